This is an optimization exercise on Yosys and OpenROAD, whose aim is small area, not a production implementation. RTL that was checked went through simulation tests only; none was proved equivalent to the original. Runs are listed by start time; runs that overlapped did not see each other's results, and the first one shown may already differ from the original design. Not every run is shown, and edits may drop behaviour that the tests do not exercise. Only the layout flow was run in runs 1 to 8, 16 and 17; the RTL was not checked for function there.

File: flow/run.sh
#!/bin/bash
# synth_recipe.tcl (not shown) runs the flow's synth.tcl, then flattens the netlist and writes it again
# the make line also repeats each setting of config.mk as NAME=value (left out here)
make -C /OpenROAD-flow-scripts/flow DESIGN_CONFIG=/design/flow/config.mk WORK_HOME=/design/flow/orfs CLKGATE_MAP_FILE= SYNTH_SCRIPT=/design/flow/synth_recipe.tcl finish
File: flow/config.mk
export PLATFORM = sky130hd
export DESIGN_NAME = lsort_detect
export DESIGN_NICKNAME = lsort_detect
export VERILOG_FILES = /design/flow/design.v
export SDC_FILE = /design/flow/constraint.sdc
export NUM_CORES = 4
export LEC_CHECK = 0
export CAP_MARGIN = 20
export CORE_MARGIN = 2
export CORE_UTILIZATION = 40
export SLEW_MARGIN = 20
File: flow/constraint.sdc
create_clock -name core_clock -period 14.0 [get_ports {clk}]
set_input_delay 2.8000 -clock core_clock [delete_from_list [all_inputs] [get_ports {clk}]]
set_output_delay 2.8000 -clock core_clock [all_outputs]
set_load 0.01 [all_outputs]
File: flow/design.v
package conf_pkg;
  parameter int CHANNEL_COUNT = 4;
  parameter int WINDOW_LENGTH = 25;
  parameter int DATA_WIDTH = 12;
  parameter int COE_WIDTH = 12;
  parameter int X_WIDTH = 11;
  parameter int Y_WIDTH = 11;
  typedef logic unsigned [$clog2(CHANNEL_COUNT)-1:0] channel_t;
  typedef logic unsigned [$clog2(WINDOW_LENGTH-1)-1:0] window_t;
  typedef logic signed [DATA_WIDTH-1:0] data_t;
  typedef logic signed [COE_WIDTH-1:0] coe_t;
  parameter coe_t COE_B0 = 12'b0001_1001_1110;
  parameter coe_t COE_B1 = 12'b0000_0000_0000;
  parameter coe_t COE_B2 = 12'b1110_0110_0010;
  parameter coe_t COE_A0 = 12'b0100_0000_0000;
  parameter coe_t COE_A1 = 12'b1011_0111_0011;
  parameter coe_t COE_A2 = 12'b0000_1100_0011;
  parameter int Q_SCALE = 10;
  typedef logic unsigned [DATA_WIDTH-2:0] udata_t;
  parameter int BUFFER_DEPTH = 4;
  typedef logic [$clog2(BUFFER_DEPTH)-1:0] buffer_pointer_t;
  typedef logic unsigned [X_WIDTH-1:0] x_t;
  typedef logic unsigned [Y_WIDTH-1:0] y_t;
  typedef logic unsigned [X_WIDTH+Y_WIDTH-1:0] p_t;
  typedef logic unsigned [X_WIDTH+DATA_WIDTH+5-1:0] x_acc_t;
  typedef logic unsigned [Y_WIDTH+DATA_WIDTH+5-1:0] y_acc_t;
  typedef logic unsigned [DATA_WIDTH+5-1:0] a_acc_t;
  parameter int TIME_TH = 12;
  parameter channel_t CHANNEL_TH = 30;
  parameter int INTERVEL = 20;
  parameter int CLUSTER_COUNT = CHANNEL_COUNT;
  typedef logic unsigned [$clog2(CLUSTER_COUNT)-1:0] cluster_t;
  typedef logic unsigned [64-X_WIDTH-Y_WIDTH-$clog2(CLUSTER_COUNT)-1-1:0] time_t;
  parameter logic unsigned [2*Y_WIDTH-1:0] POS_TH = 1600;
  parameter int C_SLACK = 31 - $clog2(CLUSTER_COUNT);
endpackage
`timescale 1ns / 1ps
module conditional_relay #(
    parameter int CYCLE = 1,
    parameter int WIDTH = 11
) (
    input clk,
    input rst_n,
    input [WIDTH-1:0] in,
    input valid,
    output [WIDTH-1:0] out
);
  genvar i;
  logic [WIDTH-1:0] data_relay[CYCLE];
  generate
    for (i = 0; i < CYCLE; i++) begin : gen_relay
      if (i == 0) begin : gen_first
        always @(posedge clk or negedge rst_n) begin
          if (~rst_n) begin
            data_relay[0] <= {WIDTH{1'b0}};
          end else begin
            if (valid) begin
              data_relay[0] <= in;
            end else begin
              data_relay[0] <= data_relay[0];
            end
          end
        end
      end else begin : gen_others
        always @(posedge clk or negedge rst_n) begin
          if (~rst_n) begin
            data_relay[i] <= {WIDTH{1'b0}};
          end else begin
            if (valid) begin
              data_relay[i] <= data_relay[i-1];
            end else begin
              data_relay[i] <= data_relay[i];
            end
          end
        end
      end
    end
  endgenerate
  assign out = data_relay[CYCLE-1];
endmodule
`timescale 1ns / 1ps
module bram_sdp #(
    parameter int WIDTH = 24,
    parameter int DEPTH = 4,
    parameter int AW = 2,
    parameter logic [WIDTH-1:0] INIT = '0
) (
    input                    rst_n,
    input        [   AW-1:0] addra,
    input                    clka,
    input        [WIDTH-1:0] dina,
    input                    ena,
    input                    wea,
    input        [   AW-1:0] addrb,
    input                    clkb,
    output logic [WIDTH-1:0] doutb,
    input                    enb,
    input                    regceb
);
  logic [DEPTH-1:0][WIDTH-1:0] mem;
  logic [WIDTH-1:0] latch_q;
  genvar i;
  generate
    for (i = 0; i < DEPTH; i++) begin : gen_word
      always @(posedge clka or negedge rst_n) begin
        if (~rst_n) begin
          mem[i] <= INIT;
        end else if (ena & wea & (addra == i)) begin
          mem[i] <= dina;
        end
      end
    end
  endgenerate
  always @(posedge clkb or negedge rst_n) begin
    if (~rst_n) begin
      latch_q <= '0;
    end else if (enb) begin
      latch_q <= mem[addrb];
    end
  end
  always @(posedge clkb or negedge rst_n) begin
    if (~rst_n) begin
      doutb <= '0;
    end else if (regceb) begin
      doutb <= latch_q;
    end
  end
endmodule
`timescale 1ns / 1ps
module bram_filter (
    input                         rst_n,
    input  conf_pkg::channel_t              addra,
    input                         clka,
    input  [  2*conf_pkg::DATA_WIDTH-1:0]   dina,
    input                         ena,
    input                         wea,
    input  conf_pkg::channel_t              addrb,
    input                         clkb,
    output [  2*conf_pkg::DATA_WIDTH-1:0]   doutb,
    input                         enb,
    input                         regceb
);
  bram_sdp #(
      .WIDTH(2 * conf_pkg::DATA_WIDTH),
      .DEPTH(conf_pkg::CHANNEL_COUNT),
      .AW($clog2(conf_pkg::CHANNEL_COUNT)),
      .INIT('0)
  ) u_ram (
      .rst_n(rst_n),
      .addra(addra),
      .clka(clka),
      .dina(dina),
      .ena(ena),
      .wea(wea),
      .addrb(addrb),
      .clkb(clkb),
      .doutb(doutb),
      .enb(enb),
      .regceb(regceb)
  );
endmodule
`timescale 1ns / 1ps
module bram_median (
    input                   rst_n,
    input  conf_pkg::channel_t        addra,
    input                   clka,
    input  [(conf_pkg::WINDOW_LENGTH-1)*($clog2(conf_pkg::WINDOW_LENGTH-1)+conf_pkg::DATA_WIDTH-1)-1:0]   dina,
    input                   ena,
    input                   wea,
    input  conf_pkg::channel_t        addrb,
    input                   clkb,
    output [(conf_pkg::WINDOW_LENGTH-1)*($clog2(conf_pkg::WINDOW_LENGTH-1)+conf_pkg::DATA_WIDTH-1)-1:0]   doutb,
    input                   enb,
    input                   regceb
);
  localparam int SLOT_CNT_WIDTH = $clog2(conf_pkg::WINDOW_LENGTH - 1);
  localparam int SLOT_WIDTH = $clog2(conf_pkg::WINDOW_LENGTH - 1) + conf_pkg::DATA_WIDTH - 1;
  localparam int MW_WIDTH = (conf_pkg::WINDOW_LENGTH - 1) * SLOT_WIDTH;
  function automatic logic [(conf_pkg::WINDOW_LENGTH-1)*($clog2(conf_pkg::WINDOW_LENGTH-1)+conf_pkg::DATA_WIDTH-1)-1:0] init_word();
    logic [(conf_pkg::WINDOW_LENGTH-1)*($clog2(conf_pkg::WINDOW_LENGTH-1)+conf_pkg::DATA_WIDTH-1)-1:0] w;
    logic [SLOT_CNT_WIDTH-1:0] age;
    w = '0;
    for (int s = 0; s < conf_pkg::WINDOW_LENGTH - 1; s++) begin
      age = s + 1;
      w[s*SLOT_WIDTH+:SLOT_WIDTH] = {age, {(conf_pkg::DATA_WIDTH - 1) {1'b1}}};
    end
    init_word = w;
  endfunction
  bram_sdp #(
      .WIDTH(MW_WIDTH),
      .DEPTH(conf_pkg::CHANNEL_COUNT),
      .AW($clog2(conf_pkg::CHANNEL_COUNT)),
      .INIT(init_word())
  ) u_ram (
      .rst_n(rst_n),
      .addra(addra),
      .clka(clka),
      .dina(dina),
      .ena(ena),
      .wea(wea),
      .addrb(addrb),
      .clkb(clkb),
      .doutb(doutb),
      .enb(enb),
      .regceb(regceb)
  );
endmodule
`timescale 1ns / 1ps
module insert_index (
    input  [conf_pkg::WINDOW_LENGTH-2:0][conf_pkg::DATA_WIDTH-2:0] buffer,
    input  conf_pkg::udata_t   data,
    output conf_pkg::window_t index
);
  logic [conf_pkg::WINDOW_LENGTH-2:0] comparison;
  genvar i;
  generate
    for (i = 0; i < conf_pkg::WINDOW_LENGTH - 1; i++) begin : gen_comparison
      assign comparison[i] = (data < buffer[i]);
    end
  endgenerate
  always_comb begin
    index = 0;
    if (!comparison) begin
        index = conf_pkg::WINDOW_LENGTH - 1;
    end
    else begin
        for (int j = conf_pkg::WINDOW_LENGTH - 2; j >= 0; j = j - 1) begin
          if (comparison[j] == 1'b1) begin
            index = j;   
          end
        end
    end
  end
endmodule
`timescale 1ns / 1ps
module digital_filter (
    input clk,
    input rst_n,
    input  conf_pkg::channel_t s_axis_a_tchannel,
    input  conf_pkg::data_t    s_axis_a_tdata,
    input            s_axis_a_tvalid,
    input            s_axis_a_tlast,
    output conf_pkg::channel_t m_axis_b_tchannel,
    output conf_pkg::data_t    m_axis_b_tdata,
    output logic     m_axis_b_tvalid,
    output logic     m_axis_b_tlast
);
  conf_pkg::channel_t                             bram_read_channel;
  logic        [      2*conf_pkg::DATA_WIDTH-1:0] bram_dout;
  logic                                 bram_ena;
  conf_pkg::channel_t                             bram_write_channel;
  logic        [      2*conf_pkg::DATA_WIDTH-1:0] bram_din;
  logic                                 bram_wea;
  logic                                 bram_ceb;
  conf_pkg::data_t                                D                  [3];
  logic signed [conf_pkg::Q_SCALE+conf_pkg::DATA_WIDTH-1:0] d_partial          [3];
  logic signed [conf_pkg::Q_SCALE+conf_pkg::DATA_WIDTH-1:0] d_temp;
  logic signed [conf_pkg::Q_SCALE+conf_pkg::DATA_WIDTH-1:0] result_partial     [3];
  logic signed [conf_pkg::Q_SCALE+conf_pkg::DATA_WIDTH-1:0] result;
  conf_pkg::data_t                                data_relay;
  assign D[0] = bram_dout[0+:conf_pkg::DATA_WIDTH];
  assign D[1] = bram_dout[conf_pkg::DATA_WIDTH+:conf_pkg::DATA_WIDTH];
  assign bram_din[0+:conf_pkg::DATA_WIDTH] = D[1];
  assign bram_din[conf_pkg::DATA_WIDTH+:conf_pkg::DATA_WIDTH] = D[2];
  bram_filter u_bram_filter (
      .rst_n(rst_n),
      .addra(bram_write_channel),
      .clka (clk),
      .dina (bram_din),
      .ena  (bram_wea),
      .wea  (bram_wea),
      .addrb(bram_read_channel),
      .clkb (clk),
      .doutb(bram_dout),
      .enb  (bram_ena),
      .regceb(bram_ceb)
  );
  assign bram_read_channel = s_axis_a_tchannel;
  assign bram_ena = s_axis_a_tvalid;
  conditional_relay #(
      .CYCLE(2),
      .WIDTH($clog2(conf_pkg::CHANNEL_COUNT))
  ) u_conditional_relay_channel (
      .clk(clk),
      .rst_n(rst_n),
      .in(s_axis_a_tchannel),
      .valid(1'b1),
      .out(bram_write_channel)
  );   
  conditional_relay #(
      .CYCLE(2),
      .WIDTH(conf_pkg::DATA_WIDTH)
  ) u_conditional_relay_data (
      .clk(clk),
      .rst_n(rst_n),
      .in(s_axis_a_tdata),
      .valid(1'b1),
      .out(data_relay)
  );   
  conditional_relay #(
      .CYCLE(1),
      .WIDTH(1)
  ) u_conditional_relay_ceb (
      .clk(clk),
      .rst_n(rst_n),
      .in(s_axis_a_tvalid),
      .valid(1'b1),
      .out(bram_ceb)
  );   
  conditional_relay #(
      .CYCLE(1),
      .WIDTH(1)
  ) u_conditional_relay_wea (
      .clk(clk),
      .rst_n(rst_n),
      .in(bram_ceb),
      .valid(1'b1),
      .out(bram_wea)
  );   
  conditional_relay #(
      .CYCLE(2),
      .WIDTH(1)
  ) u_conditional_relay_last (
      .clk(clk),
      .rst_n(rst_n),
      .in(s_axis_a_tlast),
      .valid(1'b1),
      .out(m_axis_b_tlast)
  );   
  assign d_partial[0] = {data_relay, {conf_pkg::Q_SCALE{data_relay[conf_pkg::DATA_WIDTH-1]}}};
  assign d_partial[1] = conf_pkg::COE_A1 * D[1];
  assign d_partial[2] = conf_pkg::COE_A2 * D[0];
  assign d_temp = d_partial[0] - d_partial[1] - d_partial[2];
  assign D[2] = d_temp[conf_pkg::Q_SCALE+conf_pkg::DATA_WIDTH-1:conf_pkg::Q_SCALE];
  assign result_partial[0] = conf_pkg::COE_B0 * D[2];
  assign result_partial[1] = conf_pkg::COE_B1 * D[1];
  assign result_partial[2] = conf_pkg::COE_B2 * D[0];
  assign result = result_partial[0] + result_partial[1] + result_partial[2];
  assign m_axis_b_tdata = result[conf_pkg::Q_SCALE+conf_pkg::DATA_WIDTH-1:conf_pkg::Q_SCALE];
  assign m_axis_b_tchannel = bram_write_channel;
  assign m_axis_b_tvalid = bram_wea;
endmodule
`timescale 1ns / 1ps
module median_detector (
    input clk,
    input rst_n,
    input  conf_pkg::channel_t s_axis_a_tchannel,
    input  conf_pkg::udata_t   s_axis_a_tdata,
    input            s_axis_a_tvalid,
    input  logic     s_axis_a_tlast,
    output conf_pkg::time_t    m_axis_b_time,
    output conf_pkg::channel_t m_axis_b_tchannel,
    output conf_pkg::udata_t   m_axis_b_tdata,
    output           m_axis_b_tvalid,
    output logic     m_axis_b_tlast
);
  genvar i;
  conf_pkg::channel_t bram_read_channel;
  conf_pkg::window_t bram_read_counter[conf_pkg::WINDOW_LENGTH-1];
  logic [conf_pkg::WINDOW_LENGTH-2:0][conf_pkg::DATA_WIDTH-2:0] bram_read_data;
  logic bram_ena;
  conf_pkg::channel_t bram_write_channel;
  conf_pkg::window_t bram_write_counter[conf_pkg::WINDOW_LENGTH-1];
  conf_pkg::udata_t bram_write_data[conf_pkg::WINDOW_LENGTH-1];
  logic bram_wea;
  logic bram_ceb;
  logic [(conf_pkg::WINDOW_LENGTH-1)*($clog2(conf_pkg::WINDOW_LENGTH-1)+conf_pkg::DATA_WIDTH-1)-1:0] bram_dout;
  logic [(conf_pkg::WINDOW_LENGTH-1)*($clog2(conf_pkg::WINDOW_LENGTH-1)+conf_pkg::DATA_WIDTH-1)-1:0] bram_din;
  conf_pkg::window_t tmp_counter[conf_pkg::WINDOW_LENGTH-2];
  conf_pkg::udata_t  tmp_data[conf_pkg::WINDOW_LENGTH-2];
  logic unsigned [conf_pkg::DATA_WIDTH-1+5-1:0] com[2];
  logic vld_relay;
  generate
    for (i = 0; i < conf_pkg::WINDOW_LENGTH - 1; i++) begin : gen_bram
      assign bram_read_counter[i] = bram_dout[(($clog2(conf_pkg::WINDOW_LENGTH-1)+conf_pkg::DATA_WIDTH-1)*i+conf_pkg::DATA_WIDTH-1)+:$clog2(conf_pkg::WINDOW_LENGTH-1)];
      assign bram_read_data[i] = bram_dout[(($clog2(conf_pkg::WINDOW_LENGTH-1)+conf_pkg::DATA_WIDTH-1)*i)+:(conf_pkg::DATA_WIDTH-1)];
      assign bram_din[(($clog2(conf_pkg::WINDOW_LENGTH-1)+conf_pkg::DATA_WIDTH-1)*i+conf_pkg::DATA_WIDTH-1)+:$clog2(conf_pkg::WINDOW_LENGTH-1)] = bram_write_counter[i];
      assign bram_din[(($clog2(conf_pkg::WINDOW_LENGTH-1)+conf_pkg::DATA_WIDTH-1)*i)+:(conf_pkg::DATA_WIDTH-1)] = bram_write_data[i];
    end
  endgenerate
  bram_median u_bram_median (
      .rst_n(rst_n),
      .addra(bram_write_channel),
      .clka (clk),
      .dina (bram_din),
      .ena  (bram_wea),
      .wea  (bram_wea),
      .addrb(bram_read_channel),
      .clkb (clk),
      .doutb(bram_dout),
      .enb  (bram_ena),
      .regceb(bram_ceb)
  );
  conf_pkg::window_t index_in;
  conf_pkg::window_t index_out;
  conf_pkg::window_t index_insert;
  conf_pkg::window_t reduced_counter[conf_pkg::WINDOW_LENGTH-1];
  assign bram_read_channel = s_axis_a_tchannel;   
  assign bram_ena = s_axis_a_tvalid;
  assign m_axis_b_tchannel = bram_write_channel;   
     conditional_relay #(
      .CYCLE(2),
      .WIDTH($clog2(conf_pkg::CHANNEL_COUNT))
  ) u_conditional_relay_channel (
      .clk(clk),
      .rst_n(rst_n),
      .in(s_axis_a_tchannel),
      .valid(1'b1),
      .out(bram_write_channel)
  );   
  conditional_relay #(
      .CYCLE(2),
      .WIDTH(conf_pkg::DATA_WIDTH)
  ) u_conditional_relay_data (
      .clk(clk),
      .rst_n(rst_n),
      .in(s_axis_a_tdata),
      .valid(1'b1),
      .out(m_axis_b_tdata)
  );   
  conditional_relay #(
      .CYCLE(1),
      .WIDTH(1)
  ) u_conditional_relay_ceb (
      .clk(clk),
      .rst_n(rst_n),
      .in(s_axis_a_tvalid),
      .valid(1'b1),
      .out(bram_ceb)
  );   
  conditional_relay #(
      .CYCLE(1),
      .WIDTH(1)
  ) u_conditional_relay_wea (
      .clk(clk),
      .rst_n(rst_n),
      .in(bram_ceb),
      .valid(1'b1),
      .out(bram_wea)
  );   
  conditional_relay #(
      .CYCLE(2),
      .WIDTH(1)
  ) u_conditional_relay_last (
      .clk(clk),
      .rst_n(rst_n),
      .in(s_axis_a_tlast),
      .valid(1'b1),
      .out(m_axis_b_tlast)
  );   
    conditional_relay #(
      .CYCLE(2),
      .WIDTH(1)
    ) u_conditional_relay_vld (
      .clk(clk),
      .rst_n(rst_n),
      .in(s_axis_a_tvalid),
      .valid(1'b1),
      .out(vld_relay)
  );   
  insert_index u_insert_index (
      .buffer(bram_read_data),
      .data  (m_axis_b_tdata),
      .index (index_in)
  );   
  generate
    for (i = 0; i < conf_pkg::WINDOW_LENGTH - 1; i++) begin : gen_reduced_counter
      assign reduced_counter[i] = bram_read_counter[i] - 1;   
    end
  endgenerate
  always_comb begin
    index_out = 0;
    for (int j = conf_pkg::WINDOW_LENGTH - 2; j >= 0; j = j - 1) begin
      if (reduced_counter[j] == {$clog2(conf_pkg::WINDOW_LENGTH - 1) {1'b0}}) begin
        index_out = j;   
      end
    end
  end
  assign index_insert = index_in - (index_out < index_in);   
  generate
    for (i = 0; i < conf_pkg::WINDOW_LENGTH - 2; i++) begin : gen_tmp
      assign tmp_counter[i] = reduced_counter[i + (i >= index_out)];
      assign tmp_data[i] = bram_read_data[i + (i >= index_out)];
    end
  endgenerate
  generate
    for (i = 0; i < conf_pkg::WINDOW_LENGTH - 1; i++) begin : gen_writer
      assign bram_write_counter[i] = (index_insert == i) ? (conf_pkg::WINDOW_LENGTH-1) : tmp_counter[i - (i > index_insert)];
      assign bram_write_data[i] = (index_insert == i) ? m_axis_b_tdata : tmp_data[i - (i > index_insert)];
    end
  endgenerate
  assign com[0] = {5'b0, m_axis_b_tdata};
  assign com[1] = {bram_write_data[(conf_pkg::WINDOW_LENGTH-1)/2], 5'b0};
  assign m_axis_b_tvalid = (com[0] > com[1]) & (com[0] > 32);
  always @(posedge clk or negedge rst_n) begin
    if (~rst_n) begin
      m_axis_b_time <= 0;
    end else begin
      if ((m_axis_b_tchannel == conf_pkg::CHANNEL_COUNT - 1) & vld_relay) begin
        m_axis_b_time <= m_axis_b_time + 1'b1;
      end else begin
        m_axis_b_time <= m_axis_b_time;
      end
    end
  end
endmodule
`timescale 1ns / 1ps
module lsort_detect (
    input               clk,
    input               rst_n,
    input               in_valid,
    input  conf_pkg::channel_t    in_channel,
    input  conf_pkg::data_t       in_data,
    output logic        out_valid,
    output conf_pkg::channel_t    out_channel,
    output conf_pkg::udata_t      out_data,
    output logic        out_spike,
    output conf_pkg::time_t       out_time
);
  conf_pkg::channel_t filtered_channel;
  conf_pkg::data_t    filtered_data;
  logic     filtered_valid;
  logic     filtered_last;
  conf_pkg::udata_t   ufiltered_data;
  logic     detected_last;
  digital_filter u_digital_filter (
      .clk(clk),
      .rst_n(rst_n),
      .s_axis_a_tchannel(in_channel),
      .s_axis_a_tdata(in_data),
      .s_axis_a_tvalid(in_valid),
      .s_axis_a_tlast(1'b0),
      .m_axis_b_tchannel(filtered_channel),
      .m_axis_b_tdata(filtered_data),
      .m_axis_b_tvalid(filtered_valid),
      .m_axis_b_tlast(filtered_last)
  );
  assign ufiltered_data = filtered_data[conf_pkg::DATA_WIDTH-1] ? (~filtered_data[conf_pkg::DATA_WIDTH-2:0] + 1'b1) : filtered_data[conf_pkg::DATA_WIDTH-2:0];
  median_detector u_median_detector (
      .clk(clk),
      .rst_n(rst_n),
      .s_axis_a_tchannel(filtered_channel),
      .s_axis_a_tdata(ufiltered_data),
      .s_axis_a_tvalid(filtered_valid),
      .s_axis_a_tlast(filtered_last),
      .m_axis_b_time(out_time),
      .m_axis_b_tchannel(out_channel),
      .m_axis_b_tdata(out_data),
      .m_axis_b_tvalid(out_spike),
      .m_axis_b_tlast(detected_last)
  );
  conditional_relay #(
      .CYCLE(2),
      .WIDTH(1)
  ) u_conditional_relay_valid (
      .clk(clk),
      .rst_n(rst_n),
      .in(filtered_valid),
      .valid(1'b1),
      .out(out_valid)
  );
endmodule
==> summary.txt, run 1 <==
outcome - finished clean
post-synthesis register bit count - 2,545
die area - 333,000 µm²
CTS tree - done
commonest non-fill, non-tap cell in the layout - nand2_1
hpwl dp - 247,000 µm
CP Capture Type - output port
Hold WC Path Type - flip-flop to flip-flop
post-synthesis cell count - 12.3k
Worst Skew - 77.7 ps
worst hold stages - 0
starting density of the core - 0.402
Routed Antenna Nets - 0
period utilization - 0.963
RSZ-0062 raised after global routing - no
Max Slew Vio Count - 0
Final Hold Fails - 0
# IOs - 71
clk sinks - 2,545
max_slew headroom - 0.219
DR vias - 91.9k
Synth Warn # - 25
Critical Path RT - 11,200 ps
global-route wire length before repair - 579,000 µm
largest net degree at the start of global routing - 199
FF-to-FF Start - u_digital_filter.u_bram_filter.u_ram.doutb[13]
EDFF count, synth - 0
Crit Path Category - flip-flop to output port
post-synth cell types - 104
Layout area overhead - 11.4%
total grt overflow - 0
DR DRC count - 0
FF-to-FF setup slack - 1240 ps
cell family with most CP delay - compound AO/OA/AOI/OAI gates
Worst-Margin Slew - 1160 ps
critical path launch point type - flip-flop
Clk Latency, worst-skew pair - 920 ps
sequential fraction of the synthesis area - 0.497
commonest cells after routing, fill and taps aside - nand2_1 (2,175), o21ai_0 (1,957), dfstp_2 (1,272)
Total Routing Usage GR - 0.222
core footprint - 327,000 µm²
Main synth FF type - dfrtp_1
CP max stage delay - 910 ps
Worst path slowest cell - dfrtp_4
R2R depth - 47
CTS max path bufs - 4
Num CTS Buffers - 290
Syn Nets - 13.1k
Crit Path Max Fanout - 24
NumNets Final - 12.9k
DRT iter0 DRCs - 7,020
H-tree depth - 5
post-route cell area - 146,000 µm²
Avg WL per Cell - 22.2 µm
asr flop ratio synth - 1.00
initial antenna violation count - 7
WP data arrival - 10,680 ps
I/O Buffers - 70
most frequent CP cell - ha_1
chip width - 577 µm
Syn Area/Cell - 10.7 µm²
layout cells sized above 1 - 0.246
Clk Tree Root Cell - clkbuf_16
Mapped Area - 131,000 µm²
DRT Wirelength - 371,000 µm
TritonRoute pass-1 iters - 8
vias in the first global route - 92.9k
fin crit period - 13,480 ps
Post-DP Area - 137,000 µm²
CP Buf/Inv Count - 6
Clock transition at path regs - 60 ps
fmax - 74.2 MHz
max cap viols - 0
final setup violation count - 0
FP Rows - 210
sum of negative setup slack - 0 ps
Placer Congestion - 0.897
DIE HEIGHT - 577 µm
Vias/cell - 5.50
## layer usage
layer	wire length [µm]	global-route usage	vias to the layer above
li1	-	-	42435
met3	17900	0.0257	632
met4	12100	0.0698	4
met5	27	0	-
met2	174000	0.359	2422
met1	167000	0.312	46442
## cell type report
type,count,area (µm²)
fillers,30650,181000
well taps,4346,5440
flip-flops and latches,2545,65300
clock buffers,450,8540
inverters,742,2790
clock inverters,83,1050
repair buffers,276,2540
multi-input cells,8259,60800
diodes,3,7.51
## state kept, by name, summed over array words and instances, names as in the netlist
name	cells
u_median_detector.u_bram_median.u_ram.doutb	384
u_median_detector.u_conditional_relay_ceb.data_relay	1
u_median_detector.u_conditional_relay_data.data_relay	22
u_median_detector.u_bram_median.u_ram.latch_q	384
u_median_detector.m_axis_b_time	39
u_digital_filter.u_conditional_relay_ceb.data_relay	1
u_median_detector.u_conditional_relay_channel.data_relay	4
u_median_detector.u_bram_median.u_ram.mem	1536
u_digital_filter.u_bram_filter.u_ram.latch_q	24
u_digital_filter.u_bram_filter.u_ram.mem	96
u_median_detector.u_conditional_relay_wea.data_relay	1
u_digital_filter.u_bram_filter.u_ram.doutb	24
u_digital_filter.u_conditional_relay_data.data_relay	24
u_digital_filter.u_conditional_relay_channel.data_relay	4
u_digital_filter.u_conditional_relay_wea.data_relay	1
## kinds of logic (layout without fill, tap and decap cells)
group,after synthesis,after routing,synth area share
xor+xnor,168,168,0.0112
flops,2545,2545,0.497
compound gates,3038,3038,0.132
simple gates,3097,3097,0.0976
other cells,0,3,0
buf+inv,1512,1551,0.0436
mux,1192,1192,0.135
fa+ha+maj,764,764,0.0843
## cell usage after synthesis (28+ instances only)
master       n  area share
nor3_1      58      0.0022
clkbuf_1   643       0.018
o21ai_1     29      0.0011
o22ai_1     59      0.0028
nand2b_1    48      0.0023
and2_1      54      0.0026
nor2b_1     28      0.0013
mux4_2     408       0.070
buf_2       32      0.0012
a31oi_1     53      0.0025
a221o_1     30      0.0023
dfrtp_1   1273        0.24
o21ai_0   1960       0.075
mux2i_1    220       0.017
a21o_1      53      0.0030
o31ai_1     32      0.0018
a21oi_1    364       0.014
nor3b_1     32      0.0018
dfstp_2   1272        0.25
ha_1       561       0.053
xor2_1      34      0.0023
a22oi_1     45      0.0026
a211oi_1   100      0.0057
o21a_1      40      0.0023
xnor2_1    133      0.0089
fa_1       203       0.031
nor2_1     462       0.013
nand3_1     59      0.0022
nand2_1   2175       0.062
a221oi_1    34      0.0023
nand4_1     34      0.0016
buf_1       88      0.0025
inv_1      738       0.021
mux2_2     562       0.048
## stage by stage
step	hold slack, ps	setup slack (ps)	std cells	utilization
after floorplan	331	2110	12316	-
after global placement	332	1220	16167	0.418
after detailed placement	335	1040	16167	0.418
after CTS	347	637	16700	0.448
after global routing	354	76.5	16702	0.448
final	345	525	16704	0.448
## timing repair
action,CTS,global route
endpoints found under the hold margin,0,0
gates resized for setup,0,1
setup endpoints to repair,0,1
buffers inserted,0,0
hold buffers,0,0
## worst max path at each step
stage | slack, ps | from | cells past startpoint | endpoint
2_1_floorplan | 2110 | u_digital_filter.u_bram_filter.u_ram.doutb[13] | 39 | flip-flop
3_3_place_gp | 1220 | u_digital_filter.u_bram_filter.u_ram.doutb[13] | 47 | flip-flop
3_5_place_dp | 1040 | u_digital_filter.u_bram_filter.u_ram.doutb[13] | 47 | flip-flop
4_1_cts | 640 | flip-flop | 34 | out_spike
5_1_grt | 80 | flip-flop | 34 | out_spike
6_report | 520 | flip-flop | 34 | out_spike
Power of run 1 is left out: the tool's default activity adds up to more than one toggle a clock period on the data nets, which glitch-free logic cannot reach.
==> inputs of run 2 (changes only) <==
==> flow/design.v (replaced) <==
`timescale 1ns / 1ps
module lsort_detect (
    input               clk,
    input               rst_n,
    input               in_valid,
    input        [ 1:0] in_channel,
    input        [11:0] in_data,
    output logic        out_valid,
    output logic [ 1:0] out_channel,
    output logic [10:0] out_data,
    output logic        out_spike,
    output logic [37:0] out_time
);
  localparam int NS = 24;   
  logic [1:0] ph;
  always_ff @(posedge clk or negedge rst_n)
    if (!rst_n) ph <= 2'd0;
    else ph <= ph + 2'd1;
  logic [3:1] dv;
  logic [1:0] dc[1:3];
  logic [11:0] dd[1:3];
  always_ff @(posedge clk or negedge rst_n)
    if (!rst_n) dv <= '0;
    else dv <= {dv[2:1], in_valid};
  always_ff @(posedge clk) begin
    dc[1] <= in_channel;
    dd[1] <= in_data;
    dc[2] <= dc[1];
    dd[2] <= dd[1];
    dc[3] <= dc[2];
    dd[3] <= dd[2];
  end
  logic pv;
  logic [11:0] x;
  always_comb begin
    pv = 1'b0;
    x  = in_data;
    if (in_valid && in_channel == ph) begin
      pv = 1'b1;
      x  = in_data;
    end else if (dv[1] && dc[1] == ph) begin
      pv = 1'b1;
      x  = dd[1];
    end else if (dv[2] && dc[2] == ph) begin
      pv = 1'b1;
      x  = dd[2];
    end else if (dv[3] && dc[3] == ph) begin
      pv = 1'b1;
      x  = dd[3];
    end
  end
  logic [23:0] flt0, flt1, flt2, flt3;   
  logic [NS-1:0][5:0] win0, win1, win2, win3;
  logic [4:0] fill;
  always_ff @(posedge clk or negedge rst_n)
    if (!rst_n) fill <= '0;
    else if (pv && ph == 2'd3 && fill != 5'd24) fill <= fill + 5'd1;
  logic first;
  logic signed [11:0] s1, s2, d, y;
  logic signed [21:0] w;
  logic signed [12:0] t;
  logic signed [21:0] r;
  logic [10:0] u;
  logic [5:0] g;
  assign first = (fill == 5'd0);
  assign s1 = first ? 12'sd0 : flt3[23:12];
  assign s2 = first ? 12'sd0 : flt3[11:0];
  always_comb begin
    w = $signed({x, {10{x[11]}}}) + 22'sd1165 * s1 - 22'sd195 * s2;
    d = w[21:10];
    t = $signed({d[11], d}) - $signed({s2[11], s2});
    r = 22'sd414 * t;
    y = r[21:10];
    u = y[11] ? (~y[10:0] + 11'd1) : y[10:0];
    g = (u[10:6] != 0) ? 6'd63 : (u[5:0] == 0) ? 6'd0 : u[5:0] - 6'd1;
  end
  always_ff @(posedge clk) begin
    flt0 <= pv ? {d, s1} : flt3;
    flt1 <= flt0;
    flt2 <= flt1;
    flt3 <= flt2;
    win0[0] <= pv ? g : win3[0];
    for (int j = 1; j < NS; j++) win0[j] <= pv ? win3[j-1] : win3[j];
    win1 <= win0;
    win2 <= win1;
    win3 <= win2;
  end
  logic v1;
  logic [10:0] u1;
  always_ff @(posedge clk or negedge rst_n)
    if (!rst_n) v1 <= 1'b0;
    else v1 <= pv;
  always_ff @(posedge clk) u1 <= u;
  logic is3;
  logic [NS-1:0] valid_slot;
  assign is3 = (ph == 2'd0);   
  always_comb
    for (int j = 0; j < NS; j++) valid_slot[j] = (5'(j) + {4'd0, is3}) <= fill;
  logic [NS-1:0] c1;
  logic [3:0] k1;
  logic [2:0] mh;
  always_comb begin
    logic [NS-1:0] c, z;
    logic [4:0] cnt;
    logic [3:0] k;
    c = valid_slot;
    k = 4'd12;
    for (int b = 5; b >= 3; b--) begin
      cnt = '0;
      for (int j = 0; j < NS; j++) begin
        z[j] = c[j] & ~win0[j][b];
        cnt = cnt + 5'(z[j]);
      end
      if (cnt > 5'(k)) begin
        mh[b-3] = 1'b0;
        c = z;
      end else begin
        mh[b-3] = 1'b1;
        k = k - 4'(cnt);
        c = c & ~z;
      end
    end
    c1 = c;
    k1 = k;
  end
  logic v2;
  logic [10:0] u2;
  logic [NS-1:0] c2;
  logic [3:0] k2;
  logic [2:0] mh2;
  always_ff @(posedge clk or negedge rst_n)
    if (!rst_n) v2 <= 1'b0;
    else v2 <= v1;
  always_ff @(posedge clk) begin
    u2  <= u1;
    c2  <= c1;
    k2  <= k1;
    mh2 <= mh;
  end
  logic [2:0] ml;
  always_comb begin
    logic [NS-1:0] c, z;
    logic [4:0] cnt;
    logic [3:0] k;
    c = c2;
    k = k2;
    for (int b = 2; b >= 0; b--) begin
      cnt = '0;
      for (int j = 0; j < NS; j++) begin
        z[j] = c[j] & ~win1[j][b];
        cnt = cnt + 5'(z[j]);
      end
      if (cnt > 5'(k)) begin
        ml[b] = 1'b0;
        c = z;
      end else begin
        ml[b] = 1'b1;
        k = k - 4'(cnt);
        c = c & ~z;
      end
    end
  end
  logic [6:0] thr;   
  assign thr = {1'b0, mh2, ml} + 7'd1;
  assign out_valid = v2;
  assign out_data  = u2;
  assign out_spike = {1'b0, u2} > {thr, 5'd0};
  always_ff @(posedge clk or negedge rst_n)
    if (!rst_n) {out_time, out_channel} <= '0;
    else if (v2) {out_time, out_channel} <= {out_time, out_channel} + 40'd1;
endmodule
==> run 2 against run 1 <==
Against the previous run:
- the layout now fails its checks (setup timing)
- register-to-register slack lost 4100 ps
- largest cell class is now multi-input combinational cells
- synthesized cell count shrank 73%
- highest routed layer is now met4
- sequential cell count shrank 1726
- routed wire length shrank 79%
- critical path depth grew 33
- non-clock buffer count grew 334
- sequential share of layout area shrank 8.9 points
==> summary.txt, run 2 <==
post-synthesis xor/xnor area fraction - 0.0615 (was 0.0112)
RSZ-0062 raised after global routing - yes (was no)
Clock transition at path regs - 70 ps (was 60 ps)
Synth Area in Adders - 0.248 (was 0.0843)
final setup violation count - 35 (was 0)
Max Slew Vio Count - 0 (unchanged)
max cap viols - 0 (unchanged)
Num CTS Buffers - 83 (was 290)
hold buffers post-CTS - 0 (unchanged)
Syn Nets - 3,945 (was 13.1k)
Clk Tree Root Cell - clkbuf_16 (unchanged)
post-synthesis register bit count - 819 (was 2,545)
CP Buf/Inv Count - 12 (was 6)
SO Viols - setup timing
commonest non-fill, non-tap cell in the layout - dfxtp_1 (was nand2_1)
WHS - 286 ps (was 345 ps)
most frequent CP cell - fa_1 (was ha_1)
Avg WL per Cell - 15.1 µm (was 22.2 µm)
# IOs - 70 (was 71)
I/O Buffers - 69 (was 70)
Crit Path Category - flip-flop to output port (unchanged)
die area - 92,100 µm² (was 333,000 µm²)
FP Rows - 109 (was 210)
layout cells sized above 1 - 0.246 (about the same)
Worst path slowest cell - fa_2 (was dfrtp_4)
global-route wire length before repair - 130,000 µm (was 579,000 µm)
Hold Path End - flt1[16]
ranking of synthesized cells by area - dfxtp_1 (43%), fa_1 (15%), ha_1 (9.7%), nand2_1 (5.9%), inv_1 (4.9%) (was dfstp_2 (25%), dfrtp_1 (24%), o21ai_0 (7.5%), mux4_2 (7.0%), nand2_1 (6.2%))
max_slew headroom - 0.367 (was 0.219)
DIE HEIGHT - 303 µm (was 577 µm)
fin crit period - 19,870 ps (was 13,480 ps)
largest net degree at the start of global routing - 165 (was 199)
clk sinks - 819 (was 2,545)
Worst-Margin Slew - 949 ps (was 1160 ps)
R2R depth - 68 (was 47)
Placer Congestion - 0.835 (was 0.897)
DR vias - 23.6k (was 91.9k)
Crit Path Max Fanout - 8 (was 24)
mux cell area share after synthesis - 0.00530 (was 0.135)
CP max stage delay - 570 ps (was 910 ps)
total grt overflow - 0 (unchanged)
H-tree depth - 3 (was 5)
outcome - finished with violations (was finished clean)
leading area contributor after synthesis - dfxtp_1 (was dfstp_2)
commonest cells after routing, fill and taps aside - dfxtp_1 (766), nand2_1 (556), buf_4 (502) (was nand2_1 (2,175), o21ai_0 (1,957), dfstp_2 (1,272))
sum of negative setup slack - -87,310 ps (was 0 ps)
Hold WC Path Type - flip-flop to flip-flop (unchanged)
post-synthesis cell count - 3,379 (was 12.3k)
FF-to-FF Start - ph[0] (was u_digital_filter.u_bram_filter.u_ram.doutb[13])
critical path depth - 67 (was 34)
TritonRoute pass-1 iters - 5 (was 8)
asr flop ratio synth - 0.0635 (was 1.00)
Layout area overhead - 30.2% (was 11.4%)
WP data arrival - 17,070 ps (was 10,680 ps)
RR Endpoint - c2[4]
top-area cell type share of the netlist area - 0.428 (was 0.254)
DRT iter0 DRCs - 1,050 (was 7,020)
chip width - 303 µm (was 577 µm)
EDFF count, synth - 0 (unchanged)
Main synth FF type - dfxtp_1 (was dfrtp_1)
fmax - 50.3 MHz (was 74.2 MHz)
initial antenna violation count - 1 (was 7)
core footprint - 88,600 µm² (was 327,000 µm²)
starting density of the core - 0.405 (was 0.402)
Routed Antenna Nets - 0 (unchanged)
NumNets Final - 4,566 (was 12.9k)
Synth Warn # - 3 (was 25)
FF-to-FF setup slack - -2890 ps (was 1240 ps)
top-count cell post-synth - dfxtp_1 (was nand2_1)
post-synth cell types - 66 (was 104)
CTS max path bufs - 3 (was 4)
DR DRC count - 0 (unchanged)
post-synthesis simple-gate area fraction - 0.120 (was 0.0976)
DRT Wirelength - 78,900 µm (was 371,000 µm)
CTS tree - done (unchanged)
cell family with most CP delay - adder cells (was compound AO/OA/AOI/OAI gates)
Worst Skew - 60.0 ps (was 77.7 ps)
Final Hold Fails - 0 (unchanged)
vias in the first global route - 24.6k (was 92.9k)
period utilization - 1.42 (was 0.963)
Total Routing Usage GR - 0.179 (was 0.222)
Commonest cells post-synth - dfxtp_1 (767), nand2_1 (559), inv_1 (468) (was nand2_1 (2,175), o21ai_0 (1,960), dfrtp_1 (1,273))
Vias/cell - 4.51 (was 5.50)
Critical Path RT - 11,200 ps (about the same)
sequential fraction of the synthesis area - 0.464 (was 0.497)
Final Worst Setup Slack - -5870 ps (was 525 ps)
largest family of logic cells by synthesized area - adder cells (was multiplexers)
Syn Area/Cell - 10.6 µm² (was 10.7 µm²)
beginning of the worst hold path - flt0[16]
Clk Latency, worst-skew pair - 670 ps (was 920 ps)
CP Capture Type - output port (unchanged)
critical path launch point type - flip-flop (unchanged)
hpwl dp - 58,000 µm (was 247,000 µm)
worst hold stages - 0 (unchanged)
Mapped Area - 35,900 µm² (was 131,000 µm²)
pre-CTS setup slack - -5800 ps (was 1040 ps)
Compound-Gate Fraction of Synth Area - 0.0434 (was 0.132)
[run 2: changes by cell type after synthesis, sizes merged, moves of 408 or more]
cell    delta
o21ai   -1938
nand2   -1617
dfstp   -1272
dfrtp   -1221
dfxtp    +767
clkbuf   -587
mux2     -556
mux4     -408
[run 2: final cells by class]
type                       instances  area [µm²]
antenna                            1        2.50
clock buffer                     108        2340
clock inverter                    42         547
fill                            7826       42000
inverter                         469        1780
multi-input combinational       2017       18900
sequential                       819       16700
tap                             1165        1460
timing repair buffer             610        5030
[run 2: kinds of logic after synthesis]
group	count (synthesis)
simple gates	956
flops	819
fa+ha+maj	549
buf+inv	543
xor+xnor	252
compound gates	242
mux	18
[run 2: worst register-to-register path, delay by kind of cell, from the launching register on]
kind	cells	cell delay, ps
compound gates	11	1930
fa+ha+maj	26	10720
xor+xnor	3	400
flops	1	410
buf+inv	17	1690
simple gates	11	1700
[run 2: worst max path at each step]
| stage | endpoint | startpoint | slack, ps |
|---|---|---|---|
| 2_1_floorplan | out_spike | c2[17] | -4460 |
| 3_3_place_gp | out_spike | c2[0] | -5650 |
| 3_5_place_dp | out_spike | c2[0] | -5800 |
| 4_1_cts | out_spike | c2[7] | -6020 |
| 5_1_grt | out_spike | c2[5] | -6710 |
| 6_report | out_spike | c2[5] | -5870 |
[run 2: per-layer routing]
layer  routed length [µm]  GRT usage  vias to the layer above
met5                    0          0                        -
li1                     -          -                    11767
met4                 1480     0.0473                        0
met3                 2590     0.0221                       95
met1                39400      0.257                    11451
met2                35500      0.286                      277
[run 2: repair_timing]
item | in CTS | in global routing
buffers inserted | 103 | 24
cloned | 2 | 0
pin swaps | 125 | 128
resized for setup | 166 | 132
endpoints found under the setup margin | 46 | 46
[run 2: stage by stage]
step                      instance area (µm²)  utilization  instances
after global routing                    46700        0.527       5230
after global placement                  41500        0.469       4968
after detailed placement                41500        0.469       4968
after CTS                               46000        0.519       5218
final                                   46700        0.527       5231
after floorplan                         36600            -       3379
Power of run 2 is left out for the same reason.
==> inputs of run 3 (changes only) <==
==> flow/design.v (replaced) <==
module lsd_filter (
    input  [11:0] x,
    input  [11:0] s1,
    input  [11:0] s2,
    output [11:0] d
);
  wire f0, f1, f2, f3, f4, f5, f6, f7;
  wire f8, f9, f10, f11, f12, f13, f14, f15;
  wire f16, f17, f18, f19, f20, f21, f22, f23;
  wire f24, f25, f26, f27, f28, f29, f30, f31;
  wire f32, f33, f34, f35, f36, f37, f38, f39;
  wire f40, f41, f42, f43, f44, f45, f46, f47;
  wire f48, f49, f50, f51, f52, f53, f54, f55;
  wire f56, f57, f58, f59, f60, f61, f62, f63;
  wire f64, f65, f66, f67, f68, f69, f70, f71;
  wire f72, f73, f74, f75, f76, f77, f78, f79;
  wire f80, f81, f82, f83, f84, f85, f86, f87;
  wire f88, f89, f90, f91, f92, f93, f94, f95;
  wire f96, f97, f98, f99, f100, f101, f102, f103;
  wire f104, f105, f106, f107, f108, f109, f110, f111;
  wire f112, f113, f114, f115, f116, f117, f118, f119;
  wire f120, f121, f122, f123, f124, f125, f126, f127;
  wire f128, f129, f130, f131, f132, f133, f134, f135;
  wire f136, f137, f138, f139, f140, f141, f142, f143;
  wire f144, f145, f146, f147, f148, f149, f150, f151;
  wire f152, f153, f154, f155, f156, f157, f158, f159;
  wire f160, f161, f162, f163, f164, f165, f166, f167;
  wire f168, f169, f170, f171, f172, f173, f174, f175;
  wire f176, f177, f178, f179, f180, f181, f182, f183;
  wire f184, f185, f186, f187, f188, f189, f190, f191;
  wire f192, f193, f194, f195, f196, f197, f198, f199;
  wire f200, f201, f202, f203, f204, f205, f206, f207;
  wire f208, f209, f210, f211, f212, f213, f214, f215;
  wire f216, f217;
  assign f0 = s1[1] ^ ~s2[0] ^ ~s2[1];
  assign f1 = (s1[1] & ~s2[0]) | (s1[1] & ~s2[1]) | (~s2[0] & ~s2[1]);
  assign f2 = s1[0] ^ s1[2] ^ ~s2[1];
  assign f3 = (s1[0] & s1[2]) | (s1[0] & ~s2[1]) | (s1[2] & ~s2[1]);
  assign f4 = ~s2[2] ^ f1 ^ f2;
  assign f5 = (~s2[2] & f1) | (~s2[2] & f2) | (f1 & f2);
  assign f6 = s1[0] ^ s1[1] ^ s1[3];
  assign f7 = (s1[0] & s1[1]) | (s1[0] & s1[3]) | (s1[1] & s1[3]);
  assign f8 = ~s2[2] ^ ~s2[3] ^ f3;
  assign f9 = (~s2[2] & ~s2[3]) | (~s2[2] & f3) | (~s2[3] & f3);
  assign f10 = f5 ^ f6 ^ f8;
  assign f11 = (f5 & f6) | (f5 & f8) | (f6 & f8);
  assign f12 = s1[1] ^ s1[2] ^ s1[4];
  assign f13 = (s1[1] & s1[2]) | (s1[1] & s1[4]) | (s1[2] & s1[4]);
  assign f14 = ~s2[3] ^ ~s2[4] ^ f7;
  assign f15 = (~s2[3] & ~s2[4]) | (~s2[3] & f7) | (~s2[4] & f7);
  assign f16 = f9 ^ f11 ^ f12;
  assign f17 = (f9 & f11) | (f9 & f12) | (f11 & f12);
  assign f18 = s1[2] ^ s1[3] ^ s1[5];
  assign f19 = (s1[2] & s1[3]) | (s1[2] & s1[5]) | (s1[3] & s1[5]);
  assign f20 = ~s2[4] ^ ~s2[5] ^ f13;
  assign f21 = (~s2[4] & ~s2[5]) | (~s2[4] & f13) | (~s2[5] & f13);
  assign f22 = f15 ^ f17 ^ f18;
  assign f23 = (f15 & f17) | (f15 & f18) | (f17 & f18);
  assign f24 = s1[3] ^ s1[4] ^ s1[6];
  assign f25 = (s1[3] & s1[4]) | (s1[3] & s1[6]) | (s1[4] & s1[6]);
  assign f26 = ~s2[0] ^ ~s2[5] ^ ~s2[6];
  assign f27 = (~s2[0] & ~s2[5]) | (~s2[0] & ~s2[6]) | (~s2[5] & ~s2[6]);
  assign f28 = f19 ^ f21 ^ f23;
  assign f29 = (f19 & f21) | (f19 & f23) | (f21 & f23);
  assign f30 = f24 ^ f26 ^ f28;
  assign f31 = (f24 & f26) | (f24 & f28) | (f26 & f28);
  assign f32 = s1[0] ^ s1[4] ^ s1[5];
  assign f33 = (s1[0] & s1[4]) | (s1[0] & s1[5]) | (s1[4] & s1[5]);
  assign f34 = s1[7] ^ ~s2[0] ^ ~s2[1];
  assign f35 = (s1[7] & ~s2[0]) | (s1[7] & ~s2[1]) | (~s2[0] & ~s2[1]);
  assign f36 = ~s2[6] ^ ~s2[7] ^ f25;
  assign f37 = (~s2[6] & ~s2[7]) | (~s2[6] & f25) | (~s2[7] & f25);
  assign f38 = f27 ^ f29 ^ f31;
  assign f39 = (f27 & f29) | (f27 & f31) | (f29 & f31);
  assign f40 = f32 ^ f34 ^ f36;
  assign f41 = (f32 & f34) | (f32 & f36) | (f34 & f36);
  assign f42 = ~(f38 ^ f40);
  assign f43 = f38 | f40;
  assign f44 = s1[1] ^ s1[5] ^ s1[6];
  assign f45 = (s1[1] & s1[5]) | (s1[1] & s1[6]) | (s1[5] & s1[6]);
  assign f46 = s1[8] ^ ~s2[1] ^ ~s2[2];
  assign f47 = (s1[8] & ~s2[1]) | (s1[8] & ~s2[2]) | (~s2[1] & ~s2[2]);
  assign f48 = ~s2[7] ^ ~s2[8] ^ f33;
  assign f49 = (~s2[7] & ~s2[8]) | (~s2[7] & f33) | (~s2[8] & f33);
  assign f50 = f35 ^ f37 ^ f39;
  assign f51 = (f35 & f37) | (f35 & f39) | (f37 & f39);
  assign f52 = f41 ^ f43 ^ f44;
  assign f53 = (f41 & f43) | (f41 & f44) | (f43 & f44);
  assign f54 = f46 ^ f48 ^ f50;
  assign f55 = (f46 & f48) | (f46 & f50) | (f48 & f50);
  assign f56 = s1[2] ^ s1[6] ^ s1[7];
  assign f57 = (s1[2] & s1[6]) | (s1[2] & s1[7]) | (s1[6] & s1[7]);
  assign f58 = s1[9] ^ ~s2[2] ^ ~s2[3];
  assign f59 = (s1[9] & ~s2[2]) | (s1[9] & ~s2[3]) | (~s2[2] & ~s2[3]);
  assign f60 = ~s2[8] ^ ~s2[9] ^ f45;
  assign f61 = (~s2[8] & ~s2[9]) | (~s2[8] & f45) | (~s2[9] & f45);
  assign f62 = f47 ^ f49 ^ f51;
  assign f63 = (f47 & f49) | (f47 & f51) | (f49 & f51);
  assign f64 = f53 ^ f55 ^ f56;
  assign f65 = (f53 & f55) | (f53 & f56) | (f55 & f56);
  assign f66 = f58 ^ f60 ^ f62;
  assign f67 = (f58 & f60) | (f58 & f62) | (f60 & f62);
  assign f68 = s1[0] ^ s1[3] ^ s1[7];
  assign f69 = (s1[0] & s1[3]) | (s1[0] & s1[7]) | (s1[3] & s1[7]);
  assign f70 = s1[8] ^ s1[10] ^ ~s2[3];
  assign f71 = (s1[8] & s1[10]) | (s1[8] & ~s2[3]) | (s1[10] & ~s2[3]);
  assign f72 = ~s2[4] ^ ~s2[9] ^ ~s2[10];
  assign f73 = (~s2[4] & ~s2[9]) | (~s2[4] & ~s2[10]) | (~s2[9] & ~s2[10]);
  assign f74 = f57 ^ f59 ^ f61;
  assign f75 = (f57 & f59) | (f57 & f61) | (f59 & f61);
  assign f76 = f63 ^ f65 ^ f67;
  assign f77 = (f63 & f65) | (f63 & f67) | (f65 & f67);
  assign f78 = f68 ^ f70 ^ f72;
  assign f79 = (f68 & f70) | (f68 & f72) | (f70 & f72);
  assign f80 = f74 ^ f76 ^ f78;
  assign f81 = (f74 & f76) | (f74 & f78) | (f76 & f78);
  assign f82 = s1[1] ^ s1[4] ^ s1[8];
  assign f83 = (s1[1] & s1[4]) | (s1[1] & s1[8]) | (s1[4] & s1[8]);
  assign f84 = s1[9] ^ ~s1[11] ^ ~s2[4];
  assign f85 = (s1[9] & ~s1[11]) | (s1[9] & ~s2[4]) | (~s1[11] & ~s2[4]);
  assign f86 = ~s2[5] ^ ~s2[10] ^ s2[11];
  assign f87 = (~s2[5] & ~s2[10]) | (~s2[5] & s2[11]) | (~s2[10] & s2[11]);
  assign f88 = f69 ^ f71 ^ f73;
  assign f89 = (f69 & f71) | (f69 & f73) | (f71 & f73);
  assign f90 = f75 ^ f77 ^ f79;
  assign f91 = (f75 & f77) | (f75 & f79) | (f77 & f79);
  assign f92 = f81 ^ f82 ^ f84;
  assign f93 = (f81 & f82) | (f81 & f84) | (f82 & f84);
  assign f94 = f86 ^ f88 ^ f90;
  assign f95 = (f86 & f88) | (f86 & f90) | (f88 & f90);
  assign f96 = s1[2] ^ s1[5] ^ s1[9];
  assign f97 = (s1[2] & s1[5]) | (s1[2] & s1[9]) | (s1[5] & s1[9]);
  assign f98 = s1[10] ^ ~s2[5] ^ ~s2[6];
  assign f99 = (s1[10] & ~s2[5]) | (s1[10] & ~s2[6]) | (~s2[5] & ~s2[6]);
  assign f100 = s2[11] ^ f83 ^ f85;
  assign f101 = (s2[11] & f83) | (s2[11] & f85) | (f83 & f85);
  assign f102 = f87 ^ f89 ^ f91;
  assign f103 = (f87 & f89) | (f87 & f91) | (f89 & f91);
  assign f104 = f93 ^ f95 ^ f96;
  assign f105 = (f93 & f95) | (f93 & f96) | (f95 & f96);
  assign f106 = f98 ^ f100 ^ f102;
  assign f107 = (f98 & f100) | (f98 & f102) | (f100 & f102);
  assign f108 = s1[3] ^ s1[6] ^ s1[10];
  assign f109 = (s1[3] & s1[6]) | (s1[3] & s1[10]) | (s1[6] & s1[10]);
  assign f110 = ~s1[11] ^ ~s2[6] ^ ~s2[7];
  assign f111 = (~s1[11] & ~s2[6]) | (~s1[11] & ~s2[7]) | (~s2[6] & ~s2[7]);
  assign f112 = f97 ^ f99 ^ f101;
  assign f113 = (f97 & f99) | (f97 & f101) | (f99 & f101);
  assign f114 = f103 ^ f105 ^ f107;
  assign f115 = (f103 & f105) | (f103 & f107) | (f105 & f107);
  assign f116 = f108 ^ f110 ^ f112;
  assign f117 = (f108 & f110) | (f108 & f112) | (f110 & f112);
  assign f118 = s1[4] ^ s1[7] ^ ~s1[11];
  assign f119 = (s1[4] & s1[7]) | (s1[4] & ~s1[11]) | (s1[7] & ~s1[11]);
  assign f120 = ~s2[7] ^ ~s2[8] ^ f109;
  assign f121 = (~s2[7] & ~s2[8]) | (~s2[7] & f109) | (~s2[8] & f109);
  assign f122 = f111 ^ f113 ^ f115;
  assign f123 = (f111 & f113) | (f111 & f115) | (f113 & f115);
  assign f124 = f117 ^ f118 ^ f120;
  assign f125 = (f117 & f118) | (f117 & f120) | (f118 & f120);
  assign f126 = s1[5] ^ s1[8] ^ ~s2[8];
  assign f127 = (s1[5] & s1[8]) | (s1[5] & ~s2[8]) | (s1[8] & ~s2[8]);
  assign f128 = ~s2[9] ^ f119 ^ f121;
  assign f129 = (~s2[9] & f119) | (~s2[9] & f121) | (f119 & f121);
  assign f130 = f123 ^ f125 ^ f126;
  assign f131 = (f123 & f125) | (f123 & f126) | (f125 & f126);
  assign f132 = ~(f128 ^ f130);
  assign f133 = f128 | f130;
  assign f134 = s1[6] ^ s1[9] ^ ~s2[9];
  assign f135 = (s1[6] & s1[9]) | (s1[6] & ~s2[9]) | (s1[9] & ~s2[9]);
  assign f136 = ~s2[10] ^ f127 ^ f129;
  assign f137 = (~s2[10] & f127) | (~s2[10] & f129) | (f127 & f129);
  assign f138 = f131 ^ f133 ^ f134;
  assign f139 = (f131 & f133) | (f131 & f134) | (f133 & f134);
  assign f140 = ~(f136 ^ f138);
  assign f141 = f136 | f138;
  assign f142 = s1[7] ^ s1[10] ^ ~s2[10];
  assign f143 = (s1[7] & s1[10]) | (s1[7] & ~s2[10]) | (s1[10] & ~s2[10]);
  assign f144 = s2[11] ^ f135 ^ f137;
  assign f145 = (s2[11] & f135) | (s2[11] & f137) | (f135 & f137);
  assign f146 = f139 ^ f141 ^ f142;
  assign f147 = (f139 & f141) | (f139 & f142) | (f141 & f142);
  assign f148 = s1[8] ^ ~s1[11] ^ s2[11];
  assign f149 = (s1[8] & ~s1[11]) | (s1[8] & s2[11]) | (~s1[11] & s2[11]);
  assign f150 = f143 ^ f145 ^ f147;
  assign f151 = (f143 & f145) | (f143 & f147) | (f145 & f147);
  assign f152 = ~(f148 ^ f150);
  assign f153 = f148 | f150;
  assign f154 = s1[9] ^ f149 ^ f151;
  assign f155 = (s1[9] & f149) | (s1[9] & f151) | (f149 & f151);
  assign f156 = ~(s1[10] ^ f155);
  assign f157 = s1[10] | f155;
  assign f158 = ~(~s1[11] ^ f157);
  assign f159 = ~s1[11] | f157;
  assign f160 = f80 ^ x[0] ^ x[11];
  assign f161 = (f80 & x[0]) | (f80 & x[11]) | (x[0] & x[11]);
  assign f162 = f92 ^ f94 ^ x[1];
  assign f163 = (f92 & f94) | (f92 & x[1]) | (f94 & x[1]);
  assign f164 = f104 ^ f106 ^ x[2];
  assign f165 = (f104 & f106) | (f104 & x[2]) | (f106 & x[2]);
  assign f166 = f114 ^ f116 ^ x[3];
  assign f167 = (f114 & f116) | (f114 & x[3]) | (f116 & x[3]);
  assign f168 = f122 ^ f124 ^ x[4];
  assign f169 = (f122 & f124) | (f122 & x[4]) | (f124 & x[4]);
  assign f170 = f132 ^ x[5] ^ f169;
  assign f171 = (f132 & x[5]) | (f132 & f169) | (x[5] & f169);
  assign f172 = f140 ^ x[6] ^ f171;
  assign f173 = (f140 & x[6]) | (f140 & f171) | (x[6] & f171);
  assign f174 = f144 ^ f146 ^ x[7];
  assign f175 = (f144 & f146) | (f144 & x[7]) | (f146 & x[7]);
  assign f176 = f152 ^ x[8] ^ f175;
  assign f177 = (f152 & x[8]) | (f152 & f175) | (x[8] & f175);
  assign f178 = f153 ^ f154 ^ x[9];
  assign f179 = (f153 & f154) | (f153 & x[9]) | (f154 & x[9]);
  assign f180 = f156 ^ x[10] ^ f179;
  assign f181 = (f156 & x[10]) | (f156 & f179) | (x[10] & f179);
  assign f182 = f158 ^ ~x[11] ^ f181;
  assign f183 = (f158 & ~x[11]) | (f158 & f181) | (~x[11] & f181);
  assign f184 = (s1[0] & ~s2[0]) | (s1[0] & ~x[11]) | (~s2[0] & ~x[11]);
  assign f185 = (1'b1 & f0) | (1'b1 & f184) | (f0 & f184);
  assign f186 = f4 & f185;
  assign f187 = f10 & f186;
  assign f188 = (f14 & f16) | (f14 & f187) | (f16 & f187);
  assign f189 = (f20 & f22) | (f20 & f188) | (f22 & f188);
  assign f190 = (1'b1 & f30) | (1'b1 & f189) | (f30 & f189);
  assign f191 = f42 & f190;
  assign f192 = (f52 & f54) | (f52 & f191) | (f54 & f191);
  assign f193 = (f64 & f66) | (f64 & f192) | (f66 & f192);
  assign f194 = f160 ^ f193;
  assign f195 = f160 & f193;
  assign f196 = f161 ^ f162 ^ f195;
  assign f197 = (f161 & f162) | (f161 & f195) | (f162 & f195);
  assign f198 = f163 ^ f164 ^ f197;
  assign f199 = (f163 & f164) | (f163 & f197) | (f164 & f197);
  assign f200 = f165 ^ f166 ^ f199;
  assign f201 = (f165 & f166) | (f165 & f199) | (f166 & f199);
  assign f202 = f167 ^ f168 ^ f201;
  assign f203 = (f167 & f168) | (f167 & f201) | (f168 & f201);
  assign f204 = f170 ^ f203;
  assign f205 = f170 & f203;
  assign f206 = f172 ^ f205;
  assign f207 = f172 & f205;
  assign f208 = f173 ^ f174 ^ f207;
  assign f209 = (f173 & f174) | (f173 & f207) | (f174 & f207);
  assign f210 = f176 ^ f209;
  assign f211 = f176 & f209;
  assign f212 = f177 ^ f178 ^ f211;
  assign f213 = (f177 & f178) | (f177 & f211) | (f178 & f211);
  assign f214 = f180 ^ f213;
  assign f215 = f180 & f213;
  assign f216 = f182 ^ f215;
  assign f217 = f182 & f215;
  assign d = {f216, f214, f212, f210, f208, f206, f204, f202, f200, f198, f196, f194};
endmodule
module lsd_mag (
    input  [11:0] d,
    input  [11:0] s2,
    output [10:0] u
);
  wire m0, m1, m2, m3, m4, m5, m6, m7;
  wire m8, m9, m10, m11, m12, m13, m14, m15;
  wire m16, m17, m18, m19, m20, m21, m22, m23;
  wire m24, m25, m26, m27, m28, m29, m30, m31;
  wire m32, m33, m34, m35, m36, m37, m38, m39;
  wire m40, m41, m42, m43, m44, m45, m46, m47;
  wire m48, m49, m50, m51, m52, m53, m54, m55;
  wire m56, m57, m58, m59, m60, m61, m62, m63;
  wire m64, m65, m66, m67, m68, m69, m70, m71;
  wire m72, m73, m74, m75, m76, m77, m78, m79;
  wire m80, m81, m82, m83, m84, m85, m86, m87;
  wire m88, m89, m90, m91, m92, m93, m94, m95;
  wire m96, m97, m98, m99, m100, m101, m102, m103;
  wire m104, m105, m106, m107, m108, m109, m110, m111;
  wire m112, m113, m114, m115, m116, m117, m118, m119;
  wire m120, m121, m122, m123, m124, m125, m126, m127;
  wire m128, m129, m130, m131, m132, m133, m134, m135;
  wire m136, m137, m138, m139, m140, m141, m142, m143;
  wire m144, m145, m146;
  assign m0 = ~(d[0] ^ ~s2[0]);
  assign m1 = d[0] | ~s2[0];
  assign m2 = d[1] ^ ~s2[1] ^ m1;
  assign m3 = (d[1] & ~s2[1]) | (d[1] & m1) | (~s2[1] & m1);
  assign m4 = d[2] ^ ~s2[2] ^ m3;
  assign m5 = (d[2] & ~s2[2]) | (d[2] & m3) | (~s2[2] & m3);
  assign m6 = d[3] ^ ~s2[3] ^ m5;
  assign m7 = (d[3] & ~s2[3]) | (d[3] & m5) | (~s2[3] & m5);
  assign m8 = d[4] ^ ~s2[4] ^ m7;
  assign m9 = (d[4] & ~s2[4]) | (d[4] & m7) | (~s2[4] & m7);
  assign m10 = d[5] ^ ~s2[5] ^ m9;
  assign m11 = (d[5] & ~s2[5]) | (d[5] & m9) | (~s2[5] & m9);
  assign m12 = d[6] ^ ~s2[6] ^ m11;
  assign m13 = (d[6] & ~s2[6]) | (d[6] & m11) | (~s2[6] & m11);
  assign m14 = d[7] ^ ~s2[7] ^ m13;
  assign m15 = (d[7] & ~s2[7]) | (d[7] & m13) | (~s2[7] & m13);
  assign m16 = d[8] ^ ~s2[8] ^ m15;
  assign m17 = (d[8] & ~s2[8]) | (d[8] & m15) | (~s2[8] & m15);
  assign m18 = d[9] ^ ~s2[9] ^ m17;
  assign m19 = (d[9] & ~s2[9]) | (d[9] & m17) | (~s2[9] & m17);
  assign m20 = d[10] ^ ~s2[10] ^ m19;
  assign m21 = (d[10] & ~s2[10]) | (d[10] & m19) | (~s2[10] & m19);
  assign m22 = ~d[11] ^ s2[11] ^ m21;
  assign m23 = (~d[11] & s2[11]) | (~d[11] & m21) | (s2[11] & m21);
  assign m24 = 1'b1 ^ m23;
  assign m25 = 1'b1 & m23;
  assign m26 = ~m0 ^ m4 ^ ~m12;
  assign m27 = (~m0 & m4) | (~m0 & ~m12) | (m4 & ~m12);
  assign m28 = ~m2 ^ m6 ^ ~m14;
  assign m29 = (~m2 & m6) | (~m2 & ~m14) | (m6 & ~m14);
  assign m30 = m0 ^ ~m4 ^ m8;
  assign m31 = (m0 & ~m4) | (m0 & m8) | (~m4 & m8);
  assign m32 = ~m16 ^ m29 ^ m30;
  assign m33 = (~m16 & m29) | (~m16 & m30) | (m29 & m30);
  assign m34 = m2 ^ ~m6 ^ m10;
  assign m35 = (m2 & ~m6) | (m2 & m10) | (~m6 & m10);
  assign m36 = ~m18 ^ m31 ^ m33;
  assign m37 = (~m18 & m31) | (~m18 & m33) | (m31 & m33);
  assign m38 = m4 ^ ~m8 ^ m12;
  assign m39 = (m4 & ~m8) | (m4 & m12) | (~m8 & m12);
  assign m40 = ~m20 ^ m35 ^ m37;
  assign m41 = (~m20 & m35) | (~m20 & m37) | (m35 & m37);
  assign m42 = m6 ^ ~m10 ^ m14;
  assign m43 = (m6 & ~m10) | (m6 & m14) | (~m10 & m14);
  assign m44 = ~m22 ^ m39 ^ m41;
  assign m45 = (~m22 & m39) | (~m22 & m41) | (m39 & m41);
  assign m46 = m8 ^ ~m12 ^ m16;
  assign m47 = (m8 & ~m12) | (m8 & m16) | (~m12 & m16);
  assign m48 = m24 ^ m43 ^ m45;
  assign m49 = (m24 & m43) | (m24 & m45) | (m43 & m45);
  assign m50 = ~(m46 ^ m48);
  assign m51 = m46 | m48;
  assign m52 = m10 ^ ~m14 ^ m18;
  assign m53 = (m10 & ~m14) | (m10 & m18) | (~m14 & m18);
  assign m54 = m47 ^ m49 ^ m51;
  assign m55 = (m47 & m49) | (m47 & m51) | (m49 & m51);
  assign m56 = ~(m52 ^ m54);
  assign m57 = m52 | m54;
  assign m58 = m12 ^ ~m16 ^ m20;
  assign m59 = (m12 & ~m16) | (m12 & m20) | (~m16 & m20);
  assign m60 = m53 ^ m55 ^ m57;
  assign m61 = (m53 & m55) | (m53 & m57) | (m55 & m57);
  assign m62 = ~(m58 ^ m60);
  assign m63 = m58 | m60;
  assign m64 = m14 ^ ~m18 ^ m22;
  assign m65 = (m14 & ~m18) | (m14 & m22) | (~m18 & m22);
  assign m66 = m59 ^ m61 ^ m63;
  assign m67 = (m59 & m61) | (m59 & m63) | (m61 & m63);
  assign m68 = ~(m64 ^ m66);
  assign m69 = m64 | m66;
  assign m70 = m16 ^ ~m20 ^ ~m24;
  assign m71 = (m16 & ~m20) | (m16 & ~m24) | (~m20 & ~m24);
  assign m72 = m65 ^ m67 ^ m69;
  assign m73 = (m65 & m67) | (m65 & m69) | (m67 & m69);
  assign m74 = m18 ^ ~m22 ^ m71;
  assign m75 = (m18 & ~m22) | (m18 & m71) | (~m22 & m71);
  assign m76 = ~(m73 ^ m74);
  assign m77 = m73 | m74;
  assign m78 = m20 ^ m24 ^ m75;
  assign m79 = (m20 & m24) | (m20 & m75) | (m24 & m75);
  assign m80 = ~(m22 ^ m79);
  assign m81 = m22 | m79;
  assign m82 = ~m0 & 1'b1;
  assign m83 = ~m2 & m82;
  assign m84 = ~m4 & m83;
  assign m85 = ~m6 & m84;
  assign m86 = (m0 & ~m8) | (m0 & m85) | (~m8 & m85);
  assign m87 = (m2 & ~m10) | (m2 & m86) | (~m10 & m86);
  assign m88 = (1'b1 & m26) | (1'b1 & m87) | (m26 & m87);
  assign m89 = (m27 & m28) | (m27 & m88) | (m28 & m88);
  assign m90 = m32 & m89;
  assign m91 = m34 ^ m36 ^ m90;
  assign m92 = (m34 & m36) | (m34 & m90) | (m36 & m90);
  assign m93 = m38 ^ m40 ^ m92;
  assign m94 = (m38 & m40) | (m38 & m92) | (m40 & m92);
  assign m95 = m42 ^ m44 ^ m94;
  assign m96 = (m42 & m44) | (m42 & m94) | (m44 & m94);
  assign m97 = m50 ^ m96;
  assign m98 = m50 & m96;
  assign m99 = m56 ^ m98;
  assign m100 = m56 & m98;
  assign m101 = m62 ^ m100;
  assign m102 = m62 & m100;
  assign m103 = m68 ^ m102;
  assign m104 = m68 & m102;
  assign m105 = m70 ^ m72 ^ m104;
  assign m106 = (m70 & m72) | (m70 & m104) | (m72 & m104);
  assign m107 = m76 ^ m106;
  assign m108 = m76 & m106;
  assign m109 = m77 ^ m78 ^ m108;
  assign m110 = (m77 & m78) | (m77 & m108) | (m78 & m108);
  assign m111 = m80 ^ m110;
  assign m112 = m80 & m110;
  assign m113 = ~m24 ^ m81 ^ m112;
  assign m114 = (~m24 & m81) | (~m24 & m112) | (m81 & m112);
  assign m115 = m91 ^ m113;
  assign m116 = m115 ^ m113;
  assign m117 = m115 & m113;
  assign m118 = m93 ^ m113;
  assign m119 = m118 ^ m117;
  assign m120 = m118 & m117;
  assign m121 = m95 ^ m113;
  assign m122 = m121 ^ m120;
  assign m123 = m121 & m120;
  assign m124 = m97 ^ m113;
  assign m125 = m124 ^ m123;
  assign m126 = m124 & m123;
  assign m127 = m99 ^ m113;
  assign m128 = m127 ^ m126;
  assign m129 = m127 & m126;
  assign m130 = m101 ^ m113;
  assign m131 = m130 ^ m129;
  assign m132 = m130 & m129;
  assign m133 = m103 ^ m113;
  assign m134 = m133 ^ m132;
  assign m135 = m133 & m132;
  assign m136 = m105 ^ m113;
  assign m137 = m136 ^ m135;
  assign m138 = m136 & m135;
  assign m139 = m107 ^ m113;
  assign m140 = m139 ^ m138;
  assign m141 = m139 & m138;
  assign m142 = m109 ^ m113;
  assign m143 = m142 ^ m141;
  assign m144 = m142 & m141;
  assign m145 = m111 ^ m113;
  assign m146 = m145 ^ m144;
  assign u = {m146, m143, m140, m137, m134, m131, m128, m125, m122, m119, m116};
endmodule
module lsd_radix (
    input  [23:0] c,
    input  [23:0] v,
    input  [3:0] kc,
    output bit1,
    output [23:0] co,
    output [3:0] kco
);
  wire r0, r1, r2, r3, r4, r5, r6, r7;
  wire r8, r9, r10, r11, r12, r13, r14, r15;
  wire r16, r17, r18, r19, r20, r21, r22, r23;
  wire r24, r25, r26, r27, r28, r29, r30, r31;
  wire r32, r33, r34, r35, r36, r37, r38, r39;
  wire r40, r41, r42, r43, r44, r45, r46, r47;
  wire r48, r49, r50, r51, r52, r53, r54, r55;
  wire r56, r57, r58, r59, r60, r61, r62, r63;
  wire r64, r65, r66, r67, r68, r69, r70, r71;
  assign r0 = c[0] & ~v[0];
  assign r1 = c[1] & ~v[1];
  assign r2 = c[2] & ~v[2];
  assign r3 = c[3] & ~v[3];
  assign r4 = c[4] & ~v[4];
  assign r5 = c[5] & ~v[5];
  assign r6 = c[6] & ~v[6];
  assign r7 = c[7] & ~v[7];
  assign r8 = c[8] & ~v[8];
  assign r9 = c[9] & ~v[9];
  assign r10 = c[10] & ~v[10];
  assign r11 = c[11] & ~v[11];
  assign r12 = c[12] & ~v[12];
  assign r13 = c[13] & ~v[13];
  assign r14 = c[14] & ~v[14];
  assign r15 = c[15] & ~v[15];
  assign r16 = c[16] & ~v[16];
  assign r17 = c[17] & ~v[17];
  assign r18 = c[18] & ~v[18];
  assign r19 = c[19] & ~v[19];
  assign r20 = c[20] & ~v[20];
  assign r21 = c[21] & ~v[21];
  assign r22 = c[22] & ~v[22];
  assign r23 = c[23] & ~v[23];
  assign r24 = r0 ^ r1 ^ r2;
  assign r25 = (r0 & r1) | (r0 & r2) | (r1 & r2);
  assign r26 = r3 ^ r4 ^ r5;
  assign r27 = (r3 & r4) | (r3 & r5) | (r4 & r5);
  assign r28 = r6 ^ r7 ^ r8;
  assign r29 = (r6 & r7) | (r6 & r8) | (r7 & r8);
  assign r30 = r9 ^ r10 ^ r11;
  assign r31 = (r9 & r10) | (r9 & r11) | (r10 & r11);
  assign r32 = r12 ^ r13 ^ r14;
  assign r33 = (r12 & r13) | (r12 & r14) | (r13 & r14);
  assign r34 = r15 ^ r16 ^ r17;
  assign r35 = (r15 & r16) | (r15 & r17) | (r16 & r17);
  assign r36 = r18 ^ r19 ^ r20;
  assign r37 = (r18 & r19) | (r18 & r20) | (r19 & r20);
  assign r38 = r21 ^ r22 ^ r23;
  assign r39 = (r21 & r22) | (r21 & r23) | (r22 & r23);
  assign r40 = kc[0] ^ r24 ^ r26;
  assign r41 = (kc[0] & r24) | (kc[0] & r26) | (r24 & r26);
  assign r42 = r28 ^ r30 ^ r32;
  assign r43 = (r28 & r30) | (r28 & r32) | (r30 & r32);
  assign r44 = r34 ^ r36 ^ r38;
  assign r45 = (r34 & r36) | (r34 & r38) | (r36 & r38);
  assign r46 = r40 ^ r42 ^ r44;
  assign r47 = (r40 & r42) | (r40 & r44) | (r42 & r44);
  assign r48 = kc[1] ^ r25 ^ r27;
  assign r49 = (kc[1] & r25) | (kc[1] & r27) | (r25 & r27);
  assign r50 = r29 ^ r31 ^ r33;
  assign r51 = (r29 & r31) | (r29 & r33) | (r31 & r33);
  assign r52 = r35 ^ r37 ^ r39;
  assign r53 = (r35 & r37) | (r35 & r39) | (r37 & r39);
  assign r54 = r41 ^ r43 ^ r45;
  assign r55 = (r41 & r43) | (r41 & r45) | (r43 & r45);
  assign r56 = r47 ^ r48 ^ r50;
  assign r57 = (r47 & r48) | (r47 & r50) | (r48 & r50);
  assign r58 = r52 ^ r54 ^ r56;
  assign r59 = (r52 & r54) | (r52 & r56) | (r54 & r56);
  assign r60 = kc[2] ^ r49 ^ r51;
  assign r61 = (kc[2] & r49) | (kc[2] & r51) | (r49 & r51);
  assign r62 = r53 ^ r55 ^ r57;
  assign r63 = (r53 & r55) | (r53 & r57) | (r55 & r57);
  assign r64 = r59 ^ r60 ^ r62;
  assign r65 = (r59 & r60) | (r59 & r62) | (r60 & r62);
  assign r66 = kc[3] ^ r61 ^ r63;
  assign r67 = (kc[3] & r61) | (kc[3] & r63) | (r61 & r63);
  assign r68 = r65 ^ r66;
  assign r69 = r65 & r66;
  assign r70 = r67 ^ r69;
  assign r71 = r67 & r69;
  assign bit1 = ~(r71 | r70);
  assign kco = bit1 ? {r68, r64, r58, r46} : kc;
  assign co = bit1 ? (c & v) : (c & ~v);
endmodule
`timescale 1ns / 1ps
module lsort_detect (
    input               clk,
    input               rst_n,
    input               in_valid,
    input        [ 1:0] in_channel,
    input        [11:0] in_data,
    output logic        out_valid,
    output logic [ 1:0] out_channel,
    output logic [10:0] out_data,
    output logic        out_spike,
    output logic [37:0] out_time
);
  localparam int NS = 24;   
  localparam int NB1 = 3;   
  logic [1:0] ph;
  always_ff @(posedge clk or negedge rst_n)
    if (!rst_n) ph <= 2'd0;
    else ph <= ph + 2'd1;
  logic [3:1] dv;
  logic [1:0] dc1, dc2, dc3;
  logic [11:0] dd1, dd2, dd3;
  always_ff @(posedge clk or negedge rst_n)
    if (!rst_n) dv <= '0;
    else dv <= {dv[2:1], in_valid};
  always_ff @(posedge clk) begin
    dc1 <= in_channel;
    dd1 <= in_data;
    dc2 <= dc1;
    dd2 <= dd1;
    dc3 <= dc2;
    dd3 <= dd2;
  end
  logic pv;
  logic [11:0] x;
  always_comb begin
    pv = 1'b1;
    if (in_valid && in_channel == ph) x = in_data;
    else if (dv[1] && dc1 == ph) x = dd1;
    else if (dv[2] && dc2 == ph) x = dd2;
    else begin
      x  = dd3;
      pv = dv[3] && dc3 == ph;
    end
  end
  logic [23:0] flt0, flt1, flt2, flt3;   
  logic seen3;
  always_ff @(posedge clk or negedge rst_n)
    if (!rst_n) seen3 <= 1'b0;
    else if (pv && ph == 2'd3) seen3 <= 1'b1;
  logic [11:0] s1, s2, d;
  assign s1 = seen3 ? flt3[23:12] : 12'd0;
  assign s2 = seen3 ? flt3[11:0] : 12'd0;
  lsd_filter u_filter (
      .x (x),
      .s1(s1),
      .s2(s2),
      .d (d)
  );
  logic v1;
  logic [11:0] s2o;
  always_ff @(posedge clk or negedge rst_n)
    if (!rst_n) v1 <= 1'b0;
    else v1 <= pv;
  always_ff @(posedge clk) begin
    flt0 <= pv ? {d, s1} : flt3;
    flt1 <= flt0;
    flt2 <= flt1;
    flt3 <= flt2;
    s2o  <= s2;
  end
  logic [10:0] u;
  logic [5:0] g;
  lsd_mag u_mag (
      .d (flt0[23:12]),
      .s2(s2o),
      .u (u)
  );
  assign g = (u[10:6] != 0) ? 6'd63 : (u[5:0] == 0) ? 6'd0 : u[5:0] - 6'd1;
  logic [NS-1:0][5:0] win0, win1, win2, win3;   
  always_ff @(posedge clk) begin
    win0[0] <= v1 ? g : win3[0];
    for (int j = 1; j < NS; j++) win0[j] <= v1 ? win3[j-1] : win3[j];
    win1 <= win0;
    win2 <= win1;
    win3 <= win2;
  end
  logic v2;
  logic [10:0] u2;
  always_ff @(posedge clk or negedge rst_n)
    if (!rst_n) v2 <= 1'b0;
    else v2 <= v1;
  always_ff @(posedge clk) u2 <= u;
  logic [4:0] fill;
  always_ff @(posedge clk or negedge rst_n)
    if (!rst_n) fill <= '0;
    else if (v2 && ph == 2'd1 && fill != 5'd24) fill <= fill + 5'd1;
  logic [NS-1:0] vld;   
  always_comb for (int j = 0; j < NS; j++) vld[j] = 5'(j) <= fill;
  logic [5:0][NS-1:0] vb0, vb1;   
  always_comb
    for (int b = 0; b < 6; b++)
      for (int j = 0; j < NS; j++) begin
        vb0[b][j] = win0[j][b];
        vb1[b][j] = win1[j][b];
      end
  logic [6:0][NS-1:0] cand;
  logic [6:0][3:0] kc;
  logic [5:0] mb;
  logic [NS-1:0] cand_q;
  logic [3:0] kc_q;
  logic [5:0] mb_q;
  assign cand[0] = vld;
  assign kc[0] = 4'd3;   
  genvar i;
  generate
    for (i = 0; i < 6; i++) begin : gen_step
      logic [NS-1:0] ci;
      logic [3:0] ki;
      if (i == NB1) begin : gen_m2
        assign ci = cand_q;
        assign ki = kc_q;
      end else begin : gen_m1
        assign ci = cand[i];
        assign ki = kc[i];
      end
      lsd_radix u_radix (
          .c   (ci),
          .v   (i < NB1 ? vb0[5-i] : vb1[5-i]),
          .kc  (ki),
          .bit1(mb[5-i]),
          .co  (cand[i+1]),
          .kco (kc[i+1])
      );
    end
  endgenerate
  logic v3;
  logic [10:0] u3;
  always_ff @(posedge clk or negedge rst_n)
    if (!rst_n) v3 <= 1'b0;
    else v3 <= v2;
  always_ff @(posedge clk) begin
    u3 <= u2;
    cand_q <= cand[NB1];
    kc_q <= kc[NB1];
    mb_q <= mb;
  end
  logic [5:0] med, q;
  always_comb
    for (int b = 0; b < 6; b++) med[b] = (b >= 6 - NB1) ? mb_q[b] : mb[b];
  assign q = u3[10:5] - {5'd0, u3[4:0] == 5'd0};
  assign out_valid = v3;
  assign out_data  = u3;
  assign out_spike = (u3 != 11'd0) && (q > med);
  logic [39:0] cnt, cnt_carry;
  assign {out_time, out_channel} = cnt;
  always_comb begin
    cnt_carry[0] = v3;
    for (int b = 1; b < 40; b++) cnt_carry[b] = cnt_carry[b-1] & cnt[b-1];
  end
  always_ff @(posedge clk or negedge rst_n)
    if (!rst_n) cnt <= '0;
    else cnt <= cnt ^ cnt_carry;
endmodule
==> run 3 against run 2 <==
Against the previous run:
- still fails the layout checks on setup timing
- die area down 16%
- first-iteration DRC count down 49%
- via count down 34%
- critical path depth down 22
- synthesized cell count down 33%
- hold slack better by 28 ps
- highest routed layer unchanged
==> summary.txt, run 3 <==
diodes inserted - 0 (was 1)
initial antenna violation count - 0 (was 1)
Layout area overhead - 19.3% (was 30.2%)
vias in the first global route - 17.3k (was 24.6k)
global-route wire length before repair - 91,100 µm (was 130,000 µm)
chip width - 279 µm (was 303 µm)
CP max stage delay - 590 ps (was 570 ps)
I/O Buffers - 69 (unchanged)
WP data arrival - 11,750 ps (was 17,070 ps)
CTS tree - done (unchanged)
DR vias - 15.6k (was 23.6k)
Clock transition at path regs - 60 ps (was 70 ps)
Synth Warn # - 1 (was 3)
SO Viols - setup timing (unchanged)
Clk Latency, worst-skew pair - 630 ps (was 670 ps)
max_slew headroom - 0.365 (was 0.367)
asr flop ratio synth - 0.0648 (was 0.0635)
core footprint - 74,600 µm² (was 88,600 µm²)
most frequent CP cell - fa_2 (was fa_1)
clk sinks - 833 (was 819)
die area - 77,700 µm² (was 92,100 µm²)
DIE HEIGHT - 279 µm (was 303 µm)
Num CTS Buffers - 81 (was 83)
Mapped Area - 30,200 µm² (was 35,900 µm²)
Syn Nets - 2,644 (was 3,945)
Avg WL per Cell - 15.9 µm (was 15.1 µm)
top-count cell post-synth - dfxtp_1 (unchanged)
Max Slew Vio Count - 0 (unchanged)
# fillers - 6,552 (was 7,826)
commonest cells after routing, fill and taps aside - dfxtp_1 (776), inv_1 (249), fa_1 (236) (was dfxtp_1 (766), nand2_1 (556), buf_4 (502))
Commonest cells post-synth - dfxtp_1 (779), inv_1 (257), fa_1 (255) (was dfxtp_1 (767), nand2_1 (559), inv_1 (468))
Critical Path RT - 11,200 ps (about the same)
fmax - 68.7 MHz (was 50.3 MHz)
Placer Congestion - 0.830 (was 0.835)
FP Rows - 100 (was 109)
post-synthesis register bit count - 833 (was 819)
EDFF count, synth - 0 (unchanged)
sequential fraction of the synthesis area - 0.561 (was 0.464)
ranking of synthesized cells by area - dfxtp_1 (52%), fa_1 (17%), mux2_2 (5.7%), dfrtp_1 (4.5%), ha_1 (3.9%) (was dfxtp_1 (43%), fa_1 (15%), ha_1 (9.7%), nand2_1 (5.9%), inv_1 (4.9%))
Final Worst Setup Slack - -549 ps (was -5870 ps)
Final Hold Fails - 0 (unchanged)
starting density of the core - 0.405 (about the same)
Total Routing Usage GR - 0.148 (was 0.179)
DRT Wirelength - 56,100 µm (was 78,900 µm)
DR DRC count - 0 (unchanged)
Worst-Margin Slew - 953 ps (was 949 ps)
largest net degree at the start of global routing - 73 (was 165)
CTS max path bufs - 3 (unchanged)
CP Capture Type - output port (unchanged)
top-area cell type share of the netlist area - 0.516 (was 0.428)
Main synth FF type - dfxtp_1 (unchanged)
total grt overflow - 0 (unchanged)
Worst Skew - 40.2 ps (was 60.0 ps)
RSZ-0062 raised after global routing - yes (unchanged)
H-tree depth - 3 (unchanged)
TritonRoute pass-1 iters - 6 (was 5)
hpwl dp - 42,000 µm (was 58,000 µm)
post-synth cell types - 53 (was 66)
critical path launch point type - flip-flop (unchanged)
post-synthesis cell count - 2,279 (was 3,379)
sum of negative setup slack - -549 ps (was -87,310 ps)
Crit Path Category - flip-flop to output port (unchanged)
Syn Area/Cell - 13.3 µm² (was 10.6 µm²)
Worst path slowest cell - fa_2 (unchanged)
hold buffers post-CTS - 0 (unchanged)
max cap viols - 0 (unchanged)
# IOs - 70 (unchanged)
Vias/cell - 4.41 (was 4.51)
outcome - finished with violations (unchanged)
fin crit period - 14,550 ps (was 19,870 ps)
period utilization - 1.04 (was 1.42)
Hold WC Path Type - flip-flop to flip-flop (unchanged)
layout cells sized above 1 - 0.211 (was 0.246)
final setup violation count - 1 (was 35)
Clk Tree Root Cell - clkbuf_16 (unchanged)
leading area contributor after synthesis - dfxtp_1 (unchanged)
commonest non-fill, non-tap cell in the layout - dfxtp_1 (unchanged)
Routed Antenna Nets - 0 (unchanged)
Crit Path Max Fanout - 6 (was 8)
NumNets Final - 2,858 (was 4,566)
DRT iter0 DRCs - 531 (was 1,050)
## run 3: cell families after synthesis
kind of cell	after synthesis	synth area share
compound gates	94	0.0197
flops	833	0.561
simple gates	357	0.0589
buf+inv	317	0.0418
xor+xnor	157	0.0465
fa+ha+maj	350	0.208
mux	171	0.0640
## run 3: worst paths after layout
path / startpoint / end / slack, ps / depth (start not counted)
hold reg to reg: win2[118] / win3[118] / 310 / 0
hold / removal: win2[118] / win3[118] / 310 / 0
setup reg to reg: fill[1] / cand_q[0] / 440 / 47
setup / recovery: cand_q[11] / out_spike / -550 / 45
min in group asynchronous: rst_n / dv[1] / 2310 / 2
max in group asynchronous: rst_n / v1 / 11120 / 2
## run 3: repair_timing
item / CTS / global route
cloned: 0 / 1
gates resized for setup: 35 / 56
setup endpoints to repair: 5 / 36
setup buffers: 4 / 12
pin swaps: 29 / 57
## run 3: per-layer routing
metal,track usage,part of all wire
met3,0.0261,0.028
met5,0,0
met2,0.254,0.49
met1,0.189,0.45
met4,0.0495,0.027
## run 3: layout make-up
cell class,count,area [µm²],area share
well taps,969,1210,0.0336
inverters,259,972,0.0270
clock inverters,44,644,0.0179
flip-flops and latches,833,17000,0.471
repair buffers,189,1680,0.0467
clock buffers,105,2310,0.0642
multi-input cells,1129,12300,0.340
## run 3: critical path, delay by kind of cell, from the launching register on
| family | cells | cell delay [ps] |
|---|---|---|
| AO/OA/AOI/OAI | 4 | 370 |
| XOR/XNOR | 2 | 230 |
| adder cells (fa/ha/maj) | 20 | 8080 |
| buffers and inverters | 9 | 800 |
| flip-flops | 1 | 310 |
| AND/OR/NAND/NOR | 10 | 1300 |
## run 3: metrics by stage
stage	std cells	hold slack, ps	instance area [µm²]	worst slack, ps	utilization
after floorplan	2279	310	30200	17.7	-
after global placement	3362	310	32700	-617	0.438
after detailed placement	3362	312	32700	-789	0.438
after CTS	3515	320	35700	-798	0.479
after global routing	3528	324	36000	-926	0.483
final	3528	314	36000	-549	0.483
Power of run 3 is left out for the same reason.
==> inputs of run 4 (changes only) <==
==> flow/design.v (replaced) <==
module lsd_filter (
    input  [11:0] x,
    input  [11:0] s1,
    input  [11:0] s2,
    output [11:0] d
);
  wire f0, f1, f2, f3, f4, f5, f6, f7;
  wire f8, f9, f10, f11, f12, f13, f14, f15;
  wire f16, f17, f18, f19, f20, f21, f22, f23;
  wire f24, f25, f26, f27, f28, f29, f30, f31;
  wire f32, f33, f34, f35, f36, f37, f38, f39;
  wire f40, f41, f42, f43, f44, f45, f46, f47;
  wire f48, f49, f50, f51, f52, f53, f54, f55;
  wire f56, f57, f58, f59, f60, f61, f62, f63;
  wire f64, f65, f66, f67, f68, f69, f70, f71;
  wire f72, f73, f74, f75, f76, f77, f78, f79;
  wire f80, f81, f82, f83, f84, f85, f86, f87;
  wire f88, f89, f90, f91, f92, f93, f94, f95;
  wire f96, f97, f98, f99, f100, f101, f102, f103;
  wire f104, f105, f106, f107, f108, f109, f110, f111;
  wire f112, f113, f114, f115, f116, f117, f118, f119;
  wire f120, f121, f122, f123, f124, f125, f126, f127;
  wire f128, f129, f130, f131, f132, f133, f134, f135;
  wire f136, f137, f138, f139, f140, f141, f142, f143;
  wire f144, f145, f146, f147, f148, f149, f150, f151;
  wire f152, f153, f154, f155, f156, f157, f158, f159;
  wire f160, f161, f162, f163, f164, f165, f166, f167;
  wire f168, f169, f170, f171, f172, f173, f174, f175;
  wire f176, f177, f178, f179, f180, f181, f182, f183;
  wire f184, f185, f186, f187, f188, f189, f190, f191;
  wire f192, f193, f194, f195, f196, f197, f198, f199;
  wire f200, f201, f202, f203, f204, f205, f206, f207;
  wire f208, f209, f210, f211, f212, f213, f214, f215;
  wire f216, f217;
  assign f0 = s1[1] ^ ~s2[0] ^ ~s2[1];
  assign f1 = (s1[1] & ~s2[0]) | (s1[1] & ~s2[1]) | (~s2[0] & ~s2[1]);
  assign f2 = s1[0] ^ s1[2] ^ ~s2[1];
  assign f3 = (s1[0] & s1[2]) | (s1[0] & ~s2[1]) | (s1[2] & ~s2[1]);
  assign f4 = s1[0] ^ s1[1] ^ s1[3];
  assign f5 = (s1[0] & s1[1]) | (s1[0] & s1[3]) | (s1[1] & s1[3]);
  assign f6 = s1[1] ^ s1[2] ^ s1[4];
  assign f7 = (s1[1] & s1[2]) | (s1[1] & s1[4]) | (s1[2] & s1[4]);
  assign f8 = s1[2] ^ s1[3] ^ s1[5];
  assign f9 = (s1[2] & s1[3]) | (s1[2] & s1[5]) | (s1[3] & s1[5]);
  assign f10 = s1[3] ^ s1[4] ^ s1[6];
  assign f11 = (s1[3] & s1[4]) | (s1[3] & s1[6]) | (s1[4] & s1[6]);
  assign f12 = ~s2[0] ^ ~s2[5] ^ ~s2[6];
  assign f13 = (~s2[0] & ~s2[5]) | (~s2[0] & ~s2[6]) | (~s2[5] & ~s2[6]);
  assign f14 = s1[0] ^ s1[4] ^ s1[5];
  assign f15 = (s1[0] & s1[4]) | (s1[0] & s1[5]) | (s1[4] & s1[5]);
  assign f16 = s1[7] ^ ~s2[0] ^ ~s2[1];
  assign f17 = (s1[7] & ~s2[0]) | (s1[7] & ~s2[1]) | (~s2[0] & ~s2[1]);
  assign f18 = ~(~s2[6] ^ ~s2[7]);
  assign f19 = ~s2[6] | ~s2[7];
  assign f20 = s1[1] ^ s1[5] ^ s1[6];
  assign f21 = (s1[1] & s1[5]) | (s1[1] & s1[6]) | (s1[5] & s1[6]);
  assign f22 = s1[8] ^ ~s2[1] ^ ~s2[2];
  assign f23 = (s1[8] & ~s2[1]) | (s1[8] & ~s2[2]) | (~s2[1] & ~s2[2]);
  assign f24 = s1[2] ^ s1[6] ^ s1[7];
  assign f25 = (s1[2] & s1[6]) | (s1[2] & s1[7]) | (s1[6] & s1[7]);
  assign f26 = s1[9] ^ ~s2[2] ^ ~s2[3];
  assign f27 = (s1[9] & ~s2[2]) | (s1[9] & ~s2[3]) | (~s2[2] & ~s2[3]);
  assign f28 = s1[0] ^ s1[3] ^ s1[7];
  assign f29 = (s1[0] & s1[3]) | (s1[0] & s1[7]) | (s1[3] & s1[7]);
  assign f30 = s1[8] ^ s1[10] ^ ~s2[3];
  assign f31 = (s1[8] & s1[10]) | (s1[8] & ~s2[3]) | (s1[10] & ~s2[3]);
  assign f32 = ~s2[4] ^ ~s2[9] ^ ~s2[10];
  assign f33 = (~s2[4] & ~s2[9]) | (~s2[4] & ~s2[10]) | (~s2[9] & ~s2[10]);
  assign f34 = s1[1] ^ s1[4] ^ s1[8];
  assign f35 = (s1[1] & s1[4]) | (s1[1] & s1[8]) | (s1[4] & s1[8]);
  assign f36 = s1[9] ^ ~s1[11] ^ ~s2[4];
  assign f37 = (s1[9] & ~s1[11]) | (s1[9] & ~s2[4]) | (~s1[11] & ~s2[4]);
  assign f38 = ~s2[5] ^ ~s2[10] ^ s2[11];
  assign f39 = (~s2[5] & ~s2[10]) | (~s2[5] & s2[11]) | (~s2[10] & s2[11]);
  assign f40 = s1[2] ^ s1[5] ^ s1[9];
  assign f41 = (s1[2] & s1[5]) | (s1[2] & s1[9]) | (s1[5] & s1[9]);
  assign f42 = s1[10] ^ ~s2[5] ^ ~s2[6];
  assign f43 = (s1[10] & ~s2[5]) | (s1[10] & ~s2[6]) | (~s2[5] & ~s2[6]);
  assign f44 = s1[3] ^ s1[6] ^ s1[10];
  assign f45 = (s1[3] & s1[6]) | (s1[3] & s1[10]) | (s1[6] & s1[10]);
  assign f46 = ~s1[11] ^ ~s2[6] ^ ~s2[7];
  assign f47 = (~s1[11] & ~s2[6]) | (~s1[11] & ~s2[7]) | (~s2[6] & ~s2[7]);
  assign f48 = s1[4] ^ s1[7] ^ ~s1[11];
  assign f49 = (s1[4] & s1[7]) | (s1[4] & ~s1[11]) | (s1[7] & ~s1[11]);
  assign f50 = s1[5] ^ s1[8] ^ ~s2[8];
  assign f51 = (s1[5] & s1[8]) | (s1[5] & ~s2[8]) | (s1[8] & ~s2[8]);
  assign f52 = s1[6] ^ s1[9] ^ ~s2[9];
  assign f53 = (s1[6] & s1[9]) | (s1[6] & ~s2[9]) | (s1[9] & ~s2[9]);
  assign f54 = s1[7] ^ s1[10] ^ ~s2[10];
  assign f55 = (s1[7] & s1[10]) | (s1[7] & ~s2[10]) | (s1[10] & ~s2[10]);
  assign f56 = s1[8] ^ ~s1[11] ^ s2[11];
  assign f57 = (s1[8] & ~s1[11]) | (s1[8] & s2[11]) | (~s1[11] & s2[11]);
  assign f58 = f1 ^ f2 ^ ~s2[2];
  assign f59 = (f1 & f2) | (f1 & ~s2[2]) | (f2 & ~s2[2]);
  assign f60 = f3 ^ f4 ^ ~s2[2];
  assign f61 = (f3 & f4) | (f3 & ~s2[2]) | (f4 & ~s2[2]);
  assign f62 = f5 ^ f6 ^ ~s2[3];
  assign f63 = (f5 & f6) | (f5 & ~s2[3]) | (f6 & ~s2[3]);
  assign f64 = f7 ^ f8 ^ ~s2[4];
  assign f65 = (f7 & f8) | (f7 & ~s2[4]) | (f8 & ~s2[4]);
  assign f66 = f9 ^ f10 ^ f12;
  assign f67 = (f9 & f10) | (f9 & f12) | (f10 & f12);
  assign f68 = f11 ^ f13 ^ f14;
  assign f69 = (f11 & f13) | (f11 & f14) | (f13 & f14);
  assign f70 = f15 ^ f17 ^ f19;
  assign f71 = (f15 & f17) | (f15 & f19) | (f17 & f19);
  assign f72 = f20 ^ f22 ^ ~s2[7];
  assign f73 = (f20 & f22) | (f20 & ~s2[7]) | (f22 & ~s2[7]);
  assign f74 = f21 ^ f23 ^ f24;
  assign f75 = (f21 & f23) | (f21 & f24) | (f23 & f24);
  assign f76 = f26 ^ ~s2[8] ^ ~s2[9];
  assign f77 = (f26 & ~s2[8]) | (f26 & ~s2[9]) | (~s2[8] & ~s2[9]);
  assign f78 = f25 ^ f27 ^ f28;
  assign f79 = (f25 & f27) | (f25 & f28) | (f27 & f28);
  assign f80 = f29 ^ f31 ^ f33;
  assign f81 = (f29 & f31) | (f29 & f33) | (f31 & f33);
  assign f82 = f34 ^ f36 ^ f38;
  assign f83 = (f34 & f36) | (f34 & f38) | (f36 & f38);
  assign f84 = f35 ^ f37 ^ f39;
  assign f85 = (f35 & f37) | (f35 & f39) | (f37 & f39);
  assign f86 = f40 ^ f42 ^ s2[11];
  assign f87 = (f40 & f42) | (f40 & s2[11]) | (f42 & s2[11]);
  assign f88 = f41 ^ f43 ^ f44;
  assign f89 = (f41 & f43) | (f41 & f44) | (f43 & f44);
  assign f90 = f45 ^ f47 ^ f48;
  assign f91 = (f45 & f47) | (f45 & f48) | (f47 & f48);
  assign f92 = f49 ^ f50 ^ ~s2[9];
  assign f93 = (f49 & f50) | (f49 & ~s2[9]) | (f50 & ~s2[9]);
  assign f94 = f51 ^ f52 ^ ~s2[10];
  assign f95 = (f51 & f52) | (f51 & ~s2[10]) | (f52 & ~s2[10]);
  assign f96 = f53 ^ f54 ^ s2[11];
  assign f97 = (f53 & f54) | (f53 & s2[11]) | (f54 & s2[11]);
  assign f98 = ~(f55 ^ f56);
  assign f99 = f55 | f56;
  assign f100 = f59 ^ f60 ^ ~s2[3];
  assign f101 = (f59 & f60) | (f59 & ~s2[3]) | (f60 & ~s2[3]);
  assign f102 = f61 ^ f62 ^ ~s2[4];
  assign f103 = (f61 & f62) | (f61 & ~s2[4]) | (f62 & ~s2[4]);
  assign f104 = f63 ^ f64 ^ ~s2[5];
  assign f105 = (f63 & f64) | (f63 & ~s2[5]) | (f64 & ~s2[5]);
  assign f106 = ~(f65 ^ f66);
  assign f107 = f65 | f66;
  assign f108 = f67 ^ f68 ^ f16;
  assign f109 = (f67 & f68) | (f67 & f16) | (f68 & f16);
  assign f110 = f69 ^ f70 ^ f72;
  assign f111 = (f69 & f70) | (f69 & f72) | (f70 & f72);
  assign f112 = f71 ^ f73 ^ f74;
  assign f113 = (f71 & f73) | (f71 & f74) | (f73 & f74);
  assign f114 = f75 ^ f77 ^ f78;
  assign f115 = (f75 & f77) | (f75 & f78) | (f77 & f78);
  assign f116 = f30 ^ f32 ^ x[0];
  assign f117 = (f30 & f32) | (f30 & x[0]) | (f32 & x[0]);
  assign f118 = f79 ^ f80 ^ f82;
  assign f119 = (f79 & f80) | (f79 & f82) | (f80 & f82);
  assign f120 = f81 ^ f83 ^ f84;
  assign f121 = (f81 & f83) | (f81 & f84) | (f83 & f84);
  assign f122 = f85 ^ f87 ^ f88;
  assign f123 = (f85 & f87) | (f85 & f88) | (f87 & f88);
  assign f124 = f89 ^ f90 ^ ~s2[7];
  assign f125 = (f89 & f90) | (f89 & ~s2[7]) | (f90 & ~s2[7]);
  assign f126 = f91 ^ f92 ^ x[5];
  assign f127 = (f91 & f92) | (f91 & x[5]) | (f92 & x[5]);
  assign f128 = f93 ^ f94 ^ x[6];
  assign f129 = (f93 & f94) | (f93 & x[6]) | (f94 & x[6]);
  assign f130 = f95 ^ f96 ^ x[7];
  assign f131 = (f95 & f96) | (f95 & x[7]) | (f96 & x[7]);
  assign f132 = f97 ^ f98 ^ x[8];
  assign f133 = (f97 & f98) | (f97 & x[8]) | (f98 & x[8]);
  assign f134 = f99 ^ f57 ^ s1[9];
  assign f135 = (f99 & f57) | (f99 & s1[9]) | (f57 & s1[9]);
  assign f136 = ~(s1[10] ^ x[10]);
  assign f137 = s1[10] | x[10];
  assign f138 = ~(~s1[11] ^ ~x[11]);
  assign f139 = ~s1[11] | ~x[11];
  assign f140 = f107 ^ f108 ^ f18;
  assign f141 = (f107 & f108) | (f107 & f18) | (f108 & f18);
  assign f142 = f109 ^ f110 ^ ~s2[8];
  assign f143 = (f109 & f110) | (f109 & ~s2[8]) | (f110 & ~s2[8]);
  assign f144 = f111 ^ f112 ^ f76;
  assign f145 = (f111 & f112) | (f111 & f76) | (f112 & f76);
  assign f146 = f113 ^ f114 ^ f116;
  assign f147 = (f113 & f114) | (f113 & f116) | (f114 & f116);
  assign f148 = f115 ^ f117 ^ f118;
  assign f149 = (f115 & f117) | (f115 & f118) | (f117 & f118);
  assign f150 = f119 ^ f120 ^ f86;
  assign f151 = (f119 & f120) | (f119 & f86) | (f120 & f86);
  assign f152 = f121 ^ f122 ^ f46;
  assign f153 = (f121 & f122) | (f121 & f46) | (f122 & f46);
  assign f154 = f123 ^ f124 ^ ~s2[8];
  assign f155 = (f123 & f124) | (f123 & ~s2[8]) | (f124 & ~s2[8]);
  assign f156 = ~(f125 ^ f126);
  assign f157 = f125 | f126;
  assign f158 = ~(f127 ^ f128);
  assign f159 = f127 | f128;
  assign f160 = f133 ^ f134 ^ x[9];
  assign f161 = (f133 & f134) | (f133 & x[9]) | (f134 & x[9]);
  assign f162 = f145 ^ f146 ^ x[11];
  assign f163 = (f145 & f146) | (f145 & x[11]) | (f146 & x[11]);
  assign f164 = f147 ^ f148 ^ x[1];
  assign f165 = (f147 & f148) | (f147 & x[1]) | (f148 & x[1]);
  assign f166 = f149 ^ f150 ^ x[2];
  assign f167 = (f149 & f150) | (f149 & x[2]) | (f150 & x[2]);
  assign f168 = f151 ^ f152 ^ x[3];
  assign f169 = (f151 & f152) | (f151 & x[3]) | (f152 & x[3]);
  assign f170 = f153 ^ f154 ^ x[4];
  assign f171 = (f153 & f154) | (f153 & x[4]) | (f154 & x[4]);
  assign f172 = f159 ^ f129 ^ f130;
  assign f173 = (f159 & f129) | (f159 & f130) | (f129 & f130);
  assign f174 = f161 ^ f135 ^ f136;
  assign f175 = (f161 & f135) | (f161 & f136) | (f135 & f136);
  assign f176 = f171 ^ f155 ^ f156;
  assign f177 = (f171 & f155) | (f171 & f156) | (f155 & f156);
  assign f178 = f173 ^ f131 ^ f132;
  assign f179 = (f173 & f131) | (f173 & f132) | (f131 & f132);
  assign f180 = f175 ^ f137 ^ f138;
  assign f181 = (f175 & f137) | (f175 & f138) | (f137 & f138);
  assign f182 = f177 ^ f157 ^ f158;
  assign f183 = (f177 & f157) | (f177 & f158) | (f157 & f158);
  assign f184 = (s1[0] & ~s2[0]) | (s1[0] & ~x[11]) | (~s2[0] & ~x[11]);
  assign f185 = (f0 & 1'b1) | (f0 & f184) | (1'b1 & f184);
  assign f186 = f58 & f185;
  assign f187 = f100 & f186;
  assign f188 = (f101 & f102) | (f101 & f187) | (f102 & f187);
  assign f189 = (f103 & f104) | (f103 & f188) | (f104 & f188);
  assign f190 = (f105 & f106) | (f105 & f189) | (f106 & f189);
  assign f191 = f140 & f190;
  assign f192 = (f141 & f142) | (f141 & f191) | (f142 & f191);
  assign f193 = (f143 & f144) | (f143 & f192) | (f144 & f192);
  assign f194 = f162 ^ f193;
  assign f195 = f162 & f193;
  assign f196 = f163 ^ f164 ^ f195;
  assign f197 = (f163 & f164) | (f163 & f195) | (f164 & f195);
  assign f198 = f165 ^ f166 ^ f197;
  assign f199 = (f165 & f166) | (f165 & f197) | (f166 & f197);
  assign f200 = f167 ^ f168 ^ f199;
  assign f201 = (f167 & f168) | (f167 & f199) | (f168 & f199);
  assign f202 = f169 ^ f170 ^ f201;
  assign f203 = (f169 & f170) | (f169 & f201) | (f170 & f201);
  assign f204 = f176 ^ f203;
  assign f205 = f176 & f203;
  assign f206 = f182 ^ f205;
  assign f207 = f182 & f205;
  assign f208 = f183 ^ f172 ^ f207;
  assign f209 = (f183 & f172) | (f183 & f207) | (f172 & f207);
  assign f210 = f178 ^ f209;
  assign f211 = f178 & f209;
  assign f212 = f179 ^ f160 ^ f211;
  assign f213 = (f179 & f160) | (f179 & f211) | (f160 & f211);
  assign f214 = f174 ^ f213;
  assign f215 = f174 & f213;
  assign f216 = f180 ^ f215;
  assign f217 = f180 & f215;
  assign d = {f216, f214, f212, f210, f208, f206, f204, f202, f200, f198, f196, f194};
endmodule
module lsd_mag (
    input  [11:0] d,
    input  [11:0] s2,
    output [11:0] y,
    output [10:0] u
);
  wire m0, m1, m2, m3, m4, m5, m6, m7;
  wire m8, m9, m10, m11, m12, m13, m14, m15;
  wire m16, m17, m18, m19, m20, m21, m22, m23;
  wire m24, m25, m26, m27, m28, m29, m30, m31;
  wire m32, m33, m34, m35, m36, m37, m38, m39;
  wire m40, m41, m42, m43, m44, m45, m46, m47;
  wire m48, m49, m50, m51, m52, m53, m54, m55;
  wire m56, m57, m58, m59, m60, m61, m62, m63;
  wire m64, m65, m66, m67, m68, m69, m70, m71;
  wire m72, m73, m74, m75, m76, m77, m78, m79;
  wire m80, m81, m82, m83, m84, m85, m86, m87;
  wire m88, m89, m90, m91, m92, m93, m94, m95;
  wire m96, m97, m98, m99, m100, m101, m102, m103;
  wire m104, m105, m106, m107, m108, m109, m110, m111;
  wire m112, m113, m114, m115, m116, m117, m118, m119;
  wire m120, m121, m122, m123, m124, m125, m126, m127;
  wire m128, m129, m130, m131, m132, m133, m134, m135;
  wire m136, m137, m138, m139, m140, m141, m142, m143;
  wire m144, m145, m146;
  assign m0 = ~(d[0] ^ ~s2[0]);
  assign m1 = d[0] | ~s2[0];
  assign m2 = m1 ^ d[1] ^ ~s2[1];
  assign m3 = (m1 & d[1]) | (m1 & ~s2[1]) | (d[1] & ~s2[1]);
  assign m4 = m3 ^ d[2] ^ ~s2[2];
  assign m5 = (m3 & d[2]) | (m3 & ~s2[2]) | (d[2] & ~s2[2]);
  assign m6 = m5 ^ d[3] ^ ~s2[3];
  assign m7 = (m5 & d[3]) | (m5 & ~s2[3]) | (d[3] & ~s2[3]);
  assign m8 = m7 ^ d[4] ^ ~s2[4];
  assign m9 = (m7 & d[4]) | (m7 & ~s2[4]) | (d[4] & ~s2[4]);
  assign m10 = m9 ^ d[5] ^ ~s2[5];
  assign m11 = (m9 & d[5]) | (m9 & ~s2[5]) | (d[5] & ~s2[5]);
  assign m12 = m11 ^ d[6] ^ ~s2[6];
  assign m13 = (m11 & d[6]) | (m11 & ~s2[6]) | (d[6] & ~s2[6]);
  assign m14 = m13 ^ d[7] ^ ~s2[7];
  assign m15 = (m13 & d[7]) | (m13 & ~s2[7]) | (d[7] & ~s2[7]);
  assign m16 = m15 ^ d[8] ^ ~s2[8];
  assign m17 = (m15 & d[8]) | (m15 & ~s2[8]) | (d[8] & ~s2[8]);
  assign m18 = m17 ^ d[9] ^ ~s2[9];
  assign m19 = (m17 & d[9]) | (m17 & ~s2[9]) | (d[9] & ~s2[9]);
  assign m20 = m19 ^ d[10] ^ ~s2[10];
  assign m21 = (m19 & d[10]) | (m19 & ~s2[10]) | (d[10] & ~s2[10]);
  assign m22 = m21 ^ ~d[11] ^ s2[11];
  assign m23 = (m21 & ~d[11]) | (m21 & s2[11]) | (~d[11] & s2[11]);
  assign m24 = m23 ^ 1'b1;
  assign m25 = m23 & 1'b1;
  assign m26 = ~m0 ^ m4 ^ ~m12;
  assign m27 = (~m0 & m4) | (~m0 & ~m12) | (m4 & ~m12);
  assign m28 = ~m2 ^ m6 ^ ~m14;
  assign m29 = (~m2 & m6) | (~m2 & ~m14) | (m6 & ~m14);
  assign m30 = m0 ^ ~m4 ^ m8;
  assign m31 = (m0 & ~m4) | (m0 & m8) | (~m4 & m8);
  assign m32 = m2 ^ ~m6 ^ m10;
  assign m33 = (m2 & ~m6) | (m2 & m10) | (~m6 & m10);
  assign m34 = m4 ^ ~m8 ^ m12;
  assign m35 = (m4 & ~m8) | (m4 & m12) | (~m8 & m12);
  assign m36 = m6 ^ ~m10 ^ m14;
  assign m37 = (m6 & ~m10) | (m6 & m14) | (~m10 & m14);
  assign m38 = m8 ^ ~m12 ^ m16;
  assign m39 = (m8 & ~m12) | (m8 & m16) | (~m12 & m16);
  assign m40 = m10 ^ ~m14 ^ m18;
  assign m41 = (m10 & ~m14) | (m10 & m18) | (~m14 & m18);
  assign m42 = m12 ^ ~m16 ^ m20;
  assign m43 = (m12 & ~m16) | (m12 & m20) | (~m16 & m20);
  assign m44 = m14 ^ ~m18 ^ m22;
  assign m45 = (m14 & ~m18) | (m14 & m22) | (~m18 & m22);
  assign m46 = m16 ^ ~m20 ^ ~m24;
  assign m47 = (m16 & ~m20) | (m16 & ~m24) | (~m20 & ~m24);
  assign m48 = ~(m18 ^ ~m22);
  assign m49 = m18 | ~m22;
  assign m50 = m29 ^ m30 ^ ~m16;
  assign m51 = (m29 & m30) | (m29 & ~m16) | (m30 & ~m16);
  assign m52 = m31 ^ m32 ^ ~m18;
  assign m53 = (m31 & m32) | (m31 & ~m18) | (m32 & ~m18);
  assign m54 = m33 ^ m34 ^ ~m20;
  assign m55 = (m33 & m34) | (m33 & ~m20) | (m34 & ~m20);
  assign m56 = m35 ^ m36 ^ ~m22;
  assign m57 = (m35 & m36) | (m35 & ~m22) | (m36 & ~m22);
  assign m58 = m37 ^ m38 ^ m24;
  assign m59 = (m37 & m38) | (m37 & m24) | (m38 & m24);
  assign m60 = ~(m39 ^ m40);
  assign m61 = m39 | m40;
  assign m62 = ~(m41 ^ m42);
  assign m63 = m41 | m42;
  assign m64 = ~(m43 ^ m44);
  assign m65 = m43 | m44;
  assign m66 = m49 ^ m20 ^ m24;
  assign m67 = (m49 & m20) | (m49 & m24) | (m20 & m24);
  assign m68 = ~(m57 ^ m58);
  assign m69 = m57 | m58;
  assign m70 = m65 ^ m45 ^ m46;
  assign m71 = (m65 & m45) | (m65 & m46) | (m45 & m46);
  assign m72 = ~(m67 ^ m22);
  assign m73 = m67 | m22;
  assign m74 = m69 ^ m59 ^ m60;
  assign m75 = (m69 & m59) | (m69 & m60) | (m59 & m60);
  assign m76 = m71 ^ m47 ^ m48;
  assign m77 = (m71 & m47) | (m71 & m48) | (m47 & m48);
  assign m78 = m75 ^ m61 ^ m62;
  assign m79 = (m75 & m61) | (m75 & m62) | (m61 & m62);
  assign m80 = m79 ^ m63 ^ m64;
  assign m81 = (m79 & m63) | (m79 & m64) | (m63 & m64);
  assign m82 = ~m0 & 1'b1;
  assign m83 = ~m2 & m82;
  assign m84 = ~m4 & m83;
  assign m85 = ~m6 & m84;
  assign m86 = (m0 & ~m8) | (m0 & m85) | (~m8 & m85);
  assign m87 = (m2 & ~m10) | (m2 & m86) | (~m10 & m86);
  assign m88 = (m26 & 1'b1) | (m26 & m87) | (1'b1 & m87);
  assign m89 = (m27 & m28) | (m27 & m88) | (m28 & m88);
  assign m90 = m50 & m89;
  assign m91 = m51 ^ m52 ^ m90;
  assign m92 = (m51 & m52) | (m51 & m90) | (m52 & m90);
  assign m93 = m53 ^ m54 ^ m92;
  assign m94 = (m53 & m54) | (m53 & m92) | (m54 & m92);
  assign m95 = m55 ^ m56 ^ m94;
  assign m96 = (m55 & m56) | (m55 & m94) | (m56 & m94);
  assign m97 = m68 ^ m96;
  assign m98 = m68 & m96;
  assign m99 = m74 ^ m98;
  assign m100 = m74 & m98;
  assign m101 = m78 ^ m100;
  assign m102 = m78 & m100;
  assign m103 = m80 ^ m102;
  assign m104 = m80 & m102;
  assign m105 = m81 ^ m70 ^ m104;
  assign m106 = (m81 & m70) | (m81 & m104) | (m70 & m104);
  assign m107 = m76 ^ m106;
  assign m108 = m76 & m106;
  assign m109 = m77 ^ m66 ^ m108;
  assign m110 = (m77 & m66) | (m77 & m108) | (m66 & m108);
  assign m111 = m72 ^ m110;
  assign m112 = m72 & m110;
  assign m113 = m73 ^ ~m24 ^ m112;
  assign m114 = (m73 & ~m24) | (m73 & m112) | (~m24 & m112);
  assign m115 = m91 ^ m113;
  assign m116 = m115 ^ m113;
  assign m117 = m115 & m113;
  assign m118 = m93 ^ m113;
  assign m119 = m118 ^ m117;
  assign m120 = m118 & m117;
  assign m121 = m95 ^ m113;
  assign m122 = m121 ^ m120;
  assign m123 = m121 & m120;
  assign m124 = m97 ^ m113;
  assign m125 = m124 ^ m123;
  assign m126 = m124 & m123;
  assign m127 = m99 ^ m113;
  assign m128 = m127 ^ m126;
  assign m129 = m127 & m126;
  assign m130 = m101 ^ m113;
  assign m131 = m130 ^ m129;
  assign m132 = m130 & m129;
  assign m133 = m103 ^ m113;
  assign m134 = m133 ^ m132;
  assign m135 = m133 & m132;
  assign m136 = m105 ^ m113;
  assign m137 = m136 ^ m135;
  assign m138 = m136 & m135;
  assign m139 = m107 ^ m113;
  assign m140 = m139 ^ m138;
  assign m141 = m139 & m138;
  assign m142 = m109 ^ m113;
  assign m143 = m142 ^ m141;
  assign m144 = m142 & m141;
  assign m145 = m111 ^ m113;
  assign m146 = m145 ^ m144;
  assign u = {m146, m143, m140, m137, m134, m131, m128, m125, m122, m119, m116};
  assign y = {m113, m111, m109, m107, m105, m103, m101, m99, m97, m95, m93, m91};
endmodule
module lsd_radix (
    input  [23:0] c,
    input  [23:0] v,
    input  [3:0] kc,
    output bit1,
    output [23:0] co,
    output [3:0] kco
);
  wire r0, r1, r2, r3, r4, r5, r6, r7;
  wire r8, r9, r10, r11, r12, r13, r14, r15;
  wire r16, r17, r18, r19, r20, r21, r22, r23;
  wire r24, r25, r26, r27, r28, r29, r30, r31;
  wire r32, r33, r34, r35, r36, r37, r38, r39;
  wire r40, r41, r42, r43, r44, r45, r46, r47;
  wire r48, r49, r50, r51, r52, r53, r54, r55;
  wire r56, r57, r58, r59, r60, r61, r62, r63;
  wire r64, r65, r66, r67, r68, r69, r70;
  assign r0 = c[0] & ~v[0];
  assign r1 = c[1] & ~v[1];
  assign r2 = c[2] & ~v[2];
  assign r3 = c[3] & ~v[3];
  assign r4 = c[4] & ~v[4];
  assign r5 = c[5] & ~v[5];
  assign r6 = c[6] & ~v[6];
  assign r7 = c[7] & ~v[7];
  assign r8 = c[8] & ~v[8];
  assign r9 = c[9] & ~v[9];
  assign r10 = c[10] & ~v[10];
  assign r11 = c[11] & ~v[11];
  assign r12 = c[12] & ~v[12];
  assign r13 = c[13] & ~v[13];
  assign r14 = c[14] & ~v[14];
  assign r15 = c[15] & ~v[15];
  assign r16 = c[16] & ~v[16];
  assign r17 = c[17] & ~v[17];
  assign r18 = c[18] & ~v[18];
  assign r19 = c[19] & ~v[19];
  assign r20 = c[20] & ~v[20];
  assign r21 = c[21] & ~v[21];
  assign r22 = c[22] & ~v[22];
  assign r23 = c[23] & ~v[23];
  assign r24 = r0 ^ r1 ^ r2;
  assign r25 = (r0 & r1) | (r0 & r2) | (r1 & r2);
  assign r26 = r3 ^ r4 ^ r5;
  assign r27 = (r3 & r4) | (r3 & r5) | (r4 & r5);
  assign r28 = r6 ^ r7 ^ r8;
  assign r29 = (r6 & r7) | (r6 & r8) | (r7 & r8);
  assign r30 = r9 ^ r10 ^ r11;
  assign r31 = (r9 & r10) | (r9 & r11) | (r10 & r11);
  assign r32 = r12 ^ r13 ^ r14;
  assign r33 = (r12 & r13) | (r12 & r14) | (r13 & r14);
  assign r34 = r15 ^ r16 ^ r17;
  assign r35 = (r15 & r16) | (r15 & r17) | (r16 & r17);
  assign r36 = r18 ^ r19 ^ r20;
  assign r37 = (r18 & r19) | (r18 & r20) | (r19 & r20);
  assign r38 = r21 ^ r22 ^ r23;
  assign r39 = (r21 & r22) | (r21 & r23) | (r22 & r23);
  assign r40 = r24 ^ r26 ^ r28;
  assign r41 = (r24 & r26) | (r24 & r28) | (r26 & r28);
  assign r42 = r30 ^ r32 ^ r34;
  assign r43 = (r30 & r32) | (r30 & r34) | (r32 & r34);
  assign r44 = r25 ^ r27 ^ r29;
  assign r45 = (r25 & r27) | (r25 & r29) | (r27 & r29);
  assign r46 = r31 ^ r33 ^ r35;
  assign r47 = (r31 & r33) | (r31 & r35) | (r33 & r35);
  assign r48 = r40 ^ r42 ^ r36;
  assign r49 = (r40 & r42) | (r40 & r36) | (r42 & r36);
  assign r50 = r41 ^ r43 ^ r44;
  assign r51 = (r41 & r43) | (r41 & r44) | (r43 & r44);
  assign r52 = r46 ^ r37 ^ r39;
  assign r53 = (r46 & r37) | (r46 & r39) | (r37 & r39);
  assign r54 = r45 ^ r47 ^ kc[2];
  assign r55 = (r45 & r47) | (r45 & kc[2]) | (r47 & kc[2]);
  assign r56 = r48 ^ r38 ^ kc[0];
  assign r57 = (r48 & r38) | (r48 & kc[0]) | (r38 & kc[0]);
  assign r58 = r49 ^ r50 ^ r52;
  assign r59 = (r49 & r50) | (r49 & r52) | (r50 & r52);
  assign r60 = r51 ^ r53 ^ r54;
  assign r61 = (r51 & r53) | (r51 & r54) | (r53 & r54);
  assign r62 = r57 ^ r58 ^ kc[1];
  assign r63 = (r57 & r58) | (r57 & kc[1]) | (r58 & kc[1]);
  assign r64 = r61 ^ r55 ^ kc[3];
  assign r65 = (r61 & r55) | (r61 & kc[3]) | (r55 & kc[3]);
  assign r66 = r63 ^ r59 ^ r60;
  assign r67 = (r63 & r59) | (r63 & r60) | (r59 & r60);
  assign r68 = r67 ^ r64;
  assign r69 = r67 & r64;
  assign r70 = (1'b0 & r62 & r66 & (r67 | r64)) | (1'b0 & r66 & (r67 | r64)) | (1'b0 & (r67 | r64)) | ((r67 & r64));
  assign bit1 = ~(r70 | r65);
  assign kco = bit1 ? {r68, r66, r62, r56} : kc;
  assign co = bit1 ? (c & v) : (c & ~v);
endmodule
`timescale 1ns / 1ps
module lsort_detect (
    input               clk,
    input               rst_n,
    input               in_valid,
    input        [ 1:0] in_channel,
    input        [11:0] in_data,
    output logic        out_valid,
    output logic [ 1:0] out_channel,
    output logic [10:0] out_data,
    output logic        out_spike,
    output logic [37:0] out_time
);
  localparam int NS = 24;   
  localparam int NB1 = 4;   
  logic [1:0] ph;
  always_ff @(posedge clk or negedge rst_n)
    if (!rst_n) ph <= 2'd0;
    else ph <= ph + 2'd1;
  logic [3:1] dv;
  logic [1:0] dc1, dc2, dc3;
  logic [11:0] dd1, dd2, dd3;
  always_ff @(posedge clk or negedge rst_n)
    if (!rst_n) dv <= '0;
    else dv <= {dv[2:1], in_valid};
  always_ff @(posedge clk) begin
    dc1 <= in_channel;
    dd1 <= in_data;
    dc2 <= dc1;
    dd2 <= dd1;
    dc3 <= dc2;
    dd3 <= dd2;
  end
  logic pv;
  logic [11:0] x;
  always_comb begin
    pv = 1'b1;
    if (in_valid && in_channel == ph) x = in_data;
    else if (dv[1] && dc1 == ph) x = dd1;
    else if (dv[2] && dc2 == ph) x = dd2;
    else begin
      x  = dd3;
      pv = dv[3] && dc3 == ph;
    end
  end
  logic [23:0] flt0, flt1, flt2, flt3;   
  logic seen3;
  always_ff @(posedge clk or negedge rst_n)
    if (!rst_n) seen3 <= 1'b0;
    else if (pv && ph == 2'd3) seen3 <= 1'b1;
  logic [11:0] s1, s2, d;
  assign s1 = seen3 ? flt3[23:12] : 12'd0;
  assign s2 = seen3 ? flt3[11:0] : 12'd0;
  lsd_filter u_filter (
      .x (x),
      .s1(s1),
      .s2(s2),
      .d (d)
  );
  logic v1;
  logic [11:0] s2o;
  always_ff @(posedge clk or negedge rst_n)
    if (!rst_n) v1 <= 1'b0;
    else v1 <= pv;
  always_ff @(posedge clk) begin
    flt0 <= pv ? {d, s1} : flt3;
    flt1 <= flt0;
    flt2 <= flt1;
    flt3 <= flt2;
    s2o  <= s2;
  end
  logic [10:0] u;
  logic [11:0] y;
  logic [5:0] g;
  lsd_mag u_mag (
      .d (flt0[23:12]),
      .s2(s2o),
      .y (y),
      .u (u)
  );
  always_comb
    if (y[11]) g = (&y[10:6]) ? ~y[5:0] : 6'd63;
    else if (y[10:6] != 0) g = 6'd63;
    else g = (y[5:0] == 0) ? 6'd0 : y[5:0] - 6'd1;
  logic [NS-1:0][5:0] win0, win1, win2, win3;   
  always_ff @(posedge clk) begin
    win0[0] <= v1 ? g : win3[0];
    for (int j = 1; j < NS; j++) win0[j] <= v1 ? win3[j-1] : win3[j];
    win1 <= win0;
    win2 <= win1;
    win3 <= win2;
  end
  logic v2;
  logic [10:0] u2;
  always_ff @(posedge clk or negedge rst_n)
    if (!rst_n) v2 <= 1'b0;
    else v2 <= v1;
  always_ff @(posedge clk) u2 <= u;
  logic [4:0] fill;
  always_ff @(posedge clk or negedge rst_n)
    if (!rst_n) fill <= '0;
    else if (v2 && ph == 2'd1 && fill != 5'd24) fill <= fill + 5'd1;
  logic [NS-1:0] vld;   
  always_comb for (int j = 0; j < NS; j++) vld[j] = 5'(j) <= fill;
  logic [5:0][NS-1:0] vb0, vb1;   
  always_comb
    for (int b = 0; b < 6; b++)
      for (int j = 0; j < NS; j++) begin
        vb0[b][j] = win0[j][b];
        vb1[b][j] = win1[j][b];
      end
  logic [6:0][NS-1:0] cand;
  logic [6:0][3:0] kc;
  logic [5:0] mb;
  logic [NS-1:0] cand_q;
  logic [3:0] kc_q;
  logic [5:0] mb_q;
  assign cand[0] = vld;
  assign kc[0] = 4'd3;   
  genvar i;
  generate
    for (i = 0; i < 6; i++) begin : gen_step
      logic [NS-1:0] ci;
      logic [3:0] ki;
      if (i == NB1) begin : gen_m2
        assign ci = cand_q;
        assign ki = kc_q;
      end else begin : gen_m1
        assign ci = cand[i];
        assign ki = kc[i];
      end
      lsd_radix u_radix (
          .c   (ci),
          .v   (i < NB1 ? vb0[5-i] : vb1[5-i]),
          .kc  (ki),
          .bit1(mb[5-i]),
          .co  (cand[i+1]),
          .kco (kc[i+1])
      );
    end
  endgenerate
  logic v3;
  logic [10:0] u3;
  always_ff @(posedge clk or negedge rst_n)
    if (!rst_n) v3 <= 1'b0;
    else v3 <= v2;
  always_ff @(posedge clk) begin
    u3 <= u2;
    cand_q <= cand[NB1];
    kc_q <= kc[NB1];
    mb_q <= mb;
  end
  logic [5:0] med, q;
  always_comb
    for (int b = 0; b < 6; b++) med[b] = (b >= 6 - NB1) ? mb_q[b] : mb[b];
  assign q = u3[10:5] - {5'd0, u3[4:0] == 5'd0};
  assign out_valid = v3;
  assign out_data  = u3;
  assign out_spike = (u3 != 11'd0) && (q > med);
  logic [39:0] cnt, cnt_carry;
  assign {out_time, out_channel} = cnt;
  always_comb begin
    cnt_carry[0] = v3;
    for (int b = 1; b < 40; b++) cnt_carry[b] = cnt_carry[b-1] & cnt[b-1];
  end
  always_ff @(posedge clk or negedge rst_n)
    if (!rst_n) cnt <= '0;
    else cnt <= cnt ^ cnt_carry;
endmodule
==> run 4 against run 3 <==
Against the previous run:
- the layout still fails its checks (setup timing)
- fmax is 6.8% lower
- non-clock buffer count up 100
- first-iteration DRC count increased by 17%
==> summary.txt, run 4 <==
outcome - finished with violations (unchanged)
SO Viols - setup timing (unchanged)
post-synth cell types - 63 (was 53)
final setup violation count - 29 (was 1)
Crit Path Category - flip-flop to flip-flop (was flip-flop to output port)
Final Worst Setup Slack - -1620 ps (was -549 ps)
Main synth FF type - dfxtp_1 (unchanged)
period utilization - 1.12 (was 1.04)
Avg WL per Cell - 15.8 µm (was 15.9 µm)
core footprint - 75,700 µm² (was 74,600 µm²)
Mapped Area - 30,500 µm² (was 30,200 µm²)
Syn Area/Cell - 13.2 µm² (was 13.3 µm²)
DRT iter0 DRCs - 622 (was 531)
Worst-Margin Slew - 1020 ps (was 953 ps)
# fillers - 6,574 (was 6,552)
area of the multi-input gates - 12,700 µm² (was 12,300 µm²)
post-synthesis cell count - 2,311 (was 2,279)
Hold WC Path Type - flip-flop to flip-flop (unchanged)
met3 GRT Util - 0.0249 (was 0.0261)
Total Routing Usage GR - 0.152 (was 0.148)
initial antenna violation count - 0 (unchanged)
Finished Layout Cells - 3,667 (was 3,528)
Syn Nets - 2,677 (was 2,644)
Clock transition at path regs - 60 ps (about the same)
pre-CTS setup slack - -1770 ps (was -789 ps)
Crit Path Max Fanout - 16 (was 6)
layout cells sized above 1 - 0.247 (was 0.211)
Commonest cells post-synth - dfxtp_1 (780), inv_1 (278), fa_1 (254) (was dfxtp_1 (779), inv_1 (257), fa_1 (255))
FP Rows - 101 (was 100)
DR vias - 16.1k (was 15.6k)
Critical Path RT - 14,520 ps (was 11,200 ps)
sequential fraction of the synthesis area - 0.557 (was 0.561)
leading area contributor after synthesis - dfxtp_1 (unchanged)
most frequent CP cell - fa_2 (unchanged)
max_slew headroom - 0.322 (was 0.365)
critical path launch point type - flip-flop (unchanged)
CTS tree - done (unchanged)
hpwl dp - 42,300 µm (was 42,000 µm)
fin crit period - 15,620 ps (was 14,550 ps)
fmax - 64.0 MHz (was 68.7 MHz)
top-count cell post-synth - dfxtp_1 (unchanged)
EDFF count, synth - 0 (unchanged)
Placer Congestion - 0.846 (was 0.830)
ranking of synthesized cells by area - dfxtp_1 (51%), fa_1 (17%), mux2_2 (5.7%), dfrtp_1 (4.4%), ha_1 (3.9%) (was dfxtp_1 (52%), fa_1 (17%), mux2_2 (5.7%), dfrtp_1 (4.5%), ha_1 (3.9%))
Worst Skew - 43.3 ps (was 40.2 ps)
hold buffers post-CTS - 0 (unchanged)
CP Capture Type - flip-flop (was output port)
Routed Antenna Nets - 0 (unchanged)
Num CTS Buffers - 80 (was 81)
DR DRC count - 0 (unchanged)
global-route wire length before repair - 94,000 µm (was 91,100 µm)
asr flop ratio synth - 0.0647 (was 0.0648)
total grt overflow - 0 (unchanged)
die area - 78,400 µm² (was 77,700 µm²)
I/O Buffers - 69 (unchanged)
Max Slew Vio Count - 0 (unchanged)
Worst path slowest cell - fa_2 (unchanged)
chip width - 280 µm (was 279 µm)
diodes inserted - 0 (unchanged)
placed insts - 3,465 (was 3,362)
CTS max path bufs - 3 (unchanged)
WP data arrival - 16,130 ps (was 11,750 ps)
NumNets Final - 2,991 (was 2,858)
starting density of the core - 0.402 (was 0.405)
GR Layer Usage met1 - 0.198 (was 0.189)
Clk Tree Root Cell - clkbuf_16 (unchanged)
DIE HEIGHT - 280 µm (was 279 µm)
max cap viols - 0 (unchanged)
Vias/cell - 4.40 (was 4.41)
Sequential Area - 17,000 µm² (about the same)
CP max stage delay - 560 ps (was 590 ps)
Layout area overhead - 22.4% (was 19.3%)
largest net degree at the start of global routing - 63 (was 73)
GR Util met2 - 0.256 (was 0.254)
post-synthesis register bit count - 834 (was 833)
vias in the first global route - 17.7k (was 17.3k)
H-tree depth - 3 (unchanged)
# IOs - 70 (unchanged)
DRT Wirelength - 58,000 µm (was 56,100 µm)
Final Hold Fails - 0 (unchanged)
clk sinks - 834 (was 833)
TritonRoute pass-1 iters - 5 (was 6)
commonest cells after routing, fill and taps aside - dfxtp_1 (780), inv_1 (253), fa_1 (225) (was dfxtp_1 (776), inv_1 (249), fa_1 (236))
RSZ-0062 raised after global routing - yes (unchanged)
sum of negative setup slack - -45,070 ps (was -549 ps)
Synth Warn # - 1 (unchanged)
global route hottest layer - met2 (unchanged)
top-area cell type share of the netlist area - 0.513 (was 0.516)
commonest non-fill, non-tap cell in the layout - dfxtp_1 (unchanged)
Clk Latency, worst-skew pair - 640 ps (was 630 ps)
## run 4: cell types whose count changed in the layout (fill, tap and decap cells not counted), sizes merged, moves of 6 or more
cell    delta
clkbuf    +10
nor2b     +14
o22a       -6
bufinv     -6
or2        -8
nand3b    +27
buf       +97
inv       +22
nand2     -28
nand3     +14
nor2      -15
or3       -43
nor3b     +23
o21ai     +14
## run 4: worst max-delay path, delay by kind of cell, from the launching register on
family	cells	cell delay, ps
multiplexers	1	300
AND/OR/NAND/NOR	8	1910
XOR/XNOR	3	360
buffers and inverters	19	1600
AO/OA/AOI/OAI	3	470
flip-flops	1	450
adder cells (fa/ha/maj)	28	10410
## run 4: worst paths after layout
check / start / cells past startpoint / slack [ps] / end
setup / recovery: fill[1] / 62 / -1620 / kc_q[1]
hold / removal: flt2[5] / 0 / 280 / flt3[5]
setup reg to reg: fill[1] / 62 / -1620 / kc_q[1]
hold reg to reg: flt2[5] / 0 / 280 / flt3[5]
max in group asynchronous: rst_n / 2 / 11140 / v1
min in group asynchronous: rst_n / 2 / 2300 / dv[1]
## run 4: cell type report
class / instances / area share
clock inverters: 33 / 0.0121
repair buffers: 289 / 0.0680
multi-input cells: 1140 / 0.341
well taps: 978 / 0.0328
clock buffers: 113 / 0.0621
flip-flops and latches: 834 / 0.455
inverters: 280 / 0.0284
## run 4: metrics by stage
step / util / hold slack [ps] / cell area (µm²)
after floorplan: - / 310 / 30800
after global placement: 0.444 / 310 / 33600
after detailed placement: 0.444 / 312 / 33600
after CTS: 0.486 / 282 / 36800
after global routing: 0.493 / 300 / 37300
final: 0.493 / 282 / 37300
## run 4: what timing repair did
item / 4_1_cts / 5_1_grt
buffers inserted: 35 / 17
gates resized for setup: 23 / 73
setup endpoints to repair: 29 / 29
pin swaps: 1 / 48
cloned: 2 / 3
endpoints found under the hold margin: 0 / 0
## run 4: cells by family (layout without fill, tap and decap cells)
family / count (synthesis) / in the layout / synth area share
flip-flops: 834 / 834 / 0.557
AO/OA/AOI/OAI: 124 / 124 / 0.0258
XOR/XNOR: 153 / 153 / 0.0444
adder cells (fa/ha/maj): 351 / 351 / 0.207
multiplexers: 171 / 171 / 0.0627
AND/OR/NAND/NOR: 341 / 341 / 0.0606
buffers and inverters: 337 / 715 / 0.0429
## run 4: layer usage
layer | up-vias | wire length [µm]
met5 | - | 0
met4 | 0 | 1580
met3 | 99 | 1450
li1 | 7909 | -
met2 | 170 | 28200
met1 | 7959 | 26700
Power of run 4 is left out for the same reason.
==> inputs of run 5 (changes only) <==
--- a/flow/design.v
+++ b/flow/design.v
@@ -519,6 +519,62 @@
   assign kco = bit1 ? {r68, r66, r62, r56} : kc;
   assign co = bit1 ? (c & v) : (c & ~v);
 endmodule
+module lsd_pop (
+    input  [22:0] z,
+    output [4:0] cnt
+);
+  wire p0, p1, p2, p3, p4, p5, p6, p7;
+  wire p8, p9, p10, p11, p12, p13, p14, p15;
+  wire p16, p17, p18, p19, p20, p21, p22, p23;
+  wire p24, p25, p26, p27, p28, p29, p30, p31;
+  wire p32, p33, p34, p35, p36, p37, p38, p39;
+  wire p40, p41, p42, p43;
+  assign p0 = z[0] ^ z[1] ^ z[2];
+  assign p1 = (z[0] & z[1]) | (z[0] & z[2]) | (z[1] & z[2]);
+  assign p2 = z[3] ^ z[4] ^ z[5];
+  assign p3 = (z[3] & z[4]) | (z[3] & z[5]) | (z[4] & z[5]);
+  assign p4 = z[6] ^ z[7] ^ z[8];
+  assign p5 = (z[6] & z[7]) | (z[6] & z[8]) | (z[7] & z[8]);
+  assign p6 = z[9] ^ z[10] ^ z[11];
+  assign p7 = (z[9] & z[10]) | (z[9] & z[11]) | (z[10] & z[11]);
+  assign p8 = z[12] ^ z[13] ^ z[14];
+  assign p9 = (z[12] & z[13]) | (z[12] & z[14]) | (z[13] & z[14]);
+  assign p10 = z[15] ^ z[16] ^ z[17];
+  assign p11 = (z[15] & z[16]) | (z[15] & z[17]) | (z[16] & z[17]);
+  assign p12 = z[18] ^ z[19] ^ z[20];
+  assign p13 = (z[18] & z[19]) | (z[18] & z[20]) | (z[19] & z[20]);
+  assign p14 = ~(z[21] ^ z[22]);
+  assign p15 = z[21] | z[22];
+  assign p16 = p0 ^ p2 ^ p4;
+  assign p17 = (p0 & p2) | (p0 & p4) | (p2 & p4);
+  assign p18 = p6 ^ p8 ^ p10;
+  assign p19 = (p6 & p8) | (p6 & p10) | (p8 & p10);
+  assign p20 = p1 ^ p3 ^ p5;
+  assign p21 = (p1 & p3) | (p1 & p5) | (p3 & p5);
+  assign p22 = p7 ^ p9 ^ p11;
+  assign p23 = (p7 & p9) | (p7 & p11) | (p9 & p11);
+  assign p24 = ~(p13 ^ p15);
+  assign p25 = p13 | p15;
+  assign p26 = p16 ^ p18 ^ p12;
+  assign p27 = (p16 & p18) | (p16 & p12) | (p18 & p12);
+  assign p28 = p17 ^ p19 ^ p20;
+  assign p29 = (p17 & p19) | (p17 & p20) | (p19 & p20);
+  assign p30 = p21 ^ p23 ^ p25;
+  assign p31 = (p21 & p23) | (p21 & p25) | (p23 & p25);
+  assign p32 = p27 ^ p28 ^ p22;
+  assign p33 = (p27 & p28) | (p27 & p22) | (p28 & p22);
+  assign p34 = p33 ^ p29 ^ p30;
+  assign p35 = (p33 & p29) | (p33 & p30) | (p29 & p30);
+  assign p36 = p26 ^ p14;
+  assign p37 = p26 & p14;
+  assign p38 = p32 ^ p24 ^ p37;
+  assign p39 = (p32 & p24) | (p32 & p37) | (p24 & p37);
+  assign p40 = p34 ^ p39;
+  assign p41 = p34 & p39;
+  assign p42 = p35 ^ p31 ^ p41;
+  assign p43 = (p35 & p31) | (p35 & p41) | (p31 & p41);
+  assign cnt = {p43, p42, p40, p38, p36};
+endmodule
 `timescale 1ns / 1ps
 module lsort_detect (
     input               clk,
@@ -538,32 +594,26 @@
   always_ff @(posedge clk or negedge rst_n)
     if (!rst_n) ph <= 2'd0;
     else ph <= ph + 2'd1;
-  logic [3:1] dv;
-  logic [1:0] dc1, dc2, dc3;
-  logic [11:0] dd1, dd2, dd3;
+  logic [1:0] dly;
+  logic [3:1] ev;
+  logic [11:0] ed1, ed2, ed3;
+  assign dly = in_channel - ph;
   always_ff @(posedge clk or negedge rst_n)
-    if (!rst_n) dv <= '0;
-    else dv <= {dv[2:1], in_valid};
+    if (!rst_n) ev <= '0;
+    else begin
+      ev[1] <= in_valid && dly == 2'd3;
+      ev[2] <= ev[1] || (in_valid && dly == 2'd2);
+      ev[3] <= ev[2] || (in_valid && dly == 2'd1);
+    end
   always_ff @(posedge clk) begin
-    dc1 <= in_channel;
-    dd1 <= in_data;
-    dc2 <= dc1;
-    dd2 <= dd1;
-    dc3 <= dc2;
-    dd3 <= dd2;
+    ed1 <= in_data;
+    ed2 <= (in_valid && dly == 2'd2) ? in_data : ed1;
+    ed3 <= (in_valid && dly == 2'd1) ? in_data : ed2;
   end
   logic pv;
   logic [11:0] x;
-  always_comb begin
-    pv = 1'b1;
-    if (in_valid && in_channel == ph) x = in_data;
-    else if (dv[1] && dc1 == ph) x = dd1;
-    else if (dv[2] && dc2 == ph) x = dd2;
-    else begin
-      x  = dd3;
-      pv = dv[3] && dc3 == ph;
-    end
-  end
+  assign pv = ev[3] || (in_valid && dly == 2'd0);
+  assign x  = ev[3] ? ed3 : in_data;
   logic [23:0] flt0, flt1, flt2, flt3;   
   logic seen3;
   always_ff @(posedge clk or negedge rst_n)
@@ -611,18 +661,31 @@
     win2 <= win1;
     win3 <= win2;
   end
+  logic [4:0] fill;
+  always_ff @(posedge clk or negedge rst_n)
+    if (!rst_n) fill <= '0;
+    else if (v1 && ph == 2'd0 && fill != 5'd24) fill <= fill + 5'd1;
+  logic [NS-1:1] z1;
+  logic [4:0] cnt1;
+  always_comb for (int j = 1; j < NS; j++) z1[j] = (5'(j) <= fill) && !win3[j-1][5];
+  lsd_pop u_pop (
+      .z  (z1),
+      .cnt(cnt1)
+  );
   logic v2;
   logic [10:0] u2;
+  logic [4:0] cnt1_q;
   always_ff @(posedge clk or negedge rst_n)
     if (!rst_n) v2 <= 1'b0;
     else v2 <= v1;
-  always_ff @(posedge clk) u2 <= u;
-  logic [4:0] fill;
-  always_ff @(posedge clk or negedge rst_n)
-    if (!rst_n) fill <= '0;
-    else if (v2 && ph == 2'd1 && fill != 5'd24) fill <= fill + 5'd1;
+  always_ff @(posedge clk) begin
+    u2 <= u;
+    cnt1_q <= cnt1;
+  end
+  logic is3;
   logic [NS-1:0] vld;   
-  always_comb for (int j = 0; j < NS; j++) vld[j] = 5'(j) <= fill;
+  assign is3 = (ph == 2'd1);
+  always_comb for (int j = 0; j < NS; j++) vld[j] = 5'(j) + {4'd0, is3} <= fill;
   logic [5:0][NS-1:0] vb0, vb1;   
   always_comb
     for (int b = 0; b < 6; b++)
@@ -636,11 +699,14 @@
   logic [NS-1:0] cand_q;
   logic [3:0] kc_q;
   logic [5:0] mb_q;
-  assign cand[0] = vld;
-  assign kc[0] = 4'd3;   
+  logic [4:0] s1c;
+  assign s1c = cnt1_q + {4'd0, !win0[0][5]};
+  assign mb[5] = s1c < 5'd16;
+  assign kc[1] = mb[5] ? s1c[3:0] : 4'd3;
+  assign cand[1] = mb[5] ? (vld & vb0[5]) : (vld & ~vb0[5]);
   genvar i;
   generate
-    for (i = 0; i < 6; i++) begin : gen_step
+    for (i = 1; i < 6; i++) begin : gen_step
       logic [NS-1:0] ci;
       logic [3:0] ki;
       if (i == NB1) begin : gen_m2
==> run 5 against run 4 <==
Against the previous run:
- the run now finishes clean
- count of clock-buffer cells in the layout up 1
- final area fell by 2.8%
- final cell count fell by 2.0%
- critical path depth decreased by 5
- clock skew rose by 12 ps
- setup slack better by 2200 ps
- non-clock buffer count shrank 166
- synthesized cell count up 1.0%
- fmax rose by 17%
- area after synthesis up 1.1%
- utilization down 1.6 points
- via count up 0.26%
- largest cell class unchanged
- highest routed layer unchanged
==> summary.txt, run 5 <==
DR vias - 16.2k (was 16.1k)
# fillers - 6,823 (was 6,574)
post-synthesis register bit count - 833 (was 834)
FP Rows - 101 (unchanged)
global-route wire length before repair - 95,400 µm (was 94,000 µm)
DIE HEIGHT - 281 µm (was 280 µm)
Commonest cells post-synth - dfxtp_1 (779), inv_1 (298), fa_1 (253) (was dfxtp_1 (780), inv_1 (278), fa_1 (254))
top-count cell post-synth - dfxtp_1 (unchanged)
clk sinks - 833 (was 834)
largest net degree at the start of global routing - 74 (was 63)
Worst path slowest cell - fa_2 (unchanged)
max_slew headroom - 0.305 (was 0.322)
ranking of synthesized cells by area - dfxtp_1 (51%), fa_1 (16%), mux2_2 (6.8%), dfrtp_1 (4.4%), ha_1 (4.3%) (was dfxtp_1 (51%), fa_1 (17%), mux2_2 (5.7%), dfrtp_1 (4.4%), ha_1 (3.9%))
leading area contributor after synthesis - dfxtp_1 (unchanged)
hold buffers post-CTS - 0 (unchanged)
H-tree depth - 3 (unchanged)
diodes inserted - 0 (unchanged)
RSZ-0062 raised after global routing - no (was yes)
CP Capture Type - flip-flop (unchanged)
Clock transition at path regs - 60 ps (about the same)
post-route cell area - 36,300 µm² (was 37,300 µm²)
Avg WL per Cell - 16.5 µm (was 15.8 µm)
fin crit period - 13,400 ps (was 15,620 ps)
WP data arrival - 13,910 ps (was 16,130 ps)
EDFF count, synth - 0 (unchanged)
Clk Latency, worst-skew pair - 650 ps (was 640 ps)
vias in the first global route - 17.5k (was 17.7k)
Total Routing Usage GR - 0.155 (was 0.152)
Final Hold Fails - 0 (unchanged)
commonest non-fill, non-tap cell in the layout - dfxtp_1 (unchanged)
commonest cells after routing, fill and taps aside - dfxtp_1 (778), inv_1 (294), fa_1 (246) (was dfxtp_1 (780), inv_1 (253), fa_1 (225))
initial antenna violation count - 1 (was 0)
asr flop ratio synth - 0.0648 (was 0.0647)
starting density of the core - 0.405 (was 0.402)
Worst Skew - 55.4 ps (was 43.3 ps)
TritonRoute pass-1 iters - 5 (unchanged)
Final Worst Setup Slack - 601 ps (was -1620 ps)
final setup violation count - 0 (was 29)
CP max stage delay - 550 ps (was 560 ps)
Num CTS Buffers - 84 (was 80)
period utilization - 0.957 (was 1.12)
core footprint - 76,100 µm² (was 75,700 µm²)
Layout area overhead - 17.7% (was 22.4%)
outcome - finished clean (was finished with violations)
I/O Buffers - 69 (unchanged)
chip width - 281 µm (was 280 µm)
max cap viols - 0 (unchanged)
Clk Tree Root Cell - clkbuf_16 (unchanged)
fmax - 74.6 MHz (was 64.0 MHz)
Crit Path Category - flip-flop to flip-flop (unchanged)
pre-CTS setup slack - -437 ps (was -1770 ps)
NumNets Final - 2,867 (was 2,991)
die area - 79,200 µm² (was 78,400 µm²)
Worst-Margin Slew - 1040 ps (was 1020 ps)
Mapped Area - 30,800 µm² (was 30,500 µm²)
utilization after layout - 0.477 (was 0.493)
Syn Area/Cell - 13.2 µm² (about the same)
Synth Warn # - 1 (unchanged)
Routed Antenna Nets - 0 (unchanged)
DRT Wirelength - 59,300 µm (was 58,000 µm)
top-area cell type share of the netlist area - 0.506 (was 0.513)
DRT iter0 DRCs - 842 (was 622)
Crit Path Max Fanout - 9 (was 16)
Placer Congestion - 0.826 (was 0.846)
DR DRC count - 0 (unchanged)
most frequent CP cell - fa_1 (was fa_2)
Vias/cell - 4.50 (was 4.40)
Syn Nets - 2,710 (was 2,677)
CTS max path bufs - 3 (unchanged)
CTS tree - done (unchanged)
critical path launch point type - flip-flop (unchanged)
WHS - 272 ps (was 282 ps)
Post-DP Area - 32,900 µm² (was 33,600 µm²)
layout cells sized above 1 - 0.179 (was 0.247)
hpwl dp - 43,700 µm (was 42,300 µm)
total grt overflow - 0 (unchanged)
Hold WC Path Type - flip-flop to flip-flop (unchanged)
post-synthesis cell count - 2,335 (was 2,311)
Max Slew Vio Count - 0 (unchanged)
post-synth cell types - 66 (was 63)
# IOs - 70 (unchanged)
sequential fraction of the synthesis area - 0.550 (was 0.557)
Main synth FF type - dfxtp_1 (unchanged)
Critical Path RT - 14,510 ps (was 14,520 ps)
-- run 5: changes by cell type after synthesis, sizes merged, moves of 10 or more --
cell | previous run | this run
nand2 | 55 | 74
inv | 280 | 298
nor4 | 4 | 16
nor3 | 12 | 23
nor2 | 86 | 50
ha | 95 | 105
nand3 | 19 | 8
mux2 | 155 | 187
or2 | 28 | 6
xor2 | 54 | 43
-- run 5: kinds of logic after synthesis --
group                    Yosys count  synth area share
AO/OA/AOI/OAI                    122            0.0251
buffers and inverters            353            0.0442
XOR/XNOR                         150            0.0433
multiplexers                     196            0.0713
flip-flops                       833             0.550
adder cells (fa/ha/maj)          362             0.208
AND/OR/NAND/NOR                  319            0.0574
-- run 5: metal layers --
metal | vias to the layer above | track usage | wire [µm] | share of wire
li1 | 7737 | - | - | -
met1 | 8070 | 0.204 | 27000 | 0.46
met2 | 259 | 0.255 | 28500 | 0.48
met3 | 113 | 0.0270 | 1980 | 0.033
met4 | 0 | 0.0569 | 1800 | 0.030
met5 | - | 0 | 0 | 0
-- run 5: worst max-delay path, delay by kind of cell, from the launching register on --
kind | cells | cell delay [ps]
AOI/OAI and AO/OA | 1 | 130
buffers and inverters | 18 | 1570
xor gates and xnor gates | 5 | 660
and+or+nand+nor | 10 | 2040
adders and majority gates | 23 | 8510
DFF | 1 | 350
-- run 5: metrics by stage --
step           cells  setup TNS (ps)
6_report        3592               0
2_1_floorplan   2335               0
3_3_place_gp    3422            -348
4_1_cts         3579               0
5_1_grt         3592               0
3_5_place_dp    3422           -4400
-- run 5: final timing paths --
path                                    to  cells after the start  slack, ps  startpoint
worst max-delay path            cand_q[11]                     57        600     win0[5]
worst min-delay path              win2[53]                      0        270    win1[53]
worst max register to register  cand_q[11]                     57        600     win0[5]
worst min register to register    win2[53]                      0        270    win1[53]
max in group asynchronous               v1                      2      11190       rst_n
min in group asynchronous            ev[2]                      2       2290       rst_n
-- run 5: repair_timing --
action	in CTS	in global routing
endpoints found under the setup margin	28	29
setup buffers	1	11
cloned	0	1
pin swaps	2	19
gates resized for setup	10	73
-- run 5: area by class of cell --
class / instances / area [µm²] / area share
tap: 1030 / 1290 / 0.0355
clock inverter: 42 / 507 / 0.0140
timing repair buffer: 123 / 1190 / 0.0328
inverter: 301 / 1130 / 0.0313
multi-input combinational: 1149 / 12800 / 0.353
sequential: 833 / 17000 / 0.468
clock buffer: 114 / 2380 / 0.0656
Power of run 5 is left out for the same reason.
==> inputs of run 6 (changes only) <==
--- a/flow/config.mk
+++ b/flow/config.mk
@@ -7,5 +7,8 @@
 export LEC_CHECK = 0
 export CAP_MARGIN = 20
 export CORE_MARGIN = 2
-export CORE_UTILIZATION = 40
+export CORE_UTILIZATION = 50
+export CTS_BUF_LIST = sky130_fd_sc_hd__clkbuf_8
+export CTS_CLUSTER_SIZE = 20
+export GPL_TIMING_DRIVEN = 0
 export SLEW_MARGIN = 20
==> run 6 against run 5 <==
Against the previous run:
- non-clock buffer count rose by 100
- register-to-register slack got worse by 400 ps
- utilization rose by 13 points
- critical endpoint is now cand_q[17]
- die area fell by 20%
- clock skew fell by 26 ps
- via count rose by 5.2%
- area after synthesis did not move
- global-route usage rose by 5.1 points
- synthesized cell count did not move
- final cell count fell by 1.8%
- critical path depth rose by 21
- still clean
==> summary.txt, run 6 <==
top-count cell post-synth - dfxtp_1 (unchanged)
starting density of the core - 0.508 (was 0.405)
EDFF count, synth - 0 (unchanged)
TritonRoute pass-1 iters - 5 (unchanged)
max_slew headroom - 0.342 (was 0.305)
largest net degree at the start of global routing - 55 (was 74)
NumNets Final - 3,017 (was 2,867)
Worst-Margin Slew - 987 ps (was 1040 ps)
WL met3 - 2380 µm (was 1980 µm)
Crit Path Max Fanout - 8 (was 9)
DR vias - 17.0k (was 16.2k)
fin crit period - 13,800 ps (was 13,400 ps)
Placer Congestion - 0.855 (was 0.826)
Layout area overhead - 19.5% (was 17.7%)
Commonest cells post-synth - dfxtp_1 (779), inv_1 (298), fa_1 (253) (unchanged)
Mapped Area - 30,800 µm² (unchanged)
CTS max path bufs - 3 (unchanged)
die area - 63,600 µm² (was 79,200 µm²)
highest metal used - met4 (unchanged)
clk sinks - 833 (unchanged)
Critical Path RT - 14,720 ps (was 14,510 ps)
Avg WL per Cell - 17.8 µm (was 16.5 µm)
Clk Latency, worst-skew pair - 800 ps (was 650 ps)
Clk Tree Root Cell - clkbuf_8 (was clkbuf_16)
Syn Area/Cell - 13.2 µm² (unchanged)
asr flop ratio synth - 0.0648 (unchanged)
FP Rows - 90 (was 101)
Worst path slowest cell - fa_2 (unchanged)
Synth Warn # - 1 (unchanged)
hold buffers post-CTS - 0 (unchanged)
# fillers - 4,768 (was 6,823)
H-tree depth - 4 (was 3)
R2R depth - 78 (was 57)
ranking of synthesized cells by area - dfxtp_1 (51%), fa_1 (16%), mux2_2 (6.8%), dfrtp_1 (4.4%), ha_1 (4.3%) (unchanged)
I/O Buffers - 69 (unchanged)
most frequent CP cell - buf_4 (was fa_1)
total grt overflow - 0 (unchanged)
Hold WC Path Type - flip-flop to flip-flop (unchanged)
Syn Nets - 2,710 (unchanged)
layout cells sized above 1 - 0.232 (was 0.179)
core footprint - 60,600 µm² (was 76,100 µm²)
CP Capture Type - flip-flop (unchanged)
Num CTS Buffers - 134 (was 84)
commonest cells after routing, fill and taps aside - dfxtp_1 (778), inv_1 (308), fa_1 (233) (was dfxtp_1 (778), inv_1 (294), fa_1 (246))
WP data arrival - 14,520 ps (was 13,910 ps)
Max Slew Vio Count - 0 (unchanged)
worst hold stages - 0 (unchanged)
chip width - 252 µm (was 281 µm)
metal2 WL - 28,900 µm (was 28,500 µm)
final setup violation count - 0 (unchanged)
Main synth FF type - dfxtp_1 (unchanged)
outcome - finished clean (unchanged)
WHS - 306 ps (was 272 ps)
Final Worst Setup Slack - 202 ps (was 601 ps)
period utilization - 0.986 (was 0.957)
Vias/cell - 4.83 (was 4.50)
fmax - 72.5 MHz (was 74.6 MHz)
CP max stage delay - 550 ps (about the same)
DR DRC count - 0 (unchanged)
vias in the first global route - 18.2k (was 17.5k)
DRT iter0 DRCs - 789 (was 842)
Crit Path Category - flip-flop to flip-flop (unchanged)
initial antenna violation count - 2 (was 1)
CTS tree - done (unchanged)
global-route wire length before repair - 99,400 µm (was 95,400 µm)
Routed Antenna Nets - 0 (unchanged)
# IOs - 70 (unchanged)
hpwl dp - 45,200 µm (was 43,700 µm)
Total Routing Usage GR - 0.206 (was 0.155)
Clock transition at path regs - 70 ps (was 60 ps)
post-synthesis register bit count - 833 (unchanged)
top-area cell type share of the netlist area - 0.506 (unchanged)
post-synthesis cell count - 2,335 (unchanged)
DRT Wirelength - 62,900 µm (was 59,300 µm)
commonest non-fill, non-tap cell in the layout - dfxtp_1 (unchanged)
Final Hold Fails - 0 (unchanged)
sequential fraction of the synthesis area - 0.550 (unchanged)
Worst Skew - 29.3 ps (was 55.4 ps)
post-synth cell types - 66 (unchanged)
DIE HEIGHT - 252 µm (was 281 µm)
pre-CTS setup slack - -2960 ps (was -437 ps)
critical path launch point type - flip-flop (unchanged)
leading area contributor after synthesis - dfxtp_1 (unchanged)
max cap viols - 0 (unchanged)
WL met1 - 29,700 µm (was 27,000 µm)
==> run 6: logic make-up after synthesis <==
group / synth area share
AOI/OAI and AO/OA: 0.0251
adders and majority gates: 0.208
and+or+nand+nor: 0.0574
buffers and inverters: 0.0442
muxes: 0.0713
DFF: 0.550
xor gates and xnor gates: 0.0433
==> run 6: cell type report <==
class,instances,area (µm²),share of cell area
Clock inverter,71,598,0.0163
Inverter,301,1150,0.0312
Sequential cell,833,17000,0.461
Clock buffer,167,2300,0.0625
Buffer,51,359,0.00976
Antenna cell,2,5.00,0.000136
Timing Repair Buffer,172,1530,0.0416
Multi-Input combinational cell,1149,12900,0.351
Tap cell,782,978,0.0266
==> run 6: metal layers <==
metal  GRT usage  vias to the layer above
met1       0.277                     8501
met4      0.0847                        0
met5           0                        -
met3      0.0503                      131
met2       0.320                      305
li1            -                     8091
==> run 6: worst max-delay path: cells and delay by family, from the launching register on <==
kind	cells	cell delay, ps
adder cells (fa/ha/maj)	16	5750
buffers and inverters	50	5660
AO/OA/AOI/OAI	4	800
AND/OR/NAND/NOR	6	720
flip-flops	1	430
XOR/XNOR	2	280
==> run 6: final timing paths <==
| kind | from | endpoint | slack, ps |
|---|---|---|---|
| hold / removal | win2[80] | win3[80] | 310 |
| max in group asynchronous | rst_n | cnt[39] | 11730 |
| setup reg to reg | ph[1] | cand_q[17] | 200 |
| min in group asynchronous | rst_n | seen3 | 2000 |
| hold reg to reg | win2[80] | win3[80] | 310 |
| setup / recovery | ph[1] | cand_q[17] | 200 |
==> run 6: timing repair <==
| action | 4_1_cts | 5_1_grt |
|---|---|---|
| setup endpoints to repair | 29 | 29 |
| gates resized for setup | 110 | 56 |
| endpoints found under the hold margin | 0 | 0 |
| setup buffers | 66 | 37 |
| pin swaps | 21 | 37 |
==> run 6: metrics by stage <==
step	instance area, µm²	setup TNS (ps)	std cells	util
after global placement	32500	-72650	3186	0.536
final	36800	0	3528	0.607
after CTS	36300	0	3490	0.599
after floorplan	30800	0	2335	-
after detailed placement	32500	-76540	3187	0.536
after global routing	36800	-756	3528	0.607
Power of run 6 is left out for the same reason.
==> inputs of run 7 (changes only) <==
--- a/flow/config.mk
+++ b/flow/config.mk
@@ -7,8 +7,7 @@
 export LEC_CHECK = 0
 export CAP_MARGIN = 20
 export CORE_MARGIN = 2
-export CORE_UTILIZATION = 50
-export CTS_BUF_LIST = sky130_fd_sc_hd__clkbuf_8
-export CTS_CLUSTER_SIZE = 20
-export GPL_TIMING_DRIVEN = 0
+export CORE_UTILIZATION = 40
+export CTS_CLUSTER_DIAMETER = 100
+export CTS_CLUSTER_SIZE = 30
 export SLEW_MARGIN = 20
==> run 7 against run 6 <==
Against the previous run:
- area after synthesis stayed put
- sequential share of layout area is 3.3 points higher
- setup slack better by 380 ps
- routed wire length is 8.7% lower
- largest cell class unchanged
- highest routed layer unchanged
- sequential cell count stayed put
- non-clock buffer count is 102 lower
- critical endpoint is now cand_q[11]
==> summary.txt, run 7 <==
Num CTS Buffers - 34 (was 134)
max cap viols - 0 (unchanged)
CP max stage delay - 550 ps (about the same)
asr flop ratio synth - 0.0648 (unchanged)
period utilization - 0.958 (was 0.986)
Avg WL per Cell - 16.5 µm (was 17.8 µm)
post-synthesis register bit count - 833 (unchanged)
diodes inserted - 0 (was 2)
EDFF count, synth - 0 (unchanged)
hpwl dp - 43,700 µm (was 45,200 µm)
Clock transition at path regs - 100 ps (was 70 ps)
final setup violation count - 0 (unchanged)
Layout area overhead - 11.5% (was 19.5%)
FP Rows - 101 (was 90)
vias in the first global route - 16.8k (was 18.2k)
Finished Layout Cells - 3,481 (was 3,528)
top-area cell type share of the netlist area - 0.506 (unchanged)
Post-DP Area - 32,900 µm² (was 32,500 µm²)
Worst-Margin Slew - 1040 ps (was 987 ps)
R2R depth - 55 (was 78)
sequential fraction of the synthesis area - 0.550 (unchanged)
initial antenna violation count - 1 (was 2)
I/O Buffers - 69 (unchanged)
Crit Path Max Fanout - 9 (was 8)
DRT iter0 DRCs - 786 (was 789)
Total Routing Usage GR - 0.149 (was 0.206)
TritonRoute pass-1 iters - 5 (unchanged)
commonest non-fill, non-tap cell in the layout - dfxtp_1 (unchanged)
Crit Path Category - flip-flop to flip-flop (unchanged)
post-synthesis cell count - 2,335 (unchanged)
Synth Warn # - 1 (unchanged)
Routed Antenna Nets - 0 (unchanged)
FF-to-FF setup slack - 590 ps (was 200 ps)
most frequent CP cell - fa_1 (was buf_4)
total grt overflow - 0 (unchanged)
beginning of the worst hold path - flt2[1] (was win2[80])
ranking of synthesized cells by area - dfxtp_1 (51%), fa_1 (16%), mux2_2 (6.8%), dfrtp_1 (4.4%), ha_1 (4.3%) (unchanged)
worst hold stages - 0 (unchanged)
Mapped Area - 30,800 µm² (unchanged)
DIE HEIGHT - 281 µm (was 252 µm)
Hold Path End - flt3[1] (was win3[80])
CTS max path bufs - 3 (unchanged)
die area - 79,200 µm² (was 63,600 µm²)
Syn Nets - 2,710 (unchanged)
critical path launch point type - flip-flop (unchanged)
Hold WC Path Type - flip-flop to flip-flop (unchanged)
placed insts - 3,422 (was 3,187)
Commonest cells post-synth - dfxtp_1 (779), inv_1 (298), fa_1 (253) (unchanged)
DR vias - 15.7k (was 17.0k)
Worst path slowest cell - fa_1 (was fa_2)
post-route cell area - 34,300 µm² (was 36,800 µm²)
fin crit period - 13,410 ps (was 13,800 ps)
outcome - finished clean (unchanged)
largest net degree at the start of global routing - 74 (was 55)
hold buffers post-CTS - 0 (unchanged)
sum of negative setup slack - 0 ps (unchanged)
# fillers - 6,982 (was 4,768)
DRT Wirelength - 57,400 µm (was 62,900 µm)
top-count cell post-synth - dfxtp_1 (unchanged)
Max Slew Vio Count - 0 (unchanged)
H-tree depth - 2 (was 4)
Syn Area/Cell - 13.2 µm² (unchanged)
max_slew headroom - 0.306 (was 0.342)
Final Hold Fails - 0 (unchanged)
fmax - 74.5 MHz (was 72.5 MHz)
DR DRC count - 0 (unchanged)
Clk Tree Root Cell - clkbuf_16 (was clkbuf_8)
clk sinks - 833 (unchanged)
Sequential Area - 17,000 µm² (about the same)
FF-to-FF Start - win0[5] (was ph[1])
chip width - 281 µm (was 252 µm)
Clk Latency, worst-skew pair - 600 ps (was 800 ps)
core footprint - 76,100 µm² (was 60,600 µm²)
Critical Path RT - 14,450 ps (was 14,720 ps)
post-synth cell types - 66 (unchanged)
layout cells sized above 1 - 0.145 (was 0.232)
NumNets Final - 2,815 (was 3,017)
WP data arrival - 13,870 ps (was 14,520 ps)
leading area contributor after synthesis - dfxtp_1 (unchanged)
area of the multi-input gates - 12,800 µm² (was 12,900 µm²)
Vias/cell - 4.50 (was 4.83)
CP Capture Type - flip-flop (unchanged)
starting density of the core - 0.405 (was 0.508)
# IOs - 70 (unchanged)
Worst Skew - 30.8 ps (was 29.3 ps)
global-route wire length before repair - 92,700 µm (was 99,400 µm)
commonest cells after routing, fill and taps aside - dfxtp_1 (778), inv_1 (295), fa_1 (247) (was dfxtp_1 (778), inv_1 (308), fa_1 (233))
CTS tree - done (unchanged)
RR Endpoint - cand_q[11] (was cand_q[17])
Main synth FF type - dfxtp_1 (unchanged)
Placer Congestion - 0.826 (was 0.855)
[run 7: cell count changes in the layout (fill, tap and decap cells not counted), moves of 6 or more]
cell,previous run,this run
fa_2,20,6
buf_12,9,3
buf_2,8,1
clkinvlp_4,12,0
clkbuf_16,0,37
fa_1,233,247
clkinv_2,16,0
buf_4,100,40
bufinv_16,8,0
clkbuf_1,26,6
inv_1,308,295
clkbuf_8,169,0
inv_2,13,2
xor2_2,1,7
[run 7: routing by layer]
metal / part of all wire / global-route usage
met5: 0 / 0
met4: 0.023 / 0.0391
met3: 0.027 / 0.0193
met2: 0.48 / 0.251
met1: 0.47 / 0.203
[run 7: cells by family after synthesis]
| family | Yosys count | synth area share |
|---|---|---|
| adders and majority gates | 362 | 0.208 |
| xor gates and xnor gates | 150 | 0.0433 |
| buffers and inverters | 353 | 0.0442 |
| muxes | 196 | 0.0713 |
| DFF | 833 | 0.550 |
| and+or+nand+nor | 319 | 0.0574 |
| AOI/OAI and AO/OA | 122 | 0.0251 |
[run 7: metrics by stage]
step / setup WS [ps] / util / hold WS [ps]
floorplan: 53.6 / - / 310
global placement: -195 / 0.432 / 310
detailed placement: -437 / 0.432 / 312
CTS: 13.9 / 0.446 / 296
global route: -1.28 / 0.451 / 298
finish: 585 / 0.451 / 309
[run 7: layout make-up]
class | count | share of cell area
clock buffer | 41 | 0.0262
clock inverter | 6 | 0.00215
inverter | 301 | 0.0330
multi-input combinational | 1149 | 0.373
sequential | 833 | 0.494
tap | 1030 | 0.0375
timing repair buffer | 121 | 0.0348
[run 7: worst max-delay path, delay by kind of cell (launching register included)]
kind	cells	cell delay, ps
AND/OR/NAND/NOR	10	2350
adder cells (fa/ha/maj)	23	8390
XOR/XNOR	5	720
flip-flops	1	360
buffers and inverters	17	1450
[run 7: worst max-delay path by stage]
stage,to,cells after the start,slack [ps],startpoint
2_1_floorplan,cand_q[14],53,50,win0[5]
3_3_place_gp,cand_q[11],51,-200,ph[1]
3_5_place_dp,cand_q[11],50,-440,ph[1]
4_1_cts,cand_q[8],52,10,ph[1]
5_1_grt,cand_q[11],57,-1,win0[5]
6_report,cand_q[11],55,590,win0[5]
[run 7: timing repair]
item                       in CTS  in global routing
setup endpoints to repair      27                 29
pin swaps                       2                 17
buffers inserted                1                  8
cloned                          0                  2
resized for setup               8                 73
Power of run 7 is left out for the same reason.
==> inputs of run 8 (changes only) <==
--- a/flow/config.mk
+++ b/flow/config.mk
@@ -8,6 +8,6 @@
 export CAP_MARGIN = 20
 export CORE_MARGIN = 2
 export CORE_UTILIZATION = 40
-export CTS_CLUSTER_DIAMETER = 100
-export CTS_CLUSTER_SIZE = 30
+export CTS_CLUSTER_DIAMETER = 70
+export CTS_CLUSTER_SIZE = 24
 export SLEW_MARGIN = 20
==> run 8 against run 7 <==
Against the previous run:
- final cell count rose by 0.60%
- sequential share of layout area shrank 0.62 points
- final area grew 1.3%
- largest cell class unchanged
- area after synthesis is the same
- sequential cell count is the same
- setup slack worse by 5.2 ps
- critical path type unchanged
==> summary.txt, run 8 <==
commonest cells after routing, fill and taps aside - dfxtp_1 (778), inv_1 (295), fa_1 (247) (unchanged)
Mapped Area - 30,800 µm² (unchanged)
Worst-Margin Slew - 1040 ps (about the same)
die area - 79,200 µm² (unchanged)
FF-to-FF Start - win0[5] (unchanged)
utilization after layout - 0.457 (was 0.451)
DR DRC count - 0 (unchanged)
diodes inserted - 0 (unchanged)
TritonRoute pass-1 iters - 5 (unchanged)
CP Buf/Inv Count - 16 (was 17)
post-synthesis cell count - 2,335 (unchanged)
ranking of synthesized cells by area - dfxtp_1 (51%), fa_1 (16%), mux2_2 (6.8%), dfrtp_1 (4.4%), ha_1 (4.3%) (unchanged)
Routed Antenna Nets - 0 (unchanged)
core footprint - 76,100 µm² (unchanged)
hpwl dp - 43,700 µm (unchanged)
cell family with most CP delay - adder cells (unchanged)
Final Hold Fails - 0 (unchanged)
post-synth cell types - 66 (unchanged)
Commonest cells post-synth - dfxtp_1 (779), inv_1 (298), fa_1 (253) (unchanged)
Final Worst Setup Slack - 580 ps (was 585 ps)
WP data arrival - 13,900 ps (was 13,870 ps)
initial antenna violation count - 1 (unchanged)
EDFF count, synth - 0 (unchanged)
DRT Wirelength - 57,800 µm (was 57,400 µm)
global-route wire length before repair - 93,500 µm (was 92,700 µm)
total grt overflow - 0 (unchanged)
beginning of the worst hold path - win2[88] (was flt2[1])
fin crit period - 13,420 ps (was 13,410 ps)
Crit Path Max Fanout - 7 (was 9)
final setup violation count - 0 (unchanged)
largest net degree at the start of global routing - 74 (unchanged)
Avg WL per Cell - 16.5 µm (about the same)
max_slew headroom - 0.307 (was 0.306)
FP Rows - 101 (unchanged)
vias in the first global route - 17.0k (was 16.8k)
Worst path slowest cell - fa_1 (unchanged)
starting density of the core - 0.405 (unchanged)
Num CTS Buffers - 45 (was 34)
CP max stage delay - 610 ps (was 550 ps)
RSZ-0062 raised after global routing - yes
max cap viols - 0 (unchanged)
H-tree depth - 2 (unchanged)
clk sinks - 833 (unchanged)
Total Routing Usage GR - 0.150 (was 0.149)
Layout area overhead - 12.9% (was 11.5%)
DRT iter0 DRCs - 725 (was 786)
fmax - 74.5 MHz (about the same)
outcome - finished clean (unchanged)
leading area contributor after synthesis - dfxtp_1 (unchanged)
Placer Congestion - 0.826 (unchanged)
CP Capture Type - flip-flop (unchanged)
# IOs - 70 (unchanged)
Worst Skew - 48.9 ps (was 30.8 ps)
Hold WC Path Type - flip-flop to flip-flop (unchanged)
Syn Area/Cell - 13.2 µm² (unchanged)
CTS tree - done (unchanged)
chip width - 281 µm (unchanged)
NumNets Final - 2,827 (was 2,815)
crit path launch - win0[5] (unchanged)
I/O Buffers - 69 (unchanged)
sequential fraction of the synthesis area - 0.550 (unchanged)
post-synthesis register bit count - 833 (unchanged)
top-count cell post-synth - dfxtp_1 (unchanged)
commonest non-fill, non-tap cell in the layout - dfxtp_1 (unchanged)
Critical Path RT - 14,480 ps (was 14,450 ps)
hold buffers post-CTS - 0 (unchanged)
Vias/cell - 4.52 (was 4.50)
Syn Nets - 2,710 (unchanged)
Clk Tree Root Cell - clkbuf_16 (unchanged)
CTS max path bufs - 3 (unchanged)
DR vias - 15.8k (was 15.7k)
DIE HEIGHT - 281 µm (unchanged)
pre-CTS setup slack - -437 ps (unchanged)
layout cells sized above 1 - 0.153 (was 0.145)
Max Slew Vio Count - 0 (unchanged)
most frequent CP cell - fa_1 (unchanged)
Clock transition at path regs - 90 ps (was 100 ps)
top-area cell type share of the netlist area - 0.506 (unchanged)
critical path launch point type - flip-flop (unchanged)
post-route cell area - 34,800 µm² (was 34,300 µm²)
Synth Warn # - 1 (unchanged)
Main synth FF type - dfxtp_1 (unchanged)
asr flop ratio synth - 0.0648 (unchanged)
period utilization - 0.959 (was 0.958)
Crit Path Category - flip-flop to flip-flop (unchanged)
Clk Latency, worst-skew pair - 620 ps (was 600 ps)
Post-DP Area - 32,900 µm² (unchanged)
run 8: final timing paths:
| path | to | slack [ps] | cells after the start |
|---|---|---|---|
| worst max-delay path | cand_q[11] | 580 | 53 |
| worst min-delay path | win3[88] | 280 | 0 |
| worst max register to register | cand_q[11] | 580 | 53 |
| worst min register to register | win3[88] | 280 | 0 |
| max in group asynchronous | v1 | 11140 | 2 |
| min in group asynchronous | ev[2] | 2310 | 2 |
run 8: worst reg2reg max path, delay by kind of cell, from the launching register on:
kind | cells | cell delay [ps]
xor+xnor | 5 | 800
buf+inv | 16 | 1450
flops | 1 | 350
simple gates | 9 | 2160
fa+ha+maj | 23 | 8490
run 8: cells by family after synthesis:
| group | Yosys count | synth area share |
|---|---|---|
| AOI/OAI and AO/OA | 122 | 0.0251 |
| xor gates and xnor gates | 150 | 0.0433 |
| adders and majority gates | 362 | 0.208 |
| buffers and inverters | 353 | 0.0442 |
| DFF | 833 | 0.550 |
| muxes | 196 | 0.0713 |
| and+or+nand+nor | 319 | 0.0574 |
run 8: through the flow:
step / hold slack [ps] / cells / setup TNS, ps
3_5_place_dp: 312 / 3422 / -4400
3_3_place_gp: 310 / 3422 / -348
4_1_cts: 272 / 3490 / 0
5_1_grt: 285 / 3502 / -12.7
2_1_floorplan: 310 / 2335 / 0
6_report: 284 / 3502 / 0
run 8: cell type report:
class	instances	area (µm²)
Clock buffer	52	1180
Clock inverter	15	213
Fill cell	6937	41300
Inverter	301	1130
Multi-Input combinational cell	1149	12800
Sequential cell	833	17000
Tap cell	1030	1290
Timing Repair Buffer	122	1210
run 8: per-layer routing:
metal,up-vias,global-route usage,part of all wire
met3,89,0.0191,0.031
met5,-,0,0
met1,7891,0.204,0.46
li1,7626,-,-
met4,0,0.0430,0.025
met2,207,0.252,0.48
run 8: repair_timing:
item,4_1_cts,5_1_grt
buffers inserted,1,9
resized for setup,6,77
pin swaps,2,17
endpoints found under the setup margin,27,29
gates cloned,0,2
Power of run 8 is left out for the same reason.
==> inputs of run 9 (changes only) <==
--- a/flow/design.v
+++ b/flow/design.v
@@ -586,7 +586,7 @@
     output logic [ 1:0] out_channel,
     output logic [10:0] out_data,
     output logic        out_spike,
-    output logic [37:0] out_time
+    output logic [38:0] out_time
 );
   localparam int NS = 24;   
   localparam int NB1 = 4;   
@@ -744,11 +744,11 @@
   assign out_valid = v3;
   assign out_data  = u3;
   assign out_spike = (u3 != 11'd0) && (q > med);
-  logic [39:0] cnt, cnt_carry;
+  logic [40:0] cnt, cnt_carry;
   assign {out_time, out_channel} = cnt;
   always_comb begin
     cnt_carry[0] = v3;
-    for (int b = 1; b < 40; b++) cnt_carry[b] = cnt_carry[b-1] & cnt[b-1];
+    for (int b = 1; b < 41; b++) cnt_carry[b] = cnt_carry[b-1] & cnt[b-1];
   end
   always_ff @(posedge clk or negedge rst_n)
     if (!rst_n) cnt <= '0;
--- a/flow/config.mk
+++ b/flow/config.mk
@@ -8,6 +8,6 @@
 export CAP_MARGIN = 20
 export CORE_MARGIN = 2
 export CORE_UTILIZATION = 40
-export CTS_CLUSTER_DIAMETER = 70
-export CTS_CLUSTER_SIZE = 24
+export CTS_CLUSTER_DIAMETER = 100
+export CTS_CLUSTER_SIZE = 30
 export SLEW_MARGIN = 20
==> run 9 against run 8 <==
Against the previous run:
- sequential share of layout area is 0.63 points higher
- highest routed layer unchanged
- area after synthesis grew 0.30%
- global-route usage barely moved
- non-clock buffer count is 6 lower
- critical endpoint is now cand_q[15]
- sequential cell count increased by 1
- final area is 1.1% lower
==> summary.txt, run 9 <==
outcome - finished clean (unchanged)
initial antenna violation count - 0 (was 1)
vias in the first global route - 16.7k (was 17.0k)
FF-to-FF Start - win0[5] (unchanged)
RR Endpoint - cand_q[15] (was cand_q[11])
Crit Path Category - flip-flop to flip-flop (unchanged)
DIE HEIGHT - 282 µm (was 281 µm)
Final Hold Fails - 0 (unchanged)
chip width - 282 µm (was 281 µm)
CTS tree - done (unchanged)
# IOs - 71 (was 70)
fmax - 73.9 MHz (was 74.5 MHz)
Clock transition at path regs - 110 ps (was 90 ps)
pre-CTS setup slack - -23.2 ps (was -437 ps)
hold buffers post-CTS - 0 (unchanged)
FF-to-FF setup slack - 480 ps (was 580 ps)
sequential fraction of the synthesis area - 0.549 (was 0.550)
Num CTS Buffers - 36 (was 45)
top-count cell post-synth - dfxtp_1 (unchanged)
Commonest cells post-synth - dfxtp_1 (779), inv_1 (298), fa_1 (253) (unchanged)
Mapped Area - 30,900 µm² (was 30,800 µm²)
DR DRC count - 0 (unchanged)
CP Buf/Inv Count - 15 (was 16)
period utilization - 0.966 (was 0.959)
ranking of synthesized cells by area - dfxtp_1 (50%), fa_1 (16%), mux2_2 (6.9%), dfrtp_1 (4.5%), ha_1 (4.3%) (was dfxtp_1 (51%), fa_1 (16%), mux2_2 (6.8%), dfrtp_1 (4.4%), ha_1 (4.3%))
Max Slew Vio Count - 0 (unchanged)
R2R depth - 54 (was 53)
starting density of the core - 0.405 (about the same)
layout cells sized above 1 - 0.141 (was 0.153)
Crit Path Max Fanout - 8 (was 7)
Placer Congestion - 0.854 (was 0.826)
fin crit period - 13,520 ps (was 13,420 ps)
Critical Path RT - 14,530 ps (was 14,480 ps)
most frequent CP cell - fa_1 (unchanged)
critical path launch point type - flip-flop (unchanged)
critical path depth - 54 (was 53)
post-synthesis cell count - 2,340 (was 2,335)
largest net degree at the start of global routing - 78 (was 74)
final setup violation count - 0 (unchanged)
CP max stage delay - 560 ps (was 610 ps)
max_slew headroom - 0.284 (was 0.307)
worst hold stages - 0 (unchanged)
core footprint - 76,200 µm² (was 76,100 µm²)
die area - 79,500 µm² (was 79,200 µm²)
Vias/cell - 4.56 (was 4.52)
Layout area overhead - 11.3% (was 12.9%)
asr flop ratio synth - 0.0659 (was 0.0648)
clk sinks - 834 (was 833)
TritonRoute pass-1 iters - 5 (unchanged)
global-route wire length before repair - 93,300 µm (was 93,500 µm)
Clk Latency, worst-skew pair - 600 ps (was 620 ps)
EDFF count, synth - 0 (unchanged)
DRT Wirelength - 58,300 µm (was 57,800 µm)
Worst path slowest cell - fa_1 (unchanged)
# fillers - 6,914 (was 6,937)
post-synth cell types - 70 (was 66)
DRT iter0 DRCs - 803 (was 725)
Synth Warn # - 1 (unchanged)
utilization after layout - 0.451 (was 0.457)
commonest non-fill, non-tap cell in the layout - dfxtp_1 (unchanged)
Hold Path End - flt3[2] (was win3[88])
Main synth FF type - dfxtp_1 (unchanged)
Clk Tree Root Cell - clkbuf_16 (unchanged)
H-tree depth - 2 (unchanged)
max cap viols - 0 (unchanged)
total grt overflow - 0 (unchanged)
Avg WL per Cell - 16.7 µm (was 16.5 µm)
FP Rows - 101 (unchanged)
top-area cell type share of the netlist area - 0.505 (was 0.506)
CP Capture Type - flip-flop (unchanged)
post-synthesis register bit count - 834 (was 833)
I/O Buffers - 70 (was 69)
cell family with most CP delay - adder cells (unchanged)
Finished Layout Cells - 3,483 (was 3,502)
Syn Nets - 2,716 (was 2,710)
hpwl dp - 44,100 µm (was 43,700 µm)
Routed Antenna Nets - 0 (unchanged)
leading area contributor after synthesis - dfxtp_1 (unchanged)
commonest cells after routing, fill and taps aside - dfxtp_1 (778), inv_1 (296), fa_1 (250) (was dfxtp_1 (778), inv_1 (295), fa_1 (247))
WP data arrival - 14,050 ps (was 13,900 ps)
placed insts - 3,414 (was 3,422)
CTS max path bufs - 3 (unchanged)
Final Worst Setup Slack - 477 ps (was 580 ps)
Total Routing Usage GR - 0.150 (about the same)
RSZ-0062 raised after global routing - yes (unchanged)
beginning of the worst hold path - flt2[2] (was win2[88])
Worst-Margin Slew - 1070 ps (was 1040 ps)
Syn Area/Cell - 13.2 µm² (about the same)
DR vias - 15.9k (was 15.8k)
Hold WC Path Type - flip-flop to flip-flop (unchanged)
NumNets Final - 2,816 (was 2,827)
Worst Skew - 37.2 ps (was 48.9 ps)
-- run 9: kinds of logic (layout without fill, tap and decap cells) --
kind of cell | after synthesis | after routing | synth area share
simple gates | 317 | 317 | 0.0574
buf+inv | 354 | 466 | 0.0442
other cells | 0 | 1 | 0
fa+ha+maj | 363 | 363 | 0.208
flops | 834 | 834 | 0.549
compound gates | 127 | 127 | 0.0266
mux | 197 | 197 | 0.0714
xor+xnor | 148 | 148 | 0.0427
-- run 9: worst register-to-register path, delay by kind of cell (launching register included) --
family / cells / cell delay, ps
buffers and inverters: 15 / 1480
XOR/XNOR: 5 / 950
adder cells (fa/ha/maj): 23 / 8530
AND/OR/NAND/NOR: 10 / 1980
AO/OA/AOI/OAI: 1 / 170
flip-flops: 1 / 340
-- run 9: final cells by class --
| cell class | count | area [µm²] | area share |
|---|---|---|---|
| Antenna cell | 1 | 2.50 | 0.0000728 |
| Clock buffer | 43 | 958 | 0.0279 |
| Clock inverter | 7 | 134 | 0.00389 |
| Inverter | 300 | 1130 | 0.0329 |
| Multi-Input combinational cell | 1152 | 12700 | 0.370 |
| Sequential cell | 834 | 17000 | 0.494 |
| Tap cell | 1030 | 1290 | 0.0375 |
| Timing Repair Buffer | 116 | 1160 | 0.0337 |
-- run 9: timing repair --
item                                    4_1_cts  5_1_grt
endpoints found under the setup margin        9       29
resized for setup                             1       63
buffers inserted                              0       16
gates cloned                                  0        1
pin swaps                                     0       13
-- run 9: how the worst max path moves through the flow --
stage | endpoint | slack [ps] | from
after global routing | cand_q[18] | -60 | win0[5]
after CTS | cand_q[15] | 4 | win0[5]
after floorplan | cand_q[15] | 120 | win0[5]
after global placement | cand_q[15] | 290 | ph[1]
after detailed placement | cand_q[15] | -20 | win0[5]
final | cand_q[15] | 480 | win0[5]
-- run 9: routing by layer --
metal	track usage	part of all wire	up-vias
li1	-	-	7610
met1	0.207	0.47	7974
met2	0.250	0.48	220
met3	0.0186	0.029	66
met4	0.0400	0.021	0
met5	0	0	-
-- run 9: per-stage QoR --
| stage | TNS, ps | hold WS (ps) | instance area [µm²] |
|---|---|---|---|
| 5_1_grt | -255 | 294 | 34400 |
| 4_1_cts | 0 | 297 | 34000 |
| 6_report | 0 | 307 | 34400 |
| 3_3_place_gp | 0 | 310 | 32900 |
| 3_5_place_dp | -25.1 | 312 | 32900 |
| 2_1_floorplan | 0 | 310 | 30900 |
Power of run 9 is left out for the same reason.
==> inputs of run 10 (changes only) <==
==> flow/flow/run.sh (new file) <==
#!/bin/bash
# Layout flow: the standard layout (standard.sh), with the port buffers
# made of the smallest buffer cell. Each tool's output goes to its own log
# under orfs/logs; this script's own output goes to flow_standard.log.
set -euo pipefail
export BUFFER_PORTS_ARGS="-buffer_cell sky130_fd_sc_hd__buf_1"
bash standard.sh finish > flow_standard.log 2>&1
==> flow/standard.sh (new file) <==
#!/bin/bash
# synth_recipe.tcl (not shown) runs the flow's synth.tcl, then flattens the netlist and writes it again
# the make line also repeats each setting of config.mk as NAME=value (left out here)
make -C /OpenROAD-flow-scripts/flow DESIGN_CONFIG=/design/flow/config.mk WORK_HOME=/design/flow/orfs CLKGATE_MAP_FILE= SYNTH_SCRIPT=/design/flow/synth_recipe.tcl "${@:-finish}"
removed: flow/run.sh
==> run 10 against run 9 <==
Against the previous run:
- hold slack gained 0.98 ps
- global-route usage shrank 0.066 points
- first-iteration DRC count grew 0.75%
- highest routed layer unchanged
- via count shrank 0.11%
- register-to-register slack gained 97 ps
- sequential cell count is the same
- area after synthesis is the same
- critical endpoint is now cand_q[7]
- sequential share of layout area grew 0.55 points
- non-clock buffer count grew 14
- setup slack gained 97 ps
==> summary.txt, run 10 <==
WL met1 - 27,200 µm (was 27,100 µm)
core footprint - 76,200 µm² (unchanged)
top-count cell post-synth - dfxtp_1 (unchanged)
Finished Layout Cells - 3,495 (was 3,483)
Syn Nets - 2,716 (unchanged)
worst hold stages - 0 (unchanged)
critical path depth - 53 (was 54)
asr flop ratio synth - 0.0659 (unchanged)
Placer Congestion - 0.863 (was 0.854)
FP Rows - 101 (unchanged)
top-area cell type share of the netlist area - 0.505 (unchanged)
beginning of the worst hold path - flt2[2] (unchanged)
Routed Antenna Nets - 0 (unchanged)
sequential fraction of the synthesis area - 0.549 (unchanged)
Worst path slowest cell - fa_1 (unchanged)
ranking of synthesized cells by area - dfxtp_1 (50%), fa_1 (16%), mux2_2 (6.9%), dfrtp_1 (4.5%), ha_1 (4.3%) (unchanged)
# IOs - 71 (unchanged)
final setup violation count - 0 (unchanged)
period utilization - 0.959 (was 0.966)
Vias/cell - 4.54 (was 4.56)
post-route cell area - 34,000 µm² (was 34,400 µm²)
DR DRC count - 0 (unchanged)
CP max stage delay - 580 ps (was 560 ps)
initial antenna violation count - 0 (unchanged)
Final Worst Setup Slack - 573 ps (was 477 ps)
Commonest cells post-synth - dfxtp_1 (779), inv_1 (298), fa_1 (253) (unchanged)
DRT iter0 DRCs - 809 (was 803)
WP data arrival - 13,940 ps (was 14,050 ps)
commonest cells after routing, fill and taps aside - dfxtp_1 (778), inv_1 (294), fa_1 (248) (was dfxtp_1 (778), inv_1 (296), fa_1 (250))
DR vias - 15.9k (about the same)
Clock transition at path regs - 110 ps (about the same)
Synth Warn # - 1 (unchanged)
Final Hold Fails - 0 (unchanged)
total grt overflow - 0 (unchanged)
DIE HEIGHT - 282 µm (unchanged)
hpwl dp - 44,200 µm (was 44,100 µm)
Layout area overhead - 10.1% (was 11.3%)
diodes inserted - 0 (was 1)
Crit Path Max Fanout - 10 (was 8)
cell family with most CP delay - adder cells (unchanged)
DRT Wirelength - 58,000 µm (was 58,300 µm)
layout cells sized above 1 - 0.145 (was 0.141)
I/O Buffers - 70 (unchanged)
CP Capture Type - flip-flop (unchanged)
clk sinks - 834 (unchanged)
utilization after layout - 0.446 (was 0.451)
Clk Tree Root Cell - clkbuf_16 (unchanged)
H-tree depth - 2 (unchanged)
leading area contributor after synthesis - dfxtp_1 (unchanged)
metal2 WL - 27,600 µm (was 28,200 µm)
post-synthesis cell count - 2,340 (unchanged)
Syn Area/Cell - 13.2 µm² (unchanged)
Post-DP Area - 32,500 µm² (was 32,900 µm²)
placed insts - 3,422 (was 3,414)
most frequent CP cell - fa_1 (unchanged)
EDFF count, synth - 0 (unchanged)
CTS tree - done (unchanged)
hold buffers post-CTS - 0 (unchanged)
Avg WL per Cell - 16.6 µm (was 16.7 µm)
NumNets Final - 2,828 (was 2,816)
Worst-Margin Slew - 811 ps (was 1070 ps)
R2R depth - 53 (was 54)
highest metal used - met4 (unchanged)
chip width - 282 µm (unchanged)
largest net degree at the start of global routing - 61 (was 78)
Total Routing Usage GR - 0.150 (about the same)
post-synth cell types - 70 (unchanged)
FF-to-FF Start - win0[5] (unchanged)
global-route wire length before repair - 93,600 µm (was 93,300 µm)
die area - 79,500 µm² (unchanged)
outcome - finished clean (unchanged)
critical path launch point type - flip-flop (unchanged)
commonest non-fill, non-tap cell in the layout - dfxtp_1 (unchanged)
fmax - 74.5 MHz (was 73.9 MHz)
Clk Latency, worst-skew pair - 600 ps (about the same)
TritonRoute pass-1 iters - 7 (was 5)
post-synthesis register bit count - 834 (unchanged)
Main synth FF type - dfxtp_1 (unchanged)
Num CTS Buffers - 34 (was 36)
Mapped Area - 30,900 µm² (unchanged)
Hold WC Path Type - flip-flop to flip-flop (unchanged)
starting density of the core - 0.405 (unchanged)
CTS max path bufs - 3 (unchanged)
fin crit period - 13,430 ps (was 13,520 ps)
vias in the first global route - 17.0k (was 16.7k)
max cap viols - 0 (unchanged)
Crit Path Category - flip-flop to flip-flop (unchanged)
crit path launch - win0[5] (unchanged)
WL met3 - 1710 µm (was 1700 µm)
CP Buf/Inv Count - 14 (was 15)
Worst Skew - 35.9 ps (was 37.2 ps)
pre-CTS setup slack - -257 ps (was -23.2 ps)
Max Slew Vio Count - 0 (unchanged)
Critical Path RT - 14,510 ps (was 14,530 ps)
max_slew headroom - 0.459 (was 0.284)
-- run 10: cell types whose count changed in the layout (fill, tap and decap cells not counted), sizes merged --
cell | previous run | this run
buf | 46 | 126
bufinv | 0 | 1
clkbuf | 44 | 48
clkdlybuf4s50 | 69 | 0
clkinv | 5 | 2
diode | 1 | 0
-- run 10: worst register-to-register path: cells and delay by family (launching register included) --
| kind | cells | cell delay [ps] |
|---|---|---|
| fa+ha+maj | 23 | 8570 |
| xor+xnor | 4 | 570 |
| flops | 1 | 380 |
| buf+inv | 14 | 1320 |
| simple gates | 9 | 1890 |
| compound gates | 3 | 580 |
-- run 10: final timing paths --
path,end,slack [ps]
max,cand_q[7],570
min,flt3[2],310
max reg2reg,cand_q[7],570
min in group asynchronous,ev[1],2320
max in group asynchronous,v1,11130
min reg2reg,flt3[2],310
-- run 10: area by class of cell --
type	instances	area, µm²
fillers	6868	42200
flip-flops and latches	834	17000
multi-input cells	1152	12800
well taps	1030	1290
inverters	300	1130
clock buffers	44	910
repair buffers	130	856
clock inverters	5	95.1
-- run 10: what timing repair did --
action	in CTS	in global routing
buffers inserted	6	14
pin swaps	1	11
endpoints found under the setup margin	28	29
cloned	0	3
gates resized for setup	2	53
-- run 10: stage by stage --
| stage | TNS [ps] | hold slack, ps |
|---|---|---|
| final | 0 | 308 |
| after global routing | -16.8 | 306 |
| after CTS | 0 | 309 |
| after detailed placement | -4250 | 312 |
| after global placement | 0 | 310 |
| after floorplan | 0 | 310 |
-- run 10: cells by family (layout without fill, tap and decap cells) --
group                      count (synthesis)  count (layout)  share of synthesized area
AOI/OAI and AO/OA                        127             127                     0.0266
xor gates and xnor gates                 148             148                     0.0427
adders and majority gates                363             363                      0.208
buffers and inverters                    354             479                     0.0442
DFF                                      834             834                      0.549
muxes                                    197             197                     0.0714
and+or+nand+nor                          317             317                     0.0574
-- run 10: metal layers --
metal	vias up	global-route usage
met1	7954	0.207
met3	67	0.0185
met5	-	0
met4	0	0.0412
met2	208	0.248
li1	7623	-
Power of run 10 is left out for the same reason.
==> inputs of run 11 (changes only) <==
==> flow/flow/run.sh (replaced) <==
#!/bin/bash
# Layout flow: the standard layout (standard.sh) with two changes:
#  - after the standard synthesis, fa_polarity.py picks the polarity of each
#    full adder so that fewer inverters sit between adders (the registers and
#    all other cells stay as synthesis made them);
#  - the port buffers are the smallest buffer cell.
# Each step's output goes to a log of its own here; the tools' own logs are
# under orfs/logs.
set -euo pipefail
export BUFFER_PORTS_ARGS="-buffer_cell sky130_fd_sc_hd__buf_1"
R=orfs/results/${FLOW_PLATFORM}/lsort_detect/base
bash standard.sh synth > flow_synth.log 2>&1
cp $R/1_2_yosys.v flow_yosys_standard.v
python3 flow/fa_polarity.py flow_yosys_standard.v $R/1_2_yosys.new.v > flow_fa_polarity.log 2>&1
# the edited netlist is newer than 1_synth.odb, so make rebuilds it from there
mv $R/1_2_yosys.new.v $R/1_2_yosys.v
bash standard.sh finish > flow_finish.log 2>&1
==> flow/flow/fa_polarity.py (new file) <==
#!/usr/bin/env python3
"""Removes inverters around full adders in a Yosys gate-level netlist.

Yosys's extract_fa gives each full adder the polarity it finds first, so
chains of adders often pass through inverters. A full adder is self-dual:
FA(~a, ~b, ~c) = (~sum, ~carry), so each adder may take either polarity.
This pass folds the netlist's inverters into signal polarities, chooses the
polarity of every adder by local search to need the fewest inverters, and
writes the netlist back with one inverter per signal that some sink needs
inverted. Registers and all other cells are left as they are.

usage: fa_polarity.py IN.v OUT.v
"""
import random
import re
import sys

INV = "sky130_fd_sc_hd__inv_1"
OUT_PINS = {"X", "Y", "Q", "Q_N", "SUM", "COUT", "HI", "LO"}


def parse(text):
    m = re.search(r"^\s*module\s+(\S+)\s*\((.*?)\);", text, re.S | re.M)
    head_end = m.end()
    body_end = text.rindex("endmodule")
    body = text[head_end:body_end]
    items = []
    cell_re = re.compile(
        r"\s*(\S+)\s+(\\\S+\s|\S+)\s*\(\s*((?:\.\w+\([^()]*\)\s*,?\s*)*)\);", re.S)
    stmts = re.findall(r"[^;]*;", body, re.S)
    for s in stmts:
        cm = cell_re.fullmatch(s)
        if cm and cm.group(1).startswith("sky130_"):
            pins = [[p, n.strip()] for p, n in re.findall(r"\.(\w+)\(([^()]*)\)", cm.group(3))]
            items.append(["cell", cm.group(1), cm.group(2).strip(), pins])
        else:
            items.append(["text", s])
    tail = body[sum(len(x) for x in stmts):]
    return text[:head_end], items, tail, text[body_end:]


def run(src, dst, iters=300000, seed=1):
    text = open(src).read()
    head, items, tail, end = parse(text)
    cells = [it for it in items if it[0] == "cell"]

    # nets that assigns or ports name keep their driver and value
    fixed_text = " ".join(it[1] for it in items
                          if it[0] == "text" and it[1].strip().startswith("assign")) + head
    names = set(re.findall(r"\\\S+|[A-Za-z_][\w$]*", fixed_text))

    def fixed(n):
        return n in names or n.split("[")[0] in names

    def is_inv(c):
        return re.fullmatch(r"sky130_fd_sc_hd__inv_\d+", c[1]) is not None

    def is_fa(c):
        return re.fullmatch(r"sky130_fd_sc_hd__fa_\d+", c[1]) is not None

    drv = {}
    for c in cells:
        for p, n in c[3]:
            if p in OUT_PINS:
                drv[n] = c
    # foldable inverters: those whose output net is not fixed
    fold = set()
    for c in cells:
        if is_inv(c) and not fixed(dict(c[3])["Y"]):
            fold.add(id(c))

    def base(n):
        pol = 0
        seen = 0
        while n in drv and id(drv[n]) in fold and seen < 100:
            n = dict(drv[n][3])["A"]
            pol ^= 1
            seen += 1
        return n, pol

    fas = [c for c in cells if is_fa(c)]
    fa_index = {id(c): i for i, c in enumerate(fas)}
    # requirements: signal -> list of (adder index or -1, polarity)
    req = {}
    for c in cells:
        if id(c) in fold:
            continue
        fi = fa_index.get(id(c), -1)
        for p, n in c[3]:
            if p in OUT_PINS:
                continue
            s, pol = base(n)
            req.setdefault(s, []).append((fi, pol))
    for c in cells:
        if id(c) in fold:
            continue
        for p, n in c[3]:
            if p in OUT_PINS and fixed(n):
                req.setdefault(n, []).append((-1, 0))
    src_fa = {}
    for c in fas:
        for p, n in c[3]:
            if p in ("SUM", "COUT"):
                src_fa[n] = fa_index[id(c)]
    sigs = list(req)
    sig_id = {s: i for i, s in enumerate(sigs)}
    touch = [[] for _ in fas]
    for s in sigs:
        if s in src_fa:
            touch[src_fa[s]].append(sig_id[s])
        for fi, _ in req[s]:
            if fi >= 0:
                touch[fi].append(sig_id[s])
    touch = [sorted(set(t)) for t in touch]
    x = [0] * len(fas)

    def cost(si):
        s = sigs[si]
        pi = x[src_fa[s]] if s in src_fa else 0
        for fi, pol in req[s]:
            if (pol ^ (x[fi] if fi >= 0 else 0)) != pi:
                return 1
        return 0

    cur = [cost(i) for i in range(len(sigs))]
    total0 = sum(cur)
    total = total0
    best = total
    best_x = list(x)
    rng = random.Random(seed)
    for it in range(iters if fas else 0):
        temp = max(0.05, 1.0 - it / (0.8 * iters))
        f = rng.randrange(len(fas))
        x[f] ^= 1
        new = [(si, cost(si)) for si in touch[f]]
        delta = sum(c for _, c in new) - sum(cur[si] for si in touch[f])
        if delta <= 0 or rng.random() < pow(2.718281828, -delta / temp):
            for si, c in new:
                cur[si] = c
            total += delta
            if total < best:
                best = total
                best_x = list(x)
        else:
            x[f] ^= 1
    x = best_x

    # rebuild: one inverter per signal that some sink needs inverted
    inv_net = {}
    new_cells = []
    for s in sigs:
        pi = x[src_fa[s]] if s in src_fa else 0
        if any((pol ^ (x[fi] if fi >= 0 else 0)) != pi for fi, pol in req[s]):
            m = f"fapol_n{len(inv_net)}"
            inv_net[s] = m
            new_cells.append(["cell", INV, f"fapol_i{len(inv_net)}", [["A", s], ["Y", m]]])
    for c in cells:
        if id(c) in fold:
            continue
        fi = fa_index.get(id(c), -1)
        for pn in c[3]:
            p, n = pn
            if p in OUT_PINS:
                continue
            s, pol = base(n)
            want = pol ^ (x[fi] if fi >= 0 else 0)
            pi = x[src_fa[s]] if s in src_fa else 0
            pn[1] = s if want == pi else inv_net[s]
    for c in cells:
        if id(c) in fold:
            c[1] = None
    out = [head]
    out.append("".join(f"\n  wire {w};" for w in sorted(inv_net.values())))
    esc = chr(92)
    for it in items + new_cells:
        if it[0] == "text":
            out.append(it[1])
        elif it[1] is not None:
            conns = ",\n".join(f"    .{p}({n}{' ' if n.startswith(esc) else ''})"
                               for p, n in it[3])
            name = it[2] + (" " if it[2].startswith(esc) else "")
            out.append(f"\n  {it[1]} {name} (\n{conns}\n  );")
    out.append(tail)
    out.append(end)
    open(dst, "w").write("".join(out))
    print(f"fa_polarity: {len(fas)} adders, {len(fold)} inverters folded, "
          f"{len(inv_net)} placed ({total0} before the search)")


if __name__ == "__main__":
    run(sys.argv[1], sys.argv[2])
==> run 11 against run 10 <==
Against the previous run:
- still clean on timing, DRC and antenna
- critical path depth decreased by 5
- count of clock-buffer cells in the layout decreased by 2
- utilization decreased by 0.23 points
- sequential share of layout area increased by 0.67 points
- fmax decreased by 0.40%
- clock skew decreased by 0.90 ps
- final cell count decreased by 5.1%
- register-to-register slack got worse by 50 ps
- final area decreased by 1.3%
- non-clock buffer count increased by 5
==> summary.txt, run 11 <==
outcome - finished clean (unchanged)
critical path launch point type - flip-flop (unchanged)
Worst Skew - 35.0 ps (was 35.9 ps)
Clock transition at path regs - 110 ps (about the same)
FP Rows - 101 (unchanged)
Final Worst Setup Slack - 520 ps (was 573 ps)
CTS tree - done (unchanged)
Mapped Area - 30,400 µm² (was 30,900 µm²)
Total Routing Usage GR - 0.149 (was 0.150)
vias in the first global route - 16.6k (was 17.0k)
max cap viols - 0 (unchanged)
Syn Area/Cell - 13.8 µm² (was 13.2 µm²)
diodes inserted - 0 (unchanged)
WP data arrival - 14,020 ps (was 13,940 ps)
Layout area overhead - 10.4% (was 10.1%)
Critical Path RT - 14,540 ps (was 14,510 ps)
TritonRoute pass-1 iters - 5 (was 7)
CP max stage delay - 590 ps (was 580 ps)
Crit Path Category - flip-flop to flip-flop (unchanged)
pre-CTS setup slack - -561 ps (was -257 ps)
largest net degree at the start of global routing - 75 (was 61)
WHS - 298 ps (was 308 ps)
chip width - 280 µm (was 282 µm)
DR vias - 15.3k (was 15.9k)
Clk Latency, worst-skew pair - 610 ps (was 600 ps)
initial antenna violation count - 1 (was 0)
I/O Buffers - 70 (unchanged)
DR DRC count - 0 (unchanged)
Worst-Margin Slew - 1010 ps (was 811 ps)
Worst path slowest cell - fa_2 (was fa_1)
DRT iter0 DRCs - 714 (was 809)
Num CTS Buffers - 35 (was 34)
starting density of the core - 0.402 (was 0.405)
CTS max path bufs - 3 (unchanged)
die area - 78,200 µm² (was 79,500 µm²)
Crit Path Max Fanout - 7 (was 10)
final setup violation count - 0 (unchanged)
Clk Tree Root Cell - clkbuf_16 (unchanged)
commonest non-fill, non-tap cell in the layout - dfxtp_1 (unchanged)
CP Capture Type - flip-flop (unchanged)
post-route cell area - 33,600 µm² (was 34,000 µm²)
# IOs - 71 (unchanged)
post-synthesis cell count - 2,208 (was 2,340)
Vias/cell - 4.62 (was 4.54)
Max Slew Vio Count - 0 (unchanged)
core footprint - 75,600 µm² (was 76,200 µm²)
layout cells sized above 1 - 0.159 (was 0.145)
hpwl dp - 43,100 µm (was 44,200 µm)
clk sinks - 834 (unchanged)
Placer Congestion - 0.860 (was 0.863)
commonest cells after routing, fill and taps aside - dfxtp_1 (778), fa_1 (242), mux2_2 (188) (was dfxtp_1 (778), inv_1 (294), fa_1 (248))
utilization after layout - 0.444 (was 0.446)
global-route wire length before repair - 91,700 µm (was 93,600 µm)
period utilization - 0.963 (was 0.959)
Avg WL per Cell - 17.1 µm (was 16.6 µm)
DIE HEIGHT - 280 µm (was 282 µm)
NumNets Final - 2,703 (was 2,828)
total grt overflow - 0 (unchanged)
Post-DP Area - 32,100 µm² (was 32,500 µm²)
Final Hold Fails - 0 (unchanged)
most frequent CP cell - fa_1 (unchanged)
Hold WC Path Type - flip-flop to flip-flop (unchanged)
fin crit period - 13,480 ps (was 13,430 ps)
Synth Warn # - 1 (unchanged)
Syn Nets - 2,584 (was 2,716)
max_slew headroom - 0.328 (was 0.459)
fmax - 74.2 MHz (was 74.5 MHz)
DRT Wirelength - 56,900 µm (was 58,000 µm)
H-tree depth - 2 (unchanged)
Routed Antenna Nets - 0 (unchanged)
==> run 11: through the flow <==
step | instances | setup TNS [ps]
after floorplan | 2208 | 0
after global placement | 3252 | -330
after detailed placement | 3252 | -8620
after CTS | 3305 | 0
after global routing | 3317 | -15.8
final | 3317 | 0
==> run 11: timing repair <==
| item | CTS | global route |
|---|---|---|
| hold buffers | 0 | 0 |
| setup buffers | 3 | 10 |
| endpoints found under the setup margin | 29 | 29 |
| gates resized for setup | 18 | 46 |
| pin swaps | 5 | 18 |
| gates cloned | 1 | 2 |
==> run 11: layer usage <==
layer / share of wire / wire length, µm / vias to the layer above / track usage
met5: 0.00023 / 13 / - / 0
li1: - / - / 7371 / -
met4: 0.028 / 1580 / 2 / 0.0444
met1: 0.47 / 26500 / 7672 / 0.203
met3: 0.027 / 1530 / 89 / 0.0181
met2: 0.48 / 27300 / 190 / 0.249
==> run 11: worst max-delay path, delay by kind of cell (launching register included) <==
family                   cells  cell delay [ps]
flip-flops                   1              350
AO/OA/AOI/OAI                1              180
AND/OR/NAND/NOR              9             1690
adder cells (fa/ha/maj)     23             9100
XOR/XNOR                     5              800
buffers and inverters       10             1290
==> run 11: cell type report <==
type | count | area (µm²)
timing repair buffer | 135 | 862
tap | 978 | 1220
multi-input combinational | 1153 | 12800
clock buffer | 42 | 902
sequential | 834 | 17000
fill | 6841 | 42000
clock inverter | 7 | 134
inverter | 168 | 631
==> run 11: final timing paths <==
| path | from | to | slack, ps | depth (start not counted) |
|---|---|---|---|---|
| min in group asynchronous | rst_n | ev[1] | 2340 | 2 |
| max reg2reg | win0[5] | cand_q[3] | 520 | 48 |
| max | win0[5] | cand_q[3] | 520 | 48 |
| min | win1[65] | win2[65] | 300 | 0 |
| max in group asynchronous | rst_n | v1 | 11100 | 2 |
| min reg2reg | win1[65] | win2[65] | 300 | 0 |
Power of run 11 is left out for the same reason.
==> inputs of run 12 (changes only) <==
==> flow/run.sh (new file) <==
#!/bin/bash
# synth_recipe.tcl (not shown) runs the flow's synth.tcl, then flattens the netlist and writes it again
# the make line also repeats each setting of config.mk as NAME=value (left out here)
make -C /OpenROAD-flow-scripts/flow DESIGN_CONFIG=/design/flow/config.mk WORK_HOME=/design/flow/orfs CLKGATE_MAP_FILE= SYNTH_SCRIPT=/design/flow/synth_recipe.tcl finish
--- a/flow/config.mk
+++ b/flow/config.mk
@@ -8,6 +8,6 @@
 export CAP_MARGIN = 20
 export CORE_MARGIN = 2
 export CORE_UTILIZATION = 40
-export CTS_CLUSTER_DIAMETER = 100
-export CTS_CLUSTER_SIZE = 30
+export CTS_CLUSTER_DIAMETER = 110
+export CTS_CLUSTER_SIZE = 36
 export SLEW_MARGIN = 20
removed: flow/flow/run.sh
removed: flow/flow/fa_polarity.py
removed: flow/standard.sh
==> run 12 against run 11 <==
Against the previous run:
- via count increased by 2.8%
- count of clock-buffer cells in the layout decreased by 9
- fmax increased by 0.14%
- global-route usage about the same
- area after synthesis increased by 1.6%
- non-clock buffer count decreased by 21
- hold slack improved by 6.9 ps
- final cell count increased by 4.7%
- sequential cell count unchanged
- routed wire length increased by 2.1%
- sequential share of layout area decreased by 0.96 points
- critical path type unchanged
==> summary.txt, run 12 <==
outcome - finished clean (unchanged)
TritonRoute pass-1 iters - 6 (was 5)
commonest cells after routing, fill and taps aside - dfxtp_1 (778), inv_1 (297), fa_1 (250) (was dfxtp_1 (778), fa_1 (242), mux2_2 (188))
largest net degree at the start of global routing - 78 (was 75)
beginning of the worst hold path - win1[83] (was win1[65])
commonest non-fill, non-tap cell in the layout - dfxtp_1 (unchanged)
RSZ-0062 raised after global routing - no
I/O Buffers - 70 (unchanged)
top-area cell type share of the netlist area - 0.505
core footprint - 76,200 µm² (was 75,600 µm²)
final setup violation count - 0 (unchanged)
Num CTS Buffers - 29 (was 35)
Syn Area/Cell - 13.2 µm² (was 13.8 µm²)
CTS max path bufs - 3 (unchanged)
starting density of the core - 0.405 (was 0.402)
top-count cell post-synth - dfxtp_1
period utilization - 0.962 (was 0.963)
NumNets Final - 2,807 (was 2,703)
Clock transition at path regs - 130 ps (was 110 ps)
post-synthesis register bit count - 834
Main synth FF type - dfxtp_1
Synth Area in Adders - 0.208
Vias/cell - 4.54 (was 4.62)
Crit Path Max Fanout - 8 (was 7)
chip width - 282 µm (was 280 µm)
FF-to-FF Start - win0[5] (unchanged)
most frequent CP cell - fa_1 (unchanged)
leading area contributor after synthesis - dfxtp_1
Total Routing Usage GR - 0.149 (about the same)
Clk Latency, worst-skew pair - 640 ps (was 610 ps)
mux cell area share after synthesis - 0.0714
Max Slew Vio Count - 0 (unchanged)
fmax - 74.3 MHz (was 74.2 MHz)
sequential fraction of the synthesis area - 0.549
critical path launch point type - flip-flop (unchanged)
crit path launch - win0[5] (unchanged)
Commonest cells post-synth - dfxtp_1 (779), inv_1 (298), fa_1 (253)
max_slew headroom - 0.289 (was 0.328)
Layout area overhead - 10.7% (was 10.4%)
initial antenna violation count - 0 (was 1)
max cap viols - 0 (unchanged)
DRT Wirelength - 58,100 µm (was 56,900 µm)
Synth Warn # - 1 (unchanged)
Routed Antenna Nets - 0 (unchanged)
CP max stage delay - 560 ps (was 590 ps)
post-synth cell types - 70
post-synthesis xor/xnor area fraction - 0.0427
fin crit period - 13,460 ps (was 13,480 ps)
total grt overflow - 0 (unchanged)
FP Rows - 101 (unchanged)
EDFF count, synth - 0
Finished Layout Cells - 3,473 (was 3,317)
layout cells sized above 1 - 0.139 (was 0.159)
largest family of logic cells by synthesized area - adder cells
post-synthesis cell count - 2,340 (was 2,208)
Worst-Margin Slew - 1060 ps (was 1010 ps)
CTS tree - done (unchanged)
Avg WL per Cell - 16.7 µm (was 17.1 µm)
Worst path slowest cell - fa_1 (was fa_2)
global-route wire length before repair - 92,700 µm (was 91,700 µm)
die area - 79,500 µm² (was 78,200 µm²)
DR DRC count - 0 (unchanged)
WP data arrival - 14,010 ps (was 14,020 ps)
asr flop ratio synth - 0.0659
Clk Tree Root Cell - clkbuf_16 (unchanged)
Placer Congestion - 0.854 (was 0.860)
clk sinks - 834 (unchanged)
vias in the first global route - 16.6k (about the same)
Hold WC Path Type - flip-flop to flip-flop (unchanged)
DR vias - 15.8k (was 15.3k)
Crit Path Category - flip-flop to flip-flop (unchanged)
ranking of synthesized cells by area - dfxtp_1 (50%), fa_1 (16%), mux2_2 (6.9%), dfrtp_1 (4.5%), ha_1 (4.3%)
diodes inserted - 0 (unchanged)
Final Hold Fails - 0 (unchanged)
DRT iter0 DRCs - 901 (was 714)
CP Capture Type - flip-flop (unchanged)
post-synthesis simple-gate area fraction - 0.0574
# IOs - 71 (unchanged)
Syn Nets - 2,716 (was 2,584)
cell family with most CP delay - adder cells (unchanged)
hpwl dp - 44,100 µm (was 43,100 µm)
Compound-Gate Fraction of Synth Area - 0.0266
Critical Path RT - 14,550 ps (was 14,540 ps)
Worst Skew - 27.9 ps (was 35.0 ps)
placed insts - 3,414 (was 3,252)
DIE HEIGHT - 282 µm (was 280 µm)
CP Buf/Inv Count - 14 (was 10)
Mapped Area - 30,900 µm² (was 30,400 µm²)
H-tree depth - 1 (was 2)
[run 12: through the flow]
stage | instance area [µm²] | util | hold slack, ps | setup WS (ps) | setup TNS (ps)
after CTS | 33800 | 0.443 | 305 | 25.1 | 0
final | 34200 | 0.449 | 305 | 539 | 0
after global routing | 34200 | 0.449 | 300 | 2.84 | 0
after floorplan | 30900 | - | 310 | 121 | 0
after detailed placement | 32900 | 0.431 | 312 | -23.2 | -25.1
after global placement | 32900 | 0.431 | 310 | 293 | 0
[run 12: area by class of cell]
class | count | area, µm²
Clock inverter | 10 | 165
Inverter | 300 | 1130
Multi-Input combinational cell | 1152 | 12800
Clock buffer | 33 | 741
Fill cell | 6925 | 42000
Timing Repair Buffer | 114 | 1140
Tap cell | 1030 | 1290
Sequential cell | 834 | 17000
[run 12: cells by family after synthesis]
logic type               after synthesis
flip-flops                           834
XOR/XNOR                             148
AND/OR/NAND/NOR                      317
buffers and inverters                354
AO/OA/AOI/OAI                        127
adder cells (fa/ha/maj)              363
multiplexers                         197
[run 12: layer usage]
| layer | GRT usage | wire length (µm) | vias to the layer above | part of all wire |
|---|---|---|---|---|
| met5 | 0 | 0 | - | 0 |
| met4 | 0.0355 | 1240 | 0 | 0.021 |
| met3 | 0.0161 | 1740 | 67 | 0.030 |
| met2 | 0.249 | 27800 | 237 | 0.48 |
| met1 | 0.207 | 27300 | 7868 | 0.47 |
| li1 | - | - | 7586 | - |
[run 12: final timing paths]
kind	endpoint	slack, ps	depth (start not counted)
worst max-delay path	cand_q[11]	540	52
worst max register to register	cand_q[11]	540	52
min in group asynchronous	ev[3]	2280	2
max in group asynchronous	v1	11190	2
worst min-delay path	win2[83]	300	0
worst min register to register	win2[83]	300	0
[run 12: timing repair]
action / CTS / global route
gates resized for setup: 1 / 66
buffers inserted: 0 / 14
setup endpoints to repair: 4 / 29
cloned: 0 / 1
pin swaps: 0 / 13
hold endpoints to repair: 0 / 0
hold buffers: 0 / 0
Power of run 12 is left out for the same reason.
==> inputs of run 13 (changes only) <==
==> flow/flow/run.sh (new file) <==
#!/bin/bash
# Layout flow: the standard layout (standard.sh) with two changes:
#  - after the standard synthesis, fa_polarity.py picks the polarity of each
#    full adder so that fewer inverters sit between adders (the registers and
#    all other cells stay as synthesis made them);
#  - the port buffers are the smallest buffer cell.
# Each step's output goes to a log of its own here; the tools' own logs are
# under orfs/logs.
set -euo pipefail
export BUFFER_PORTS_ARGS="-buffer_cell sky130_fd_sc_hd__buf_1"
R=orfs/results/${FLOW_PLATFORM}/lsort_detect/base
bash standard.sh synth > flow_synth.log 2>&1
cp $R/1_2_yosys.v flow_yosys_standard.v
python3 flow/fa_polarity.py flow_yosys_standard.v $R/1_2_yosys.new.v > flow_fa_polarity.log 2>&1
# the edited netlist is newer than 1_synth.odb, so make rebuilds it from there
mv $R/1_2_yosys.new.v $R/1_2_yosys.v
bash standard.sh finish > flow_finish.log 2>&1
==> flow/flow/fa_polarity.py: back to that of run 11 <==
==> flow/standard.sh (new file) <==
#!/bin/bash
# synth_recipe.tcl (not shown) runs the flow's synth.tcl, then flattens the netlist and writes it again
# the make line also repeats each setting of config.mk as NAME=value (left out here)
make -C /OpenROAD-flow-scripts/flow DESIGN_CONFIG=/design/flow/config.mk WORK_HOME=/design/flow/orfs CLKGATE_MAP_FILE= SYNTH_SCRIPT=/design/flow/synth_recipe.tcl "${@:-finish}"
--- a/flow/config.mk
+++ b/flow/config.mk
@@ -7,7 +7,7 @@
 export LEC_CHECK = 0
 export CAP_MARGIN = 20
 export CORE_MARGIN = 2
-export CORE_UTILIZATION = 40
-export CTS_CLUSTER_DIAMETER = 110
-export CTS_CLUSTER_SIZE = 36
+export CORE_UTILIZATION = 55
+export CTS_CLUSTER_DIAMETER = 100
+export CTS_CLUSTER_SIZE = 30
 export SLEW_MARGIN = 20
removed: flow/run.sh
==> run 13 against run 12 <==
Against the previous run:
- non-clock buffer count up 53
- clock skew shrank 0.58 ps
- first-iteration DRC count fell by 8.2%
- count of clock-buffer cells in the layout is 12 higher
- setup slack lost 160 ps
- die area fell by 28%
- fmax decreased by 1.2%
==> summary.txt, run 13 <==
hpwl dp - 42,500 µm (was 44,100 µm)
post-synthesis cell count - 2,208 (was 2,340)
Syn Nets - 2,584 (was 2,716)
Synth Warn # - 1 (unchanged)
Final Worst Setup Slack - 380 ps (was 539 ps)
Worst-Margin Slew - 1020 ps (was 1060 ps)
max cap viols - 0 (unchanged)
critical path depth - 69 (was 52)
DRT Wirelength - 57,100 µm (was 58,100 µm)
WP data arrival - 14,140 ps (was 14,010 ps)
Max Slew Vio Count - 0 (unchanged)
starting density of the core - 0.554 (was 0.405)
Total Routing Usage GR - 0.208 (was 0.149)
Clk Tree Root Cell - clkbuf_16 (unchanged)
Critical Path RT - 14,520 ps (was 14,550 ps)
Avg WL per Cell - 18.6 µm (was 16.7 µm)
DR vias - 15.5k (was 15.8k)
I/O Buffers - 70 (unchanged)
max_slew headroom - 0.318 (was 0.289)
CP Buf/Inv Count - 40 (was 14)
die area - 57,200 µm² (was 79,500 µm²)
Crit Path Category - flip-flop to flip-flop (unchanged)
outcome - finished clean (unchanged)
# fillers - 4,392 (was 6,925)
pre-CTS setup slack - -480 ps (was -23.2 ps)
Vias/cell - 5.02 (was 4.54)
diodes inserted - 0 (unchanged)
commonest non-fill, non-tap cell in the layout - dfxtp_1 (unchanged)
WL met1 - 26,800 µm (was 27,300 µm)
DIE HEIGHT - 239 µm (was 282 µm)
chip width - 239 µm (was 282 µm)
Hold WC Path Type - flip-flop to flip-flop (unchanged)
CTS max path bufs - 3 (unchanged)
total grt overflow - 0 (unchanged)
Syn Area/Cell - 13.8 µm² (was 13.2 µm²)
largest net degree at the start of global routing - 71 (was 78)
global-route wire length before repair - 91,400 µm (was 92,700 µm)
commonest cells after routing, fill and taps aside - dfxtp_1 (778), fa_1 (244), mux2_2 (188) (was dfxtp_1 (778), inv_1 (297), fa_1 (250))
period utilization - 0.973 (was 0.962)
H-tree depth - 2 (was 1)
initial antenna violation count - 1 (was 0)
area of the multi-input gates - 12,900 µm² (was 12,800 µm²)
clk sinks - 834 (unchanged)
highest metal used - met4 (unchanged)
worst hold stages - 0 (unchanged)
layout cells sized above 1 - 0.172 (was 0.139)
core footprint - 54,900 µm² (was 76,200 µm²)
critical path launch point type - flip-flop (unchanged)
Mapped Area - 30,400 µm² (was 30,900 µm²)
NumNets Final - 2,734 (was 2,807)
R2R depth - 69 (was 52)
FP Rows - 86 (was 101)
most frequent CP cell - buf_4 (was fa_1)
hold buffers post-CTS - 0 (unchanged)
Worst Skew - 27.4 ps (was 27.9 ps)
Crit Path Max Fanout - 8 (unchanged)
Routed Antenna Nets - 0 (unchanged)
WHS - 321 ps (was 305 ps)
cell family with most CP delay - adder cells (unchanged)
DR DRC count - 0 (unchanged)
DRT iter0 DRCs - 827 (was 901)
CP Capture Type - flip-flop (unchanged)
placed insts - 2,975 (was 3,414)
fmax - 73.4 MHz (was 74.3 MHz)
Worst path slowest cell - fa_2 (was fa_1)
Finished Layout Cells - 3,076 (was 3,473)
fin crit period - 13,620 ps (was 13,460 ps)
Clk Latency, worst-skew pair - 590 ps (was 640 ps)
utilization after layout - 0.610 (was 0.449)
WL met3 - 2060 µm (was 1740 µm)
Final Hold Fails - 0 (unchanged)
Clock transition at path regs - 110 ps (was 130 ps)
metal2 WL - 27,000 µm (was 27,800 µm)
TritonRoute pass-1 iters - 5 (was 6)
Layout area overhead - 10.2% (was 10.7%)
vias in the first global route - 16.6k (about the same)
Sequential Area - 17,000 µm² (about the same)
# IOs - 71 (unchanged)
final setup violation count - 0 (unchanged)
Num CTS Buffers - 35 (was 29)
CP max stage delay - 570 ps (was 560 ps)
CTS tree - done (unchanged)
Placer Congestion - 0.861 (was 0.854)
run 13: worst register-to-register path: cells and delay by family, from the launching register on:
family / cells / cell delay (ps)
adder cells (fa/ha/maj): 16 / 6190
buffers and inverters: 40 / 4850
AO/OA/AOI/OAI: 3 / 630
flip-flops: 1 / 400
AND/OR/NAND/NOR: 8 / 1250
XOR/XNOR: 2 / 270
run 13: area by class of cell:
type	instances	share of cell area
Timing Repair Buffer	167	0.0330
Clock inverter	6	0.00228
Clock buffer	45	0.0288
Multi-Input combinational cell	1152	0.384
Tap cell	704	0.0263
Sequential cell	834	0.507
Inverter	168	0.0188
run 13: final timing paths:
| check | from | to | slack, ps |
|---|---|---|---|
| worst max register to register | ph[1] | cand_q[17] | 380 |
| worst max-delay path | ph[1] | cand_q[17] | 380 |
| min in group asynchronous | rst_n | cnt[14] | 2370 |
| worst min register to register | win2[41] | win3[41] | 320 |
| worst min-delay path | win2[41] | win3[41] | 320 |
| max in group asynchronous | rst_n | v1 | 11020 |
run 13: through the flow:
step / instance area [µm²] / TNS, ps
6_report: 33500 / 0
3_5_place_dp: 31700 / -9940
4_1_cts: 33100 / 0
2_1_floorplan: 30400 / 0
3_3_place_gp: 31700 / -5940
5_1_grt: 33500 / -10.9
run 13: what timing repair did:
item,4_1_cts,5_1_grt
pin swaps,7,25
buffers inserted,39,9
gates cloned,0,1
setup endpoints to repair,29,29
gates resized for setup,17,55
run 13: layer usage:
layer,global-route usage,up-vias
li1,-,7444
met1,0.291,7707
met2,0.340,226
met3,0.0341,74
met4,0.0534,0
met5,0,-
Power of run 13 is left out for the same reason.
==> inputs of run 14 (changes only) <==
--- a/flow/config.mk
+++ b/flow/config.mk
@@ -7,7 +7,8 @@
 export LEC_CHECK = 0
 export CAP_MARGIN = 20
 export CORE_MARGIN = 2
-export CORE_UTILIZATION = 55
+export CORE_UTILIZATION = 40
 export CTS_CLUSTER_DIAMETER = 100
 export CTS_CLUSTER_SIZE = 30
+export GPL_TIMING_DRIVEN = 0
 export SLEW_MARGIN = 20
==> run 14 against run 13 <==
Against the previous run:
- fmax increased by 0.53%
- synthesized cell count unchanged
- global-route usage decreased by 5.0 points
- die area increased by 37%
- sequential cell count unchanged
- critical path depth decreased by 19
- setup slack improved by 71 ps
- largest cell class unchanged
==> summary.txt, run 14 <==
most frequent CP cell - fa_2 (was buf_4)
outcome - finished clean (unchanged)
FF-to-FF setup slack - 450 ps (was 380 ps)
commonest non-fill, non-tap cell in the layout - dfxtp_1 (unchanged)
Vias/cell - 4.70 (was 5.02)
Post-DP Area - 31,900 µm² (was 31,700 µm²)
fmax - 73.8 MHz (was 73.4 MHz)
Clk Latency, worst-skew pair - 600 ps (was 590 ps)
RR Endpoint - cand_q[0] (was cand_q[17])
final setup violation count - 0 (unchanged)
GR Util met2 - 0.264 (was 0.340)
Mapped Area - 30,400 µm² (unchanged)
period utilization - 0.968 (was 0.973)
total grt overflow - 0 (unchanged)
Crit Path Category - flip-flop to flip-flop (unchanged)
Clock transition at path regs - 110 ps (about the same)
global route hottest layer - met2 (unchanged)
Syn Nets - 2,584 (unchanged)
Routed Antenna Nets - 0 (unchanged)
Num CTS Buffers - 35 (unchanged)
crit path launch - win0[5] (was ph[1])
Max Slew Vio Count - 0 (unchanged)
Avg WL per Cell - 17.6 µm (was 18.6 µm)
post-route cell area - 34,500 µm² (was 33,500 µm²)
Layout area overhead - 13.5% (was 10.2%)
placed insts - 3,257 (was 2,975)
H-tree depth - 2 (unchanged)
Final Hold Fails - 0 (unchanged)
global-route wire length before repair - 96,500 µm (was 91,400 µm)
met3 GRT Util - 0.0203 (was 0.0341)
diodes inserted - 0 (unchanged)
DIE HEIGHT - 280 µm (was 239 µm)
die area - 78,200 µm² (was 57,200 µm²)
Placer Congestion - 0.886 (was 0.861)
Finished Layout Cells - 3,411 (was 3,076)
beginning of the worst hold path - flt2[18] (was win2[41])
pre-CTS setup slack - -2620 ps (was -480 ps)
DRT iter0 DRCs - 761 (was 827)
vias in the first global route - 17.5k (was 16.6k)
Syn Area/Cell - 13.8 µm² (unchanged)
NumNets Final - 2,797 (was 2,734)
WP data arrival - 14,020 ps (was 14,140 ps)
hpwl dp - 45,100 µm (was 42,500 µm)
hold buffers post-CTS - 0 (unchanged)
Final Worst Setup Slack - 451 ps (was 380 ps)
initial antenna violation count - 1 (unchanged)
starting density of the core - 0.402 (was 0.554)
critical path launch point type - flip-flop (unchanged)
fin crit period - 13,550 ps (was 13,620 ps)
DR DRC count - 0 (unchanged)
Critical Path End - cand_q[0] (was cand_q[17])
core footprint - 75,600 µm² (was 54,900 µm²)
# IOs - 71 (unchanged)
Worst path slowest cell - fa_2 (unchanged)
CTS max path bufs - 3 (unchanged)
utilization after layout - 0.456 (was 0.610)
post-synthesis cell count - 2,208 (unchanged)
max_slew headroom - 0.502 (was 0.318)
TritonRoute pass-1 iters - 5 (unchanged)
R2R depth - 50 (was 69)
commonest cells after routing, fill and taps aside - dfxtp_1 (778), fa_1 (232), mux2_2 (188) (was dfxtp_1 (778), fa_1 (244), mux2_2 (188))
layout cells sized above 1 - 0.202 (was 0.172)
FF-to-FF Start - win0[5] (was ph[1])
GR Layer Usage met1 - 0.210 (was 0.291)
I/O Buffers - 70 (unchanged)
chip width - 280 µm (was 239 µm)
Clk Tree Root Cell - clkbuf_16 (unchanged)
DRT Wirelength - 60,100 µm (was 57,100 µm)
Worst-Margin Slew - 747 ps (was 1020 ps)
clk sinks - 834 (unchanged)
CP max stage delay - 620 ps (was 570 ps)
max cap viols - 0 (unchanged)
FP Rows - 101 (was 86)
Total Routing Usage GR - 0.158 (was 0.208)
DR vias - 16.0k (was 15.5k)
Crit Path Max Fanout - 10 (was 8)
CTS tree - done (unchanged)
Hold WC Path Type - flip-flop to flip-flop (unchanged)
CP Capture Type - flip-flop (unchanged)
largest net degree at the start of global routing - 33 (was 71)
Critical Path RT - 14,470 ps (was 14,520 ps)
Synth Warn # - 1 (unchanged)
Worst Skew - 42.6 ps (was 27.4 ps)
[run 14: cell count changes in the layout (fill, tap and decap cells not counted), sizes merged]
cell / previous run / this run
bufbuf: 0 / 1
buf: 165 / 206
clkinv: 2 / 6
clkbuf: 47 / 65
inv: 171 / 169
clkinvlp: 1 / 0
[run 14: worst min path at each step]
stage                            to  cells after the start
after global placement      win3[2]                      0
after CTS                 win3[130]                      0
after detailed placement   flt3[17]                      0
final                      flt3[18]                      0
after floorplan             flt1[0]                      0
after global routing       flt3[18]                      0
[run 14: worst max-delay path, delay by kind of cell (launching register included)]
kind	cells	cell delay, ps
flops	1	390
compound gates	1	110
buf+inv	13	1530
simple gates	8	1510
fa+ha+maj	23	9000
xor+xnor	5	850
[run 14: layout make-up]
type / instances / area, µm²
fill: 6742 / 41100
clock inverter: 7 / 116
sequential: 834 / 17000
multi-input combinational: 1152 / 13100
clock buffer: 42 / 902
inverter: 168 / 638
tap: 978 / 1220
timing repair buffer: 178 / 1120
buffer: 52 / 359
[run 14: timing repair]
action,4_1_cts,5_1_grt
gates resized for setup,124,59
setup buffers,93,19
setup endpoints to repair,29,29
gates cloned,1,0
pin swaps,31,42
[run 14: metrics by stage]
stage,TNS [ps],hold WS [ps]
4_1_cts,0,309
2_1_floorplan,0,310
6_report,0,311
5_1_grt,-13.9,310
3_3_place_gp,-58940,310
3_5_place_dp,-63810,312
[run 14: metal layers]
metal  share of wire  up-vias
met1            0.45     8077
li1                -     7576
met3           0.030      120
met5               0        -
met2            0.48      256
met4           0.036        0
Power of run 14 is left out for the same reason.
==> inputs of run 15 (changes only) <==
--- a/flow/design.v
+++ b/flow/design.v
@@ -656,7 +656,8 @@
   logic [NS-1:0][5:0] win0, win1, win2, win3;   
   always_ff @(posedge clk) begin
     win0[0] <= v1 ? g : win3[0];
-    for (int j = 1; j < NS; j++) win0[j] <= v1 ? win3[j-1] : win3[j];
+    for (int j = 1; j < NS - 1; j++) win0[j] <= v1 ? win3[j-1] : win3[j];
+    win0[NS-1] <= win3[NS-2];
     win1 <= win0;
     win2 <= win1;
     win3 <= win2;
--- a/flow/config.mk
+++ b/flow/config.mk
@@ -10,5 +10,4 @@
 export CORE_UTILIZATION = 40
 export CTS_CLUSTER_DIAMETER = 100
 export CTS_CLUSTER_SIZE = 30
-export GPL_TIMING_DRIVEN = 0
 export SLEW_MARGIN = 20
==> run 15 against run 14 <==
Against the previous run:
- highest routed layer unchanged
- register-to-register slack better by 70 ps
- fmax up 0.52%
- final area down 3.6%
- via count down 5.1%
- global-route usage down 0.82 points
- critical endpoint is now cand_q[15]
- utilization down 1.0 points
- count of clock-buffer cells in the layout up 2
- routed wire length down 6.1%
- sequential share of layout area up 0.88 points
- critical path type unchanged
- clock skew about the same
==> summary.txt, run 15 <==
max reg flops - 144
Hold Path End - win3[77] (was flt3[18])
CTS max path bufs - 3 (unchanged)
largest net degree at the start of global routing - 69 (was 33)
Crit Path Max Fanout - 8 (was 10)
Clk Tree Root Cell - clkbuf_16 (unchanged)
critical path launch point type - flip-flop (unchanged)
Total Routing Usage GR - 0.150 (was 0.158)
DRT iter0 DRCs - 792 (was 761)
max cap viols - 0 (unchanged)
placed insts - 3,227 (was 3,257)
Critical Path RT - 14,540 ps (was 14,470 ps)
FF-to-FF setup slack - 520 ps (was 450 ps)
DIE HEIGHT - 278 µm (was 280 µm)
fmax - 74.2 MHz (was 73.8 MHz)
global-route wire length before repair - 91,500 µm (was 96,500 µm)
RR Endpoint - cand_q[15] (was cand_q[0])
DRT Wirelength - 56,400 µm (was 60,100 µm)
Final Hold Fails - 0 (unchanged)
core footprint - 74,400 µm² (was 75,600 µm²)
Clk Latency, worst-skew pair - 600 ps (about the same)
starting density of the core - 0.404 (was 0.402)
most frequent CP cell - fa_1 (was fa_2)
total grt overflow - 0 (unchanged)
chip width - 278 µm (was 280 µm)
fin crit period - 13,480 ps (was 13,550 ps)
max_slew headroom - 0.350 (was 0.502)
CP Capture Type - flip-flop (unchanged)
biggest regs - win0: 144 flops, win1: 140 flops
layout cells sized above 1 - 0.162 (was 0.202)
commonest non-fill, non-tap cell in the layout - dfxtp_1 (unchanged)
Routed Antenna Nets - 0 (unchanged)
sum of negative setup slack - 0 ps (unchanged)
commonest cells after routing, fill and taps aside - dfxtp_1 (763), fa_1 (243), mux2_2 (178) (was dfxtp_1 (778), fa_1 (232), mux2_2 (188))
Finished Layout Cells - 3,295 (was 3,411)
H-tree depth - 2 (unchanged)
Worst-Margin Slew - 975 ps (was 747 ps)
Placer Congestion - 0.869 (was 0.886)
DR DRC count - 0 (unchanged)
Post-DP Area - 31,800 µm² (was 31,900 µm²)
Num CTS Buffers - 36 (was 35)
Mapped Area - 30,100 µm² (was 30,400 µm²)
period utilization - 0.963 (was 0.968)
post-synthesis cell count - 2,182 (was 2,208)
Final Worst Setup Slack - 521 ps (was 451 ps)
outcome - finished clean (unchanged)
CP max stage delay - 590 ps (was 620 ps)
Clock transition at path regs - 120 ps (was 110 ps)
Hold WC Path Type - flip-flop to flip-flop (unchanged)
DR vias - 15.2k (was 16.0k)
post-route cell area - 33,200 µm² (was 34,500 µm²)
worst hold stages - 0 (unchanged)
vias in the first global route - 16.5k (was 17.5k)
I/O Buffers - 70 (unchanged)
final setup violation count - 0 (unchanged)
WP data arrival - 14,020 ps (about the same)
Crit Path Category - flip-flop to flip-flop (unchanged)
FP Rows - 100 (was 101)
pre-CTS setup slack - -424 ps (was -2620 ps)
beginning of the worst hold path - win2[77] (was flt2[18])
hpwl dp - 42,700 µm (was 45,100 µm)
Syn Nets - 2,558 (was 2,584)
Worst path slowest cell - fa_2 (unchanged)
# IOs - 71 (unchanged)
clk sinks - 818 (was 834)
hold buffers post-CTS - 0 (unchanged)
R2R depth - 47 (was 50)
diodes inserted - 0 (unchanged)
Biggest register - win0
TritonRoute pass-1 iters - 5 (unchanged)
Vias/cell - 4.62 (was 4.70)
Syn Area/Cell - 13.8 µm² (about the same)
Avg WL per Cell - 17.1 µm (was 17.6 µm)
CTS tree - done (unchanged)
die area - 77,400 µm² (was 78,200 µm²)
FF-to-FF Start - win0[5] (unchanged)
NumNets Final - 2,686 (was 2,797)
Layout area overhead - 10.6% (was 13.5%)
Worst Skew - 42.3 ps (was 42.6 ps)
RSZ-0062 raised after global routing - no
Max Slew Vio Count - 0 (unchanged)
initial antenna violation count - 1 (unchanged)
Synth Warn # - 1 (unchanged)
==> run 15: timing repair <==
action | in CTS | in global routing
resized for setup | 9 | 41
pin swaps | 2 | 17
gates cloned | 1 | 0
setup buffers | 3 | 9
setup endpoints to repair | 28 | 29
==> run 15: through the flow <==
stage | util | hold WS [ps]
6_report | 0.446 | 315
5_1_grt | 0.446 | 312
3_3_place_gp | 0.427 | 310
2_1_floorplan | - | 310
4_1_cts | 0.443 | 305
3_5_place_dp | 0.427 | 312
==> run 15: worst max path at each step <==
stage                     startpoint    endpoint  slack (ps)  cells past startpoint
after global placement         ph[1]  cand_q[15]          90                     45
after CTS                      ph[1]  cand_q[15]           4                     45
final                        win0[5]  cand_q[15]         520                     47
after floorplan                ph[1]  cand_q[16]          50                     49
after global routing         win0[5]  cand_q[15]           4                     46
after detailed placement       ph[1]  cand_q[15]        -420                     45
==> run 15: routing by layer <==
layer | up-vias | global-route usage | part of all wire
met5 | - | 0 | 0
met4 | 0 | 0.0380 | 0.022
met3 | 67 | 0.0180 | 0.027
met2 | 160 | 0.256 | 0.49
met1 | 7711 | 0.202 | 0.46
li1 | 7281 | - | -
==> run 15: critical path, delay by kind of cell (launching register included) <==
family                     cells  cell delay (ps)
AOI/OAI and AO/OA              1              100
DFF                            1              350
buffers and inverters          8              950
xor gates and xnor gates       5              700
adders and majority gates     23             9180
and+or+nand+nor               10             2160
==> run 15: area by class of cell <==
class / instances / area (µm²)
fill: 6707 / 41200
sequential: 818 / 16700
multi-input combinational: 1141 / 12800
tap: 969 / 1210
clock buffer: 44 / 941
timing repair buffer: 141 / 842
inverter: 172 / 646
clock inverter: 10 / 181
Power of run 15 is left out for the same reason.
==> inputs of run 16 (changes only) <==
--- a/flow/design.v
+++ b/flow/design.v
@@ -427,98 +427,6 @@
   assign u = {m146, m143, m140, m137, m134, m131, m128, m125, m122, m119, m116};
   assign y = {m113, m111, m109, m107, m105, m103, m101, m99, m97, m95, m93, m91};
 endmodule
-module lsd_radix (
-    input  [23:0] c,
-    input  [23:0] v,
-    input  [3:0] kc,
-    output bit1,
-    output [23:0] co,
-    output [3:0] kco
-);
-  wire r0, r1, r2, r3, r4, r5, r6, r7;
-  wire r8, r9, r10, r11, r12, r13, r14, r15;
-  wire r16, r17, r18, r19, r20, r21, r22, r23;
-  wire r24, r25, r26, r27, r28, r29, r30, r31;
-  wire r32, r33, r34, r35, r36, r37, r38, r39;
-  wire r40, r41, r42, r43, r44, r45, r46, r47;
-  wire r48, r49, r50, r51, r52, r53, r54, r55;
-  wire r56, r57, r58, r59, r60, r61, r62, r63;
-  wire r64, r65, r66, r67, r68, r69, r70;
-  assign r0 = c[0] & ~v[0];
-  assign r1 = c[1] & ~v[1];
-  assign r2 = c[2] & ~v[2];
-  assign r3 = c[3] & ~v[3];
-  assign r4 = c[4] & ~v[4];
-  assign r5 = c[5] & ~v[5];
-  assign r6 = c[6] & ~v[6];
-  assign r7 = c[7] & ~v[7];
-  assign r8 = c[8] & ~v[8];
-  assign r9 = c[9] & ~v[9];
-  assign r10 = c[10] & ~v[10];
-  assign r11 = c[11] & ~v[11];
-  assign r12 = c[12] & ~v[12];
-  assign r13 = c[13] & ~v[13];
-  assign r14 = c[14] & ~v[14];
-  assign r15 = c[15] & ~v[15];
-  assign r16 = c[16] & ~v[16];
-  assign r17 = c[17] & ~v[17];
-  assign r18 = c[18] & ~v[18];
-  assign r19 = c[19] & ~v[19];
-  assign r20 = c[20] & ~v[20];
-  assign r21 = c[21] & ~v[21];
-  assign r22 = c[22] & ~v[22];
-  assign r23 = c[23] & ~v[23];
-  assign r24 = r0 ^ r1 ^ r2;
-  assign r25 = (r0 & r1) | (r0 & r2) | (r1 & r2);
-  assign r26 = r3 ^ r4 ^ r5;
-  assign r27 = (r3 & r4) | (r3 & r5) | (r4 & r5);
-  assign r28 = r6 ^ r7 ^ r8;
-  assign r29 = (r6 & r7) | (r6 & r8) | (r7 & r8);
-  assign r30 = r9 ^ r10 ^ r11;
-  assign r31 = (r9 & r10) | (r9 & r11) | (r10 & r11);
-  assign r32 = r12 ^ r13 ^ r14;
-  assign r33 = (r12 & r13) | (r12 & r14) | (r13 & r14);
-  assign r34 = r15 ^ r16 ^ r17;
-  assign r35 = (r15 & r16) | (r15 & r17) | (r16 & r17);
-  assign r36 = r18 ^ r19 ^ r20;
-  assign r37 = (r18 & r19) | (r18 & r20) | (r19 & r20);
-  assign r38 = r21 ^ r22 ^ r23;
-  assign r39 = (r21 & r22) | (r21 & r23) | (r22 & r23);
-  assign r40 = r24 ^ r26 ^ r28;
-  assign r41 = (r24 & r26) | (r24 & r28) | (r26 & r28);
-  assign r42 = r30 ^ r32 ^ r34;
-  assign r43 = (r30 & r32) | (r30 & r34) | (r32 & r34);
-  assign r44 = r25 ^ r27 ^ r29;
-  assign r45 = (r25 & r27) | (r25 & r29) | (r27 & r29);
-  assign r46 = r31 ^ r33 ^ r35;
-  assign r47 = (r31 & r33) | (r31 & r35) | (r33 & r35);
-  assign r48 = r40 ^ r42 ^ r36;
-  assign r49 = (r40 & r42) | (r40 & r36) | (r42 & r36);
-  assign r50 = r41 ^ r43 ^ r44;
-  assign r51 = (r41 & r43) | (r41 & r44) | (r43 & r44);
-  assign r52 = r46 ^ r37 ^ r39;
-  assign r53 = (r46 & r37) | (r46 & r39) | (r37 & r39);
-  assign r54 = r45 ^ r47 ^ kc[2];
-  assign r55 = (r45 & r47) | (r45 & kc[2]) | (r47 & kc[2]);
-  assign r56 = r48 ^ r38 ^ kc[0];
-  assign r57 = (r48 & r38) | (r48 & kc[0]) | (r38 & kc[0]);
-  assign r58 = r49 ^ r50 ^ r52;
-  assign r59 = (r49 & r50) | (r49 & r52) | (r50 & r52);
-  assign r60 = r51 ^ r53 ^ r54;
-  assign r61 = (r51 & r53) | (r51 & r54) | (r53 & r54);
-  assign r62 = r57 ^ r58 ^ kc[1];
-  assign r63 = (r57 & r58) | (r57 & kc[1]) | (r58 & kc[1]);
-  assign r64 = r61 ^ r55 ^ kc[3];
-  assign r65 = (r61 & r55) | (r61 & kc[3]) | (r55 & kc[3]);
-  assign r66 = r63 ^ r59 ^ r60;
-  assign r67 = (r63 & r59) | (r63 & r60) | (r59 & r60);
-  assign r68 = r67 ^ r64;
-  assign r69 = r67 & r64;
-  assign r70 = (1'b0 & r62 & r66 & (r67 | r64)) | (1'b0 & r66 & (r67 | r64)) | (1'b0 & (r67 | r64)) | ((r67 & r64));
-  assign bit1 = ~(r70 | r65);
-  assign kco = bit1 ? {r68, r66, r62, r56} : kc;
-  assign co = bit1 ? (c & v) : (c & ~v);
-endmodule
 module lsd_pop (
     input  [22:0] z,
     output [4:0] cnt
@@ -589,7 +497,6 @@
     output logic [38:0] out_time
 );
   localparam int NS = 24;   
-  localparam int NB1 = 4;   
   logic [1:0] ph;
   always_ff @(posedge clk or negedge rst_n)
     if (!rst_n) ph <= 2'd0;
@@ -666,89 +573,31 @@
   always_ff @(posedge clk or negedge rst_n)
     if (!rst_n) fill <= '0;
     else if (v1 && ph == 2'd0 && fill != 5'd24) fill <= fill + 5'd1;
-  logic [NS-1:1] z1;
-  logic [4:0] cnt1;
-  always_comb for (int j = 1; j < NS; j++) z1[j] = (5'(j) <= fill) && !win3[j-1][5];
-  lsd_pop u_pop (
-      .z  (z1),
-      .cnt(cnt1)
-  );
   logic v2;
   logic [10:0] u2;
-  logic [4:0] cnt1_q;
   always_ff @(posedge clk or negedge rst_n)
     if (!rst_n) v2 <= 1'b0;
     else v2 <= v1;
-  always_ff @(posedge clk) begin
-    u2 <= u;
-    cnt1_q <= cnt1;
-  end
+  always_ff @(posedge clk) u2 <= u;
   logic is3;
-  logic [NS-1:0] vld;   
-  assign is3 = (ph == 2'd1);
-  always_comb for (int j = 0; j < NS; j++) vld[j] = 5'(j) + {4'd0, is3} <= fill;
-  logic [5:0][NS-1:0] vb0, vb1;   
+  logic [5:0] q;
+  logic [NS-1:1] lt;
+  logic [4:0] nlt;
+  assign is3 = (ph == 2'd1);   
+  assign q = u2[10:5] - {5'd0, u2[4:0] == 5'd0};
   always_comb
-    for (int b = 0; b < 6; b++)
-      for (int j = 0; j < NS; j++) begin
-        vb0[b][j] = win0[j][b];
-        vb1[b][j] = win1[j][b];
-      end
-  logic [6:0][NS-1:0] cand;
-  logic [6:0][3:0] kc;
-  logic [5:0] mb;
-  logic [NS-1:0] cand_q;
-  logic [3:0] kc_q;
-  logic [5:0] mb_q;
-  logic [4:0] s1c;
-  assign s1c = cnt1_q + {4'd0, !win0[0][5]};
-  assign mb[5] = s1c < 5'd16;
-  assign kc[1] = mb[5] ? s1c[3:0] : 4'd3;
-  assign cand[1] = mb[5] ? (vld & vb0[5]) : (vld & ~vb0[5]);
-  genvar i;
-  generate
-    for (i = 1; i < 6; i++) begin : gen_step
-      logic [NS-1:0] ci;
-      logic [3:0] ki;
-      if (i == NB1) begin : gen_m2
-        assign ci = cand_q;
-        assign ki = kc_q;
-      end else begin : gen_m1
-        assign ci = cand[i];
-        assign ki = kc[i];
-      end
-      lsd_radix u_radix (
-          .c   (ci),
-          .v   (i < NB1 ? vb0[5-i] : vb1[5-i]),
-          .kc  (ki),
-          .bit1(mb[5-i]),
-          .co  (cand[i+1]),
-          .kco (kc[i+1])
-      );
-    end
-  endgenerate
-  logic v3;
-  logic [10:0] u3;
-  always_ff @(posedge clk or negedge rst_n)
-    if (!rst_n) v3 <= 1'b0;
-    else v3 <= v2;
-  always_ff @(posedge clk) begin
-    u3 <= u2;
-    cand_q <= cand[NB1];
-    kc_q <= kc[NB1];
-    mb_q <= mb;
-  end
-  logic [5:0] med, q;
-  always_comb
-    for (int b = 0; b < 6; b++) med[b] = (b >= 6 - NB1) ? mb_q[b] : mb[b];
-  assign q = u3[10:5] - {5'd0, u3[4:0] == 5'd0};
-  assign out_valid = v3;
-  assign out_data  = u3;
-  assign out_spike = (u3 != 11'd0) && (q > med);
+    for (int j = 1; j < NS; j++) lt[j] = (5'(j) + {4'd0, is3} <= fill) && (win0[j] < q);
+  lsd_pop u_pop (
+      .z  (lt),
+      .cnt(nlt)   
+  );
+  assign out_valid = v2;
+  assign out_data  = u2;
+  assign out_spike = (u2 != 11'd0) && nlt[4];
   logic [40:0] cnt, cnt_carry;
   assign {out_time, out_channel} = cnt;
   always_comb begin
-    cnt_carry[0] = v3;
+    cnt_carry[0] = v2;
     for (int b = 1; b < 41; b++) cnt_carry[b] = cnt_carry[b-1] & cnt[b-1];
   end
   always_ff @(posedge clk or negedge rst_n)
==> run 16 against run 15 <==
Against the previous run:
- hold slack better by 14 ps
- still clean on timing, DRC and antenna
- clock skew shrank 14 ps
- routed wire length fell by 22%
- fmax increased by 19%
- critical endpoint is now u2[10]
- critical path type unchanged
- final area down 15%
- setup slack gained 2200 ps
==> summary.txt, run 16 <==
DIE HEIGHT - 259 µm (was 278 µm)
die area - 66,900 µm² (was 77,400 µm²)
utilization after layout - 0.438 (was 0.446)
max cap viols - 0 (unchanged)
DR vias - 12.8k (was 15.2k)
# IOs - 71 (unchanged)
max reg flops - 144 (unchanged)
Layout area overhead - 8.49% (was 10.6%)
total grt overflow - 0 (unchanged)
starting density of the core - 0.404 (about the same)
Hold WC Path Type - flip-flop to flip-flop (unchanged)
# fillers - 5,837 (was 6,707)
NumNets Final - 2,271 (was 2,686)
Worst path slowest cell - xnor3_1 (was fa_2)
CP Capture Type - flip-flop (unchanged)
TritonRoute pass-1 iters - 4 (was 5)
WHS - 329 ps (was 315 ps)
Syn Area/Cell - 14.3 µm² (was 13.8 µm²)
postcts setup bufs - 0 (was 3)
post-synthesis cell count - 1,818 (was 2,182)
critical path launch point type - flip-flop (unchanged)
initial antenna violation count - 0 (was 1)
WP data arrival - 11,790 ps (was 14,020 ps)
Vias/cell - 4.61 (was 4.62)
period utilization - 0.806 (was 0.963)
FP Rows - 93 (was 100)
Worst-Margin Slew - 951 ps (was 975 ps)
DRT Wirelength - 43,900 µm (was 56,400 µm)
clk sinks - 767 (was 818)
commonest non-fill, non-tap cell in the layout - dfxtp_1 (unchanged)
placed insts - 2,721 (was 3,227)
chip width - 259 µm (was 278 µm)
Biggest register - win0 (unchanged)
DR DRC count - 0 (unchanged)
fin crit period - 11,290 ps (was 13,480 ps)
I/O Buffers - 70 (unchanged)
vias in the first global route - 13.7k (was 16.5k)
Crit Path Category - flip-flop to flip-flop (unchanged)
max_slew headroom - 0.348 (was 0.350)
hold buffers post-CTS - 0 (unchanged)
Finished Layout Cells - 2,764 (was 3,295)
H-tree depth - 1 (was 2)
DRT iter0 DRCs - 454 (was 792)
CP max stage delay - 670 ps (was 590 ps)
most frequent CP cell - fa_1 (unchanged)
fmax - 88.6 MHz (was 74.2 MHz)
Clk Latency, worst-skew pair - 620 ps (was 600 ps)
largest net degree at the start of global routing - 55 (was 69)
Clk Tree Root Cell - clkbuf_16 (unchanged)
diodes inserted - 0 (unchanged)
outcome - finished clean (unchanged)
Synth Warn # - 1 (unchanged)
RSZ-0062 raised after global routing - no (unchanged)
Total Routing Usage GR - 0.135 (was 0.150)
global-route wire length before repair - 72,400 µm (was 91,500 µm)
# resized after CTS - 0 (was 9)
Num CTS Buffers - 31 (was 36)
CTS tree - done (unchanged)
Crit Path Max Fanout - 13 (was 8)
Syn Nets - 2,189 (was 2,558)
Avg WL per Cell - 15.9 µm (was 17.1 µm)
core footprint - 64,200 µm² (was 74,400 µm²)
Max Slew Vio Count - 0 (unchanged)
CTS max path bufs - 3 (unchanged)
Mapped Area - 25,900 µm² (was 30,100 µm²)
Worst Skew - 28.3 ps (was 42.3 ps)
cell family with most CP delay - adder cells (unchanged)
layout cells sized above 1 - 0.124 (was 0.162)
Critical Path RT - 14,500 ps (was 14,540 ps)
sum of negative setup slack - 0 ps (unchanged)
Clock transition at path regs - 110 ps (was 120 ps)
Routed Antenna Nets - 0 (unchanged)
final setup violation count - 0 (unchanged)
Final Hold Fails - 0 (unchanged)
Placer Congestion - 0.792 (was 0.869)
CP Buf/Inv Count - 5 (was 8)
hpwl dp - 30,900 µm (was 42,700 µm)
commonest cells after routing, fill and taps aside - dfxtp_1 (713), ha_1 (212), mux2_2 (172) (was dfxtp_1 (763), fa_1 (243), mux2_2 (178))
[run 16: final timing paths]
path | startpoint | to | slack, ps | cells past startpoint
max in group asynchronous | rst_n | v1 | 11170 | 2
min in group asynchronous | rst_n | cnt[10] | 2300 | 2
setup / recovery | flt0[12] | u2[10] | 2710 | 40
hold reg to reg | win2[95] | win3[95] | 330 | 0
hold / removal | win2[95] | win3[95] | 330 | 0
setup reg to reg | flt0[12] | u2[10] | 2710 | 40
[run 16: final cells by class]
cell class,count,area [µm²],share of cell area
Sequential cell,767,15600,0.555
Multi-Input combinational cell,904,9780,0.347
Tap cell,855,1070,0.0380
Clock buffer,36,805,0.0286
Inverter,115,432,0.0153
Timing Repair Buffer,81,354,0.0126
Clock inverter,6,78.8,0.00280
[run 16: stage by stage]
| step | setup slack, ps | instance area, µm² |
|---|---|---|
| CTS | 2640 | 28100 |
| finish | 2710 | 28100 |
| global route | 2280 | 28100 |
| floorplan | 3290 | 25900 |
| detailed placement | 2640 | 27200 |
| global placement | 2830 | 27200 |
[run 16: per-layer routing]
layer | vias up | wire [µm] | track usage | part of all wire
li1 | 6234 | - | - | -
met3 | 61 | 1250 | 0.0186 | 0.029
met4 | 0 | 1140 | 0.0368 | 0.026
met5 | - | 0 | 0 | 0
met1 | 6318 | 21300 | 0.185 | 0.49
met2 | 140 | 20100 | 0.222 | 0.46
Power of run 16 is left out for the same reason.
==> inputs of run 17 (changes only) <==
--- a/flow/design.v
+++ b/flow/design.v
@@ -496,7 +496,7 @@
     output logic        out_spike,
     output logic [38:0] out_time
 );
-  localparam int NS = 24;   
+  localparam int NW = 23;   
   logic [1:0] ph;
   always_ff @(posedge clk or negedge rst_n)
     if (!rst_n) ph <= 2'd0;
@@ -548,45 +548,36 @@
     s2o  <= s2;
   end
   logic [10:0] u;
-  logic [11:0] y;
-  logic [5:0] g;
   lsd_mag u_mag (
       .d (flt0[23:12]),
       .s2(s2o),
-      .y (y),
+      .y (),
       .u (u)
   );
-  always_comb
-    if (y[11]) g = (&y[10:6]) ? ~y[5:0] : 6'd63;
-    else if (y[10:6] != 0) g = 6'd63;
-    else g = (y[5:0] == 0) ? 6'd0 : y[5:0] - 6'd1;
-  logic [NS-1:0][5:0] win0, win1, win2, win3;   
+  logic v2;
+  logic [10:0] u2;
+  always_ff @(posedge clk or negedge rst_n)
+    if (!rst_n) v2 <= 1'b0;
+    else v2 <= v1;
+  always_ff @(posedge clk) u2 <= u;
+  logic [5:0] g;   
+  assign g = (u2[10:6] != 0) ? 6'd63 : (u2[5:0] == 0) ? 6'd0 : u2[5:0] - 6'd1;
+  logic [NW-1:0][5:0] win0, win1, win2, win3;
   always_ff @(posedge clk) begin
-    win0[0] <= v1 ? g : win3[0];
-    for (int j = 1; j < NS - 1; j++) win0[j] <= v1 ? win3[j-1] : win3[j];
-    win0[NS-1] <= win3[NS-2];
-    win1 <= win0;
+    win0 <= win3;
+    win1 <= v2 ? {win0[NW-2:0], g} : win0;
     win2 <= win1;
     win3 <= win2;
   end
   logic [4:0] fill;
   always_ff @(posedge clk or negedge rst_n)
     if (!rst_n) fill <= '0;
-    else if (v1 && ph == 2'd0 && fill != 5'd24) fill <= fill + 5'd1;
-  logic v2;
-  logic [10:0] u2;
-  always_ff @(posedge clk or negedge rst_n)
-    if (!rst_n) v2 <= 1'b0;
-    else v2 <= v1;
-  always_ff @(posedge clk) u2 <= u;
-  logic is3;
+    else if (v2 && ph == 2'd1 && fill != 5'd23) fill <= fill + 5'd1;
   logic [5:0] q;
-  logic [NS-1:1] lt;
+  logic [NW-1:0] lt;
   logic [4:0] nlt;
-  assign is3 = (ph == 2'd1);   
   assign q = u2[10:5] - {5'd0, u2[4:0] == 5'd0};
-  always_comb
-    for (int j = 1; j < NS; j++) lt[j] = (5'(j) + {4'd0, is3} <= fill) && (win0[j] < q);
+  always_comb for (int j = 0; j < NW; j++) lt[j] = (5'(j) < fill) && (win0[j] < q);
   lsd_pop u_pop (
       .z  (lt),
       .cnt(nlt)   
==> run 17 against run 16 <==
Against the previous run:
- first-iteration DRC count increased by 10%
- register-to-register slack got worse by 210 ps
- setup slack worse by 210 ps
- critical path depth increased by 5
- sequential share of layout area increased by 0.69 points
- still clean
==> summary.txt, run 17 <==
highest metal used - met4 (unchanged)
Crit Path Max Fanout - 12 (was 13)
Syn Nets - 2,116 (was 2,189)
largest net degree at the start of global routing - 55 (unchanged)
period utilization - 0.821 (was 0.806)
CP max stage delay - 590 ps (was 670 ps)
DRT iter0 DRCs - 501 (was 454)
WHS - 309 ps (was 329 ps)
diodes inserted - 0 (unchanged)
TritonRoute pass-1 iters - 4 (unchanged)
WP data arrival - 12,020 ps (was 11,790 ps)
outcome - finished clean (unchanged)
chip width - 256 µm (was 259 µm)
Syn Area/Cell - 14.5 µm² (was 14.3 µm²)
I/O Buffers - 70 (unchanged)
H-tree depth - 1 (unchanged)
NumNets Final - 2,193 (was 2,271)
metal2 WL - 20,300 µm (was 20,100 µm)
Avg WL per Cell - 15.4 µm (was 15.9 µm)
Sequential Area - 15,500 µm² (was 15,600 µm²)
Hold WC Path Type - flip-flop to flip-flop (unchanged)
most frequent CP cell - fa_1 (unchanged)
Final Hold Fails - 0 (unchanged)
Clk Tree Root Cell - clkbuf_16 (unchanged)
Clk Latency, worst-skew pair - 620 ps (about the same)
sum of negative setup slack - 0 ps (unchanged)
Clock transition at path regs - 110 ps (about the same)
global-route wire length before repair - 69,400 µm (was 72,400 µm)
Placer Congestion - 0.789 (was 0.792)
clk sinks - 761 (was 767)
critical path launch point type - flip-flop (unchanged)
Synth Warn # - 1 (unchanged)
starting density of the core - 0.404 (about the same)
post-route cell area - 27,600 µm² (was 28,100 µm²)
CTS tree - done (unchanged)
hold buffers post-CTS - 0 (unchanged)
CTS max path bufs - 3 (unchanged)
commonest non-fill, non-tap cell in the layout - dfxtp_1 (unchanged)
pre-CTS setup slack - 2410 ps (was 2640 ps)
Mapped Area - 25,500 µm² (was 25,900 µm²)
Critical Path RT - 14,520 ps (was 14,500 ps)
Worst Skew - 27.8 ps (was 28.3 ps)
core footprint - 63,000 µm² (was 64,200 µm²)
commonest cells after routing, fill and taps aside - dfxtp_1 (707), ha_1 (200), mux2_2 (174) (was dfxtp_1 (713), ha_1 (212), mux2_2 (172))
layout cells sized above 1 - 0.125 (was 0.124)
Final Worst Setup Slack - 2500 ps (was 2710 ps)
RSZ-0062 raised after global routing - no (unchanged)
WL met1 - 19,600 µm (was 21,300 µm)
FF-to-FF setup slack - 2500 ps (was 2710 ps)
vias in the first global route - 13.1k (was 13.7k)
Vias/cell - 4.49 (was 4.61)
DR vias - 12.1k (was 12.8k)
# fillers - 5,693 (was 5,837)
Max Slew Vio Count - 0 (unchanged)
postcts setup bufs - 0 (unchanged)
FP Rows - 92 (was 93)
# resized after CTS - 0 (unchanged)
Routed Antenna Nets - 0 (unchanged)
Num CTS Buffers - 29 (was 31)
Layout area overhead - 8.32% (was 8.49%)
CP Buf/Inv Count - 9 (was 5)
max_slew headroom - 0.316 (was 0.348)
post-synthesis cell count - 1,756 (was 1,818)
die area - 65,700 µm² (was 66,900 µm²)
cell family with most CP delay - adder cells (unchanged)
DR DRC count - 0 (unchanged)
area of the multi-input gates - 9440 µm² (was 9780 µm²)
max cap viols - 0 (unchanged)
# IOs - 71 (unchanged)
WL met3 - 831 µm (was 1250 µm)
DIE HEIGHT - 256 µm (was 259 µm)
initial antenna violation count - 0 (unchanged)
Worst path slowest cell - fa_1 (was xnor3_1)
total grt overflow - 0 (unchanged)
Total Routing Usage GR - 0.129 (was 0.135)
fin crit period - 11,500 ps (was 11,290 ps)
CP Capture Type - flip-flop (unchanged)
Worst-Margin Slew - 1030 ps (was 951 ps)
fmax - 87.0 MHz (was 88.6 MHz)
DRT Wirelength - 41,500 µm (was 43,900 µm)
final setup violation count - 0 (unchanged)
hpwl dp - 28,600 µm (was 30,900 µm)
Crit Path Category - flip-flop to flip-flop (unchanged)
Post-DP Area - 26,700 µm² (was 27,200 µm²)
-- run 17: cell types whose count changed in the layout (fill, tap and decap cells not counted), sizes merged, moves of 5 or more --
| cell | change |
|---|---|
| o21a | +5 |
| dfxtp | -6 |
| ha | -12 |
| o21ai | -5 |
| o22ai | -5 |
| o211ai | -5 |
| inv | -12 |
| a21oi | -14 |
| nor2b | -5 |
| nand3 | -7 |
-- run 17: routing by layer --
metal | vias to the layer above | track usage
li1 | 5995 | -
met1 | 5956 | 0.171
met2 | 78 | 0.228
met3 | 46 | 0.0158
met4 | 0 | 0.0273
met5 | - | 0
-- run 17: path summary, 6_finish.rpt --
kind | startpoint | endpoint | cells past startpoint
min in group asynchronous | rst_n | cnt[7] | 2
worst min-delay path | flt0[8] | flt1[8] | 0
worst max-delay path | flt0[12] | u2[10] | 45
max in group asynchronous | rst_n | v2 | 2
worst max register to register | flt0[12] | u2[10] | 45
worst min register to register | flt0[8] | flt1[8] | 0
-- run 17: layout make-up --
type	count	area share
inverter	106	0.0144
clock inverter	3	0.00240
sequential	761	0.562
multi-input combinational	853	0.342
clock buffer	37	0.0274
tap	846	0.0384
timing repair buffer	82	0.0131
-- run 17: worst register-to-register path, delay by kind of cell (launching register included) --
family	cells	cell delay, ps
buffers and inverters	9	750
flip-flops	1	330
XOR/XNOR	4	590
adder cells (fa/ha/maj)	32	9720
-- run 17: per-stage QoR --
stage | utilization | std cells
6_report | 0.438 | 2688
5_1_grt | 0.438 | 2688
4_1_cts | 0.438 | 2687
3_5_place_dp | 0.425 | 2647
3_3_place_gp | 0.425 | 2647
2_1_floorplan | - | 1756
Power of run 17 is left out for the same reason.
==> inputs of run 18 (changes only) <==
--- a/flow/design.v
+++ b/flow/design.v
@@ -577,7 +577,13 @@
   logic [NW-1:0] lt;
   logic [4:0] nlt;
   assign q = u2[10:5] - {5'd0, u2[4:0] == 5'd0};
-  always_comb for (int j = 0; j < NW; j++) lt[j] = (5'(j) < fill) && (win0[j] < q);
+  always_comb
+    for (int j = 0; j < NW; j++) begin
+      logic c;
+      c = 1'b0;
+      for (int b = 0; b < 6; b++) c = (~win0[j][b] & q[b]) | ((~win0[j][b] | q[b]) & c);
+      lt[j] = (5'(j) < fill) && c;
+    end
   lsd_pop u_pop (
       .z  (lt),
       .cnt(nlt)   
==> run 18 against run 17 <==
Against the previous run:
- utilization is essentially flat
- register-to-register slack gained 70 ps
- final cell count grew 0.52%
- final area shrank 2.2%
==> summary.txt, run 18 <==
hold buffers post-CTS - 0 (unchanged)
postcts setup bufs - 0 (unchanged)
Worst path slowest cell - fa_1 (unchanged)
RR Endpoint - u2[10] (unchanged)
Placer Congestion - 0.815 (was 0.789)
max_slew headroom - 0.335 (was 0.316)
Crit Path Max Fanout - 12 (unchanged)
CTS max path bufs - 3 (unchanged)
NumNets Final - 2,104 (was 2,193)
commonest cells after routing, fill and taps aside - dfxtp_1 (707), mux2_2 (178), fa_1 (143) (was dfxtp_1 (707), ha_1 (200), mux2_2 (174))
starting density of the core - 0.403 (was 0.404)
I/O Buffers - 70 (unchanged)
sum of negative setup slack - 0 ps (unchanged)
diodes inserted - 0 (unchanged)
DRT Wirelength - 42,300 µm (was 41,500 µm)
Total Routing Usage GR - 0.137 (was 0.129)
Mapped Area - 24,900 µm² (was 25,500 µm²)
Syn Nets - 2,049 (was 2,116)
DIE HEIGHT - 253 µm (was 256 µm)
# resized after CTS - 0 (unchanged)
CP Capture Type - flip-flop (unchanged)
commonest non-fill, non-tap cell in the layout - dfxtp_1 (unchanged)
clk sinks - 761 (unchanged)
CTS tree - done (unchanged)
Worst Skew - 27.0 ps (was 27.8 ps)
Syn Area/Cell - 13.8 µm² (was 14.5 µm²)
post-synthesis cell count - 1,804 (was 1,756)
fmax - 87.5 MHz (was 87.0 MHz)
initial antenna violation count - 1 (was 0)
TritonRoute pass-1 iters - 6 (was 4)
max cap viols - 0 (unchanged)
period utilization - 0.816 (was 0.821)
total grt overflow - 0 (unchanged)
largest net degree at the start of global routing - 66 (was 55)
outcome - finished clean (unchanged)
RSZ-0062 raised after global routing - no (unchanged)
global-route wire length before repair - 71,300 µm (was 69,400 µm)
DR vias - 12.8k (was 12.1k)
Routed Antenna Nets - 0 (unchanged)
Num CTS Buffers - 30 (was 29)
die area - 64,100 µm² (was 65,700 µm²)
Final Hold Fails - 0 (unchanged)
Max Slew Vio Count - 0 (unchanged)
DR DRC count - 0 (unchanged)
FP Rows - 91 (was 92)
Crit Path Category - flip-flop to flip-flop (unchanged)
critical path launch point type - flip-flop (unchanged)
Clk Tree Root Cell - clkbuf_16 (unchanged)
hpwl dp - 29,100 µm (was 28,600 µm)
Hold WC Path Type - flip-flop to flip-flop (unchanged)
most frequent CP cell - fa_1 (unchanged)
Avg WL per Cell - 15.7 µm (was 15.4 µm)
layout cells sized above 1 - 0.130 (was 0.125)
crit path launch - flt0[12] (unchanged)
Clk Latency, worst-skew pair - 640 ps (was 620 ps)
FF-to-FF setup slack - 2570 ps (was 2500 ps)
CP max stage delay - 590 ps (about the same)
FF-to-FF Start - flt0[12] (unchanged)
vias in the first global route - 13.5k (was 13.1k)
Synth Warn # - 1 (unchanged)
DRT iter0 DRCs - 635 (was 501)
Layout area overhead - 8.50% (was 8.32%)
R2R depth - 45 (unchanged)
Critical Path RT - 14,540 ps (was 14,520 ps)
Vias/cell - 4.72 (was 4.49)
chip width - 253 µm (was 256 µm)
final setup violation count - 0 (unchanged)
Critical Path End - u2[10] (unchanged)
Worst-Margin Slew - 997 ps (was 1030 ps)
fin crit period - 11,430 ps (was 11,500 ps)
# IOs - 71 (unchanged)
core footprint - 61,600 µm² (was 63,000 µm²)
H-tree depth - 1 (unchanged)
WP data arrival - 11,970 ps (was 12,020 ps)
Clock transition at path regs - 120 ps (was 110 ps)
[run 18: cell count changes in the layout (fill, tap and decap cells not counted), moves of 22 or more]
cell / previous run / this run
o221ai_1: 0 / 23
nor2_1: 26 / 56
nand3_1: 6 / 54
ha_1: 200 / 85
o21a_1: 24 / 2
nand2_1: 63 / 93
[run 18: worst min-delay path by stage]
| stage | start | to | slack (ps) | cells after the start |
|---|---|---|---|---|
| floorplan | flt0[0] | flt1[0] | 310 | 0 |
| global placement | win1[3] | win2[3] | 310 | 0 |
| detailed placement | win3[98] | win0[98] | 310 | 0 |
| CTS | win1[85] | win2[85] | 320 | 0 |
| global route | win2[48] | win3[48] | 330 | 0 |
| finish | flt2[16] | flt3[16] | 320 | 0 |
[run 18: layout make-up]
type                    count  area (µm²)
flip-flops and latches    761       15500
repair buffers             84         369
well taps                 837        1050
multi-input cells         874        8770
inverters                 108         405
clock inverters             4        92.6
fillers                  5612       34600
clock buffers              34         776
[run 18: critical path, delay by kind of cell, from the launching register on]
| kind | cells | cell delay [ps] |
|---|---|---|
| flops | 1 | 340 |
| xor+xnor | 4 | 570 |
| fa+ha+maj | 32 | 9680 |
| buf+inv | 9 | 760 |
[run 18: per-stage QoR]
| step | cells | hold WS, ps | area, µm² | utilization | setup slack (ps) |
|---|---|---|---|---|---|
| after floorplan | 1804 | 310 | 24900 | - | 2670 |
| after global placement | 2664 | 310 | 26100 | 0.424 | 2720 |
| after detailed placement | 2664 | 312 | 26100 | 0.424 | 2460 |
| after CTS | 2702 | 319 | 27000 | 0.438 | 2480 |
| after global routing | 2702 | 328 | 27000 | 0.438 | 1970 |
| final | 2702 | 324 | 27000 | 0.438 | 2570 |
[run 18: per-layer routing]
layer / global-route usage / routed length (µm)
met5: 0 / 0
met4: 0.0303 / 725
met3: 0.0170 / 1130
met2: 0.225 / 19700
met1: 0.192 / 20700
Power of run 18 is left out for the same reason.
==> inputs of run 19 (changes only) <==
--- a/flow/design.v
+++ b/flow/design.v
@@ -569,10 +569,9 @@
     win2 <= win1;
     win3 <= win2;
   end
-  logic [4:0] fill;
-  always_ff @(posedge clk or negedge rst_n)
-    if (!rst_n) fill <= '0;
-    else if (v2 && ph == 2'd1 && fill != 5'd23) fill <= fill + 5'd1;
+  logic [NW-1:0] old_ok;
+  always_comb
+    for (int j = 0; j < NW; j++) old_ok[j] = (out_time[38:5] != 0) || (5'(j) < out_time[4:0]);
   logic [5:0] q;
   logic [NW-1:0] lt;
   logic [4:0] nlt;
@@ -582,7 +581,7 @@
       logic c;
       c = 1'b0;
       for (int b = 0; b < 6; b++) c = (~win0[j][b] & q[b]) | ((~win0[j][b] | q[b]) & c);
-      lt[j] = (5'(j) < fill) && c;
+      lt[j] = old_ok[j] && c;
     end
   lsd_pop u_pop (
       .z  (lt),
@@ -591,13 +590,13 @@
   assign out_valid = v2;
   assign out_data  = u2;
   assign out_spike = (u2 != 11'd0) && nlt[4];
-  logic [40:0] cnt, cnt_carry;
-  assign {out_time, out_channel} = cnt;
+  assign out_channel = ph + 2'd2;
+  logic [38:0] tcarry;
   always_comb begin
-    cnt_carry[0] = v2;
-    for (int b = 1; b < 41; b++) cnt_carry[b] = cnt_carry[b-1] & cnt[b-1];
+    tcarry[0] = v2 && ph == 2'd1;
+    for (int b = 1; b < 39; b++) tcarry[b] = tcarry[b-1] & out_time[b-1];
   end
   always_ff @(posedge clk or negedge rst_n)
-    if (!rst_n) cnt <= '0;
-    else cnt <= cnt ^ cnt_carry;
+    if (!rst_n) out_time <= '0;
+    else out_time <= out_time ^ tcarry;
 endmodule
==> run 19 against run 18 <==
Against the previous run:
- register-to-register slack gained 30 ps
- final area fell by 1.7%
- highest routed layer unchanged
- count of clock-buffer cells in the layout unchanged
- utilization is 0.057 points higher
- sequential share of layout area increased by 0.34 points
- area after synthesis shrank 1.4%
- routed wire length fell by 0.11%
- fmax rose by 0.29%
- non-clock buffer count did not move
- hold slack got worse by 12 ps
- critical endpoint unchanged
- critical path depth unchanged
- still clean on timing, DRC and antenna
==> summary.txt, run 19 <==
outcome - finished clean (unchanged)
most frequent CP cell - fa_1 (unchanged)
Critical Path RT - 14,500 ps (was 14,540 ps)
Finished Layout Cells - 2,584 (was 2,702)
TritonRoute pass-1 iters - 5 (was 6)
core footprint - 60,500 µm² (was 61,600 µm²)
Crit Path Max Fanout - 12 (unchanged)
critical path launch point type - flip-flop (unchanged)
post-route cell area - 26,500 µm² (was 27,000 µm²)
DRT Wirelength - 42,300 µm (about the same)
total grt overflow - 0 (unchanged)
sum of negative setup slack - 0 ps (unchanged)
commonest non-fill, non-tap cell in the layout - dfxtp_1 (unchanged)
RSZ-0062 raised after global routing - no (unchanged)
CP max stage delay - 570 ps (was 590 ps)
Worst-Margin Slew - 857 ps (was 997 ps)
post-synthesis cell count - 1,735 (was 1,804)
vias in the first global route - 13.0k (was 13.5k)
placed insts - 2,546 (was 2,664)
hpwl dp - 29,600 µm (was 29,100 µm)
Clk Latency, worst-skew pair - 610 ps (was 640 ps)
global-route wire length before repair - 70,300 µm (was 71,300 µm)
H-tree depth - 1 (unchanged)
Sequential Area - 15,300 µm² (was 15,500 µm²)
max cap viols - 0 (unchanged)
Placer Congestion - 0.794 (was 0.815)
period utilization - 0.814 (was 0.816)
largest net degree at the start of global routing - 56 (was 66)
Worst Skew - 21.6 ps (was 27.0 ps)
Syn Area/Cell - 14.1 µm² (was 13.8 µm²)
DIE HEIGHT - 251 µm (was 253 µm)
Avg WL per Cell - 16.4 µm (was 15.7 µm)
Final Hold Fails - 0 (unchanged)
# resized after CTS - 0 (unchanged)
Worst path slowest cell - fa_1 (unchanged)
initial antenna violation count - 0 (was 1)
hold buffers post-CTS - 0 (unchanged)
NumNets Final - 2,038 (was 2,104)
starting density of the core - 0.405 (was 0.403)
I/O Buffers - 70 (unchanged)
Routed Antenna Nets - 0 (unchanged)
CTS max path bufs - 3 (unchanged)
fin crit period - 11,390 ps (was 11,430 ps)
diodes inserted - 0 (unchanged)
Syn Nets - 1,977 (was 2,049)
DR DRC count - 0 (unchanged)
R2R depth - 45 (unchanged)
Max Slew Vio Count - 0 (unchanged)
CP Capture Type - flip-flop (unchanged)
FP Rows - 90 (was 91)
Clk Tree Root Cell - clkbuf_16 (unchanged)
DRT iter0 DRCs - 583 (was 635)
Num CTS Buffers - 29 (was 30)
clk sinks - 754 (was 761)
Vias/cell - 4.78 (was 4.72)
# fillers - 5,423 (was 5,612)
Hold WC Path Type - flip-flop to flip-flop (unchanged)
layout cells sized above 1 - 0.135 (was 0.130)
# IOs - 71 (unchanged)
worst hold stages - 0 (unchanged)
Post-DP Area - 25,700 µm² (was 26,100 µm²)
postcts setup bufs - 0 (unchanged)
final setup violation count - 0 (unchanged)
WHS - 312 ps (was 324 ps)
Clock transition at path regs - 110 ps (was 120 ps)
commonest cells after routing, fill and taps aside - dfxtp_1 (707), mux2_2 (179), fa_1 (143) (was dfxtp_1 (707), mux2_2 (178), fa_1 (143))
area of the multi-input gates - 8600 µm² (was 8770 µm²)
Total Routing Usage GR - 0.138 (was 0.137)
die area - 63,200 µm² (was 64,100 µm²)
Layout area overhead - 8.21% (was 8.50%)
Synth Warn # - 1 (unchanged)
Crit Path Category - flip-flop to flip-flop (unchanged)
WP data arrival - 11,900 ps (was 11,970 ps)
DR vias - 12.4k (was 12.8k)
chip width - 251 µm (was 253 µm)
CTS tree - done (unchanged)
max_slew headroom - 0.412 (was 0.335)
fmax - 87.8 MHz (was 87.5 MHz)
Mapped Area - 24,500 µm² (was 24,900 µm²)
[run 19: changes by cell type in the layout (fill, tap and decap cells not counted), moves of 9 or more]
cell       change
maj3_1        +21
nand2_1       -18
nor4_1         +9
o221ai_1      -13
nand3_1       -45
nor2_1        -27
o311a_1       -10
a221o_1        +9
o2111ai_1     -18
o22a_1        +10
nand2b_1      +14
[run 19: routing by layer]
layer	GRT usage	wire length, µm
met1	0.197	20800
met2	0.222	19300
met3	0.0197	1360
met4	0.0333	823
met5	0	0
[run 19: cell type report]
class | instances | share of cell area
Sequential cell | 754 | 0.578
Multi-Input combinational cell | 818 | 0.325
Tap cell | 782 | 0.0369
Clock buffer | 34 | 0.0285
Inverter | 109 | 0.0154
Timing Repair Buffer | 84 | 0.0147
Clock inverter | 3 | 0.00142
[run 19: final timing paths]
check	start	to	slack [ps]
setup / recovery	flt0[12]	u2[10]	2610
hold / removal	flt1[10]	flt2[10]	310
setup reg to reg	flt0[12]	u2[10]	2610
hold reg to reg	flt1[10]	flt2[10]	310
max in group asynchronous	rst_n	v2	11250
min in group asynchronous	rst_n	out_time[9]	2280
[run 19: worst max-delay path, delay by kind of cell, from the launching register on]
family                   cells  cell delay [ps]
XOR/XNOR                     4              590
adder cells (fa/ha/maj)     32             9590
buffers and inverters        9              750
flip-flops                   1              340
[run 19: metrics by stage]
step	util	setup slack, ps
4_1_cts	0.438	2500
3_3_place_gp	0.425	2670
3_5_place_dp	0.425	2530
5_1_grt	0.438	2010
6_report	0.438	2610
2_1_floorplan	-	2670
Power of run 19 is left out for the same reason.
==> inputs of run 20 (changes only) <==
--- a/flow/config.mk
+++ b/flow/config.mk
@@ -7,7 +7,7 @@
 export LEC_CHECK = 0
 export CAP_MARGIN = 20
 export CORE_MARGIN = 2
-export CORE_UTILIZATION = 40
-export CTS_CLUSTER_DIAMETER = 100
-export CTS_CLUSTER_SIZE = 30
+export CORE_UTILIZATION = 60
+export CTS_CLUSTER_DIAMETER = 80
+export CTS_CLUSTER_SIZE = 36
 export SLEW_MARGIN = 20
==> run 20 against run 19 <==
Against the previous run:
- final area decreased by 0.19%
- clock skew increased by 16 ps
- final cell count decreased by 9.1%
- non-clock buffer count unchanged
- first-iteration DRC count increased by 3.6%
- fmax decreased by 0.46%
- utilization increased by 21 points
- count of clock-buffer cells in the layout decreased by 1
- still clean on timing, DRC and antenna
==> summary.txt, run 20 <==
outcome - finished clean (unchanged)
FF-to-FF Start - flt0[12] (unchanged)
FF-to-FF setup slack - 2550 ps (was 2610 ps)
Final Hold Fails - 0 (unchanged)
CP Capture Type - flip-flop (unchanged)
diodes inserted - 0 (unchanged)
Syn Area/Cell - 14.1 µm² (unchanged)
max_slew headroom - 0.399 (was 0.412)
post-synthesis cell count - 1,735 (unchanged)
fin crit period - 11,450 ps (was 11,390 ps)
Mapped Area - 24,500 µm² (unchanged)
die area - 42,500 µm² (was 63,200 µm²)
DRT iter0 DRCs - 604 (was 583)
Routed Antenna Nets - 0 (unchanged)
H-tree depth - 1 (unchanged)
period utilization - 0.818 (was 0.814)
total grt overflow - 0 (unchanged)
RSZ-0062 raised after global routing - no (unchanged)
Worst Skew - 37.4 ps (was 21.6 ps)
Synth Warn # - 1 (unchanged)
Critical Path RT - 14,520 ps (was 14,500 ps)
Clk Tree Root Cell - clkbuf_16 (unchanged)
Worst-Margin Slew - 877 ps (was 857 ps)
R2R depth - 45 (unchanged)
critical path launch point type - flip-flop (unchanged)
Syn Nets - 1,977 (unchanged)
crit path launch - flt0[12] (unchanged)
utilization after layout - 0.652 (was 0.438)
vias in the first global route - 12.2k (was 13.0k)
clk sinks - 754 (unchanged)
final setup violation count - 0 (unchanged)
CTS max path bufs - 3 (unchanged)
core footprint - 40,600 µm² (was 60,500 µm²)
Placer Congestion - 0.782 (was 0.794)
FP Rows - 74 (was 90)
# IOs - 71 (unchanged)
sum of negative setup slack - 0 ps (unchanged)
NumNets Final - 2,039 (was 2,038)
Clk Latency, worst-skew pair - 620 ps (was 610 ps)
Layout area overhead - 8.00% (was 8.21%)
DR DRC count - 0 (unchanged)
DIE HEIGHT - 206 µm (was 251 µm)
TritonRoute pass-1 iters - 4 (was 5)
global-route wire length before repair - 67,200 µm (was 70,300 µm)
postcts setup bufs - 0 (unchanged)
Vias/cell - 5.19 (was 4.78)
CTS tree - done (unchanged)
Total Routing Usage GR - 0.204 (was 0.138)
most frequent CP cell - fa_1 (unchanged)
WP data arrival - 11,970 ps (was 11,900 ps)
I/O Buffers - 70 (unchanged)
Hold WC Path Type - flip-flop to flip-flop (unchanged)
# resized after CTS - 0 (unchanged)
layout cells sized above 1 - 0.143 (was 0.135)
Worst path slowest cell - fa_1 (unchanged)
worst hold stages - 0 (unchanged)
commonest non-fill, non-tap cell in the layout - dfxtp_1 (unchanged)
chip width - 206 µm (was 251 µm)
hold buffers post-CTS - 0 (unchanged)
CP max stage delay - 580 ps (was 570 ps)
commonest cells after routing, fill and taps aside - dfxtp_1 (707), mux2_2 (179), fa_1 (143) (unchanged)
DRT Wirelength - 42,000 µm (was 42,300 µm)
Avg WL per Cell - 17.9 µm (was 16.4 µm)
initial antenna violation count - 0 (unchanged)
max cap viols - 0 (unchanged)
DR vias - 12.2k (was 12.4k)
Clock transition at path regs - 120 ps (was 110 ps)
starting density of the core - 0.604 (was 0.405)
Crit Path Max Fanout - 12 (unchanged)
Num CTS Buffers - 30 (was 29)
hpwl dp - 29,200 µm (was 29,600 µm)
Max Slew Vio Count - 0 (unchanged)
largest net degree at the start of global routing - 62 (was 56)
fmax - 87.4 MHz (was 87.8 MHz)
beginning of the worst hold path - flt1[11] (was flt1[10])
Crit Path Category - flip-flop to flip-flop (unchanged)
run 20: per-layer routing:
layer	up-vias	track usage	wire [µm]
met1	6083	0.313	21200
met4	0	0.0365	700
met2	149	0.313	18700
met5	-	0	0
met3	46	0.0271	1400
li1	5897	-	-
run 20: path summary, 6_finish.rpt:
check,endpoint
max in group asynchronous,v2
min in group asynchronous,out_time[12]
hold / removal,flt2[11]
hold reg to reg,flt2[11]
setup / recovery,u2[10]
setup reg to reg,u2[10]
run 20: through the flow:
step,setup WS [ps],hold WS (ps),cell area (µm²),std cells
detailed placement,2460,312,25400,2296
finish,2550,296,26500,2348
floorplan,2670,310,24500,1735
global route,1880,299,26500,2348
CTS,2440,296,26400,2347
global placement,2720,310,25400,2296
run 20: critical path: cells and delay by family (launching register included):
kind | cells | cell delay (ps)
DFF | 1 | 350
xor gates and xnor gates | 4 | 590
buffers and inverters | 9 | 750
adders and majority gates | 32 | 9640
run 20: layout make-up:
type | instances | area, µm²
sequential | 754 | 15300
fill | 3038 | 14100
multi-input combinational | 818 | 8590
clock buffer | 33 | 783
tap | 532 | 666
inverter | 109 | 409
timing repair buffer | 84 | 389
clock inverter | 18 | 285
Power of run 20 is left out for the same reason.
==> inputs of run 21 (changes only) <==
==> flow/config.mk (replaced) <==
export PLATFORM = sky130hd
export DESIGN_NAME = lsort_detect
export DESIGN_NICKNAME = lsort_detect
export VERILOG_FILES = /design/flow/design.v
export SDC_FILE = /design/flow/constraint.sdc
export NUM_CORES = 4
export LEC_CHECK = 0
export CAP_MARGIN = 5
export CORE_MARGIN = 2
export CORE_UTILIZATION = 40
export CTS_CLUSTER_DIAMETER = 100
export CTS_CLUSTER_SIZE = 30
export SLEW_MARGIN = 5
==> run 21 against run 20 <==
Against the previous run:
- still clean on timing, DRC and antenna
- fmax grew 0.36%
- die area grew 49%
- setup slack gained 41 ps
- routed wire length grew 0.94%
- utilization shrank 21 points
- synthesized cell count is the same
- final area is essentially flat
- via count grew 1.1%
- global-route usage shrank 6.6 points
- sequential share of layout area is essentially flat
- hold slack gained 16 ps
- clock skew shrank 14 ps
- largest cell class unchanged
==> summary.txt, run 21 <==
outcome - finished clean (unchanged)
commonest cells after routing, fill and taps aside - dfxtp_1 (707), mux2_2 (179), fa_1 (143) (unchanged)
Critical Path RT - 14,500 ps (was 14,520 ps)
clk sinks - 754 (unchanged)
Clk Tree Root Cell - clkbuf_16 (unchanged)
Num CTS Buffers - 29 (was 30)
Syn Area/Cell - 14.1 µm² (unchanged)
hold buffers post-CTS - 0 (unchanged)
Avg WL per Cell - 16.4 µm (was 17.9 µm)
DR DRC count - 0 (unchanged)
R2R depth - 45 (unchanged)
DRT Wirelength - 42,400 µm (was 42,000 µm)
die area - 63,200 µm² (was 42,500 µm²)
RSZ-0062 raised after global routing - no (unchanged)
diodes inserted - 0 (unchanged)
Layout area overhead - 8.03% (was 8.00%)
DIE HEIGHT - 251 µm (was 206 µm)
fmax - 87.7 MHz (was 87.4 MHz)
WP data arrival - 11,910 ps (was 11,970 ps)
Hold WC Path Type - flip-flop to flip-flop (unchanged)
CP Buf/Inv Count - 9 (unchanged)
period utilization - 0.815 (was 0.818)
Syn Nets - 1,977 (unchanged)
Clock transition at path regs - 110 ps (was 120 ps)
most frequent CP cell - fa_1 (unchanged)
crit path launch - flt0[12] (unchanged)
Clk Latency, worst-skew pair - 610 ps (was 620 ps)
Routed Antenna Nets - 0 (unchanged)
NumNets Final - 2,037 (was 2,039)
fin crit period - 11,410 ps (was 11,450 ps)
# resized after CTS - 0 (unchanged)
cell family with most CP delay - adder cells (unchanged)
Worst-Margin Slew - 1170 ps (was 877 ps)
Synth Warn # - 1 (unchanged)
Crit Path Max Fanout - 12 (unchanged)
DRT iter0 DRCs - 501 (was 604)
final setup violation count - 0 (unchanged)
core footprint - 60,500 µm² (was 40,600 µm²)
Vias/cell - 4.77 (was 5.19)
total grt overflow - 0 (unchanged)
chip width - 251 µm (was 206 µm)
# IOs - 71 (unchanged)
CTS max path bufs - 3 (unchanged)
commonest non-fill, non-tap cell in the layout - dfxtp_1 (unchanged)
global-route wire length before repair - 70,300 µm (was 67,200 µm)
RR Endpoint - u2[10] (unchanged)
initial antenna violation count - 0 (unchanged)
Total Routing Usage GR - 0.138 (was 0.204)
Critical Path End - u2[10] (unchanged)
critical path launch point type - flip-flop (unchanged)
postcts setup bufs - 0 (unchanged)
Worst Skew - 23.5 ps (was 37.4 ps)
FP Rows - 90 (was 74)
Worst path slowest cell - fa_1 (unchanged)
post-synthesis cell count - 1,735 (unchanged)
largest net degree at the start of global routing - 56 (was 62)
FF-to-FF Start - flt0[12] (unchanged)
DR vias - 12.3k (was 12.2k)
hpwl dp - 29,600 µm (was 29,200 µm)
critical path depth - 45 (unchanged)
FF-to-FF setup slack - 2590 ps (was 2550 ps)
TritonRoute pass-1 iters - 7 (was 4)
Crit Path Category - flip-flop to flip-flop (unchanged)
max_slew headroom - 0.217 (was 0.399)
CP max stage delay - 560 ps (was 580 ps)
Final Hold Fails - 0 (unchanged)
Placer Congestion - 0.794 (was 0.782)
sum of negative setup slack - 0 ps (unchanged)
Mapped Area - 24,500 µm² (unchanged)
CTS tree - done (unchanged)
starting density of the core - 0.405 (was 0.604)
max cap viols - 0 (unchanged)
layout cells sized above 1 - 0.134 (was 0.143)
vias in the first global route - 13.1k (was 12.2k)
H-tree depth - 1 (unchanged)
CP Capture Type - flip-flop (unchanged)
I/O Buffers - 70 (unchanged)
Max Slew Vio Count - 0 (unchanged)
## run 21: how the worst min path moves through the flow
stage / start / to / slack [ps] / cells past startpoint
final: flt0[10] / flt1[10] / 310 / 0
after global routing: flt0[10] / flt1[10] / 310 / 0
after CTS: flt0[10] / flt1[10] / 310 / 0
after detailed placement: win3[133] / win0[133] / 310 / 0
after global placement: win1[65] / win2[65] / 310 / 0
after floorplan: flt0[0] / flt1[0] / 310 / 0
## run 21: area by class of cell
cell class,count,area [µm²]
clock buffer,34,754
inverter,109,409
clock inverter,3,37.5
fill,5426,34000
multi-input combinational,818,8590
sequential,754,15300
timing repair buffer,83,362
tap,782,978
## run 21: routing by layer
| metal | wire (µm) | vias to the layer above | global-route usage |
|---|---|---|---|
| met2 | 19200 | 119 | 0.221 |
| met4 | 849 | 0 | 0.0342 |
| li1 | - | 5883 | - |
| met3 | 1420 | 63 | 0.0217 |
| met1 | 21000 | 6247 | 0.196 |
| met5 | 0 | - | 0 |
## run 21: through the flow
step | instances | hold slack, ps | area, µm² | worst slack (ps) | util
floorplan | 1735 | 310 | 24500 | 2670 | -
global placement | 2546 | 310 | 25700 | 2670 | 0.425
detailed placement | 2546 | 312 | 25700 | 2500 | 0.425
CTS | 2583 | 313 | 26500 | 2480 | 0.438
global route | 2583 | 314 | 26500 | 1980 | 0.438
finish | 2583 | 312 | 26500 | 2590 | 0.438
Power of run 21 is left out for the same reason.
==> inputs of run 22 (changes only) <==
==> flow/config.mk (replaced) <==
export PLATFORM = sky130hd
export DESIGN_NAME = lsort_detect
export DESIGN_NICKNAME = lsort_detect
export VERILOG_FILES = /design/flow/design.v
export SDC_FILE = /design/flow/constraint.sdc
export NUM_CORES = 4
export LEC_CHECK = 0
export CAP_MARGIN = 20
export CORE_MARGIN = 2
export CORE_UTILIZATION = 35
export CTS_CLUSTER_DIAMETER = 100
export CTS_CLUSTER_SIZE = 30
export SLEW_MARGIN = 20
==> run 22 against run 21 <==
Against the previous run:
- largest cell class unchanged
- highest routed layer unchanged
- sequential cell count is the same
- synthesized cell count is the same
- via count shrank 0.82%
==> summary.txt, run 22 <==
Vias/cell - 4.47 (was 4.77)
Avg WL per Cell - 15.6 µm (was 16.4 µm)
max_slew headroom - 0.289 (was 0.217)
NumNets Final - 2,035 (was 2,037)
Clk Latency, worst-skew pair - 620 ps (was 610 ps)
die area - 72,100 µm² (was 63,200 µm²)
WP data arrival - 12,050 ps (was 11,910 ps)
FP Rows - 96 (was 90)
fin crit period - 11,560 ps (was 11,410 ps)
Final Hold Fails - 0 (unchanged)
Num CTS Buffers - 29 (unchanged)
global-route wire length before repair - 70,300 µm (about the same)
initial antenna violation count - 0 (unchanged)
Crit Path Category - flip-flop to flip-flop (unchanged)
Clk Tree Root Cell - clkbuf_16 (unchanged)
DIE HEIGHT - 269 µm (was 251 µm)
outcome - finished clean (unchanged)
clk sinks - 754 (unchanged)
# resized after CTS - 0 (unchanged)
Worst-Margin Slew - 1070 ps (was 1170 ps)
largest net degree at the start of global routing - 77 (was 56)
DRT Wirelength - 42,500 µm (was 42,400 µm)
CTS tree - done (unchanged)
Worst path slowest cell - fa_1 (unchanged)
H-tree depth - 1 (unchanged)
Hold WC Path Type - flip-flop to flip-flop (unchanged)
period utilization - 0.826 (was 0.815)
Syn Area/Cell - 14.1 µm² (unchanged)
sum of negative setup slack - 0 ps (unchanged)
commonest non-fill, non-tap cell in the layout - dfxtp_1 (unchanged)
Critical Path RT - 14,490 ps (was 14,500 ps)
DRT iter0 DRCs - 642 (was 501)
layout cells sized above 1 - 0.134 (about the same)
post-synthesis cell count - 1,735 (unchanged)
RSZ-0062 raised after global routing - no (unchanged)
hold buffers post-CTS - 0 (unchanged)
critical path launch point type - flip-flop (unchanged)
Sequential Area - 15,300 µm² (unchanged)
CP Buf/Inv Count - 9 (unchanged)
final setup violation count - 0 (unchanged)
total grt overflow - 0 (unchanged)
WHS - 316 ps (was 312 ps)
DR DRC count - 0 (unchanged)
Syn Nets - 1,977 (unchanged)
Worst Skew - 38.3 ps (was 23.5 ps)
hpwl dp - 29,800 µm (was 29,600 µm)
Synth Warn # - 1 (unchanged)
Placer Congestion - 0.778 (was 0.794)
Mapped Area - 24,500 µm² (unchanged)
FF-to-FF setup slack - 2440 ps (was 2590 ps)
CP Capture Type - flip-flop (unchanged)
postcts setup bufs - 0 (unchanged)
vias in the first global route - 12.9k (was 13.1k)
# fillers - 6,513 (was 5,426)
core footprint - 68,900 µm² (was 60,500 µm²)
most frequent CP cell - fa_1 (unchanged)
diodes inserted - 0 (unchanged)
CTS max path bufs - 3 (unchanged)
I/O Buffers - 70 (unchanged)
starting density of the core - 0.355 (was 0.405)
area of the multi-input gates - 8600 µm² (was 8590 µm²)
Clock transition at path regs - 110 ps (about the same)
chip width - 269 µm (was 251 µm)
# IOs - 71 (unchanged)
TritonRoute pass-1 iters - 5 (was 7)
Routed Antenna Nets - 0 (unchanged)
Crit Path Max Fanout - 12 (unchanged)
CP max stage delay - 570 ps (was 560 ps)
Total Routing Usage GR - 0.122 (was 0.138)
cell family with most CP delay - adder cells (unchanged)
utilization after layout - 0.387 (was 0.438)
commonest cells after routing, fill and taps aside - dfxtp_1 (707), mux2_2 (179), fa_1 (143) (unchanged)
Layout area overhead - 8.87% (was 8.03%)
DR vias - 12.2k (was 12.3k)
fmax - 86.5 MHz (was 87.7 MHz)
Max Slew Vio Count - 0 (unchanged)
max cap viols - 0 (unchanged)
## run 22: per-layer routing
layer | track usage | routed length [µm] | vias up
met5 | 0 | 0 | -
met4 | 0.0332 | 973 | 0
met3 | 0.0170 | 1310 | 59
met2 | 0.202 | 19700 | 131
met1 | 0.168 | 20500 | 6145
li1 | - | - | 5876
## run 22: cell type report
cell class | instances | share of cell area
Multi-Input combinational cell | 818 | 0.322
Tap cell | 931 | 0.0437
Timing Repair Buffer | 81 | 0.0130
Sequential cell | 754 | 0.575
Inverter | 109 | 0.0153
Clock buffer | 35 | 0.0281
Clock inverter | 5 | 0.00258
## run 22: worst paths after layout
kind / start / end / depth (start not counted)
hold reg to reg: win1[5] / win2[5] / 0
max in group asynchronous: rst_n / v2 / 2
hold / removal: win1[5] / win2[5] / 0
setup / recovery: flt0[12] / u2[10] / 45
min in group asynchronous: rst_n / ev[1] / 2
setup reg to reg: flt0[12] / u2[10] / 45
## run 22: metrics by stage
stage / instances / setup WS, ps / area, µm²
floorplan: 1735 / 2670 / 24500
global placement: 2693 / 2700 / 25800
detailed placement: 2693 / 2400 / 25800
CTS: 2733 / 2380 / 26700
global route: 2733 / 1860 / 26700
finish: 2733 / 2440 / 26700
Power of run 22 is left out for the same reason.
==> inputs of run 23 (changes only) <==
--- a/flow/config.mk
+++ b/flow/config.mk
@@ -7,7 +7,7 @@
 export LEC_CHECK = 0
 export CAP_MARGIN = 20
 export CORE_MARGIN = 2
-export CORE_UTILIZATION = 35
+export CORE_UTILIZATION = 45
 export CTS_CLUSTER_DIAMETER = 100
 export CTS_CLUSTER_SIZE = 30
 export SLEW_MARGIN = 20
==> run 23 against run 22 <==
Against the previous run:
- largest cell class unchanged
- final area down 1.1%
- via count about the same
- hold slack better by 13 ps
- count of clock-buffer cells in the layout down 1
- sequential share of layout area up 0.65 points
- utilization up 10 points
- final cell count down 8.6%
- critical path depth unchanged
- clock skew down 18 ps
- area after synthesis unchanged
- first-iteration DRC count down 9.0%
- critical path type unchanged
==> summary.txt, run 23 <==
outcome - finished clean (unchanged)
Placer Congestion - 0.801 (was 0.778)
H-tree depth - 1 (unchanged)
Post-DP Area - 25,600 µm² (was 25,800 µm²)
fmax - 87.2 MHz (was 86.5 MHz)
I/O Buffers - 70 (unchanged)
Crit Path Max Fanout - 12 (unchanged)
DRT iter0 DRCs - 584 (was 642)
RSZ-0062 raised after global routing - no (unchanged)
largest net degree at the start of global routing - 67 (was 77)
max cap viols - 0 (unchanged)
Clk Tree Root Cell - clkbuf_16 (unchanged)
Routed Antenna Nets - 0 (unchanged)
Max Slew Vio Count - 0 (unchanged)
layout cells sized above 1 - 0.134 (about the same)
Clk Latency, worst-skew pair - 610 ps (was 620 ps)
critical path launch point type - flip-flop (unchanged)
Vias/cell - 4.88 (was 4.47)
post-route cell area - 26,400 µm² (was 26,700 µm²)
fin crit period - 11,470 ps (was 11,560 ps)
CP max stage delay - 570 ps (about the same)
starting density of the core - 0.455 (was 0.355)
postcts setup bufs - 0 (unchanged)
period utilization - 0.819 (was 0.826)
sum of negative setup slack - 0 ps (unchanged)
# IOs - 71 (unchanged)
CTS tree - done (unchanged)
WL met1 - 20,900 µm (was 20,500 µm)
Crit Path Category - flip-flop to flip-flop (unchanged)
vias in the first global route - 12.7k (was 12.9k)
most frequent CP cell - fa_1 (unchanged)
TritonRoute pass-1 iters - 5 (unchanged)
Mapped Area - 24,500 µm² (unchanged)
Final Hold Fails - 0 (unchanged)
NumNets Final - 2,039 (was 2,035)
clk sinks - 754 (unchanged)
metal2 WL - 19,600 µm (was 19,700 µm)
Clock transition at path regs - 110 ps (about the same)
commonest non-fill, non-tap cell in the layout - dfxtp_1 (unchanged)
WP data arrival - 12,000 ps (was 12,050 ps)
diodes inserted - 0 (unchanged)
Synth Warn # - 1 (unchanged)
global-route wire length before repair - 69,800 µm (was 70,300 µm)
final setup violation count - 0 (unchanged)
Worst-Margin Slew - 968 ps (was 1070 ps)
Critical Path RT - 14,540 ps (was 14,490 ps)
initial antenna violation count - 0 (unchanged)
chip width - 237 µm (was 269 µm)
highest metal used - met4 (unchanged)
Syn Area/Cell - 14.1 µm² (unchanged)
Hold WC Path Type - flip-flop to flip-flop (unchanged)
Syn Nets - 1,977 (unchanged)
CTS max path bufs - 3 (unchanged)
Worst Skew - 20.0 ps (was 38.3 ps)
total grt overflow - 0 (unchanged)
core footprint - 53,800 µm² (was 68,900 µm²)
CP Capture Type - flip-flop (unchanged)
DIE HEIGHT - 237 µm (was 269 µm)
post-synthesis cell count - 1,735 (unchanged)
max_slew headroom - 0.355 (was 0.289)
# resized after CTS - 0 (unchanged)
Layout area overhead - 7.65% (was 8.87%)
DRT Wirelength - 42,700 µm (was 42,500 µm)
Num CTS Buffers - 29 (unchanged)
WL met3 - 1530 µm (was 1310 µm)
DR vias - 12.2k (about the same)
Total Routing Usage GR - 0.156 (was 0.122)
Avg WL per Cell - 17.1 µm (was 15.6 µm)
FP Rows - 85 (was 96)
commonest cells after routing, fill and taps aside - dfxtp_1 (707), mux2_2 (179), fa_1 (143) (unchanged)
die area - 56,300 µm² (was 72,100 µm²)
hpwl dp - 29,500 µm (was 29,800 µm)
DR DRC count - 0 (unchanged)
hold buffers post-CTS - 0 (unchanged)
Worst path slowest cell - fa_1 (unchanged)
run 23: final timing paths:
check,endpoint,from,slack [ps],cells after the start
worst min-delay path,win0[3],win3[3],330,0
max in group asynchronous,v2,rst_n,11230,2
worst max register to register,u2[10],flt0[12],2530,45
min in group asynchronous,out_time[14],rst_n,2280,2
worst min register to register,win0[3],win3[3],330,0
worst max-delay path,u2[10],flt0[12],2530,45
run 23: layer usage:
metal | vias up | global-route usage
li1 | 5890 | -
met4 | 0 | 0.0332
met1 | 6149 | 0.223
met3 | 36 | 0.0231
met5 | - | 0
met2 | 125 | 0.252
run 23: stage by stage:
| stage | setup slack, ps | util | std cells | hold WS [ps] |
|---|---|---|---|---|
| CTS | 2410 | 0.490 | 2498 | 330 |
| floorplan | 2670 | - | 1735 | 310 |
| global route | 1940 | 0.490 | 2499 | 333 |
| global placement | 2680 | 0.475 | 2460 | 310 |
| detailed placement | 2450 | 0.475 | 2461 | 312 |
| finish | 2530 | 0.490 | 2499 | 329 |
run 23: cell type report:
cell class / count / area [µm²]
clock buffers: 34 / 744
multi-input cells: 818 / 8590
well taps: 696 / 871
inverters: 109 / 409
fillers: 4702 / 27400
flip-flops and latches: 754 / 15300
repair buffers: 85 / 384
clock inverters: 3 / 40.0
run 23: worst max-delay path: cells and delay by family (launching register included):
kind,cells,cell delay [ps]
XOR/XNOR,4,620
adder cells (fa/ha/maj),32,9680
buffers and inverters,9,750
flip-flops,1,340
Power of run 23 is left out for the same reason.

## afterwards: timing with drivers on the ports
The results above use ideal ports. As a check the final layouts listed here were re-extracted and re-timed, cells and wires unchanged.
Step 1, drivers: a clkbuf_16 drives clk and a buf_2 each remaining input, both assumed.
Step 2 moves the port delays by t, midway between the first and last clock arrival at a register: inputs arrive t later, outputs are due t later. That takes back most of the time a late clock gives input paths.
Three values: ideal ports, drivers, drivers and shift; two values: the first two.
run	t (ns)	setup slack, ns	hold slack, ns	worst slew at a driven data input, ns
run 1	0.979	0.525 / 0.427 / 1.240	0.345 / 0.345 / 0.345	0.14
run 2	0.706	-5.875 / -5.937 / -5.232	0.286 / 0.286 / 0.286	0.05
run 3	0.663	-0.549 / -0.607 / 0.056	0.314 / 0.314 / 0.314	0.06
run 4	0.677	-1.616 / -1.616 / -1.616	0.282 / 0.282 / 0.282	0.04
run 5	0.681	0.601 / 0.601 / 0.601	0.272 / 0.272 / 0.272	0.04
run 6	0.837	0.202 / 0.202 / 0.202	0.306 / 0.306 / 0.306	0.03
run 7	0.639	0.585 / 0.585 / 0.585	0.309 / 0.309 / 0.309	0.04
run 8	0.653	0.580 / 0.580 / 0.580	0.284 / 0.284 / 0.284	0.04
run 9	0.638	0.477 / 0.477 / 0.477	0.307 / 0.307 / 0.307	0.04
run 10	0.642	0.573 / 0.573 / 0.573	0.308 / 0.308 / 0.308	0.04
run 11	0.633	0.520 / 0.520 / 0.520	0.298 / 0.298 / 0.298	0.04
run 12	0.691	0.539 / 0.539 / 0.539	0.305 / 0.305 / 0.305	0.04
run 13	0.637	0.380 / 0.380 / 0.380	0.321 / 0.321 / 0.321	0.04
run 14	0.637	0.451 / 0.451 / 0.451	0.311 / 0.311 / 0.311	0.03
run 15	0.633	0.521 / 0.521 / 0.521	0.315 / 0.315 / 0.315	0.04
run 16	0.674	2.712 / 2.712 / 2.712	0.329 / 0.329 / 0.329	0.04
run 17	0.667	2.502 / 2.502 / 2.502	0.309 / 0.309 / 0.309	0.04
run 18	0.683	2.572 / 2.572 / 2.572	0.324 / 0.324 / 0.324	0.03
run 19	0.653	2.606 / 2.606 / 2.606	0.312 / 0.312 / 0.312	0.03
run 20	0.660	2.554 / 2.554 / 2.554	0.296 / 0.296 / 0.296	0.04
run 21	0.653	2.595 / 2.595 / 2.595	0.312 / 0.312 / 0.312	0.03
run 22	0.663	2.442 / 2.442 / 2.442	0.316 / 0.316 / 0.316	0.04
run 23	0.657	2.533 / 2.533 / 2.533	0.329 / 0.329 / 0.329	0.04
